Context: an optimization exercise on an open-source flow, tuned for small area, a short achievable clock period and few clock cycles. The choices shown serve that exercise and are no tape-out recipe.
Where RTL was checked, it was by simulation tests only, not by an equivalence proof against the original.
Runs are listed by start time; runs that overlapped did not see each other's results, and the first one shown may already differ from the original design.
Some runs may be left out. An edit can pass the tests and still lose a function that they never use.
For runs 3 to 14, 20, 21, 25, 26, 31 and 50, only the layout was checked, not whether the RTL still works.
The clock cells of runs 10, 11 and 13 to 52 come from the design's own scripts or RTL, not from TritonCTS.
The clock input has no modelled driver; a real chip could not lean on it and would need a root buffer or a full tree.

$ cat design.v
`timescale 1ns/10ps
module LBP ( clk, reset, gray_addr, gray_req, gray_ready, gray_data, lbp_addr, lbp_valid, lbp_data, finish);
input   	clk;
input   	reset;
output  reg [13:0] 	gray_addr;
output  reg      	gray_req;
input   	    gray_ready;
input   [7:0] 	gray_data;
output  reg [13:0] 	lbp_addr;
output  reg 	lbp_valid;
output  reg [7:0] 	lbp_data;
output  reg 	finish;
parameter   IDLE = 0,
            R0   = 1,
            R1   = 2,
            R2   = 3,
            R3   = 4,
            R4   = 5,
            R5   = 6,
            R6   = 7,
            R7   = 8,
            R8   = 9,
            R9   = 10,
            WRITE = 11,
            DONE = 12;
reg [12:0] cs,ns; 
reg [13:0] g4_addr;
wire [13:0] g0_addr;
wire [13:0] g1_addr;
wire [13:0] g2_addr;
wire [13:0] g3_addr;
wire [13:0] g5_addr;
wire [13:0] g6_addr;
wire [13:0] g7_addr;
wire [13:0] g8_addr;
assign g0_addr = g4_addr - 14'd129;
assign g1_addr = g4_addr - 14'd128;
assign g2_addr = g4_addr - 14'd127;
assign g3_addr = g4_addr - 14'd1;
assign g5_addr = g4_addr + 14'b1;
assign g6_addr = g4_addr + 14'd127;
assign g7_addr = g4_addr + 14'd128;
assign g8_addr = g4_addr + 14'd129;
reg [7:0] g0;
reg [7:0] g1;
reg [7:0] g2;
reg [7:0] g3;
reg [7:0] g4;
reg [7:0] g5;
reg [7:0] g6;
reg [7:0] g7;
reg [7:0] g8;
wire comp_g0;
wire comp_g1;
wire comp_g2;
wire comp_g3;
wire comp_g5;
wire comp_g6;
wire comp_g7;
wire comp_g8;
wire [7:0] k_out;  
reg [6:0] cnt;
reg o_en;
assign comp_g0 = (g0>=g4)? 1'b1:1'b0;
assign comp_g1 = (g1>=g4)? 1'b1:1'b0;
assign comp_g2 = (g2>=g4)? 1'b1:1'b0;
assign comp_g3 = (g3>=g4)? 1'b1:1'b0;
assign comp_g5 = (g5>=g4)? 1'b1:1'b0;
assign comp_g6 = (g6>=g4)? 1'b1:1'b0;
assign comp_g7 = (g7>=g4)? 1'b1:1'b0;
assign comp_g8 = (g8>=g4)? 1'b1:1'b0;
assign k_out = {comp_g8,comp_g7,comp_g6,comp_g5,comp_g3,comp_g2,comp_g1,comp_g0};
always@(posedge clk or posedge reset)begin
    if(reset) begin
        cs <= 'd0;
	cs[IDLE] <= 1'b1;
    end
    else cs <= ns;
end
always@(*)begin
    ns = 13'd0;
    case(1'b1) 
        cs[IDLE]: ns[R0] = 1'b1;
        cs[R0]:begin
            if(gray_ready) ns[R1] = 1'b1;
            else ns[R0] = 1'b1;
        end
        cs[R1]:begin
            if(gray_ready) ns[R2] = 1'b1;
            else ns[R1] = 1'b1;
        end
        cs[R2]:begin
            if(gray_ready) ns[R3] = 1'b1;
            else ns[R2] = 1'b1;
        end
        cs[R3]:begin
            if(gray_ready) ns[R4] = 1'b1;
            else ns[R3] = 1'b1;
        end
        cs[R4]:begin
            if(gray_ready) ns[R5] = 1'b1;
            else ns[R4] = 1'b1;
        end
        cs[R5]:begin
            if(gray_ready) ns[R6] = 1'b1;
            else ns[R5] = 1'b1;
        end
        cs[R6]:begin
            if(gray_ready) ns[R7] = 1'b1;
            else ns[R6] = 1'b1;
        end
        cs[R7]:begin
            if(gray_ready) ns[R8] = 1'b1;
            else ns[R7] = 1'b1;
        end
        cs[R8]:begin
            if(gray_ready) ns[R9] = 1'b1;
            else ns[R8] = 1'b1;
        end
        cs[R9]: ns[WRITE] = 1'b1;
        cs[WRITE]:begin
            if(o_en) ns[DONE] = 1'b1;            
            else ns[R0] = 1'b1;
        end
		  default:begin
				ns[R0] = 1'b1;
		  end
    endcase
end
always@(posedge clk or posedge reset)begin
    if(reset)begin
        finish <= 1'b0;
        gray_addr <= 14'd0;
        gray_req <= 1'b0;
        lbp_addr <= 14'd0;
        lbp_valid <= 1'b0;
        lbp_data <= 8'd0;
        g4_addr <= 14'd129;
        cnt <= 7'b0;
        o_en <= 1'b0;
        g0 <= 8'd0;
        g1 <= 8'd0;
        g2 <= 8'd0;
        g3 <= 8'd0;
        g4 <= 8'd0;
        g5 <= 8'd0;
        g6 <= 8'd0;
        g7 <= 8'd0;
        g8 <= 8'd0;
    end
    else begin 
		case(1'b1) 
        cs[IDLE]:begin
            finish <= 1'b0;
            lbp_valid <= 1'b0;
            g4_addr <= 14'd129;
            gray_req <= 1'b0;
            cnt <= 7'b0;
        end
        cs[R0]:begin
            gray_req <= 1'b1;
            gray_addr <= g0_addr;
            lbp_valid <= 1'b0;
            finish <= 1'b0;
        end
        cs[R1]:begin
            gray_addr <= g1_addr;
            g0 <= gray_data;
        end
        cs[R2]:begin
            gray_addr <= g2_addr;
            g1 <= gray_data;
        end
        cs[R3]:begin
            gray_addr <= g3_addr;
            g2 <= gray_data;
        end
        cs[R4]:begin
            gray_addr <= g4_addr;
            g3 <= gray_data;
        end
        cs[R5]:begin
            gray_addr <= g5_addr;
            g4 <= gray_data;
        end
        cs[R6]:begin
            gray_addr <= g6_addr;
            g5 <= gray_data;
        end
        cs[R7]:begin
            gray_addr <= g7_addr;
            g6 <= gray_data;
        end
        cs[R8]:begin
            gray_addr <= g8_addr;
            g7 <= gray_data;
        end
        cs[R9]:begin
            g8 <= gray_data;
        end
        cs[WRITE]:begin
            gray_req <= 1'b0;
            lbp_addr <= g4_addr;
            lbp_valid <= 1'b1;
            lbp_data <= k_out;
            o_en <= (g4_addr == 14'd16253)? 1'b1:1'b0;
            if(cnt == 7'd125)begin
                g4_addr <= g4_addr + 7'd3;
                cnt <= 7'd0;
            end
            else begin
                g4_addr <= g4_addr + 7'd1;
                cnt <= cnt + 1'b1;
            end
        end
        cs[DONE]:begin
            gray_req <= 1'b0;
            lbp_valid <= 1'b0;
            finish <= 1'b1;
        end
    endcase
	 end
end
endmodule
$ cat constraint.sdc
create_clock -name core_clock -period 3.3 [get_ports {clk}]
set_input_delay 0.6600 -clock core_clock [delete_from_list [all_inputs] [get_ports {clk}]]
set_output_delay 0.6600 -clock core_clock [all_outputs]
set_load 0.01 [all_outputs]
$ cat config.mk
export PLATFORM = sky130hd
export DESIGN_NAME = LBP
export DESIGN_NICKNAME = LBP
export VERILOG_FILES = /design/flow/design.v
export SDC_FILE = /design/flow/constraint.sdc
export NUM_CORES = 4
export LEC_CHECK = 0
export CAP_MARGIN = 20
export CORE_MARGIN = 2
export CORE_UTILIZATION = 40
export PLACE_DENSITY = 0.6
export SLEW_MARGIN = 20
$ cat run.sh
#!/bin/bash
# synth_recipe.tcl (not shown) runs the flow's synth.tcl, then flattens the netlist and writes it again
# the make line also repeats each setting of config.mk as NAME=value (left out here)
make -C /OpenROAD-flow-scripts/flow DESIGN_CONFIG=/design/flow/config.mk WORK_HOME=/design/flow/orfs CLKGATE_MAP_FILE= SYNTH_SCRIPT=/design/flow/synth_recipe.tcl finish
==> summary.txt, run 1 <==
Outcome = finished clean
RSZ-0062 raised after global routing = no
Vias in the first global route = 6842
Worst-skew pair later-pin latency = 0.43 ns
GRT Total Usage = 0.208
Net Count, Synth = 986
Final antenna-violating net count = 0
Die width = 154 um
Fin. max-slew vios = 0
Post-CTS setup buffer count = 0
Mean post-synth cell area = 9.96 um^2
First-pass GRT wire length = 38600 um
CP Data Required Time = 3.62 ns
Initial cell density of the core = 0.410
Maximum number of pins on one net before global-route repair = 81
TritonCTS Buffers = 17
Worst-margin pin slew = 0.709 ns
Post-Synth Simple-Gate Area = 0.160
Synthesized flop and latch total = 146
Worst-path clk slew = 0.06 ns
Die height = 154 um
Ys Warns = 1
Syn Inst Count = 901
CP max FO = 14
Crit start category = register
CP Cell Sequence = inv_1 -> ha_1 -> nor3b_2 -> nand2_1 -> o31a_1 -> nor4b_1 -> o21ai_0 -> a21o_1
Hold Vio Cnt, Final = 0
Htree depth = 4
Drt drc = 0
Clk buf depth = 2
Slowest cell on crit path = dfrtp_1
Hold crit path type = register to register
Initial antenna violation count = 0
Adder-Cell Fraction of Synth Area = 0.103
DR WL/cell = 19.7 um
Post-DP HPWL = 16800 um
Die ar. = 23700 um^2
Hold Buf Count CTS = 0
Setup TNS Final = 0 ns
Crit path kind = register to register
Layout cells sized above 1 = 0.164
Max-cap viol count = 0
Synth Cell Area = 8970 um^2
Relative slew slack = 0.527
Ys flop type = dfrtp_1
Register area share after synthesis = 0.408
Mux contribution to synthesized area = 0.0961
Num rows = 54
Fill count = 2066
Skew final = 0.0115 ns
Post-CTS sizing = 0
IO Port Bufs = 49
Commonest cells after routing, fill and taps aside = dfrtp_1 (143), nor2_1 (78), ha_1 (74)
Layout area overhead = 16.5%
Slowest stage delay, CP = 0.54 ns
Non-filler cells, final = 1233
Global route overflow = 0
# nets final = 1025
RePlAce Congestion = 0.911
Setup-failing EPs final = 0
Vias per cell = 5.76
Max frequency = 353 MHz
Commonest non-fill, non-tap cell in the layout = dfrtp_1
CP Capture Type = register
Combinational family with the most area after synthesis = simple AND/OR/NAND/NOR gates
DRC marker count from the first detailed-route iteration = 727
Data arrival, critical path = 3.15 ns
CTS tree = yes
Post-Synth XOR/XNOR Area = 0.0351
Final period util = 0.858
Dpl cells = 1201
Core ar. = 21900 um^2
Inserted Diodes = 0
Clock Sinks = 146
CTS root buf = clkbuf_16
Total number of vias = 7107
Library cells used by synthesis = 79
Post-synthesis compound-gate area fraction = 0.157
Drt pass-1 iters = 5
Total length of routed wires = 24300 um
Post-synth EDFFs = 0
Ys async rst share = 1.00
Crit path time final = 2.83 ns
Ports = 50
-- stage by stage --
stage	utilization	hold WS (ns)	cell area (um^2)	worst slack, ns
CTS	0.478	0.490	10500	0.542
floorplan	-	0.449	8980	0.809
global route	0.478	0.522	10500	0.327
detailed placement	0.447	0.476	9790	0.620
finish	0.478	0.479	10500	0.470
global placement	0.447	0.468	9790	0.707
-- kinds of logic (layout without fill, tap and decap cells) --
family | after synthesis | in the layout
compound gates | 210 | 210
simple gates | 273 | 273
mux | 77 | 77
buf+inv | 84 | 136
xor+xnor | 36 | 36
fa+ha+maj | 74 | 74
other cells | 1 | 1
flops | 146 | 146
-- Yosys cell counts (22+ instances only) --
master      n  area, um^2
mux2_2     73         822
o21ai_0    50         250
inv_1      31         116
nand2_1    57         214
a21oi_1    44         220
clkbuf_1   24        90.1
nor3_1     22         110
nand3_1    25         125
a21o_1     26         195
dfrtp_1   143        3580
nor2_1     78         293
ha_1       74         926
-- cell type report --
cell class | count | area [um^2] | share of cell area
well taps | 280 | 350 | 0.0335
clock buffers | 20 | 437 | 0.0418
repair buffers | 72 | 701 | 0.0670
flip-flops and latches | 146 | 3660 | 0.350
clock inverters | 12 | 228 | 0.0218
inverters | 32 | 124 | 0.0118
multi-input cells | 671 | 4960 | 0.474
-- final timing paths --
| path | from | end | slack [ns] | cells after the start |
|---|---|---|---|---|
| max in group asynchronous | reset | cs[0] | 1.90 | 3 |
| max | g4_addr[1] | gray_addr[12] | 0.47 | 8 |
| min | lbp_addr[6] | lbp_addr[6] | 0.48 | 2 |
| min reg2reg | lbp_addr[6] | lbp_addr[6] | 0.48 | 2 |
| min in group asynchronous | reset | g7[3] | 0.61 | 2 |
| max reg2reg | g4_addr[1] | gray_addr[12] | 0.47 | 8 |
-- state kept, by name, summed over array words and instances (netlist names), 13 cells and up --
| signal | count |
|---|---|
| cs | 13 |
| g4_addr | 14 |
| gray_addr | 14 |
| lbp_addr | 14 |
-- layer usage --
| metal | share of wire | routed length, um | GRT usage | vias up |
|---|---|---|---|---|
| met5 | 0 | 0 | 0 | - |
| met3 | 0.053 | 1280 | 0.0403 | 38 |
| met4 | 0.025 | 599 | 0.0699 | 0 |
| met2 | 0.45 | 10900 | 0.316 | 248 |
| met1 | 0.48 | 11500 | 0.299 | 3451 |
| li1 | - | - | - | 3370 |
-- critical path: cells and delay by family (launching register included) --
family / cells / cell delay [ns]
flops: 1 / 0.54
simple gates: 3 / 0.99
compound gates: 3 / 0.57
buf+inv: 1 / 0.22
fa+ha+maj: 1 / 0.40
Testbench counts, summed over its fixed seeds: cycles 1,397,104.
Power of run 1 is not shown: the default activity estimate is doubtful for this run.
==> run 2: changes to the inputs <==
==> design.v (replaced) <==
`timescale 1ns/10ps
module LBP ( clk, reset, gray_addr, gray_req, gray_ready, gray_data, lbp_addr, lbp_valid, lbp_data, finish);
input   	clk;
input   	reset;
output  reg [13:0] 	gray_addr;
output       	gray_req;
input   	    gray_ready;
input   [7:0] 	gray_data;
output  reg [13:0] 	lbp_addr;
output  reg 	lbp_valid;
output  reg [7:0] 	lbp_data;
output  reg 	finish;
localparam K = 8;
reg        run;       
reg [2:0]  idx;       
reg [7:0]  sr [0:2*K+1];    
wire [6:0] row = gray_addr[13:7];
wire [6:0] col = gray_addr[6:0];
assign gray_req = run;
wire [7:0] g8 = gray_data;
wire [7:0] g5 = sr[0];
wire [7:0] g2 = sr[1];
wire [7:0] g7 = sr[K-1];
wire [7:0] g4 = sr[K];
wire [7:0] g1 = sr[K+1];
wire [7:0] g6 = sr[2*K-1];
wire [7:0] g3 = sr[2*K];
wire [7:0] g0 = sr[2*K+1];
wire [7:0] k_out = {g8>=g4, g7>=g4, g6>=g4, g5>=g4, g3>=g4, g2>=g4, g1>=g4, g0>=g4};
integer j;
always @(posedge clk) begin
    sr[0] <= gray_data;
    for (j = 1; j < 2*K+2; j = j + 1) sr[j] <= sr[j-1];
end
always @(posedge clk or posedge reset) begin
    if (reset) begin
        run <= 1'b0;
        idx <= 3'd0;
        gray_addr <= 14'd0;
        lbp_valid <= 1'b0;
        finish <= 1'b0;
    end else begin
        run <= run | gray_ready;
        lbp_valid <= run && idx >= 3'd2 && col >= 7'd2;
        finish <= run && idx == 3'd7 && col == 7'd127 && row == 7'd127;
        if (run) begin
            idx <= idx + 3'd1;
            if (idx == 3'd7) begin
                gray_addr[6:0] <= col + 7'd1;
                gray_addr[13:7] <= (col == 7'd127) ? row - 7'd1 : row - 7'd7;
            end else begin
                gray_addr[13:7] <= row + 7'd1;
            end
        end
    end
end
always @(posedge clk) begin
    lbp_addr <= {row - 7'd1, col - 7'd1};
    lbp_data <= k_out;
end
endmodule
==> run 2 against run 1 <==
Net effect:
- register-to-register slack improved by 0.64 ns
- maximum frequency rose by 20%
- clock skew fell by 0.0046 ns
- critical path depth fell by 7
- flip-flop and latch count rose by 40
- sequential share of layout area rose by 18 points
- first-iteration DRC count fell by 86%
- critical path type is now register to output port
- non-clock buffer count fell by 23
- core utilization rose by 1.8 points
- synthesized cell count fell by 48%
- count of clock-buffer cells in the layout did not move
==> summary.txt, run 2 <==
Outcome = finished clean
Post-synth EDFFs = 0
Layout cells sized above 1 = 0.0667
Area fraction of the dominant cell type after synthesis = 0.558
Largest registers = sr x144, gray_addr x14, lbp_addr x14
WHS = 0.322 ns
Die height = 126 um
Ys Warns = 2
Clock Sinks = 186
Net Count, Synth = 552
DR WL/cell = 12.4 um
Inserted Diodes = 0
Core ar. = 14500 um^2
RePlAce Congestion = 0.819
DRC marker count from the first detailed-route iteration = 104
Die width = 126 um
RSZ-0062 raised after global routing = no
Total number of vias = 3376
Total length of routed wires = 9010 um
Commonest non-fill, non-tap cell in the layout = dfxtp_1
Dpl cells = 692
Worst-margin pin slew = 0.789 ns
Slowest stage delay, CP = 0.66 ns
Post-DP HPWL = 6390 um
Relative slew slack = 0.473
Synth Cell Area = 5960 um^2
Fill count = 1299
Biggest register = sr
Fin area = 7200 um^2
Max frequency = 422 MHz
CTS tree = yes
Vias in the first global route = 3384
Layout area overhead = 21.0%
IO Port Bufs = 49
Syn Inst Count = 469
Worst-skew pair later-pin latency = 0.42 ns
WP buf/inv = 1
Library cells used by synthesis = 45
Non-filler cells, final = 724
Die ar. = 15900 um^2
Max reg flops = 144
Hold Vio Cnt, Final = 0
Ys async rst share = 0.108
CP max FO = 15
Register area share after synthesis = 0.642
Worst-path clk slew = 0.07 ns
Maximum number of pins on one net before global-route repair = 21
Final antenna-violating net count = 0
Mean post-synth cell area = 12.7 um^2
GRT Total Usage = 0.122
Htree depth = 4
CP top delay family = flip-flops
Data arrival, critical path = 1.71 ns
Synth area leaders = dfxtp_1 (56%), ha_1 (15%), dfrtp_1 (8.4%)
Commonest cells after routing, fill and taps aside = dfxtp_1 (166), ha_1 (72), clkdlybuf4s50_1 (49)
Final period util = 0.718
Setup TNS Final = 0 ns
Crit path kind = register to output port
Skew final = 0.00682 ns
Seq. cell area = 3820 um^2
Fin. max-slew vios = 0
CP Data Required Time = 2.64 ns
Post-synth top cells = dfxtp_1 (166), ha_1 (72), inv_1 (25), nor2_1 (24), nand2_1 (21)
Post-CTS setup buffer count = 0
CP Capture Type = output port
Max-cap viol count = 0
Initial cell density of the core = 0.410
Crit path time final = 2.37 ns
First-pass GRT wire length = 15400 um
Ys flop type = dfxtp_1
Biggest area consumer among synthesized cells = dfxtp_1
TritonCTS Buffers = 17
Slowest cell on crit path = dfrtp_1
Ports = 50
# nets final = 610
Synthesized flop and latch total = 186
Drt pass-1 iters = 4
Post-CTS sizing = 0
Num rows = 44
Vias per cell = 4.66
Drt drc = 0
Hold Buf Count CTS = 0
Area occupied by multi-input gates = 1980 um^2
Initial antenna violation count = 0
Most common cell in the synthesized netlist = dfxtp_1
Placed inst area = 6620 um^2
Hold crit path type = register to register
Crit start category = register
CTS root buf = clkbuf_16
CP Cell Sequence = clkdlybuf4s50_1
Clk buf depth = 2
Global route overflow = 0
Setup-failing EPs final = 0
## run 2: changes by cell type after synthesis, sizes merged, moves of 24 or more
cell and change:
mux2 -72, a21oi -24, nor2 -57, nand2 -36, dfxtp +166, dfrtp -123, o21ai -51
## run 2: path summary, 6_finish.rpt
path                       depth (start not counted)             to          from  slack, ns
min in group asynchronous                          2   gray_addr[2]         reset       0.69
min reg2reg                                        0      sr[14][7]     sr[13][7]       0.32
min                                                0      sr[14][7]     sr[13][7]       0.32
max                                                1       gray_req           run       0.93
max reg2reg                                        6  gray_addr[13]  gray_addr[8]       1.11
max in group asynchronous                          2   gray_addr[5]         reset       2.12
## run 2: per-stage QoR
step,utilization,setup slack (ns)
after floorplan,-,1.21
after global placement,0.455,1.15
after global routing,0.496,0.849
after detailed placement,0.455,1.11
final,0.496,0.932
after CTS,0.496,0.917
## run 2: cells by family after synthesis
logic type               count (synthesis)  share of synthesized area
AND/OR/NAND/NOR                         90                     0.0746
multiplexers                             2                    0.00357
flip-flops                             186                      0.642
adder cells (fa/ha/maj)                 72                      0.151
buffers and inverters                   35                     0.0252
AO/OA/AOI/OAI                           62                     0.0710
XOR/XNOR                                22                     0.0324
## run 2: cell type report
class | count | area share
multi-input combinational | 248 | 0.275
tap | 184 | 0.0320
sequential | 186 | 0.531
clock buffer | 20 | 0.0620
timing repair buffer | 49 | 0.0681
inverter | 25 | 0.0130
clock inverter | 12 | 0.0191
## run 2: metal layers
layer	global-route usage	vias to the layer above	part of all wire
li1	-	1723	-
met1	0.155	1583	0.49
met2	0.193	54	0.45
met3	0.0412	16	0.039
met4	0.0478	0	0.018
met5	0	-	0
Testbench counts for the RTL of run 2, summed over its fixed seeds: cycles 172,040.
Power of run 2 is not shown: the default activity estimate is doubtful for this run.
==> run 3: changes to the inputs <==
--- a/design.v
+++ b/design.v
@@ -14,22 +14,30 @@
 reg        run;       
 reg [2:0]  idx;       
-reg [7:0]  sr [0:2*K+1];    
+reg [7:0]  sr [0:K];  
 wire [6:0] row = gray_addr[13:7];
 wire [6:0] col = gray_addr[6:0];
 assign gray_req = run;
-wire [7:0] g8 = gray_data;
-wire [7:0] g5 = sr[0];
-wire [7:0] g2 = sr[1];
-wire [7:0] g7 = sr[K-1];
-wire [7:0] g4 = sr[K];
-wire [7:0] g1 = sr[K+1];
-wire [7:0] g6 = sr[2*K-1];
-wire [7:0] g3 = sr[2*K];
-wire [7:0] g0 = sr[2*K+1];
-wire [7:0] k_out = {g8>=g4, g7>=g4, g6>=g4, g5>=g4, g3>=g4, g2>=g4, g1>=g4, g0>=g4};
+wire [7:0] p  = gray_data;
+wire [7:0] u  = sr[0];
+wire [7:0] dl = sr[K-2];
+wire [7:0] l  = sr[K-1];
+wire [7:0] ul = sr[K];
+reg [3:0] pb [0:K];
+wire [7:0] u2 = sr[1];          
+function ge;
+    input [7:0] a, b;
+    integer k;
+    begin
+        ge = 1'b1;
+        for (k = 0; k < 8; k = k + 1)
+            ge = (a[k] & ~b[k]) | ((a[k] | ~b[k]) & ge);
+    end
+endfunction
 integer j;
 always @(posedge clk) begin
-    sr[0] <= gray_data;
-    for (j = 1; j < 2*K+2; j = j + 1) sr[j] <= sr[j-1];
+    sr[0] <= p;
+    for (j = 1; j <= K; j = j + 1) sr[j] <= sr[j-1];
+    pb[0] <= {ge(dl, p), ge(l, p), ge(u, p), ge(ul, p)};
+    for (j = 1; j <= K; j = j + 1) pb[j] <= pb[j-1];
 end
 always @(posedge clk or posedge reset) begin
@@ -57,5 +65,5 @@
 always @(posedge clk) begin
     lbp_addr <= {row - 7'd1, col - 7'd1};
-    lbp_data <= k_out;
+    lbp_data <= {ge(p, ul), ge(l, ul), pb[K][3], ge(u, ul), pb[K][2], ge(u2, ul), pb[K][1:0]};
 end
 endmodule
--- a/config.mk
+++ b/config.mk
@@ -10,3 +10,4 @@
 export CORE_UTILIZATION = 40
 export PLACE_DENSITY = 0.6
+export SETUP_SLACK_MARGIN = 1.7
 export SLEW_MARGIN = 20
==> run 3 against run 2 <==
Net effect:
- hold slack gained 0.0022 ns
- core utilization is 5.1 points higher
- die area is 20% lower
- maximum frequency up 37%
- cell area down 13%
- worst setup slack better by 0.64 ns
- clock skew hardly changed
- largest cell class unchanged
- routed wire length up 1.8%
- critical path depth increased by 6
- non-clock buffer count is 36 higher
- synthesized cell count is 12% lower
- still clean
- global-route usage up 2.8 points
==> summary.txt, run 3 <==
Outcome = finished clean
Skew final = 0.00636 ns
IO Port Bufs = 49
Biggest area consumer among synthesized cells = dfxtp_1
Num rows = 39
Library cells used by synthesis = 47
Post-DP HPWL = 5660 um
Global route overflow = 0
FF-to-FF path depth = 7
Clock Sinks = 150
Worst r2r src = gray_addr[1]
Layout cells sized above 1 = 0.308
Setup-failing EPs final = 0
DRC marker count from the first detailed-route iteration = 196
Most common cell in the synthesized netlist = dfxtp_1
Post-Synth Simple-Gate Area = 0.122
CTS tree = yes
Final antenna-violating net count = 0
WHS = 0.324 ns
Die ar. = 12800 um^2
Net Count, Synth = 430
Commonest cells after routing, fill and taps aside = dfxtp_1 (127), buf_4 (31), inv_1 (29)
Crit start category = register
Layout area overhead = 32.5%
Worst-path clk slew = 0.06 ns
Area fraction of the dominant cell type after synthesis = 0.548
Register area share after synthesis = 0.653
Initial antenna violation count = 0
Die height = 113 um
Post-Synth XOR/XNOR Area = 0.0387
Ys async rst share = 0.133
Max frequency = 577 MHz
Maximum number of pins on one net before global-route repair = 21
Post-synth EDFFs = 0
Largest registers = sr x72, pb x36
Post-synthesis compound-gate area fraction = 0.102
Data arrival, critical path = 2.02 ns
CP Capture Type = register
Biggest register = sr
Synth area leaders = dfxtp_1 (55%), dfrtp_1 (11%), inv_1 (2.6%)
Clk buf depth = 2
TritonCTS Buffers = 17
Die width = 113 um
Adder-Cell Fraction of Synth Area = 0.0395
Max-cap viol count = 0
Setup TNS Final = 0 ns
CP max FO = 6
Worst r2r dst = gray_addr[9]
CTS root buf = clkbuf_16
Worst-margin pin slew = 0.798 ns
DR WL/cell = 13.9 um
# nets final = 524
Combinational family with the most area after synthesis = simple AND/OR/NAND/NOR gates
Post-synth top cells = dfxtp_1 (130), inv_1 (33), nand2_1 (22), dfrtp_1 (20), nand2b_1 (16)
Synthesized flop and latch total = 150
CP Data Required Time = 3.59 ns
Commonest non-fill, non-tap cell in the layout = dfxtp_1
Initial cell density of the core = 0.413
Mean post-synth cell area = 11.5 um^2
Hold Vio Cnt, Final = 0
Hold Buf Count CTS = 0
GRT Total Usage = 0.150
Inserted Diodes = 0
Ports = 50
Drt pass-1 iters = 18
Hold worst-path end = sr[4][3]
Hold crit path type = register to register
Htree depth = 4
Crit path kind = register to register
First-pass GRT wire length = 14600 um
FF-to-FF setup slack = 1.57 ns
Final period util = 0.525
Vias in the first global route = 3053
Vias per cell = 4.91
Drt drc = 0
Relative slew slack = 0.468
Mux contribution to synthesized area = 0.00895
Synth Cell Area = 4750 um^2
Fin. max-slew vios = 0
RSZ-0062 raised after global routing = yes
Total number of vias = 3253
Hold path depth = 0
Syn Inst Count = 412
Total length of routed wires = 9170 um
Worst-skew pair later-pin latency = 0.42 ns
Core ar. = 11500 um^2
RePlAce Congestion = 0.882
Crit path time final = 1.73 ns
Hold Crit Start = sr[3][3]
Max reg flops = 72
Ys flop type = dfxtp_1
Ys Warns = 3
## run 3: cell types whose count changed after synthesis, sizes merged, moves of 9 or more
| cell | before | now |
|---|---|---|
| nand3 | 19 | 9 |
| nor2b | 1 | 15 |
| dfxtp | 166 | 130 |
| nor2 | 24 | 15 |
| ha | 72 | 7 |
| maj3 | 0 | 10 |
## run 3: stage by stage
stage               instance area (um^2)  std cells   util  worst slack, ns
CTS                                 6120        650  0.532             1.56
global route                        6300        662  0.547             1.51
finish                              6300        662  0.547             1.57
floorplan                           4820        412      -             1.52
global placement                    5440        595  0.472            0.968
detailed placement                  5440        595  0.472            0.951
## run 3: critical path, stage by stage, from the launching register on
cell     delay, ns
dfrtp_2       0.37
buf_6         0.10
ha_4          0.14
nand3_4       0.09
or3_4         0.44
or3_1         0.31
o21ai_1       0.08
a22oi_1       0.09
## run 3: timing repair
item,CTS,global route
hold endpoints to repair,0,0
buffers inserted,23,12
gates resized for setup,200,27
endpoints found under the setup margin,52,31
pin swaps,9,10
## run 3: worst max path at each step
| stage | to | cells after the start | startpoint |
|---|---|---|---|
| after global routing | pb[0][2] | 6 | gray_data[5] |
| after floorplan | gray_addr[9] | 7 | gray_addr[1] |
| after global placement | pb[0][2] | 6 | gray_data[0] |
| final | gray_addr[9] | 7 | gray_addr[1] |
| after detailed placement | pb[0][2] | 6 | gray_data[4] |
| after CTS | gray_addr[9] | 7 | idx[0] |
## run 3: layout make-up
| class | instances | area, um^2 |
|---|---|---|
| Multi-Input combinational cell | 219 | 1660 |
| Clock inverter | 13 | 119 |
| Fill cell | 998 | 5220 |
| Sequential cell | 150 | 3120 |
| Inverter | 33 | 126 |
| Tap cell | 143 | 179 |
| Timing Repair Buffer | 85 | 658 |
| Clock buffer | 19 | 433 |
## run 3: cells by family after synthesis
group	Yosys count
multiplexers	4
AO/OA/AOI/OAI	70
AND/OR/NAND/NOR	107
buffers and inverters	43
flip-flops	150
adder cells (fa/ha/maj)	17
XOR/XNOR	21
## run 3: metal layers
layer | share of wire | global-route usage
met4 | 0.017 | 0.0724
met2 | 0.48 | 0.236
met1 | 0.46 | 0.183
met3 | 0.050 | 0.0536
met5 | 0 | 0
Power of run 3 is not shown: the default activity estimate is doubtful for this run.
==> run 4: changes to the inputs <==
--- a/config.mk
+++ b/config.mk
@@ -10,4 +10,4 @@
 export CORE_UTILIZATION = 40
 export PLACE_DENSITY = 0.6
-export SETUP_SLACK_MARGIN = 1.7
+export SETUP_SLACK_MARGIN = 1.2
 export SLEW_MARGIN = 20
==> run 4 against run 3 <==
Net effect:
- critical path depth fell by 6
- worst setup slack got worse by 0.31 ns
- register-to-register slack got worse by 0.24 ns
- critical endpoint is now gray_addr[6]
==> summary.txt, run 4 <==
Hold crit path type = register to register
Ys async rst share = 0.133
Inserted Diodes = 0
Total number of vias = 3082
Clock Sinks = 150
Core ar. = 11500 um^2
Layout cells sized above 1 = 0.133
Syn Inst Count = 412
Crit path time final = 2.04 ns
Htree depth = 4
Final period util = 0.620
Relative slew slack = 0.493
Ys Warns = 3
Final antenna-violating net count = 0
Biggest register = sr
Initial antenna violation count = 0
Maximum number of pins on one net before global-route repair = 21
IO Port Bufs = 49
# nets final = 503
Biggest area consumer among synthesized cells = dfxtp_1
RSZ-0062 raised after global routing = yes
Net Count, Synth = 430
CP max FO = 6
Crit path kind = register to output port
Fin area = 6070 um^2
Synth area leaders = dfxtp_1 (55%), dfrtp_1 (11%), inv_1 (2.6%)
CP Capture Type = output port
Die height = 113 um
Met3 GRT Util = 0.0562
Largest registers = sr x72, pb x36
Area fraction of the dominant cell type after synthesis = 0.548
FF-to-FF path depth = 7
Total length of routed wires = 8310 um
GRT Total Usage = 0.139
Layout area overhead = 27.7%
Hold path depth = 0
Initial cell density of the core = 0.413
Vias per cell = 4.82
DRC marker count from the first detailed-route iteration = 167
Synthesized flop and latch total = 150
CP Data Required Time = 2.64 ns
Die width = 113 um
DR WL/cell = 13.0 um
Max frequency = 489 MHz
Worst-margin pin slew = 0.760 ns
Register area share after synthesis = 0.653
Global route overflow = 0
Post-DP HPWL = 5660 um
Placed inst area = 5380 um^2
Ports = 50
Seq. cell area = 3120 um^2
GRT busiest layer = met2
Hold Vio Cnt, Final = 0
Skew final = 0.00891 ns
Post-synth EDFFs = 0
First-pass GRT wire length = 13500 um
Met1 Usage GRT = 0.174
Slowest cell on crit path = clkdlybuf4s50_1
Outcome = finished clean
Drt pass-1 iters = 23
Library cells used by synthesis = 47
Clk buf depth = 2
Vias in the first global route = 2826
Setup TNS Final = 0 ns
Ys flop type = dfxtp_1
Slowest stage delay, CP = 0.56 ns
CTS tree = yes
Data arrival, critical path = 1.38 ns
Area occupied by multi-input gates = 1490 um^2
Num rows = 39
Most common cell in the synthesized netlist = dfxtp_1
Max reg flops = 72
Post-synth top cells = dfxtp_1 (130), inv_1 (33), nand2_1 (22), dfrtp_1 (20), nand2b_1 (16)
Commonest non-fill, non-tap cell in the layout = dfxtp_1
Die ar. = 12800 um^2
TritonCTS Buffers = 17
Worst-path clk slew = 0.05 ns
CP Cell Sequence = clkdlybuf4s50_1
Drt drc = 0
Mean post-synth cell area = 11.5 um^2
Levels on crit path = 1
Hold Buf Count CTS = 0
CP top delay family = buffers and inverters
Setup-failing EPs final = 0
Synth Cell Area = 4750 um^2
FF-to-FF setup slack = 1.33 ns
RePlAce Congestion = 0.874
Fill count = 1011
Worst-skew pair later-pin latency = 0.41 ns
Crit start category = register
GR Layer Usage met2 = 0.210
Commonest cells after routing, fill and taps aside = dfxtp_1 (130), clkdlybuf4s50_1 (49), inv_1 (33)
Max-cap viol count = 0
Fin. max-slew vios = 0
WP buf/inv = 1
CTS root buf = clkbuf_16
run 4: area by class of cell:
type	instances	share of cell area
repair buffers	64	0.0993
clock buffers	19	0.0730
flip-flops and latches	150	0.514
inverters	33	0.0204
multi-input cells	219	0.246
well taps	143	0.0295
clock inverters	11	0.0179
run 4: final timing paths:
path,from,endpoint
max,gray_addr[6],gray_addr[6]
min,pb[7][0],pb[8][0]
max reg2reg,idx[0],gray_addr[9]
min reg2reg,pb[7][0],pb[8][0]
max in group asynchronous,reset,gray_addr[11]
min in group asynchronous,reset,gray_addr[9]
run 4: cell families after synthesis:
logic type	count (synthesis)	synth area share
multiplexers	4	0.00895
adder cells (fa/ha/maj)	17	0.0395
flip-flops	150	0.653
XOR/XNOR	21	0.0387
buffers and inverters	43	0.0366
AO/OA/AOI/OAI	70	0.102
AND/OR/NAND/NOR	107	0.122
run 4: repair_timing:
item	4_1_cts	5_1_grt
gates resized for setup	14	2
endpoints found under the setup margin	14	9
setup buffers	5	9
run 4: per-stage QoR:
step | hold WS [ns] | worst slack [ns] | instances | util
6_report | 0.324 | 1.26 | 639 | 0.527
4_1_cts | 0.325 | 1.17 | 630 | 0.520
3_3_place_gp | 0.310 | 0.972 | 595 | 0.467
3_5_place_dp | 0.312 | 0.937 | 595 | 0.467
2_1_floorplan | 0.310 | 1.40 | 412 | -
5_1_grt | 0.328 | 1.17 | 639 | 0.527
run 4: metal layers:
layer | part of all wire | vias to the layer above | wire length [um]
li1 | - | 1568 | -
met1 | 0.48 | 1426 | 4010
met2 | 0.46 | 80 | 3820
met3 | 0.044 | 8 | 368
met4 | 0.014 | 0 | 115
met5 | 0 | - | 0
Power of run 4 is not shown: the default activity estimate is doubtful for this run.
==> run 5: changes to the inputs <==
==> design.v (replaced) <==
`timescale 1ns/10ps
module LBP ( clk, reset, gray_addr, gray_req, gray_ready, gray_data, lbp_addr, lbp_valid, lbp_data, finish);
input   	clk;
input   	reset;
output  reg [13:0] 	gray_addr;
output  reg      	gray_req;
input   	    gray_ready;
input   [7:0] 	gray_data;
output  reg [13:0] 	lbp_addr;
output  reg 	lbp_valid;
output  reg [7:0] 	lbp_data;
output  reg 	finish;
localparam K = 8;
reg        run;       
reg [2:0]  idx;       
reg        last;      
reg        cend;      
reg [6:0]  row, col;  
wire [6:0] row_n = !run ? row :
                   !last ? row + 7'd1 :
                   cend ? row - 7'd1 : row - 7'd7;
wire [6:0] col_n = (run && last) ? col + 7'd1 : col;
always @(posedge clk or posedge reset) begin
    if (reset) begin
        run <= 1'b0;
        idx <= 3'd0;
        last <= 1'b0;
        cend <= 1'b0;
        row <= 7'd0;
        col <= 7'd0;
        gray_req <= 1'b0;
        lbp_valid <= 1'b0;
        finish <= 1'b0;
    end else begin
        run <= run | gray_ready;
        gray_req <= 1'b1;
        row <= row_n;
        col <= col_n;
        if (run) begin
            idx <= idx + 3'd1;
            last <= (idx == 3'd6);
            if (last) cend <= (col == 7'd126);
        end
        lbp_valid <= run && (idx[2] | idx[1]) && (col[6:1] != 6'd0);
        finish <= run && last && cend && (row == 7'd127);
    end
end
function [1:0] cmp2;
    input [7:0] a, b;
    reg [7:0] g, p;
    reg g76, p76, g54, p54, g32, p32, g10, p10, g74, p74, g30, p30, gg, pp;
    begin
        g = a & ~b;
        p = a | ~b;
        g76 = g[7] | (p[7] & g[6]);  p76 = p[7] & p[6];
        g54 = g[5] | (p[5] & g[4]);  p54 = p[5] & p[4];
        g32 = g[3] | (p[3] & g[2]);  p32 = p[3] & p[2];
        g10 = g[1] | (p[1] & g[0]);  p10 = p[1] & p[0];
        g74 = g76 | (p76 & g54);     p74 = p76 & p54;
        g30 = g32 | (p32 & g10);     p30 = p32 & p10;
        gg  = g74 | (p74 & g30);     pp  = p74 & p30;
        cmp2 = {gg | pp, ~gg};
    end
endfunction
reg [7:0]  sr [0:K];  
reg [2:0]  pb [0:K];  
reg        q5;        
reg        q1;        
reg        q2a, q2b;  
wire [7:0] p  = gray_data;
wire [7:0] dl = sr[K-2];    
wire [7:0] l  = sr[K-1];    
wire [7:0] ul = sr[K];      
wire p_ge_ul, ul_ge_p, p_ge_l, l_ge_p, p_ge_dl, dl_ge_p, l_ge_ul, ul_ge_l;
assign {p_ge_ul, ul_ge_p} = cmp2(p, ul);
assign {p_ge_l,  l_ge_p}  = cmp2(p, l);
assign {p_ge_dl, dl_ge_p} = cmp2(p, dl);
assign {l_ge_ul, ul_ge_l} = cmp2(l, ul);
integer j;
always @(posedge clk) begin
    sr[0] <= p;
    for (j = 1; j <= K; j = j + 1) sr[j] <= sr[j-1];
    pb[0] <= {dl_ge_p, l_ge_p, ul_ge_p};
    for (j = 1; j <= K; j = j + 1) pb[j] <= pb[j-1];
    q5 <= p_ge_l;
    q1 <= ul_ge_l;
    q2a <= p_ge_dl;
    q2b <= q2a;
    gray_addr <= {row_n, col_n};
    lbp_addr <= {row - 7'd1, col - 7'd1};
    lbp_data <= {p_ge_ul, l_ge_ul, pb[K][2], q5, pb[K][1], q2b, q1, pb[K][0]};
end
endmodule
--- a/config.mk
+++ b/config.mk
@@ -10,4 +10,4 @@
 export CORE_UTILIZATION = 40
 export PLACE_DENSITY = 0.6
-export SETUP_SLACK_MARGIN = 1.2
+export SETUP_SLACK_MARGIN = 1.9
 export SLEW_MARGIN = 20
==> run 5 against run 4 <==
Net effect:
- still clean
- sequential share of layout area is 4.4 points higher
- maximum frequency up 28%
- register-to-register slack better by 0.40 ns
- routed wire length down 3.9%
- cell area rose by 0.10%
- largest cell class unchanged
- via count fell by 6.2%
==> summary.txt, run 5 <==
Largest registers = sr x72, pb x27
Ports = 50
Ys Warns = 3
Hold Vio Cnt, Final = 0
Relative slew slack = 0.643
Die height = 112 um
Worst-skew pair later-pin latency = 0.42 ns
CP Capture Type = output port
IO Port Bufs = 49
Drt drc = 0
CP Cell Sequence = buf_2
Initial cell density of the core = 0.410
Max frequency = 628 MHz
Pre-CTS setup slack = 1.00 ns
Synth Cell Area = 4690 um^2
Setup-failing EPs final = 0
Net Count, Synth = 395
Outcome = finished clean
Register area share after synthesis = 0.717
Syn Inst Count = 377
Vias per cell = 4.73
Htree depth = 4
CP top delay family = flip-flops
Inserted Diodes = 0
Global route overflow = 0
Worst-margin pin slew = 0.534 ns
CTS tree = yes
Slowest stage delay, CP = 0.38 ns
Synthesized flop and latch total = 162
Fin. max-slew vios = 0
Num rows = 39
Post-synth top cells = dfxtp_1 (139), inv_1 (28), dfrtp_1 (23), nand2_1 (18), nor2_1 (18)
Dpl cells = 558
Post-DP HPWL = 4840 um
Ys async rst share = 0.142
Clock Sinks = 162
Library cells used by synthesis = 43
Hold crit path type = register to register
# nets final = 474
RSZ-0062 raised after global routing = yes
Most common cell in the synthesized netlist = dfxtp_1
Total number of vias = 2890
Setup TNS Final = 0 ns
Biggest register = sr
Worst Slack Setup Final = 1.71 ns
Area fraction of the dominant cell type after synthesis = 0.594
Die width = 112 um
Max-cap viol count = 0
Area occupied by multi-input gates = 1290 um^2
Crit path time final = 1.59 ns
Vias in the first global route = 2747
Skew final = 0.00615 ns
Max reg flops = 72
RePlAce Congestion = 0.841
Total length of routed wires = 7990 um
First-pass GRT wire length = 12900 um
Non-filler cells, final = 611
Final antenna-violating net count = 0
Clk buf depth = 2
Maximum number of pins on one net before global-route repair = 24
Commonest cells after routing, fill and taps aside = dfxtp_1 (122), buf_2 (25), buf_4 (22)
Seq. cell area = 3390 um^2
GRT Total Usage = 0.131
Core ar. = 11400 um^2
CP Data Required Time = 2.64 ns
Data arrival, critical path = 0.93 ns
Synth area leaders = dfxtp_1 (59%), dfrtp_1 (12%), xnor2_1 (2.4%)
Biggest area consumer among synthesized cells = dfxtp_1
WP buf/inv = 1
Die ar. = 12600 um^2
TritonCTS Buffers = 17
Worst-path clk slew = 0.06 ns
Layout cells sized above 1 = 0.327
Crit path kind = register to output port
CP max FO = 1
Final period util = 0.483
Initial antenna violation count = 0
Mean post-synth cell area = 12.4 um^2
Commonest non-fill, non-tap cell in the layout = dfxtp_1
Layout area overhead = 29.7%
WHS = 0.321 ns
CTS root buf = clkbuf_16
Crit start category = register
DRC marker count from the first detailed-route iteration = 88
Ys flop type = dfxtp_1
Fill count = 990
Post-synth EDFFs = 0
Drt pass-1 iters = 5
DR WL/cell = 13.1 um
Slowest cell on crit path = dfrtp_1
run 5: changes by cell type after synthesis, sizes merged, moves of 7 or more:
cell   delta
nor2b    -11
o21ai     +7
maj3      -8
dfxtp     +9
run 5: repair_timing:
action	in CTS	in global routing
pin swaps	7	7
resized for setup	212	43
hold buffers	0	0
setup buffers	12	10
setup endpoints to repair	85	60
hold endpoints to repair	0	0
run 5: final timing paths:
| path | endpoint | from | slack, ns | depth (start not counted) |
|---|---|---|---|---|
| max in group asynchronous | row[0] | reset | 2.33 | 2 |
| max reg2reg | row[6] | row[0] | 1.73 | 7 |
| max | lbp_valid | lbp_valid | 1.71 | 1 |
| min | sr[4][1] | sr[3][1] | 0.32 | 0 |
| min in group asynchronous | row[6] | reset | 0.64 | 2 |
| min reg2reg | sr[4][1] | sr[3][1] | 0.32 | 0 |
run 5: layout make-up:
class,instances,area share
Timing Repair Buffer,71,0.0883
Clock buffer,24,0.0811
Inverter,28,0.0220
Sequential cell,162,0.558
Tap cell,143,0.0294
Clock inverter,7,0.00824
Multi-Input combinational cell,176,0.213
run 5: cells by family after synthesis:
family / after synthesis / share of synthesized area
compound gates: 63 / 0.0903
simple gates: 75 / 0.0814
flops: 162 / 0.717
buf+inv: 39 / 0.0339
mux: 4 / 0.00908
fa+ha+maj: 9 / 0.0230
other cells: 1 / 0.000800
xor+xnor: 24 / 0.0449
run 5: metrics by stage:
stage | utilization | area (um^2)
after global placement | 0.469 | 5350
after detailed placement | 0.469 | 5350
final | 0.532 | 6080
after global routing | 0.532 | 6080
after CTS | 0.514 | 5870
after floorplan | - | 4750
run 5: metal layers:
metal / vias up / GRT usage / share of wire
met5: - / 0 / 0
met4: 0 / 0.0691 / 0.019
met3: 15 / 0.0594 / 0.058
met2: 77 / 0.186 / 0.45
met1: 1382 / 0.168 / 0.47
li1: 1416 / - / -
Power of run 5 is not shown: the default activity estimate is doubtful for this run.
==> run 6: changes to the inputs <==
--- a/config.mk
+++ b/config.mk
@@ -9,4 +9,7 @@
 export CORE_MARGIN = 2
 export CORE_UTILIZATION = 40
+export CTS_BUF_LIST = sky130_fd_sc_hd__clkbuf_4 sky130_fd_sc_hd__clkbuf_8
+export CTS_CLUSTER_DIAMETER = 100
+export CTS_CLUSTER_SIZE = 40
 export PLACE_DENSITY = 0.6
 export SETUP_SLACK_MARGIN = 1.9
==> run 6 against run 5 <==
Net effect:
- still clean
- critical path depth unchanged
- maximum frequency down 1.2%
- die area unchanged
- highest routed layer unchanged
==> summary.txt, run 6 <==
Clk buf depth = 2
DR WL met3 = 433 um
Skew final = 0.0107 ns
Ys Warns = 3
Final period util = 0.488
Ports = 50
Die ar. = 12600 um^2
Drt pass-1 iters = 7
Fill count = 1021
Inserted Diodes = 0
CP max FO = 1
Biggest register = sr
CP Capture Type = output port
Data arrival, critical path = 0.95 ns
Clock Sinks = 162
Outcome = finished clean
FF-to-FF setup slack = 1.77 ns
Initial cell density of the core = 0.410
Commonest non-fill, non-tap cell in the layout = dfxtp_1
GRT Total Usage = 0.131
Setup-failing EPs final = 0
CTS tree = yes
Crit start category = register
Biggest area consumer among synthesized cells = dfxtp_1
Total number of vias = 2851
Register area share after synthesis = 0.717
Vias per cell = 4.69
Synth area leaders = dfxtp_1 (59%), dfrtp_1 (12%), xnor2_1 (2.4%)
RePlAce Congestion = 0.841
Crit path time final = 1.61 ns
CTS root buf = clkbuf_8
Worst-skew pair later-pin latency = 0.44 ns
First-pass GRT wire length = 12900 um
Commonest cells after routing, fill and taps aside = dfxtp_1 (122), buf_2 (26), inv_1 (19), clkbuf_8 (19), buf_6 (19)
Post-synthesis compound-gate area fraction = 0.0903
TritonCTS Buffers = 17
Layout area overhead = 26.0%
Max reg flops = 72
Fin. max-slew vios = 0
Worst-path clk slew = 0.08 ns
Maximum number of pins on one net before global-route repair = 24
Crit path kind = register to output port
Htree depth = 4
Adder-Cell Fraction of Synth Area = 0.0230
Die width = 112 um
RSZ-0062 raised after global routing = yes
CP Cell Sequence = buf_2
Setup TNS Final = 0 ns
Mean post-synth cell area = 12.4 um^2
Num rows = 39
Area fraction of the dominant cell type after synthesis = 0.594
Met2 wire length = 3530 um
Post-synth top cells = dfxtp_1 (139), inv_1 (28), dfrtp_1 (23), nand2_1 (18), nor2_1 (18)
Hold Crit Start = sr[3][1]
Vias in the first global route = 2734
IO Port Bufs = 49
Synthesized flop and latch total = 162
Highest Signal Layer = met4
Net Count, Synth = 395
Library cells used by synthesis = 43
M1 WL = 3560 um
Most common cell in the synthesized netlist = dfxtp_1
Ys flop type = dfxtp_1
Post-Synth XOR/XNOR Area = 0.0449
Fin area = 5900 um^2
Combinational family with the most area after synthesis = compound AO/OA/AOI/OAI gates
Worst r2r src = row[0]
Total length of routed wires = 7680 um
Max-cap viol count = 0
DR WL/cell = 12.6 um
Post-DP HPWL = 4840 um
Die height = 112 um
Synth Cell Area = 4690 um^2
WP buf/inv = 1
CP top delay family = flip-flops
Core ar. = 11400 um^2
DRC marker count from the first detailed-route iteration = 110
# nets final = 471
CP Data Required Time = 2.64 ns
Placed inst area = 5350 um^2
Global route overflow = 0
Ys async rst share = 0.142
Initial antenna violation count = 0
Hold Vio Cnt, Final = 0
Slowest stage delay, CP = 0.38 ns
Drt drc = 0
Hold crit path type = register to register
Relative slew slack = 0.644
Crit path launch = lbp_valid
Worst-margin pin slew = 0.533 ns
Mux contribution to synthesized area = 0.00908
Post-Synth Simple-Gate Area = 0.0814
Slowest cell on crit path = dfrtp_1
Layout cells sized above 1 = 0.335
Max frequency = 620 MHz
Final antenna-violating net count = 0
Syn Inst Count = 377
Largest registers = sr x72, pb x27
Post-synth EDFFs = 0
-- run 6: worst reg2reg max path, delay by kind of cell, from the launching register on --
| kind | cells | cell delay, ns |
|---|---|---|
| simple gates | 2 | 0.17 |
| buf+inv | 1 | 0.10 |
| fa+ha+maj | 1 | 0.14 |
| flops | 1 | 0.46 |
| mux | 1 | 0.32 |
| compound gates | 2 | 0.23 |
-- run 6: routing by layer --
metal | track usage | vias up
met5 | 0 | -
met4 | 0.0756 | 0
met3 | 0.0524 | 16
met2 | 0.188 | 69
met1 | 0.168 | 1358
li1 | - | 1408
-- run 6: final timing paths --
path	cells after the start	endpoint
setup / recovery	1	lbp_valid
hold / removal	0	sr[4][1]
setup reg to reg	7	row[6]
hold reg to reg	0	sr[4][1]
max in group asynchronous	2	run
min in group asynchronous	2	row[6]
-- run 6: stage by stage --
stage                util  cells  worst slack (ns)  hold slack (ns)
finish              0.517    608              1.69            0.326
global route        0.517    608              1.63            0.334
CTS                 0.504    605              1.65            0.330
detailed placement  0.469    558              1.00            0.312
global placement    0.469    558              1.07            0.310
floorplan               -    377              1.84            0.310
-- run 6: timing repair --
action	CTS	global route
pin swaps	8	11
endpoints found under the hold margin	0	0
setup endpoints to repair	62	85
buffers inserted	16	3
gates resized for setup	201	56
hold buffers	0	0
-- run 6: final cells by class --
class                           instances  area, um^2  share of cell area
Tap cell                              143         179              0.0303
Multi-Input combinational cell        176        1310               0.222
Sequential cell                       162        3390               0.574
Timing Repair Buffer                   68         520              0.0882
Clock inverter                          8        80.1              0.0136
Clock buffer                           23         292              0.0494
Inverter                               28         134              0.0227
-- run 6: logic make-up (layout without fill, tap and decap cells) --
kind of cell	Yosys count	count (layout)
DFF	162	162
and+or+nand+nor	75	75
AOI/OAI and AO/OA	63	63
buffers and inverters	39	127
xor gates and xnor gates	24	24
adders and majority gates	9	9
muxes	4	4
other	1	1
Power of run 6 is not shown: the default activity estimate is doubtful for this run.
==> run 7: changes to the inputs <==
--- a/design.v
+++ b/design.v
@@ -29,10 +29,6 @@
         row <= 7'd0;
         col <= 7'd0;
-        gray_req <= 1'b0;
-        lbp_valid <= 1'b0;
-        finish <= 1'b0;
     end else begin
         run <= run | gray_ready;
-        gray_req <= 1'b1;
         row <= row_n;
         col <= col_n;
@@ -42,6 +38,4 @@
             if (last) cend <= (col == 7'd126);
         end
-        lbp_valid <= run && (idx[2] | idx[1]) && (col[6:1] != 6'd0);
-        finish <= run && last && cend && (row == 7'd127);
     end
 end
@@ -87,4 +81,7 @@
     q2a <= p_ge_dl;
     q2b <= q2a;
+    gray_req <= run | gray_ready;
+    lbp_valid <= run && (idx[2] | idx[1]) && (col[6:1] != 6'd0);
+    finish <= run && last && cend && (row == 7'd127);
     gray_addr <= {row_n, col_n};
     lbp_addr <= {row - 7'd1, col - 7'd1};
--- a/config.mk
+++ b/config.mk
@@ -8,9 +8,9 @@
 export CAP_MARGIN = 20
 export CORE_MARGIN = 2
-export CORE_UTILIZATION = 40
+export CORE_UTILIZATION = 65
 export CTS_BUF_LIST = sky130_fd_sc_hd__clkbuf_4 sky130_fd_sc_hd__clkbuf_8
 export CTS_CLUSTER_DIAMETER = 100
 export CTS_CLUSTER_SIZE = 40
-export PLACE_DENSITY = 0.6
-export SETUP_SLACK_MARGIN = 1.9
+export PLACE_DENSITY = 0.8
+export SETUP_SLACK_MARGIN = 1.8
 export SLEW_MARGIN = 20
==> run 7 against run 6 <==
Net effect:
- count of clock-buffer cells in the layout is 5 lower
- hold slack worse by 0.0024 ns
- non-clock buffer count is 13 lower
- routed wire length is 16% higher
- still clean on timing, DRC and antenna
- critical endpoint is now lbp_data[0]
- highest routed layer unchanged
==> summary.txt, run 7 <==
Outcome = finished clean
Setup-failing EPs final = 0
Slowest stage delay, CP = 0.33 ns
Largest registers = sr x72, pb x27
Post-synth top cells = dfxtp_1 (142), inv_1 (29), dfrtp_1 (20), nor2_1 (16), xnor2_1 (16)
Die width = 90.1 um
Mux contribution to synthesized area = 0.00650
TritonCTS Buffers = 17
Worst-margin pin slew = 0.801 ns
Total length of routed wires = 8920 um
Htree depth = 4
Slowest cell on crit path = dfxtp_1
Combinational family with the most area after synthesis = compound AO/OA/AOI/OAI gates
CP Capture Type = output port
Crit path time final = 1.54 ns
Maximum number of pins on one net before global-route repair = 21
RePlAce Congestion = 0.868
Post-synthesis compound-gate area fraction = 0.0990
CTS root buf = clkbuf_8
Worst-skew pair later-pin latency = 0.44 ns
# nets final = 467
Setup TNS Final = 0 ns
Global route overflow = 0
Layout cells sized above 1 = 0.301
Ys Warns = 3
Area fraction of the dominant cell type after synthesis = 0.590
CP max FO = 1
Synthesized flop and latch total = 162
CP Cell Sequence = buf_2
Core ar. = 7210 um^2
Post-Synth Simple-Gate Area = 0.0915
Ys async rst share = 0.123
Synth area leaders = dfxtp_1 (59%), dfrtp_1 (10%), xnor2_1 (2.9%)
Post-Synth XOR/XNOR Area = 0.0436
CP top delay family = flip-flops
CTS tree = yes
Register area share after synthesis = 0.694
Clk buf depth = 2
DRC marker count from the first detailed-route iteration = 137
Die height = 90.1 um
Ports = 50
Layout area overhead = 22.4%
Most common cell in the synthesized netlist = dfxtp_1
First-pass GRT wire length = 14600 um
Final period util = 0.467
Commonest non-fill, non-tap cell in the layout = dfxtp_1
Initial cell density of the core = 0.668
Max-cap viol count = 0
DR WL/cell = 15.9 um
Crit path kind = register to output port
Seq. cell area = 3370 um^2
WHS = 0.323 ns
Synth Cell Area = 4820 um^2
Post-synth EDFFs = 0
Relative slew slack = 0.465
Max frequency = 648 MHz
Worst-path clk slew = 0.09 ns
Vias per cell = 5.30
Max reg flops = 72
Crit start category = register
Die ar. = 8110 um^2
Drt drc = 0
Final antenna-violating net count = 0
Hold crit path type = register to register
Drt pass-1 iters = 5
WP buf/inv = 1
Biggest register = sr
Hold Vio Cnt, Final = 0
Skew final = 0.0143 ns
Inserted Diodes = 0
Placed inst area = 5380 um^2
Biggest area consumer among synthesized cells = dfxtp_1
Fin. max-slew vios = 0
Post-DP HPWL = 5550 um
Library cells used by synthesis = 56
Hold Buf Count CTS = 0
IO Port Bufs = 49
Area occupied by multi-input gates = 1440 um^2
Commonest cells after routing, fill and taps aside = dfxtp_1 (125), inv_1 (27), buf_2 (22)
Vias in the first global route = 2976
Mean post-synth cell area = 12.5 um^2
Syn Inst Count = 386
Fill count = 410
Fin area = 5900 um^2
Initial antenna violation count = 0
Adder-Cell Fraction of Synth Area = 0.0288
CP Data Required Time = 2.64 ns
Ys flop type = dfxtp_1
Num rows = 31
Net Count, Synth = 404
GRT Total Usage = 0.231
RSZ-0062 raised after global routing = yes
Total number of vias = 2975
Data arrival, critical path = 0.88 ns
Clock Sinks = 162
## run 7: stage by stage
step           setup WS (ns)   util  instances
2_1_floorplan           1.76      -        386
3_3_place_gp            1.08  0.746        523
6_report                1.76  0.817        561
3_5_place_dp            1.00  0.746        523
5_1_grt                 1.70  0.817        561
4_1_cts                 1.74  0.795        561
## run 7: layout make-up
class | instances | area share
Inverter | 29 | 0.0185
Tap cell | 99 | 0.0210
Multi-Input combinational cell | 184 | 0.244
Clock buffer | 18 | 0.0410
Timing Repair Buffer | 55 | 0.0757
Clock inverter | 14 | 0.0282
Sequential cell | 162 | 0.572
## run 7: path summary, 6_finish.rpt
kind,endpoint,startpoint,slack [ns],cells after the start
setup / recovery,lbp_data[0],lbp_data[0],1.76,1
hold / removal,pb[4][0],pb[3][0],0.32,0
setup reg to reg,row[3],row[0],1.79,5
hold reg to reg,pb[4][0],pb[3][0],0.32,0
max in group asynchronous,row[0],reset,2.07,2
min in group asynchronous,row[1],reset,0.68,2
## run 7: worst reg2reg max path: stages (launching register included)
cell and delay, ns:
dfrtp_2 0.46, buf_6 0.15, o31a_1 0.32, a211oi_2 0.18, o21ai_1 0.13, xnor2_1 0.15
## run 7: timing repair
item / CTS / global route
setup buffers: 6 / 0
gates resized for setup: 194 / 48
pin swaps: 4 / 10
setup endpoints to repair: 63 / 57
## run 7: cell families (layout without fill, tap and decap cells)
kind of cell,Yosys count,after routing
AO/OA/AOI/OAI,65,65
XOR/XNOR,24,24
adder cells (fa/ha/maj),12,12
buffers and inverters,40,116
flip-flops,162,162
multiplexers,3,3
AND/OR/NAND/NOR,80,80
## run 7: routing by layer
layer / share of wire / vias to the layer above / track usage
met4: 0.015 / 0 / 0.0769
met2: 0.51 / 102 / 0.390
li1: - / 1426 / -
met3: 0.049 / 15 / 0.0847
met5: 0 / - / 0
met1: 0.43 / 1432 / 0.274
Power of run 7 is not shown: the default activity estimate is doubtful for this run.
==> run 8: changes to the inputs <==
--- a/config.mk
+++ b/config.mk
@@ -8,9 +8,9 @@
 export CAP_MARGIN = 20
 export CORE_MARGIN = 2
-export CORE_UTILIZATION = 65
+export CORE_UTILIZATION = 40
 export CTS_BUF_LIST = sky130_fd_sc_hd__clkbuf_4 sky130_fd_sc_hd__clkbuf_8
 export CTS_CLUSTER_DIAMETER = 100
 export CTS_CLUSTER_SIZE = 40
-export PLACE_DENSITY = 0.8
+export PLACE_DENSITY = 0.6
 export SETUP_SLACK_MARGIN = 1.8
 export SLEW_MARGIN = 20
==> run 8 against run 7 <==
Net effect:
- first-iteration DRC count rose by 0.73%
- non-clock buffer count rose by 2
- flip-flop and latch count did not move
- global-route usage fell by 9.9 points
- count of clock-buffer cells in the layout rose by 2
- sequential share of layout area fell by 1.2 points
- register-to-register slack improved by 0.02 ns
- hold slack got worse by 0.0021 ns
- worst setup slack got worse by 0.0042 ns
- maximum frequency fell by 0.27%
- largest cell class unchanged
==> summary.txt, run 8 <==
CP Cell Sequence = buf_2
Slowest cell on crit path = dfxtp_1
Drt drc = 0
Core ar. = 11900 um^2
Global route overflow = 0
Crit start category = register
Inserted Diodes = 0
Post-DP HPWL = 5180 um
Die width = 114 um
Ys Warns = 3
Layout cells sized above 1 = 0.291
Vias per cell = 4.61
Worst-skew pair later-pin latency = 0.43 ns
DR WL/cell = 13.0 um
Crit path kind = register to output port
Data arrival, critical path = 0.89 ns
Max frequency = 646 MHz
Final antenna-violating net count = 0
Total number of vias = 2815
CTS root buf = clkbuf_8
Synth area leaders = dfxtp_1 (59%), dfrtp_1 (10%), xnor2_1 (2.9%)
Clk buf depth = 2
WP buf/inv = 1
Drt pass-1 iters = 4
Fill count = 1042
Relative slew slack = 0.443
Levels on crit path = 1
Worst-path clk slew = 0.08 ns
Hold Vio Cnt, Final = 0
Maximum number of pins on one net before global-route repair = 21
Most common cell in the synthesized netlist = dfxtp_1
Post-synth EDFFs = 0
Worst-margin pin slew = 0.835 ns
GRT Total Usage = 0.131
Clock Sinks = 162
Slowest stage delay, CP = 0.32 ns
CP max FO = 1
CP Capture Type = output port
Vias in the first global route = 2698
DRC marker count from the first detailed-route iteration = 138
Skew final = 0.00766 ns
Initial antenna violation count = 0
Area fraction of the dominant cell type after synthesis = 0.590
Net Count, Synth = 404
Num rows = 40
TritonCTS Buffers = 17
Synthesized flop and latch total = 162
Hold crit path type = register to register
CP top delay family = flip-flops
Mean post-synth cell area = 12.5 um^2
Max reg flops = 72
Fin. max-slew vios = 0
Largest registers = sr x72, pb x27
CTS tree = yes
Ys async rst share = 0.123
FF-to-FF path depth = 5
Synth Cell Area = 4820 um^2
Ys flop type = dfxtp_1
Commonest non-fill, non-tap cell in the layout = dfxtp_1
Outcome = finished clean
RePlAce Congestion = 0.858
Initial cell density of the core = 0.406
Die height = 114 um
FF-to-FF setup slack = 1.81 ns
Post-synth top cells = dfxtp_1 (142), inv_1 (29), dfrtp_1 (20), nor2_1 (16), xnor2_1 (16)
Setup-failing EPs final = 0
Biggest area consumer among synthesized cells = dfxtp_1
Hold path depth = 0
IO Port Bufs = 49
Syn Inst Count = 386
Biggest register = sr
Hold Buf Count CTS = 0
First-pass GRT wire length = 13000 um
Max-cap viol count = 0
Setup TNS Final = 0 ns
Library cells used by synthesis = 56
Commonest cells after routing, fill and taps aside = dfxtp_1 (128), inv_1 (26), buf_2 (25)
Htree depth = 4
Total length of routed wires = 7920 um
Crit path time final = 1.55 ns
Layout area overhead = 25.1%
Die ar. = 12900 um^2
# nets final = 469
RSZ-0062 raised after global routing = yes
Register area share after synthesis = 0.694
Final period util = 0.469
Ports = 50
CP Data Required Time = 2.64 ns
[run 8: cell types whose count changed in the layout (fill, tap and decap cells not counted), moves of 3 or more]
cell	previous run	this run
dfxtp_1	125	128
buf_6	19	16
dfrtp_1	15	12
clkbuf_8	17	20
bufinv_16	2	6
inv_6	3	0
dfxtp_2	17	14
dfrtp_2	5	8
buf_2	22	25
inv_8	3	0
[run 8: kinds of logic (layout without fill, tap and decap cells)]
family                   Yosys count  after routing  synth area share
multiplexers                       3              3           0.00650
flip-flops                       162            162             0.694
adder cells (fa/ha/maj)           12             12            0.0288
AND/OR/NAND/NOR                   80             80            0.0915
buffers and inverters             40            118            0.0364
AO/OA/AOI/OAI                     65             65            0.0990
XOR/XNOR                          24             24            0.0436
[run 8: layout make-up]
class | count | area (um^2) | area share
Inverter | 29 | 111 | 0.0185
Tap cell | 147 | 184 | 0.0305
Sequential cell | 162 | 3370 | 0.560
Clock inverter | 12 | 226 | 0.0376
Multi-Input combinational cell | 184 | 1420 | 0.235
Timing Repair Buffer | 57 | 438 | 0.0727
Clock buffer | 20 | 275 | 0.0457
[run 8: path summary, 6_finish.rpt]
kind / from / endpoint
min in group asynchronous: reset / col[2]
max in group asynchronous: reset / row[5]
min: pb[2][2] / pb[3][2]
max reg2reg: row[1] / row[3]
max: lbp_data[7] / lbp_data[7]
min reg2reg: pb[2][2] / pb[3][2]
[run 8: timing repair]
item / 4_1_cts / 5_1_grt
endpoints found under the setup margin: 65 / 57
pin swaps: 2 / 13
buffers inserted: 4 / 4
endpoints found under the hold margin: 0 / 0
gates resized for setup: 187 / 45
[run 8: routing by layer]
layer,part of all wire,GRT usage,up-vias
li1,-,-,1429
met1,0.46,0.169,1312
met2,0.47,0.200,60
met3,0.049,0.0420,14
met4,0.018,0.0675,0
met5,0,0,-
[run 8: stage by stage]
| stage | utilization | cell area, um^2 | cells | worst slack [ns] | hold WS (ns) |
|---|---|---|---|---|---|
| CTS | 0.492 | 5840 | 607 | 1.71 | 0.325 |
| finish | 0.508 | 6020 | 611 | 1.75 | 0.321 |
| global route | 0.508 | 6020 | 611 | 1.71 | 0.331 |
| detailed placement | 0.459 | 5440 | 571 | 1.02 | 0.312 |
| floorplan | - | 4830 | 386 | 1.76 | 0.310 |
| global placement | 0.459 | 5440 | 571 | 1.12 | 0.310 |
Power of run 8 is not shown: the default activity estimate is doubtful for this run.
==> run 9: changes to the inputs <==
--- a/design.v
+++ b/design.v
@@ -17,4 +17,5 @@
 reg        cend;      
 reg [6:0]  row, col;  
+reg        v1, f1;    
 wire [6:0] row_n = !run ? row :
                    !last ? row + 7'd1 :
@@ -40,4 +41,7 @@
     end
 end
+wire       first = (idx == 3'd0);
+wire [6:0] lrow = row + (!first ? 7'd126 : (col == 7'd0) ? 7'd0 : 7'd6);
+wire [6:0] lcol = col - (first ? 7'd2 : 7'd1);
 function [1:0] cmp2;
     input [7:0] a, b;
@@ -57,13 +61,13 @@
     end
 endfunction
-reg [7:0]  sr [0:K];  
-reg [2:0]  pb [0:K];  
-reg        q5;        
-reg        q1;        
-reg        q2a, q2b;  
-wire [7:0] p  = gray_data;
-wire [7:0] dl = sr[K-2];    
-wire [7:0] l  = sr[K-1];    
-wire [7:0] ul = sr[K];      
+reg [7:0]  sr [0:K+1];  
+reg [2:0]  pb [0:K];    
+reg        q5;          
+reg        q1;          
+reg        q2a, q2b;    
+wire [7:0] p  = sr[0];      
+wire [7:0] dl = sr[K-1];    
+wire [7:0] l  = sr[K];      
+wire [7:0] ul = sr[K+1];    
 wire p_ge_ul, ul_ge_p, p_ge_l, l_ge_p, p_ge_dl, dl_ge_p, l_ge_ul, ul_ge_l;
 assign {p_ge_ul, ul_ge_p} = cmp2(p, ul);
@@ -73,6 +77,6 @@
 integer j;
 always @(posedge clk) begin
-    sr[0] <= p;
-    for (j = 1; j <= K; j = j + 1) sr[j] <= sr[j-1];
+    sr[0] <= gray_data;
+    for (j = 1; j <= K+1; j = j + 1) sr[j] <= sr[j-1];
     pb[0] <= {dl_ge_p, l_ge_p, ul_ge_p};
     for (j = 1; j <= K; j = j + 1) pb[j] <= pb[j-1];
@@ -82,8 +86,10 @@
     q2b <= q2a;
     gray_req <= run | gray_ready;
-    lbp_valid <= run && (idx[2] | idx[1]) && (col[6:1] != 6'd0);
-    finish <= run && last && cend && (row == 7'd127);
     gray_addr <= {row_n, col_n};
-    lbp_addr <= {row - 7'd1, col - 7'd1};
+    v1 <= run && (idx[2] | idx[1]) && (col[6:1] != 6'd0);
+    f1 <= run && last && cend && (row == 7'd127);
+    lbp_valid <= v1;
+    finish <= f1;
+    lbp_addr <= {lrow, lcol};
     lbp_data <= {p_ge_ul, l_ge_ul, pb[K][2], q5, pb[K][1], q2b, q1, pb[K][0]};
 end
==> run 9 against run 8 <==
Net effect:
- cell count grew 10%
- sequential share of layout area down 1.2 points
- via count up 7.3%
- first-iteration DRC count fell by 8.7%
- global-route usage shrank 0.099 points
- critical path depth up 8
- worst setup slack lost 0.58 ns
- non-clock buffer count is 26 higher
- routed wire length is 4.3% higher
- hold slack improved by 0.0040 ns
- maximum frequency decreased by 27%
- critical path type is now register to register
- critical endpoint is now lbp_addr[13]
==> summary.txt, run 9 <==
Drt drc = 0
Hold Vio Cnt, Final = 0
Initial antenna violation count = 0
Htree depth = 4
Max reg flops = 80
Synthesized flop and latch total = 172
Worst-path clk slew = 0.09 ns
CP max FO = 3
Crit-path most repeated cell = a21oi_2
Clock Sinks = 172
Vias in the first global route = 2899
Relative slew slack = 0.478
Synth Cell Area = 5010 um^2
Mean post-synth cell area = 12.7 um^2
Post-synth EDFFs = 0
Slowest stage delay, CP = 0.41 ns
Hold crit path type = register to register
Biggest register = sr
CP Capture Type = register
CP Cell Sequence = or3_4 -> nor3_4 -> nand3_4 -> ha_4 -> a21o_1 -> a21oi_2 -> o21bai_1 -> a21oi_2 -> xnor2_1
Fin. max-slew vios = 0
Drt pass-1 iters = 4
Final period util = 0.644
Post-layout util = 0.538
GRT Total Usage = 0.130
Worst-skew pair later-pin latency = 0.44 ns
Crit path kind = register to register
TritonCTS Buffers = 17
Synth area leaders = dfxtp_1 (61%), dfrtp_1 (10%), ha_1 (4.5%)
Maximum number of pins on one net before global-route repair = 21
Most common cell in the synthesized netlist = dfxtp_1
Data arrival, critical path = 2.50 ns
Final antenna-violating net count = 0
Fin area = 6520 um^2
Setup TNS Final = 0 ns
Ports = 50
Worst-margin pin slew = 0.782 ns
Ys async rst share = 0.116
Net Count, Synth = 426
DRC marker count from the first detailed-route iteration = 126
Layout area overhead = 30.2%
First-pass GRT wire length = 13400 um
Crit start category = register
Outcome = finished clean
Commonest non-fill, non-tap cell in the layout = dfxtp_1
CTS tree = yes
Post-synth top cells = dfxtp_1 (152), inv_1 (35), nand2_1 (25), dfrtp_1 (20), a21oi_1 (19)
Fill count = 1059
CP Data Required Time = 3.68 ns
Register area share after synthesis = 0.708
Area fraction of the dominant cell type after synthesis = 0.608
Library cells used by synthesis = 39
Largest registers = sr x80, pb x27
IO Port Bufs = 49
Setup-failing EPs final = 0
RSZ-0062 raised after global routing = yes
Post-DP HPWL = 5310 um
Non-filler cells, final = 673
CTS root buf = clkbuf_8
Skew final = 0.0113 ns
Seq. cell area = 3570 um^2
Crit path time final = 2.12 ns
Total number of vias = 3021
Vias per cell = 4.49
Ys flop type = dfxtp_1
Layout cells sized above 1 = 0.352
RePlAce Congestion = 0.812
Num rows = 40
Dpl cells = 607
Total length of routed wires = 8260 um
DR WL/cell = 12.3 um
Global route overflow = 0
Clk buf depth = 2
Area occupied by multi-input gates = 1600 um^2
# nets final = 524
Slowest cell on crit path = dfrtp_2
Max frequency = 471 MHz
Ys Warns = 3
Biggest area consumer among synthesized cells = dfxtp_1
Core ar. = 12100 um^2
Commonest cells after routing, fill and taps aside = dfxtp_1 (140), buf_2 (29), inv_1 (27)
Max-cap viol count = 0
Die height = 116 um
Inserted Diodes = 0
Syn Inst Count = 394
Initial cell density of the core = 0.413
Die ar. = 13400 um^2
Placed inst area = 5800 um^2
Die width = 116 um
## run 9: cell families (layout without fill, tap and decap cells)
group,count (synthesis),count (layout),synth area share
flip-flops,172,172,0.708
AO/OA/AOI/OAI,68,68,0.0907
multiplexers,3,3,0.00650
adder cells (fa/ha/maj),22,22,0.0590
buffers and inverters,39,150,0.0312
AND/OR/NAND/NOR,68,68,0.0662
XOR/XNOR,22,22,0.0385
## run 9: final cells by class
class | count | share of cell area
clock inverters | 13 | 0.0163
clock buffers | 19 | 0.0382
repair buffers | 83 | 0.0987
flip-flops and latches | 172 | 0.548
multi-input cells | 183 | 0.245
well taps | 168 | 0.0322
inverters | 35 | 0.0217
## run 9: path summary, 6_finish.rpt
check | start | endpoint | slack [ns] | depth (start not counted)
max | col[4] | lbp_addr[13] | 1.18 | 9
min reg2reg | sr[6][7] | sr[7][7] | 0.33 | 0
max reg2reg | col[4] | lbp_addr[13] | 1.18 | 9
min in group asynchronous | reset | col[5] | 0.68 | 2
min | sr[6][7] | sr[7][7] | 0.33 | 0
max in group asynchronous | reset | row[0] | 2.07 | 2
## run 9: routing by layer
metal	global-route usage	routed length [um]
met5	0	0
met1	0.154	3660
met4	0.0746	219
met2	0.204	3920
met3	0.0507	453
## run 9: through the flow
step / hold slack (ns) / worst slack [ns]
2_1_floorplan: 0.310 / 1.20
3_3_place_gp: 0.311 / 1.04
3_5_place_dp: 0.312 / 0.996
4_1_cts: 0.322 / 1.19
5_1_grt: 0.333 / 1.05
6_report: 0.325 / 1.18
## run 9: what timing repair did
action	in CTS	in global routing
hold buffers	0	0
setup buffers	22	12
setup endpoints to repair	73	71
gates resized for setup	191	39
pin swaps	12	19
## run 9: critical path, delay by kind of cell, from the launching register on
kind,cells,cell delay (ns)
compound gates,4,0.56
xor+xnor,1,0.12
fa+ha+maj,1,0.23
flops,1,0.41
simple gates,3,0.74
Power of run 9 is not shown: the default activity estimate is doubtful for this run.
==> run 10: changes to the inputs <==
--- a/design.v
+++ b/design.v
@@ -18,4 +18,5 @@
 reg [6:0]  row, col;  
 reg        v1, f1;    
+reg [13:0] la;        
 wire [6:0] row_n = !run ? row :
                    !last ? row + 7'd1 :
@@ -41,7 +42,4 @@
     end
 end
-wire       first = (idx == 3'd0);
-wire [6:0] lrow = row + (!first ? 7'd126 : (col == 7'd0) ? 7'd0 : 7'd6);
-wire [6:0] lcol = col - (first ? 7'd2 : 7'd1);
 function [1:0] cmp2;
     input [7:0] a, b;
@@ -91,5 +89,6 @@
     lbp_valid <= v1;
     finish <= f1;
-    lbp_addr <= {lrow, lcol};
+    la <= {row - 7'd1, col - 7'd1};    
+    lbp_addr <= la;
     lbp_data <= {p_ge_ul, l_ge_ul, pb[K][2], q5, pb[K][1], q2b, q1, pb[K][0]};
 end
==> flow/run.sh (new file) <==
#!/bin/bash
# Own layout flow: the standard flow (standard.sh, unchanged synthesis),
# except that the clock tree is one level of clock buffers driven by the
# clock port, built by flow/clock_tree.tcl before CTS (PRE_CTS_TCL hook);
# TritonCTS is skipped. standard.sh's output goes to standard.log; each
# ORFS step keeps its own log under orfs/logs.
set -euo pipefail
cd "$(dirname "$0")/.."
export PRE_CTS_TCL="$(pwd)/flow/clock_tree.tcl"
bash standard.sh > standard.log 2>&1
==> flow/clock_tree.tcl (new file) <==
# Clock tree of two levels, built before CTS (PRE_CTS_TCL); the CTS command
# itself is then skipped. The registers are split by balanced k-means on their
# places into NLEAF groups, each clocked by a leaf buffer at its centre; the
# leaf buffers are split the same way into NTOP groups, each driven by a top
# buffer at its centre, and the clock port drives the NTOP top buffers.
proc env_or {name default} {
  if {[info exists ::env($name)]} { return $::env($name) }
  return $default
}
set nleaf [env_or MY_CLK_NLEAF 8]
set ntop [env_or MY_CLK_NTOP 4]
set leafcell [env_or MY_CLK_LEAF sky130_fd_sc_hd__clkbuf_16]
set topcell [env_or MY_CLK_TOP sky130_fd_sc_hd__clkbuf_8]

# balanced k-means of points {x y} into k groups of at most ceil(n/k);
# returns the group of each point
proc bkmeans {pts k} {
  set n [llength $pts]
  set mx 0.0; set my 0.0
  foreach p $pts { set mx [expr {$mx + [lindex $p 0]}]; set my [expr {$my + [lindex $p 1]}] }
  set mx [expr {$mx / $n}]; set my [expr {$my / $n}]
  set order {}
  for {set i 0} {$i < $n} {incr i} {
    set p [lindex $pts $i]
    lappend order [list $i [expr {atan2([lindex $p 1] - $my, [lindex $p 0] - $mx)}]]
  }
  set order [lsort -real -index 1 $order]
  set assign [lrepeat $n 0]
  for {set j 0} {$j < $n} {incr j} { lset assign [lindex $order $j 0] [expr {$j * $k / $n}] }
  set cap [expr {($n + $k - 1) / $k}]
  for {set iter 0} {$iter < 50} {incr iter} {
    set cx [lrepeat $k 0.0]; set cy [lrepeat $k 0.0]; set cn [lrepeat $k 0]
    for {set i 0} {$i < $n} {incr i} {
      set c [lindex $assign $i]; set p [lindex $pts $i]
      lset cx $c [expr {[lindex $cx $c] + [lindex $p 0]}]
      lset cy $c [expr {[lindex $cy $c] + [lindex $p 1]}]
      lset cn $c [expr {[lindex $cn $c] + 1}]
    }
    for {set c 0} {$c < $k} {incr c} {
      if {[lindex $cn $c] > 0} {
        lset cx $c [expr {[lindex $cx $c] / [lindex $cn $c]}]
        lset cy $c [expr {[lindex $cy $c] / [lindex $cn $c]}]
      }
    }
    set pairs {}
    for {set i 0} {$i < $n} {incr i} {
      set p [lindex $pts $i]
      for {set c 0} {$c < $k} {incr c} {
        lappend pairs [list [expr {abs([lindex $p 0] - [lindex $cx $c]) + abs([lindex $p 1] - [lindex $cy $c])}] $i $c]
      }
    }
    set new [lrepeat $n -1]; set used [lrepeat $k 0]
    foreach pr [lsort -real -index 0 $pairs] {
      lassign $pr d i c
      if {[lindex $new $i] >= 0 || [lindex $used $c] >= $cap} { continue }
      lset new $i $c
      lset used $c [expr {[lindex $used $c] + 1}]
    }
    if {$new eq $assign} { break }
    set assign $new
  }
  return $assign
}

# centre of each group
proc centres {pts assign k} {
  set cx [lrepeat $k 0.0]; set cy [lrepeat $k 0.0]; set cn [lrepeat $k 0]
  foreach p $pts c $assign {
    lset cx $c [expr {[lindex $cx $c] + [lindex $p 0]}]
    lset cy $c [expr {[lindex $cy $c] + [lindex $p 1]}]
    lset cn $c [expr {[lindex $cn $c] + 1}]
  }
  set out {}
  for {set c 0} {$c < $k} {incr c} {
    lappend out [list [expr {[lindex $cx $c] / max(1, [lindex $cn $c])}] [expr {[lindex $cy $c] / max(1, [lindex $cn $c])}]]
  }
  return $out
}

set block [ord::get_db_block]
set core [$block getCoreArea]
proc add_buffer {name cell at in_net} {
  set block [ord::get_db_block]
  set core [$block getCoreArea]
  set master [[ord::get_db] findMaster $cell]
  set inst [odb::dbInst_create $block $master $name]
  set x [expr {int([lindex $at 0]) - [$master getWidth] / 2}]
  set y [expr {int([lindex $at 1]) - [$master getHeight] / 2}]
  set x [expr {max([$core xMin], min($x, [$core xMax] - [$master getWidth]))}]
  set y [expr {max([$core yMin], min($y, [$core yMax] - [$master getHeight]))}]
  $inst setLocation $x $y
  $inst setPlacementStatus PLACED
  set net [odb::dbNet_create $block clknet_$name]
  $net setSigType CLOCK
  [$inst findITerm A] connect $in_net
  [$inst findITerm X] connect $net
  return $net
}

set clk_net [$block findNet clk]
set sinks [$clk_net getITerms]
set pts {}
foreach it $sinks {
  set bb [[$it getInst] getBBox]
  lappend pts [list [expr {([$bb xMin] + [$bb xMax]) / 2.0}] [expr {([$bb yMin] + [$bb yMax]) / 2.0}]]
}
set leaf_of [bkmeans $pts $nleaf]
set leaf_at [centres $pts $leaf_of $nleaf]
set top_of [bkmeans $leaf_at $ntop]
set top_at [centres $leaf_at $top_of $ntop]

set top_net {}
for {set t 0} {$t < $ntop} {incr t} {
  lappend top_net [add_buffer clktop_$t $topcell [lindex $top_at $t] $clk_net]
}
for {set c 0} {$c < $nleaf} {incr c} {
  set net [add_buffer clkleaf_$c $leafcell [lindex $leaf_at $c] [lindex $top_net [lindex $top_of $c]]]
  set cnt 0
  foreach it $sinks g $leaf_of {
    if {$g == $c} { $it disconnect; $it connect $net; incr cnt }
  }
  puts "clock leaf $c (top [lindex $top_of $c]) at [lindex $leaf_at $c] drives $cnt registers"
}
set_propagated_clock [all_clocks]
rename clock_tree_synthesis {}
proc clock_tree_synthesis {args} { puts "clock_tree_synthesis skipped: the clock tree is built by clock_tree.tcl" }
==> standard.sh (new file) <==
#!/bin/bash
# synth_recipe.tcl (not shown) runs the flow's synth.tcl, then flattens the netlist and writes it again
# the make line also repeats each setting of config.mk as NAME=value (left out here)
make -C /OpenROAD-flow-scripts/flow DESIGN_CONFIG=/design/flow/config.mk WORK_HOME=/design/flow/orfs CLKGATE_MAP_FILE= SYNTH_SCRIPT=/design/flow/synth_recipe.tcl "${@:-finish}"
--- a/config.mk
+++ b/config.mk
@@ -9,8 +9,5 @@
 export CORE_MARGIN = 2
 export CORE_UTILIZATION = 40
-export CTS_BUF_LIST = sky130_fd_sc_hd__clkbuf_4 sky130_fd_sc_hd__clkbuf_8
-export CTS_CLUSTER_DIAMETER = 100
-export CTS_CLUSTER_SIZE = 40
 export PLACE_DENSITY = 0.6
-export SETUP_SLACK_MARGIN = 1.8
+export SETUP_SLACK_MARGIN = 2.0
 export SLEW_MARGIN = 20
removed: run.sh
==> run 10 against run 9 <==
Net effect:
- synthesized cell count down 0.25%
- register-to-register slack better by 0.65 ns
- cell count fell by 5.1%
- sequential share of layout area grew 5.5 points
- cell area is 1.1% lower
- core utilization is 2.7 points lower
- hold slack lost 0.0096 ns
- critical path type unchanged
- largest cell class unchanged
- highest routed layer unchanged
==> summary.txt, run 10 <==
Outcome = finished clean
Relative slew slack = 0.684
DR WL/cell = 12.4 um
Worst-margin pin slew = 0.473 ns
GRT Total Usage = 0.107
Max reg flops = 80
Ys async rst share = 0.108
Final antenna-violating net count = 0
Synthesized flop and latch total = 186
Fin. max-slew vios = 0
Net Count, Synth = 411
Crit path kind = register to register
Ys Warns = 3
DRC marker count from the first detailed-route iteration = 142
Maximum number of pins on one net before global-route repair = 25
Biggest area consumer among synthesized cells = dfxtp_1
Hold Vio Cnt, Final = 0
Setup-failing EPs final = 0
Drt drc = 0
Total length of routed wires = 7930 um
Final period util = 0.446
Hold Buf Count CTS = 0
Hold crit path type = register to register
Skew final = 0.0156 ns
Ports = 50
Worst-skew pair later-pin latency = 0.30 ns
Crit start category = register
First-pass GRT wire length = 12900 um
Global route overflow = 0
Die width = 118 um
IO Port Bufs = 49
Total number of vias = 2906
Commonest non-fill, non-tap cell in the layout = dfxtp_1
Biggest register = sr
Worst-path clk slew = 0.09 ns
Initial antenna violation count = 0
Setup TNS Final = 0 ns
Layout cells sized above 1 = 0.340
Syn Inst Count = 393
Vias per cell = 4.55
CP max FO = 5
Max frequency = 679 MHz
Inserted Diodes = 0
Post-DP HPWL = 4990 um
Most common cell in the synthesized netlist = dfxtp_1
Mean post-synth cell area = 13.2 um^2
Die height = 118 um
RSZ-0062 raised after global routing = yes
Num rows = 41
Register area share after synthesis = 0.738
Crit path time final = 1.47 ns
Largest registers = sr x80, pb x27
Post-synth top cells = dfxtp_1 (166), inv_1 (22), nand2_1 (21), dfrtp_1 (20), xnor2_1 (15)
Layout area overhead = 24.5%
CP Data Required Time = 3.51 ns
Post-synth EDFFs = 0
Data arrival, critical path = 1.68 ns
Die ar. = 13900 um^2
Synth area leaders = dfxtp_1 (64%), dfrtp_1 (9.7%), xnor2_1 (2.5%)
Core ar. = 12600 um^2
Library cells used by synthesis = 54
Commonest cells after routing, fill and taps aside = dfxtp_1 (138), buf_2 (26), dfxtp_2 (24)
Vias in the first global route = 2744
Drt pass-1 iters = 4
Ys flop type = dfxtp_1
Synth Cell Area = 5180 um^2
Area fraction of the dominant cell type after synthesis = 0.641
CP Capture Type = register
RePlAce Congestion = 0.850
# nets final = 487
Initial cell density of the core = 0.411
Max-cap viol count = 0
[run 10: cell types whose count changed in the layout (fill, tap and decap cells not counted), moves of 5 or more]
cell	change
nor2b_1	+5
dfrtp_1	-5
dfxtp_2	+13
clkbuf_8	-13
inv_6	-5
buf_4	-6
dfrtp_2	+5
ha_4	-6
a21oi_2	-5
clkbuf_16	+8
inv_1	-10
[run 10: per-layer routing]
| metal | wire length, um | vias up | global-route usage |
|---|---|---|---|
| met2 | 3640 | 66 | 0.180 |
| met4 | 236 | 0 | 0.0339 |
| met1 | 3630 | 1359 | 0.139 |
| met3 | 425 | 15 | 0.0208 |
| li1 | - | 1466 | - |
| met5 | 0 | - | 0 |
[run 10: what timing repair did]
action | 4_1_cts | 5_1_grt
pin swaps | 19 | 15
buffers inserted | 13 | 8
gates cloned | 0 | 0
endpoints found under the setup margin | 95 | 68
gates resized for setup | 198 | 68
[run 10: per-stage QoR]
step / instance area [um^2] / hold slack [ns] / util / setup slack [ns] / std cells
final: 6450 / 0.316 / 0.511 / 1.83 / 639
after CTS: 6150 / 0.326 / 0.488 / 1.85 / 631
after detailed placement: 5850 / 0.312 / 0.463 / 1.56 / 606
after floorplan: 5190 / 0.310 / - / 1.85 / 393
after global placement: 5850 / 0.310 / 0.463 / 1.63 / 606
after global routing: 6450 / 0.335 / 0.511 / 1.77 / 639
[run 10: cell type report]
cell class,instances,area [um^2]
Tap cell,172,215
Fill cell,1109,6170
Sequential cell,186,3880
Buffer,12,255
Timing Repair Buffer,70,538
Multi-Input combinational cell,176,1470
Inverter,23,90.1
[run 10: critical path, cell delays in order, from the launching register on]
cell and delay (ns):
dfrtp_2 0.45, ha_4 0.19, a2111oi_4 0.28, o21a_1 0.16, o221ai_2 0.09, xnor2_1 0.21
[run 10: kinds of logic after synthesis]
kind of cell | Yosys count | share of synthesized area
and+or+nand+nor | 83 | 0.0867
AOI/OAI and AO/OA | 57 | 0.0821
buffers and inverters | 31 | 0.0258
muxes | 2 | 0.00411
xor gates and xnor gates | 25 | 0.0423
DFF | 186 | 0.738
adders and majority gates | 9 | 0.0210
[run 10: final timing paths]
check / startpoint / to / slack [ns] / depth (start not counted)
min: pb[6][2] / pb[7][2] / 0.32 / 0
max: row[0] / row[6] / 1.83 / 5
max in group asynchronous: reset / row[2] / 2.25 / 2
min reg2reg: pb[6][2] / pb[7][2] / 0.32 / 0
max reg2reg: row[0] / row[6] / 1.83 / 5
min in group asynchronous: reset / idx[1] / 0.73 / 2
Power of run 10 is not shown: the default activity estimate is doubtful for this run.
==> run 11: changes to the inputs <==
--- a/config.mk
+++ b/config.mk
@@ -8,6 +8,6 @@
 export CAP_MARGIN = 20
 export CORE_MARGIN = 2
-export CORE_UTILIZATION = 40
-export PLACE_DENSITY = 0.6
+export CORE_UTILIZATION = 60
+export PLACE_DENSITY = 0.75
 export SETUP_SLACK_MARGIN = 2.0
 export SLEW_MARGIN = 20
==> run 11 against run 10 <==
Net effect:
- hold slack better by 0.010 ns
- via count grew 1.8%
- global-route usage up 5.6 points
- routed wire length rose by 4.3%
- flip-flop and latch count unchanged
- first-iteration DRC count decreased by 28%
- core utilization up 26 points
- sequential share of layout area rose by 0.45 points
- maximum frequency decreased by 2.2%
==> summary.txt, run 11 <==
Synthesized flop and latch total = 186
CP max FO = 4
Most common cell in the synthesized netlist = dfxtp_1
Ys Warns = 3
Final antenna-violating net count = 0
WHS = 0.326 ns
Setup-failing EPs final = 0
IO Port Bufs = 49
Inserted Diodes = 0
Data arrival, critical path = 1.71 ns
Met3 GRT Util = 0.0173
CP Cell Sequence = ha_4 -> a2111oi_4 -> o21a_1 -> o221ai_2 -> xnor2_1
Max reg flops = 80
WP buf/inv = 0
Syn Inst Count = 393
Synth Cell Area = 5180 um^2
Die width = 96.9 um
Vias in the first global route = 2901
Met1 Usage GRT = 0.202
Drt pass-1 iters = 4
First-pass GRT wire length = 13200 um
Hold crit path type = register to register
CP Capture Type = register
CP Data Required Time = 3.51 ns
Slowest cell on crit path = dfrtp_2
Register area share after synthesis = 0.738
Library cells used by synthesis = 54
Area fraction of the dominant cell type after synthesis = 0.641
Crit path kind = register to register
Layout area overhead = 23.4%
Commonest non-fill, non-tap cell in the layout = dfxtp_1
Global route overflow = 0
Final period util = 0.457
Setup TNS Final = 0 ns
CP top delay family = compound AO/OA/AOI/OAI gates
Worst-margin pin slew = 0.462 ns
Hold Buf Count CTS = 0
Biggest area consumer among synthesized cells = dfxtp_1
Num rows = 33
Ys flop type = dfxtp_1
Core ar. = 8300 um^2
Post-synth EDFFs = 0
Die ar. = 9390 um^2
Crit path time final = 1.51 ns
Max frequency = 663 MHz
Hold Vio Cnt, Final = 0
Layout cells sized above 1 = 0.350
# nets final = 492
Total number of vias = 2959
Max-cap viol count = 0
DRC marker count from the first detailed-route iteration = 102
RSZ-0062 raised after global routing = yes
Skew final = 0.0163 ns
Outcome = finished clean
GRT Total Usage = 0.163
Worst-skew pair later-pin latency = 0.30 ns
Worst-path clk slew = 0.09 ns
DR WL/cell = 14.3 um
GR Layer Usage met2 = 0.295
Biggest register = sr
Drt drc = 0
Fin. max-slew vios = 0
RePlAce Congestion = 0.864
Post-DP HPWL = 5070 um
GRT busiest layer = met2
Initial antenna violation count = 0
Commonest cells after routing, fill and taps aside = dfxtp_1 (136), dfxtp_2 (28), buf_4 (25)
Total length of routed wires = 8270 um
Mean post-synth cell area = 13.2 um^2
Relative slew slack = 0.691
Die height = 96.9 um
Slowest stage delay, CP = 0.46 ns
Crit start category = register
Vias per cell = 5.13
Maximum number of pins on one net before global-route repair = 25
Initial cell density of the core = 0.624
Ports = 50
Ys async rst share = 0.108
Largest registers = sr x80, pb x27
Net Count, Synth = 411
Post-synth top cells = dfxtp_1 (166), inv_1 (22), nand2_1 (21), dfrtp_1 (20), xnor2_1 (15)
Synth area leaders = dfxtp_1 (64%), dfrtp_1 (9.7%), xnor2_1 (2.5%)
## run 11: changes by cell type in the layout (fill, tap and decap cells not counted), sizes merged
cell	change
buf	+5
## run 11: cell families (layout without fill, tap and decap cells)
group,count (synthesis),after routing,synth area share
buffers and inverters,31,110,0.0258
muxes,2,2,0.00411
adders and majority gates,9,9,0.0210
xor gates and xnor gates,25,25,0.0423
DFF,186,186,0.738
AOI/OAI and AO/OA,57,57,0.0821
and+or+nand+nor,83,83,0.0867
## run 11: final cells by class
class,count,area (um^2)
buffer,12,255
sequential,186,3880
inverter,23,92.6
fill,528,1910
multi-input combinational,176,1440
timing repair buffer,75,594
tap,105,131
## run 11: per-layer routing
metal	vias to the layer above	wire, um
li1	1472	-
met1	1391	3560
met3	19	325
met2	77	4100
met4	0	287
met5	-	0
## run 11: final timing paths
path	start	to	slack, ns	cells past startpoint
max in group asynchronous	reset	row[0]	2.26	2
min in group asynchronous	reset	col[6]	0.73	2
setup / recovery	row[1]	gray_addr[13]	1.79	5
setup reg to reg	row[1]	gray_addr[13]	1.79	5
hold reg to reg	q2a	q2b	0.33	0
hold / removal	q2a	q2b	0.33	0
## run 11: timing repair
| action | 4_1_cts | 5_1_grt |
|---|---|---|
| resized for setup | 205 | 57 |
| cloned | 0 | 0 |
| endpoints found under the setup margin | 95 | 67 |
| setup buffers | 13 | 13 |
| pin swaps | 20 | 16 |
## run 11: stage by stage
stage	cells	setup WS, ns	instance area [um^2]	util
2_1_floorplan	393	1.85	5190	-
3_5_place_dp	539	1.60	5760	0.695
6_report	577	1.79	6390	0.770
4_1_cts	564	1.85	6090	0.734
5_1_grt	577	1.76	6390	0.770
3_3_place_gp	539	1.65	5760	0.695
Power of run 11 is not shown: the default activity estimate is doubtful for this run.
==> run 12: changes to the inputs <==
--- a/design.v
+++ b/design.v
@@ -11,35 +11,43 @@
 output  reg [7:0] 	lbp_data;
 output  reg 	finish;
-localparam K = 8;
+localparam K = 10;
 reg        run;       
-reg [2:0]  idx;       
-reg        last;      
+reg [3:0]  idx;       
+reg [3:0]  s;         
+reg [6:0]  col;       
 reg        cend;      
-reg [6:0]  row, col;  
 reg        v1, f1;    
-reg [13:0] la;        
-wire [6:0] row_n = !run ? row :
-                   !last ? row + 7'd1 :
-                   cend ? row - 7'd1 : row - 7'd7;
-wire [6:0] col_n = (run && last) ? col + 7'd1 : col;
+reg        first;     
+reg        wrapped;   
+wire       last = idx[3] & idx[0];           
+wire       step_col = run & last;            
+wire       step_strip = step_col & cend;     
+wire [3:0] idx_n = !run ? idx : last ? 4'd0 : idx + 4'd1;
+wire [3:0] s_p1 = s + 4'd1;
+wire [3:0] s_n = step_strip ? s_p1 : s;
+wire [6:0] col_n = step_col ? col + 7'd1 : col;
+wire [3:0] hi_n = (idx_n[3] | step_strip) ? s_p1 : s;
 always @(posedge clk or posedge reset) begin
     if (reset) begin
         run <= 1'b0;
-        idx <= 3'd0;
-        last <= 1'b0;
+        idx <= 4'd0;
+        s <= 4'd0;
+        col <= 7'd0;
         cend <= 1'b0;
-        row <= 7'd0;
-        col <= 7'd0;
+        first <= 1'b0;
+        wrapped <= 1'b0;
     end else begin
+        first <= step_col;
+        wrapped <= step_strip;
         run <= run | gray_ready;
-        row <= row_n;
+        idx <= idx_n;
+        s <= s_n;
         col <= col_n;
-        if (run) begin
-            idx <= idx + 3'd1;
-            last <= (idx == 3'd6);
-            if (last) cend <= (col == 7'd126);
-        end
+        if (step_col) cend <= (col == 7'd126);
     end
 end
+wire [2:0] idx_m2 = idx[2:0] - 3'd2;
+wire [6:0] lrow = first ? {(wrapped ? s : s_p1), 3'd0} : {s, idx_m2};
+wire [6:0] lcol = first ? col - 7'd2 : col - 7'd1;
 function [1:0] cmp2;
     input [7:0] a, b;
@@ -84,11 +92,10 @@
     q2b <= q2a;
     gray_req <= run | gray_ready;
-    gray_addr <= {row_n, col_n};
-    v1 <= run && (idx[2] | idx[1]) && (col[6:1] != 6'd0);
-    f1 <= run && last && cend && (row == 7'd127);
+    gray_addr <= {hi_n, idx_n[2:0], col_n};
+    v1 <= run && (idx[3:1] != 3'd0) && (col[6:1] != 6'd0) && !(s == 4'd15 && idx[3]);
+    f1 <= run && cend && (s == 4'd15) && (idx == 4'd7);
     lbp_valid <= v1;
     finish <= f1;
-    la <= {row - 7'd1, col - 7'd1};    
-    lbp_addr <= la;
+    lbp_addr <= {lrow, lcol};
     lbp_data <= {p_ge_ul, l_ge_ul, pb[K][2], q5, pb[K][1], q2b, q1, pb[K][0]};
 end
==> run.sh (new file) <==
#!/bin/bash
# synth_recipe.tcl (not shown) runs the flow's synth.tcl, then flattens the netlist and writes it again
# the make line also repeats each setting of config.mk as NAME=value (left out here)
make -C /OpenROAD-flow-scripts/flow DESIGN_CONFIG=/design/flow/config.mk WORK_HOME=/design/flow/orfs CLKGATE_MAP_FILE= SYNTH_SCRIPT=/design/flow/synth_recipe.tcl finish
--- a/config.mk
+++ b/config.mk
@@ -8,6 +8,9 @@
 export CAP_MARGIN = 20
 export CORE_MARGIN = 2
-export CORE_UTILIZATION = 60
-export PLACE_DENSITY = 0.75
-export SETUP_SLACK_MARGIN = 2.0
+export CORE_UTILIZATION = 40
+export CTS_BUF_LIST = sky130_fd_sc_hd__clkbuf_4 sky130_fd_sc_hd__clkbuf_8
+export CTS_CLUSTER_DIAMETER = 100
+export CTS_CLUSTER_SIZE = 40
+export PLACE_DENSITY = 0.6
+export SETUP_SLACK_MARGIN = 1.85
 export SLEW_MARGIN = 20
removed: flow/run.sh
removed: flow/clock_tree.tcl
removed: standard.sh
==> run 12 against run 11 <==
Net effect:
- maximum frequency down 3.1%
- synthesized cell count down 0.76%
- still clean on timing, DRC and antenna
- area after synthesis is 2.1% higher
- routed wire length shrank 5.7%
- critical endpoint is now lbp_addr[3]
- core utilization shrank 28 points
- global-route usage shrank 4.4 points
==> summary.txt, run 12 <==
RSZ-0062 raised after global routing = yes
Worst-margin pin slew = 0.769 ns
Maximum number of pins on one net before global-route repair = 20
Max frequency = 643 MHz
CP max FO = 1
CP Data Required Time = 2.64 ns
Die height = 119 um
CP Cell Sequence = buf_2
Final antenna-violating net count = 0
GRT Total Usage = 0.119
Crit start category = register
Outcome = finished clean
Final period util = 0.471
Setup-failing EPs final = 0
Crit path kind = register to output port
Post-synth top cells = dfxtp_1 (174), inv_1 (20), dfrtp_1 (19), nor2b_1 (19), nand2_1 (15)
Clk buf depth = 2
RePlAce Congestion = 0.841
Total number of vias = 2893
Net Count, Synth = 411
Total length of routed wires = 7800 um
Mean post-synth cell area = 13.6 um^2
DR WL/cell = 11.9 um
Global route overflow = 0
Layout cells sized above 1 = 0.251
Die ar. = 14200 um^2
Vias per cell = 4.42
Biggest register = sr
Max reg flops = 96
Data arrival, critical path = 0.90 ns
Library cells used by synthesis = 51
Area fraction of the dominant cell type after synthesis = 0.658
Crit path time final = 1.56 ns
Drt pass-1 iters = 5
Htree depth = 4
Ports = 50
Commonest non-fill, non-tap cell in the layout = dfxtp_1
CP Capture Type = output port
Syn Inst Count = 390
Fill count = 1148
Relative slew slack = 0.487
Drt drc = 0
Slowest cell on crit path = dfxtp_1
Synth area leaders = dfxtp_1 (66%), dfrtp_1 (9.0%), ha_1 (2.4%)
DRC marker count from the first detailed-route iteration = 170
Area occupied by multi-input gates = 1240 um^2
Ys flop type = dfxtp_1
Clock Sinks = 193
Ys async rst share = 0.0984
Num rows = 42
IO Port Bufs = 49
Most common cell in the synthesized netlist = dfxtp_1
Synthesized flop and latch total = 193
Fin. max-slew vios = 0
# nets final = 486
TritonCTS Buffers = 17
Setup TNS Final = 0 ns
Seq. cell area = 3980 um^2
Vias in the first global route = 2816
Worst-skew pair later-pin latency = 0.45 ns
Biggest area consumer among synthesized cells = dfxtp_1
Hold crit path type = register to register
Register area share after synthesis = 0.748
Max-cap viol count = 0
Die width = 119 um
Inserted Diodes = 0
Ys Warns = 3
Largest registers = sr x96, pb x33
Worst-path clk slew = 0.10 ns
Slowest stage delay, CP = 0.32 ns
CP top delay family = flip-flops
Synth Cell Area = 5290 um^2
Layout area overhead = 21.5%
Initial antenna violation count = 0
Initial cell density of the core = 0.404
CTS root buf = clkbuf_8
Commonest cells after routing, fill and taps aside = dfxtp_1 (159), buf_2 (27), inv_1 (20), clkbuf_8 (20), nor2b_1 (17)
Hold Vio Cnt, Final = 0
Post-synth EDFFs = 0
CTS tree = yes
First-pass GRT wire length = 13000 um
Core ar. = 13100 um^2
Skew final = 0.00966 ns
WP buf/inv = 1
Post-DP HPWL = 5080 um
## run 12: cell count changes in the layout (fill, tap and decap cells not counted), sizes merged, moves of 3 or more
cell | before | now
o21a | 3 | 0
clkbuf | 12 | 21
nand2 | 21 | 15
dfxtp | 166 | 174
buf | 65 | 53
and2b | 3 | 0
clkinv | 0 | 3
nor2b | 14 | 19
nor3 | 9 | 6
nor2 | 10 | 13
ha | 7 | 10
inv | 22 | 26
## run 12: worst paths after layout
kind                       slack, ns            end         from  cells past startpoint
max                             1.74    lbp_addr[3]  lbp_addr[3]                      1
min                             0.32       pb[7][1]     pb[6][1]                      0
max reg2reg                     1.81  gray_addr[11]       idx[2]                      4
min reg2reg                     0.32       pb[7][1]     pb[6][1]                      0
max in group asynchronous       2.10         idx[0]        reset                      2
min in group asynchronous       0.66         col[4]        reset                      2
## run 12: metal layers
| metal | track usage | vias to the layer above | routed length [um] |
|---|---|---|---|
| li1 | - | 1455 | - |
| met1 | 0.141 | 1344 | 3560 |
| met2 | 0.182 | 78 | 3590 |
| met3 | 0.0493 | 16 | 422 |
| met4 | 0.0677 | 0 | 219 |
| met5 | 0 | - | 0 |
## run 12: layout make-up
cell class | instances | area share
Tap cell | 176 | 0.0343
Clock buffer | 21 | 0.0440
Sequential cell | 193 | 0.620
Timing Repair Buffer | 63 | 0.0740
Inverter | 21 | 0.0127
Clock inverter | 11 | 0.0228
Multi-Input combinational cell | 169 | 0.192
## run 12: logic make-up (layout without fill, tap and decap cells)
group | Yosys count | after routing | share of synthesized area
flops | 193 | 193 | 0.748
simple gates | 79 | 79 | 0.0811
compound gates | 50 | 50 | 0.0707
buf+inv | 28 | 116 | 0.0232
xor+xnor | 23 | 23 | 0.0381
fa+ha+maj | 12 | 12 | 0.0277
mux | 5 | 5 | 0.0109
## run 12: repair_timing
action,4_1_cts,5_1_grt
buffers inserted,5,9
hold endpoints to repair,0,0
setup endpoints to repair,45,55
pin swaps,2,3
gates resized for setup,167,31
hold buffers,0,0
## run 12: through the flow
stage                     setup WS [ns]  cells  area (um^2)  utilization  hold slack (ns)
after floorplan                    1.83    390         5290            -            0.310
after global placement             1.64    608         5960        0.455            0.310
after detailed placement           1.60    608         5960        0.455            0.312
after CTS                          1.69    645         6250        0.478            0.330
after global routing               1.68    654         6420        0.491            0.331
final                              1.74    654         6420        0.491            0.323
Power of run 12 is not shown: the default activity estimate is doubtful for this run.
==> run 13: changes to the inputs <==
==> flow/run.sh (new file) <==
#!/bin/bash
# Own layout flow: the standard flow (standard.sh, unchanged synthesis),
# except that the clock tree is one level of clock buffers driven by the
# clock port, built by flow/clock_tree.tcl before CTS (PRE_CTS_TCL hook);
# TritonCTS is skipped. standard.sh's output goes to standard.log; each
# ORFS step keeps its own log under orfs/logs.
set -euo pipefail
cd "$(dirname "$0")/.."
export PRE_CTS_TCL="$(pwd)/flow/clock_tree.tcl"
bash standard.sh > standard.log 2>&1
==> flow/clock_tree.tcl: back to that of run 10 <==
==> standard.sh (new file) <==
#!/bin/bash
# synth_recipe.tcl (not shown) runs the flow's synth.tcl, then flattens the netlist and writes it again
# the make line also repeats each setting of config.mk as NAME=value (left out here)
make -C /OpenROAD-flow-scripts/flow DESIGN_CONFIG=/design/flow/config.mk WORK_HOME=/design/flow/orfs CLKGATE_MAP_FILE= SYNTH_SCRIPT=/design/flow/synth_recipe.tcl "${@:-finish}"
--- a/config.mk
+++ b/config.mk
@@ -9,8 +9,5 @@
 export CORE_MARGIN = 2
 export CORE_UTILIZATION = 40
-export CTS_BUF_LIST = sky130_fd_sc_hd__clkbuf_4 sky130_fd_sc_hd__clkbuf_8
-export CTS_CLUSTER_DIAMETER = 100
-export CTS_CLUSTER_SIZE = 40
 export PLACE_DENSITY = 0.6
-export SETUP_SLACK_MARGIN = 1.85
+export SETUP_SLACK_MARGIN = 2.0
 export SLEW_MARGIN = 20
removed: run.sh
==> run 13 against run 12 <==
Net effect:
- core utilization is essentially flat
- synthesized cell count is the same
- clock skew grew 0.0017 ns
- flip-flop and latch count is the same
- maximum frequency grew 4.2%
- cell count shrank 2.4%
- still clean on timing, DRC and antenna
==> summary.txt, run 13 <==
DRC marker count from the first detailed-route iteration = 178
Crit path kind = register to register
Initial cell density of the core = 0.404
Biggest register = sr
Fin. max-slew vios = 0
Setup-failing EPs final = 0
Drt drc = 0
Critical Path End = gray_addr[11]
First-pass GRT wire length = 12500 um
Post-layout util = 0.491
Crit start category = register
Die ar. = 14200 um^2
Largest registers = sr x96, pb x33
Worst r2r dst = gray_addr[11]
Max-cap viol count = 0
CP max FO = 3
Hold crit path type = register to register
Levels on crit path = 4
CP Data Required Time = 3.48 ns
Global route overflow = 0
Library cells used by synthesis = 51
Final antenna-violating net count = 0
Commonest cells after routing, fill and taps aside = dfxtp_1 (154), buf_2 (32), buf_4 (17)
Ys Warns = 3
WP buf/inv = 0
Met2 wire length = 3730 um
Initial antenna violation count = 0
RSZ-0062 raised after global routing = yes
Data arrival, critical path = 1.68 ns
Fill count = 1129
IO Port Bufs = 49
Core ar. = 13100 um^2
Commonest non-fill, non-tap cell in the layout = dfxtp_1
Layout cells sized above 1 = 0.303
Setup TNS Final = 0 ns
Total number of vias = 2887
Total length of routed wires = 7860 um
Worst-skew pair later-pin latency = 0.29 ns
Hold Vio Cnt, Final = 0
M1 WL = 3450 um
Syn Inst Count = 390
GRT Total Usage = 0.103
Worst r2r src = idx[2]
Inserted Diodes = 0
# nets final = 485
Final period util = 0.452
Drt pass-1 iters = 4
Post-DP HPWL = 4940 um
Synth Cell Area = 5290 um^2
Vias per cell = 4.53
WHS = 0.323 ns
FF-to-FF setup slack = 1.81 ns
Die height = 119 um
Dpl cells = 608
Crit path launch = idx[2]
Vias in the first global route = 2694
Highest Signal Layer = met4
Most common cell in the synthesized netlist = dfxtp_1
Post-synth top cells = dfxtp_1 (174), inv_1 (20), dfrtp_1 (19), nor2b_1 (19), nand2_1 (15)
Register area share after synthesis = 0.748
Net Count, Synth = 411
Num rows = 42
Synth area leaders = dfxtp_1 (66%), dfrtp_1 (9.0%), ha_1 (2.4%)
Worst-path clk slew = 0.09 ns
Non-filler cells, final = 638
Ports = 50
Max frequency = 670 MHz
Area occupied by multi-input gates = 1370 um^2
Die width = 119 um
Seq. cell area = 4010 um^2
Worst-margin pin slew = 0.489 ns
Hold Buf Count CTS = 0
Post-synth EDFFs = 0
CP Cell Sequence = ha_2 -> and4b_1 -> a211oi_4 -> mux2_4
Synthesized flop and latch total = 193
Mean post-synth cell area = 13.6 um^2
Biggest area consumer among synthesized cells = dfxtp_1
Ys flop type = dfxtp_1
RePlAce Congestion = 0.876
DR WL/cell = 12.3 um
Slowest stage delay, CP = 0.41 ns
DR WL met3 = 433 um
Maximum number of pins on one net before global-route repair = 26
Relative slew slack = 0.673
Ys async rst share = 0.0984
Skew final = 0.0114 ns
Layout area overhead = 21.4%
Slowest cell on crit path = dfrtp_1
Crit path time final = 1.49 ns
Outcome = finished clean
Max reg flops = 96
FF-to-FF path depth = 4
CP top delay family = flip-flops
Area fraction of the dominant cell type after synthesis = 0.658
CP Capture Type = register
## run 13: cell type report
class | instances | share of cell area
plain buffers | 12 | 0.0397
inverters | 21 | 0.0144
multi-input cells | 169 | 0.213
flip-flops and latches | 193 | 0.624
well taps | 176 | 0.0343
repair buffers | 67 | 0.0744
## run 13: logic make-up (layout without fill, tap and decap cells)
logic type,Yosys count,in the layout,share of synthesized area
buffers and inverters,28,100,0.0232
AND/OR/NAND/NOR,79,79,0.0811
XOR/XNOR,23,23,0.0381
adder cells (fa/ha/maj),12,12,0.0277
multiplexers,5,5,0.0109
AO/OA/AOI/OAI,50,50,0.0707
flip-flops,193,193,0.748
## run 13: per-layer routing
| metal | GRT usage | up-vias |
|---|---|---|
| met5 | 0 | - |
| met4 | 0.0327 | 0 |
| met3 | 0.0182 | 18 |
| met2 | 0.182 | 75 |
| met1 | 0.129 | 1360 |
| li1 | - | 1434 |
## run 13: timing repair
action                     4_1_cts  5_1_grt
buffers inserted                16        2
setup endpoints to repair       83       61
pin swaps                       15       13
resized for setup              191       48
hold endpoints to repair         0        0
## run 13: worst register-to-register path, cell delays in order, from the launching register on
cell	delay, ns
dfrtp_1	0.41
ha_2	0.17
and4b_1	0.22
a211oi_4	0.26
mux2_4	0.33
## run 13: how the worst min path moves through the flow
| stage | start | to | slack [ns] | cells past startpoint |
|---|---|---|---|---|
| 6_report | q2a | q2b | 0.32 | 0 |
| 4_1_cts | sr[3][0] | sr[4][0] | 0.33 | 0 |
| 2_1_floorplan | f1 | finish | 0.31 | 0 |
| 3_5_place_dp | sr[5][4] | sr[6][4] | 0.31 | 0 |
| 5_1_grt | q2a | q2b | 0.33 | 0 |
| 3_3_place_gp | sr[7][6] | sr[8][6] | 0.31 | 0 |
## run 13: per-stage QoR
stage,setup slack [ns],area (um^2)
5_1_grt,1.74,6420
4_1_cts,1.74,6240
2_1_floorplan,1.86,5300
3_3_place_gp,1.57,5960
6_report,1.81,6420
3_5_place_dp,1.59,5960
Power of run 13 is not shown: the default activity estimate is doubtful for this run.
==> run 14: changes to the inputs <==
--- a/design.v
+++ b/design.v
@@ -15,10 +15,12 @@
 reg [3:0]  idx;       
 reg [3:0]  s;         
+reg [3:0]  rh;        
 reg [6:0]  col;       
 reg        cend;      
+reg        at7;       
+reg        last;      
 reg        v1, f1;    
 reg        first;     
 reg        wrapped;   
-wire       last = idx[3] & idx[0];           
 wire       step_col = run & last;            
 wire       step_strip = step_col & cend;     
@@ -27,5 +29,5 @@
 wire [3:0] s_n = step_strip ? s_p1 : s;
 wire [6:0] col_n = step_col ? col + 7'd1 : col;
-wire [3:0] hi_n = (idx_n[3] | step_strip) ? s_p1 : s;
+wire [3:0] rh_n = (run & at7) ? rh + 4'd1 : (step_col & ~cend) ? rh - 4'd1 : rh;
 always @(posedge clk or posedge reset) begin
     if (reset) begin
@@ -33,6 +35,9 @@
         idx <= 4'd0;
         s <= 4'd0;
+        rh <= 4'd0;
         col <= 7'd0;
         cend <= 1'b0;
+        at7 <= 1'b0;
+        last <= 1'b0;
         first <= 1'b0;
         wrapped <= 1'b0;
@@ -43,6 +48,9 @@
         idx <= idx_n;
         s <= s_n;
+        rh <= rh_n;
         col <= col_n;
         if (step_col) cend <= (col == 7'd126);
+        at7 <= run & (idx == 4'd6);
+        last <= run & (idx == 4'd8);
     end
 end
@@ -92,5 +100,5 @@
     q2b <= q2a;
     gray_req <= run | gray_ready;
-    gray_addr <= {hi_n, idx_n[2:0], col_n};
+    gray_addr <= {rh_n, idx_n[2:0], col_n};
     v1 <= run && (idx[3:1] != 3'd0) && (col[6:1] != 6'd0) && !(s == 4'd15 && idx[3]);
     f1 <= run && cend && (s == 4'd15) && (idx == 4'd7);
--- a/config.mk
+++ b/config.mk
@@ -10,4 +10,4 @@
 export CORE_UTILIZATION = 40
 export PLACE_DENSITY = 0.6
-export SETUP_SLACK_MARGIN = 2.0
+export SETUP_SLACK_MARGIN = 1.9
 export SLEW_MARGIN = 20
==> run 14 against run 13 <==
Net effect:
- global-route usage increased by 1.1 points
- die area increased by 4.5%
- clock skew increased by 0.0090 ns
- flip-flop and latch count increased by 6
- critical path type is now register to output port
- cell area increased by 4.2%
- maximum frequency increased by 3.9%
- largest cell class unchanged
- sequential share of layout area decreased by 0.36 points
- still clean
==> summary.txt, run 14 <==
Initial cell density of the core = 0.413
Synth Cell Area = 5540 um^2
Data arrival, critical path = 0.78 ns
Worst r2r src = col[0]
WP buf/inv = 1
Ys Warns = 3
Vias in the first global route = 3036
Skew final = 0.0204 ns
Outcome = finished clean
CP Data Required Time = 2.64 ns
RSZ-0062 raised after global routing = yes
Synth area leaders = dfxtp_1 (63%), dfrtp_1 (11%), ha_1 (3.2%)
Max reg flops = 96
Crit path launch = lbp_addr[11]
CP max FO = 1
Ports = 50
Max-cap viol count = 0
RePlAce Congestion = 0.834
Worst-margin pin slew = 0.573 ns
Vias per cell = 4.67
Setup-failing EPs final = 0
FF-to-FF path depth = 6
DRC marker count from the first detailed-route iteration = 162
Hold Buf Count CTS = 0
Library cells used by synthesis = 51
Layout area overhead = 20.9%
Post-DP HPWL = 5500 um
First-pass GRT wire length = 14100 um
Total length of routed wires = 8680 um
Worst-skew pair later-pin latency = 0.30 ns
CP top delay family = flip-flops
Fin. max-slew vios = 0
Levels on crit path = 1
Die height = 122 um
Area fraction of the dominant cell type after synthesis = 0.629
Post-synth EDFFs = 0
Post-layout util = 0.500
# nets final = 524
Hold crit path type = register to register
Worst Slack Setup Final = 1.86 ns
Net Count, Synth = 446
FF-to-FF setup slack = 1.89 ns
Syn Inst Count = 421
Hold Vio Cnt, Final = 0
Post-synth top cells = dfxtp_1 (174), dfrtp_1 (25), inv_1 (24), nand2_1 (22), xnor2_1 (17)
Critical Path End = lbp_addr[11]
Die width = 122 um
Drt pass-1 iters = 5
Die ar. = 14800 um^2
IO Port Bufs = 49
GRT Total Usage = 0.114
Core ar. = 13400 um^2
Fin area = 6700 um^2
Final period util = 0.435
Synthesized flop and latch total = 199
Num rows = 42
Crit path kind = register to output port
Total number of vias = 3144
Crit path time final = 1.44 ns
Placed inst area = 6230 um^2
Inserted Diodes = 0
Pre-CTS setup slack = 1.34 ns
Global route overflow = 0
CP Capture Type = output port
Crit start category = register
Ys flop type = dfxtp_1
Biggest area consumer among synthesized cells = dfxtp_1
Ys async rst share = 0.126
Relative slew slack = 0.617
Most common cell in the synthesized netlist = dfxtp_1
Final antenna-violating net count = 0
Initial antenna violation count = 0
Drt drc = 0
Largest registers = sr x96, pb x33
DR WL/cell = 12.9 um
Mean post-synth cell area = 13.2 um^2
Max frequency = 696 MHz
CP Cell Sequence = clkbuf_2
Slowest cell on crit path = dfxtp_2
Slowest stage delay, CP = 0.34 ns
Maximum number of pins on one net before global-route repair = 26
Register area share after synthesis = 0.742
Setup TNS Final = 0 ns
Worst-path clk slew = 0.10 ns
Hold Crit Start = pb[6][1]
Commonest cells after routing, fill and taps aside = dfxtp_1 (148), dfxtp_2 (25), buf_2 (21)
Commonest non-fill, non-tap cell in the layout = dfxtp_1
Worst r2r dst = lbp_addr[6]
Biggest register = sr
Layout cells sized above 1 = 0.260
-- run 14: worst min-delay path by stage --
stage	to	slack [ns]	cells after the start
2_1_floorplan	finish	0.31	0
3_3_place_gp	sr[6][5]	0.31	0
3_5_place_dp	pb[8][2]	0.31	0
4_1_cts	pb[2][0]	0.31	0
5_1_grt	pb[7][1]	0.32	0
6_report	pb[7][1]	0.31	0
-- run 14: cells by family (layout without fill, tap and decap cells) --
family                   count (synthesis)  in the layout  share of synthesized area
XOR/XNOR                                21             21                     0.0332
AO/OA/AOI/OAI                           57             57                     0.0721
multiplexers                             3              3                    0.00588
AND/OR/NAND/NOR                         95             95                     0.0897
buffers and inverters                   30            106                     0.0215
adder cells (fa/ha/maj)                 16             16                     0.0355
flip-flops                             199            199                      0.742
-- run 14: repair_timing --
action                                  4_1_cts  5_1_grt
hold endpoints to repair                      0        0
buffers inserted                             16        3
resized for setup                           182       48
endpoints found under the setup margin       74       52
pin swaps                                     7       10
-- run 14: metrics by stage --
step,hold WS (ns),std cells
5_1_grt,0.318,673
6_report,0.314,673
3_3_place_gp,0.310,642
2_1_floorplan,0.310,421
4_1_cts,0.315,670
3_5_place_dp,0.312,642
-- run 14: cell type report --
class	instances	area, um^2
fillers	1176	6710
flip-flops and latches	199	4150
multi-input cells	192	1400
repair buffers	68	561
plain buffers	12	255
well taps	176	220
inverters	26	104
-- run 14: routing by layer --
| layer | up-vias | GRT usage | wire [um] |
|---|---|---|---|
| li1 | 1551 | - | - |
| met2 | 92 | 0.190 | 3990 |
| met5 | - | 0 | 0 |
| met4 | 0 | 0.0338 | 223 |
| met3 | 21 | 0.0154 | 479 |
| met1 | 1480 | 0.156 | 3990 |
Power of run 14 is not shown: the default activity estimate is doubtful for this run.
==> run 15: changes to the inputs <==
--- a/design.v
+++ b/design.v
@@ -103,6 +103,6 @@
     v1 <= run && (idx[3:1] != 3'd0) && (col[6:1] != 6'd0) && !(s == 4'd15 && idx[3]);
     f1 <= run && cend && (s == 4'd15) && (idx == 4'd7);
-    lbp_valid <= v1;
-    finish <= f1;
+    lbp_valid <= v1 & run;    
+    finish <= f1 & run;
     lbp_addr <= {lrow, lcol};
     lbp_data <= {p_ge_ul, l_ge_ul, pb[K][2], q5, pb[K][1], q2b, q1, pb[K][0]};
--- a/config.mk
+++ b/config.mk
@@ -10,4 +10,4 @@
 export CORE_UTILIZATION = 40
 export PLACE_DENSITY = 0.6
-export SETUP_SLACK_MARGIN = 1.9
+export SETUP_SLACK_MARGIN = 1.8
 export SLEW_MARGIN = 20
==> run 15 against run 14 <==
Net effect:
- register-to-register slack worse by 0.04 ns
- routed wire length down 4.6%
- flip-flop and latch count unchanged
- sequential share of layout area up 2.0 points
- critical path depth up 5
- clock skew down 0.0092 ns
- hold slack better by 0.012 ns
- synthesized cell count up 0.24%
- cell count down 0.74%
- via count down 3.1%
- critical path type is now register to register
- highest routed layer unchanged
==> summary.txt, run 15 <==
Setup TNS Final = 0 ns
Total length of routed wires = 8280 um
Max-cap viol count = 0
Layout cells sized above 1 = 0.203
Vias per cell = 4.56
# nets final = 515
Worst-margin pin slew = 0.555 ns
Hold Vio Cnt, Final = 0
Slowest cell on crit path = dfrtp_1
Ports = 50
Maximum number of pins on one net before global-route repair = 26
CP Cell Sequence = inv_2 -> ha_4 -> nor2b_4 -> o21ai_2 -> or3_1 -> xnor2_1
Setup-failing EPs final = 0
Hold crit path type = register to register
Layout area overhead = 16.0%
Net Count, Synth = 447
Drt drc = 0
DRC marker count from the first detailed-route iteration = 172
WP buf/inv = 1
First-pass GRT wire length = 13300 um
IO Port Bufs = 49
Crit path kind = register to register
Worst r2r src = col[1]
Max reg flops = 96
Hold Crit Start = pb[2][0]
Core ar. = 13700 um^2
Largest registers = sr x96, pb x33
Skew final = 0.0112 ns
Mean post-synth cell area = 13.2 um^2
Die height = 122 um
Syn Inst Count = 422
Inserted Diodes = 0
CP Data Required Time = 3.49 ns
Library cells used by synthesis = 51
Die width = 122 um
Commonest cells after routing, fill and taps aside = dfxtp_1 (159), buf_2 (35), inv_1 (22)
Synthesized flop and latch total = 199
Final antenna-violating net count = 0
CP max FO = 4
Initial antenna violation count = 0
Outcome = finished clean
Die ar. = 14900 um^2
Area fraction of the dominant cell type after synthesis = 0.625
Fin. max-slew vios = 0
Worst-skew pair later-pin latency = 0.30 ns
Post-DP HPWL = 5640 um
Ys Warns = 3
Relative slew slack = 0.629
Data arrival, critical path = 1.64 ns
Slowest stage delay, CP = 0.41 ns
Ys async rst share = 0.126
Worst-path clk slew = 0.09 ns
DR WL/cell = 12.4 um
Vias in the first global route = 2923
CP Capture Type = register
Total number of vias = 3045
CP top delay family = simple AND/OR/NAND/NOR gates
Post-synth EDFFs = 0
RePlAce Congestion = 0.849
Final period util = 0.439
RSZ-0062 raised after global routing = yes
Placed inst area = 6270 um^2
Synth area leaders = dfxtp_1 (63%), dfrtp_1 (11%), ha_1 (3.1%)
Num rows = 43
Commonest non-fill, non-tap cell in the layout = dfxtp_1
Biggest area consumer among synthesized cells = dfxtp_1
WHS = 0.326 ns
Crit path launch = col[1]
Drt pass-1 iters = 4
Synth Cell Area = 5570 um^2
Global route overflow = 0
Fin area = 6460 um^2
Max frequency = 690 MHz
Initial cell density of the core = 0.406
Most common cell in the synthesized netlist = dfxtp_1
Biggest register = sr
Register area share after synthesis = 0.738
Crit start category = register
Ys flop type = dfxtp_1
GRT Total Usage = 0.107
Crit path time final = 1.45 ns
Post-synth top cells = dfxtp_1 (174), dfrtp_1 (25), inv_1 (25), nand2_1 (20), xnor2_1 (17)
[run 15: cell count changes after synthesis, sizes merged]
cell    previous run  this run
buf                3         2
clkbuf             1         2
nor2              15        16
nor2b             15        13
nand2             22        20
nor3               6         5
and2b              3         5
nand4              1         2
and2               0         2
[run 15: per-stage QoR]
step | setup slack, ns | utilization | cells
6_report | 1.85 | 0.471 | 668
3_5_place_dp | 1.36 | 0.457 | 647
3_3_place_gp | 1.40 | 0.457 | 647
2_1_floorplan | 1.84 | - | 422
5_1_grt | 1.79 | 0.471 | 668
4_1_cts | 1.71 | 0.478 | 661
[run 15: kinds of logic (layout without fill, tap and decap cells)]
group,Yosys count,count (layout),share of synthesized area
simple gates,96,96,0.0921
xor+xnor,21,21,0.0330
fa+ha+maj,16,16,0.0353
compound gates,57,57,0.0750
mux,3,3,0.00584
buf+inv,30,96,0.0211
flops,199,199,0.738
[run 15: what timing repair did]
item | CTS | global route
hold buffers | 0 | 0
pin swaps | 0 | 5
setup buffers | 2 | 7
setup endpoints to repair | 68 | 39
hold endpoints to repair | 0 | 0
gates resized for setup | 131 | 53
[run 15: final timing paths]
check                           slack (ns)          end  depth (start not counted)
worst max register to register        1.85  lbp_addr[6]                          6
worst min register to register        0.33     pb[3][0]                          0
min in group asynchronous             0.79        first                          2
max in group asynchronous             2.16          run                          2
worst max-delay path                  1.85  lbp_addr[6]                          6
worst min-delay path                  0.33     pb[3][0]                          0
[run 15: routing by layer]
layer,GRT usage,vias to the layer above,routed length [um]
li1,-,1541,-
met1,0.141,1421,3800
met2,0.185,68,3840
met3,0.0159,15,478
met4,0.0244,0,172
met5,0,-,0
[run 15: cell type report]
cell class | count | area (um^2)
multi-input combinational | 193 | 1380
buffer | 12 | 255
timing repair buffer | 58 | 367
tap | 180 | 225
fill | 1254 | 7260
inverter | 26 | 104
sequential | 199 | 4130
Testbench counts for the RTL of run 15, summed over its fixed seeds: cycles 163,840.
Power of run 15 is not shown: the default activity estimate is doubtful for this run.
==> run 16: changes to the inputs <==
--- a/config.mk
+++ b/config.mk
@@ -10,4 +10,4 @@
 export CORE_UTILIZATION = 40
 export PLACE_DENSITY = 0.6
-export SETUP_SLACK_MARGIN = 1.8
+export SETUP_SLACK_MARGIN = 1.9
 export SLEW_MARGIN = 20
==> run 16 against run 15 <==
Net effect:
- critical path type is now register to output port
- flip-flop and latch count unchanged
- routed wire length up 1.8%
- hold slack got worse by 0.0079 ns
- global-route usage grew 0.60 points
- critical endpoint is now lbp_addr[11]
==> summary.txt, run 16 <==
Highest Signal Layer = met4
Post-Synth XOR/XNOR Area = 0.0330
Drt pass-1 iters = 5
Adder-Cell Fraction of Synth Area = 0.0353
Vias in the first global route = 2943
Worst Slack Setup Final = 1.87 ns
Worst r2r dst = lbp_addr[5]
Combinational family with the most area after synthesis = simple AND/OR/NAND/NOR gates
Total length of routed wires = 8440 um
Synth area leaders = dfxtp_1 (63%), dfrtp_1 (11%), ha_1 (3.1%)
Slowest stage delay, CP = 0.34 ns
Biggest area consumer among synthesized cells = dfxtp_1
Synth Cell Area = 5570 um^2
Mean post-synth cell area = 13.2 um^2
Setup-failing EPs final = 0
Net Count, Synth = 447
Commonest cells after routing, fill and taps aside = dfxtp_1 (160), buf_2 (31), inv_1 (20)
Crit path time final = 1.43 ns
Outcome = finished clean
Met2 wire length = 3910 um
RSZ-0062 raised after global routing = yes
Ys Warns = 3
Core ar. = 13700 um^2
# nets final = 520
Crit path kind = register to output port
Initial cell density of the core = 0.406
Max frequency = 701 MHz
Hold worst-path end = pb[4][0]
Worst-path clk slew = 0.10 ns
Final antenna-violating net count = 0
Biggest register = sr
Worst-margin pin slew = 0.554 ns
Layout area overhead = 18.4%
Hold crit path type = register to register
Die width = 122 um
Area fraction of the dominant cell type after synthesis = 0.625
Mux contribution to synthesized area = 0.00584
Final period util = 0.433
Total number of vias = 3053
FF-to-FF path depth = 6
Hold path depth = 0
Library cells used by synthesis = 51
Post-synth top cells = dfxtp_1 (174), dfrtp_1 (25), inv_1 (25), nand2_1 (20), xnor2_1 (17)
DR WL/cell = 12.5 um
DRC marker count from the first detailed-route iteration = 181
Hold Crit Start = pb[3][0]
Setup TNS Final = 0 ns
CP Cell Sequence = clkbuf_2
Ys async rst share = 0.126
Worst-skew pair later-pin latency = 0.30 ns
GRT Total Usage = 0.113
CP top delay family = flip-flops
Relative slew slack = 0.630
Global route overflow = 0
Placed inst area = 6270 um^2
Syn Inst Count = 422
Max-cap viol count = 0
DR WL met3 = 500 um
Inserted Diodes = 0
FF-to-FF setup slack = 1.89 ns
Num rows = 43
Maximum number of pins on one net before global-route repair = 26
Dpl cells = 647
Drt drc = 0
Non-filler cells, final = 673
CP Capture Type = output port
RePlAce Congestion = 0.784
Ports = 50
Register area share after synthesis = 0.738
Die height = 122 um
Skew final = 0.0158 ns
Slowest cell on crit path = dfxtp_2
Crit start category = register
Hold Vio Cnt, Final = 0
Commonest non-fill, non-tap cell in the layout = dfxtp_1
CP max FO = 1
Vias per cell = 4.54
Initial antenna violation count = 0
Pre-CTS setup slack = 1.37 ns
Data arrival, critical path = 0.77 ns
Synthesized flop and latch total = 199
IO Port Bufs = 49
Most common cell in the synthesized netlist = dfxtp_1
Fin area = 6600 um^2
WP buf/inv = 1
Fin. max-slew vios = 0
Worst r2r src = col[1]
Ys flop type = dfxtp_1
First-pass GRT wire length = 14000 um
Die ar. = 14900 um^2
Post-synth EDFFs = 0
M1 WL = 3810 um
Largest registers = sr x96, pb x33
Post-synthesis compound-gate area fraction = 0.0750
CP Data Required Time = 2.64 ns
Post-Synth Simple-Gate Area = 0.0921
Layout cells sized above 1 = 0.233
Max reg flops = 96
Post-DP HPWL = 5580 um
-- run 16: cell counts after synthesis --
Identical to the previous run, type by type.
-- run 16: per-stage QoR --
step,util,hold slack [ns]
finish,0.481,0.318
floorplan,-,0.310
global placement,0.457,0.310
global route,0.481,0.325
CTS,0.470,0.315
detailed placement,0.457,0.312
-- run 16: layout make-up --
class,count,area [um^2]
plain buffers,12,255
fillers,1214,7120
inverters,26,106
multi-input cells,193,1430
flip-flops and latches,199,4140
well taps,180,225
repair buffers,63,444
-- run 16: cell families after synthesis --
| kind of cell | Yosys count |
|---|---|
| AOI/OAI and AO/OA | 57 |
| adders and majority gates | 16 |
| and+or+nand+nor | 96 |
| DFF | 199 |
| muxes | 3 |
| buffers and inverters | 30 |
| xor gates and xnor gates | 21 |
-- run 16: worst max-delay path by stage --
stage                 startpoint            to  slack, ns  cells past startpoint
floorplan                 col[0]   lbp_addr[6]       1.86                      6
global placement           reset         rh[2]       1.39                      2
detailed placement         reset         rh[2]       1.37                      2
CTS                 lbp_addr[11]  lbp_addr[11]       1.72                      1
global route              col[0]   lbp_addr[6]       1.84                      6
finish              lbp_addr[11]  lbp_addr[11]       1.87                      1
-- run 16: repair_timing --
| item | in CTS | in global routing |
|---|---|---|
| setup endpoints to repair | 85 | 55 |
| hold buffers | 0 | 0 |
| resized for setup | 173 | 33 |
| pin swaps | 0 | 7 |
| buffers inserted | 7 | 7 |
-- run 16: routing by layer --
layer,track usage,vias to the layer above
li1,-,1546
met1,0.150,1417
met2,0.194,69
met3,0.0178,21
met4,0.0259,0
met5,0,-
Power of run 16 is not shown: the default activity estimate is doubtful for this run.
==> run 17: changes to the inputs <==
==> flow/run.sh (replaced) <==
#!/bin/bash
# Own layout flow: the standard flow (standard.sh, unchanged synthesis),
# with two hooks: flow/ports.tcl after global placement sets the port
# buffers' cells (POST_GLOBAL_PLACE_TCL), and flow/clock_tree.tcl builds a
# two-level clock tree before CTS, which TritonCTS then skips (PRE_CTS_TCL).
# standard.sh's output goes to standard.log; each ORFS step keeps its own log
# under orfs/logs.
set -euo pipefail
cd "$(dirname "$0")/.."
export POST_GLOBAL_PLACE_TCL="$(pwd)/flow/ports.tcl"
export PRE_CTS_TCL="$(pwd)/flow/clock_tree.tcl"
bash standard.sh > standard.log 2>&1
==> flow/ports.tcl (new file) <==
# After global placement (POST_GLOBAL_PLACE_TCL): the port buffers that
# buffer_ports inserted become buf_1 on inputs (each drives few pins) and
# buf_2 on outputs (each drives one port).
foreach inst [[ord::get_db_block] getInsts] {
  set name [$inst getName]
  set cell [[$inst getMaster] getName]
  if {[string match "input*" $name] && $cell ne "sky130_fd_sc_hd__buf_1"} {
    replace_cell $name sky130_fd_sc_hd__buf_1
  } elseif {[string match "output*" $name] && $cell ne "sky130_fd_sc_hd__buf_2"} {
    replace_cell $name sky130_fd_sc_hd__buf_2
  }
}
==> run 17 against run 16 <==
Net effect:
- still clean
- maximum frequency rose by 0.60%
- core utilization fell by 0.46 points
- sequential share of layout area rose by 0.66 points
- cell count rose by 0.15%
- clock skew barely moved
- area after synthesis did not move
- cell area fell by 0.95%
- critical path depth rose by 5
- critical path type is now register to register
==> summary.txt, run 17 <==
Slowest cell on crit path = dfrtp_2
Setup TNS Final = 0 ns
Maximum number of pins on one net before global-route repair = 26
First-pass GRT wire length = 14000 um
CP Capture Type = register
CP top delay family = simple AND/OR/NAND/NOR gates
Max reg flops = 96
Ports = 50
Ys flop type = dfxtp_1
Biggest area consumer among synthesized cells = dfxtp_1
Non-filler cells, final = 674
Final antenna-violating net count = 0
Worst-margin pin slew = 0.921 ns
Final period util = 0.430
IO Port Bufs = 49
Drt drc = 0
Worst-path clk slew = 0.10 ns
Most common cell in the synthesized netlist = dfxtp_1
Num rows = 43
Post-synth EDFFs = 0
Fin area = 6530 um^2
Dpl cells = 647
Largest registers = sr x96, pb x33
CP Data Required Time = 3.49 ns
Slowest stage delay, CP = 0.44 ns
Worst-skew pair later-pin latency = 0.30 ns
Die height = 122 um
Die ar. = 14900 um^2
Hold Vio Cnt, Final = 0
Crit path time final = 1.42 ns
DR WL/cell = 12.4 um
Synth Cell Area = 5570 um^2
Initial cell density of the core = 0.406
Library cells used by synthesis = 51
Initial antenna violation count = 0
Drt pass-1 iters = 4
Crit path kind = register to register
Max frequency = 705 MHz
Register area share after synthesis = 0.738
Ys Warns = 3
Area fraction of the dominant cell type after synthesis = 0.625
Total length of routed wires = 8340 um
Relative slew slack = 0.382
RSZ-0062 raised after global routing = yes
Synthesized flop and latch total = 199
Ys async rst share = 0.126
Skew final = 0.0153 ns
DRC marker count from the first detailed-route iteration = 174
Vias per cell = 4.56
Fin. max-slew vios = 0
Hold crit path type = register to register
Inserted Diodes = 0
Biggest register = sr
Vias in the first global route = 2987
Post-DP HPWL = 5580 um
Synth area leaders = dfxtp_1 (63%), dfrtp_1 (11%), ha_1 (3.1%)
Layout cells sized above 1 = 0.225
Core ar. = 13700 um^2
Global route overflow = 0
Syn Inst Count = 422
Outcome = finished clean
Commonest cells after routing, fill and taps aside = dfxtp_1 (160), buf_2 (30), inv_1 (22)
Commonest non-fill, non-tap cell in the layout = dfxtp_1
Crit start category = register
Layout area overhead = 17.3%
Setup-failing EPs final = 0
CP max FO = 3
Total number of vias = 3072
Die width = 122 um
GRT Total Usage = 0.113
Placed inst area = 6010 um^2
Data arrival, critical path = 1.60 ns
WHS = 0.315 ns
Net Count, Synth = 447
CP Cell Sequence = inv_4 -> ha_4 -> nor2b_4 -> o21ai_2 -> or3_4 -> xnor2_1
Max-cap viol count = 0
Mean post-synth cell area = 13.2 um^2
# nets final = 521
Post-synth top cells = dfxtp_1 (174), dfrtp_1 (25), inv_1 (25), nand2_1 (20), xnor2_1 (17)
WP buf/inv = 1
run 17: changes by cell type in the layout (fill, tap and decap cells not counted), sizes merged:
cell           before  now
clkinv              0    1
clkdlybuf4s50      10    0
clkinvlp            1    0
clkbuf             13   12
buf                52   64
run 17: path summary, 6_finish.rpt:
kind | startpoint | endpoint | slack, ns | depth (start not counted)
max | col[1] | lbp_addr[6] | 1.88 | 6
min | pb[10][1] | lbp_data[3] | 0.31 | 0
max reg2reg | col[1] | lbp_addr[6] | 1.88 | 6
min reg2reg | pb[10][1] | lbp_data[3] | 0.31 | 0
max in group asynchronous | reset | col[3] | 2.38 | 2
min in group asynchronous | reset | col[0] | 0.44 | 2
run 17: per-stage QoR:
stage               worst slack (ns)   util
floorplan                       1.86      -
global placement                1.39  0.457
detailed placement              1.70  0.438
CTS                             1.86  0.468
global route                    1.81  0.476
finish                          1.88  0.476
run 17: layout make-up:
cell class	instances	area, um^2
plain buffers	12	255
inverters	26	103
well taps	180	225
flip-flops and latches	199	4140
fillers	1234	7190
repair buffers	64	405
multi-input cells	193	1400
run 17: cell families (layout without fill, tap and decap cells):
| family | after synthesis | count (layout) | share of synthesized area |
|---|---|---|---|
| compound gates | 57 | 57 | 0.0750 |
| buf+inv | 30 | 102 | 0.0211 |
| fa+ha+maj | 16 | 16 | 0.0353 |
| xor+xnor | 21 | 21 | 0.0330 |
| simple gates | 96 | 96 | 0.0921 |
| mux | 3 | 3 | 0.00584 |
| flops | 199 | 199 | 0.738 |
run 17: layer usage:
layer	part of all wire	vias to the layer above	global-route usage
li1	-	1559	-
met1	0.46	1430	0.151
met3	0.055	11	0.0164
met2	0.47	72	0.197
met5	0	-	0
met4	0.014	0	0.0172
run 17: what timing repair did:
action,4_1_cts,5_1_grt
hold buffers,0,0
pin swaps,5,7
resized for setup,19,30
setup endpoints to repair,37,54
endpoints found under the hold margin,0,0
setup buffers,13,2
Power of run 17 is not shown: the default activity estimate is doubtful for this run.
==> run 18: changes to the inputs <==
--- a/flow/run.sh
+++ b/flow/run.sh
@@ -10,3 +10,4 @@
 export POST_GLOBAL_PLACE_TCL="$(pwd)/flow/ports.tcl"
 export PRE_CTS_TCL="$(pwd)/flow/clock_tree.tcl"
+export MY_CLK_NLEAF=16 MY_CLK_LEAF=sky130_fd_sc_hd__clkinv_4 MY_CLK_TOP=sky130_fd_sc_hd__clkinv_16
 bash standard.sh > standard.log 2>&1
--- a/flow/clock_tree.tcl
+++ b/flow/clock_tree.tcl
@@ -94,5 +94,5 @@
   $net setSigType CLOCK
   [$inst findITerm A] connect $in_net
-  [$inst findITerm X] connect $net
+  [$inst findITerm [expr {[string match "*inv*" $cell] ? "Y" : "X"}]] connect $net
   return $net
 }
@@ -125,2 +125,5 @@
 rename clock_tree_synthesis {}
 proc clock_tree_synthesis {args} { puts "clock_tree_synthesis skipped: the clock tree is built by clock_tree.tcl" }
+# the tree's inverters are its own: no cloning next to the registers
+rename repair_clock_inverters {}
+proc repair_clock_inverters {args} { puts "repair_clock_inverters skipped: the clock tree is built by clock_tree.tcl" }
--- a/config.mk
+++ b/config.mk
@@ -10,4 +10,4 @@
 export CORE_UTILIZATION = 40
 export PLACE_DENSITY = 0.6
-export SETUP_SLACK_MARGIN = 1.9
+export SETUP_SLACK_MARGIN = 2.0
 export SLEW_MARGIN = 20
==> run 18 against run 17 <==
Net effect:
- still clean
- worst setup slack improved by 0.017 ns
- core utilization up 1.3 points
- register-to-register slack improved by 0.02 ns
- synthesized cell count unchanged
- maximum frequency rose by 1.2%
==> summary.txt, run 18 <==
Synthesized flop and latch total = 199
Fin. max-slew vios = 0
Setup TNS Final = 0 ns
Hold worst-path end = sr[9][3]
Library cells used by synthesis = 51
Fill count = 1201
Layout area overhead = 20.4%
Post-synth top cells = dfxtp_1 (174), dfrtp_1 (25), inv_1 (25), nand2_1 (20), xnor2_1 (17)
Worst-skew pair later-pin latency = 0.14 ns
First-pass GRT wire length = 14400 um
CP max FO = 4
Die ar. = 14900 um^2
DRC marker count from the first detailed-route iteration = 225
Net Count, Synth = 447
Post-synth EDFFs = 0
Total length of routed wires = 8680 um
Drt drc = 0
Worst r2r dst = lbp_addr[6]
Mean post-synth cell area = 13.2 um^2
Syn Inst Count = 422
Crit start category = register
Synth Cell Area = 5570 um^2
Max reg flops = 96
Ys async rst share = 0.126
WHS = 0.313 ns
Die height = 122 um
Initial antenna violation count = 0
RSZ-0062 raised after global routing = yes
Skew final = 0.0177 ns
Hold Crit Start = sr[8][3]
Dpl cells = 647
Initial cell density of the core = 0.406
Area fraction of the dominant cell type after synthesis = 0.625
Crit path kind = register to register
Largest registers = sr x96, pb x33
Synth area leaders = dfxtp_1 (63%), dfrtp_1 (11%), ha_1 (3.1%)
Final period util = 0.425
Worst r2r src = col[1]
Hold path depth = 0
Num rows = 43
Max frequency = 714 MHz
Ports = 50
Setup-failing EPs final = 0
Total number of vias = 3147
Worst-path clk slew = 0.08 ns
Met3 GRT Util = 0.0211
Layout cells sized above 1 = 0.303
Data arrival, critical path = 1.43 ns
Worst-margin pin slew = 0.585 ns
CP Capture Type = register
FF-to-FF path depth = 6
Post-DP HPWL = 5530 um
Non-filler cells, final = 688
GR Layer Usage met2 = 0.201
Commonest non-fill, non-tap cell in the layout = dfxtp_1
Final antenna-violating net count = 0
Most common cell in the synthesized netlist = dfxtp_1
Ys Warns = 3
Die width = 122 um
IO Port Bufs = 49
GRT busiest layer = met2
Max-cap viol count = 0
Register area share after synthesis = 0.738
Vias per cell = 4.57
DR WL/cell = 12.6 um
Hold crit path type = register to register
Maximum number of pins on one net before global-route repair = 26
Met1 Usage GRT = 0.146
FF-to-FF setup slack = 1.90 ns
Fin area = 6710 um^2
Global route overflow = 0
GRT Total Usage = 0.116
Vias in the first global route = 3108
CP Data Required Time = 3.33 ns
Inserted Diodes = 0
Commonest cells after routing, fill and taps aside = dfxtp_1 (160), buf_2 (39), inv_1 (19), buf_4 (19), dfrtp_1 (18)
Ys flop type = dfxtp_1
Core ar. = 13700 um^2
Hold Vio Cnt, Final = 0
Relative slew slack = 0.609
Outcome = finished clean
Drt pass-1 iters = 4
Crit path time final = 1.40 ns
Placed inst area = 6010 um^2
Biggest register = sr
Biggest area consumer among synthesized cells = dfxtp_1
# nets final = 535
## run 18: cell counts after synthesis
Identical to the previous run, type by type.
## run 18: per-stage QoR
step	setup WS [ns]	util
finish	1.90	0.489
floorplan	1.86	-
CTS	1.86	0.478
global placement	1.39	0.457
detailed placement	1.70	0.438
global route	1.85	0.489
## run 18: cell type report
type                       instances  area (um^2)  area share
sequential                       199         4150       0.618
timing repair buffer              70          398      0.0593
tap                              180          225      0.0336
inverter                          46          369      0.0550
multi-input combinational        193         1570       0.234
## run 18: worst max-delay path: stages, from the launching register on
cell	delay [ns]
dfrtp_2	0.43
inv_4	0.09
ha_4	0.13
nor2b_4	0.13
o21ai_2	0.07
or3_1	0.32
xnor2_1	0.13
## run 18: kinds of logic after synthesis
logic type,share of synthesized area
flops,0.738
mux,0.00584
buf+inv,0.0211
xor+xnor,0.0330
fa+ha+maj,0.0353
compound gates,0.0750
simple gates,0.0921
## run 18: how the worst max path moves through the flow
| stage | end | cells past startpoint | slack, ns | start |
|---|---|---|---|---|
| after global routing | lbp_addr[6] | 6 | 1.85 | col[1] |
| after floorplan | lbp_addr[6] | 6 | 1.86 | col[0] |
| after CTS | lbp_addr[6] | 6 | 1.86 | col[1] |
| after global placement | run | 2 | 1.39 | reset |
| final | lbp_addr[6] | 6 | 1.90 | col[1] |
| after detailed placement | rh[0] | 2 | 1.70 | reset |
## run 18: per-layer routing
metal,vias to the layer above,wire [um]
met5,-,0
li1,1587,-
met3,27,553
met2,93,4010
met4,0,340
met1,1440,3770
## run 18: timing repair
action | in CTS | in global routing
pin swaps | 17 | 14
endpoints found under the setup margin | 59 | 25
hold endpoints to repair | 0 | 0
buffers inserted | 17 | 4
cloned | 0 | 0
gates resized for setup | 48 | 33
hold buffers | 0 | 0
Power of run 18 is not shown: the default activity estimate is doubtful for this run.
==> run 19: changes to the inputs <==
--- a/flow/run.sh
+++ b/flow/run.sh
@@ -10,4 +10,4 @@
 export POST_GLOBAL_PLACE_TCL="$(pwd)/flow/ports.tcl"
 export PRE_CTS_TCL="$(pwd)/flow/clock_tree.tcl"
-export MY_CLK_NLEAF=16 MY_CLK_LEAF=sky130_fd_sc_hd__clkinv_4 MY_CLK_TOP=sky130_fd_sc_hd__clkinv_16
+export MY_CLK_NLEAF=8 MY_CLK_LEAF=sky130_fd_sc_hd__clkinv_16 MY_CLK_TOP=sky130_fd_sc_hd__clkinv_8
 bash standard.sh > standard.log 2>&1
==> run 19 against run 18 <==
Net effect:
- sequential share of layout area rose by 0.19 points
- clock skew fell by 0.0039 ns
- still clean on timing, DRC and antenna
- cell count fell by 2.0%
- register-to-register slack barely moved
- critical path depth did not move
==> summary.txt, run 19 <==
Ys async rst share = 0.126
Register area share after synthesis = 0.738
DR WL/cell = 12.7 um
Largest registers = sr x96, pb x33
Hold Vio Cnt, Final = 0
CP top delay family = flip-flops
Max reg flops = 96
Worst r2r dst = lbp_addr[5]
Hold path depth = 0
IO Port Bufs = 49
Outcome = finished clean
Ys Warns = 3
Inserted Diodes = 0
RSZ-0062 raised after global routing = yes
DRC marker count from the first detailed-route iteration = 257
Initial antenna violation count = 0
Crit start category = register
Crit path kind = register to register
Most common cell in the synthesized netlist = dfxtp_1
CP Data Required Time = 3.35 ns
Ports = 50
Skew final = 0.0137 ns
Hold Crit Start = pb[0][0]
Ys flop type = dfxtp_1
Data arrival, critical path = 1.45 ns
Vias in the first global route = 3030
Initial cell density of the core = 0.406
Synthesized flop and latch total = 199
Biggest area consumer among synthesized cells = dfxtp_1
FF-to-FF setup slack = 1.91 ns
Layout area overhead = 20.4%
Worst-margin pin slew = 0.582 ns
Syn Inst Count = 422
Total number of vias = 3058
Area fraction of the dominant cell type after synthesis = 0.625
Total length of routed wires = 8550 um
Crit path time final = 1.39 ns
Final antenna-violating net count = 0
Slowest cell on crit path = dfrtp_2
Post-DP HPWL = 5530 um
Net Count, Synth = 447
Worst r2r src = col[1]
CP max FO = 4
Maximum number of pins on one net before global-route repair = 26
Max frequency = 718 MHz
Slowest stage delay, CP = 0.43 ns
Die ar. = 14900 um^2
Worst-path clk slew = 0.07 ns
Global route overflow = 0
Synth area leaders = dfxtp_1 (63%), dfrtp_1 (11%), ha_1 (3.1%)
Synth Cell Area = 5570 um^2
Drt drc = 0
Library cells used by synthesis = 51
GRT Total Usage = 0.113
Post-synth EDFFs = 0
Fin. max-slew vios = 0
Die height = 122 um
Worst-skew pair later-pin latency = 0.17 ns
Mean post-synth cell area = 13.2 um^2
Core ar. = 13700 um^2
Max-cap viol count = 0
First-pass GRT wire length = 14100 um
Post-synth top cells = dfxtp_1 (174), dfrtp_1 (25), inv_1 (25), nand2_1 (20), xnor2_1 (17)
CP Capture Type = register
Commonest non-fill, non-tap cell in the layout = dfxtp_1
Hold worst-path end = pb[1][0]
Layout cells sized above 1 = 0.285
Final period util = 0.422
FF-to-FF path depth = 6
Drt pass-1 iters = 4
Setup-failing EPs final = 0
CP Cell Sequence = inv_4 -> buf_4 -> ha_1 -> nand2_1 -> or3_1 -> xnor2_1
Biggest register = sr
WP buf/inv = 2
Setup TNS Final = 0 ns
Relative slew slack = 0.611
# nets final = 521
Vias per cell = 4.54
Num rows = 43
Commonest cells after routing, fill and taps aside = dfxtp_1 (155), buf_2 (35), inv_1 (20)
Die width = 122 um
Hold crit path type = register to register
-- run 19: cell counts after synthesis --
No cell type changed its count.
-- run 19: metrics by stage --
stage	hold slack (ns)	utilization	worst slack (ns)	std cells	cell area [um^2]
after floorplan	0.310	-	1.86	422	5570
final	0.320	0.489	1.91	674	6710
after detailed placement	0.312	0.438	1.70	647	6010
after global routing	0.326	0.489	1.84	674	6710
after CTS	0.320	0.478	1.87	673	6560
after global placement	0.310	0.457	1.39	647	6270
-- run 19: worst reg2reg max path: cells and delay by family (launching register included) --
kind | cells | cell delay, ns
simple gates | 2 | 0.41
flops | 1 | 0.43
xor+xnor | 1 | 0.13
fa+ha+maj | 1 | 0.13
buf+inv | 2 | 0.18
-- run 19: cells by family after synthesis --
family | after synthesis | share of synthesized area
buffers and inverters | 30 | 0.0211
xor gates and xnor gates | 21 | 0.0330
AOI/OAI and AO/OA | 57 | 0.0750
DFF | 199 | 0.738
and+or+nand+nor | 96 | 0.0921
muxes | 3 | 0.00584
adders and majority gates | 16 | 0.0353
-- run 19: final cells by class --
| type | instances | area, um^2 |
|---|---|---|
| fillers | 1195 | 7010 |
| inverters | 38 | 412 |
| multi-input cells | 193 | 1540 |
| flip-flops and latches | 199 | 4160 |
| well taps | 180 | 225 |
| repair buffers | 64 | 374 |
-- run 19: worst max path at each step --
stage | from | to | cells after the start
global route | col[1] | lbp_addr[5] | 6
detailed placement | reset | rh[0] | 2
finish | col[1] | lbp_addr[5] | 6
global placement | reset | run | 2
floorplan | col[0] | lbp_addr[6] | 6
CTS | col[1] | lbp_addr[6] | 6
-- run 19: what timing repair did --
action / CTS / global route
hold buffers: 0 / 0
cloned: 0 / 0
pin swaps: 11 / 18
gates resized for setup: 40 / 45
setup buffers: 14 / 1
endpoints found under the setup margin: 60 / 31
hold endpoints to repair: 0 / 0
-- run 19: routing by layer --
metal,GRT usage,vias to the layer above,wire (um)
li1,-,1545,-
met1,0.145,1424,3830
met2,0.199,77,4010
met3,0.0225,12,556
met4,0.0223,0,150
met5,0,-,0
Power of run 19 is not shown: the default activity estimate is doubtful for this run.
==> run 20: changes to the inputs <==
--- a/design.v
+++ b/design.v
@@ -31,6 +31,9 @@
 wire [3:0] rh_n = (run & at7) ? rh + 4'd1 : (step_col & ~cend) ? rh - 4'd1 : rh;
 always @(posedge clk or posedge reset) begin
-    if (reset) begin
-        run <= 1'b0;
+    if (reset) run <= 1'b0;
+    else run <= run | gray_ready;
+end
+always @(posedge clk) begin
+    if (!run) begin
         idx <= 4'd0;
         s <= 4'd0;
@@ -43,14 +46,13 @@
         wrapped <= 1'b0;
     end else begin
-        first <= step_col;
-        wrapped <= step_strip;
-        run <= run | gray_ready;
-        idx <= idx_n;
+        first <= last;
+        wrapped <= last & cend;
+        idx <= last ? 4'd0 : idx + 4'd1;
         s <= s_n;
         rh <= rh_n;
         col <= col_n;
-        if (step_col) cend <= (col == 7'd126);
-        at7 <= run & (idx == 4'd6);
-        last <= run & (idx == 4'd8);
+        if (last) cend <= (col == 7'd126);
+        at7 <= (idx == 4'd6);
+        last <= (idx == 4'd8);
     end
 end
--- a/config.mk
+++ b/config.mk
@@ -10,4 +10,4 @@
 export CORE_UTILIZATION = 40
 export PLACE_DENSITY = 0.6
-export SETUP_SLACK_MARGIN = 2.0
+export SETUP_SLACK_MARGIN = 2.1
 export SLEW_MARGIN = 20
==> run 20 against run 19 <==
Net effect:
- first-iteration DRC count is 29% lower
- core utilization is 1.5 points higher
- die area is 0.24% lower
- critical path type unchanged
- largest cell class unchanged
==> summary.txt, run 20 <==
Outcome = finished clean
Worst-skew pair later-pin latency = 0.17 ns
Vias per cell = 4.55
Vias in the first global route = 2922
Inserted Diodes = 0
Net Count, Synth = 467
Crit start category = register
Hold Buf Count CTS = 0
Library cells used by synthesis = 52
Commonest cells after routing, fill and taps aside = dfxtp_1 (158), dfxtp_2 (31), nand2_1 (24)
Final antenna-violating net count = 0
Global route overflow = 0
DRC marker count from the first detailed-route iteration = 182
IO Port Bufs = 49
Ys Warns = 3
Worst r2r src = run
Fin. max-slew vios = 0
Synth Cell Area = 5560 um^2
Ports = 50
Total number of vias = 3204
Most common cell in the synthesized netlist = dfxtp_1
Data arrival, critical path = 1.47 ns
Core ar. = 13700 um^2
Layout area overhead = 24.3%
FF-to-FF setup slack = 1.89 ns
Setup-failing EPs final = 0
Crit path time final = 1.41 ns
DR WL/cell = 12.2 um
CP max FO = 4
Drt drc = 0
Worst r2r dst = rh[3]
Post-synth top cells = dfxtp_1 (198), inv_1 (26), nand2_1 (25), nor2b_1 (19)
Die width = 122 um
Synthesized flop and latch total = 199
Drt pass-1 iters = 8
Hold crit path type = primary input to asynchronous set/reset pin
Post-synth EDFFs = 0
Post-DP HPWL = 5540 um
Synth area leaders = dfxtp_1 (71%), ha_1 (3.2%), nor2b_1 (2.1%)
Worst-path clk slew = 0.06 ns
Syn Inst Count = 442
Commonest non-fill, non-tap cell in the layout = dfxtp_1
FF-to-FF path depth = 4
Ys flop type = dfxtp_1
Biggest register = sr
Area fraction of the dominant cell type after synthesis = 0.713
Crit path kind = register to register
Num rows = 43
Mean post-synth cell area = 12.6 um^2
Max reg flops = 96
GRT Total Usage = 0.111
# nets final = 551
Largest registers = sr x96, pb x33
RSZ-0062 raised after global routing = yes
Final period util = 0.427
Die height = 122 um
Layout cells sized above 1 = 0.319
WHS = 0.287 ns
Hold Vio Cnt, Final = 0
CP Data Required Time = 3.36 ns
Initial antenna violation count = 0
Initial cell density of the core = 0.405
Maximum number of pins on one net before global-route repair = 26
Register area share after synthesis = 0.718
Skew final = 0.0112 ns
Setup TNS Final = 0 ns
Max-cap viol count = 0
Die ar. = 14800 um^2
CP Capture Type = register
First-pass GRT wire length = 13800 um
Worst-margin pin slew = 0.432 ns
Biggest area consumer among synthesized cells = dfxtp_1
Relative slew slack = 0.712
Ys async rst share = 0.00503
Max frequency = 710 MHz
Total length of routed wires = 8570 um
[run 20: repair_timing]
action	in CTS	in global routing
gates resized for setup	63	59
setup buffers	22	6
pin swaps	17	16
setup endpoints to repair	95	86
[run 20: cells by family (layout without fill, tap and decap cells)]
family	Yosys count	count (layout)	share of synthesized area
and+or+nand+nor	114	114	0.110
adders and majority gates	16	16	0.0354
xor gates and xnor gates	22	22	0.0360
DFF	199	199	0.718
muxes	2	2	0.00360
buffers and inverters	33	115	0.0241
AOI/OAI and AO/OA	56	56	0.0734
[run 20: worst max-delay path by stage]
stage	startpoint	end	slack [ns]	cells after the start
6_report	run	rh[3]	1.89	4
5_1_grt	run	rh[3]	1.85	4
4_1_cts	run	rh[3]	1.89	4
3_5_place_dp	run	rh[1]	1.34	3
3_3_place_gp	run	rh[2]	1.44	4
2_1_floorplan	run	rh[3]	1.95	5
[run 20: final cells by class]
type,instances,area (um^2)
fillers,1221,6810
inverters,38,410
multi-input cells,210,1640
flip-flops and latches,199,4070
well taps,180,225
repair buffers,77,568
[run 20: through the flow]
stage / setup slack (ns) / utilization / instances / area [um^2]
2_1_floorplan: 1.95 / - / 442 / 5590
3_3_place_gp: 1.44 / 0.457 / 664 / 6260
3_5_place_dp: 1.34 / 0.438 / 664 / 6010
4_1_cts: 1.89 / 0.485 / 698 / 6650
5_1_grt: 1.85 / 0.504 / 704 / 6910
6_report: 1.89 / 0.504 / 704 / 6910
[run 20: per-layer routing]
metal,up-vias,share of wire,wire length (um),track usage
met5,-,0,0,0
met4,0,0.022,190,0.0244
met3,14,0.038,328,0.0159
met2,65,0.45,3870,0.184
met1,1502,0.49,4170,0.156
li1,1623,-,-,-
[run 20: worst max-delay path, cell delays in order (launching register included)]
cell	delay (ns)
dfrtp_4	0.50
a2111o_1	0.38
o22ai_2	0.18
xor2_2	0.08
and2_1	0.15
Power of run 20 is not shown: the default activity estimate is doubtful for this run.
==> run 21: changes to the inputs <==
--- a/config.mk
+++ b/config.mk
@@ -10,4 +10,4 @@
 export CORE_UTILIZATION = 40
 export PLACE_DENSITY = 0.6
-export SETUP_SLACK_MARGIN = 2.1
+export SETUP_SLACK_MARGIN = 2.0
 export SLEW_MARGIN = 20
==> run 21 against run 20 <==
Net effect:
- still clean
- synthesized cell count unchanged
- global-route usage up 0.064 points
- core utilization down 1.1 points
==> summary.txt, run 21 <==
Max reg flops = 96
Slowest stage delay, CP = 0.43 ns
DR WL/cell = 12.1 um
Outcome = finished clean
Largest registers = sr x96, pb x33
Final period util = 0.450
Commonest non-fill, non-tap cell in the layout = dfxtp_1
Ys async rst share = 0.00503
Setup-failing EPs final = 0
Non-filler cells, final = 701
Synthesized flop and latch total = 199
Drt pass-1 iters = 4
Crit path time final = 1.48 ns
Most common cell in the synthesized netlist = dfxtp_1
Fin. max-slew vios = 0
Inserted Diodes = 0
Initial antenna violation count = 0
Max-cap viol count = 0
Total number of vias = 3211
Hold Buf Count CTS = 0
Core ar. = 13700 um^2
Global route overflow = 0
GRT Total Usage = 0.112
Die width = 122 um
Vias per cell = 4.58
Data arrival, critical path = 1.55 ns
Worst-margin pin slew = 0.412 ns
Worst-path clk slew = 0.06 ns
Num rows = 43
Crit start category = register
Mean post-synth cell area = 12.6 um^2
Dpl cells = 665
Post-layout util = 0.492
Net Count, Synth = 467
Synth Cell Area = 5560 um^2
Initial cell density of the core = 0.405
Layout area overhead = 21.5%
FF-to-FF setup slack = 1.82 ns
Total length of routed wires = 8500 um
Post-DP HPWL = 5600 um
CP Capture Type = register
Max frequency = 674 MHz
Levels on crit path = 5
First-pass GRT wire length = 14000 um
CP Data Required Time = 3.37 ns
Worst-skew pair later-pin latency = 0.17 ns
Crit path kind = register to register
Slowest cell on crit path = dfrtp_2
Setup TNS Final = 0 ns
Worst r2r src = run
Hold crit path type = primary input to asynchronous set/reset pin
# nets final = 548
Die height = 122 um
RSZ-0062 raised after global routing = yes
Register area share after synthesis = 0.718
WP buf/inv = 1
Hold Vio Cnt, Final = 0
Die ar. = 14800 um^2
Syn Inst Count = 442
Worst r2r dst = rh[3]
IO Port Bufs = 49
Biggest area consumer among synthesized cells = dfxtp_1
Commonest cells after routing, fill and taps aside = dfxtp_1 (174), buf_2 (37), inv_1 (22), nand2_1 (22), buf_4 (19)
Post-synth top cells = dfxtp_1 (198), inv_1 (26), nand2_1 (25), nor2b_1 (19)
Vias in the first global route = 3047
CP max FO = 4
Post-synth EDFFs = 0
CP Cell Sequence = buf_8 -> a2111o_1 -> o22ai_2 -> xor2_2 -> and2_1
Relative slew slack = 0.725
Drt drc = 0
Skew final = 0.0103 ns
Layout cells sized above 1 = 0.253
Final antenna-violating net count = 0
Maximum number of pins on one net before global-route repair = 26
Library cells used by synthesis = 52
Synth area leaders = dfxtp_1 (71%), ha_1 (3.2%), nor2b_1 (2.1%)
Area fraction of the dominant cell type after synthesis = 0.713
Ys flop type = dfxtp_1
Biggest register = sr
Ports = 50
FF-to-FF path depth = 5
DRC marker count from the first detailed-route iteration = 227
Ys Warns = 3
CP top delay family = compound AO/OA/AOI/OAI gates
run 21: cell counts after synthesis:
No cell type changed its count.
run 21: kinds of logic after synthesis:
| kind of cell | share of synthesized area |
|---|---|
| AO/OA/AOI/OAI | 0.0734 |
| XOR/XNOR | 0.0360 |
| adder cells (fa/ha/maj) | 0.0354 |
| buffers and inverters | 0.0241 |
| flip-flops | 0.718 |
| multiplexers | 0.00360 |
| AND/OR/NAND/NOR | 0.110 |
run 21: metal layers:
metal  GRT usage  vias to the layer above  share of wire
met1       0.151                     1506           0.48
met4      0.0366                        0          0.029
met2       0.188                       68           0.45
met3      0.0131                       17          0.039
met5           0                        -              0
li1            -                     1620              -
run 21: stage by stage:
| step | instance area [um^2] | hold slack (ns) | setup slack, ns |
|---|---|---|---|
| detailed placement | 5990 | 0.312 | 1.58 |
| global route | 6750 | 0.298 | 1.79 |
| floorplan | 5560 | 0.310 | 1.95 |
| global placement | 6250 | 0.310 | 1.59 |
| CTS | 6580 | 0.300 | 1.82 |
| finish | 6750 | 0.299 | 1.82 |
run 21: worst register-to-register path: stages (launching register included):
cell and delay (ns):
dfrtp_2 0.43, buf_8 0.13, a2111o_1 0.37, o22ai_2 0.20, xor2_2 0.10, and2_1 0.16
run 21: what timing repair did:
item,CTS,global route
endpoints found under the hold margin,0,0
resized for setup,42,40
buffers inserted,18,5
pin swaps,18,17
gates cloned,1,0
endpoints found under the setup margin,34,31
run 21: worst max path at each step:
stage	from	to	slack (ns)
2_1_floorplan	run	rh[3]	1.95
3_3_place_gp	run	rh[3]	1.59
3_5_place_dp	run	rh[3]	1.58
4_1_cts	run	rh[3]	1.82
5_1_grt	run	rh[3]	1.79
6_report	run	rh[3]	1.82
run 21: cell type report:
type / instances / area [um^2]
sequential: 199 / 4050
tap: 180 / 225
timing repair buffer: 74 / 493
fill: 1212 / 6970
multi-input combinational: 210 / 1580
inverter: 38 / 408
Power of run 21 is not shown: the default activity estimate is doubtful for this run.
==> run 22: changes to the inputs <==
--- a/design.v
+++ b/design.v
@@ -23,11 +23,10 @@
 reg        first;     
 reg        wrapped;   
-wire       step_col = run & last;            
-wire       step_strip = step_col & cend;     
-wire [3:0] idx_n = !run ? idx : last ? 4'd0 : idx + 4'd1;
+wire       step_strip = last & cend;         
+wire [3:0] idx_n = !run ? 4'd0 : last ? 4'd0 : idx + 4'd1;
 wire [3:0] s_p1 = s + 4'd1;
 wire [3:0] s_n = step_strip ? s_p1 : s;
-wire [6:0] col_n = step_col ? col + 7'd1 : col;
-wire [3:0] rh_n = (run & at7) ? rh + 4'd1 : (step_col & ~cend) ? rh - 4'd1 : rh;
+wire [6:0] col_n = last ? col + 7'd1 : col;
+wire [3:0] rh_n = at7 ? rh + 4'd1 : (last & ~cend) ? rh - 4'd1 : rh;
 always @(posedge clk or posedge reset) begin
     if (reset) run <= 1'b0;
@@ -48,5 +47,5 @@
         first <= last;
         wrapped <= last & cend;
-        idx <= last ? 4'd0 : idx + 4'd1;
+        idx <= idx_n;
         s <= s_n;
         rh <= rh_n;
@@ -59,5 +58,5 @@
 wire [2:0] idx_m2 = idx[2:0] - 3'd2;
 wire [6:0] lrow = first ? {(wrapped ? s : s_p1), 3'd0} : {s, idx_m2};
-wire [6:0] lcol = first ? col - 7'd2 : col - 7'd1;
+wire [6:0] lcol = col + {6'b111111, ~first};    
 function [1:0] cmp2;
     input [7:0] a, b;
--- a/config.mk
+++ b/config.mk
@@ -10,4 +10,4 @@
 export CORE_UTILIZATION = 40
 export PLACE_DENSITY = 0.6
-export SETUP_SLACK_MARGIN = 2.0
+export SETUP_SLACK_MARGIN = 2.1
 export SLEW_MARGIN = 20
==> run 22 against run 21 <==
Net effect:
- worst setup slack better by 0.16 ns
- highest routed layer unchanged
- first-iteration DRC count shrank 34%
- area after synthesis down 1.8%
- hold slack got worse by 0.0074 ns
- core utilization is 1.4 points higher
- global-route usage shrank 0.36 points
- clock skew rose by 0.0035 ns
- synthesized cell count decreased by 2.0%
- die area shrank 1.8%
==> summary.txt, run 22 <==
Outcome = finished clean
Drt drc = 0
Maximum number of pins on one net before global-route repair = 26
Biggest area consumer among synthesized cells = dfxtp_1
CP Capture Type = register
CP Data Required Time = 3.35 ns
Fin. max-slew vios = 0
Synthesized flop and latch total = 199
Crit path kind = register to register
Net Count, Synth = 456
Relative slew slack = 0.759
CP Cell Sequence = nor2b_4 -> maj3_2 -> a211o_1 -> a21o_1
Pre-CTS setup slack = 1.82 ns
Final antenna-violating net count = 0
Ports = 50
Worst r2r src = sr[0][2]
Hold Vio Cnt, Final = 0
Syn Inst Count = 433
Final period util = 0.401
Drt pass-1 iters = 6
Ys Warns = 3
FF-to-FF setup slack = 1.98 ns
Num rows = 42
Max reg flops = 96
Die ar. = 14600 um^2
Initial cell density of the core = 0.410
Vias in the first global route = 2903
Inserted Diodes = 0
Die width = 121 um
Commonest cells after routing, fill and taps aside = dfxtp_1 (161), buf_2 (28), dfxtp_2 (24)
Worst-margin pin slew = 0.361 ns
Setup-failing EPs final = 0
Skew final = 0.0138 ns
Post-DP HPWL = 5250 um
Die height = 121 um
Commonest non-fill, non-tap cell in the layout = dfxtp_1
Data arrival, critical path = 1.38 ns
Layout cells sized above 1 = 0.313
Slowest stage delay, CP = 0.36 ns
Synth Cell Area = 5450 um^2
Ys async rst share = 0.00503
Most common cell in the synthesized netlist = dfxtp_1
Largest registers = sr x96, pb x33
Biggest register = sr
Crit path time final = 1.32 ns
Hold Buf Count CTS = 0
Max-cap viol count = 0
Ys flop type = dfxtp_1
Total number of vias = 3069
Total length of routed wires = 8220 um
Slowest cell on crit path = dfxtp_4
Global route overflow = 0
FF-to-FF path depth = 4
GRT Total Usage = 0.108
Initial antenna violation count = 0
Worst r2r dst = lbp_data[7]
Hold crit path type = primary input to asynchronous set/reset pin
CP max FO = 7
Area fraction of the dominant cell type after synthesis = 0.727
Core ar. = 13300 um^2
Post-synth top cells = dfxtp_1 (198), inv_1 (26), nor2_1 (24), nand2_1 (23), and2_1 (16)
Setup TNS Final = 0 ns
Synth area leaders = dfxtp_1 (73%), ha_1 (2.8%), xnor2_1 (1.9%)
DR WL/cell = 12.1 um
IO Port Bufs = 49
Register area share after synthesis = 0.731
Library cells used by synthesis = 50
Vias per cell = 4.51
DRC marker count from the first detailed-route iteration = 150
Crit start category = register
First-pass GRT wire length = 13300 um
Layout area overhead = 23.4%
Worst-skew pair later-pin latency = 0.17 ns
Max frequency = 755 MHz
Post-synth EDFFs = 0
Worst Slack Setup Final = 1.98 ns
Mean post-synth cell area = 12.6 um^2
RSZ-0062 raised after global routing = yes
# nets final = 529
Worst-path clk slew = 0.06 ns
run 22: changes by cell type after synthesis, moves of 3 or more:
cell,before,now
nand3_1,8,5
nor2_1,16,24
nor2b_1,19,14
o21ai_0,7,4
run 22: repair_timing:
item / in CTS / in global routing
pin swaps: 13 / 10
resized for setup: 68 / 61
buffers inserted: 11 / 5
endpoints found under the setup margin: 76 / 61
run 22: kinds of logic after synthesis:
logic type,count (synthesis),share of synthesized area
and+or+nand+nor,113,0.109
AOI/OAI and AO/OA,53,0.0707
adders and majority gates,14,0.0314
DFF,199,0.731
xor gates and xnor gates,21,0.0337
buffers and inverters,33,0.0236
run 22: worst max-delay path by stage:
stage,from,end,slack (ns),cells after the start
2_1_floorplan,first,lbp_addr[6],2.09,7
3_3_place_gp,gray_req,gray_req,1.74,1
3_5_place_dp,last,rh[1],1.82,4
4_1_cts,sr[0][2],lbp_data[7],1.96,4
5_1_grt,sr[11][1],lbp_data[7],1.93,4
6_report,sr[0][2],lbp_data[7],1.98,4
run 22: routing by layer:
metal	global-route usage	wire length, um	vias to the layer above
met1	0.151	3910	1444
met4	0.0211	128	0
li1	-	-	1571
met2	0.182	3900	45
met3	0.0142	290	9
met5	0	0	-
run 22: worst max-delay path, delay by kind of cell (launching register included):
family | cells | cell delay, ns
AOI/OAI and AO/OA | 2 | 0.41
DFF | 1 | 0.36
adders and majority gates | 1 | 0.32
and+or+nand+nor | 1 | 0.12
run 22: cell type report:
cell class,instances,area [um^2]
multi-input cells,201,1600
fillers,1175,6570
well taps,176,220
flip-flops and latches,199,4070
repair buffers,65,423
inverters,39,414
run 22: stage by stage:
stage                     instances  instance area (um^2)   util  hold slack [ns]
final                           680                  6730  0.506            0.291
after global placement          652                  6150  0.462            0.311
after CTS                       675                  6480  0.488            0.288
after detailed placement        652                  5890  0.443            0.312
after floorplan                 433                  5460      -            0.310
after global routing            680                  6730  0.506            0.279
Testbench counts for the RTL of run 22, summed over its fixed seeds: cycles 163,840.
Power of run 22 is not shown: the default activity estimate is doubtful for this run.
==> run 23: changes to the inputs <==
--- a/config.mk
+++ b/config.mk
@@ -10,4 +10,4 @@
 export CORE_UTILIZATION = 40
 export PLACE_DENSITY = 0.6
-export SETUP_SLACK_MARGIN = 2.1
+export SETUP_SLACK_MARGIN = 2.0
 export SLEW_MARGIN = 20
==> run 23 against run 22 <==
Net effect:
- area after synthesis unchanged
- highest routed layer unchanged
- cell count down 1.5%
- flip-flop and latch count unchanged
- via count down 1.6%
- largest cell class unchanged
==> summary.txt, run 23 <==
Die ar. = 14600 um^2
CP Data Required Time = 3.35 ns
Drt drc = 0
Final antenna-violating net count = 0
Register area share after synthesis = 0.731
DR WL/cell = 11.5 um
Syn Inst Count = 433
Post-layout util = 0.481
Data arrival, critical path = 1.39 ns
Hold Vio Cnt, Final = 0
Initial antenna violation count = 0
Non-filler cells, final = 670
IO Port Bufs = 49
Fill count = 1216
Die width = 121 um
Global route overflow = 0
Max frequency = 748 MHz
Die height = 121 um
Worst-margin pin slew = 0.500 ns
Maximum number of pins on one net before global-route repair = 26
Crit path time final = 1.34 ns
# nets final = 519
Layout cells sized above 1 = 0.229
Relative slew slack = 0.667
Most common cell in the synthesized netlist = dfxtp_1
Worst-path clk slew = 0.06 ns
Ys Warns = 3
CP max FO = 7
DRC marker count from the first detailed-route iteration = 159
Area fraction of the dominant cell type after synthesis = 0.727
Synth Cell Area = 5450 um^2
GRT Total Usage = 0.106
Post-DP HPWL = 5180 um
Largest registers = sr x96, pb x33
Net Count, Synth = 456
Hold Buf Count CTS = 0
Worst-skew pair later-pin latency = 0.17 ns
Outcome = finished clean
Setup TNS Final = 0 ns
Commonest non-fill, non-tap cell in the layout = dfxtp_1
Layout area overhead = 17.4%
RSZ-0062 raised after global routing = yes
Vias per cell = 4.51
Synth area leaders = dfxtp_1 (73%), ha_1 (2.8%), xnor2_1 (1.9%)
Max reg flops = 96
Final period util = 0.405
Ys async rst share = 0.00503
Post-synth EDFFs = 0
CP Capture Type = register
Hold crit path type = primary input to asynchronous set/reset pin
Ys flop type = dfxtp_1
First-pass GRT wire length = 13200 um
Ports = 50
Crit path kind = register to register
Total length of routed wires = 7700 um
Skew final = 0.0102 ns
Crit start category = register
Inserted Diodes = 0
Drt pass-1 iters = 5
Total number of vias = 3019
Synthesized flop and latch total = 199
Biggest area consumer among synthesized cells = dfxtp_1
Post-synth top cells = dfxtp_1 (198), inv_1 (26), nor2_1 (24), nand2_1 (23), and2_1 (16)
Core ar. = 13300 um^2
Num rows = 42
Vias in the first global route = 2884
Library cells used by synthesis = 50
Biggest register = sr
Mean post-synth cell area = 12.6 um^2
Initial cell density of the core = 0.410
Commonest cells after routing, fill and taps aside = dfxtp_1 (174), buf_2 (39), nor2_1 (24)
Setup-failing EPs final = 0
Fin. max-slew vios = 0
Dpl cells = 652
Max-cap viol count = 0
## run 23: metal layers
metal	part of all wire	wire length, um	GRT usage	vias to the layer above
met5	0	0	0	-
met4	0.017	133	0.0233	0
met3	0.043	331	0.0156	10
met2	0.45	3480	0.175	55
met1	0.49	3750	0.149	1411
li1	-	-	-	1543
## run 23: repair_timing
| item | 4_1_cts | 5_1_grt |
|---|---|---|
| setup buffers | 2 | 4 |
| pin swaps | 8 | 7 |
| resized for setup | 33 | 31 |
| hold endpoints to repair | 0 | 0 |
| setup endpoints to repair | 27 | 19 |
## run 23: worst paths after layout
path	startpoint	to	slack (ns)	cells past startpoint
max reg2reg	sr[0][2]	lbp_data[7]	1.96	4
min reg2reg	sr[8][2]	sr[9][2]	0.32	0
max in group asynchronous	reset	run	2.91	2
min	reset	run	0.29	2
max	sr[0][2]	lbp_data[7]	1.96	4
min in group core_clock	sr[8][2]	sr[9][2]	0.32	0
## run 23: through the flow
step | hold slack [ns] | setup slack [ns] | cell area [um^2]
final | 0.293 | 1.96 | 6400
after global routing | 0.302 | 1.84 | 6400
after CTS | 0.288 | 1.96 | 6300
after detailed placement | 0.312 | 1.80 | 5880
after global placement | 0.310 | 1.80 | 6140
after floorplan | 0.310 | 2.01 | 5450
## run 23: cell families (layout without fill, tap and decap cells)
| group | Yosys count | count (layout) | synth area share |
|---|---|---|---|
| xor+xnor | 21 | 21 | 0.0337 |
| flops | 199 | 199 | 0.731 |
| buf+inv | 33 | 94 | 0.0236 |
| fa+ha+maj | 14 | 14 | 0.0314 |
| simple gates | 113 | 113 | 0.109 |
| compound gates | 53 | 53 | 0.0707 |
## run 23: final cells by class
cell class,count,area [um^2],share of cell area
sequential,199,4040,0.631
multi-input combinational,201,1460,0.228
inverter,39,407,0.0635
timing repair buffer,55,278,0.0434
tap,176,220,0.0344
## run 23: worst max-delay path, cell delays in order, from the launching register on
cell and delay, ns:
dfxtp_4 0.36, nor2b_4 0.12, maj3_2 0.30, a211o_1 0.25, a21o_1 0.19
Power of run 23 is not shown: the default activity estimate is doubtful for this run.
==> run 24: changes to the inputs <==
--- a/config.mk
+++ b/config.mk
@@ -8,6 +8,6 @@
 export CAP_MARGIN = 20
 export CORE_MARGIN = 2
-export CORE_UTILIZATION = 40
-export PLACE_DENSITY = 0.6
+export CORE_UTILIZATION = 55
+export PLACE_DENSITY = 0.75
 export SETUP_SLACK_MARGIN = 2.0
 export SLEW_MARGIN = 20
==> run 24 against run 23 <==
Net effect:
- global-route usage is 3.4 points higher
- maximum frequency is 0.56% higher
- cell area is 1.2% lower
- hold slack worse by 0.0056 ns
- clock skew is 0.00059 ns higher
- core utilization is 17 points higher
- flip-flop and latch count stayed put
- die area is 26% lower
- first-iteration DRC count is 23% lower
- critical path type unchanged
==> summary.txt, run 24 <==
Outcome = finished clean
DRC marker count from the first detailed-route iteration = 122
Core ar. = 9680 um^2
Combinational family with the most area after synthesis = simple AND/OR/NAND/NOR gates
Data arrival, critical path = 1.38 ns
Initial cell density of the core = 0.563
Relative slew slack = 0.749
Vias per cell = 4.77
Drt pass-1 iters = 4
Drt drc = 0
Largest registers = sr x96, pb x33
Adder-Cell Fraction of Synth Area = 0.0314
Maximum number of pins on one net before global-route repair = 26
Area fraction of the dominant cell type after synthesis = 0.727
IO Port Bufs = 49
Post-synth EDFFs = 0
Synth area leaders = dfxtp_1 (73%), ha_1 (2.8%), xnor2_1 (1.9%)
Max reg flops = 96
Num rows = 36
Post-synthesis compound-gate area fraction = 0.0707
Max frequency = 752 MHz
Global route overflow = 0
Ys flop type = dfxtp_1
Commonest cells after routing, fill and taps aside = dfxtp_1 (174), buf_2 (39), nor2_1 (24)
Register area share after synthesis = 0.731
CP Capture Type = register
Most common cell in the synthesized netlist = dfxtp_1
First-pass GRT wire length = 12900 um
Post-synth top cells = dfxtp_1 (198), inv_1 (26), nor2_1 (24), nand2_1 (23), and2_1 (16)
Library cells used by synthesis = 50
FF-to-FF path depth = 4
Worst r2r dst = lbp_data[7]
Max-cap viol count = 0
Ports = 50
Worst r2r src = sr[0][2]
Worst-skew pair later-pin latency = 0.17 ns
Total number of vias = 2984
Setup TNS Final = 0 ns
Worst-path clk slew = 0.06 ns
Fin. max-slew vios = 0
Net Count, Synth = 456
CP max FO = 7
Vias in the first global route = 2819
Mean post-synth cell area = 12.6 um^2
CP Data Required Time = 3.35 ns
Commonest non-fill, non-tap cell in the layout = dfxtp_1
DR WL/cell = 12.5 um
Layout cells sized above 1 = 0.220
Setup-failing EPs final = 0
RSZ-0062 raised after global routing = yes
Skew final = 0.0108 ns
Syn Inst Count = 433
Initial antenna violation count = 0
Worst-margin pin slew = 0.376 ns
Ys Warns = 3
Hold Vio Cnt, Final = 0
Die ar. = 10700 um^2
Post-Synth XOR/XNOR Area = 0.0337
Layout area overhead = 16.0%
Crit path kind = register to register
Crit start category = register
FF-to-FF setup slack = 1.97 ns
Inserted Diodes = 0
Post-DP HPWL = 5160 um
GRT Total Usage = 0.140
Synth Cell Area = 5450 um^2
Hold crit path type = primary input to asynchronous set/reset pin
Biggest register = sr
Mux contribution to synthesized area = 0
Die width = 104 um
Final period util = 0.403
Final antenna-violating net count = 0
Biggest area consumer among synthesized cells = dfxtp_1
Post-Synth Simple-Gate Area = 0.109
Synthesized flop and latch total = 199
Ys async rst share = 0.00503
# nets final = 517
Crit path time final = 1.33 ns
Total length of routed wires = 7810 um
Hold Buf Count CTS = 0
Die height = 104 um
[run 24: cell counts after synthesis]
No cell type changed its count.
[run 24: area by class of cell]
cell class / count / area (um^2)
flip-flops and latches: 199 / 4040
fillers: 719 / 3360
multi-input cells: 201 / 1450
inverters: 39 / 407
repair buffers: 53 / 263
well taps: 133 / 166
[run 24: layer usage]
layer	vias to the layer above	wire length, um	share of wire	track usage
li1	1532	-	-	-
met1	1373	3630	0.46	0.189
met2	68	3650	0.47	0.240
met3	11	379	0.049	0.0233
met4	0	159	0.020	0.0299
met5	-	0	0	0
[run 24: cell families after synthesis]
family,Yosys count
adders and majority gates,14
and+or+nand+nor,113
xor gates and xnor gates,21
AOI/OAI and AO/OA,53
DFF,199
buffers and inverters,33
[run 24: repair_timing]
| item | CTS | global route |
|---|---|---|
| setup buffers | 3 | 1 |
| endpoints found under the hold margin | 0 | 0 |
| setup endpoints to repair | 26 | 20 |
| gates resized for setup | 16 | 45 |
| pin swaps | 8 | 11 |
[run 24: critical path, cell delays in order, from the launching register on]
cell	delay [ns]
dfxtp_4	0.36
nor2b_1	0.13
maj3_2	0.32
a211o_1	0.24
a21o_1	0.17
[run 24: how the worst max path moves through the flow]
stage | start | to | slack [ns] | cells past startpoint
4_1_cts | sr[0][2] | lbp_data[7] | 1.97 | 4
3_5_place_dp | last | rh[1] | 1.82 | 4
5_1_grt | sr[0][0] | q2a | 1.91 | 4
6_report | sr[0][2] | lbp_data[7] | 1.97 | 4
3_3_place_gp | gray_ready | run | 1.78 | 2
2_1_floorplan | first | lbp_addr[6] | 2.01 | 7
[run 24: metrics by stage]
| step | utilization | hold slack (ns) | instances | instance area (um^2) | setup WS (ns) |
|---|---|---|---|---|---|
| 3_3_place_gp | 0.628 | 0.310 | 609 | 6080 | 1.78 |
| 3_5_place_dp | 0.602 | 0.312 | 609 | 5830 | 1.82 |
| 5_1_grt | 0.653 | 0.272 | 625 | 6320 | 1.91 |
| 6_report | 0.653 | 0.287 | 625 | 6320 | 1.97 |
| 2_1_floorplan | - | 0.310 | 433 | 5450 | 2.01 |
| 4_1_cts | 0.640 | 0.284 | 624 | 6190 | 1.97 |
Power of run 24 is not shown: the default activity estimate is doubtful for this run.
==> run 25: changes to the inputs <==
--- a/design.v
+++ b/design.v
@@ -3,5 +3,5 @@
 input   	clk;
 input   	reset;
-output  reg [13:0] 	gray_addr;
+output      [13:0] 	gray_addr;
 output  reg      	gray_req;
 input   	    gray_ready;
@@ -23,4 +23,5 @@
 reg        first;     
 reg        wrapped;   
+assign gray_addr = {rh, idx[2:0], col};
 wire       step_strip = last & cend;         
 wire [3:0] idx_n = !run ? 4'd0 : last ? 4'd0 : idx + 4'd1;
@@ -101,5 +102,4 @@
     q2b <= q2a;
     gray_req <= run | gray_ready;
-    gray_addr <= {rh_n, idx_n[2:0], col_n};
     v1 <= run && (idx[3:1] != 3'd0) && (col[6:1] != 6'd0) && !(s == 4'd15 && idx[3]);
     f1 <= run && cend && (s == 4'd15) && (idx == 4'd7);
--- a/config.mk
+++ b/config.mk
@@ -8,6 +8,6 @@
 export CAP_MARGIN = 20
 export CORE_MARGIN = 2
-export CORE_UTILIZATION = 55
-export PLACE_DENSITY = 0.75
+export CORE_UTILIZATION = 40
+export PLACE_DENSITY = 0.6
 export SETUP_SLACK_MARGIN = 2.0
 export SLEW_MARGIN = 20
==> run 25 against run 24 <==
Net effect:
- still clean on timing, DRC and antenna
- cell area grew 0.97%
- synthesized cell count shrank 3.5%
- clock skew grew 0.0014 ns
- routed wire length grew 3.8%
- via count grew 1.4%
- die area grew 30%
- area after synthesis shrank 4.4%
- global-route usage shrank 2.6 points
- critical endpoint is now rh[3]
- largest cell class unchanged
==> summary.txt, run 25 <==
Data arrival, critical path = 1.43 ns
Layout area overhead = 22.5%
Ports = 50
Total number of vias = 3025
Hold Buf Count CTS = 0
Library cells used by synthesis = 56
Crit path kind = register to register
Dpl cells = 629
FF-to-FF path depth = 6
Worst-margin pin slew = 0.397 ns
Biggest register = sr
Setup TNS Final = 0 ns
Initial cell density of the core = 0.412
Biggest area consumer among synthesized cells = dfxtp_1
Drt pass-1 iters = 4
Vias in the first global route = 2962
WP buf/inv = 1
DRC marker count from the first detailed-route iteration = 192
Most common cell in the synthesized netlist = dfxtp_1
Worst-skew pair later-pin latency = 0.17 ns
Post-synth EDFFs = 0
Core ar. = 12700 um^2
Register area share after synthesis = 0.711
# nets final = 518
Syn Inst Count = 418
Fin. max-slew vios = 0
Slowest stage delay, CP = 0.35 ns
Setup-failing EPs final = 0
Fill count = 1143
Initial antenna violation count = 0
Area fraction of the dominant cell type after synthesis = 0.706
Maximum number of pins on one net before global-route repair = 29
Max reg flops = 96
Final period util = 0.418
Drt drc = 0
Commonest non-fill, non-tap cell in the layout = dfxtp_1
Non-filler cells, final = 664
Worst r2r src = at7
Mean post-synth cell area = 12.5 um^2
Layout cells sized above 1 = 0.274
RSZ-0062 raised after global routing = yes
DR WL/cell = 12.2 um
Post-DP HPWL = 5120 um
First-pass GRT wire length = 13800 um
GRT Total Usage = 0.115
Die width = 118 um
Largest registers = sr x96, pb x33, lbp_addr x14
Net Count, Synth = 442
Post-synth top cells = dfxtp_1 (184), inv_1 (24), nand2_1 (24), nor2b_1 (16), nor2_1 (14)
CP Capture Type = register
Relative slew slack = 0.735
Final antenna-violating net count = 0
Synth area leaders = dfxtp_1 (71%), ha_1 (2.9%), nor2b_1 (1.9%)
Global route overflow = 0
Commonest cells after routing, fill and taps aside = dfxtp_1 (152), buf_2 (27), nand2_1 (23)
Worst-path clk slew = 0.06 ns
Outcome = finished clean
Slowest cell on crit path = dfxtp_4
CP Data Required Time = 3.35 ns
FF-to-FF setup slack = 1.92 ns
Num rows = 41
Max frequency = 725 MHz
Synth Cell Area = 5220 um^2
Ys Warns = 3
CP Cell Sequence = inv_4 -> ha_4 -> a21o_1 -> a21oi_2 -> a21oi_1 -> a311o_1
CP top delay family = compound AO/OA/AOI/OAI gates
Die height = 118 um
Crit path time final = 1.38 ns
Skew final = 0.0121 ns
Worst r2r dst = rh[3]
Total length of routed wires = 8110 um
Hold crit path type = primary input to asynchronous set/reset pin
CP max FO = 3
Hold Vio Cnt, Final = 0
Crit start category = register
Synthesized flop and latch total = 185
Vias per cell = 4.56
Inserted Diodes = 0
Ys async rst share = 0.00541
IO Port Bufs = 49
Ys flop type = dfxtp_1
Die ar. = 14000 um^2
Max-cap viol count = 0
## run 25: cell families after synthesis
family | count (synthesis) | share of synthesized area
flip-flops | 185 | 0.711
AND/OR/NAND/NOR | 106 | 0.111
AO/OA/AOI/OAI | 57 | 0.0792
buffers and inverters | 35 | 0.0283
XOR/XNOR | 18 | 0.0302
adder cells (fa/ha/maj) | 15 | 0.0367
multiplexers | 2 | 0.00384
## run 25: how the worst max path moves through the flow
stage               startpoint      endpoint  cells after the start
floorplan                  at7         rh[3]                      6
global placement        col[2]  gray_addr[2]                      1
CTS                        at7         rh[3]                      6
global route               at7         rh[3]                      6
finish                     at7         rh[3]                      6
detailed placement        last        col[5]                      3
## run 25: stage by stage
step	setup slack, ns	hold slack [ns]	util	area [um^2]
final	1.92	0.296	0.504	6390
after global routing	1.84	0.306	0.504	6390
after CTS	1.90	0.296	0.489	6200
after detailed placement	1.77	0.312	0.444	5630
after global placement	1.56	0.310	0.465	5890
after floorplan	1.95	0.310	-	5230
## run 25: final cells by class
cell class              instances  area, um^2  share of cell area
multi-input cells             198        1480               0.232
well taps                     172         215              0.0337
flip-flops and latches        185        3790               0.594
inverters                      37         404              0.0633
repair buffers                 72         493              0.0772
## run 25: repair_timing
action | in CTS | in global routing
gates resized for setup | 48 | 43
endpoints found under the setup margin | 35 | 31
setup buffers | 18 | 5
pin swaps | 7 | 8
## run 25: routing by layer
| metal | up-vias | part of all wire | track usage | wire, um |
|---|---|---|---|---|
| li1 | 1533 | - | - | - |
| met1 | 1406 | 0.46 | 0.153 | 3760 |
| met2 | 67 | 0.47 | 0.196 | 3810 |
| met3 | 19 | 0.038 | 0.0140 | 304 |
| met4 | 0 | 0.028 | 0.0316 | 225 |
| met5 | - | 0 | 0 | 0 |
Power of run 25 is not shown: the default activity estimate is doubtful for this run.
==> run 26: changes to the inputs <==
--- a/config.mk
+++ b/config.mk
@@ -8,6 +8,6 @@
 export CAP_MARGIN = 20
 export CORE_MARGIN = 2
-export CORE_UTILIZATION = 40
-export PLACE_DENSITY = 0.6
+export CORE_UTILIZATION = 55
+export PLACE_DENSITY = 0.75
 export SETUP_SLACK_MARGIN = 2.0
 export SLEW_MARGIN = 20
==> run 26 against run 25 <==
Net effect:
- global-route usage up 4.2 points
- largest cell class unchanged
- core utilization grew 18 points
- first-iteration DRC count down 51%
- still clean
- die area shrank 26%
- synthesized cell count unchanged
==> summary.txt, run 26 <==
Commonest non-fill, non-tap cell in the layout = dfxtp_1
RSZ-0062 raised after global routing = yes
Worst r2r src = at7
Ys Warns = 3
Relative slew slack = 0.754
Synthesized flop and latch total = 185
Net Count, Synth = 442
Syn Inst Count = 418
Setup-failing EPs final = 0
Skew final = 0.0115 ns
Layout cells sized above 1 = 0.277
Die ar. = 10300 um^2
FF-to-FF setup slack = 1.86 ns
Crit start category = register
Post-synth EDFFs = 0
CP top delay family = compound AO/OA/AOI/OAI gates
Worst Slack Setup Final = 1.86 ns
Biggest register = sr
Ys async rst share = 0.00541
Drt pass-1 iters = 4
Commonest cells after routing, fill and taps aside = dfxtp_1 (155), buf_2 (26), buf_4 (26)
GRT Total Usage = 0.157
Max-cap viol count = 0
Data arrival, critical path = 1.49 ns
Drt drc = 0
Mean post-synth cell area = 12.5 um^2
Fill count = 659
Die height = 101 um
Die width = 101 um
Vias in the first global route = 2948
Synth Cell Area = 5220 um^2
# nets final = 521
CP Capture Type = register
Hold crit path type = primary input to asynchronous set/reset pin
Post-DP HPWL = 5130 um
WHS = 0.296 ns
Initial antenna violation count = 0
CP Data Required Time = 3.35 ns
Total number of vias = 3064
Core ar. = 9240 um^2
Seq. cell area = 3790 um^2
CP Cell Sequence = inv_6 -> ha_4 -> a21o_1 -> a21oi_2 -> and4b_1 -> a311o_1
Final antenna-violating net count = 0
Most common cell in the synthesized netlist = dfxtp_1
Worst-path clk slew = 0.06 ns
Largest registers = sr x96, pb x33, lbp_addr x14
Slowest cell on crit path = dfxtp_4
Area occupied by multi-input gates = 1480 um^2
IO Port Bufs = 49
Library cells used by synthesis = 56
Ys flop type = dfxtp_1
Worst-skew pair later-pin latency = 0.17 ns
Fin. max-slew vios = 0
Max frequency = 693 MHz
Max reg flops = 96
DRC marker count from the first detailed-route iteration = 94
Pre-CTS setup slack = 1.77 ns
Total length of routed wires = 8190 um
DR WL/cell = 13.1 um
Area fraction of the dominant cell type after synthesis = 0.706
Num rows = 35
Slowest stage delay, CP = 0.37 ns
Setup TNS Final = 0 ns
Hold Vio Cnt, Final = 0
Synth area leaders = dfxtp_1 (71%), ha_1 (2.9%), nor2b_1 (1.9%)
Final period util = 0.437
Initial cell density of the core = 0.564
Worst-margin pin slew = 0.360 ns
Crit path time final = 1.44 ns
Ports = 50
Global route overflow = 0
First-pass GRT wire length = 13400 um
Register area share after synthesis = 0.711
Inserted Diodes = 0
FF-to-FF path depth = 6
Crit path kind = register to register
Outcome = finished clean
WP buf/inv = 1
Vias per cell = 4.91
Maximum number of pins on one net before global-route repair = 29
Layout area overhead = 21.6%
Biggest area consumer among synthesized cells = dfxtp_1
Worst r2r dst = rh[3]
CP max FO = 4
Post-synth top cells = dfxtp_1 (184), inv_1 (24), nand2_1 (24), nor2b_1 (16), nor2_1 (14)
run 26: worst max-delay path by stage:
stage                     startpoint            to  slack [ns]  cells after the start
after floorplan                  at7         rh[3]        1.95                      6
after global placement        col[2]  gray_addr[2]        1.56                      1
after detailed placement        last        col[5]        1.77                      3
after CTS                        at7         rh[3]        1.87                      6
after global routing             at7         rh[3]        1.81                      6
final                            at7         rh[3]        1.86                      6
run 26: logic make-up after synthesis:
group                    after synthesis  synth area share
buffers and inverters                 35            0.0283
multiplexers                           2           0.00384
adder cells (fa/ha/maj)               15            0.0367
flip-flops                           185             0.711
AO/OA/AOI/OAI                         57            0.0792
XOR/XNOR                              18            0.0302
AND/OR/NAND/NOR                      106             0.111
run 26: through the flow:
stage          cells  utilization  area (um^2)
2_1_floorplan    418            -         5230
3_5_place_dp     586        0.603         5570
3_3_place_gp     586        0.631         5830
5_1_grt          624        0.686         6340
6_report         624        0.686         6340
4_1_cts          618        0.666         6150
run 26: layer usage:
layer  vias to the layer above  track usage  wire length [um]
li1                       1542            -                 -
met1                      1438        0.196              3570
met2                        75        0.290              4190
met3                         9       0.0179               295
met4                         0       0.0364               134
met5                         -            0                 0
run 26: area by class of cell:
cell class / count / share of cell area
multi-input combinational: 198 / 0.233
sequential: 185 / 0.597
inverter: 37 / 0.0637
timing repair buffer: 75 / 0.0803
tap: 129 / 0.0254
run 26: repair_timing:
action | CTS | global route
setup buffers | 20 | 6
hold buffers | 0 | 0
endpoints found under the setup margin | 30 | 31
pin swaps | 9 | 12
gates resized for setup | 50 | 38
Power of run 26 is not shown: the default activity estimate is doubtful for this run.
==> run 27: changes to the inputs <==
--- a/design.v
+++ b/design.v
@@ -3,5 +3,5 @@
 input   	clk;
 input   	reset;
-output      [13:0] 	gray_addr;
+output  reg [13:0] 	gray_addr;
 output  reg      	gray_req;
 input   	    gray_ready;
@@ -23,5 +23,4 @@
 reg        first;     
 reg        wrapped;   
-assign gray_addr = {rh, idx[2:0], col};
 wire       step_strip = last & cend;         
 wire [3:0] idx_n = !run ? 4'd0 : last ? 4'd0 : idx + 4'd1;
@@ -102,4 +101,5 @@
     q2b <= q2a;
     gray_req <= run | gray_ready;
+    gray_addr <= {rh_n, idx_n[2:0], col_n};
     v1 <= run && (idx[3:1] != 3'd0) && (col[6:1] != 6'd0) && !(s == 4'd15 && idx[3]);
     f1 <= run && cend && (s == 4'd15) && (idx == 4'd7);
--- a/config.mk
+++ b/config.mk
@@ -10,4 +10,4 @@
 export CORE_UTILIZATION = 55
 export PLACE_DENSITY = 0.75
-export SETUP_SLACK_MARGIN = 2.0
+export SETUP_SLACK_MARGIN = 1.95
 export SLEW_MARGIN = 20
==> run 27 against run 26 <==
Net effect:
- synthesized cell count rose by 3.6%
- highest routed layer unchanged
- critical path depth down 2
- first-iteration DRC count rose by 7.4%
- critical endpoint is now q5
- maximum frequency rose by 6.1%
- cell area decreased by 1.3%
- core utilization shrank 4.0 points
- clock skew about the same
==> summary.txt, run 27 <==
Area fraction of the dominant cell type after synthesis = 0.727
Ys flop type = dfxtp_1
DRC marker count from the first detailed-route iteration = 101
Drt pass-1 iters = 4
Worst-path clk slew = 0.06 ns
Setup-failing EPs final = 0
Worst-skew pair later-pin latency = 0.17 ns
Total length of routed wires = 7730 um
# nets final = 517
Core ar. = 9680 um^2
RSZ-0062 raised after global routing = yes
Maximum number of pins on one net before global-route repair = 26
Crit start category = register
Largest registers = sr x96, pb x33
Most common cell in the synthesized netlist = dfxtp_1
Initial cell density of the core = 0.563
Global route overflow = 0
Biggest area consumer among synthesized cells = dfxtp_1
Max-cap viol count = 0
Hold Vio Cnt, Final = 0
Post-synth EDFFs = 0
Synthesized flop and latch total = 199
Register area share after synthesis = 0.731
Hold crit path type = primary input to asynchronous set/reset pin
Post-synth top cells = dfxtp_1 (198), inv_1 (26), nor2_1 (24), nand2_1 (23), and2_1 (16)
Data arrival, critical path = 1.39 ns
DR WL/cell = 12.4 um
Ports = 50
CP Data Required Time = 3.33 ns
Worst-margin pin slew = 0.432 ns
Ys async rst share = 0.00503
Layout cells sized above 1 = 0.181
Drt drc = 0
Outcome = finished clean
Max frequency = 735 MHz
Skew final = 0.0111 ns
Num rows = 36
Die height = 104 um
Post-DP HPWL = 5160 um
CP Capture Type = register
Initial antenna violation count = 0
Net Count, Synth = 456
WHS = 0.287 ns
Final period util = 0.412
Commonest non-fill, non-tap cell in the layout = dfxtp_1
Relative slew slack = 0.712
Crit path kind = register to register
Ys Warns = 3
Setup TNS Final = 0 ns
Total number of vias = 2968
Non-filler cells, final = 625
Die ar. = 10700 um^2
Fin. max-slew vios = 0
Library cells used by synthesis = 50
Hold Buf Count CTS = 0
Syn Inst Count = 433
Die width = 104 um
First-pass GRT wire length = 12800 um
Vias per cell = 4.75
CP max FO = 5
Post-layout util = 0.646
Vias in the first global route = 2804
Biggest register = sr
Synth area leaders = dfxtp_1 (73%), ha_1 (2.8%), xnor2_1 (1.9%)
Inserted Diodes = 0
Max reg flops = 96
Crit path time final = 1.36 ns
GRT Total Usage = 0.139
Synth Cell Area = 5450 um^2
Dpl cells = 609
Mean post-synth cell area = 12.6 um^2
Commonest cells after routing, fill and taps aside = dfxtp_1 (186), buf_2 (39), inv_1 (24), nor2_1 (24), nand2_1 (22)
Final antenna-violating net count = 0
IO Port Bufs = 49
Layout area overhead = 14.8%
-- run 27: cell type report --
type                       instances  area, um^2
fill                             729        3420
inverter                          39         407
tap                              133         166
multi-input combinational        201        1410
sequential                       199        4020
timing repair buffer              53         263
-- run 27: worst paths after layout --
kind	startpoint	end	slack, ns	cells past startpoint
worst max-delay path	sr[10][1]	q5	1.94	4
worst min-delay path	reset	run	0.29	2
worst max register to register	sr[10][1]	q5	1.94	4
worst min register to register	pb[0][0]	pb[1][0]	0.32	0
max in group asynchronous	reset	run	2.91	2
min in group core_clock	pb[0][0]	pb[1][0]	0.32	0
-- run 27: layer usage --
metal	vias up	track usage	routed length, um
met2	66	0.238	3570
met1	1360	0.188	3620
met5	-	0	0
li1	1531	-	-
met3	11	0.0233	377
met4	0	0.0299	159
-- run 27: timing repair --
action	CTS	global route
pin swaps	3	6
setup buffers	0	4
endpoints found under the setup margin	15	22
resized for setup	8	28
-- run 27: metrics by stage --
stage                     setup slack [ns]  cell area, um^2
after floorplan                       2.01             5450
after global placement                1.78             6080
after detailed placement              1.82             5830
after CTS                             1.95             6150
after global routing                  1.87             6260
final                                 1.94             6260
-- run 27: critical path: stages, from the launching register on --
cell,delay (ns)
dfxtp_1,0.40
nor2b_1,0.20
nor3_1,0.08
a221oi_1,0.42
o21bai_1,0.13
-- run 27: kinds of logic after synthesis --
| logic type | after synthesis | synth area share |
|---|---|---|
| AOI/OAI and AO/OA | 53 | 0.0707 |
| adders and majority gates | 14 | 0.0314 |
| xor gates and xnor gates | 21 | 0.0337 |
| DFF | 199 | 0.731 |
| buffers and inverters | 33 | 0.0236 |
| and+or+nand+nor | 113 | 0.109 |
Testbench counts for the RTL of run 27, summed over its fixed seeds: cycles 163,840.
Power of run 27 is not shown: the default activity estimate is doubtful for this run.
==> run 28: changes to the inputs <==
--- a/config.mk
+++ b/config.mk
@@ -10,4 +10,4 @@
 export CORE_UTILIZATION = 55
 export PLACE_DENSITY = 0.75
-export SETUP_SLACK_MARGIN = 1.95
+export SETUP_SLACK_MARGIN = 1.9
 export SLEW_MARGIN = 20
==> run 28 against run 27 <==
Net effect:
- via count shrank 0.24%
- register-to-register slack is essentially flat
- first-iteration DRC count grew 13%
- routed wire length shrank 1.4%
- core utilization shrank 0.59 points
- synthesized cell count is the same
- sequential share of layout area grew 0.43 points
==> summary.txt, run 28 <==
Outcome = finished clean
Skew final = 0.0109 ns
CP Data Required Time = 3.31 ns
DR WL met3 = 357 um
Worst-path clk slew = 0.06 ns
Worst r2r src = sr[0][2]
Commonest cells after routing, fill and taps aside = dfxtp_1 (190), buf_2 (39), inv_1 (26)
Library cells used by synthesis = 50
Hold Buf Count CTS = 0
Vias per cell = 4.76
Net Count, Synth = 456
Crit path launch = sr[0][2]
# nets final = 514
Fin. max-slew vios = 0
Syn Inst Count = 433
Max frequency = 734 MHz
FF-to-FF setup slack = 1.94 ns
Final antenna-violating net count = 0
IO Port Bufs = 49
Highest Signal Layer = met4
Die height = 104 um
Area fraction of the dominant cell type after synthesis = 0.727
FF-to-FF path depth = 4
CP Capture Type = register
Met2 wire length = 3510 um
Post-synth top cells = dfxtp_1 (198), inv_1 (26), nor2_1 (24), nand2_1 (23), and2_1 (16)
First-pass GRT wire length = 12700 um
Crit path time final = 1.36 ns
Drt drc = 0
M1 WL = 3590 um
Largest registers = sr x96, pb x33
DRC marker count from the first detailed-route iteration = 114
Commonest non-fill, non-tap cell in the layout = dfxtp_1
Setup TNS Final = 0 ns
Mean post-synth cell area = 12.6 um^2
Ys async rst share = 0.00503
Final period util = 0.413
Ys flop type = dfxtp_1
Biggest area consumer among synthesized cells = dfxtp_1
Worst-margin pin slew = 0.462 ns
Relative slew slack = 0.692
Die width = 104 um
Total number of vias = 2961
Vias in the first global route = 2797
Hold Vio Cnt, Final = 0
Drt pass-1 iters = 5
Setup-failing EPs final = 0
Post-DP HPWL = 5160 um
Layout cells sized above 1 = 0.155
Die ar. = 10700 um^2
Initial cell density of the core = 0.563
Core ar. = 9680 um^2
Crit start category = register
Crit path kind = register to register
Synth area leaders = dfxtp_1 (73%), ha_1 (2.8%), xnor2_1 (1.9%)
Layout area overhead = 13.7%
Data arrival, critical path = 1.37 ns
DR WL/cell = 12.2 um
RSZ-0062 raised after global routing = yes
Maximum number of pins on one net before global-route repair = 26
Ys Warns = 3
Synthesized flop and latch total = 199
CP max FO = 7
GRT Total Usage = 0.139
Initial antenna violation count = 0
Total length of routed wires = 7620 um
Biggest register = sr
Inserted Diodes = 0
Most common cell in the synthesized netlist = dfxtp_1
Synth Cell Area = 5450 um^2
Global route overflow = 0
Post-synth EDFFs = 0
Num rows = 36
Ports = 50
Max reg flops = 96
Max-cap viol count = 0
Register area share after synthesis = 0.731
Worst-skew pair later-pin latency = 0.17 ns
Critical Path End = pb[0][1]
Hold crit path type = primary input to asynchronous set/reset pin
Worst r2r dst = pb[0][1]
-- run 28: cell counts after synthesis --
No cell type changed its count.
-- run 28: through the flow --
step / cell area (um^2) / worst slack [ns] / std cells / util / hold slack [ns]
2_1_floorplan: 5450 / 2.01 / 433 / - / 0.310
3_3_place_gp: 6080 / 1.78 / 609 / 0.628 / 0.310
3_5_place_dp: 5830 / 1.82 / 609 / 0.602 / 0.312
4_1_cts: 6140 / 1.91 / 621 / 0.634 / 0.284
5_1_grt: 6200 / 1.85 / 622 / 0.640 / 0.272
6_report: 6200 / 1.94 / 622 / 0.640 / 0.287
-- run 28: routing by layer --
| layer | vias to the layer above | GRT usage |
|---|---|---|
| met5 | - | 0 |
| met4 | 0 | 0.0299 |
| met3 | 11 | 0.0233 |
| met2 | 60 | 0.237 |
| met1 | 1365 | 0.187 |
| li1 | 1525 | - |
-- run 28: worst min path at each step --
stage | from | to | slack (ns) | cells past startpoint
floorplan | pb[10][0] | lbp_data[0] | 0.31 | 0
global placement | pb[0][2] | pb[1][2] | 0.31 | 0
detailed placement | sr[3][5] | sr[4][5] | 0.31 | 0
CTS | reset | run | 0.28 | 2
global route | reset | run | 0.27 | 2
finish | reset | run | 0.29 | 2
-- run 28: logic make-up (layout without fill, tap and decap cells) --
group,count (synthesis),count (layout),synth area share
AND/OR/NAND/NOR,113,113,0.109
adder cells (fa/ha/maj),14,14,0.0314
buffers and inverters,33,89,0.0236
AO/OA/AOI/OAI,53,53,0.0707
flip-flops,199,199,0.731
XOR/XNOR,21,21,0.0337
-- run 28: critical path: stages, from the launching register on --
cell and delay, ns:
dfxtp_4 0.37, and2b_1 0.21, nor3_1 0.29, a22o_1 0.22, a31oi_1 0.11
-- run 28: what timing repair did --
action,CTS,global route
setup buffers,0,1
resized for setup,4,19
setup endpoints to repair,9,18
pin swaps,0,6
-- run 28: area by class of cell --
type,count,area [um^2]
fill,742,3480
tap,133,166
multi-input combinational,201,1380
timing repair buffer,50,240
inverter,39,407
sequential,199,4010
Power of run 28 is not shown: the default activity estimate is doubtful for this run.
==> run 29: changes to the inputs <==
--- a/flow/run.sh
+++ b/flow/run.sh
@@ -10,4 +10,4 @@
 export POST_GLOBAL_PLACE_TCL="$(pwd)/flow/ports.tcl"
 export PRE_CTS_TCL="$(pwd)/flow/clock_tree.tcl"
-export MY_CLK_NLEAF=8 MY_CLK_LEAF=sky130_fd_sc_hd__clkinv_16 MY_CLK_TOP=sky130_fd_sc_hd__clkinv_8
+export MY_CLK_NLEAF=12 MY_CLK_LEAF=sky130_fd_sc_hd__clkinv_8 MY_CLK_TOP=sky130_fd_sc_hd__clkinv_8
 bash standard.sh > standard.log 2>&1
--- a/config.mk
+++ b/config.mk
@@ -10,4 +10,4 @@
 export CORE_UTILIZATION = 55
 export PLACE_DENSITY = 0.75
-export SETUP_SLACK_MARGIN = 1.9
+export SETUP_SLACK_MARGIN = 1.95
 export SLEW_MARGIN = 20
==> run 29 against run 28 <==
Net effect:
- clock skew hardly changed
- sequential share of layout area is 0.087 points higher
- routed wire length is 0.83% lower
- die area stayed put
- first-iteration DRC count is 26% lower
- maximum frequency is 2.1% higher
- flip-flop and latch count stayed put
- via count is 0.98% higher
- cell area is 0.30% higher
- worst setup slack better by 0.028 ns
- global-route usage is 0.13 points lower
- synthesized cell count stayed put
- critical path type unchanged
==> summary.txt, run 29 <==
Outcome = finished clean
DRC marker count from the first detailed-route iteration = 84
FF-to-FF path depth = 4
Ys async rst share = 0.00503
Initial cell density of the core = 0.563
Levels on crit path = 4
Commonest non-fill, non-tap cell in the layout = dfxtp_1
Final antenna-violating net count = 0
Max frequency = 749 MHz
Final period util = 0.405
Crit start category = register
Slowest cell on crit path = dfxtp_4
Post-Synth XOR/XNOR Area = 0.0337
Drt drc = 0
GRT Total Usage = 0.137
Worst-margin pin slew = 0.454 ns
Combinational family with the most area after synthesis = simple AND/OR/NAND/NOR gates
CP Data Required Time = 3.34 ns
# nets final = 519
Worst-path clk slew = 0.06 ns
Die ar. = 10700 um^2
Biggest register = sr
Setup TNS Final = 0 ns
Adder-Cell Fraction of Synth Area = 0.0314
Register area share after synthesis = 0.731
Most common cell in the synthesized netlist = dfxtp_1
FF-to-FF setup slack = 1.96 ns
Slowest stage delay, CP = 0.36 ns
Total length of routed wires = 7550 um
Initial antenna violation count = 0
Commonest cells after routing, fill and taps aside = dfxtp_1 (182), buf_2 (39), inv_1 (24), nor2_1 (24), nand2_1 (22)
Vias per cell = 4.77
Relative slew slack = 0.697
CP Capture Type = register
Net Count, Synth = 456
Die width = 104 um
DR WL/cell = 12.0 um
Global route overflow = 0
Max-cap viol count = 0
Layout area overhead = 14.1%
Dpl cells = 609
First-pass GRT wire length = 12700 um
Pre-CTS setup slack = 1.82 ns
Area occupied by multi-input gates = 1420 um^2
CP Cell Sequence = nor2b_1 -> maj3_2 -> a211o_1 -> a21o_1
Fill count = 733
Crit path time final = 1.34 ns
Post-synthesis compound-gate area fraction = 0.0707
Vias in the first global route = 2839
Post-Synth Simple-Gate Area = 0.109
Mean post-synth cell area = 12.6 um^2
Core ar. = 9680 um^2
Setup-failing EPs final = 0
Mux contribution to synthesized area = 0
Total number of vias = 2990
Crit path launch = sr[0][2]
Largest registers = sr x96, pb x33
Ys flop type = dfxtp_1
Drt pass-1 iters = 4
RSZ-0062 raised after global routing = yes
Worst-skew pair later-pin latency = 0.15 ns
Hold crit path type = primary input to asynchronous set/reset pin
WP buf/inv = 0
Area fraction of the dominant cell type after synthesis = 0.727
Hold Buf Count CTS = 0
Synth area leaders = dfxtp_1 (73%), ha_1 (2.8%), xnor2_1 (1.9%)
Inserted Diodes = 0
Ys Warns = 3
Worst r2r src = sr[0][2]
Crit path kind = register to register
Biggest area consumer among synthesized cells = dfxtp_1
Fin. max-slew vios = 0
Skew final = 0.0112 ns
Post-DP HPWL = 5160 um
Num rows = 36
Post-synth EDFFs = 0
CP top delay family = compound AO/OA/AOI/OAI gates
Max reg flops = 96
Data arrival, critical path = 1.38 ns
Worst Slack Setup Final = 1.96 ns
Layout cells sized above 1 = 0.192
Ports = 50
Worst r2r dst = lbp_data[7]
Die height = 104 um
Seq. cell area = 4020 um^2
Synthesized flop and latch total = 199
Library cells used by synthesis = 50
Maximum number of pins on one net before global-route repair = 26
Synth Cell Area = 5450 um^2
IO Port Bufs = 49
CP max FO = 7
Hold Vio Cnt, Final = 0
Non-filler cells, final = 627
Critical Path End = lbp_data[7]
Syn Inst Count = 433
Post-synth top cells = dfxtp_1 (198), inv_1 (26), nor2_1 (24), nand2_1 (23), and2_1 (16)
run 29: cell count changes in the layout (fill, tap and decap cells not counted), sizes merged:
cell	delta
buf	+1
clkinv	+4
run 29: what timing repair did:
item | CTS | global route
setup buffers | 0 | 2
setup endpoints to repair | 13 | 22
gates cloned | 0 | 0
resized for setup | 10 | 33
pin swaps | 5 | 7
run 29: cells by family after synthesis:
group / Yosys count
DFF: 199
and+or+nand+nor: 113
AOI/OAI and AO/OA: 53
xor gates and xnor gates: 21
buffers and inverters: 33
adders and majority gates: 14
run 29: worst min-delay path by stage:
stage,end,cells after the start
3_5_place_dp,sr[4][5],0
5_1_grt,run,2
3_3_place_gp,pb[1][2],0
6_report,run,2
4_1_cts,run,2
2_1_floorplan,lbp_data[0],0
run 29: final cells by class:
| type | count | area share |
|---|---|---|
| sequential | 199 | 0.647 |
| inverter | 43 | 0.0581 |
| tap | 133 | 0.0267 |
| timing repair buffer | 51 | 0.0398 |
| multi-input combinational | 201 | 0.229 |
run 29: per-stage QoR:
stage / hold WS [ns] / instance area, um^2 / util
2_1_floorplan: 0.310 / 5450 / -
3_5_place_dp: 0.312 / 5830 / 0.602
3_3_place_gp: 0.310 / 6080 / 0.628
4_1_cts: 0.303 / 6110 / 0.631
5_1_grt: 0.294 / 6220 / 0.642
6_report: 0.304 / 6220 / 0.642
run 29: worst register-to-register path, cell delays in order, from the launching register on:
cell,delay (ns)
dfxtp_4,0.36
nor2b_1,0.13
maj3_2,0.32
a211o_1,0.24
a21o_1,0.17
run 29: per-layer routing:
layer	up-vias	track usage	routed length [um]
met3	22	0.0252	388
li1	1545	-	-
met1	1356	0.183	3510
met2	67	0.228	3420
met5	-	0	0
met4	0	0.0463	235
Power of run 29 is not shown: the default activity estimate is doubtful for this run.
==> run 30: changes to the inputs <==
--- a/flow/run.sh
+++ b/flow/run.sh
@@ -10,4 +10,4 @@
 export POST_GLOBAL_PLACE_TCL="$(pwd)/flow/ports.tcl"
 export PRE_CTS_TCL="$(pwd)/flow/clock_tree.tcl"
-export MY_CLK_NLEAF=12 MY_CLK_LEAF=sky130_fd_sc_hd__clkinv_8 MY_CLK_TOP=sky130_fd_sc_hd__clkinv_8
+export MY_CLK_NLEAF=8 MY_CLK_LEAF=sky130_fd_sc_hd__clkinv_16 MY_CLK_TOP=sky130_fd_sc_hd__clkinv_8
 bash standard.sh > standard.log 2>&1
==> flow/ports.tcl (replaced) <==
# After global placement (POST_GLOBAL_PLACE_TCL): the port buffers that
# buffer_ports inserted become buf_1 on inputs (each drives few pins) and
# buf_1 on outputs (each drives one port).
foreach inst [[ord::get_db_block] getInsts] {
  set name [$inst getName]
  set cell [[$inst getMaster] getName]
  if {[string match "input*" $name] && $cell ne "sky130_fd_sc_hd__buf_1"} {
    replace_cell $name sky130_fd_sc_hd__buf_1
  } elseif {[string match "output*" $name] && $cell ne "sky130_fd_sc_hd__buf_1"} {
    replace_cell $name sky130_fd_sc_hd__buf_1
  }
}
==> run 30 against run 29 <==
Net effect:
- still clean
- critical path depth unchanged
- cell area down 0.20%
- area after synthesis unchanged
- hold slack worse by 0.020 ns
- sequential share of layout area about the same
- synthesized cell count unchanged
- highest routed layer unchanged
==> summary.txt, run 30 <==
Layout area overhead = 13.8%
Ys async rst share = 0.00503
Post-synth EDFFs = 0
Fin area = 6210 um^2
Crit path time final = 1.36 ns
Core ar. = 9680 um^2
Drt drc = 0
Hold Buf Count CTS = 0
Max frequency = 733 MHz
DR WL/cell = 12.4 um
Worst-margin pin slew = 0.415 ns
CP Capture Type = register
Drt pass-1 iters = 5
Max-cap viol count = 0
Placed inst area = 5780 um^2
Hold Vio Cnt, Final = 0
GRT Total Usage = 0.140
Data arrival, critical path = 1.41 ns
Die height = 104 um
Total length of routed wires = 7760 um
First-pass GRT wire length = 12800 um
Initial cell density of the core = 0.563
Vias in the first global route = 2775
Global route overflow = 0
IO Port Bufs = 49
Layout cells sized above 1 = 0.104
Area occupied by multi-input gates = 1400 um^2
Relative slew slack = 0.716
Crit start category = register
Die width = 104 um
Syn Inst Count = 433
Outcome = finished clean
Post-DP HPWL = 5150 um
Skew final = 0.0113 ns
Crit path kind = register to register
Setup TNS Final = 0 ns
Ys Warns = 3
Synth Cell Area = 5450 um^2
Synthesized flop and latch total = 199
Seq. cell area = 4020 um^2
WHS = 0.284 ns
Worst-path clk slew = 0.06 ns
Final period util = 0.413
Max reg flops = 96
Ys flop type = dfxtp_1
Crit path launch = sr[10][1]
Synth area leaders = dfxtp_1 (73%), ha_1 (2.8%), xnor2_1 (1.9%)
Maximum number of pins on one net before global-route repair = 26
Final antenna-violating net count = 0
Library cells used by synthesis = 50
Die ar. = 10700 um^2
Vias per cell = 4.81
RSZ-0062 raised after global routing = yes
Total number of vias = 3004
DRC marker count from the first detailed-route iteration = 98
Commonest cells after routing, fill and taps aside = dfxtp_1 (184), buf_1 (49), inv_1 (24), nor2_1 (24), nand2_1 (22)
CP max FO = 5
Commonest non-fill, non-tap cell in the layout = dfxtp_1
Mean post-synth cell area = 12.6 um^2
Ports = 50
Most common cell in the synthesized netlist = dfxtp_1
Worst r2r src = sr[10][1]
Biggest area consumer among synthesized cells = dfxtp_1
Hold crit path type = primary input to asynchronous set/reset pin
Biggest register = sr
CP Data Required Time = 3.34 ns
Num rows = 36
# nets final = 517
Worst-skew pair later-pin latency = 0.17 ns
Register area share after synthesis = 0.731
Largest registers = sr x96, pb x33
Fin. max-slew vios = 0
Fill count = 774
Area fraction of the dominant cell type after synthesis = 0.727
Setup-failing EPs final = 0
FF-to-FF setup slack = 1.94 ns
Post-synth top cells = dfxtp_1 (198), inv_1 (26), nor2_1 (24), nand2_1 (23), and2_1 (16)
Net Count, Synth = 456
Initial antenna violation count = 0
Inserted Diodes = 0
## run 30: area by class of cell
class                   count  area share
well taps                 133      0.0268
multi-input cells         201       0.226
repair buffers             53      0.0345
inverters                  39      0.0655
flip-flops and latches    199       0.647
## run 30: cells by family (layout without fill, tap and decap cells)
kind of cell,Yosys count,count (layout),synth area share
compound gates,53,53,0.0707
flops,199,199,0.731
simple gates,113,113,0.109
buf+inv,33,92,0.0236
xor+xnor,21,21,0.0337
fa+ha+maj,14,14,0.0314
## run 30: routing by layer
metal  vias to the layer above  share of wire  global-route usage
met3                        14          0.047              0.0233
met5                         -              0                   0
met2                        68           0.46               0.230
met4                         0          0.019              0.0299
li1                       1535              -                   -
met1                      1387           0.47               0.197
## run 30: repair_timing
| action | in CTS | in global routing |
|---|---|---|
| setup endpoints to repair | 13 | 24 |
| gates resized for setup | 7 | 29 |
| buffers inserted | 0 | 4 |
| pin swaps | 1 | 8 |
## run 30: final timing paths
kind                             to  cells past startpoint
min in group core_clock    sr[5][6]                      0
max reg2reg                      q5                      4
min reg2reg                sr[5][6]                      0
max                              q5                      4
max in group asynchronous       run                      2
min                             run                      2
## run 30: critical path, cell delays in order, from the launching register on
cell and delay, ns:
dfxtp_1 0.39, nor2b_1 0.28, nor3_2 0.08, a221oi_1 0.38, o21bai_1 0.12
## run 30: metrics by stage
stage / std cells / setup WS [ns] / util
4_1_cts: 621 / 1.95 / 0.630
6_report: 625 / 1.94 / 0.641
5_1_grt: 625 / 1.85 / 0.641
3_5_place_dp: 609 / 1.81 / 0.597
2_1_floorplan: 433 / 2.01 / -
3_3_place_gp: 609 / 1.78 / 0.628
Power of run 30 is not shown: the default activity estimate is doubtful for this run.
==> run 31: changes to the inputs <==
--- a/design.v
+++ b/design.v
@@ -81,16 +81,39 @@
 reg        q1;          
 reg        q2a, q2b;    
+reg [1:0]  h_ul, h_l, h_dl;
 wire [7:0] p  = sr[0];      
 wire [7:0] dl = sr[K-1];    
 wire [7:0] l  = sr[K];      
 wire [7:0] ul = sr[K+1];    
+function [1:0] gtlt4;
+    input [3:0] a, b;
+    reg [3:0] ga, pa, gb, pb;
+    begin
+        ga = a & ~b;  pa = a | ~b;
+        gb = b & ~a;  pb = b | ~a;
+        gtlt4 = {ga[3] | (pa[3] & (ga[2] | (pa[2] & (ga[1] | (pa[1] & ga[0]))))),
+                 gb[3] | (pb[3] & (gb[2] | (pb[2] & (gb[1] | (pb[1] & gb[0])))))};
+    end
+endfunction
+function [1:0] cmp2h;
+    input [1:0] h;
+    input [3:0] a, b;
+    reg [1:0] lo;
+    begin
+        lo = gtlt4(a, b);
+        cmp2h = {h[1] | (~h[0] & ~lo[0]), h[0] | (~h[1] & ~lo[1])};
+    end
+endfunction
 wire p_ge_ul, ul_ge_p, p_ge_l, l_ge_p, p_ge_dl, dl_ge_p, l_ge_ul, ul_ge_l;
-assign {p_ge_ul, ul_ge_p} = cmp2(p, ul);
-assign {p_ge_l,  l_ge_p}  = cmp2(p, l);
-assign {p_ge_dl, dl_ge_p} = cmp2(p, dl);
+assign {p_ge_ul, ul_ge_p} = cmp2h(h_ul, p[3:0], ul[3:0]);
+assign {p_ge_l,  l_ge_p}  = cmp2h(h_l, p[3:0], l[3:0]);
+assign {p_ge_dl, dl_ge_p} = cmp2h(h_dl, p[3:0], dl[3:0]);
 assign {l_ge_ul, ul_ge_l} = cmp2(l, ul);
 integer j;
 always @(posedge clk) begin
     sr[0] <= gray_data;
+    h_ul <= gtlt4(gray_data[7:4], sr[K][7:4]);
+    h_l  <= gtlt4(gray_data[7:4], sr[K-1][7:4]);
+    h_dl <= gtlt4(gray_data[7:4], sr[K-2][7:4]);
     for (j = 1; j <= K+1; j = j + 1) sr[j] <= sr[j-1];
     pb[0] <= {dl_ge_p, l_ge_p, ul_ge_p};
==> flow/ports.tcl (replaced) <==
# After global placement (POST_GLOBAL_PLACE_TCL): the port buffers that
# buffer_ports inserted become buf_1 on inputs (each drives few pins) and
# buf_2 on outputs (each drives one port).
foreach inst [[ord::get_db_block] getInsts] {
  set name [$inst getName]
  set cell [[$inst getMaster] getName]
  if {[string match "input*" $name] && $cell ne "sky130_fd_sc_hd__buf_1"} {
    replace_cell $name sky130_fd_sc_hd__buf_1
  } elseif {[string match "output*" $name] && $cell ne "sky130_fd_sc_hd__buf_2"} {
    replace_cell $name sky130_fd_sc_hd__buf_2
  }
}
--- a/config.mk
+++ b/config.mk
@@ -10,4 +10,4 @@
 export CORE_UTILIZATION = 55
 export PLACE_DENSITY = 0.75
-export SETUP_SLACK_MARGIN = 1.95
+export SETUP_SLACK_MARGIN = 2.0
 export SLEW_MARGIN = 20
==> run 31 against run 30 <==
Net effect:
- still clean
- global-route usage increased by 0.80 points
- maximum frequency decreased by 20%
- flip-flop and latch count increased by 6
- worst setup slack got worse by 0.34 ns
- via count increased by 7.2%
- cell count increased by 6.6%
- core utilization increased by 2.1 points
- routed wire length increased by 9.5%
- area after synthesis increased by 5.2%
- critical path depth increased by 2
- register-to-register slack got worse by 0.17 ns
- die area increased by 5.0%
- largest cell class unchanged
- highest routed layer unchanged
==> summary.txt, run 31 <==
Die width = 106 um
Drt drc = 0
CP Capture Type = register
Largest registers = sr x96, pb x33
RSZ-0062 raised after global routing = yes
Global route overflow = 0
Maximum number of pins on one net before global-route repair = 27
Crit path kind = primary input to register
First-pass GRT wire length = 13800 um
Drt pass-1 iters = 4
Commonest non-fill, non-tap cell in the layout = dfxtp_1
Mean post-synth cell area = 12.5 um^2
Synth area leaders = dfxtp_1 (71%), ha_1 (2.6%), nor2b_1 (2.1%)
Hold crit path type = primary input to asynchronous set/reset pin
DR WL/cell = 12.8 um
Synth Cell Area = 5740 um^2
Initial cell density of the core = 0.561
Outcome = finished clean
Hold Vio Cnt, Final = 0
Layout area overhead = 18.1%
Setup TNS Final = 0 ns
Ys flop type = dfxtp_1
Die height = 106 um
Post-synth top cells = dfxtp_1 (204), nor2_1 (27), inv_1 (25), nand2_1 (21), nor2b_1 (19)
Max-cap viol count = 0
Post-synth EDFFs = 0
Inserted Diodes = 0
Core ar. = 10200 um^2
Ys async rst share = 0.00488
Worst-margin pin slew = 0.403 ns
Synthesized flop and latch total = 205
Final period util = 0.517
Num rows = 37
Setup-failing EPs final = 0
Syn Inst Count = 460
CP max FO = 3
Most common cell in the synthesized netlist = dfxtp_1
Fin. max-slew vios = 0
Register area share after synthesis = 0.716
Total length of routed wires = 8490 um
DRC marker count from the first detailed-route iteration = 148
Worst-path clk slew = 0.06 ns
GRT Total Usage = 0.148
Hold Buf Count CTS = 0
Crit start category = primary input
Commonest cells after routing, fill and taps aside = dfxtp_1 (184), buf_2 (39), nor2_1 (27)
Max reg flops = 96
Total number of vias = 3220
CP Data Required Time = 3.36 ns
Skew final = 0.00648 ns
Data arrival, critical path = 1.76 ns
Layout cells sized above 1 = 0.236
Max frequency = 586 MHz
Biggest register = sr
Pre-CTS setup slack = 1.06 ns
IO Port Bufs = 49
Ports = 50
Post-DP HPWL = 5520 um
Relative slew slack = 0.731
Library cells used by synthesis = 42
Final antenna-violating net count = 0
Vias in the first global route = 2948
Area fraction of the dominant cell type after synthesis = 0.712
Net Count, Synth = 483
Worst Slack Setup Final = 1.59 ns
Biggest area consumer among synthesized cells = dfxtp_1
Vias per cell = 4.83
Worst-skew pair later-pin latency = 0.17 ns
Ys Warns = 3
Die ar. = 11300 um^2
# nets final = 555
Initial antenna violation count = 0
Crit path time final = 1.71 ns
[run 31: changes by cell type after synthesis, sizes merged, moves of 5 or more]
cell	delta
clkbuf	+5
nor3b	+8
maj3	+13
o211ai	+5
nand2b	+6
dfxtp	+6
[run 31: logic make-up (layout without fill, tap and decap cells)]
family	after synthesis	after routing	share of synthesized area
DFF	205	205	0.716
buffers and inverters	32	102	0.0209
xor gates and xnor gates	21	21	0.0321
adders and majority gates	27	27	0.0536
and+or+nand+nor	136	136	0.128
AOI/OAI and AO/OA	39	39	0.0495
[run 31: worst paths after layout]
path                              to  depth (start not counted)          from  slack [ns]
max in group asynchronous        run                          2         reset        2.92
setup reg to reg             h_ul[0]                          4     sr[10][4]        1.77
min in group core_clock    pb[10][0]                          0      pb[9][0]        0.32
hold / removal                   run                          2         reset        0.28
hold reg to reg            pb[10][0]                          0      pb[9][0]        0.32
setup / recovery             h_ul[0]                          6  gray_data[4]        1.59
[run 31: cell type report]
type,instances,area [um^2]
inverters,37,412
multi-input cells,223,1640
flip-flops and latches,205,4150
fillers,762,3450
well taps,136,170
repair buffers,65,408
[run 31: per-layer routing]
metal | vias up | wire length, um | part of all wire | track usage
met4 | 0 | 181 | 0.021 | 0.0301
met3 | 14 | 394 | 0.046 | 0.0239
li1 | 1647 | - | - | -
met1 | 1493 | 3990 | 0.47 | 0.205
met5 | - | 0 | 0 | 0
met2 | 66 | 3930 | 0.46 | 0.247
[run 31: stage by stage]
stage / utilization / std cells / area (um^2) / hold WS [ns]
after floorplan: - / 460 / 5800 / 0.310
after CTS: 0.649 / 660 / 6640 / 0.277
after global placement: 0.629 / 638 / 6440 / 0.310
final: 0.662 / 666 / 6780 / 0.283
after global routing: 0.662 / 666 / 6780 / 0.281
after detailed placement: 0.604 / 638 / 6180 / 0.312
[run 31: critical path: stages]
cell and delay, ns:
buf_12 0.07, buf_8 0.10, nor2b_4 0.04, maj3_2 0.30
maj3_2 0.29, maj3_2 0.30
[run 31: repair_timing]
action	4_1_cts	5_1_grt
pin swaps	8	14
cloned	0	0
gates resized for setup	27	32
buffers inserted	10	6
setup endpoints to repair	24	35
Power of run 31 is not shown: the default activity estimate is doubtful for this run.
==> run 32: changes to the inputs <==
--- a/design.v
+++ b/design.v
@@ -81,39 +81,16 @@
 reg        q1;          
 reg        q2a, q2b;    
-reg [1:0]  h_ul, h_l, h_dl;
 wire [7:0] p  = sr[0];      
 wire [7:0] dl = sr[K-1];    
 wire [7:0] l  = sr[K];      
 wire [7:0] ul = sr[K+1];    
-function [1:0] gtlt4;
-    input [3:0] a, b;
-    reg [3:0] ga, pa, gb, pb;
-    begin
-        ga = a & ~b;  pa = a | ~b;
-        gb = b & ~a;  pb = b | ~a;
-        gtlt4 = {ga[3] | (pa[3] & (ga[2] | (pa[2] & (ga[1] | (pa[1] & ga[0]))))),
-                 gb[3] | (pb[3] & (gb[2] | (pb[2] & (gb[1] | (pb[1] & gb[0])))))};
-    end
-endfunction
-function [1:0] cmp2h;
-    input [1:0] h;
-    input [3:0] a, b;
-    reg [1:0] lo;
-    begin
-        lo = gtlt4(a, b);
-        cmp2h = {h[1] | (~h[0] & ~lo[0]), h[0] | (~h[1] & ~lo[1])};
-    end
-endfunction
 wire p_ge_ul, ul_ge_p, p_ge_l, l_ge_p, p_ge_dl, dl_ge_p, l_ge_ul, ul_ge_l;
-assign {p_ge_ul, ul_ge_p} = cmp2h(h_ul, p[3:0], ul[3:0]);
-assign {p_ge_l,  l_ge_p}  = cmp2h(h_l, p[3:0], l[3:0]);
-assign {p_ge_dl, dl_ge_p} = cmp2h(h_dl, p[3:0], dl[3:0]);
+assign {p_ge_ul, ul_ge_p} = cmp2(p, ul);
+assign {p_ge_l,  l_ge_p}  = cmp2(p, l);
+assign {p_ge_dl, dl_ge_p} = cmp2(p, dl);
 assign {l_ge_ul, ul_ge_l} = cmp2(l, ul);
 integer j;
 always @(posedge clk) begin
     sr[0] <= gray_data;
-    h_ul <= gtlt4(gray_data[7:4], sr[K][7:4]);
-    h_l  <= gtlt4(gray_data[7:4], sr[K-1][7:4]);
-    h_dl <= gtlt4(gray_data[7:4], sr[K-2][7:4]);
     for (j = 1; j <= K+1; j = j + 1) sr[j] <= sr[j-1];
     pb[0] <= {dl_ge_p, l_ge_p, ul_ge_p};
--- a/flow/run.sh
+++ b/flow/run.sh
@@ -10,4 +10,4 @@
 export POST_GLOBAL_PLACE_TCL="$(pwd)/flow/ports.tcl"
 export PRE_CTS_TCL="$(pwd)/flow/clock_tree.tcl"
-export MY_CLK_NLEAF=8 MY_CLK_LEAF=sky130_fd_sc_hd__clkinv_16 MY_CLK_TOP=sky130_fd_sc_hd__clkinv_8
+export MY_CLK_NLEAF=12 MY_CLK_LEAF=sky130_fd_sc_hd__clkinv_8 MY_CLK_TOP=sky130_fd_sc_hd__clkinv_8
 bash standard.sh > standard.log 2>&1
==> flow/ports.tcl (replaced) <==
# After global placement (POST_GLOBAL_PLACE_TCL): the port buffers that
# buffer_ports inserted become buf_1 on inputs (each drives few pins) and
# buf_1 on outputs (each drives one port).
foreach inst [[ord::get_db_block] getInsts] {
  set name [$inst getName]
  set cell [[$inst getMaster] getName]
  if {[string match "input*" $name] && $cell ne "sky130_fd_sc_hd__buf_1"} {
    replace_cell $name sky130_fd_sc_hd__buf_1
  } elseif {[string match "output*" $name] && $cell ne "sky130_fd_sc_hd__buf_1"} {
    replace_cell $name sky130_fd_sc_hd__buf_1
  }
}
--- a/config.mk
+++ b/config.mk
@@ -10,4 +10,4 @@
 export CORE_UTILIZATION = 55
 export PLACE_DENSITY = 0.75
-export SETUP_SLACK_MARGIN = 2.0
+export SETUP_SLACK_MARGIN = 1.95
 export SLEW_MARGIN = 20
==> run 32 against run 31 <==
Net effect:
- area after synthesis is 4.9% lower
- via count is 6.7% lower
- clock skew increased by 0.0031 ns
- critical path type is now register to register
- cell count fell by 5.6%
- register-to-register slack gained 0.14 ns
- die area down 4.8%
- synthesized cell count down 5.9%
- flip-flop and latch count fell by 6
- sequential share of layout area up 3.8 points
- largest cell class unchanged
- critical path depth down 2
==> summary.txt, run 32 <==
Outcome = finished clean
RSZ-0062 raised after global routing = yes
Post-DP HPWL = 5150 um
Dpl cells = 609
Area fraction of the dominant cell type after synthesis = 0.727
Mean post-synth cell area = 12.6 um^2
Initial antenna violation count = 0
Synthesized flop and latch total = 199
Ports = 50
Max reg flops = 96
Data arrival, critical path = 1.41 ns
# nets final = 521
Largest registers = sr x96, pb x33
Total length of routed wires = 7600 um
Total number of vias = 3003
Die height = 104 um
Die ar. = 10700 um^2
Worst-path clk slew = 0.06 ns
Global route overflow = 0
Drt drc = 0
Net Count, Synth = 456
Max frequency = 719 MHz
First-pass GRT wire length = 12700 um
Biggest area consumer among synthesized cells = dfxtp_1
Inserted Diodes = 0
Layout cells sized above 1 = 0.115
Drt pass-1 iters = 4
Setup-failing EPs final = 0
Highest Signal Layer = met4
CP top delay family = compound AO/OA/AOI/OAI gates
Final antenna-violating net count = 0
Commonest non-fill, non-tap cell in the layout = dfxtp_1
Synth area leaders = dfxtp_1 (73%), ha_1 (2.8%), xnor2_1 (1.9%)
CP Capture Type = register
Relative slew slack = 0.705
Syn Inst Count = 433
Hold Vio Cnt, Final = 0
Vias in the first global route = 2817
Synth Cell Area = 5450 um^2
Ys Warns = 3
Non-filler cells, final = 629
Maximum number of pins on one net before global-route repair = 26
WHS = 0.291 ns
Crit path kind = register to register
CP max FO = 5
Commonest cells after routing, fill and taps aside = dfxtp_1 (185), buf_1 (49), inv_1 (24), nor2_1 (24), nand2_1 (22)
Worst-skew pair later-pin latency = 0.16 ns
M1 WL = 3520 um
DR WL met3 = 378 um
Biggest register = sr
Final period util = 0.422
WP buf/inv = 0
Met2 wire length = 3510 um
Max-cap viol count = 0
Post-synth top cells = dfxtp_1 (198), inv_1 (26), nor2_1 (24), nand2_1 (23), and2_1 (16)
Hold Buf Count CTS = 0
Worst-margin pin slew = 0.443 ns
Most common cell in the synthesized netlist = dfxtp_1
Hold crit path type = primary input to asynchronous set/reset pin
Setup TNS Final = 0 ns
Crit start category = register
Crit path time final = 1.39 ns
DRC marker count from the first detailed-route iteration = 86
Skew final = 0.00957 ns
Ys async rst share = 0.00503
Register area share after synthesis = 0.731
Fin. max-slew vios = 0
DR WL/cell = 12.1 um
Library cells used by synthesis = 50
Num rows = 36
Layout area overhead = 13.2%
Slowest stage delay, CP = 0.40 ns
Initial cell density of the core = 0.563
CP Data Required Time = 3.32 ns
Vias per cell = 4.77
Ys flop type = dfxtp_1
CP Cell Sequence = nor2b_1 -> nor3_2 -> a221oi_1 -> o21bai_1
IO Port Bufs = 49
Slowest cell on crit path = a221oi_1
GRT Total Usage = 0.137
Core ar. = 9680 um^2
Die width = 104 um
Post-synth EDFFs = 0
## run 32: cell types whose count changed after synthesis, moves of 5 or more
cell and delta:
maj3_1 -8, nand2b_1 -6, nor2b_1 -5, nor3b_1 -8, maj3_2 -5, clkbuf_1 -5, dfxtp_1 -6, o211ai_1 -5
## run 32: logic make-up after synthesis
logic type,Yosys count,synth area share
AOI/OAI and AO/OA,53,0.0707
xor gates and xnor gates,21,0.0337
adders and majority gates,14,0.0314
buffers and inverters,33,0.0236
DFF,199,0.731
and+or+nand+nor,113,0.109
## run 32: stage by stage
stage | area [um^2] | setup slack, ns | utilization
4_1_cts | 6050 | 1.96 | 0.625
2_1_floorplan | 5450 | 2.01 | -
3_3_place_gp | 6080 | 1.78 | 0.628
5_1_grt | 6170 | 1.84 | 0.638
3_5_place_dp | 5780 | 1.81 | 0.597
6_report | 6170 | 1.91 | 0.638
## run 32: final cells by class
| class | count | area (um^2) |
|---|---|---|
| fill | 765 | 3510 |
| inverter | 43 | 362 |
| sequential | 199 | 4010 |
| multi-input combinational | 201 | 1420 |
| tap | 133 | 166 |
| timing repair buffer | 53 | 214 |
## run 32: final timing paths
path                                start       end  slack [ns]  depth (start not counted)
worst max-delay path            sr[10][1]        q5        1.91                          4
worst min-delay path                reset       run        0.29                          2
worst max register to register  sr[10][1]        q5        1.91                          4
worst min register to register   sr[6][7]  sr[7][7]        0.32                          0
max in group asynchronous           reset       run        2.91                          2
min in group core_clock          sr[6][7]  sr[7][7]        0.32                          0
## run 32: worst register-to-register path, delay by kind of cell (launching register included)
kind	cells	cell delay, ns
flip-flops	1	0.39
AO/OA/AOI/OAI	2	0.52
AND/OR/NAND/NOR	2	0.34
## run 32: timing repair
item                                   4_1_cts  5_1_grt
gates resized for setup                      7       31
setup buffers                                0        4
pin swaps                                    3        8
setup endpoints to repair                   13       24
endpoints found under the hold margin        0        0
## run 32: metal layers
metal / up-vias / global-route usage
met5: - / 0
li1: 1553 / -
met2: 73 / 0.234
met1: 1361 / 0.183
met4: 0 / 0.0338
met3: 16 / 0.0220
Testbench counts for the RTL of run 32, summed over its fixed seeds: cycles 163,840.
Power of run 32 is not shown: the default activity estimate is doubtful for this run.
==> run 33: changes to the inputs <==
--- a/design.v
+++ b/design.v
@@ -14,5 +14,4 @@
 reg        run;       
 reg [3:0]  idx;       
-reg [3:0]  s;         
 reg [3:0]  rh;        
 reg [6:0]  col;       
@@ -23,10 +22,9 @@
 reg        first;     
 reg        wrapped;   
-wire       step_strip = last & cend;         
 wire [3:0] idx_n = !run ? 4'd0 : last ? 4'd0 : idx + 4'd1;
-wire [3:0] s_p1 = s + 4'd1;
-wire [3:0] s_n = step_strip ? s_p1 : s;
 wire [6:0] col_n = last ? col + 7'd1 : col;
-wire [3:0] rh_n = at7 ? rh + 4'd1 : (last & ~cend) ? rh - 4'd1 : rh;
+wire [3:0] rh_p1 = rh + 4'd1;
+wire [3:0] rh_m1 = rh - 4'd1;
+wire [3:0] rh_n = at7 ? rh_p1 : (last & ~cend) ? rh_m1 : rh;
 always @(posedge clk or posedge reset) begin
     if (reset) run <= 1'b0;
@@ -36,5 +34,4 @@
     if (!run) begin
         idx <= 4'd0;
-        s <= 4'd0;
         rh <= 4'd0;
         col <= 7'd0;
@@ -48,5 +45,4 @@
         wrapped <= last & cend;
         idx <= idx_n;
-        s <= s_n;
         rh <= rh_n;
         col <= col_n;
@@ -57,5 +53,5 @@
 end
 wire [2:0] idx_m2 = idx[2:0] - 3'd2;
-wire [6:0] lrow = first ? {(wrapped ? s : s_p1), 3'd0} : {s, idx_m2};
+wire [6:0] lrow = first ? {(wrapped ? rh : rh_p1), 3'd0} : {(idx[3] ? rh_m1 : rh), idx_m2};
 wire [6:0] lcol = col + {6'b111111, ~first};    
 function [1:0] cmp2;
@@ -102,6 +98,6 @@
     gray_req <= run | gray_ready;
     gray_addr <= {rh_n, idx_n[2:0], col_n};
-    v1 <= run && (idx[3:1] != 3'd0) && (col[6:1] != 6'd0) && !(s == 4'd15 && idx[3]);
-    f1 <= run && cend && (s == 4'd15) && (idx == 4'd7);
+    v1 <= run && (idx[3:1] != 3'd0) && (col[6:1] != 6'd0) && !(rh == 4'd0 && idx[3]);
+    f1 <= run && cend && (rh == 4'd15) && (idx == 4'd7);
     lbp_valid <= v1 & run;    
     finish <= f1 & run;
--- a/config.mk
+++ b/config.mk
@@ -10,4 +10,4 @@
 export CORE_UTILIZATION = 55
 export PLACE_DENSITY = 0.75
-export SETUP_SLACK_MARGIN = 1.95
+export SETUP_SLACK_MARGIN = 2.0
 export SLEW_MARGIN = 20
==> run 33 against run 32 <==
Net effect:
- still clean on timing, DRC and antenna
- synthesized cell count fell by 1.6%
- worst setup slack better by 0.063 ns
- cell count is 0.16% higher
- cell area rose by 1.6%
- first-iteration DRC count is 40% higher
- hold slack improved by 0.013 ns
- clock skew rose by 0.0066 ns
- routed wire length rose by 5.5%
- die area decreased by 1.3%
- global-route usage rose by 0.94 points
- critical path depth is the same
- maximum frequency rose by 4.7%
- critical endpoint is now lbp_data[7]
==> summary.txt, run 33 <==
DR WL/cell = 12.7 um
CP max FO = 7
Maximum number of pins on one net before global-route repair = 23
Max-cap viol count = 0
Layout area overhead = 16.6%
Vias in the first global route = 2876
Initial cell density of the core = 0.558
Die ar. = 10600 um^2
Max frequency = 753 MHz
Worst-margin pin slew = 0.444 ns
Layout cells sized above 1 = 0.213
Ys Warns = 3
Worst-path clk slew = 0.06 ns
CP Capture Type = register
Die width = 103 um
FF-to-FF path depth = 4
GRT Total Usage = 0.146
Mean post-synth cell area = 12.6 um^2
Drt pass-1 iters = 5
DRC marker count from the first detailed-route iteration = 120
Outcome = finished clean
RSZ-0062 raised after global routing = yes
CP Data Required Time = 3.33 ns
Commonest non-fill, non-tap cell in the layout = dfxtp_1
Initial antenna violation count = 0
Setup-failing EPs final = 0
Crit path time final = 1.33 ns
Biggest area consumer among synthesized cells = dfxtp_1
Post-DP HPWL = 5290 um
Synth Cell Area = 5380 um^2
IO Port Bufs = 49
Total length of routed wires = 8020 um
Hold Vio Cnt, Final = 0
Final period util = 0.403
Post-layout util = 0.651
Ports = 50
Net Count, Synth = 449
Synth area leaders = dfxtp_1 (72%), ha_1 (2.8%), nor2b_1 (2.1%)
Inserted Diodes = 0
FF-to-FF setup slack = 1.97 ns
Post-synth EDFFs = 0
Relative slew slack = 0.703
Global route overflow = 0
Post-synth top cells = dfxtp_1 (194), inv_1 (26), nor2_1 (21), nand2_1 (20), nor2b_1 (18)
Biggest register = sr
Fin area = 6270 um^2
Num rows = 36
Setup TNS Final = 0 ns
Worst-skew pair later-pin latency = 0.16 ns
Library cells used by synthesis = 48
Skew final = 0.0161 ns
Core ar. = 9640 um^2
Pre-CTS setup slack = 1.77 ns
Die height = 103 um
Data arrival, critical path = 1.36 ns
Crit start category = register
Most common cell in the synthesized netlist = dfxtp_1
Register area share after synthesis = 0.727
Fin. max-slew vios = 0
Syn Inst Count = 426
Placed inst area = 5690 um^2
Area fraction of the dominant cell type after synthesis = 0.722
Max reg flops = 96
Hold crit path type = primary input to asynchronous set/reset pin
Largest registers = sr x96, pb x33
Ys async rst share = 0.00513
Crit path kind = register to register
Ys flop type = dfxtp_1
Worst Slack Setup Final = 1.97 ns
# nets final = 522
Final antenna-violating net count = 0
Vias per cell = 4.87
Synthesized flop and latch total = 195
Total number of vias = 3070
First-pass GRT wire length = 12800 um
Commonest cells after routing, fill and taps aside = dfxtp_1 (175), clkbuf_2 (27), inv_1 (23)
Drt drc = 0
-- run 33: repair_timing --
item,CTS,global route
buffers inserted,11,4
hold endpoints to repair,0,0
hold buffers,0,0
pin swaps,13,6
resized for setup,31,56
setup endpoints to repair,20,53
-- run 33: final timing paths --
check,start,endpoint
min in group core_clock,sr[5][1],sr[6][1]
setup reg to reg,sr[0][2],lbp_data[7]
max in group asynchronous,reset,run
setup / recovery,sr[0][2],lbp_data[7]
hold / removal,reset,run
hold reg to reg,sr[5][1],sr[6][1]
-- run 33: final cells by class --
| type | count | area [um^2] |
|---|---|---|
| flip-flops and latches | 195 | 3950 |
| fillers | 772 | 3370 |
| multi-input cells | 196 | 1450 |
| inverters | 42 | 363 |
| repair buffers | 64 | 339 |
| well taps | 133 | 166 |
-- run 33: critical path, cell delays in order (launching register included) --
cell	delay (ns)
dfxtp_4	0.36
nor2b_4	0.12
maj3_2	0.32
a211o_1	0.23
a21o_1	0.18
-- run 33: routing by layer --
metal  up-vias  share of wire  global-route usage
li1       1555              -                   -
met1      1409           0.44               0.192
met2        88           0.47               0.255
met3        18          0.060              0.0237
met4         0          0.026              0.0344
met5         -              0                   0
-- run 33: kinds of logic after synthesis --
family	after synthesis	share of synthesized area
xor gates and xnor gates	19	0.0323
DFF	195	0.727
and+or+nand+nor	109	0.107
buffers and inverters	35	0.0263
adders and majority gates	14	0.0316
AOI/OAI and AO/OA	54	0.0761
-- run 33: through the flow --
| step | cells | hold WS [ns] |
|---|---|---|
| finish | 630 | 0.303 |
| global placement | 599 | 0.310 |
| floorplan | 426 | 0.310 |
| CTS | 626 | 0.299 |
| detailed placement | 599 | 0.312 |
| global route | 630 | 0.304 |
Testbench counts for the RTL of run 33, summed over its fixed seeds: cycles 163,840.
Power of run 33 is not shown: the default activity estimate is doubtful for this run.
==> run 34: changes to the inputs <==
--- a/config.mk
+++ b/config.mk
@@ -10,4 +10,4 @@
 export CORE_UTILIZATION = 55
 export PLACE_DENSITY = 0.75
-export SETUP_SLACK_MARGIN = 2.0
+export SETUP_SLACK_MARGIN = 1.95
 export SLEW_MARGIN = 20
==> run 34 against run 33 <==
Net effect:
- clock skew decreased by 0.00084 ns
- worst setup slack worse by 0.011 ns
- area after synthesis unchanged
- register-to-register slack hardly changed
- first-iteration DRC count fell by 44%
- critical path type unchanged
==> summary.txt, run 34 <==
Commonest cells after routing, fill and taps aside = dfxtp_1 (177), buf_1 (48), inv_1 (23)
Final antenna-violating net count = 0
Skew final = 0.0153 ns
Met2 wire length = 3500 um
Synth area leaders = dfxtp_1 (72%), ha_1 (2.8%), nor2b_1 (2.1%)
Post-Synth Simple-Gate Area = 0.107
Worst r2r src = rh[2]
CP Data Required Time = 3.34 ns
DR WL/cell = 12.1 um
Hold crit path type = primary input to asynchronous set/reset pin
Post-DP HPWL = 5120 um
Setup TNS Final = 0 ns
Post-Synth XOR/XNOR Area = 0.0323
Initial antenna violation count = 0
Core ar. = 9640 um^2
GRT Total Usage = 0.142
Layout area overhead = 14.1%
Biggest register = sr
Ys Warns = 3
Inserted Diodes = 0
Largest registers = sr x96, pb x33
Hold Buf Count CTS = 0
FF-to-FF setup slack = 1.96 ns
Worst-margin pin slew = 0.423 ns
Global route overflow = 0
Placed inst area = 5690 um^2
Crit path time final = 1.34 ns
Die width = 103 um
Worst-path clk slew = 0.05 ns
Hold Vio Cnt, Final = 0
Post-synth top cells = dfxtp_1 (194), inv_1 (26), nor2_1 (21), nand2_1 (20), nor2b_1 (18)
Data arrival, critical path = 1.38 ns
Fin. max-slew vios = 0
IO Port Bufs = 49
Fill count = 772
Die ar. = 10600 um^2
Net Count, Synth = 449
Total number of vias = 2999
Mean post-synth cell area = 12.6 um^2
# nets final = 515
Max frequency = 747 MHz
FF-to-FF path depth = 4
Vias in the first global route = 2674
Combinational family with the most area after synthesis = simple AND/OR/NAND/NOR gates
Crit path launch = rh[2]
Ys async rst share = 0.00513
CP Cell Sequence = or3_4 -> o31ai_4 -> xor2_2 -> and2_1
Slowest stage delay, CP = 0.41 ns
Post-synth EDFFs = 0
CP top delay family = simple AND/OR/NAND/NOR gates
Biggest area consumer among synthesized cells = dfxtp_1
Max-cap viol count = 0
M1 WL = 3510 um
Maximum number of pins on one net before global-route repair = 23
First-pass GRT wire length = 12400 um
Layout cells sized above 1 = 0.139
Register area share after synthesis = 0.727
Setup-failing EPs final = 0
Ys flop type = dfxtp_1
Critical Path End = rh[3]
Most common cell in the synthesized netlist = dfxtp_1
Drt pass-1 iters = 5
Syn Inst Count = 426
Initial cell density of the core = 0.558
Drt drc = 0
Num rows = 36
Slowest cell on crit path = or3_4
Adder-Cell Fraction of Synth Area = 0.0316
Max reg flops = 96
Highest Signal Layer = met4
Commonest non-fill, non-tap cell in the layout = dfxtp_1
Area fraction of the dominant cell type after synthesis = 0.722
Outcome = finished clean
Levels on crit path = 4
DRC marker count from the first detailed-route iteration = 67
RSZ-0062 raised after global routing = yes
Relative slew slack = 0.717
Crit start category = register
CP Capture Type = register
Library cells used by synthesis = 48
Crit path kind = register to register
Post-synthesis compound-gate area fraction = 0.0761
Ports = 50
Final period util = 0.406
Vias per cell = 4.81
Worst r2r dst = rh[3]
CP max FO = 7
Synthesized flop and latch total = 195
Die height = 103 um
Fin area = 6140 um^2
Synth Cell Area = 5380 um^2
WP buf/inv = 0
DR WL met3 = 370 um
Mux contribution to synthesized area = 0
Total length of routed wires = 7560 um
Worst-skew pair later-pin latency = 0.16 ns
run 34: cell counts after synthesis:
Identical to the previous run, type by type.
run 34: worst min-delay path by stage:
stage	end	slack, ns	depth (start not counted)
after floorplan	lbp_data[0]	0.31	0
after global placement	lbp_data[0]	0.31	0
after detailed placement	pb[10][1]	0.31	0
after CTS	run	0.30	2
after global routing	run	0.30	2
final	run	0.31	2
run 34: metal layers:
metal  vias to the layer above  GRT usage
met2                        68      0.231
li1                       1538          -
met4                         0     0.0334
met1                      1379      0.200
met3                        14     0.0244
met5                         -          0
run 34: per-stage QoR:
step                utilization  hold slack [ns]  std cells  worst slack, ns
finish                    0.637            0.311        623             1.96
global route              0.637            0.302        623             1.92
CTS                       0.626            0.305        621             1.94
detailed placement        0.590            0.312        599             1.78
global placement          0.622            0.310        599             1.75
floorplan                     -            0.310        426             1.95
run 34: worst register-to-register path, delay by kind of cell (launching register included):
| family | cells | cell delay, ns |
|---|---|---|
| AOI/OAI and AO/OA | 1 | 0.21 |
| xor gates and xnor gates | 1 | 0.10 |
| DFF | 1 | 0.37 |
| and+or+nand+nor | 2 | 0.57 |
run 34: logic make-up after synthesis:
logic type      count (synthesis)
buf+inv                        35
compound gates                 54
simple gates                  109
xor+xnor                       19
fa+ha+maj                      14
flops                         195
run 34: what timing repair did:
item / in CTS / in global routing
buffers inserted: 6 / 2
pin swaps: 4 / 8
gates resized for setup: 13 / 34
setup endpoints to repair: 16 / 22
run 34: layout make-up:
cell class                      instances  area (um^2)  area share
Sequential cell                       195         3950       0.643
Multi-Input combinational cell        196         1420       0.232
Inverter                               42          358      0.0583
Timing Repair Buffer                   57          245      0.0399
Tap cell                              133          166      0.0271
Power of run 34 is not shown: the default activity estimate is doubtful for this run.
==> run 35: changes to the inputs <==
--- a/flow/run.sh
+++ b/flow/run.sh
@@ -10,4 +10,4 @@
 export POST_GLOBAL_PLACE_TCL="$(pwd)/flow/ports.tcl"
 export PRE_CTS_TCL="$(pwd)/flow/clock_tree.tcl"
-export MY_CLK_NLEAF=12 MY_CLK_LEAF=sky130_fd_sc_hd__clkinv_8 MY_CLK_TOP=sky130_fd_sc_hd__clkinv_8
+export MY_CLK_NLEAF=16 MY_CLK_LEAF=sky130_fd_sc_hd__clkinv_4 MY_CLK_TOP=sky130_fd_sc_hd__clkinv_8
 bash standard.sh > standard.log 2>&1
==> run 35 against run 34 <==
Net effect:
- core utilization down 0.40 points
- flip-flop and latch count is the same
- cell count grew 1.1%
- routed wire length rose by 2.0%
- clock skew rose by 0.0042 ns
- die area unchanged
- first-iteration DRC count is 48% higher
- register-to-register slack is essentially flat
- maximum frequency is essentially flat
- sequential share of layout area rose by 0.35 points
- via count up 1.6%
- cell area fell by 0.63%
- critical path type unchanged
- highest routed layer unchanged
==> summary.txt, run 35 <==
# nets final = 522
Worst-path clk slew = 0.08 ns
Mean post-synth cell area = 12.6 um^2
Crit path kind = register to register
Fin. max-slew vios = 0
Seq. cell area = 3940 um^2
Most common cell in the synthesized netlist = dfxtp_1
Synth area leaders = dfxtp_1 (72%), ha_1 (2.8%), nor2b_1 (2.1%)
Area occupied by multi-input gates = 1420 um^2
Total number of vias = 3047
Hold crit path type = primary input to asynchronous set/reset pin
Outcome = finished clean
Library cells used by synthesis = 48
Data arrival, critical path = 1.37 ns
CP max FO = 13
Global route overflow = 0
Die width = 103 um
Post-DP HPWL = 5120 um
Final period util = 0.406
Skew final = 0.0195 ns
Ports = 50
CP Capture Type = register
Ys async rst share = 0.00513
Ys Warns = 3
Largest registers = sr x96, pb x33
Register area share after synthesis = 0.727
Crit start category = register
Worst-margin pin slew = 0.441 ns
Biggest area consumer among synthesized cells = dfxtp_1
Num rows = 36
RSZ-0062 raised after global routing = yes
Setup TNS Final = 0 ns
Drt drc = 0
Drt pass-1 iters = 5
Max-cap viol count = 0
Synth Cell Area = 5380 um^2
Commonest cells after routing, fill and taps aside = dfxtp_1 (178), buf_1 (48), inv_1 (23)
GRT Total Usage = 0.145
Net Count, Synth = 449
DRC marker count from the first detailed-route iteration = 99
Syn Inst Count = 426
Maximum number of pins on one net before global-route repair = 23
Die ar. = 10600 um^2
Fill count = 770
Initial antenna violation count = 0
Inserted Diodes = 0
Max reg flops = 96
Worst-skew pair later-pin latency = 0.14 ns
Crit path time final = 1.34 ns
Initial cell density of the core = 0.558
Layout area overhead = 13.4%
Layout cells sized above 1 = 0.149
First-pass GRT wire length = 12600 um
WHS = 0.295 ns
Vias in the first global route = 2751
Total length of routed wires = 7720 um
Ys flop type = dfxtp_1
Die height = 103 um
Commonest non-fill, non-tap cell in the layout = dfxtp_1
Hold Vio Cnt, Final = 0
Post-synth top cells = dfxtp_1 (194), inv_1 (26), nor2_1 (21), nand2_1 (20), nor2b_1 (18)
Vias per cell = 4.84
Relative slew slack = 0.706
Synthesized flop and latch total = 195
Max frequency = 746 MHz
Setup-failing EPs final = 0
Final antenna-violating net count = 0
Biggest register = sr
Area fraction of the dominant cell type after synthesis = 0.722
DR WL/cell = 12.2 um
IO Port Bufs = 49
Core ar. = 9640 um^2
CP Data Required Time = 3.33 ns
Post-synth EDFFs = 0
[run 35: critical path: stages (launching register included)]
cell	delay, ns
dfxtp_2	0.47
nor2b_2	0.28
nor3_1	0.06
a211o_1	0.26
and2_1	0.15
[run 35: final timing paths]
kind                       startpoint       end  slack, ns  cells past startpoint
max                              last     rh[1]       1.96                      4
min                             reset       run       0.30                      2
max reg2reg                      last     rh[1]       1.96                      4
min reg2reg                  sr[8][1]  sr[9][1]       0.32                      0
max in group asynchronous       reset       run       2.91                      2
min in group core_clock      sr[8][1]  sr[9][1]       0.32                      0
[run 35: logic make-up (layout without fill, tap and decap cells)]
kind of cell	count (synthesis)	in the layout	synth area share
AO/OA/AOI/OAI	54	54	0.0761
XOR/XNOR	19	19	0.0323
adder cells (fa/ha/maj)	14	14	0.0316
buffers and inverters	35	106	0.0263
flip-flops	195	195	0.727
AND/OR/NAND/NOR	109	109	0.107
[run 35: what timing repair did]
| item | CTS | global route |
|---|---|---|
| resized for setup | 14 | 30 |
| setup endpoints to repair | 16 | 21 |
| pin swaps | 7 | 8 |
| hold buffers | 0 | 0 |
| buffers inserted | 6 | 5 |
[run 35: layout make-up]
class | instances | area share
multi-input cells | 196 | 0.233
flip-flops and latches | 195 | 0.646
repair buffers | 60 | 0.0439
well taps | 133 | 0.0273
inverters | 46 | 0.0496
[run 35: per-layer routing]
metal,vias to the layer above,part of all wire,track usage
met5,-,0,0
met4,0,0.022,0.0344
met3,17,0.045,0.0231
met2,70,0.47,0.242
met1,1404,0.46,0.199
li1,1556,-,-
[run 35: stage by stage]
stage / utilization / cell area [um^2] / worst slack, ns / std cells
floorplan: - / 5380 / 1.95 / 426
global placement: 0.622 / 6000 / 1.75 / 599
detailed placement: 0.590 / 5690 / 1.78 / 599
CTS: 0.620 / 5970 / 1.93 / 625
global route: 0.633 / 6100 / 1.89 / 630
finish: 0.633 / 6100 / 1.96 / 630
Power of run 35 is not shown: the default activity estimate is doubtful for this run.
==> run 36: changes to the inputs <==
--- a/flow/run.sh
+++ b/flow/run.sh
@@ -10,4 +10,4 @@
 export POST_GLOBAL_PLACE_TCL="$(pwd)/flow/ports.tcl"
 export PRE_CTS_TCL="$(pwd)/flow/clock_tree.tcl"
-export MY_CLK_NLEAF=16 MY_CLK_LEAF=sky130_fd_sc_hd__clkinv_4 MY_CLK_TOP=sky130_fd_sc_hd__clkinv_8
+export MY_CLK_NLEAF=12 MY_CLK_LEAF=sky130_fd_sc_hd__clkinv_4 MY_CLK_TOP=sky130_fd_sc_hd__clkinv_8
 bash standard.sh > standard.log 2>&1
==> run 36 against run 35 <==
Net effect:
- core utilization shrank 0.47 points
- maximum frequency grew 0.86%
- register-to-register slack is essentially flat
- critical endpoint is now rh[3]
- largest cell class unchanged
==> summary.txt, run 36 <==
DRC marker count from the first detailed-route iteration = 102
Maximum number of pins on one net before global-route repair = 23
Initial antenna violation count = 0
First-pass GRT wire length = 12300 um
IO Port Bufs = 49
GRT Total Usage = 0.142
Commonest non-fill, non-tap cell in the layout = dfxtp_1
Mean post-synth cell area = 12.6 um^2
Worst-margin pin slew = 0.429 ns
Total length of routed wires = 7520 um
Area fraction of the dominant cell type after synthesis = 0.722
Ports = 50
Net Count, Synth = 449
Relative slew slack = 0.713
Register area share after synthesis = 0.727
Max frequency = 753 MHz
Skew final = 0.0256 ns
Ys async rst share = 0.00513
Pre-CTS setup slack = 1.78 ns
Synth Cell Area = 5380 um^2
CP Data Required Time = 3.34 ns
Hold Buf Count CTS = 0
Slowest stage delay, CP = 0.40 ns
Setup TNS Final = 0 ns
Final period util = 0.403
Ys Warns = 3
Layout area overhead = 12.6%
Final antenna-violating net count = 0
Post-DP HPWL = 5120 um
Crit path kind = register to register
# nets final = 518
Biggest area consumer among synthesized cells = dfxtp_1
Outcome = finished clean
Worst-skew pair later-pin latency = 0.15 ns
Post-synth top cells = dfxtp_1 (194), inv_1 (26), nor2_1 (21), nand2_1 (20), nor2b_1 (18)
Fin area = 6060 um^2
Vias per cell = 4.79
Vias in the first global route = 2678
CP Capture Type = register
Hold crit path type = primary input to asynchronous set/reset pin
Core ar. = 9640 um^2
Crit start category = register
Data arrival, critical path = 1.36 ns
Inserted Diodes = 0
Syn Inst Count = 426
Initial cell density of the core = 0.558
Area occupied by multi-input gates = 1410 um^2
Total number of vias = 2998
Die ar. = 10600 um^2
Biggest register = sr
Hold Vio Cnt, Final = 0
CP max FO = 6
Global route overflow = 0
Post-synth EDFFs = 0
Largest registers = sr x96, pb x33
Fill count = 790
Worst-path clk slew = 0.07 ns
Max-cap viol count = 0
Worst Slack Setup Final = 1.97 ns
Drt pass-1 iters = 5
Synth area leaders = dfxtp_1 (72%), ha_1 (2.8%), nor2b_1 (2.1%)
Commonest cells after routing, fill and taps aside = dfxtp_1 (179), buf_1 (48), inv_1 (23)
Max reg flops = 96
RSZ-0062 raised after global routing = yes
Ys flop type = dfxtp_1
Layout cells sized above 1 = 0.136
Slowest cell on crit path = or3_4
DR WL/cell = 12.0 um
Crit path time final = 1.33 ns
Drt drc = 0
Die height = 103 um
CP Cell Sequence = or3_4 -> o31ai_4 -> xor2_2 -> and2_1
Most common cell in the synthesized netlist = dfxtp_1
Synthesized flop and latch total = 195
Seq. cell area = 3940 um^2
Num rows = 36
Placed inst area = 5690 um^2
Die width = 103 um
Library cells used by synthesis = 48
Fin. max-slew vios = 0
Setup-failing EPs final = 0
## run 36: cell counts after synthesis
Identical to the previous run, type by type.
## run 36: cells by family after synthesis
logic type | count (synthesis) | share of synthesized area
AO/OA/AOI/OAI | 54 | 0.0761
XOR/XNOR | 19 | 0.0323
adder cells (fa/ha/maj) | 14 | 0.0316
buffers and inverters | 35 | 0.0263
flip-flops | 195 | 0.727
AND/OR/NAND/NOR | 109 | 0.107
## run 36: cell type report
type                    count  area share
repair buffers             60      0.0442
well taps                 133      0.0275
inverters                  42      0.0446
flip-flops and latches    195       0.651
multi-input cells         196       0.232
## run 36: worst paths after layout
check	startpoint	end	slack (ns)	cells past startpoint
worst min-delay path	reset	run	0.32	2
worst max-delay path	rh[2]	rh[3]	1.97	4
min in group core_clock	pb[1][0]	pb[2][0]	0.32	0
worst max register to register	rh[2]	rh[3]	1.97	4
max in group asynchronous	reset	run	2.88	2
worst min register to register	pb[1][0]	pb[2][0]	0.32	0
## run 36: through the flow
step                      instances   util  hold slack [ns]
after floorplan                 426      -            0.310
after global placement          599  0.622            0.310
after detailed placement        599  0.590            0.312
after CTS                       622  0.618            0.314
after global routing            626  0.628            0.302
final                           626  0.628            0.315
## run 36: routing by layer
layer / share of wire / global-route usage / vias to the layer above
met1: 0.47 / 0.201 / 1388
met2: 0.47 / 0.234 / 64
met4: 0.012 / 0.0253 / 0
met3: 0.049 / 0.0231 / 7
li1: - / - / 1539
met5: 0 / 0 / -
## run 36: repair_timing
| action | CTS | global route |
|---|---|---|
| buffers inserted | 7 | 4 |
| setup endpoints to repair | 18 | 21 |
| resized for setup | 17 | 26 |
| pin swaps | 4 | 7 |
## run 36: worst max-delay path, delay by kind of cell, from the launching register on
kind | cells | cell delay, ns
xor+xnor | 1 | 0.10
compound gates | 1 | 0.21
simple gates | 2 | 0.56
flops | 1 | 0.36
Power of run 36 is not shown: the default activity estimate is doubtful for this run.
==> run 37: changes to the inputs <==
--- a/design.v
+++ b/design.v
@@ -3,5 +3,5 @@
 input   	clk;
 input   	reset;
-output  reg [13:0] 	gray_addr;
+output      [13:0] 	gray_addr;
 output  reg      	gray_req;
 input   	    gray_ready;
@@ -22,4 +22,5 @@
 reg        first;     
 reg        wrapped;   
+assign gray_addr = {rh, idx[2:0], col};
 wire [3:0] idx_n = !run ? 4'd0 : last ? 4'd0 : idx + 4'd1;
 wire [6:0] col_n = last ? col + 7'd1 : col;
@@ -97,5 +98,4 @@
     q2b <= q2a;
     gray_req <= run | gray_ready;
-    gray_addr <= {rh_n, idx_n[2:0], col_n};
     v1 <= run && (idx[3:1] != 3'd0) && (col[6:1] != 6'd0) && !(rh == 4'd0 && idx[3]);
     f1 <= run && cend && (rh == 4'd15) && (idx == 4'd7);
==> run 37 against run 36 <==
Net effect:
- first-iteration DRC count decreased by 36%
- via count decreased by 0.57%
- cell count down 6.4%
- core utilization rose by 3.2 points
==> summary.txt, run 37 <==
Outcome = finished clean
Fill count = 699
Hold Vio Cnt, Final = 0
Setup-failing EPs final = 0
Net Count, Synth = 425
Biggest register = sr
Skew final = 0.0203 ns
Library cells used by synthesis = 49
Hold Buf Count CTS = 0
Worst-margin pin slew = 0.569 ns
Crit path kind = register to register
Layout cells sized above 1 = 0.192
Maximum number of pins on one net before global-route repair = 23
Met2 wire length = 3750 um
Core ar. = 8810 um^2
Crit start category = register
Vias per cell = 5.09
Post-synth EDFFs = 0
Vias in the first global route = 2907
Total number of vias = 2981
Final antenna-violating net count = 0
FF-to-FF path depth = 4
Post-synthesis compound-gate area fraction = 0.0769
CP Data Required Time = 3.33 ns
Highest Signal Layer = met4
Fin. max-slew vios = 0
Die width = 99.9 um
Most common cell in the synthesized netlist = dfxtp_1
Area fraction of the dominant cell type after synthesis = 0.712
Hold crit path type = primary input to asynchronous set/reset pin
Setup TNS Final = 0 ns
Inserted Diodes = 0
Post-Synth Simple-Gate Area = 0.110
Synthesized flop and latch total = 181
Max-cap viol count = 0
# nets final = 503
IO Port Bufs = 49
Drt drc = 0
Largest registers = sr x96, pb x33, lbp_addr x14
Ys flop type = dfxtp_1
Layout area overhead = 15.0%
M1 WL = 3480 um
Drt pass-1 iters = 4
Ys async rst share = 0.00552
RSZ-0062 raised after global routing = yes
Ports = 50
Biggest area consumer among synthesized cells = dfxtp_1
Syn Inst Count = 402
Die ar. = 9980 um^2
Initial antenna violation count = 0
Post-Synth XOR/XNOR Area = 0.0329
Synth Cell Area = 5060 um^2
First-pass GRT wire length = 12700 um
Adder-Cell Fraction of Synth Area = 0.0339
Mean post-synth cell area = 12.6 um^2
Ys Warns = 3
Die height = 99.9 um
Synth area leaders = dfxtp_1 (71%), ha_1 (3.0%), nor2b_1 (2.3%)
Post-synth top cells = dfxtp_1 (180), inv_1 (25), nor2b_1 (19), nand2_1 (17), nor2_1 (16)
Crit path launch = sr[0][2]
Crit path time final = 1.35 ns
Register area share after synthesis = 0.717
Final period util = 0.410
Num rows = 34
Area occupied by multi-input gates = 1350 um^2
Data arrival, critical path = 1.38 ns
DR WL/cell = 13.3 um
Worst r2r src = sr[0][2]
Total length of routed wires = 7770 um
Seq. cell area = 3700 um^2
DR WL met3 = 366 um
Worst-path clk slew = 0.09 ns
Post-DP HPWL = 4980 um
GRT Total Usage = 0.151
Combinational family with the most area after synthesis = simple AND/OR/NAND/NOR gates
Mux contribution to synthesized area = 0
Relative slew slack = 0.620
Worst-skew pair later-pin latency = 0.14 ns
Global route overflow = 0
CP max FO = 4
Commonest non-fill, non-tap cell in the layout = dfxtp_1
Max reg flops = 96
DRC marker count from the first detailed-route iteration = 65
Max frequency = 739 MHz
Initial cell density of the core = 0.575
Commonest cells after routing, fill and taps aside = dfxtp_1 (156), buf_1 (35), inv_1 (22)
CP Capture Type = register
## run 37: cell count changes after synthesis, moves of 2 or more
cell / before / now
a21oi_1: 8 / 10
and2_1: 15 / 12
buf_4: 0 / 3
clkbuf_1: 6 / 4
dfxtp_1: 194 / 180
nand2_1: 20 / 17
nor2_1: 21 / 16
xnor2_1: 9 / 12
xor2_1: 9 / 7
## run 37: per-layer routing
layer | track usage | vias up
met4 | 0.0432 | 0
met1 | 0.191 | 1387
li1 | - | 1500
met3 | 0.0202 | 16
met5 | 0 | -
met2 | 0.272 | 78
## run 37: cell families after synthesis
group | Yosys count
compound gates | 53
xor+xnor | 19
fa+ha+maj | 14
buf+inv | 34
flops | 181
simple gates | 101
## run 37: stage by stage
step / setup slack [ns] / instances / instance area [um^2] / utilization / hold WS [ns]
2_1_floorplan: 1.96 / 402 / 5070 / - / 0.310
3_5_place_dp: 1.81 / 550 / 5340 / 0.606 / 0.312
4_1_cts: 1.91 / 574 / 5640 / 0.640 / 0.301
3_3_place_gp: 1.56 / 550 / 5640 / 0.641 / 0.310
5_1_grt: 1.92 / 586 / 5820 / 0.661 / 0.300
6_report: 1.95 / 586 / 5820 / 0.661 / 0.306
## run 37: critical path, stage by stage (launching register included)
cell and delay, ns:
dfxtp_4 0.36, nor2b_1 0.15, maj3_2 0.32, a211o_1 0.23
a21o_1 0.18
## run 37: path summary, 6_finish.rpt
check / to / slack [ns]
max: lbp_data[7] / 1.95
min: run / 0.31
max reg2reg: lbp_data[7] / 1.95
min reg2reg: pb[2][0] / 0.31
max in group asynchronous: run / 2.90
min in group core_clock: pb[2][0] / 0.31
## run 37: cell type report
type	count	share of cell area
sequential	181	0.636
timing repair buffer	69	0.0637
tap	108	0.0232
multi-input combinational	187	0.232
inverter	41	0.0454
## run 37: timing repair
action / CTS / global route
pin swaps: 5 / 13
gates resized for setup: 43 / 30
buffers inserted: 8 / 12
endpoints found under the setup margin: 27 / 25
Testbench counts for the RTL of run 37, summed over its fixed seeds: cycles 163,840.
Power of run 37 is not shown: the default activity estimate is doubtful for this run.
==> run 38: changes to the inputs <==
--- a/config.mk
+++ b/config.mk
@@ -8,6 +8,6 @@
 export CAP_MARGIN = 20
 export CORE_MARGIN = 2
-export CORE_UTILIZATION = 55
-export PLACE_DENSITY = 0.75
+export CORE_UTILIZATION = 65
+export PLACE_DENSITY = 0.85
 export SETUP_SLACK_MARGIN = 1.95
 export SLEW_MARGIN = 20
==> run 38 against run 37 <==
Net effect:
- still clean
- sequential share of layout area is 0.53 points lower
- via count up 0.84%
- first-iteration DRC count is 46% higher
- cell count down 1.0%
- die area fell by 15%
- clock skew increased by 0.0091 ns
- routed wire length grew 4.8%
- synthesized cell count stayed put
==> summary.txt, run 38 <==
Outcome = finished clean
Die height = 92.2 um
Total length of routed wires = 8140 um
Drt drc = 0
Worst-path clk slew = 0.08 ns
GRT Total Usage = 0.182
Hold Vio Cnt, Final = 0
Core ar. = 7650 um^2
GRT busiest layer = met2
Die width = 92.2 um
Hold Crit Start = pb[8][2]
CP Capture Type = register
Global route overflow = 0
Total number of vias = 3006
First-pass GRT wire length = 12700 um
Post-DP HPWL = 5000 um
Commonest non-fill, non-tap cell in the layout = dfxtp_1
Biggest register = sr
Relative slew slack = 0.618
Worst-skew pair later-pin latency = 0.15 ns
Layout cells sized above 1 = 0.203
Crit path kind = register to register
Hold crit path type = register to register
Ports = 50
DRC marker count from the first detailed-route iteration = 95
GR Layer Usage met2 = 0.325
Hold path depth = 0
Most common cell in the synthesized netlist = dfxtp_1
Drt pass-1 iters = 4
Maximum number of pins on one net before global-route repair = 23
Biggest area consumer among synthesized cells = dfxtp_1
Vias per cell = 5.18
Num rows = 32
Setup TNS Final = 0 ns
Crit path time final = 1.36 ns
Met3 GRT Util = 0.0271
Register area share after synthesis = 0.717
Synthesized flop and latch total = 181
Ys flop type = dfxtp_1
DR WL/cell = 14.0 um
Synth area leaders = dfxtp_1 (71%), ha_1 (3.0%), nor2b_1 (2.3%)
Crit path launch = sr[0][6]
Worst r2r src = sr[0][6]
Ys Warns = 3
Area fraction of the dominant cell type after synthesis = 0.712
IO Port Bufs = 49
Ys async rst share = 0.00552
Initial antenna violation count = 0
Skew final = 0.0294 ns
# nets final = 503
Net Count, Synth = 425
Hold Buf Count CTS = 0
CP Data Required Time = 3.35 ns
Max-cap viol count = 0
Post-synth EDFFs = 0
Final period util = 0.412
Initial cell density of the core = 0.662
Mean post-synth cell area = 12.6 um^2
Max frequency = 735 MHz
Worst-margin pin slew = 0.573 ns
RSZ-0062 raised after global routing = yes
Synth Cell Area = 5060 um^2
FF-to-FF path depth = 5
Layout area overhead = 15.9%
CP max FO = 6
Syn Inst Count = 402
FF-to-FF setup slack = 1.94 ns
Library cells used by synthesis = 49
Data arrival, critical path = 1.41 ns
Setup-failing EPs final = 0
Post-synth top cells = dfxtp_1 (180), inv_1 (25), nor2b_1 (19), nand2_1 (17), nor2_1 (16)
Die ar. = 8510 um^2
Largest registers = sr x96, pb x33, lbp_addr x14
Inserted Diodes = 0
Fin. max-slew vios = 0
Vias in the first global route = 2854
Crit start category = register
Final antenna-violating net count = 0
Max reg flops = 96
WHS = 0.316 ns
Commonest cells after routing, fill and taps aside = dfxtp_1 (156), buf_1 (35), inv_1 (21)
Met1 Usage GRT = 0.227
## run 38: cell counts after synthesis
No cell type changed its count.
## run 38: final cells by class
type / instances / area, um^2
multi-input cells: 187 / 1400
fillers: 529 / 1780
repair buffers: 69 / 370
flip-flops and latches: 181 / 3700
well taps: 102 / 128
inverters: 41 / 269
## run 38: kinds of logic after synthesis
kind of cell / Yosys count / synth area share
AND/OR/NAND/NOR: 101 / 0.110
flip-flops: 181 / 0.717
buffers and inverters: 34 / 0.0292
AO/OA/AOI/OAI: 53 / 0.0769
adder cells (fa/ha/maj): 14 / 0.0339
XOR/XNOR: 19 / 0.0329
## run 38: final timing paths
path / to
hold / removal: pb[9][2]
min in group asynchronous: run
setup / recovery: q5
hold reg to reg: pb[9][2]
setup reg to reg: q5
max in group asynchronous: run
## run 38: critical path: stages, from the launching register on
cell	delay, ns
dfxtp_4	0.39
inv_1	0.07
a222oi_1	0.36
buf_4	0.19
a211o_1	0.13
o21bai_1	0.14
## run 38: repair_timing
item	in CTS	in global routing
pin swaps	10	8
buffers inserted	8	12
endpoints found under the setup margin	30	25
cloned	0	0
gates resized for setup	36	46
## run 38: layer usage
metal	part of all wire	routed length [um]	vias up
li1	-	-	1481
met1	0.42	3450	1424
met2	0.50	4110	80
met3	0.043	353	21
met4	0.028	229	0
met5	0	0	-
## run 38: metrics by stage
stage	std cells	util	instance area (um^2)	setup slack, ns
6_report	580	0.767	5870	1.94
5_1_grt	580	0.767	5870	1.86
4_1_cts	568	0.734	5610	1.91
3_5_place_dp	544	0.697	5330	1.82
3_3_place_gp	544	0.737	5640	1.58
2_1_floorplan	402	-	5070	1.96
Power of run 38 is not shown: the default activity estimate is doubtful for this run.
==> run 39: changes to the inputs <==
--- a/flow/run.sh
+++ b/flow/run.sh
@@ -10,4 +10,4 @@
 export POST_GLOBAL_PLACE_TCL="$(pwd)/flow/ports.tcl"
 export PRE_CTS_TCL="$(pwd)/flow/clock_tree.tcl"
-export MY_CLK_NLEAF=12 MY_CLK_LEAF=sky130_fd_sc_hd__clkinv_4 MY_CLK_TOP=sky130_fd_sc_hd__clkinv_8
+export MY_CLK_NLEAF=12 MY_CLK_LEAF=sky130_fd_sc_hd__clkinv_4 MY_CLK_TOP=sky130_fd_sc_hd__clkinv_4
 bash standard.sh > standard.log 2>&1
--- a/config.mk
+++ b/config.mk
@@ -8,6 +8,6 @@
 export CAP_MARGIN = 20
 export CORE_MARGIN = 2
-export CORE_UTILIZATION = 65
-export PLACE_DENSITY = 0.85
+export CORE_UTILIZATION = 55
+export PLACE_DENSITY = 0.75
 export SETUP_SLACK_MARGIN = 1.95
 export SLEW_MARGIN = 20
==> run 39 against run 38 <==
Net effect:
- still clean
- die area increased by 17%
- area after synthesis unchanged
- via count increased by 0.43%
- sequential share of layout area decreased by 0.46 points
- maximum frequency increased by 0.75%
- clock skew decreased by 0.011 ns
- core utilization decreased by 9.5 points
- hold slack got worse by 0.045 ns
- register-to-register slack about the same
- cell count increased by 1.9%
==> summary.txt, run 39 <==
Outcome = finished clean
Relative slew slack = 0.619
Ys Warns = 3
Crit path launch = rh[1]
Hold Vio Cnt, Final = 0
Initial cell density of the core = 0.575
Ys async rst share = 0.00552
Post-layout util = 0.672
Biggest register = sr
Slowest cell on crit path = dfxtp_4
# nets final = 508
Setup TNS Final = 0 ns
Crit path kind = register to output port
Fill count = 673
Area occupied by multi-input gates = 1360 um^2
Ys flop type = dfxtp_1
Fin. max-slew vios = 0
Worst r2r dst = lbp_data[6]
Max frequency = 741 MHz
Max-cap viol count = 0
Synth Cell Area = 5060 um^2
Critical Path End = gray_addr[11]
Crit start category = register
Worst-skew pair later-pin latency = 0.18 ns
Core ar. = 8810 um^2
Largest registers = sr x96, pb x33, lbp_addr x14
FF-to-FF setup slack = 1.95 ns
Setup-failing EPs final = 0
Crit path time final = 1.35 ns
Final period util = 0.409
Net Count, Synth = 425
Synthesized flop and latch total = 181
Syn Inst Count = 402
Ports = 50
Hold Buf Count CTS = 0
Global route overflow = 0
Hold crit path type = primary input to asynchronous set/reset pin
Die ar. = 9980 um^2
RSZ-0062 raised after global routing = yes
Synth area leaders = dfxtp_1 (71%), ha_1 (3.0%), nor2b_1 (2.3%)
Post-synth top cells = dfxtp_1 (180), inv_1 (25), nor2b_1 (19), nand2_1 (17), nor2_1 (16)
Skew final = 0.0188 ns
Area fraction of the dominant cell type after synthesis = 0.712
Worst r2r src = sr[10][0]
Met2 wire length = 3740 um
Die height = 99.9 um
M1 WL = 3420 um
Seq. cell area = 3700 um^2
CP Cell Sequence = buf_6
CP top delay family = flip-flops
Layout area overhead = 16.9%
Highest Signal Layer = met4
Max reg flops = 96
Commonest cells after routing, fill and taps aside = dfxtp_1 (153), buf_4 (25), inv_1 (23), buf_1 (23), nand2_1 (17)
CP max FO = 5
Register area share after synthesis = 0.717
Die width = 99.9 um
Post-synth EDFFs = 0
Worst-path clk slew = 0.10 ns
Total length of routed wires = 7880 um
Initial antenna violation count = 0
DR WL/cell = 13.3 um
Inserted Diodes = 0
Worst-margin pin slew = 0.572 ns
Most common cell in the synthesized netlist = dfxtp_1
Data arrival, critical path = 0.69 ns
Worst Slack Setup Final = 1.95 ns
Drt pass-1 iters = 4
Slowest stage delay, CP = 0.40 ns
Post-DP HPWL = 4980 um
Library cells used by synthesis = 49
IO Port Bufs = 49
Num rows = 34
Vias per cell = 5.11
Biggest area consumer among synthesized cells = dfxtp_1
Placed inst area = 5340 um^2
DR WL met3 = 474 um
Final antenna-violating net count = 0
Drt drc = 0
Pre-CTS setup slack = 1.81 ns
Fin area = 5920 um^2
Commonest non-fill, non-tap cell in the layout = dfxtp_1
Mean post-synth cell area = 12.6 um^2
DRC marker count from the first detailed-route iteration = 96
CP Data Required Time = 2.64 ns
Layout cells sized above 1 = 0.236
WP buf/inv = 1
Maximum number of pins on one net before global-route repair = 23
CP Capture Type = output port
Vias in the first global route = 2928
Total number of vias = 3019
Levels on crit path = 1
GRT Total Usage = 0.153
FF-to-FF path depth = 4
First-pass GRT wire length = 12800 um
## run 39: cell types whose count changed in the layout (fill, tap and decap cells not counted), moves of 4 or more
cell,previous run,this run
buf_6,3,12
clkbuf_2,3,11
clkinv_8,4,0
buf_1,35,23
clkinv_4,12,16
buf_4,20,25
buf_2,8,3
## run 39: worst min-delay path by stage
stage                             end  depth (start not counted)      start  slack [ns]
after floorplan           lbp_data[0]                          0  pb[10][0]        0.31
after global placement       pb[3][0]                          0   pb[2][0]        0.31
after detailed placement     pb[5][0]                          0   pb[4][0]        0.31
after CTS                         run                          2      reset        0.26
after global routing              run                          2      reset        0.25
final                             run                          2      reset        0.27
## run 39: metrics by stage
stage	instances	hold slack, ns
global placement	550	0.310
CTS	587	0.257
finish	591	0.270
global route	591	0.253
detailed placement	550	0.312
floorplan	402	0.310
## run 39: cell families after synthesis
group / after synthesis / synth area share
buffers and inverters: 34 / 0.0292
AO/OA/AOI/OAI: 53 / 0.0769
flip-flops: 181 / 0.717
XOR/XNOR: 19 / 0.0329
AND/OR/NAND/NOR: 101 / 0.110
adder cells (fa/ha/maj): 14 / 0.0339
## run 39: layer usage
| metal | track usage | up-vias |
|---|---|---|
| met3 | 0.0237 | 23 |
| met1 | 0.193 | 1392 |
| li1 | - | 1505 |
| met5 | 0 | - |
| met4 | 0.0527 | 0 |
| met2 | 0.271 | 99 |
## run 39: what timing repair did
item	in CTS	in global routing
pin swaps	5	13
endpoints found under the setup margin	28	38
setup buffers	21	4
gates cloned	0	0
resized for setup	50	49
hold endpoints to repair	0	0
## run 39: cell type report
class	count	area share
flip-flops and latches	181	0.626
multi-input cells	187	0.230
repair buffers	74	0.0810
well taps	108	0.0228
inverters	41	0.0400
Power of run 39 is not shown: the default activity estimate is doubtful for this run.
==> run 40: changes to the inputs <==
--- a/flow/run.sh
+++ b/flow/run.sh
@@ -10,4 +10,4 @@
 export POST_GLOBAL_PLACE_TCL="$(pwd)/flow/ports.tcl"
 export PRE_CTS_TCL="$(pwd)/flow/clock_tree.tcl"
-export MY_CLK_NLEAF=12 MY_CLK_LEAF=sky130_fd_sc_hd__clkinv_4 MY_CLK_TOP=sky130_fd_sc_hd__clkinv_4
+export MY_CLK_NLEAF=12 MY_CLK_LEAF=sky130_fd_sc_hd__clkinv_4 MY_CLK_TOP=sky130_fd_sc_hd__clkinv_8
 bash standard.sh > standard.log 2>&1
--- a/config.mk
+++ b/config.mk
@@ -10,4 +10,4 @@
 export CORE_UTILIZATION = 55
 export PLACE_DENSITY = 0.75
-export SETUP_SLACK_MARGIN = 1.95
+export SETUP_SLACK_MARGIN = 2.0
 export SLEW_MARGIN = 20
==> run 40 against run 39 <==
Net effect:
- worst setup slack improved by 0.035 ns
- core utilization increased by 1.5 points
- global-route usage increased by 0.12 points
- sequential share of layout area decreased by 1.2 points
- first-iteration DRC count increased by 10%
- hold slack improved by 0.020 ns
- cell count increased by 0.51%
- register-to-register slack improved by 0.04 ns
- flip-flop and latch count unchanged
- die area unchanged
- synthesized cell count unchanged
- still clean on timing, DRC and antenna
==> summary.txt, run 40 <==
Die height = 99.9 um
Dpl cells = 550
Drt drc = 0
Most common cell in the synthesized netlist = dfxtp_1
Worst-path clk slew = 0.10 ns
Area fraction of the dominant cell type after synthesis = 0.712
Post-layout util = 0.687
GRT Total Usage = 0.155
Global route overflow = 0
Initial antenna violation count = 0
Die ar. = 9980 um^2
IO Port Bufs = 49
Biggest register = sr
Setup-failing EPs final = 0
CP Data Required Time = 3.33 ns
DRC marker count from the first detailed-route iteration = 106
Post-Synth XOR/XNOR Area = 0.0329
Post-Synth Simple-Gate Area = 0.110
Final antenna-violating net count = 0
Num rows = 34
Max frequency = 761 MHz
Post-synth EDFFs = 0
Mean post-synth cell area = 12.6 um^2
Adder-Cell Fraction of Synth Area = 0.0339
Core ar. = 8810 um^2
Inserted Diodes = 0
Synth area leaders = dfxtp_1 (71%), ha_1 (3.0%), nor2b_1 (2.3%)
Vias per cell = 5.06
DR WL/cell = 13.1 um
Commonest non-fill, non-tap cell in the layout = dfxtp_1
Combinational family with the most area after synthesis = simple AND/OR/NAND/NOR gates
Net Count, Synth = 425
Non-filler cells, final = 594
Synth Cell Area = 5060 um^2
Hold crit path type = primary input to asynchronous set/reset pin
Relative slew slack = 0.726
Maximum number of pins on one net before global-route repair = 23
Total number of vias = 3005
Mux contribution to synthesized area = 0
RSZ-0062 raised after global routing = yes
Register area share after synthesis = 0.717
Crit path kind = register to register
Largest registers = sr x96, pb x33, lbp_addr x14
Max-cap viol count = 0
Max reg flops = 96
Hold Buf Count CTS = 0
Ports = 50
Setup TNS Final = 0 ns
Post-synthesis compound-gate area fraction = 0.0769
Data arrival, critical path = 1.34 ns
Outcome = finished clean
Ys Warns = 3
Ys flop type = dfxtp_1
Library cells used by synthesis = 49
Die width = 99.9 um
CP max FO = 4
Syn Inst Count = 402
Worst-margin pin slew = 0.401 ns
Crit path time final = 1.31 ns
Total length of routed wires = 7760 um
CP Capture Type = register
Worst-skew pair later-pin latency = 0.15 ns
Layout cells sized above 1 = 0.274
Final period util = 0.398
Synthesized flop and latch total = 181
Post-synth top cells = dfxtp_1 (180), inv_1 (25), nor2b_1 (19), nand2_1 (17), nor2_1 (16)
Commonest cells after routing, fill and taps aside = dfxtp_1 (148), buf_4 (28), buf_1 (21)
Crit start category = register
Drt pass-1 iters = 4
Vias in the first global route = 2851
Layout area overhead = 19.6%
Skew final = 0.0317 ns
Initial cell density of the core = 0.575
Biggest area consumer among synthesized cells = dfxtp_1
Post-DP HPWL = 4870 um
Fin. max-slew vios = 0
Hold Vio Cnt, Final = 0
# nets final = 511
First-pass GRT wire length = 13000 um
Ys async rst share = 0.00552
run 40: metrics by stage:
| stage | worst slack (ns) | hold slack [ns] | area (um^2) |
|---|---|---|---|
| after detailed placement | 1.79 | 0.312 | 5340 |
| after global routing | 1.92 | 0.275 | 6050 |
| final | 1.99 | 0.290 | 6050 |
| after CTS | 1.97 | 0.281 | 5850 |
| after floorplan | 2.00 | 0.310 | 5070 |
| after global placement | 1.56 | 0.310 | 5650 |
run 40: worst max-delay path: stages (launching register included):
cell and delay [ns]:
dfxtp_4 0.37, and2b_1 0.18, or3_4 0.37, o211ai_1 0.19, a21oi_1 0.09
run 40: worst paths after layout:
kind                            startpoint       end  slack (ns)  cells past startpoint
worst max-delay path             sr[10][3]        q1        1.99                      4
worst max register to register   sr[10][3]        q1        1.99                      4
worst min-delay path                 reset       run        0.29                      2
worst min register to register    pb[3][2]  pb[4][2]        0.32                      0
max in group asynchronous            reset       run        2.91                      2
min in group core_clock           pb[3][2]  pb[4][2]        0.32                      0
run 40: routing by layer:
layer,vias to the layer above,wire length [um],global-route usage
met4,0,150,0.0400
met5,-,0,0
met3,12,387,0.0216
met2,75,3810,0.273
met1,1409,3410,0.201
li1,1509,-,-
run 40: cell type report:
type | instances | area (um^2)
Sequential cell | 181 | 3710
Fill cell | 660 | 2760
Multi-Input combinational cell | 187 | 1420
Timing Repair Buffer | 77 | 523
Inverter | 41 | 264
Tap cell | 108 | 135
run 40: timing repair:
item	CTS	global route
pin swaps	10	5
setup endpoints to repair	31	44
gates resized for setup	67	54
setup buffers	23	5
run 40: cells by family after synthesis:
family | Yosys count
buffers and inverters | 34
adder cells (fa/ha/maj) | 14
AO/OA/AOI/OAI | 53
XOR/XNOR | 19
AND/OR/NAND/NOR | 101
flip-flops | 181
Power of run 40 is not shown: the default activity estimate is doubtful for this run.
==> run 41: changes to the inputs <==
--- a/config.mk
+++ b/config.mk
@@ -10,4 +10,4 @@
 export CORE_UTILIZATION = 55
 export PLACE_DENSITY = 0.75
-export SETUP_SLACK_MARGIN = 2.0
+export SETUP_SLACK_MARGIN = 1.75
 export SLEW_MARGIN = 20
==> run 41 against run 40 <==
Net effect:
- still clean on timing, DRC and antenna
- first-iteration DRC count down 20%
- hold slack better by 0.011 ns
- maximum frequency down 12%
- clock skew down 0.0095 ns
==> summary.txt, run 41 <==
Ys flop type = dfxtp_1
Maximum number of pins on one net before global-route repair = 23
CP Cell Sequence = buf_1
Slowest stage delay, CP = 0.50 ns
Initial cell density of the core = 0.575
Largest registers = sr x96, pb x33, lbp_addr x14
CP top delay family = flip-flops
WHS = 0.301 ns
Relative slew slack = 0.647
Register area share after synthesis = 0.717
FF-to-FF path depth = 4
Core ar. = 8810 um^2
CP Capture Type = output port
Library cells used by synthesis = 49
Post-synth top cells = dfxtp_1 (180), inv_1 (25), nor2b_1 (19), nand2_1 (17), nor2_1 (16)
Slowest cell on crit path = dfxtp_1
Post-layout util = 0.625
Max-cap viol count = 0
DRC marker count from the first detailed-route iteration = 85
Global route overflow = 0
Synth Cell Area = 5060 um^2
Outcome = finished clean
Die height = 99.9 um
Pre-CTS setup slack = 1.81 ns
DR WL met3 = 434 um
CP Data Required Time = 2.64 ns
Max frequency = 668 MHz
Max reg flops = 96
Biggest register = sr
Drt pass-1 iters = 4
Worst r2r dst = q5
Total length of routed wires = 7040 um
Setup TNS Final = 0 ns
Biggest area consumer among synthesized cells = dfxtp_1
Seq. cell area = 3630 um^2
Skew final = 0.0222 ns
Layout area overhead = 8.73%
Most common cell in the synthesized netlist = dfxtp_1
Crit start category = register
Die width = 99.9 um
Data arrival, critical path = 0.84 ns
Syn Inst Count = 402
Ys async rst share = 0.00552
Mean post-synth cell area = 12.6 um^2
Fin. max-slew vios = 0
Commonest cells after routing, fill and taps aside = dfxtp_1 (175), buf_1 (49), inv_1 (25)
Commonest non-fill, non-tap cell in the layout = dfxtp_1
Worst r2r src = sr[0][6]
Worst-skew pair later-pin latency = 0.15 ns
Post-DP HPWL = 4760 um
RSZ-0062 raised after global routing = yes
Net Count, Synth = 425
Synth area leaders = dfxtp_1 (71%), ha_1 (3.0%), nor2b_1 (2.3%)
IO Port Bufs = 49
Ys Warns = 3
Hold Vio Cnt, Final = 0
M1 WL = 3310 um
Fill count = 742
CP max FO = 8
Die ar. = 9980 um^2
Final period util = 0.453
Worst-path clk slew = 0.09 ns
First-pass GRT wire length = 11900 um
Initial antenna violation count = 0
Inserted Diodes = 0
Num rows = 34
Worst Slack Setup Final = 1.80 ns
Vias per cell = 5.05
Synthesized flop and latch total = 181
Hold Buf Count CTS = 0
Area occupied by multi-input gates = 1280 um^2
GRT Total Usage = 0.141
# nets final = 483
DR WL/cell = 12.4 um
Post-synth EDFFs = 0
Hold crit path type = primary input to asynchronous set/reset pin
Crit path kind = register to output port
Highest Signal Layer = met4
Setup-failing EPs final = 0
WP buf/inv = 1
FF-to-FF setup slack = 1.82 ns
Ports = 50
Worst-margin pin slew = 0.530 ns
Vias in the first global route = 2647
Met2 wire length = 3120 um
Total number of vias = 2860
Layout cells sized above 1 = 0.0568
Final antenna-violating net count = 0
Crit path time final = 1.50 ns
Drt drc = 0
Area fraction of the dominant cell type after synthesis = 0.712
-- run 41: through the flow --
step	instances	instance area (um^2)
2_1_floorplan	402	5060
3_3_place_gp	550	5630
3_5_place_dp	550	5330
4_1_cts	566	5500
5_1_grt	566	5500
6_report	566	5500
-- run 41: how the worst max path moves through the flow --
stage,from,to,slack [ns],cells past startpoint
floorplan,rh[0],rh[2],1.92,6
global placement,col[1],gray_addr[1],1.56,1
detailed placement,last,rh[3],1.81,4
CTS,col[1],gray_addr[1],1.77,1
global route,rh[1],rh[2],1.73,6
finish,rh[2],gray_addr[12],1.80,1
-- run 41: layout make-up --
type | instances | share of cell area
inverter | 41 | 0.0480
multi-input combinational | 187 | 0.233
sequential | 181 | 0.661
tap | 108 | 0.0246
timing repair buffer | 49 | 0.0334
-- run 41: cells by family (layout without fill, tap and decap cells) --
logic type / Yosys count / count (layout) / synth area share
AOI/OAI and AO/OA: 53 / 53 / 0.0769
and+or+nand+nor: 101 / 101 / 0.110
adders and majority gates: 14 / 14 / 0.0339
buffers and inverters: 34 / 90 / 0.0292
DFF: 181 / 181 / 0.717
xor gates and xnor gates: 19 / 19 / 0.0329
-- run 41: repair_timing --
action,CTS,global route
buffers inserted,0,0
setup endpoints to repair,0,8
resized for setup,0,5
-- run 41: metal layers --
metal	vias to the layer above	GRT usage
li1	1451	-
met1	1311	0.187
met2	87	0.242
met3	11	0.0202
met4	0	0.0379
met5	-	0
Power of run 41 is not shown: the default activity estimate is doubtful for this run.
==> run 42: changes to the inputs <==
--- a/config.mk
+++ b/config.mk
@@ -10,4 +10,4 @@
 export CORE_UTILIZATION = 55
 export PLACE_DENSITY = 0.75
-export SETUP_SLACK_MARGIN = 1.75
+export SETUP_SLACK_MARGIN = 1.85
 export SLEW_MARGIN = 20
==> run 42 against run 41 <==
Net effect:
- die area stayed put
- routed wire length up 0.57%
- cell area rose by 0.52%
- global-route usage unchanged
- first-iteration DRC count rose by 3.5%
- hold slack about the same
- largest cell class unchanged
- highest routed layer unchanged
==> summary.txt, run 42 <==
Outcome = finished clean
CP Data Required Time = 2.64 ns
Final period util = 0.425
Hold crit path type = primary input to asynchronous set/reset pin
Crit path time final = 1.40 ns
Relative slew slack = 0.639
Worst-path clk slew = 0.09 ns
Crit path kind = register to output port
Layout area overhead = 9.30%
WP buf/inv = 1
Setup-failing EPs final = 0
Total length of routed wires = 7080 um
Setup TNS Final = 0 ns
Data arrival, critical path = 0.74 ns
Global route overflow = 0
Synth area leaders = dfxtp_1 (71%), ha_1 (3.0%), nor2b_1 (2.3%)
Fin. max-slew vios = 0
Synthesized flop and latch total = 181
Crit start category = register
Syn Inst Count = 402
Commonest cells after routing, fill and taps aside = dfxtp_1 (164), buf_1 (48), inv_1 (24)
Drt drc = 0
Inserted Diodes = 0
RSZ-0062 raised after global routing = yes
Worst r2r dst = rh[2]
CP max FO = 4
Register area share after synthesis = 0.717
Max frequency = 712 MHz
Worst r2r src = rh[0]
Maximum number of pins on one net before global-route repair = 23
IO Port Bufs = 49
CP Cell Sequence = buf_1
Die width = 99.9 um
Worst-margin pin slew = 0.541 ns
Worst-skew pair later-pin latency = 0.15 ns
Skew final = 0.0224 ns
FF-to-FF setup slack = 1.91 ns
Commonest non-fill, non-tap cell in the layout = dfxtp_1
Library cells used by synthesis = 49
Biggest area consumer among synthesized cells = dfxtp_1
GRT Total Usage = 0.141
Largest registers = sr x96, pb x33, lbp_addr x14
Drt pass-1 iters = 4
Slowest cell on crit path = dfxtp_1
Layout cells sized above 1 = 0.0873
Ys flop type = dfxtp_1
Mean post-synth cell area = 12.6 um^2
FF-to-FF path depth = 6
Die ar. = 9980 um^2
Ports = 50
CP Capture Type = output port
Max-cap viol count = 0
Post-synth top cells = dfxtp_1 (180), inv_1 (25), nor2b_1 (19), nand2_1 (17), nor2_1 (16)
Hold Vio Cnt, Final = 0
Post-synth EDFFs = 0
Most common cell in the synthesized netlist = dfxtp_1
Vias per cell = 5.07
Max reg flops = 96
Initial antenna violation count = 0
Slowest stage delay, CP = 0.40 ns
Net Count, Synth = 425
# nets final = 483
Num rows = 34
Die height = 99.9 um
Total number of vias = 2868
CP top delay family = flip-flops
Synth Cell Area = 5060 um^2
Post-CTS setup buffer count = 0
Core ar. = 8810 um^2
Vias in the first global route = 2647
DR WL/cell = 12.5 um
Post-layout util = 0.628
First-pass GRT wire length = 11900 um
Levels on crit path = 1
Final antenna-violating net count = 0
Ys async rst share = 0.00552
Biggest register = sr
Post-DP HPWL = 4760 um
Area fraction of the dominant cell type after synthesis = 0.712
Ys Warns = 3
DRC marker count from the first detailed-route iteration = 88
Initial cell density of the core = 0.575
run 42: cell count changes in the layout (fill, tap and decap cells not counted), sizes merged:
cell,previous run,this run
buf,49,48
clkbuf,0,1
run 42: final cells by class:
class / instances / area [um^2]
timing repair buffer: 49 / 185
multi-input combinational: 187 / 1290
sequential: 181 / 3660
fill: 740 / 3280
tap: 108 / 135
inverter: 41 / 264
run 42: stage by stage:
stage	setup slack, ns	hold WS (ns)	std cells	area (um^2)
4_1_cts	1.85	0.295	566	5510
6_report	1.90	0.301	566	5530
5_1_grt	1.76	0.305	566	5530
2_1_floorplan	1.92	0.310	402	5060
3_3_place_gp	1.56	0.310	550	5630
3_5_place_dp	1.81	0.312	550	5330
run 42: how the worst max path moves through the flow:
stage                              end  slack (ns)    from
final                     gray_addr[9]        1.90  idx[2]
after global routing             rh[2]        1.76   rh[0]
after CTS                 gray_addr[3]        1.85  col[3]
after detailed placement         rh[3]        1.81    last
after global placement    gray_addr[1]        1.56  col[1]
after floorplan                  rh[2]        1.92   rh[0]
run 42: logic make-up after synthesis:
| group | count (synthesis) | synth area share |
|---|---|---|
| DFF | 181 | 0.717 |
| and+or+nand+nor | 101 | 0.110 |
| AOI/OAI and AO/OA | 53 | 0.0769 |
| buffers and inverters | 34 | 0.0292 |
| xor gates and xnor gates | 19 | 0.0329 |
| adders and majority gates | 14 | 0.0339 |
run 42: timing repair:
item                       CTS  global route
pin swaps                    1             2
setup endpoints to repair   14            15
hold buffers                 0             0
resized for setup            9            13
run 42: metal layers:
layer	track usage	part of all wire	up-vias
li1	-	-	1447
met1	0.187	0.48	1323
met2	0.242	0.44	85
met3	0.0202	0.054	13
met4	0.0379	0.025	0
met5	0	0	-
Power of run 42 is not shown: the default activity estimate is doubtful for this run.
==> run 43: changes to the inputs <==
--- a/config.mk
+++ b/config.mk
@@ -10,4 +10,4 @@
 export CORE_UTILIZATION = 55
 export PLACE_DENSITY = 0.75
-export SETUP_SLACK_MARGIN = 1.85
+export SETUP_SLACK_MARGIN = 1.8
 export SLEW_MARGIN = 20
==> run 43 against run 42 <==
Net effect:
- worst setup slack got worse by 0.023 ns
- via count increased by 0.14%
- still clean
- routed wire length decreased by 0.27%
- hold slack improved by 0.00090 ns
- cell count unchanged
- register-to-register slack got worse by 0.04 ns
- critical path type is now register to register
- clock skew decreased by 0.0013 ns
- largest cell class unchanged
- cell area decreased by 0.25%
- critical path depth increased by 3
- sequential share of layout area decreased by 0.062 points
- maximum frequency decreased by 1.6%
- first-iteration DRC count decreased by 5.7%
==> summary.txt, run 43 <==
Outcome = finished clean
Initial cell density of the core = 0.575
DR WL/cell = 12.5 um
Setup-failing EPs final = 0
Mean post-synth cell area = 12.6 um^2
Drt drc = 0
Syn Inst Count = 402
Max-cap viol count = 0
Commonest cells after routing, fill and taps aside = dfxtp_1 (168), buf_1 (49), inv_1 (24)
GRT Total Usage = 0.141
Worst-margin pin slew = 0.535 ns
Synth Cell Area = 5060 um^2
Maximum number of pins on one net before global-route repair = 23
Inserted Diodes = 0
Net Count, Synth = 425
Data arrival, critical path = 1.47 ns
Global route overflow = 0
Ys Warns = 3
Total number of vias = 2872
Worst-skew pair later-pin latency = 0.15 ns
Biggest area consumer among synthesized cells = dfxtp_1
Skew final = 0.0210 ns
Final period util = 0.432
Post-synth EDFFs = 0
Die width = 99.9 um
Initial antenna violation count = 0
Hold crit path type = primary input to asynchronous set/reset pin
Most common cell in the synthesized netlist = dfxtp_1
Crit start category = register
Die ar. = 9980 um^2
Max frequency = 701 MHz
Total length of routed wires = 7060 um
CP Data Required Time = 3.34 ns
First-pass GRT wire length = 11900 um
Layout cells sized above 1 = 0.0764
DRC marker count from the first detailed-route iteration = 83
Crit path kind = register to register
Core ar. = 8810 um^2
Final antenna-violating net count = 0
CP Capture Type = register
Worst-path clk slew = 0.09 ns
Crit path time final = 1.43 ns
Post-layout util = 0.626
Biggest register = sr
Ys async rst share = 0.00552
Area occupied by multi-input gates = 1290 um^2
Setup TNS Final = 0 ns
IO Port Bufs = 49
Library cells used by synthesis = 49
Largest registers = sr x96, pb x33, lbp_addr x14
Drt pass-1 iters = 5
Die height = 99.9 um
Max reg flops = 96
Hold Buf Count CTS = 0
Seq. cell area = 3640 um^2
Ports = 50
Synthesized flop and latch total = 181
Relative slew slack = 0.643
Num rows = 34
Vias per cell = 5.07
Layout area overhead = 9.03%
Synth area leaders = dfxtp_1 (71%), ha_1 (3.0%), nor2b_1 (2.3%)
Post-DP HPWL = 4760 um
Commonest non-fill, non-tap cell in the layout = dfxtp_1
Vias in the first global route = 2647
Area fraction of the dominant cell type after synthesis = 0.712
Register area share after synthesis = 0.717
Fill count = 738
RSZ-0062 raised after global routing = yes
CP max FO = 7
Post-synth top cells = dfxtp_1 (180), inv_1 (25), nor2b_1 (19), nand2_1 (17), nor2_1 (16)
Hold Vio Cnt, Final = 0
Ys flop type = dfxtp_1
# nets final = 483
Fin. max-slew vios = 0
[run 43: final cells by class]
class	instances	area share
flip-flops and latches	181	0.660
multi-input cells	187	0.234
inverters	41	0.0479
repair buffers	49	0.0333
well taps	108	0.0245
[run 43: repair_timing]
item / in CTS / in global routing
gates resized for setup: 2 / 12
setup endpoints to repair: 3 / 14
pin swaps: 0 / 1
buffers inserted: 0 / 0
gates cloned: 0 / 0
[run 43: through the flow]
stage | worst slack [ns] | hold WS [ns] | instances | instance area (um^2)
after floorplan | 1.92 | 0.310 | 402 | 5060
after global placement | 1.56 | 0.310 | 550 | 5630
after detailed placement | 1.81 | 0.312 | 550 | 5330
after CTS | 1.80 | 0.295 | 566 | 5500
after global routing | 1.76 | 0.305 | 566 | 5520
final | 1.87 | 0.302 | 566 | 5520
[run 43: cells by family after synthesis]
logic type               Yosys count  share of synthesized area
flip-flops                       181                      0.717
AND/OR/NAND/NOR                  101                      0.110
adder cells (fa/ha/maj)           14                     0.0339
XOR/XNOR                          19                     0.0329
buffers and inverters             34                     0.0292
AO/OA/AOI/OAI                     53                     0.0769
[run 43: per-layer routing]
layer / share of wire / vias up / track usage
li1: - / 1449 / -
met1: 0.47 / 1320 / 0.187
met2: 0.44 / 92 / 0.242
met3: 0.061 / 11 / 0.0202
met4: 0.025 / 0 / 0.0379
met5: 0 / - / 0
[run 43: path summary, 6_finish.rpt]
| kind | to | slack [ns] | from | cells after the start |
|---|---|---|---|---|
| max reg2reg | lbp_data[7] | 1.87 | sr[0][2] | 4 |
| min in group core_clock | pb[8][2] | 0.32 | pb[7][2] | 0 |
| max | lbp_data[7] | 1.87 | sr[0][2] | 4 |
| max in group asynchronous | run | 2.91 | reset | 2 |
| min reg2reg | pb[8][2] | 0.32 | pb[7][2] | 0 |
| min | run | 0.30 | reset | 2 |
[run 43: critical path, cell delays in order, from the launching register on]
cell and delay [ns]:
dfxtp_1 0.39, nor2b_1 0.17, maj3_2 0.31, a211o_1 0.27, a21o_1 0.18
Power of run 43 is not shown: the default activity estimate is doubtful for this run.
==> run 44: changes to the inputs <==
--- a/config.mk
+++ b/config.mk
@@ -10,4 +10,4 @@
 export CORE_UTILIZATION = 55
 export PLACE_DENSITY = 0.75
-export SETUP_SLACK_MARGIN = 1.8
+export SETUP_SLACK_MARGIN = 1.9
 export SLEW_MARGIN = 20
==> run 44 against run 43 <==
Net effect:
- clock skew rose by 0.0011 ns
- flip-flop and latch count did not move
- via count rose by 0.70%
- first-iteration DRC count fell by 7.2%
- global-route usage barely moved
- register-to-register slack improved by 0.06 ns
- routed wire length rose by 3.1%
- critical path depth fell by 3
- hold slack got worse by 0.00079 ns
- core utilization rose by 1.6 points
- cell area rose by 2.5%
- critical endpoint is now gray_addr[9]
==> summary.txt, run 44 <==
Register area share after synthesis = 0.717
Post-DP HPWL = 4760 um
Core ar. = 8810 um^2
Fill count = 717
Most common cell in the synthesized netlist = dfxtp_1
Fin. max-slew vios = 0
Post-synth top cells = dfxtp_1 (180), inv_1 (25), nor2b_1 (19), nand2_1 (17), nor2_1 (16)
Dpl cells = 550
Initial cell density of the core = 0.575
CP Capture Type = output port
Net Count, Synth = 425
Global route overflow = 0
Layout cells sized above 1 = 0.142
Worst-margin pin slew = 0.541 ns
Vias per cell = 5.05
IO Port Bufs = 49
Hold Vio Cnt, Final = 0
Ys async rst share = 0.00552
Mean post-synth cell area = 12.6 um^2
Final period util = 0.414
Post-synth EDFFs = 0
Slowest stage delay, CP = 0.40 ns
Crit path launch = idx[2]
DRC marker count from the first detailed-route iteration = 77
Inserted Diodes = 0
CP Cell Sequence = buf_2
GRT Total Usage = 0.141
Num rows = 34
Crit path time final = 1.37 ns
Setup-failing EPs final = 0
Levels on crit path = 1
Largest registers = sr x96, pb x33, lbp_addr x14
Max-cap viol count = 0
Commonest non-fill, non-tap cell in the layout = dfxtp_1
Die ar. = 9980 um^2
WP buf/inv = 1
Initial antenna violation count = 0
Drt drc = 0
Commonest cells after routing, fill and taps aside = dfxtp_1 (159), buf_1 (41), inv_1 (23)
Setup TNS Final = 0 ns
Slowest cell on crit path = dfxtp_1
Crit start category = register
Hold crit path type = primary input to asynchronous set/reset pin
Relative slew slack = 0.639
Outcome = finished clean
# nets final = 490
Crit path kind = register to output port
Final antenna-violating net count = 0
Synth Cell Area = 5060 um^2
Synthesized flop and latch total = 181
CP max FO = 4
RSZ-0062 raised after global routing = yes
Non-filler cells, final = 573
Data arrival, critical path = 0.71 ns
Skew final = 0.0221 ns
Die height = 99.9 um
Maximum number of pins on one net before global-route repair = 23
Worst-path clk slew = 0.09 ns
Biggest register = sr
CP top delay family = flip-flops
Total number of vias = 2892
Die width = 99.9 um
Synth area leaders = dfxtp_1 (71%), ha_1 (3.0%), nor2b_1 (2.3%)
Ys Warns = 3
CP Data Required Time = 2.64 ns
Library cells used by synthesis = 49
Ys flop type = dfxtp_1
Area fraction of the dominant cell type after synthesis = 0.712
Ports = 50
Syn Inst Count = 402
Biggest area consumer among synthesized cells = dfxtp_1
Layout area overhead = 11.8%
First-pass GRT wire length = 11900 um
Total length of routed wires = 7280 um
Max frequency = 731 MHz
FF-to-FF path depth = 4
Worst-skew pair later-pin latency = 0.15 ns
DR WL/cell = 12.7 um
Drt pass-1 iters = 5
Max reg flops = 96
Vias in the first global route = 2660
Worst r2r src = sr[0][2]
run 44: cell families (layout without fill, tap and decap cells):
family / Yosys count / after routing / share of synthesized area
AND/OR/NAND/NOR: 101 / 101 / 0.110
AO/OA/AOI/OAI: 53 / 53 / 0.0769
flip-flops: 181 / 181 / 0.717
XOR/XNOR: 19 / 19 / 0.0329
adder cells (fa/ha/maj): 14 / 14 / 0.0339
buffers and inverters: 34 / 97 / 0.0292
run 44: path summary, 6_finish.rpt:
check / slack, ns / endpoint
min in group core_clock: 0.32 / pb[8][2]
worst max register to register: 1.93 / lbp_data[7]
worst max-delay path: 1.93 / gray_addr[9]
worst min register to register: 0.32 / pb[8][2]
worst min-delay path: 0.30 / run
max in group asynchronous: 2.91 / run
run 44: layout make-up:
class,count,area (um^2),area share
Inverter,41,264,0.0467
Multi-Input combinational cell,187,1330,0.235
Sequential cell,181,3680,0.651
Tap cell,108,135,0.0239
Timing Repair Buffer,56,246,0.0436
run 44: per-stage QoR:
| stage | cell area, um^2 | hold slack [ns] | util | setup slack, ns |
|---|---|---|---|---|
| 3_3_place_gp | 5630 | 0.310 | 0.640 | 1.56 |
| 3_5_place_dp | 5330 | 0.312 | 0.605 | 1.81 |
| 2_1_floorplan | 5060 | 0.310 | - | 1.92 |
| 5_1_grt | 5660 | 0.305 | 0.642 | 1.86 |
| 6_report | 5660 | 0.301 | 0.642 | 1.93 |
| 4_1_cts | 5540 | 0.295 | 0.629 | 1.88 |
run 44: timing repair:
action	4_1_cts	5_1_grt
hold buffers	0	0
gates resized for setup	21	30
endpoints found under the setup margin	25	24
pin swaps	2	6
buffers inserted	1	6
hold endpoints to repair	0	0
run 44: per-layer routing:
metal  vias up  track usage  part of all wire
met1      1333        0.188              0.47
met4         0       0.0379             0.024
li1       1469            -                 -
met5         -            0                 0
met2        79        0.243              0.45
met3        11       0.0202             0.050
run 44: worst reg2reg max path, delay by kind of cell (launching register included):
family / cells / cell delay [ns]
compound gates: 2 / 0.41
fa+ha+maj: 1 / 0.31
flops: 1 / 0.38
simple gates: 1 / 0.15
Power of run 44 is not shown: the default activity estimate is doubtful for this run.
==> run 45: changes to the inputs <==
--- a/design.v
+++ b/design.v
@@ -3,5 +3,5 @@
 input   	clk;
 input   	reset;
-output      [13:0] 	gray_addr;
+output  reg [13:0] 	gray_addr;
 output  reg      	gray_req;
 input   	    gray_ready;
@@ -22,5 +22,4 @@
 reg        first;     
 reg        wrapped;   
-assign gray_addr = {rh, idx[2:0], col};
 wire [3:0] idx_n = !run ? 4'd0 : last ? 4'd0 : idx + 4'd1;
 wire [6:0] col_n = last ? col + 7'd1 : col;
@@ -98,4 +97,5 @@
     q2b <= q2a;
     gray_req <= run | gray_ready;
+    gray_addr <= {rh_n, idx_n[2:0], col_n};
     v1 <= run && (idx[3:1] != 3'd0) && (col[6:1] != 6'd0) && !(rh == 4'd0 && idx[3]);
     f1 <= run && cend && (rh == 4'd15) && (idx == 4'd7);
--- a/config.mk
+++ b/config.mk
@@ -10,4 +10,4 @@
 export CORE_UTILIZATION = 55
 export PLACE_DENSITY = 0.75
-export SETUP_SLACK_MARGIN = 1.9
+export SETUP_SLACK_MARGIN = 1.85
 export SLEW_MARGIN = 20
==> run 45 against run 44 <==
Net effect:
- first-iteration DRC count grew 51%
- cell count up 7.5%
- routed wire length grew 3.6%
- critical path depth is 4 higher
- highest routed layer unchanged
- still clean on timing, DRC and antenna
- clock skew fell by 0.0069 ns
- worst setup slack worse by 0.033 ns
==> summary.txt, run 45 <==
Relative slew slack = 0.630
RSZ-0062 raised after global routing = yes
Hold Vio Cnt, Final = 0
Crit path time final = 1.40 ns
Global route overflow = 0
Die height = 103 um
GRT Total Usage = 0.143
Ys Warns = 3
Syn Inst Count = 426
Skew final = 0.0152 ns
Library cells used by synthesis = 48
Worst-skew pair later-pin latency = 0.15 ns
Post-synth top cells = dfxtp_1 (194), inv_1 (26), nor2_1 (21), nand2_1 (20), nor2b_1 (18)
CP max FO = 6
# nets final = 508
Layout cells sized above 1 = 0.0580
Outcome = finished clean
Max reg flops = 96
Drt drc = 0
Die ar. = 10600 um^2
Maximum number of pins on one net before global-route repair = 23
CP Capture Type = register
DR WL/cell = 12.2 um
FF-to-FF path depth = 5
Worst-path clk slew = 0.09 ns
Post-DP HPWL = 5220 um
Synth area leaders = dfxtp_1 (72%), ha_1 (2.8%), nor2b_1 (2.1%)
Ports = 50
Worst-margin pin slew = 0.554 ns
CP Data Required Time = 3.34 ns
Drt pass-1 iters = 4
Crit path kind = register to register
Commonest non-fill, non-tap cell in the layout = dfxtp_1
Total number of vias = 2959
Hold crit path type = primary input to asynchronous set/reset pin
Mean post-synth cell area = 12.6 um^2
Largest registers = sr x96, pb x33
Max frequency = 714 MHz
Crit start category = register
Ys async rst share = 0.00513
Data arrival, critical path = 1.44 ns
Commonest cells after routing, fill and taps aside = dfxtp_1 (188), buf_1 (49), inv_1 (26)
Setup-failing EPs final = 0
Biggest area consumer among synthesized cells = dfxtp_1
Layout area overhead = 9.35%
First-pass GRT wire length = 12500 um
Vias in the first global route = 2752
Total length of routed wires = 7540 um
Synth Cell Area = 5380 um^2
Inserted Diodes = 0
Setup TNS Final = 0 ns
Ys flop type = dfxtp_1
Worst r2r src = rh[1]
Biggest register = sr
Vias per cell = 4.80
Most common cell in the synthesized netlist = dfxtp_1
Synthesized flop and latch total = 195
Max-cap viol count = 0
Initial antenna violation count = 0
Final period util = 0.424
DRC marker count from the first detailed-route iteration = 116
Register area share after synthesis = 0.727
CP Cell Sequence = inv_1 -> ha_1 -> nor3_1 -> a211o_1 -> and2_1
Slowest stage delay, CP = 0.38 ns
Area fraction of the dominant cell type after synthesis = 0.722
Slowest cell on crit path = dfxtp_4
Initial cell density of the core = 0.558
Final antenna-violating net count = 0
Fin. max-slew vios = 0
Core ar. = 9640 um^2
Num rows = 36
Net Count, Synth = 449
FF-to-FF setup slack = 1.90 ns
Die width = 103 um
Post-synth EDFFs = 0
Worst r2r dst = rh[1]
IO Port Bufs = 49
==> run 45: worst max-delay path, delay by kind of cell, from the launching register on <==
family	cells	cell delay, ns
AND/OR/NAND/NOR	2	0.22
adder cells (fa/ha/maj)	1	0.34
flip-flops	1	0.38
AO/OA/AOI/OAI	1	0.28
buffers and inverters	1	0.08
==> run 45: layer usage <==
metal	routed length (um)	GRT usage	up-vias	share of wire
li1	-	-	1523	-
met1	3550	0.194	1358	0.47
met2	3490	0.244	65	0.46
met3	320	0.0197	13	0.042
met4	178	0.0374	0	0.024
met5	0	0	-	0
==> run 45: layout make-up <==
class	count	area [um^2]
multi-input combinational	196	1330
fill	807	3760
inverter	42	268
timing repair buffer	50	191
tap	133	166
sequential	195	3930
==> run 45: metrics by stage <==
| stage | util | setup WS [ns] | hold slack, ns | area, um^2 | cells |
|---|---|---|---|---|---|
| after floorplan | - | 1.90 | 0.310 | 5380 | 426 |
| after global placement | 0.622 | 1.75 | 0.310 | 5990 | 599 |
| after detailed placement | 0.590 | 1.76 | 0.312 | 5690 | 599 |
| after CTS | 0.608 | 1.85 | 0.295 | 5860 | 615 |
| after global routing | 0.610 | 1.83 | 0.288 | 5880 | 616 |
| final | 0.610 | 1.90 | 0.296 | 5880 | 616 |
==> run 45: worst max-delay path by stage <==
stage	from	to	depth (start not counted)
after floorplan	rh[0]	rh[1]	5
after global placement	gray_req	gray_req	1
after detailed placement	first	lbp_addr[4]	6
after CTS	sr[0][2]	lbp_data[7]	4
after global routing	rh[1]	rh[1]	5
final	rh[1]	rh[1]	5
==> run 45: cell families after synthesis <==
logic type / synth area share
adder cells (fa/ha/maj): 0.0316
AND/OR/NAND/NOR: 0.107
AO/OA/AOI/OAI: 0.0761
buffers and inverters: 0.0263
flip-flops: 0.727
XOR/XNOR: 0.0323
==> run 45: what timing repair did <==
item | 4_1_cts | 5_1_grt
hold buffers | 0 | 0
cloned | 0 | 0
buffers inserted | 0 | 1
setup endpoints to repair | 5 | 13
endpoints found under the hold margin | 0 | 0
resized for setup | 4 | 7
pin swaps | 0 | 3
Testbench counts for the RTL of run 45, summed over its fixed seeds: cycles 163,840.
Power of run 45 is not shown: the default activity estimate is doubtful for this run.
==> run 46: changes to the inputs <==
--- a/config.mk
+++ b/config.mk
@@ -10,4 +10,4 @@
 export CORE_UTILIZATION = 55
 export PLACE_DENSITY = 0.75
-export SETUP_SLACK_MARGIN = 1.85
+export SETUP_SLACK_MARGIN = 1.9
 export SLEW_MARGIN = 20
==> run 46 against run 45 <==
Net effect:
- cell area up 1.8%
- still clean on timing, DRC and antenna
- flip-flop and latch count unchanged
- die area unchanged
- cell count up 1.6%
- worst setup slack better by 0.038 ns
- first-iteration DRC count down 10%
- largest cell class unchanged
- register-to-register slack better by 0.04 ns
- critical path depth down 1
- via count up 3.4%
- global-route usage down 0.13 points
- core utilization up 1.1 points
==> summary.txt, run 46 <==
Outcome = finished clean
Hold Buf Count CTS = 0
Inserted Diodes = 0
CP Capture Type = register
# nets final = 518
Ys async rst share = 0.00513
Fill count = 822
Met1 Usage GRT = 0.197
Total length of routed wires = 7680 um
GRT Total Usage = 0.142
Biggest area consumer among synthesized cells = dfxtp_1
Synth Cell Area = 5380 um^2
Post-DP HPWL = 5250 um
Skew final = 0.0177 ns
First-pass GRT wire length = 12400 um
Commonest non-fill, non-tap cell in the layout = dfxtp_1
Initial antenna violation count = 0
Setup-failing EPs final = 0
DRC marker count from the first detailed-route iteration = 104
Hold Vio Cnt, Final = 0
Worst r2r dst = lbp_data[7]
Worst-path clk slew = 0.09 ns
Crit path time final = 1.36 ns
Ports = 50
Synth area leaders = dfxtp_1 (72%), ha_1 (2.8%), nor2b_1 (2.1%)
FF-to-FF path depth = 4
DR WL/cell = 12.3 um
Final antenna-violating net count = 0
Worst-margin pin slew = 0.436 ns
Worst-skew pair later-pin latency = 0.15 ns
Die width = 103 um
Maximum number of pins on one net before global-route repair = 23
Post-synth top cells = dfxtp_1 (194), inv_1 (26), nor2_1 (21), nand2_1 (20), nor2b_1 (18)
Initial cell density of the core = 0.558
IO Port Bufs = 49
Largest registers = sr x96, pb x33
FF-to-FF setup slack = 1.94 ns
Relative slew slack = 0.702
Most common cell in the synthesized netlist = dfxtp_1
Synthesized flop and latch total = 195
Final period util = 0.413
Hold crit path type = primary input to asynchronous set/reset pin
GRT busiest layer = met2
Library cells used by synthesis = 48
Met3 GRT Util = 0.0197
Die height = 103 um
Mean post-synth cell area = 12.6 um^2
Ys Warns = 3
Data arrival, critical path = 1.39 ns
Vias in the first global route = 2767
Max reg flops = 96
Max-cap viol count = 0
Biggest register = sr
Global route overflow = 0
Commonest cells after routing, fill and taps aside = dfxtp_1 (181), buf_1 (49), inv_1 (24)
Area fraction of the dominant cell type after synthesis = 0.722
Core ar. = 9640 um^2
Vias per cell = 4.89
Post-synth EDFFs = 0
Drt drc = 0
GR Layer Usage met2 = 0.236
Layout area overhead = 11.3%
Net Count, Synth = 449
Layout cells sized above 1 = 0.103
RSZ-0062 raised after global routing = no
Crit start category = register
Worst r2r src = sr[0][2]
Max frequency = 734 MHz
Register area share after synthesis = 0.727
Setup TNS Final = 0 ns
Syn Inst Count = 426
Fin. max-slew vios = 0
Die ar. = 10600 um^2
CP Data Required Time = 3.33 ns
Ys flop type = dfxtp_1
CP max FO = 4
Crit path kind = register to register
Drt pass-1 iters = 4
Num rows = 36
Total number of vias = 3061
[run 46: repair_timing]
item | CTS | global route
pin swaps | 0 | 7
gates resized for setup | 11 | 14
endpoints found under the hold margin | 0 | 0
setup buffers | 2 | 9
setup endpoints to repair | 10 | 16
[run 46: final cells by class]
class | instances | area, um^2 | share of cell area
timing repair buffer | 60 | 267 | 0.0445
sequential | 195 | 3940 | 0.658
tap | 133 | 166 | 0.0278
multi-input combinational | 196 | 1350 | 0.225
inverter | 42 | 268 | 0.0447
[run 46: worst max path at each step]
stage / from / end / slack, ns / cells past startpoint
3_5_place_dp: first / lbp_addr[6] / 1.77 / 6
5_1_grt: rh[1] / rh[2] / 1.89 / 6
3_3_place_gp: gray_req / gray_req / 1.75 / 1
4_1_cts: sr[0][6] / q5 / 1.91 / 4
6_report: sr[0][2] / lbp_data[7] / 1.94 / 4
2_1_floorplan: rh[1] / rh[1] / 1.93 / 5
[run 46: metrics by stage]
stage	setup WS [ns]	std cells	hold WS, ns	area [um^2]	utilization
after floorplan	1.93	426	0.310	5380	-
after global placement	1.75	599	0.310	5990	0.622
after detailed placement	1.77	599	0.312	5690	0.590
after CTS	1.91	617	0.316	5900	0.612
after global routing	1.89	626	0.309	5990	0.621
final	1.94	626	0.318	5990	0.621
[run 46: critical path, stage by stage, from the launching register on]
cell,delay [ns]
dfxtp_4,0.36
nor2b_1,0.14
maj3_2,0.32
a211o_1,0.27
a21o_1,0.17
[run 46: cells by family after synthesis]
logic type	Yosys count	synth area share
flip-flops	195	0.727
AND/OR/NAND/NOR	109	0.107
AO/OA/AOI/OAI	54	0.0761
buffers and inverters	35	0.0263
XOR/XNOR	19	0.0323
adder cells (fa/ha/maj)	14	0.0316
[run 46: routing by layer]
metal,up-vias,routed length [um]
met5,-,0
met1,1439,3560
li1,1544,-
met2,63,3620
met4,0,171
met3,15,324
Power of run 46 is not shown: the default activity estimate is doubtful for this run.
==> run 47: changes to the inputs <==
--- a/design.v
+++ b/design.v
@@ -3,5 +3,5 @@
 input   	clk;
 input   	reset;
-output  reg [13:0] 	gray_addr;
+output      [13:0] 	gray_addr;
 output  reg      	gray_req;
 input   	    gray_ready;
@@ -22,4 +22,5 @@
 reg        first;     
 reg        wrapped;   
+assign gray_addr = {rh, idx[2:0], col};
 wire [3:0] idx_n = !run ? 4'd0 : last ? 4'd0 : idx + 4'd1;
 wire [6:0] col_n = last ? col + 7'd1 : col;
@@ -97,5 +98,4 @@
     q2b <= q2a;
     gray_req <= run | gray_ready;
-    gray_addr <= {rh_n, idx_n[2:0], col_n};
     v1 <= run && (idx[3:1] != 3'd0) && (col[6:1] != 6'd0) && !(rh == 4'd0 && idx[3]);
     f1 <= run && cend && (rh == 4'd15) && (idx == 4'd7);
--- a/config.mk
+++ b/config.mk
@@ -8,6 +8,6 @@
 export CAP_MARGIN = 20
 export CORE_MARGIN = 2
-export CORE_UTILIZATION = 55
-export PLACE_DENSITY = 0.75
+export CORE_UTILIZATION = 60
+export PLACE_DENSITY = 0.8
 export SETUP_SLACK_MARGIN = 1.9
 export SLEW_MARGIN = 20
==> run 47 against run 46 <==
Net effect:
- still clean on timing, DRC and antenna
- routed wire length fell by 3.3%
- maximum frequency fell by 1.5%
- core utilization rose by 6.5 points
- flip-flop and latch count fell by 14
- area after synthesis fell by 5.9%
- sequential share of layout area fell by 0.10 points
- global-route usage rose by 1.7 points
- synthesized cell count fell by 5.6%
- worst setup slack got worse by 0.020 ns
- register-to-register slack got worse by 0.02 ns
- via count fell by 7.4%
- critical path depth did not move
==> summary.txt, run 47 <==
Outcome = finished clean
Drt drc = 0
Post-synth EDFFs = 0
Largest registers = sr x96, pb x33, lbp_addr x14
Skew final = 0.0200 ns
DRC marker count from the first detailed-route iteration = 107
Met1 Usage GRT = 0.205
Vias per cell = 5.01
Synth Cell Area = 5060 um^2
Library cells used by synthesis = 49
Ports = 50
Total number of vias = 2836
Core ar. = 8180 um^2
Post-DP HPWL = 5010 um
Area fraction of the dominant cell type after synthesis = 0.712
Hold Vio Cnt, Final = 0
Post-synth top cells = dfxtp_1 (180), inv_1 (25), nor2b_1 (19), nand2_1 (17), nor2_1 (16)
Worst r2r src = sr[10][3]
Maximum number of pins on one net before global-route repair = 23
Vias in the first global route = 2650
CP Data Required Time = 3.32 ns
Ys Warns = 3
Die width = 95.8 um
Commonest non-fill, non-tap cell in the layout = dfxtp_1
IO Port Bufs = 49
Worst r2r dst = q1
Synth area leaders = dfxtp_1 (71%), ha_1 (3.0%), nor2b_1 (2.3%)
Fin. max-slew vios = 0
CP max FO = 3
DR WL/cell = 13.1 um
Most common cell in the synthesized netlist = dfxtp_1
Setup TNS Final = 0 ns
Num rows = 33
Inserted Diodes = 0
# nets final = 486
Syn Inst Count = 402
GR Layer Usage met2 = 0.281
Mean post-synth cell area = 12.6 um^2
Layout area overhead = 10.9%
Register area share after synthesis = 0.717
Global route overflow = 0
Net Count, Synth = 425
Die ar. = 9180 um^2
Hold crit path type = primary input to asynchronous set/reset pin
Relative slew slack = 0.607
Data arrival, critical path = 1.40 ns
Crit path time final = 1.38 ns
Initial antenna violation count = 0
First-pass GRT wire length = 11900 um
Commonest cells after routing, fill and taps aside = dfxtp_1 (158), buf_1 (43), inv_1 (23)
Worst-path clk slew = 0.09 ns
Layout cells sized above 1 = 0.132
Max reg flops = 96
Ys async rst share = 0.00552
Met3 GRT Util = 0.0204
Worst-skew pair later-pin latency = 0.15 ns
Total length of routed wires = 7430 um
Drt pass-1 iters = 5
Hold Buf Count CTS = 0
GRT busiest layer = met2
Final antenna-violating net count = 0
Initial cell density of the core = 0.619
FF-to-FF setup slack = 1.92 ns
Crit path kind = register to register
Biggest register = sr
Setup-failing EPs final = 0
Crit start category = register
Worst-margin pin slew = 0.589 ns
Max-cap viol count = 0
Final period util = 0.419
Die height = 95.8 um
Max frequency = 723 MHz
Ys flop type = dfxtp_1
GRT Total Usage = 0.159
Synthesized flop and latch total = 181
FF-to-FF path depth = 4
CP Capture Type = register
Biggest area consumer among synthesized cells = dfxtp_1
RSZ-0062 raised after global routing = yes
-- run 47: changes by cell type in the layout (fill, tap and decap cells not counted), moves of 3 or more --
cell | previous run | this run
dfxtp_1 | 181 | 158
buf_4 | 11 | 3
buf_1 | 49 | 43
dfxtp_4 | 5 | 11
clkbuf_2 | 0 | 5
nor2_1 | 21 | 16
and2_1 | 15 | 12
dfxtp_2 | 8 | 11
nand2_1 | 20 | 17
xnor2_1 | 9 | 12
-- run 47: final cells by class --
| type | count | area [um^2] |
|---|---|---|
| Tap cell | 105 | 131 |
| Multi-Input combinational cell | 187 | 1320 |
| Fill cell | 614 | 2570 |
| Sequential cell | 181 | 3680 |
| Timing Repair Buffer | 52 | 214 |
| Inverter | 41 | 264 |
-- run 47: critical path: stages, from the launching register on --
cell	delay (ns)
dfxtp_4	0.36
and2b_1	0.20
or3_4	0.38
o211ai_1	0.21
a21oi_1	0.11
-- run 47: per-stage QoR --
stage	instances	utilization	hold WS [ns]	setup slack (ns)	cell area (um^2)
global placement	547	0.688	0.310	1.56	5630
CTS	565	0.677	0.293	1.88	5540
detailed placement	547	0.651	0.312	1.82	5320
finish	566	0.686	0.302	1.92	5610
floorplan	402	-	0.310	1.92	5060
global route	566	0.686	0.298	1.88	5610
-- run 47: kinds of logic (layout without fill, tap and decap cells) --
| family | after synthesis | count (layout) | share of synthesized area |
|---|---|---|---|
| fa+ha+maj | 14 | 14 | 0.0339 |
| buf+inv | 34 | 93 | 0.0292 |
| simple gates | 101 | 101 | 0.110 |
| compound gates | 53 | 53 | 0.0769 |
| flops | 181 | 181 | 0.717 |
| xor+xnor | 19 | 19 | 0.0329 |
-- run 47: what timing repair did --
action,in CTS,in global routing
pin swaps,3,7
buffers inserted,2,1
setup endpoints to repair,23,22
cloned,0,0
gates resized for setup,20,29
-- run 47: per-layer routing --
| layer | up-vias | wire length (um) |
|---|---|---|
| met5 | - | 0 |
| met2 | 68 | 3450 |
| li1 | 1454 | - |
| met1 | 1299 | 3400 |
| met3 | 15 | 358 |
| met4 | 0 | 222 |
-- run 47: worst max-delay path by stage --
stage,cells after the start,endpoint,from
floorplan,6,rh[2],rh[0]
global placement,1,gray_addr[1],col[1]
detailed placement,4,lbp_data[6],sr[10][3]
CTS,1,gray_addr[1],col[1]
global route,4,q1,sr[10][3]
finish,4,q1,sr[10][3]
Testbench counts for the RTL of run 47, summed over its fixed seeds: cycles 163,840.
Power of run 47 is not shown: the default activity estimate is doubtful for this run.
==> run 48: changes to the inputs <==
--- a/flow/run.sh
+++ b/flow/run.sh
@@ -10,4 +10,4 @@
 export POST_GLOBAL_PLACE_TCL="$(pwd)/flow/ports.tcl"
 export PRE_CTS_TCL="$(pwd)/flow/clock_tree.tcl"
-export MY_CLK_NLEAF=12 MY_CLK_LEAF=sky130_fd_sc_hd__clkinv_4 MY_CLK_TOP=sky130_fd_sc_hd__clkinv_8
+export MY_CLK_NLEAF=16 MY_CLK_LEAF=sky130_fd_sc_hd__clkinv_4 MY_CLK_TOP=sky130_fd_sc_hd__clkinv_8
 bash standard.sh > standard.log 2>&1
--- a/config.mk
+++ b/config.mk
@@ -8,6 +8,6 @@
 export CAP_MARGIN = 20
 export CORE_MARGIN = 2
-export CORE_UTILIZATION = 60
-export PLACE_DENSITY = 0.8
+export CORE_UTILIZATION = 55
+export PLACE_DENSITY = 0.75
 export SETUP_SLACK_MARGIN = 1.9
 export SLEW_MARGIN = 20
==> run 48 against run 47 <==
Net effect:
- global-route usage decreased by 1.5 points
- worst setup slack better by 0.020 ns
- area after synthesis unchanged
- die area is 8.7% higher
- critical path depth is 3 lower
- register-to-register slack improved by 0.03 ns
- maximum frequency grew 1.5%
- hold slack improved by 0.0088 ns
- synthesized cell count did not move
==> summary.txt, run 48 <==
Synth Cell Area = 5060 um^2
IO Port Bufs = 49
RSZ-0062 raised after global routing = yes
CP top delay family = flip-flops
DR WL/cell = 12.6 um
Global route overflow = 0
Initial cell density of the core = 0.575
Ports = 50
Mean post-synth cell area = 12.6 um^2
Setup-failing EPs final = 0
Relative slew slack = 0.639
Die width = 99.9 um
Drt pass-1 iters = 6
Ys async rst share = 0.00552
Die ar. = 9980 um^2
Max frequency = 734 MHz
FF-to-FF setup slack = 1.95 ns
GRT Total Usage = 0.144
Most common cell in the synthesized netlist = dfxtp_1
Crit start category = register
CP max FO = 6
# nets final = 488
Num rows = 34
Final antenna-violating net count = 0
Post-DP HPWL = 4760 um
Biggest area consumer among synthesized cells = dfxtp_1
Commonest non-fill, non-tap cell in the layout = dfxtp_1
Levels on crit path = 1
First-pass GRT wire length = 12100 um
Maximum number of pins on one net before global-route repair = 23
Skew final = 0.0136 ns
Data arrival, critical path = 0.70 ns
Slowest cell on crit path = dfxtp_2
Total number of vias = 2856
Post-synth EDFFs = 0
Initial antenna violation count = 0
Biggest register = sr
Outcome = finished clean
Worst Slack Setup Final = 1.94 ns
Final period util = 0.413
Pre-CTS setup slack = 1.81 ns
Syn Inst Count = 402
Synth area leaders = dfxtp_1 (71%), ha_1 (3.0%), nor2b_1 (2.3%)
Drt drc = 0
Slowest stage delay, CP = 0.40 ns
Inserted Diodes = 0
Largest registers = sr x96, pb x33, lbp_addr x14
Hold crit path type = primary input to asynchronous set/reset pin
Vias per cell = 5.00
Layout area overhead = 11.2%
FF-to-FF path depth = 4
Fin. max-slew vios = 0
Setup TNS Final = 0 ns
Library cells used by synthesis = 49
Crit path kind = register to output port
Total length of routed wires = 7180 um
Register area share after synthesis = 0.717
Hold Buf Count CTS = 0
Crit path time final = 1.36 ns
Synthesized flop and latch total = 181
Layout cells sized above 1 = 0.127
Max-cap viol count = 0
Hold Vio Cnt, Final = 0
Commonest cells after routing, fill and taps aside = dfxtp_1 (159), buf_1 (44), inv_1 (23)
Die height = 99.9 um
Net Count, Synth = 425
Post-synth top cells = dfxtp_1 (180), inv_1 (25), nor2b_1 (19), nand2_1 (17), nor2_1 (16)
CP Data Required Time = 2.64 ns
Ys flop type = dfxtp_1
CP Cell Sequence = clkbuf_2
Worst r2r dst = lbp_data[7]
Core ar. = 8810 um^2
Worst-margin pin slew = 0.541 ns
DRC marker count from the first detailed-route iteration = 89
Area fraction of the dominant cell type after synthesis = 0.712
Max reg flops = 96
Critical Path End = gray_addr[8]
WP buf/inv = 1
Worst r2r src = sr[0][2]
Crit path launch = idx[1]
CP Capture Type = output port
Worst-skew pair later-pin latency = 0.14 ns
Vias in the first global route = 2683
Worst-path clk slew = 0.07 ns
Ys Warns = 3
run 48: cell counts after synthesis:
Identical to the previous run, type by type.
run 48: what timing repair did:
action,in CTS,in global routing
endpoints found under the setup margin,20,24
setup buffers,1,0
resized for setup,17,26
pin swaps,1,7
run 48: through the flow:
step | hold slack [ns] | area (um^2) | instances | util
global route | 0.317 | 5630 | 571 | 0.639
finish | 0.311 | 5630 | 571 | 0.639
CTS | 0.306 | 5560 | 571 | 0.632
detailed placement | 0.312 | 5330 | 550 | 0.605
floorplan | 0.310 | 5060 | 402 | -
global placement | 0.310 | 5630 | 550 | 0.640
run 48: area by class of cell:
| class | instances | area [um^2] |
|---|---|---|
| well taps | 108 | 135 |
| repair buffers | 50 | 198 |
| inverters | 45 | 299 |
| multi-input cells | 187 | 1320 |
| fillers | 725 | 3180 |
| flip-flops and latches | 181 | 3680 |
run 48: logic make-up after synthesis:
group | count (synthesis) | share of synthesized area
AND/OR/NAND/NOR | 101 | 0.110
XOR/XNOR | 19 | 0.0329
flip-flops | 181 | 0.717
buffers and inverters | 34 | 0.0292
AO/OA/AOI/OAI | 53 | 0.0769
adder cells (fa/ha/maj) | 14 | 0.0339
run 48: worst min-delay path by stage:
| stage | slack (ns) | cells past startpoint | endpoint |
|---|---|---|---|
| floorplan | 0.31 | 0 | lbp_data[0] |
| global placement | 0.31 | 0 | pb[1][0] |
| detailed placement | 0.31 | 0 | pb[2][0] |
| CTS | 0.31 | 2 | run |
| global route | 0.32 | 2 | run |
| finish | 0.31 | 2 | run |
run 48: routing by layer:
| layer | routed length (um) | share of wire | up-vias | GRT usage |
|---|---|---|---|---|
| met1 | 3420 | 0.48 | 1313 | 0.195 |
| met2 | 3260 | 0.45 | 73 | 0.247 |
| met5 | 0 | 0 | - | 0 |
| li1 | - | - | 1461 | - |
| met4 | 125 | 0.017 | 0 | 0.0369 |
| met3 | 366 | 0.051 | 9 | 0.0195 |
Power of run 48 is not shown: the default activity estimate is doubtful for this run.
==> run 49: changes to the inputs <==
--- a/config.mk
+++ b/config.mk
@@ -8,6 +8,6 @@
 export CAP_MARGIN = 20
 export CORE_MARGIN = 2
-export CORE_UTILIZATION = 55
-export PLACE_DENSITY = 0.75
+export CORE_UTILIZATION = 50
+export PLACE_DENSITY = 0.7
 export SETUP_SLACK_MARGIN = 1.9
 export SLEW_MARGIN = 20
==> run 49 against run 48 <==
Net effect:
- still clean
- cell area grew 2.2%
- area after synthesis did not move
- routed wire length rose by 3.0%
- largest cell class unchanged
==> summary.txt, run 49 <==
# nets final = 497
WP buf/inv = 1
Ports = 50
Worst-path clk slew = 0.07 ns
Skew final = 0.0259 ns
Post-synth top cells = dfxtp_1 (180), inv_1 (25), nor2b_1 (19), nand2_1 (17), nor2_1 (16)
Commonest non-fill, non-tap cell in the layout = dfxtp_1
Dpl cells = 575
Mux contribution to synthesized area = 0
Library cells used by synthesis = 49
Num rows = 36
Crit path kind = register to output port
Initial cell density of the core = 0.515
RSZ-0062 raised after global routing = yes
IO Port Bufs = 49
CP Data Required Time = 2.64 ns
Ys flop type = dfxtp_1
Die height = 105 um
Die ar. = 10900 um^2
Core ar. = 9820 um^2
Non-filler cells, final = 605
Slowest cell on crit path = dfxtp_2
Ys Warns = 3
Fin. max-slew vios = 0
Total number of vias = 2950
Inserted Diodes = 0
Worst-skew pair later-pin latency = 0.15 ns
FF-to-FF setup slack = 1.93 ns
Hold Vio Cnt, Final = 0
Largest registers = sr x96, pb x33, lbp_addr x14
Synthesized flop and latch total = 181
Synth Cell Area = 5060 um^2
Worst-margin pin slew = 0.459 ns
Worst r2r dst = lbp_data[7]
Most common cell in the synthesized netlist = dfxtp_1
Synth area leaders = dfxtp_1 (71%), ha_1 (3.0%), nor2b_1 (2.3%)
Syn Inst Count = 402
CP max FO = 6
CP top delay family = flip-flops
GRT Total Usage = 0.135
Crit start category = register
Drt pass-1 iters = 4
CP Cell Sequence = buf_1
Register area share after synthesis = 0.717
Fill count = 860
Area fraction of the dominant cell type after synthesis = 0.712
Setup TNS Final = 0 ns
DRC marker count from the first detailed-route iteration = 74
Max-cap viol count = 0
Hold Buf Count CTS = 0
Die width = 105 um
Outcome = finished clean
DR WL/cell = 12.2 um
Post-synth EDFFs = 0
Biggest area consumer among synthesized cells = dfxtp_1
Post-Synth Simple-Gate Area = 0.110
Net Count, Synth = 425
Initial antenna violation count = 0
Total length of routed wires = 7400 um
Post-DP HPWL = 4990 um
Slowest stage delay, CP = 0.39 ns
Post-Synth XOR/XNOR Area = 0.0329
Adder-Cell Fraction of Synth Area = 0.0339
Layout cells sized above 1 = 0.153
Data arrival, critical path = 0.71 ns
Biggest register = sr
Hold crit path type = primary input to asynchronous set/reset pin
Mean post-synth cell area = 12.6 um^2
Seq. cell area = 3680 um^2
Maximum number of pins on one net before global-route repair = 23
Max reg flops = 96
First-pass GRT wire length = 12700 um
Global route overflow = 0
Post-synthesis compound-gate area fraction = 0.0769
Vias in the first global route = 2777
Ys async rst share = 0.00552
Drt drc = 0
Area occupied by multi-input gates = 1330 um^2
Relative slew slack = 0.690
Setup-failing EPs final = 0
Max frequency = 730 MHz
Worst r2r src = sr[0][2]
Crit path time final = 1.37 ns
Combinational family with the most area after synthesis = simple AND/OR/NAND/NOR gates
CP Capture Type = output port
Layout area overhead = 13.6%
Vias per cell = 4.88
Final antenna-violating net count = 0
Final period util = 0.415
Commonest cells after routing, fill and taps aside = dfxtp_1 (160), buf_1 (42), inv_1 (23)
FF-to-FF path depth = 4
[run 49: kinds of logic after synthesis]
| family | Yosys count |
|---|---|
| flip-flops | 181 |
| adder cells (fa/ha/maj) | 14 |
| AO/OA/AOI/OAI | 53 |
| XOR/XNOR | 19 |
| AND/OR/NAND/NOR | 101 |
| buffers and inverters | 34 |
[run 49: routing by layer]
| metal | global-route usage | up-vias | routed length (um) |
|---|---|---|---|
| met5 | 0 | - | 0 |
| met3 | 0.0250 | 14 | 439 |
| met2 | 0.221 | 82 | 3400 |
| met1 | 0.183 | 1372 | 3400 |
| li1 | - | 1482 | - |
| met4 | 0.0429 | 0 | 159 |
[run 49: final cells by class]
type                    count  share of cell area
well taps                 133              0.0289
flip-flops and latches    181               0.641
multi-input cells         187               0.232
repair buffers             59              0.0466
inverters                  45              0.0520
[run 49: worst max path at each step]
stage / slack, ns / from / depth (start not counted) / end
after floorplan: 1.92 / rh[0] / 6 / rh[2]
after global placement: 1.57 / col[2] / 1 / gray_addr[2]
after detailed placement: 1.76 / last / 4 / rh[3]
after CTS: 1.88 / last / 4 / rh[3]
after global routing: 1.88 / sr[10][3] / 4 / q1
final: 1.93 / rh[1] / 1 / gray_addr[11]
[run 49: through the flow]
step / hold slack [ns] / setup WS (ns) / util / instance area (um^2)
5_1_grt: 0.292 / 1.88 / 0.585 / 5750
2_1_floorplan: 0.310 / 1.92 / - / 5060
6_report: 0.301 / 1.93 / 0.585 / 5750
3_3_place_gp: 0.311 / 1.57 / 0.577 / 5660
4_1_cts: 0.296 / 1.88 / 0.570 / 5590
3_5_place_dp: 0.312 / 1.76 / 0.545 / 5360
[run 49: repair_timing]
action,CTS,global route
endpoints found under the setup margin,21,24
gates resized for setup,21,31
pin swaps,1,12
setup buffers,0,10
Power of run 49 is not shown: the default activity estimate is doubtful for this run.
==> run 50: changes to the inputs <==
--- a/design.v
+++ b/design.v
@@ -20,6 +20,4 @@
 reg        last;      
 reg        v1, f1;    
-reg        first;     
-reg        wrapped;   
 assign gray_addr = {rh, idx[2:0], col};
 wire [3:0] idx_n = !run ? 4'd0 : last ? 4'd0 : idx + 4'd1;
@@ -40,9 +38,5 @@
         at7 <= 1'b0;
         last <= 1'b0;
-        first <= 1'b0;
-        wrapped <= 1'b0;
     end else begin
-        first <= last;
-        wrapped <= last & cend;
         idx <= idx_n;
         rh <= rh_n;
@@ -53,4 +47,6 @@
     end
 end
+wire       first = (idx == 4'd0);
+wire       wrapped = first & (col == 7'd0);
 wire [2:0] idx_m2 = idx[2:0] - 3'd2;
 wire [6:0] lrow = first ? {(wrapped ? rh : rh_p1), 3'd0} : {(idx[3] ? rh_m1 : rh), idx_m2};
--- a/config.mk
+++ b/config.mk
@@ -8,6 +8,6 @@
 export CAP_MARGIN = 20
 export CORE_MARGIN = 2
-export CORE_UTILIZATION = 50
-export PLACE_DENSITY = 0.7
+export CORE_UTILIZATION = 55
+export PLACE_DENSITY = 0.75
 export SETUP_SLACK_MARGIN = 1.9
 export SLEW_MARGIN = 20
==> run 50 against run 49 <==
Net effect:
- via count increased by 0.44%
- hold slack gained 0.0039 ns
- critical path depth up 8
- cell count down 1.7%
- maximum frequency is 17% lower
- core utilization up 6.6 points
- synthesized cell count did not move
- routed wire length increased by 4.3%
- worst setup slack got worse by 0.28 ns
- global-route usage grew 1.6 points
- flip-flop and latch count decreased by 2
==> summary.txt, run 50 <==
Outcome = finished clean
CP Capture Type = register
Commonest non-fill, non-tap cell in the layout = dfxtp_1
Drt pass-1 iters = 4
CP Cell Sequence = inv_4 -> ha_4 -> nand2b_4 -> nor2_4 -> inv_2 -> ha_4 -> or3_4 -> nor3_4 -> xor2_1
Crit start category = register
Total number of vias = 2963
Area fraction of the dominant cell type after synthesis = 0.704
Data arrival, critical path = 1.72 ns
Post-synth EDFFs = 0
Maximum number of pins on one net before global-route repair = 20
Ys Warns = 3
# nets final = 510
Layout area overhead = 16.6%
Highest Signal Layer = met4
DR WL/cell = 13.0 um
Final period util = 0.499
Ports = 50
Die width = 100 um
Drt drc = 0
Largest registers = sr x96, pb x33, lbp_addr x14
Synth area leaders = dfxtp_1 (70%), ha_1 (3.2%), nor2b_1 (2.7%)
Layout cells sized above 1 = 0.196
Worst-skew pair later-pin latency = 0.15 ns
Max frequency = 608 MHz
Biggest register = sr
Setup-failing EPs final = 0
Worst Slack Setup Final = 1.65 ns
DR WL met3 = 389 um
Core ar. = 9060 um^2
Total length of routed wires = 7720 um
Crit path time final = 1.65 ns
Synthesized flop and latch total = 179
Seq. cell area = 3640 um^2
Crit path kind = register to register
Vias per cell = 4.98
CP Data Required Time = 3.37 ns
Die height = 100 um
Syn Inst Count = 402
GRT Total Usage = 0.152
Commonest cells after routing, fill and taps aside = dfxtp_1 (157), buf_1 (42), nor2b_1 (21)
Max-cap viol count = 0
First-pass GRT wire length = 12600 um
Initial cell density of the core = 0.559
M1 WL = 3430 um
Slowest cell on crit path = or3_4
Ys flop type = dfxtp_1
Max reg flops = 96
Most common cell in the synthesized netlist = dfxtp_1
DRC marker count from the first detailed-route iteration = 93
Biggest area consumer among synthesized cells = dfxtp_1
Inserted Diodes = 0
Worst-path clk slew = 0.07 ns
Post-DP HPWL = 5010 um
WHS = 0.305 ns
Synth Cell Area = 5060 um^2
Global route overflow = 0
Setup TNS Final = 0 ns
Post-layout util = 0.652
Worst-margin pin slew = 0.509 ns
Hold Buf Count CTS = 0
Met2 wire length = 3700 um
Die ar. = 9990 um^2
Register area share after synthesis = 0.708
Area occupied by multi-input gates = 1440 um^2
Fin. max-slew vios = 0
Net Count, Synth = 426
IO Port Bufs = 49
Initial antenna violation count = 0
Hold crit path type = primary input to asynchronous set/reset pin
Relative slew slack = 0.661
CP max FO = 2
Post-synth top cells = dfxtp_1 (178), inv_1 (27), nor2b_1 (22), nor2_1 (18)
Fill count = 697
Slowest stage delay, CP = 0.41 ns
WP buf/inv = 2
Vias in the first global route = 2846
Final antenna-violating net count = 0
Hold Vio Cnt, Final = 0
Skew final = 0.0247 ns
Ys async rst share = 0.00559
CP top delay family = simple AND/OR/NAND/NOR gates
Mean post-synth cell area = 12.6 um^2
RSZ-0062 raised after global routing = yes
Num rows = 35
Library cells used by synthesis = 50
Crit-path most repeated cell = ha_4
Pre-CTS setup slack = 1.50 ns
run 50: timing repair:
item                       4_1_cts  5_1_grt
setup endpoints to repair       30       33
pin swaps                        8        4
gates resized for setup         29       31
buffers inserted                14        7
run 50: path summary, 6_finish.rpt:
kind / start / to / slack [ns] / cells past startpoint
worst max register to register: idx[1] / lbp_addr[5] / 1.65 / 9
worst min register to register: sr[5][1] / sr[6][1] / 0.31 / 0
worst max-delay path: idx[1] / lbp_addr[5] / 1.65 / 9
min in group core_clock: sr[5][1] / sr[6][1] / 0.31 / 0
worst min-delay path: reset / run / 0.30 / 2
max in group asynchronous: reset / run / 2.91 / 2
run 50: final cells by class:
cell class / count / share of cell area
multi-input combinational: 188 / 0.243
tap: 111 / 0.0235
sequential: 179 / 0.616
inverter: 47 / 0.0523
timing repair buffer: 70 / 0.0650
run 50: kinds of logic after synthesis:
| logic type | share of synthesized area |
|---|---|
| compound gates | 0.0741 |
| xor+xnor | 0.0329 |
| fa+ha+maj | 0.0363 |
| buf+inv | 0.0306 |
| flops | 0.708 |
| mux | 0.00593 |
| simple gates | 0.112 |
run 50: metal layers:
metal  global-route usage  vias to the layer above
met5                    0                        -
met4               0.0421                        0
met2                0.265                       72
li1                     -                     1492
met3               0.0306                       18
met1                0.192                     1381
run 50: stage by stage:
stage / cells / cell area [um^2]
2_1_floorplan: 402 / 5120
3_3_place_gp: 554 / 5690
3_5_place_dp: 554 / 5390
4_1_cts: 588 / 5780
5_1_grt: 595 / 5910
6_report: 595 / 5910
Power of run 50 is not shown: the default activity estimate is doubtful for this run.
==> run 51: changes to the inputs <==
--- a/design.v
+++ b/design.v
@@ -20,4 +20,6 @@
 reg        last;      
 reg        v1, f1;    
+reg        first;     
+reg        wrapped;   
 assign gray_addr = {rh, idx[2:0], col};
 wire [3:0] idx_n = !run ? 4'd0 : last ? 4'd0 : idx + 4'd1;
@@ -38,5 +40,9 @@
         at7 <= 1'b0;
         last <= 1'b0;
+        first <= 1'b0;
+        wrapped <= 1'b0;
     end else begin
+        first <= last;
+        wrapped <= last & cend;
         idx <= idx_n;
         rh <= rh_n;
@@ -47,6 +53,4 @@
     end
 end
-wire       first = (idx == 4'd0);
-wire       wrapped = first & (col == 7'd0);
 wire [2:0] idx_m2 = idx[2:0] - 3'd2;
 wire [6:0] lrow = first ? {(wrapped ? rh : rh_p1), 3'd0} : {(idx[3] ? rh_m1 : rh), idx_m2};
--- a/config.mk
+++ b/config.mk
@@ -10,4 +10,4 @@
 export CORE_UTILIZATION = 55
 export PLACE_DENSITY = 0.75
-export SETUP_SLACK_MARGIN = 1.9
+export SETUP_SLACK_MARGIN = 1.925
 export SLEW_MARGIN = 20
==> run 51 against run 50 <==
Net effect:
- routed wire length down 5.0%
- via count shrank 1.3%
- global-route usage down 0.82 points
- critical endpoint is now lbp_data[6]
==> summary.txt, run 51 <==
Ports = 50
Post-layout util = 0.649
Die ar. = 9980 um^2
Crit start category = register
Biggest register = sr
IO Port Bufs = 49
Slowest cell on crit path = or4_1
Pre-CTS setup slack = 1.80 ns
Mean post-synth cell area = 12.6 um^2
CP Cell Sequence = and2b_1 -> or4_1 -> o2111ai_1 -> a21o_1
Crit path kind = register to register
Hold Vio Cnt, Final = 0
Post-DP HPWL = 4830 um
Crit path launch = sr[10][3]
Max frequency = 737 MHz
Initial cell density of the core = 0.575
CP top delay family = simple AND/OR/NAND/NOR gates
Core ar. = 8810 um^2
Synthesized flop and latch total = 181
Synth Cell Area = 5060 um^2
Hold Buf Count CTS = 0
Commonest non-fill, non-tap cell in the layout = dfxtp_1
Worst-skew pair later-pin latency = 0.15 ns
Vias in the first global route = 2690
CP max FO = 6
Library cells used by synthesis = 49
Fin. max-slew vios = 0
Largest registers = sr x96, pb x33, lbp_addr x14
Max-cap viol count = 0
WP buf/inv = 0
FF-to-FF path depth = 4
Hold crit path type = primary input to asynchronous set/reset pin
Synth area leaders = dfxtp_1 (71%), ha_1 (3.0%), nor2b_1 (2.3%)
Post-synth top cells = dfxtp_1 (180), inv_1 (25), nor2b_1 (19), nand2_1 (17), nor2_1 (16)
Slowest stage delay, CP = 0.50 ns
Num rows = 34
Setup-failing EPs final = 0
Area fraction of the dominant cell type after synthesis = 0.712
Levels on crit path = 4
Ys flop type = dfxtp_1
Net Count, Synth = 425
Layout cells sized above 1 = 0.165
Worst-margin pin slew = 0.554 ns
Inserted Diodes = 0
Ys Warns = 3
Die height = 99.9 um
Crit path time final = 1.36 ns
Fill count = 710
Total length of routed wires = 7330 um
Maximum number of pins on one net before global-route repair = 23
Biggest area consumer among synthesized cells = dfxtp_1
Vias per cell = 5.02
Drt pass-1 iters = 4
Data arrival, critical path = 1.44 ns
RSZ-0062 raised after global routing = yes
CP Data Required Time = 3.38 ns
Worst r2r src = sr[10][3]
# nets final = 499
Most common cell in the synthesized netlist = dfxtp_1
Initial antenna violation count = 0
Total number of vias = 2924
DRC marker count from the first detailed-route iteration = 84
DR WL/cell = 12.6 um
Layout area overhead = 13.0%
Drt drc = 0
GRT Total Usage = 0.143
Post-synth EDFFs = 0
Final period util = 0.411
Commonest cells after routing, fill and taps aside = dfxtp_1 (158), buf_1 (37), inv_1 (22)
Outcome = finished clean
Final antenna-violating net count = 0
Worst-path clk slew = 0.07 ns
Max reg flops = 96
Die width = 99.9 um
CP Capture Type = register
First-pass GRT wire length = 12000 um
Worst Slack Setup Final = 1.94 ns
Setup TNS Final = 0 ns
Syn Inst Count = 402
Global route overflow = 0
Register area share after synthesis = 0.717
Skew final = 0.0201 ns
Ys async rst share = 0.00552
Relative slew slack = 0.630
run 51: changes by cell type in the layout (fill, tap and decap cells not counted), moves of 3 or more:
cell and change:
buf_6 -7, clkbuf_2 +6, buf_1 -5, buf_4 -5, ha_4 -4, nand2_1 +4
a21oi_1 +3, ha_1 +3, inv_2 -3, mux2i_1 -3, nor2b_1 -3
run 51: cell families after synthesis:
logic type | after synthesis | share of synthesized area
DFF | 181 | 0.717
xor gates and xnor gates | 19 | 0.0329
AOI/OAI and AO/OA | 53 | 0.0769
adders and majority gates | 14 | 0.0339
buffers and inverters | 34 | 0.0292
and+or+nand+nor | 101 | 0.110
run 51: routing by layer:
metal	track usage	vias up	wire, um
li1	-	1481	-
met1	0.183	1353	3330
met2	0.254	72	3430
met3	0.0258	18	426
met4	0.0369	0	150
met5	0	-	0
run 51: final timing paths:
| path | to | slack, ns |
|---|---|---|
| max | lbp_data[6] | 1.94 |
| max in group asynchronous | run | 2.90 |
| min | run | 0.31 |
| min reg2reg | pb[2][2] | 0.31 |
| max reg2reg | lbp_data[6] | 1.94 |
| min in group core_clock | pb[2][2] | 0.31 |
run 51: area by class of cell:
cell class / count / area, um^2 / share of cell area
well taps: 108 / 135 / 0.0236
flip-flops and latches: 181 / 3680 / 0.644
inverters: 45 / 299 / 0.0523
multi-input cells: 187 / 1310 / 0.229
repair buffers: 61 / 289 / 0.0506
run 51: stage by stage:
stage                     area, um^2  std cells  hold WS (ns)
after floorplan                 5060        402         0.310
after global placement          5630        550         0.311
after detailed placement        5330        550         0.312
after CTS                       5570        570         0.302
after global routing            5720        582         0.302
final                           5720        582         0.307
run 51: timing repair:
action,CTS,global route
gates resized for setup,27,26
endpoints found under the setup margin,24,24
pin swaps,2,8
setup buffers,0,12
Testbench counts for the RTL of run 51, summed over its fixed seeds: cycles 163,840.
Power of run 51 is not shown: the default activity estimate is doubtful for this run.
==> run 52: changes to the inputs <==
--- a/config.mk
+++ b/config.mk
@@ -10,4 +10,4 @@
 export CORE_UTILIZATION = 55
 export PLACE_DENSITY = 0.75
-export SETUP_SLACK_MARGIN = 1.925
+export SETUP_SLACK_MARGIN = 1.875
 export SLEW_MARGIN = 20
==> run 52 against run 51 <==
Net effect:
- critical endpoint is now gray_addr[9]
- highest routed layer unchanged
- maximum frequency is 2.2% lower
- critical path type is now register to output port
- still clean on timing, DRC and antenna
- cell count is 1.9% lower
- register-to-register slack barely moved
- hold slack gained 0.0034 ns
==> summary.txt, run 52 <==
Layout cells sized above 1 = 0.108
Post-synth top cells = dfxtp_1 (180), inv_1 (25), nor2b_1 (19), nand2_1 (17), nor2_1 (16)
Max frequency = 721 MHz
Data arrival, critical path = 0.73 ns
Slowest stage delay, CP = 0.39 ns
Die height = 99.9 um
Ys async rst share = 0.00552
Initial cell density of the core = 0.575
Final period util = 0.421
Hold Buf Count CTS = 0
Outcome = finished clean
Library cells used by synthesis = 49
Relative slew slack = 0.634
Net Count, Synth = 425
Worst-skew pair later-pin latency = 0.14 ns
Die width = 99.9 um
Post-layout util = 0.635
CP top delay family = flip-flops
Drt pass-1 iters = 4
Vias in the first global route = 2677
Skew final = 0.0131 ns
Commonest cells after routing, fill and taps aside = dfxtp_1 (162), buf_1 (48), inv_1 (22)
Total number of vias = 2835
Synth area leaders = dfxtp_1 (71%), ha_1 (3.0%), nor2b_1 (2.3%)
Post-DP HPWL = 4760 um
Hold crit path type = primary input to asynchronous set/reset pin
# nets final = 488
Register area share after synthesis = 0.717
CP Cell Sequence = buf_1
Layout area overhead = 10.6%
Max reg flops = 96
Syn Inst Count = 402
Hold Vio Cnt, Final = 0
Most common cell in the synthesized netlist = dfxtp_1
Core ar. = 8810 um^2
DRC marker count from the first detailed-route iteration = 76
GRT Total Usage = 0.144
WP buf/inv = 1
Worst-margin pin slew = 0.549 ns
Global route overflow = 0
Setup-failing EPs final = 0
RSZ-0062 raised after global routing = yes
Mean post-synth cell area = 12.6 um^2
First-pass GRT wire length = 12100 um
CP Data Required Time = 2.64 ns
Worst r2r src = sr[10][3]
Crit path time final = 1.39 ns
Setup TNS Final = 0 ns
Inserted Diodes = 0
Ys flop type = dfxtp_1
Final antenna-violating net count = 0
Initial antenna violation count = 0
Vias per cell = 4.96
Crit path kind = register to output port
Max-cap viol count = 0
IO Port Bufs = 49
Fin. max-slew vios = 0
Ys Warns = 3
Largest registers = sr x96, pb x33, lbp_addr x14
Biggest area consumer among synthesized cells = dfxtp_1
Ports = 50
DR WL/cell = 12.4 um
Biggest register = sr
CP max FO = 4
Crit path launch = idx[2]
Synthesized flop and latch total = 181
Total length of routed wires = 7110 um
Num rows = 34
Synth Cell Area = 5060 um^2
Die ar. = 9980 um^2
Slowest cell on crit path = dfxtp_1
Maximum number of pins on one net before global-route repair = 23
Post-synth EDFFs = 0
Area fraction of the dominant cell type after synthesis = 0.712
Commonest non-fill, non-tap cell in the layout = dfxtp_1
Drt drc = 0
Worst-path clk slew = 0.07 ns
CP Capture Type = output port
Crit start category = register
-- run 52: changes by cell type in the layout (fill, tap and decap cells not counted), moves of 4 or more --
cell	change
buf_1	+11
buf_4	-11
buf_2	-4
dfxtp_4	-5
dfxtp_1	+4
clkbuf_2	-7
-- run 52: final cells by class --
cell class	count	area, um^2
timing repair buffer	50	193
sequential	181	3670
inverter	45	299
tap	108	135
fill	733	3210
multi-input combinational	187	1300
-- run 52: logic make-up (layout without fill, tap and decap cells) --
group                    Yosys count  after routing  share of synthesized area
adder cells (fa/ha/maj)           14             14                     0.0339
AO/OA/AOI/OAI                     53             53                     0.0769
AND/OR/NAND/NOR                  101            101                      0.110
XOR/XNOR                          19             19                     0.0329
buffers and inverters             34             95                     0.0292
flip-flops                       181            181                      0.717
-- run 52: layer usage --
layer,routed length (um),GRT usage,up-vias
li1,-,-,1459
met1,3410,0.194,1289
met2,3190,0.247,76
met3,374,0.0195,11
met4,138,0.0369,0
met5,0,0,-
-- run 52: path summary, 6_finish.rpt --
path | end | cells past startpoint | slack (ns)
min in group core_clock | pb[5][2] | 0 | 0.32
min | run | 2 | 0.31
max | gray_addr[9] | 1 | 1.91
max reg2reg | lbp_data[6] | 4 | 1.94
min reg2reg | pb[5][2] | 0 | 0.32
max in group asynchronous | run | 2 | 2.90
-- run 52: what timing repair did --
item                                    in CTS  in global routing
buffers inserted                             1                  0
cloned                                       0                  0
endpoints found under the setup margin      15                 18
resized for setup                           10                 21
pin swaps                                    1                  2
-- run 52: metrics by stage --
step / hold slack [ns] / instance area [um^2] / setup slack, ns / std cells
finish: 0.310 / 5590 / 1.91 / 571
detailed placement: 0.312 / 5330 / 1.81 / 550
CTS: 0.306 / 5550 / 1.88 / 571
floorplan: 0.310 / 5060 / 1.92 / 402
global placement: 0.310 / 5630 / 1.56 / 550
global route: 0.316 / 5590 / 1.83 / 571
Power of run 52 is not shown: the default activity estimate is doubtful for this run.

==> separate check: timing with driven ports <==
How much do the figures lean on ideal ports? The routed layouts below were timed once more, with nothing changed but the port constraints. Step 1 sets driving cells, clkbuf_16 on the clock port and buf_2 on the other inputs (assumed; they add their load-dependent delay and slew). Step 2 adds t to the input delays and takes it off the output delays; t is the mean of the earliest and latest rising clock arrival at the registers after step 1. Input paths then give back, and output paths get back, about the clock's delay inside the block. a / b / c = ideal / step 1 / step 2; a / b = the first two.
run | t, ns | slack for setup (ns) | hold WS [ns] | clock arrival spread, ns | worst data-port slew with drivers (ns)
run 1 | 0.472 | 0.470 / 0.470 / 0.470 | 0.479 / 0.479 / 0.479 | 0.013 / 0.013 | 0.04
run 2 | 0.454 | 0.932 / 0.890 / 1.113 | 0.322 / 0.322 / 0.322 | 0.007 / 0.008 | 0.03
run 3 | 0.451 | 1.568 / 1.537 / 1.256 | 0.324 / 0.324 / 0.324 | 0.007 / 0.008 | 0.03
run 4 | 0.443 | 1.256 / 1.215 / 0.912 | 0.324 / 0.324 / 0.324 | 0.009 / 0.009 | 0.04
run 5 | 0.454 | 1.707 / 1.669 / 1.511 | 0.321 / 0.321 / 0.321 | 0.006 / 0.007 | 0.03
run 6 | 0.468 | 1.688 / 1.655 / 1.509 | 0.326 / 0.326 / 0.326 | 0.012 / 0.012 | 0.03
run 7 | 0.460 | 1.757 / 1.726 / 1.316 | 0.323 / 0.323 / 0.323 | 0.017 / 0.017 | 0.04
run 8 | 0.465 | 1.753 / 1.719 / 1.377 | 0.321 / 0.321 / 0.321 | 0.008 / 0.009 | 0.03
run 9 | 0.472 | 1.175 / 1.175 / 1.175 | 0.325 / 0.325 / 0.325 | 0.012 / 0.011 | 0.03
run 10 | 0.354 | 1.827 / 1.827 / 1.815 | 0.316 / 0.316 / 0.316 | 0.021 / 0.021 | 0.03
run 11 | 0.351 | 1.793 / 1.793 / 1.793 | 0.326 / 0.326 / 0.326 | 0.019 / 0.019 | 0.03
run 12 | 0.479 | 1.744 / 1.712 / 1.627 | 0.323 / 0.323 / 0.323 | 0.014 / 0.014 | 0.04
run 13 | 0.353 | 1.807 / 1.807 / 1.807 | 0.323 / 0.323 / 0.323 | 0.016 / 0.016 | 0.03
run 14 | 0.356 | 1.863 / 1.800 / 1.816 | 0.314 / 0.314 / 0.314 | 0.022 / 0.021 | 0.04
run 15 | 0.355 | 1.850 / 1.789 / 1.808 | 0.326 / 0.326 / 0.326 | 0.011 / 0.011 | 0.03
run 16 | 0.359 | 1.873 / 1.805 / 1.837 | 0.318 / 0.318 / 0.318 | 0.016 / 0.017 | 0.03
run 17 | 0.360 | 1.881 / 1.824 / 1.881 | 0.315 / 0.315 / 0.315 | 0.017 / 0.017 | 0.03
run 18 | 0.333 | 1.898 / 1.840 / 1.898 | 0.313 / 0.314 / 0.314 | 0.020 / 0.022 | 0.03
run 19 | 0.306 | 1.907 / 1.891 / 1.907 | 0.320 / 0.321 / 0.321 | 0.016 / 0.016 | 0.03
run 20 | 0.305 | 1.892 / 1.884 / 1.892 | 0.287 / 0.170 / 0.322 | 0.014 / 0.014 | 0.03
run 21 | 0.304 | 1.816 / 1.816 / 1.816 | 0.299 / 0.192 / 0.322 | 0.011 / 0.010 | 0.04
run 22 | 0.307 | 1.975 / 1.885 / 1.975 | 0.291 / 0.169 / 0.312 | 0.015 / 0.015 | 0.03
run 23 | 0.304 | 1.963 / 1.893 / 1.963 | 0.293 / 0.171 / 0.318 | 0.011 / 0.010 | 0.03
run 24 | 0.300 | 1.970 / 1.892 / 1.970 | 0.287 / 0.171 / 0.317 | 0.014 / 0.014 | 0.03
run 25 | 0.302 | 1.921 / 1.810 / 1.921 | 0.296 / 0.180 / 0.315 | 0.013 / 0.014 | 0.03
run 26 | 0.297 | 1.857 / 1.824 / 1.857 | 0.296 / 0.182 / 0.320 | 0.012 / 0.012 | 0.03
run 27 | 0.300 | 1.939 / 1.890 / 1.939 | 0.287 / 0.171 / 0.316 | 0.014 / 0.014 | 0.03
run 28 | 0.300 | 1.937 / 1.890 / 1.937 | 0.287 / 0.171 / 0.317 | 0.014 / 0.014 | 0.03
run 29 | 0.287 | 1.965 / 1.897 / 1.965 | 0.304 / 0.187 / 0.315 | 0.014 / 0.014 | 0.03
run 30 | 0.303 | 1.936 / 1.866 / 1.936 | 0.284 / 0.174 / 0.322 | 0.012 / 0.012 | 0.04
run 31 | 0.309 | 1.594 / 1.675 / 1.366 | 0.283 / 0.160 / 0.319 | 0.007 / 0.007 | 0.06
run 32 | 0.288 | 1.909 / 1.853 / 1.909 | 0.291 / 0.184 / 0.320 | 0.016 / 0.016 | 0.04
run 33 | 0.290 | 1.972 / 1.880 / 1.971 | 0.303 / 0.185 / 0.312 | 0.018 / 0.018 | 0.03
run 34 | 0.289 | 1.961 / 1.882 / 1.960 | 0.311 / 0.191 / 0.319 | 0.015 / 0.016 | 0.03
run 35 | 0.276 | 1.960 / 1.870 / 1.960 | 0.295 / 0.176 / 0.315 | 0.025 / 0.026 | 0.03
run 36 | 0.280 | 1.971 / 1.883 / 1.971 | 0.315 / 0.200 / 0.316 | 0.026 / 0.026 | 0.03
run 37 | 0.268 | 1.947 / 1.849 / 1.947 | 0.306 / 0.192 / 0.307 | 0.023 / 0.024 | 0.03
run 38 | 0.272 | 1.940 / 1.830 / 1.940 | 0.316 / 0.217 / 0.316 | 0.029 / 0.030 | 0.03
run 39 | 0.262 | 1.950 / 1.861 / 1.952 | 0.270 / 0.201 / 0.306 | 0.025 / 0.026 | 0.03
run 40 | 0.274 | 1.985 / 1.862 / 1.985 | 0.290 / 0.174 / 0.319 | 0.032 / 0.032 | 0.03
run 41 | 0.269 | 1.804 / 1.671 / 1.820 | 0.301 / 0.189 / 0.321 | 0.025 / 0.025 | 0.03
run 42 | 0.269 | 1.896 / 1.763 / 1.914 | 0.301 / 0.189 / 0.321 | 0.024 / 0.024 | 0.03
run 43 | 0.269 | 1.873 / 1.747 / 1.873 | 0.302 / 0.190 / 0.321 | 0.025 / 0.025 | 0.03
run 44 | 0.270 | 1.933 / 1.800 / 1.934 | 0.301 / 0.189 / 0.321 | 0.026 / 0.026 | 0.03
run 45 | 0.283 | 1.900 / 1.844 / 1.900 | 0.296 / 0.178 / 0.321 | 0.019 / 0.019 | 0.03
run 46 | 0.276 | 1.938 / 1.850 / 1.938 | 0.318 / 0.202 / 0.329 | 0.018 / 0.018 | 0.03
run 47 | 0.273 | 1.917 / 1.800 / 1.917 | 0.302 / 0.181 / 0.322 | 0.028 / 0.027 | 0.03
run 48 | 0.271 | 1.938 / 1.804 / 1.950 | 0.311 / 0.198 / 0.317 | 0.014 / 0.013 | 0.03
run 49 | 0.271 | 1.931 / 1.797 / 1.931 | 0.301 / 0.186 / 0.317 | 0.026 / 0.026 | 0.03
run 50 | 0.273 | 1.655 / 1.654 / 1.654 | 0.305 / 0.190 / 0.310 | 0.028 / 0.028 | 0.03
run 51 | 0.272 | 1.942 / 1.825 / 1.942 | 0.307 / 0.195 / 0.308 | 0.020 / 0.020 | 0.03
run 52 | 0.270 | 1.912 / 1.779 / 1.936 | 0.310 / 0.197 / 0.317 | 0.014 / 0.014 | 0.03
After both steps setup and hold are still met in every run listed. The setup slack of run 7, which loses most, moves by -0.031 ns with the drivers and by -0.441 ns with both steps. Setup slack includes reset recovery checks.
